Source: an optimization exercise on an open RTL-to-GDS flow (aim: small area, a short achievable clock period and few clock cycles). Production flows keep margins and buffers that such runs may drop. The RTL was checked by simulation tests, not by an equivalence proof against the original design. Order is by start time. A run may have started before the one above it ended, and the first run may already hold edits. The series may have gaps, and a smaller design here may also do less where the tests do not look. Power figures rest on the tool's default switching activity, not on a simulated workload.

$ cat flow/config.mk
export PLATFORM = sky130hd
export DESIGN_NAME = TPU
export DESIGN_NICKNAME = TPU
export VERILOG_FILES = /design/flow/design.v
export SDC_FILE = /design/flow/constraint.sdc
export NUM_CORES = 4
export LEC_CHECK = 0
export CAP_MARGIN = 20
export CORE_MARGIN = 2
export CORE_UTILIZATION = 40
export SLEW_MARGIN = 20
$ cat flow/constraint.sdc
create_clock -name core_clock -period 8.0 [get_ports {clk}]
set_input_delay 1.6000 -clock core_clock [delete_from_list [all_inputs] [get_ports {clk}]]
set_output_delay 1.6000 -clock core_clock [all_outputs]
set_load 0.01 [all_outputs]
$ cat flow/design.v
module TPU(
    clk,
    rst_n,
    in_valid,
    K,
    M,
    N,
    busy,
    A_wr_en,
    A_index,
    A_data_in,
    A_data_out,
    B_wr_en,
    B_index,
    B_data_in,
    B_data_out,
    C_wr_en,
    C_index,
    C_data_in,
    C_data_out
);
input clk;
input rst_n;
input            in_valid;
input [7:0]      K;
input [7:0]      M;
input [7:0]      N;
output  reg      busy;
output           A_wr_en;
output [15:0]    A_index;
output [31:0]    A_data_in;
input  [31:0]    A_data_out;
output           B_wr_en;
output [15:0]    B_index;
output [31:0]    B_data_in;
input  [31:0]    B_data_out;
output           C_wr_en;
output [15:0]    C_index;
output [127:0]   C_data_in;
input  [127:0]   C_data_out;
parameter STATE_IDLE =      'd0;
parameter STATE_CALC =      'd1;
parameter STATE_WRITE =     'd2;
parameter STATE_OUTPUT =    'd3;
genvar idx, idy;
reg     [1:0] current_state, next_state;
reg     [5:0] cnt;           
reg     [5:0] subcnt;        
reg     [8:0] tile_cycle;    
reg     [1:0] write_cycle;   
wire    last_tile, last_tiles;
wire    not_finish_feedsig, finish_tile, finish_tiles, finish_calc, finish_write;
reg     [1:0] last_write_cycle;
reg     [7:0] A_row, A_col, B_row, B_col;
wire    [5:0] A_row_tile, B_col_tile;
reg     [127:0] C_data_in_reg;
reg     [7:0] in_left_buf_arr[3:0][3:0], in_top_buf_arr[3:0][3:0];
reg     pe_reset;
wire    [7:0] in_left_arr[3:0][3:0], in_top_arr[3:0][3:0];
wire    [7:0] out_bot_arr[3:0][3:0], out_right_arr[3:0][3:0];
wire    [31:0] out_sum_arr[3:0][3:0];
always @(posedge clk or negedge rst_n) begin
    if (!rst_n) current_state <= STATE_IDLE;
    else        current_state <= next_state;
end
always @(*) begin
    next_state = current_state;
    case (current_state)
        STATE_IDLE: if (in_valid)       next_state = STATE_CALC;
        STATE_CALC: if (finish_tile)    next_state = STATE_WRITE;
        STATE_WRITE: begin
            if (finish_write) begin
                if (finish_calc)        next_state = STATE_OUTPUT;
                else                    next_state = STATE_CALC;
            end
        end
        STATE_OUTPUT:                   next_state = STATE_IDLE;
        default:                        next_state = current_state;
    endcase
end
assign last_tile =          (B_col_tile == subcnt);
assign last_tiles =         (A_row_tile == cnt);
assign not_finish_feedsig = (current_state == STATE_CALC) && (tile_cycle <= A_col - 1);
assign finish_tile =        (tile_cycle == A_col + 6);
assign finish_tiles =       (last_tile) && (finish_tile);
assign finish_calc =        (last_tiles) && (finish_tiles);
assign finish_write =       (current_state == STATE_WRITE) && (write_cycle == 3);
always @(posedge clk or negedge rst_n) begin
    if (!rst_n)                 cnt <= 0;
    else if (finish_write) begin
        if (finish_calc)        cnt <= 0;
        else if (finish_tiles)  cnt <= cnt + 1;  
    end
end
always @(posedge clk or negedge rst_n) begin
    if (!rst_n)             subcnt <= 0;
    else if (finish_write) begin
        if (finish_tiles)   subcnt <= 0;
        else                subcnt <= subcnt + 1;  
    end
end
always @(posedge clk or negedge rst_n) begin
    if (!rst_n)                                                 tile_cycle <= 0;
    else if ((current_state == STATE_CALC) && (!finish_tile))   tile_cycle <= tile_cycle + 1;  
    else if (finish_write)                                      tile_cycle <= 0;
end
always @(posedge clk or negedge rst_n) begin
    if (!rst_n)                             write_cycle <= 0;
    else if (current_state == STATE_WRITE)  write_cycle <= write_cycle + 1;  
end
always @(posedge clk or negedge rst_n) begin
    if (!rst_n)                             busy <= 0;
    else if (in_valid)                      busy <= 1;
    else if (current_state == STATE_OUTPUT) busy <= 0;
end
assign A_wr_en =    0;
assign A_index =    cnt * A_col + tile_cycle;
assign A_data_in =  0;
assign B_wr_en =    0;
assign B_index =    subcnt * B_row + tile_cycle;
assign B_data_in =  0;
assign C_wr_en =    (current_state == STATE_WRITE) && !(last_tiles && (|A_row[1:0]) && (A_row[1:0] <= write_cycle));  
assign C_index =    (subcnt * A_row + cnt * 4) + write_cycle;  
assign C_data_in =  C_data_in_reg;
always @(*) begin
    case (write_cycle)
        'd0:        C_data_in_reg = {out_sum_arr[0][0], out_sum_arr[0][1], out_sum_arr[0][2], out_sum_arr[0][3]};
        'd1:        C_data_in_reg = {out_sum_arr[1][0], out_sum_arr[1][1], out_sum_arr[1][2], out_sum_arr[1][3]};
        'd2:        C_data_in_reg = {out_sum_arr[2][0], out_sum_arr[2][1], out_sum_arr[2][2], out_sum_arr[2][3]};
        'd3:        C_data_in_reg = {out_sum_arr[3][0], out_sum_arr[3][1], out_sum_arr[3][2], out_sum_arr[3][3]};
        default:    C_data_in_reg = 0;
    endcase
end
always @(posedge clk or negedge rst_n) begin
    if (!rst_n) begin
        A_row <= 0;
        A_col <= 0;
        B_col <= 0;
    end
    else if (in_valid) begin
        A_row <= M;
        A_col <= K;
        B_col <= N;
    end
end
always @(*) begin
    B_row = A_col;
end
assign A_row_tile = A_row[7:2] + |A_row[1:0] - 1;  
assign B_col_tile = B_col[7:2] + |B_col[1:0] - 1;  
generate
    for (idx=0; idx<4; idx=idx+1) begin
        always @(posedge clk or negedge rst_n) begin
            if (!rst_n)                     in_left_buf_arr[idx][idx] <= 0;
            else if (not_finish_feedsig)    in_left_buf_arr[idx][idx] <= A_data_out[(3-idx)*8+7:(3-idx)*8];
            else                            in_left_buf_arr[idx][idx] <= 0;
        end
        always @(posedge clk or negedge rst_n) begin
            if (!rst_n)                     in_top_buf_arr[idx][idx] <= 0;
            else if (not_finish_feedsig)    in_top_buf_arr[idx][idx] <= B_data_out[(3-idx)*8+7:(3-idx)*8];
            else                            in_top_buf_arr[idx][idx] <= 0;
        end
    end
    for (idx=1; idx<4; idx=idx+1) begin
        for (idy=0; idy< idx; idy=idy+1) begin
            always @(posedge clk or negedge rst_n) begin
                if (!rst_n) in_left_buf_arr[idx][idy] <= 0;
                else        in_left_buf_arr[idx][idy] <= in_left_buf_arr[idx][idy+1];
            end
            always @(posedge clk or negedge rst_n) begin
                if (!rst_n) in_top_buf_arr[idx][idy] <= 0;
                else        in_top_buf_arr[idx][idy] <= in_top_buf_arr[idx][idy+1];
            end
        end
    end
endgenerate
always @(posedge clk or negedge rst_n) begin
    if (!rst_n) pe_reset <= 1;
    else        pe_reset <= finish_write;
end
generate
    for (idx=0; idx<4; idx=idx+1) begin
        assign in_left_arr[idx][0] = in_left_buf_arr[idx][0];
    end
    for (idx=0; idx<4; idx=idx+1) begin
        for (idy=1; idy<4; idy=idy+1) begin
            assign in_left_arr[idx][idy] = out_right_arr[idx][idy-1];
        end
    end
    for (idy=0; idy<4; idy=idy+1) begin
        assign in_top_arr[0][idy] = in_top_buf_arr[idy][0];
    end
    for (idx=1; idx<4; idx=idx+1) begin
        for (idy=0; idy<4; idy=idy+1) begin
            assign in_top_arr[idx][idy] = out_bot_arr[idx-1][idy];
        end
    end
endgenerate
generate
    for (idx=0; idx<4; idx=idx+1) begin
        for (idy=0; idy<4; idy=idy+1) begin
            PE pe(
                .clk        (clk),
                .rst_n      (rst_n),
                .reset      (pe_reset),
                .in_top     (in_top_arr     [idx][idy]),
                .in_left    (in_left_arr    [idx][idy]),
                .out_bot    (out_bot_arr    [idx][idy]),
                .out_right  (out_right_arr  [idx][idy]),
                .out_sum    (out_sum_arr    [idx][idy])
            );
        end
    end
endgenerate
endmodule
module PE (
    clk,
    rst_n,
    reset,
    in_top,
    in_left,
    out_bot,
    out_right,
    out_sum
);
input clk;
input rst_n;
input reset;
input       [ 7:0]  in_top, in_left;
output reg  [ 7:0]  out_bot, out_right;
output reg  [31:0]  out_sum;
always @(posedge clk or negedge rst_n) begin
    if (!rst_n)     out_sum <= 0;
    else if (reset) out_sum <= 0;
    else            out_sum <= out_sum + in_top * in_left;
end
always @(posedge clk or negedge rst_n) begin
    if (!rst_n)     out_bot <= 0;
    else            out_bot <= in_top;
end
always @(posedge clk or negedge rst_n) begin
    if (!rst_n)     out_right <= 0;
    else            out_right <= in_left;
end
endmodule
$ cat flow/run.sh
#!/bin/bash
# synth_recipe.tcl (not shown) runs the flow's synth.tcl, then flattens the netlist and writes it again
# the make line also repeats each setting of config.mk as NAME=value (left out here)
make -C /OpenROAD-flow-scripts/flow DESIGN_CONFIG=/design/flow/config.mk WORK_HOME=/design/flow/orfs CLKGATE_MAP_FILE= SYNTH_SCRIPT=/design/flow/synth_recipe.tcl finish
==> run_results.csv, run 1 <==
group,metric,value,unit
run_status,outcome,"complete, no violations",
global_route,grt_pass1_wl,375000,µm
placed_design,dp_hpwl,184000,µm
logic_synthesis,synthesis.area,87500,µm²
logic_synthesis,synth_edf_count,0,
clocking,numCtsBuffers,110,
global_route,met1_usage,0.271,
layout,final_cell_mix,"1,248 x inv_1, 990 x ha_1, 944 x and2_1, 909 x dfrtp_1, 684 x fa_1",
global_route,grtUsageMet2,0.365,
global_route,grt_pass1_vias,68520,
min_path,hold_class,"reg -> reg",
die,rows,171,
critical_path,worstPathMaxFanout,18,
critical_path,cpMaxStageDelayCell,"dfrtp_1",
critical_path,worst-path-buf-inv,2,
route,dr.pass1.iters,14,
die,dieArea,223000,µm²
clocking,cts_root_buf,"clkbuf_16",
logic_synthesis,ys.warnings.count,6,
clocking,path_clk_slew,60,ps
die,num_io_pins,463,
clocking,postCtsSetupRepairBufs,0,
logic_synthesis,dominantRegCellSynth,"dfrtp_1",
timing,timing.final.crit_period,7570,ps
timing,slew_headroom,0.223,
clocking,cts_buffer_depth,3,
route,via_count,66743,
layout,final_nets,11464,
critical_path,path_common_cell,"fa_1",
global_route,antenna_found_initial,4,
placed_design,port_buffers,266,
route,drt_iter0_markers,4571,
timing,drv_slew,0,
critical_path,critPathKind,"reg -> out",
critical_path,required,6400,ps
route,vias_per_cell,5.33,
timing,fmaxAchievable,132,MHz
logic_synthesis,async_flop_share,1.00,
critical_path,crit_family,"adder cells",
layout,drive_above_1_share,0.0339,
logic_synthesis,synth-seq-cells,915,
timing,rsz0062_at_grt,"no",
clocking,cts_tree,"built",
layout,layout_commonest_cell,"inv_1",
die,die_h,472,µm
global_route,grt_busiest_layer,"met2",
logic_synthesis,post-synth-top-area-cell,"dfrtp_1",
placed_design,gp_congestion,0.891,
route,routed_wl,234000,µm
die,initial_utilization,0.403,
logic_synthesis,synth_area_per_cell,9.37,µm²
critical_path,critPathMaxStageDelay,840,ps
critical_path,start_kind,"flop",
critical_path,crit_path_end_kind,"primary output",
global_route,gr-usage-met3,0.0242,
timing,tightest_slew,1170,ps
timing,hold_ws,340,ps
critical_path,path_cells,"nand2_1, fa_1, fa_1, fa_1, inv_1, fa_1, ha_1, nand2_1, o21ai_0, or3_1, a32o_1, o221a_2, nor2_1, xnor2_1, clkdlybuf4s50_1",
logic_synthesis,synthCells,9346,
global_route,grt_use_total,0.210,
timing,period_share,0.946,
timing,setup_violations,0,
critical_path,worstPathArrival,5970,ps
global_route,grt_start_max_net_pins,218,
layout,syn_to_final_growth,11.0,%
logic_synthesis,synth_top_area_frac,0.261,
die,die_x,472,µm
logic_synthesis,synth_area_leaders,"dfrtp_1 26%, fa_1 16%, ha_1 14%, and2_1 6.7%, inv_1 5.4%",
logic_synthesis,yosysSeqAreaShare,0.262,
timing,final_hold_viol_count,0,
clocking,htreeDepth,3,
logic_synthesis,ys_types,96,
die,core-area,217000,µm²
global_route,grt_overflow_total,0,
clocking,cts.sinks,915,
clocking,clkLatencyLatePin,800,ps
route,wire_per_inst,18.7,µm
route,drc,0,
run,max_cap_violations,0,
route,antenna_left,0,
timing,finalSetupTns,0,ps
timing,clock_skew,90.0,ps
-- area by class of cell --
cell class	count	area (µm²)
fillers	20859	120000
multi-input cells	6981	59000
flip-flops and latches	915	22900
inverters	1248	4680
well taps	2854	3570
repair buffers	311	3130
clock buffers	149	3120
clock inverters	53	744
diodes	2	5.00
-- registers in the layout, indices dropped and copies added, names as in the netlist, 2 cells and up --
signal                        count
subcnt                            6
current_state                     2
cnt                               6
in_left_buf_arr                  80
write_cycle                       2
genblk7.genblk1.pe.out_right     96
A_row                             8
in_top_buf_arr                   80
tile_cycle                        9
B_col                             8
genblk7.genblk1.pe.out_bot       96
A_col                             8
genblk7.genblk1.pe.out_sum      512
-- through the flow --
stage          setup WS, ps  utilization  area (µm²)  cells
5_1_grt                83.2        0.447       97100  12511
3_3_place_gp            777        0.429       93300  12309
4_1_cts                 118        0.447       97100  12511
3_5_place_dp            745        0.429       93300  12309
6_report                434        0.447       97100  12513
2_1_floorplan          1810            -       87800   9413
-- cell families (layout without fill, tap and decap cells) --
kind of cell | count (synthesis) | count (layout) | share of synthesized area
DFF | 915 | 915 | 0.262
buffers and inverters | 1517 | 1761 | 0.0682
xor gates and xnor gates | 615 | 615 | 0.0615
other | 1 | 70 | 0.0000428
and+or+nand+nor | 2988 | 2988 | 0.178
AOI/OAI and AO/OA | 1478 | 1478 | 0.114
adders and majority gates | 1678 | 1678 | 0.299
muxes | 154 | 154 | 0.0179
-- synthesized netlist by cell type (73+ instances only) --
cell type and instances:
dfrtp_1 914, nand2_1 538, nor2_1 655, xor2_1 232, nand2b_1 76, nor2b_1 106
nand3_1 146, a21o_1 168, ha_1 994, a21oi_1 442, inv_1 1248, fa_1 684
and2_1 944, mux2i_1 134, nor3_1 133, a222oi_1 130, clkbuf_1 176, a211oi_1 122
xnor2_1 383, o21ai_0 226, and3_1 83, or3_1 73
-- final timing paths --
| path | start | to | slack, ps | depth (start not counted) |
|---|---|---|---|---|
| max | subcnt[5] | C_index[13] | 430 | 15 |
| min | in_left_buf_arr[0][3] | in_left_buf_arr[1][3] | 340 | 0 |
| max reg2reg | in_left_buf_arr[15][7] | genblk7[0].genblk1[0].pe.out_sum[20] | 700 | 22 |
| min reg2reg | in_left_buf_arr[0][3] | in_left_buf_arr[1][3] | 340 | 0 |
| max in group asynchronous | rst_n | in_top_buf_arr[5][7] | 5310 | 3 |
| min in group asynchronous | rst_n | genblk7[0].genblk1[0].pe.out_bot[7] | 840 | 1 |
-- layer usage --
metal  vias to the layer above  share of wire
li1                      31552              -
met3                       316          0.040
met4                         0          0.032
met2                      1395           0.50
met1                     33480           0.43
met5                         -              0
-- timing repair --
action	in CTS	in global routing
resized for setup	0	5
setup endpoints to repair	0	6
hold buffers	0	0
hold endpoints to repair	0	0
Testbench counts, summed over its fixed seeds: cycles 160,404.
Power of run 1 is left out: the tool's default activity adds up to more than one toggle a clock period on the data nets, which glitch-free logic cannot reach.
==> inputs of run 2 (changes only) <==
==> flow/design.v (replaced) <==
module TPU(
    clk,
    rst_n,
    in_valid,
    K,
    M,
    N,
    busy,
    A_wr_en,
    A_index,
    A_data_in,
    A_data_out,
    B_wr_en,
    B_index,
    B_data_in,
    B_data_out,
    C_wr_en,
    C_index,
    C_data_in,
    C_data_out
);
input clk;
input rst_n;
input            in_valid;
input [7:0]      K;
input [7:0]      M;
input [7:0]      N;
output  reg      busy;
output           A_wr_en;
output [15:0]    A_index;
output [31:0]    A_data_in;
input  [31:0]    A_data_out;
output           B_wr_en;
output [15:0]    B_index;
output [31:0]    B_data_in;
input  [31:0]    B_data_out;
output           C_wr_en;
output [15:0]    C_index;
output [127:0]   C_data_in;
input  [127:0]   C_data_out;
parameter PIPE = 0;      
genvar r, c;
reg  [7:0] k_last;       
reg  [7:0] k_end;        
reg  [5:0] mt_last;      
reg  [5:0] nt_last;      
reg  [3:0] last_rows;    
reg  [3:0] top_row;      
wire [5:0] mt_last_in = M[7:2] + {5'd0, |M[1:0]} - 6'd1;
wire [5:0] nt_last_in = N[7:2] + {5'd0, |N[1:0]} - 6'd1;
always @(posedge clk or negedge rst_n) begin
    if (!rst_n) begin
        k_last    <= 8'd0;
        k_end     <= 8'd3;
        mt_last   <= 6'd0;
        nt_last   <= 6'd0;
        last_rows <= 4'hF;
        top_row   <= 4'h8;
    end else if (in_valid) begin
        k_last    <= K - 8'd1;
        k_end     <= (K < 8'd4) ? 8'd3 : K - 8'd1;
        mt_last   <= mt_last_in;
        nt_last   <= nt_last_in;
        case (M[1:0])
            2'd1:    begin last_rows <= 4'b0001; top_row <= 4'b0001; end
            2'd2:    begin last_rows <= 4'b0011; top_row <= 4'b0010; end
            2'd3:    begin last_rows <= 4'b0111; top_row <= 4'b0100; end
            default: begin last_rows <= 4'b1111; top_row <= 4'b1000; end
        endcase
    end
end
reg        issuing;
reg  [7:0] kc;
reg  [5:0] ic, jc;
reg [13:0] a_addr, b_addr, b_base;
wire k_valid   = (kc <= k_last);
wire tile_end  = (kc == k_end);
wire i_end     = (ic == mt_last);
wire j_end     = (jc == nt_last);
always @(posedge clk or negedge rst_n) begin
    if (!rst_n) begin
        issuing <= 1'b0;
        kc      <= 8'd0;
        ic      <= 6'd0;
        jc      <= 6'd0;
        a_addr  <= 14'd0;
        b_addr  <= 14'd0;
        b_base  <= 14'd0;
    end else if (in_valid) begin
        issuing <= 1'b1;
        kc      <= 8'd0;
        ic      <= 6'd0;
        jc      <= 6'd0;
        a_addr  <= 14'd0;
        b_addr  <= 14'd0;
        b_base  <= 14'd0;
    end else if (issuing) begin
        if (tile_end) begin
            kc <= 8'd0;
            if (i_end) begin
                ic     <= 6'd0;
                jc     <= jc + 6'd1;
                a_addr <= 14'd0;
                b_base <= b_addr + {13'd0, k_valid};
                b_addr <= b_addr + {13'd0, k_valid};
                if (j_end) issuing <= 1'b0;
            end else begin
                ic     <= ic + 6'd1;
                a_addr <= a_addr + {13'd0, k_valid};
                b_addr <= b_base;
            end
        end else begin
            kc <= kc + 8'd1;
            if (k_valid) begin
                a_addr <= a_addr + 14'd1;
                b_addr <= b_addr + 14'd1;
            end
        end
    end
end
assign A_wr_en   = 1'b0;
assign A_data_in = 32'd0;
assign B_wr_en   = 1'b0;
assign B_data_in = 32'd0;
assign A_index   = {2'd0, a_addr};
assign B_index   = {2'd0, b_addr};
localparam CW = 11;
wire [3:0] wmask = i_end ? last_rows : 4'hF;
wire [3:0] fmask = (i_end & j_end) ? top_row : 4'h0;
wire          iss_v     = issuing & k_valid;
wire [CW-1:0] ctl_issue = {fmask, wmask, (kc == k_last), issuing & (kc == 8'd0), iss_v};
reg  [31:0] a_q, b_q;
reg  [CW-1:0] ctl_q;
always @(posedge clk) begin
    a_q <= A_data_out & {32{iss_v}};
    b_q <= B_data_out;
end
always @(posedge clk or negedge rst_n) begin
    if (!rst_n) ctl_q <= {CW{1'b0}};
    else        ctl_q <= ctl_issue;
end
reg  [31:0] b_d [1:3];
reg  [7:0]  a1_d1, a2_d1, a2_d2, a3_d1, a3_d2, a3_d3;
reg  [CW-1:0] ctl_d [1:3];
always @(posedge clk) begin
    b_d[1] <= b_q;
    b_d[2] <= b_d[1];
    b_d[3] <= b_d[2];
    a1_d1  <= a_q[23:16];
    a2_d1  <= a_q[15:8];
    a2_d2  <= a2_d1;
    a3_d1  <= a_q[7:0];
    a3_d2  <= a3_d1;
    a3_d3  <= a3_d2;
end
always @(posedge clk or negedge rst_n) begin
    if (!rst_n) begin
        ctl_d[1] <= {CW{1'b0}};
        ctl_d[2] <= {CW{1'b0}};
        ctl_d[3] <= {CW{1'b0}};
    end else begin
        ctl_d[1] <= ctl_q;
        ctl_d[2] <= ctl_d[1];
        ctl_d[3] <= ctl_d[2];
    end
end
wire [7:0]  a_row [0:3];
wire [31:0] b_row [0:3];
wire [CW-1:0] ctl_row [0:3];
assign a_row[0] = a_q[31:24];
assign a_row[1] = a1_d1;
assign a_row[2] = a2_d2;
assign a_row[3] = a3_d3;
assign b_row[0] = b_q;
assign b_row[1] = b_d[1];
assign b_row[2] = b_d[2];
assign b_row[3] = b_d[3];
assign ctl_row[0] = ctl_q;
assign ctl_row[1] = ctl_d[1];
assign ctl_row[2] = ctl_d[2];
assign ctl_row[3] = ctl_d[3];
wire [23:0] acc [0:3][0:3];
reg  [3:0]  wr_row;       
reg  [3:0]  fin_row;      
generate
    for (r = 0; r < 4; r = r + 1) begin : row
        wire [CW-1:0] ctl_m;
        wire [15:0] p [0:3];
        if (PIPE) begin : pp
            reg [CW-1:0] ctl_p;
            reg [15:0] p_q [0:3];
            always @(posedge clk or negedge rst_n) begin
                if (!rst_n) ctl_p <= {CW{1'b0}};
                else        ctl_p <= ctl_row[r];
            end
            for (c = 0; c < 4; c = c + 1) begin : col
                always @(posedge clk) p_q[c] <= a_row[r] * b_row[r][31-8*c -: 8];
                assign p[c] = p_q[c];
            end
            assign ctl_m = ctl_p;
        end else begin : np
            for (c = 0; c < 4; c = c + 1) begin : col
                assign p[c] = a_row[r] * b_row[r][31-8*c -: 8];
            end
            assign ctl_m = ctl_row[r];
        end
        for (c = 0; c < 4; c = c + 1) begin : pe
            reg [23:0] s;
            always @(posedge clk) begin
                s <= (ctl_m[1] ? 24'd0 : s) + {8'd0, p[c]};
            end
            assign acc[r][c] = s;
        end
        always @(posedge clk or negedge rst_n) begin
            if (!rst_n) begin
                wr_row[r]  <= 1'b0;
                fin_row[r] <= 1'b0;
            end else begin
                wr_row[r]  <= ctl_m[0] & ctl_m[2] & ctl_m[3+r];
                fin_row[r] <= ctl_m[0] & ctl_m[2] & ctl_m[7+r];
            end
        end
    end
endgenerate
reg [13:0] c_addr;
always @(posedge clk or negedge rst_n) begin
    if (!rst_n)         c_addr <= 14'd0;
    else if (in_valid)  c_addr <= 14'd0;
    else if (C_wr_en)   c_addr <= c_addr + 14'd1;
end
assign C_wr_en = |wr_row;
assign C_index = {2'd0, c_addr};
generate
    for (c = 0; c < 4; c = c + 1) begin : cout
        assign C_data_in[127-32*c -: 32] = {8'd0,
              ({24{wr_row[0]}} & acc[0][c]) | ({24{wr_row[1]}} & acc[1][c])
            | ({24{wr_row[2]}} & acc[2][c]) | ({24{wr_row[3]}} & acc[3][c])};
    end
endgenerate
always @(posedge clk or negedge rst_n) begin
    if (!rst_n)          busy <= 1'b0;
    else if (in_valid)   busy <= 1'b1;
    else if (|fin_row)   busy <= 1'b0;
end
endmodule
==> run_results.csv, run 2 <==
group,metric,value,unit
timing,final_hold_viol_count,0,
timing,finalSetupTns,0,ps
clocking,cts_tree,"built",
placed_design,dp_cells,9838,
logic_synthesis,async_flop_share,0.204,
timing,hold_ws,322,ps
placed_design,gp_congestion,0.872,
timing,setup_violations,0,
critical_path,start_kind,"flop",
logic_synthesis,dominantRegCellSynth,"dfxtp_1",
clocking,cts_resized,0,
route,drt_iter0_markers,2866,
global_route,grt_pass1_vias,52011,
logic_synthesis,synthTopCellsByCount,"1,386 x inv_1, 800 x fa_1, 721 x nand2_1",
logic_synthesis,synthCells,7596,
clocking,cts.hold.buffers_added,0,
layout,drive_above_1_share,0.0363,
logic_synthesis,synth_edf_count,0,
clocking,postCtsSetupRepairBufs,0,
run_status,outcome,"complete, no violations",
die,core-area,170000,µm²
run,max_cap_violations,0,
global_route,grt_use_total,0.209,
layout,multi_input_area,46200,µm²
layout,final_nets,9419,
route,antenna_left,0,
layout,diodes,0,
placed_design,port_buffers,230,
clocking,cts_buffer_depth,3,
layout,syn_to_final_growth,10.9,%
critical_path,crit_path_end_kind,"flop",
min_path,hold_class,"reg -> reg",
pwr,leakagePower,0.0378,µW
global_route,grt_overflow_total,0,
route,wire_per_inst,17.8,µm
layout,stdcell_count,10012,
clocking,numCtsBuffers,93,
timing,timing.final.crit_period,5910,ps
route,routed_wl,178000,µm
timing,drv_slew,0,
logic_synthesis,yosysSeqAreaShare,0.229,
logic_synthesis,synth_top_area_frac,0.234,
die,die_x,418,µm
die,initial_utilization,0.404,
critical_path,worstPathMaxFanout,36,
clocking,clkLatencyLatePin,750,ps
clocking,path_clk_slew,60,ps
route,drc,0,
layout,largestRegisters,"row.pe.s: 384 flops, b_d: 96 flops",
critical_path,r2r_cells,20,
global_route,grt_start_max_net_pins,80,
critical_path,worstPathArrival,6500,ps
timing,slew_headroom,0.218,
timing,rsz0062_at_grt,"no",
logic_synthesis,ys_types,94,
logic_synthesis,yosys.cell_count.top_type,"inv_1",
clocking,htreeDepth,3,
timing,clock_skew,49.0,ps
route,met1_length,81500,µm
route,vias_per_cell,5.05,
layout,final_cell_mix,"1,386 x inv_1, 800 x fa_1, 721 x nand2_1, 685 x ha_1, 647 x and2_1",
logic_synthesis,synthesis.area,68500,µm²
layout,largest_register,"row.pe.s",
route,dr.pass1.iters,6,
timing,period_share,0.739,
route,highest_layer,"met5",
clocking,cts.sinks,744,
global_route,grt_pass1_wl,288000,µm
logic_synthesis,synth_area_per_cell,9.01,µm²
logic_synthesis,post-synth-top-area-cell,"fa_1",
logic_synthesis,ys.warnings.count,3,
timing,fmaxAchievable,169,MHz
logic_synthesis,synth-seq-cells,744,
die,rows,151,
die,num_io_pins,463,
layout,fillerInstances,16413,
die,die_h,418,µm
layout,seqCellArea,15700,µm²
min_path,min_path_cells,0,
logic_synthesis,synth_area_leaders,"fa_1 23%, dfxtp_1 17%, ha_1 13%, inv_1 7.6%, and2_1 5.9%",
route,met3_wirelength,9370,µm
die,dieArea,175000,µm²
global_route,antenna_found_initial,15,
route,via_count,50584,
critical_path,critPathKind,"reg -> reg",
layout,largest_reg_flops,384,
route,route.met2.wl,80800,µm
clocking,cts_root_buf,"clkbuf_16",
placed_design,dp_hpwl,138000,µm
critical_path,required,8590,ps
layout,layout_commonest_cell,"inv_1",
pwr,powerDensity,340,nW/µm²
pwr,max-vdd-ir-drop,177,µV
timing,tightest_slew,1160,ps
run 2: cell count changes after synthesis, sizes merged, moves of 130 or more:
cell / before / now
inv: 1248 / 1386
a21oi: 444 / 228
ha: 994 / 685
and2: 945 / 647
xnor2: 383 / 200
nand2: 538 / 722
nor2: 655 / 288
a222oi: 130 / 0
dfxtp: 0 / 592
a22oi: 2 / 202
dfrtp: 914 / 147
run 2: logic make-up after synthesis:
logic type / after synthesis / synth area share
AND/OR/NAND/NOR: 2277 / 0.170
buffers and inverters: 1752 / 0.102
adder cells (fa/ha/maj): 1485 / 0.359
AO/OA/AOI/OAI: 998 / 0.0962
flip-flops: 744 / 0.229
XOR/XNOR: 312 / 0.0399
multiplexers: 26 / 0.00400
other: 2 / 0.000110
run 2: stage by stage:
stage / utilization / worst slack (ps) / power (µW) / area (µm²)
3_5_place_dp: 0.428 / 2080 / 21200 / 72600
5_1_grt: 0.448 / 1660 / 28700 / 76000
2_1_floorplan: - / 2760 / 17800 / 68900
6_report: 0.448 / 2090 / 25800 / 76000
4_1_cts: 0.448 / 2030 / 26000 / 76000
3_3_place_gp: 0.428 / 2140 / 20900 / 72600
run 2: layer usage:
| layer | up-vias | GRT usage |
|---|---|---|
| met5 | - | 0 |
| met4 | 22 | 0.0781 |
| met3 | 248 | 0.0296 |
| met2 | 1125 | 0.334 |
| met1 | 25250 | 0.287 |
| li1 | 23939 | - |
run 2: critical path, cell delays in order (launching register included):
cell and delay, ps:
dfrtp_2 380, buf_4 260, inv_1 190, buf_4 550
nand2_1 180, fa_1 460, inv_1 90, fa_1 390
ha_1 280, inv_1 50, fa_1 520, inv_1 60
ha_1 270, a21o_1 120, a21oi_1 90, nor2b_1 170
o31a_1 230, a31oi_1 160, o31ai_1 810, nand3_1 170
mux2_2 300
run 2: path summary, 6_finish.rpt:
kind,startpoint,to,slack (ps)
min in group asynchronous,rst_n,nt_last[0],900
worst max-delay path,ctl_d[1][1],row[1].pe[2].s[20],2090
worst min register to register,a_q[14],a2_d1[6],320
max in group asynchronous,rst_n,wr_row[0],5510
worst max register to register,ctl_d[1][1],row[1].pe[2].s[20],2090
worst min-delay path,a_q[14],a2_d1[6],320
run 2: final cells by class:
| class | instances | area share |
|---|---|---|
| clock inverter | 51 | 0.00945 |
| inverter | 1387 | 0.0685 |
| sequential | 744 | 0.207 |
| clock buffer | 123 | 0.0345 |
| timing repair buffer | 286 | 0.0358 |
| multi-input combinational | 5203 | 0.609 |
| tap | 2218 | 0.0365 |
run 2: power by group:
group | internal, µW | switching (µW) | total (µW)
clock | 2730 | 1890 | 4620
sequential | 4770 | 771 | 5540
combinational | 6990 | 8690 | 15700
Testbench counts for the RTL of run 2, summed over its fixed seeds: cycles 122,561.
==> inputs of run 3 (changes only) <==
--- a/flow/design.v
+++ b/flow/design.v
@@ -39,7 +39,6 @@
 output [127:0]   C_data_in;
 input  [127:0]   C_data_out;
 parameter PIPE = 0;      
-genvar r, c;
 reg  [7:0] k_last;       
 reg  [7:0] k_end;        
 reg  [5:0] mt_last;      
@@ -124,24 +123,18 @@
 assign B_data_in = 32'd0;
 assign A_index   = {2'd0, a_addr};
 assign B_index   = {2'd0, b_addr};
-localparam CW = 11;
-wire [3:0] wmask = i_end ? last_rows : 4'hF;
-wire [3:0] fmask = (i_end & j_end) ? top_row : 4'h0;
-wire          iss_v     = issuing & k_valid;
-wire [CW-1:0] ctl_issue = {fmask, wmask, (kc == k_last), issuing & (kc == 8'd0), iss_v};
+wire       iss_v   = issuing & k_valid;
+wire       iss_clr = issuing & (kc == 8'd0);
+wire       iss_wr  = iss_v & (kc == k_last);
+wire [3:0] wmask   = i_end ? last_rows : 4'hF;
+wire [3:0] fmask   = (i_end & j_end) ? top_row : 4'h0;
 reg  [31:0] a_q, b_q;
-reg  [CW-1:0] ctl_q;
 always @(posedge clk) begin
     a_q <= A_data_out & {32{iss_v}};
     b_q <= B_data_out;
 end
-always @(posedge clk or negedge rst_n) begin
-    if (!rst_n) ctl_q <= {CW{1'b0}};
-    else        ctl_q <= ctl_issue;
-end
 reg  [31:0] b_d [1:3];
 reg  [7:0]  a1_d1, a2_d1, a2_d2, a3_d1, a3_d2, a3_d3;
-reg  [CW-1:0] ctl_d [1:3];
 always @(posedge clk) begin
     b_d[1] <= b_q;
     b_d[2] <= b_d[1];
@@ -153,20 +146,8 @@
     a3_d2  <= a3_d1;
     a3_d3  <= a3_d2;
 end
-always @(posedge clk or negedge rst_n) begin
-    if (!rst_n) begin
-        ctl_d[1] <= {CW{1'b0}};
-        ctl_d[2] <= {CW{1'b0}};
-        ctl_d[3] <= {CW{1'b0}};
-    end else begin
-        ctl_d[1] <= ctl_q;
-        ctl_d[2] <= ctl_d[1];
-        ctl_d[3] <= ctl_d[2];
-    end
-end
 wire [7:0]  a_row [0:3];
 wire [31:0] b_row [0:3];
-wire [CW-1:0] ctl_row [0:3];
 assign a_row[0] = a_q[31:24];
 assign a_row[1] = a1_d1;
 assign a_row[2] = a2_d2;
@@ -175,71 +156,355 @@
 assign b_row[1] = b_d[1];
 assign b_row[2] = b_d[2];
 assign b_row[3] = b_d[3];
-assign ctl_row[0] = ctl_q;
-assign ctl_row[1] = ctl_d[1];
-assign ctl_row[2] = ctl_d[2];
-assign ctl_row[3] = ctl_d[3];
-wire [23:0] acc [0:3][0:3];
-reg  [3:0]  wr_row;       
-reg  [3:0]  fin_row;      
+reg        clr_d [0:3][0:2];
+reg  [3:0] clr_c [0:3];
+reg  [4:0] wr_d [0:3];
+reg  [4:0] fin_d [0:3];
+wire [3:0] wr_row, fin_row;
+always @(posedge clk) begin
+    clr_d[1][0] <= iss_clr;
+    clr_d[2][0] <= iss_clr;
+    clr_d[2][1] <= clr_d[2][0];
+    clr_d[3][0] <= iss_clr;
+    clr_d[3][1] <= clr_d[3][0];
+    clr_d[3][2] <= clr_d[3][1];
+    clr_c[0]    <= {4{iss_clr}};
+    clr_c[1]    <= {4{clr_d[1][0]}};
+    clr_c[2]    <= {4{clr_d[2][1]}};
+    clr_c[3]    <= {4{clr_d[3][2]}};
+end
+genvar r, c;
 generate
-    for (r = 0; r < 4; r = r + 1) begin : row
-        wire [CW-1:0] ctl_m;
-        wire [15:0] p [0:3];
-        if (PIPE) begin : pp
-            reg [CW-1:0] ctl_p;
-            reg [15:0] p_q [0:3];
-            always @(posedge clk or negedge rst_n) begin
-                if (!rst_n) ctl_p <= {CW{1'b0}};
-                else        ctl_p <= ctl_row[r];
-            end
-            for (c = 0; c < 4; c = c + 1) begin : col
-                always @(posedge clk) p_q[c] <= a_row[r] * b_row[r][31-8*c -: 8];
-                assign p[c] = p_q[c];
-            end
-            assign ctl_m = ctl_p;
-        end else begin : np
-            for (c = 0; c < 4; c = c + 1) begin : col
-                assign p[c] = a_row[r] * b_row[r][31-8*c -: 8];
-            end
-            assign ctl_m = ctl_row[r];
-        end
-        for (c = 0; c < 4; c = c + 1) begin : pe
-            reg [23:0] s;
-            always @(posedge clk) begin
-                s <= (ctl_m[1] ? 24'd0 : s) + {8'd0, p[c]};
-            end
-            assign acc[r][c] = s;
-        end
+    for (r = 0; r < 4; r = r + 1) begin : flag
         always @(posedge clk or negedge rst_n) begin
             if (!rst_n) begin
-                wr_row[r]  <= 1'b0;
-                fin_row[r] <= 1'b0;
+                wr_d[r]  <= 5'd0;
+                fin_d[r] <= 5'd0;
             end else begin
-                wr_row[r]  <= ctl_m[0] & ctl_m[2] & ctl_m[3+r];
-                fin_row[r] <= ctl_m[0] & ctl_m[2] & ctl_m[7+r];
+                wr_d[r]  <= {wr_d[r][3:0], iss_wr & wmask[r]};
+                fin_d[r] <= {fin_d[r][3:0], iss_wr & fmask[r]};
             end
         end
+        assign wr_row[r]  = wr_d[r][r+1];
+        assign fin_row[r] = fin_d[r][r+1];
     end
 endgenerate
+wire [23:0] acc_x [0:3][0:3];
+wire [23:0] acc_y [0:3][0:3];
+generate
+    for (r = 0; r < 4; r = r + 1) begin : row
+        for (c = 0; c < 4; c = c + 1) begin : pe
+            TPU_mac mac (
+                .clk (clk),
+                .clr (clr_c[r][c]),
+                .a   (a_row[r]),
+                .b   (b_row[r][31-8*c -: 8]),
+                .x   (acc_x[r][c]),
+                .y   (acc_y[r][c])
+            );
+        end
+    end
+endgenerate
+reg [23:0] out_q [0:3];
+reg        wr_q, fin_q;
 reg [13:0] c_addr;
+generate
+    for (c = 0; c < 4; c = c + 1) begin : cout
+        wire [23:0] sx = ({24{wr_row[0]}} & acc_x[0][c]) | ({24{wr_row[1]}} & acc_x[1][c])
+                       | ({24{wr_row[2]}} & acc_x[2][c]) | ({24{wr_row[3]}} & acc_x[3][c]);
+        wire [23:0] sy = ({24{wr_row[0]}} & acc_y[0][c]) | ({24{wr_row[1]}} & acc_y[1][c])
+                       | ({24{wr_row[2]}} & acc_y[2][c]) | ({24{wr_row[3]}} & acc_y[3][c]);
+        always @(posedge clk) out_q[c] <= sx + sy;
+        assign C_data_in[127-32*c -: 32] = {8'd0, out_q[c]};
+    end
+endgenerate
+always @(posedge clk or negedge rst_n) begin
+    if (!rst_n) begin
+        wr_q  <= 1'b0;
+        fin_q <= 1'b0;
+    end else begin
+        wr_q  <= |wr_row;
+        fin_q <= |fin_row;
+    end
+end
 always @(posedge clk or negedge rst_n) begin
     if (!rst_n)         c_addr <= 14'd0;
     else if (in_valid)  c_addr <= 14'd0;
-    else if (C_wr_en)   c_addr <= c_addr + 14'd1;
+    else if (wr_q)      c_addr <= c_addr + 14'd1;
 end
-assign C_wr_en = |wr_row;
+assign C_wr_en = wr_q;
 assign C_index = {2'd0, c_addr};
-generate
-    for (c = 0; c < 4; c = c + 1) begin : cout
-        assign C_data_in[127-32*c -: 32] = {8'd0,
-              ({24{wr_row[0]}} & acc[0][c]) | ({24{wr_row[1]}} & acc[1][c])
-            | ({24{wr_row[2]}} & acc[2][c]) | ({24{wr_row[3]}} & acc[3][c])};
-    end
-endgenerate
 always @(posedge clk or negedge rst_n) begin
     if (!rst_n)          busy <= 1'b0;
     else if (in_valid)   busy <= 1'b1;
-    else if (|fin_row)   busy <= 1'b0;
+    else if (fin_q)      busy <= 1'b0;
+end
+endmodule
+module TPU_mac (
+    input             clk,
+    input             clr,
+    input      [7:0]  a,
+    input      [7:0]  b,
+    output     [23:0] x,
+    output     [23:0] y
+);
+reg  [23:0] xr;
+reg  [23:0] yr;
+wire [23:0] xc = xr & {24{~clr}};
+wire [23:0] yfull;
+assign yfull[0] = yr[0];
+assign yfull[1] = yr[1];
+assign yfull[2] = yr[2];
+assign yfull[3] = yr[3];
+assign yfull[4] = yr[4];
+assign yfull[5] = yr[5];
+assign yfull[6] = yr[6];
+assign yfull[7] = yr[7];
+assign yfull[8] = yr[8];
+assign yfull[9] = yr[9];
+assign yfull[10] = yr[10];
+assign yfull[11] = yr[11];
+assign yfull[12] = yr[12];
+assign yfull[13] = yr[13];
+assign yfull[14] = yr[14];
+assign yfull[15] = yr[15];
+assign yfull[16] = yr[16];
+assign yfull[17] = yr[17];
+assign yfull[18] = yr[18];
+assign yfull[19] = yr[19];
+assign yfull[20] = yr[20];
+assign yfull[21] = yr[21];
+assign yfull[22] = yr[22];
+assign yfull[23] = yr[23];
+wire [23:0] yc = yfull & {24{~clr}};
+wire p0_0 = a[0] & b[0];
+wire p0_1 = a[0] & b[1];
+wire p0_2 = a[0] & b[2];
+wire p0_3 = a[0] & b[3];
+wire p0_4 = a[0] & b[4];
+wire p0_5 = a[0] & b[5];
+wire p0_6 = a[0] & b[6];
+wire p0_7 = a[0] & b[7];
+wire p1_0 = a[1] & b[0];
+wire p1_1 = a[1] & b[1];
+wire p1_2 = a[1] & b[2];
+wire p1_3 = a[1] & b[3];
+wire p1_4 = a[1] & b[4];
+wire p1_5 = a[1] & b[5];
+wire p1_6 = a[1] & b[6];
+wire p1_7 = a[1] & b[7];
+wire p2_0 = a[2] & b[0];
+wire p2_1 = a[2] & b[1];
+wire p2_2 = a[2] & b[2];
+wire p2_3 = a[2] & b[3];
+wire p2_4 = a[2] & b[4];
+wire p2_5 = a[2] & b[5];
+wire p2_6 = a[2] & b[6];
+wire p2_7 = a[2] & b[7];
+wire p3_0 = a[3] & b[0];
+wire p3_1 = a[3] & b[1];
+wire p3_2 = a[3] & b[2];
+wire p3_3 = a[3] & b[3];
+wire p3_4 = a[3] & b[4];
+wire p3_5 = a[3] & b[5];
+wire p3_6 = a[3] & b[6];
+wire p3_7 = a[3] & b[7];
+wire p4_0 = a[4] & b[0];
+wire p4_1 = a[4] & b[1];
+wire p4_2 = a[4] & b[2];
+wire p4_3 = a[4] & b[3];
+wire p4_4 = a[4] & b[4];
+wire p4_5 = a[4] & b[5];
+wire p4_6 = a[4] & b[6];
+wire p4_7 = a[4] & b[7];
+wire p5_0 = a[5] & b[0];
+wire p5_1 = a[5] & b[1];
+wire p5_2 = a[5] & b[2];
+wire p5_3 = a[5] & b[3];
+wire p5_4 = a[5] & b[4];
+wire p5_5 = a[5] & b[5];
+wire p5_6 = a[5] & b[6];
+wire p5_7 = a[5] & b[7];
+wire p6_0 = a[6] & b[0];
+wire p6_1 = a[6] & b[1];
+wire p6_2 = a[6] & b[2];
+wire p6_3 = a[6] & b[3];
+wire p6_4 = a[6] & b[4];
+wire p6_5 = a[6] & b[5];
+wire p6_6 = a[6] & b[6];
+wire p6_7 = a[6] & b[7];
+wire p7_0 = a[7] & b[0];
+wire p7_1 = a[7] & b[1];
+wire p7_2 = a[7] & b[2];
+wire p7_3 = a[7] & b[3];
+wire p7_4 = a[7] & b[4];
+wire p7_5 = a[7] & b[5];
+wire p7_6 = a[7] & b[6];
+wire p7_7 = a[7] & b[7];
+wire t1 = xc[7] ^ yc[7];
+wire t2 = xc[7] & yc[7];
+wire t3 = xc[8] ^ yc[8];
+wire t4 = xc[8] & yc[8];
+wire t5 = xc[4] ^ yc[4];
+wire t6 = xc[4] & yc[4];
+wire t7 = xc[5] ^ yc[5] ^ p0_5;
+wire t8 = (xc[5] & yc[5]) | (xc[5] & p0_5) | (yc[5] & p0_5);
+wire t9 = p1_4 ^ p2_3;
+wire t10 = p1_4 & p2_3;
+wire t11 = xc[6] ^ yc[6] ^ p0_6;
+wire t12 = (xc[6] & yc[6]) | (xc[6] & p0_6) | (yc[6] & p0_6);
+wire t13 = p1_5 ^ p2_4 ^ p3_3;
+wire t14 = (p1_5 & p2_4) | (p1_5 & p3_3) | (p2_4 & p3_3);
+wire t15 = p4_2 ^ p5_1;
+wire t16 = p4_2 & p5_1;
+wire t17 = t1 ^ p0_7 ^ p1_6;
+wire t18 = (t1 & p0_7) | (t1 & p1_6) | (p0_7 & p1_6);
+wire t19 = p2_5 ^ p3_4 ^ p4_3;
+wire t20 = (p2_5 & p3_4) | (p2_5 & p4_3) | (p3_4 & p4_3);
+wire t21 = p5_2 ^ p6_1 ^ p7_0;
+wire t22 = (p5_2 & p6_1) | (p5_2 & p7_0) | (p6_1 & p7_0);
+wire t23 = t2 ^ t3 ^ p1_7;
+wire t24 = (t2 & t3) | (t2 & p1_7) | (t3 & p1_7);
+wire t25 = p2_6 ^ p3_5 ^ p4_4;
+wire t26 = (p2_6 & p3_5) | (p2_6 & p4_4) | (p3_5 & p4_4);
+wire t27 = p5_3 ^ p6_2 ^ p7_1;
+wire t28 = (p5_3 & p6_2) | (p5_3 & p7_1) | (p6_2 & p7_1);
+wire t29 = t4 ^ xc[9] ^ yc[9];
+wire t30 = (t4 & xc[9]) | (t4 & yc[9]) | (xc[9] & yc[9]);
+wire t31 = p2_7 ^ p3_6 ^ p4_5;
+wire t32 = (p2_7 & p3_6) | (p2_7 & p4_5) | (p3_6 & p4_5);
+wire t33 = p5_4 ^ p6_3 ^ p7_2;
+wire t34 = (p5_4 & p6_3) | (p5_4 & p7_2) | (p6_3 & p7_2);
+wire t35 = xc[10] ^ yc[10] ^ p3_7;
+wire t36 = (xc[10] & yc[10]) | (xc[10] & p3_7) | (yc[10] & p3_7);
+wire t37 = p4_6 ^ p5_5 ^ p6_4;
+wire t38 = (p4_6 & p5_5) | (p4_6 & p6_4) | (p5_5 & p6_4);
+wire t39 = xc[11] ^ yc[11] ^ p4_7;
+wire t40 = (xc[11] & yc[11]) | (xc[11] & p4_7) | (yc[11] & p4_7);
+wire t41 = xc[2] ^ yc[2];
+wire t42 = xc[2] & yc[2];
+wire t43 = xc[3] ^ yc[3] ^ p0_3;
+wire t44 = (xc[3] & yc[3]) | (xc[3] & p0_3) | (yc[3] & p0_3);
+wire t45 = p1_2 ^ p2_1;
+wire t46 = p1_2 & p2_1;
+wire t47 = t5 ^ p0_4 ^ p1_3;
+wire t48 = (t5 & p0_4) | (t5 & p1_3) | (p0_4 & p1_3);
+wire t49 = p2_2 ^ p3_1 ^ p4_0;
+wire t50 = (p2_2 & p3_1) | (p2_2 & p4_0) | (p3_1 & p4_0);
+wire t51 = t6 ^ t7 ^ t9;
+wire t52 = (t6 & t7) | (t6 & t9) | (t7 & t9);
+wire t53 = p3_2 ^ p4_1 ^ p5_0;
+wire t54 = (p3_2 & p4_1) | (p3_2 & p5_0) | (p4_1 & p5_0);
+wire t55 = t8 ^ t10 ^ t11;
+wire t56 = (t8 & t10) | (t8 & t11) | (t10 & t11);
+wire t57 = t13 ^ t15 ^ p6_0;
+wire t58 = (t13 & t15) | (t13 & p6_0) | (t15 & p6_0);
+wire t59 = t12 ^ t14 ^ t16;
+wire t60 = (t12 & t14) | (t12 & t16) | (t14 & t16);
+wire t61 = t17 ^ t19 ^ t21;
+wire t62 = (t17 & t19) | (t17 & t21) | (t19 & t21);
+wire t63 = t18 ^ t20 ^ t22;
+wire t64 = (t18 & t20) | (t18 & t22) | (t20 & t22);
+wire t65 = t23 ^ t25 ^ t27;
+wire t66 = (t23 & t25) | (t23 & t27) | (t25 & t27);
+wire t67 = t24 ^ t26 ^ t28;
+wire t68 = (t24 & t26) | (t24 & t28) | (t26 & t28);
+wire t69 = t29 ^ t31 ^ t33;
+wire t70 = (t29 & t31) | (t29 & t33) | (t31 & t33);
+wire t71 = t30 ^ t32 ^ t34;
+wire t72 = (t30 & t32) | (t30 & t34) | (t32 & t34);
+wire t73 = t35 ^ t37 ^ p7_3;
+wire t74 = (t35 & t37) | (t35 & p7_3) | (t37 & p7_3);
+wire t75 = t36 ^ t38 ^ t39;
+wire t76 = (t36 & t38) | (t36 & t39) | (t38 & t39);
+wire t77 = p5_6 ^ p6_5 ^ p7_4;
+wire t78 = (p5_6 & p6_5) | (p5_6 & p7_4) | (p6_5 & p7_4);
+wire t79 = t40 ^ xc[12] ^ yc[12];
+wire t80 = (t40 & xc[12]) | (t40 & yc[12]) | (xc[12] & yc[12]);
+wire t81 = p5_7 ^ p6_6 ^ p7_5;
+wire t82 = (p5_7 & p6_6) | (p5_7 & p7_5) | (p6_6 & p7_5);
+wire t83 = xc[13] ^ yc[13] ^ p6_7;
+wire t84 = (xc[13] & yc[13]) | (xc[13] & p6_7) | (yc[13] & p6_7);
+wire t85 = xc[1] ^ yc[1];
+wire t86 = xc[1] & yc[1];
+wire t87 = t41 ^ p0_2 ^ p1_1;
+wire t88 = (t41 & p0_2) | (t41 & p1_1) | (p0_2 & p1_1);
+wire t89 = t42 ^ t43 ^ t45;
+wire t90 = (t42 & t43) | (t42 & t45) | (t43 & t45);
+wire t91 = t44 ^ t46 ^ t47;
+wire t92 = (t44 & t46) | (t44 & t47) | (t46 & t47);
+wire t93 = t48 ^ t50 ^ t51;
+wire t94 = (t48 & t50) | (t48 & t51) | (t50 & t51);
+wire t95 = t52 ^ t54 ^ t55;
+wire t96 = (t52 & t54) | (t52 & t55) | (t54 & t55);
+wire t97 = t56 ^ t58 ^ t59;
+wire t98 = (t56 & t58) | (t56 & t59) | (t58 & t59);
+wire t99 = t60 ^ t62 ^ t63;
+wire t100 = (t60 & t62) | (t60 & t63) | (t62 & t63);
+wire t101 = t64 ^ t66 ^ t67;
+wire t102 = (t64 & t66) | (t64 & t67) | (t66 & t67);
+wire t103 = t68 ^ t70 ^ t71;
+wire t104 = (t68 & t70) | (t68 & t71) | (t70 & t71);
+wire t105 = t72 ^ t74 ^ t75;
+wire t106 = (t72 & t74) | (t72 & t75) | (t74 & t75);
+wire t107 = t76 ^ t78 ^ t79;
+wire t108 = (t76 & t78) | (t76 & t79) | (t78 & t79);
+wire t109 = t80 ^ t82 ^ t83;
+wire t110 = (t80 & t82) | (t80 & t83) | (t82 & t83);
+wire t111 = t84 ^ xc[14] ^ yc[14];
+wire t112 = (t84 & xc[14]) | (t84 & yc[14]) | (xc[14] & yc[14]);
+wire t113 = xc[0] ^ yc[0];
+wire t114 = xc[0] & yc[0];
+wire t115 = t85 ^ p0_1 ^ p1_0;
+wire t116 = (t85 & p0_1) | (t85 & p1_0) | (p0_1 & p1_0);
+wire t117 = t86 ^ t87 ^ p2_0;
+wire t118 = (t86 & t87) | (t86 & p2_0) | (t87 & p2_0);
+wire t119 = t88 ^ t89 ^ p3_0;
+wire t120 = (t88 & t89) | (t88 & p3_0) | (t89 & p3_0);
+wire t121 = t90 ^ t91 ^ t49;
+wire t122 = (t90 & t91) | (t90 & t49) | (t91 & t49);
+wire t123 = t92 ^ t93 ^ t53;
+wire t124 = (t92 & t93) | (t92 & t53) | (t93 & t53);
+wire t125 = t94 ^ t95 ^ t57;
+wire t126 = (t94 & t95) | (t94 & t57) | (t95 & t57);
+wire t127 = t96 ^ t97 ^ t61;
+wire t128 = (t96 & t97) | (t96 & t61) | (t97 & t61);
+wire t129 = t98 ^ t99 ^ t65;
+wire t130 = (t98 & t99) | (t98 & t65) | (t99 & t65);
+wire t131 = t100 ^ t101 ^ t69;
+wire t132 = (t100 & t101) | (t100 & t69) | (t101 & t69);
+wire t133 = t102 ^ t103 ^ t73;
+wire t134 = (t102 & t103) | (t102 & t73) | (t103 & t73);
+wire t135 = t104 ^ t105 ^ t77;
+wire t136 = (t104 & t105) | (t104 & t77) | (t105 & t77);
+wire t137 = t106 ^ t107 ^ t81;
+wire t138 = (t106 & t107) | (t106 & t81) | (t107 & t81);
+wire t139 = t108 ^ t109 ^ p7_6;
+wire t140 = (t108 & t109) | (t108 & p7_6) | (t109 & p7_6);
+wire t141 = t110 ^ t111 ^ p7_7;
+wire t142 = (t110 & t111) | (t110 & p7_7) | (t111 & p7_7);
+wire t143 = t112 ^ xc[15] ^ yc[15];
+wire t144 = (t112 & xc[15]) | (t112 & yc[15]) | (xc[15] & yc[15]);
+wire t145 = xc[16] ^ yc[16];
+wire t146 = xc[16] & yc[16];
+wire t147 = xc[17] ^ yc[17];
+wire t148 = xc[17] & yc[17];
+wire t149 = xc[18] ^ yc[18];
+wire t150 = xc[18] & yc[18];
+wire t151 = xc[19] ^ yc[19];
+wire t152 = xc[19] & yc[19];
+wire t153 = xc[20] ^ yc[20];
+wire t154 = xc[20] & yc[20];
+wire t155 = xc[21] ^ yc[21];
+wire t156 = xc[21] & yc[21];
+wire t157 = xc[22] ^ yc[22];
+wire t158 = xc[22] & yc[22];
+wire t159 = xc[23] ^ yc[23];
+wire t160 = xc[23] & yc[23];
+always @(posedge clk) begin
+    xr <= {t158, t156, t154, t152, t150, t148, t146, t144, t142, t140, t138, t136, t134, t132, t130, t128, t126, t124, t122, t120, t118, t116, t114, t113};
+    yr <= {t159, t157, t155, t153, t151, t149, t147, t145, t143, t141, t139, t137, t135, t133, t131, t129, t127, t125, t123, t121, t119, t117, t115, p0_0};
 end
+assign x = xr;
+assign y = yfull;
 endmodule
==> run_results.csv, run 3 <==
group,metric,value,unit
route,antenna_left,0,
critical_path,crit_family,"compound AO/OA/AOI/OAI gates",
global_route,grt_overflow_total,0,
die,initial_utilization,0.402,
clocking,cts_root_buf,"clkbuf_16",
pwr,powerDensity,264,nW/µm²
route,dr.pass1.iters,6,
layout,final_cell_mix,"1,082 x inv_1, 1,063 x dfxtp_1, 1,012 x fa_1, 747 x and2_1, 590 x nor2b_1",
logic_synthesis,post-synth-top-area-cell,"dfxtp_1",
die,rows,160,
layout,fillerInstances,17933,
timing,hold_ws,319,ps
critical_path,crit_path_end_kind,"flop",
clocking,cts_buffer_depth,3,
critical_path,critPathMaxStageDelay,860,ps
logic_synthesis,ys_types,80,
critical_path,critPathKind,"reg -> reg",
route,drt_iter0_markers,3249,
timing,drv_slew,0,
timing,clock_skew,27.8,ps
clocking,cts.sinks,1218,
logic_synthesis,synth-seq-cells,1218,
route,routed_wl,198000,µm
logic_synthesis,dominantRegCellSynth,"dfxtp_1",
clocking,postCtsSetupRepairBufs,0,
route,via_count,51091,
timing,period_share,0.567,
pwr,leakagePower,0.0401,µW
logic_synthesis,synth_edf_count,0,
global_route,grt_pass1_vias,54370,
die,dieArea,195000,µm²
logic_synthesis,async_flop_share,0.117,
die,die_x,441,µm
min_path,hold_class,"reg -> reg",
timing,fmaxAchievable,221,MHz
pwr,p_total,22600,µW
clocking,cts_tree,"built",
clocking,numCtsBuffers,148,
layout,finalCoreUtilization,0.451,
run_status,outcome,"complete, no violations",
critical_path,required,8730,ps
critical_path,cpMaxStageDelayCell,"dfrtp_4",
clocking,htreeDepth,4,
layout,layout_commonest_cell,"inv_1",
global_route,gr-usage-met3,0.0422,
placed_design,placedInstanceArea,80800,µm²
critical_path,rrSetupSlack,3470,ps
die,num_io_pins,463,
global_route,antenna_found_initial,14,
logic_synthesis,yosys.cell_count.top_type,"inv_1",
global_route,grt_start_max_net_pins,190,
logic_synthesis,synthCells,7488,
placed_design,dp_hpwl,143000,µm
logic_synthesis,synthesis.area,76500,µm²
route,drc,0,
critical_path,worst-path-buf-inv,1,
logic_synthesis,synthTopCellsByCount,"1,082 x inv_1, 1,076 x dfxtp_1, 1,012 x fa_1",
timing,slew_headroom,0.267,
die,die_h,441,µm
pwr,max-vdd-ir-drop,181,µV
timing,tightest_slew,1100,ps
timing,finalSetupTns,0,ps
layout,syn_to_final_growth,12.1,%
route,wire_per_inst,19.4,µm
global_route,grt_busiest_layer,"met2",
layout,largestRegisters,"row.pe.mac.xr: 384 flops, row.pe.mac.yr: 384 flops",
clocking,path_clk_slew,60,ps
logic_synthesis,synth_area_leaders,"dfxtp_1 28%, fa_1 26%, ha_1 6.2%, and2_1 6.1%, inv_1 5.3%",
clocking,clkLatencyLatePin,830,ps
layout,drive_above_1_share,0.0425,
run,max_cap_violations,0,
global_route,grtUsageMet2,0.324,
global_route,met1_usage,0.298,
placed_design,port_buffers,230,
route,vias_per_cell,5.00,
critical_path,worstPathArrival,5260,ps
layout,postLayoutCellArea,85700,µm²
global_route,grt_pass1_wl,316000,µm
clocking,cts_resized,0,
logic_synthesis,synth_top_area_frac,0.282,
logic_synthesis,yosysSeqAreaShare,0.328,
global_route,grt_use_total,0.209,
placed_design,gp_congestion,0.874,
clocking,cts.hold.buffers_added,0,
critical_path,start_kind,"flop",
critical_path,path_cells,"buf_12, a22oi_1, nand2_1, ha_1, a211oi_1, o21ai_1, a31oi_1, o21ai_1, a31oi_1, o311ai_1, a21oi_1, xnor2_1",
logic_synthesis,synth_area_per_cell,10.2,µm²
timing,timing.final.crit_period,4530,ps
timing,rsz0062_at_grt,"no",
logic_synthesis,ys.warnings.count,14,
die,core-area,190000,µm²
critical_path,worstPathMaxFanout,142,
timing,setup_violations,0,
timing,final_hold_viol_count,0,
layout,final_nets,9199,
==> run 3: metal layers <==
| layer | vias to the layer above | wire [µm] |
|---|---|---|
| met1 | 26167 | 92800 |
| met5 | - | 109 |
| met2 | 1316 | 88100 |
| met4 | 18 | 4750 |
| li1 | 23313 | - |
| met3 | 277 | 12400 |
==> run 3: report_power, final <==
group / total [µW] / switching [µW] / leakage (µW) / internal [µW]
Combinational: 7330 / 4180 / 0.0269 / 3150
Sequential: 8420 / 951 / 0.0108 / 7460
Clock: 6850 / 2880 / 0.00242 / 3980
==> run 3: final timing paths <==
path                       startpoint      endpoint  depth (start not counted)
hold / removal               a3_d1[1]      a3_d2[1]                          0
min in group asynchronous       rst_n    mt_last[2]                          1
hold reg to reg              a3_d1[1]      a3_d2[1]                          0
setup / recovery           wr_d[0][1]  out_q[2][21]                         12
setup reg to reg           wr_d[0][1]  out_q[2][21]                         12
max in group asynchronous       rst_n    wr_d[1][2]                          2
==> run 3: layout make-up <==
type	count	area (µm²)	area share
antenna	3	7.51	0.0000876
clock buffer	208	4250	0.0496
clock inverter	63	696	0.00811
inverter	1083	4070	0.0474
multi-input combinational	4872	45800	0.534
sequential	1218	25100	0.293
tap	2511	3140	0.0366
timing repair buffer	268	2680	0.0313
==> run 3: cells by family (layout without fill, tap and decap cells) <==
| group | count (synthesis) | after routing | synth area share |
|---|---|---|---|
| multiplexers | 14 | 14 | 0.00193 |
| other | 1 | 107 | 0.0000490 |
| flip-flops | 1218 | 1218 | 0.328 |
| buffers and inverters | 1501 | 1622 | 0.0790 |
| XOR/XNOR | 172 | 172 | 0.0197 |
| AO/OA/AOI/OAI | 778 | 778 | 0.0710 |
| AND/OR/NAND/NOR | 2415 | 2415 | 0.174 |
| adder cells (fa/ha/maj) | 1389 | 1389 | 0.326 |
==> run 3: metrics by stage <==
stage / worst slack (ps) / instances
after global placement: 3610 / 9952
final: 3470 / 10226
after global routing: 3180 / 10223
after detailed placement: 3570 / 9952
after CTS: 3530 / 10223
after floorplan: 4560 / 7591
==> run 3: worst reg2reg max path: stages (launching register included) <==
cell	delay (ps)
dfrtp_4	860
buf_12	540
a22oi_1	550
nand2_1	200
ha_1	270
a211oi_1	330
o21ai_1	140
a31oi_1	440
o21ai_1	280
a31oi_1	310
o311ai_1	170
a21oi_1	240
xnor2_1	140
Testbench counts for the RTL of run 3, summed over its fixed seeds: cycles 122,601.
==> inputs of run 4 (changes only) <==
==> flow/design.v (replaced) <==
module TPU(
    clk,
    rst_n,
    in_valid,
    K,
    M,
    N,
    busy,
    A_wr_en,
    A_index,
    A_data_in,
    A_data_out,
    B_wr_en,
    B_index,
    B_data_in,
    B_data_out,
    C_wr_en,
    C_index,
    C_data_in,
    C_data_out
);
input clk;
input rst_n;
input            in_valid;
input [7:0]      K;
input [7:0]      M;
input [7:0]      N;
output  reg      busy;
output           A_wr_en;
output [15:0]    A_index;
output [31:0]    A_data_in;
input  [31:0]    A_data_out;
output           B_wr_en;
output [15:0]    B_index;
output [31:0]    B_data_in;
input  [31:0]    B_data_out;
output           C_wr_en;
output [15:0]    C_index;
output [127:0]   C_data_in;
input  [127:0]   C_data_out;
reg  [7:0] k_end;        
reg  [2:0] pad1;         
reg        k_one;        
reg  [5:0] mt_last;      
reg        mt_zero;      
reg  [3:0] last_rows;    
reg  [3:0] top_row;      
wire [5:0] mt_last_in = M[7:2] + {5'd0, |M[1:0]} - 6'd1;
wire [5:0] nt_last_in = N[7:2] + {5'd0, |N[1:0]} - 6'd1;
wire       k_small    = (K[7:2] == 6'd0);                
wire [7:0] k_end_in   = k_small ? 8'd3 : K - 8'd1;
always @(posedge clk) begin
    if (in_valid) begin
        k_end     <= k_end_in;
        pad1      <= k_small ? 3'd5 - {1'b0, K[1:0]} : 3'd1;
        k_one     <= (K == 8'd1);
        mt_last   <= mt_last_in;
        mt_zero   <= (mt_last_in == 6'd0);
        case (M[1:0])
            2'd1:    begin last_rows <= 4'b0001; top_row <= 4'b0001; end
            2'd2:    begin last_rows <= 4'b0011; top_row <= 4'b0010; end
            2'd3:    begin last_rows <= 4'b0111; top_row <= 4'b0100; end
            default: begin last_rows <= 4'b1111; top_row <= 4'b1000; end
        endcase
    end
end
reg        issuing;
reg  [7:0] kd;           
reg  [5:0] id, jd;       
reg        f_te;         
reg        f_k0;         
reg        f_kv;         
reg        f_kl;         
reg        f_ie;         
reg        f_je;         
reg [13:0] a_addr, b_addr, b_base;
always @(posedge clk or negedge rst_n) begin
    if (!rst_n)                          issuing <= 1'b0;
    else if (in_valid)                   issuing <= 1'b1;
    else if (f_te & f_ie & f_je)         issuing <= 1'b0;
end
always @(posedge clk) begin
    if (in_valid) begin
        kd     <= k_end_in;
        id     <= mt_last_in;
        jd     <= nt_last_in;
        f_te   <= 1'b0;
        f_k0   <= 1'b1;
        f_kv   <= 1'b1;
        f_kl   <= (K == 8'd1);
        f_ie   <= (mt_last_in == 6'd0);
        f_je   <= (nt_last_in == 6'd0);
        a_addr <= 14'd0;
        b_addr <= 14'd0;
        b_base <= 14'd0;
    end else if (issuing) begin
        f_k0 <= f_te;
        if (f_te) begin
            kd   <= k_end;
            f_te <= 1'b0;
            f_kv <= 1'b1;
            f_kl <= k_one;
            if (f_ie) begin
                id     <= mt_last;
                f_ie   <= mt_zero;
                jd     <= jd - 6'd1;
                f_je   <= (jd == 6'd1);
                a_addr <= 14'd0;
                b_base <= b_addr + {13'd0, f_kv};
                b_addr <= b_addr + {13'd0, f_kv};
            end else begin
                id     <= id - 6'd1;
                f_ie   <= (id == 6'd1);
                a_addr <= a_addr + {13'd0, f_kv};
                b_addr <= b_base;
            end
        end else begin
            kd   <= kd - 8'd1;
            f_te <= (kd == 8'd1);
            f_kv <= (kd >= {5'd0, pad1});
            f_kl <= (kd == {5'd0, pad1});
            if (f_kv) begin
                a_addr <= a_addr + 14'd1;
                b_addr <= b_addr + 14'd1;
            end
        end
    end
end
assign A_wr_en   = 1'b0;
assign A_data_in = 32'd0;
assign B_wr_en   = 1'b0;
assign B_data_in = 32'd0;
assign A_index   = {2'd0, a_addr};
assign B_index   = {2'd0, b_addr};
wire       iss_v   = issuing & f_kv;
wire       iss_clr = issuing & f_k0;
wire       iss_wr  = iss_v & f_kl;
wire [3:0] wmask   = f_ie ? last_rows : 4'hF;
wire [3:0] fmask   = (f_ie & f_je) ? top_row : 4'h0;
reg  [31:0] a_q, b_q;
always @(posedge clk) begin
    a_q <= A_data_out & {32{iss_v}};
    b_q <= B_data_out;
end
reg  [31:0] b_d [1:3];
reg  [7:0]  a1_d1, a2_d1, a2_d2, a3_d1, a3_d2, a3_d3;
always @(posedge clk) begin
    b_d[1] <= b_q;
    b_d[2] <= b_d[1];
    b_d[3] <= b_d[2];
    a1_d1  <= a_q[23:16];
    a2_d1  <= a_q[15:8];
    a2_d2  <= a2_d1;
    a3_d1  <= a_q[7:0];
    a3_d2  <= a3_d1;
    a3_d3  <= a3_d2;
end
wire [7:0]  a_row [0:3];
wire [31:0] b_row [0:3];
assign a_row[0] = a_q[31:24];
assign a_row[1] = a1_d1;
assign a_row[2] = a2_d2;
assign a_row[3] = a3_d3;
assign b_row[0] = b_q;
assign b_row[1] = b_d[1];
assign b_row[2] = b_d[2];
assign b_row[3] = b_d[3];
reg        clr_d [0:3][0:2];
reg  [3:0] clr_c [0:3];
reg  [4:0] wr_d [0:3];
reg  [4:0] fin_d [0:3];
wire [3:0] wr_row, fin_row;
always @(posedge clk) begin
    clr_d[1][0] <= iss_clr;
    clr_d[2][0] <= iss_clr;
    clr_d[2][1] <= clr_d[2][0];
    clr_d[3][0] <= iss_clr;
    clr_d[3][1] <= clr_d[3][0];
    clr_d[3][2] <= clr_d[3][1];
    clr_c[0]    <= {4{iss_clr}};
    clr_c[1]    <= {4{clr_d[1][0]}};
    clr_c[2]    <= {4{clr_d[2][1]}};
    clr_c[3]    <= {4{clr_d[3][2]}};
end
genvar r, c;
generate
    for (r = 0; r < 4; r = r + 1) begin : flag
        always @(posedge clk or negedge rst_n) begin
            if (!rst_n) begin
                wr_d[r]  <= 5'd0;
                fin_d[r] <= 5'd0;
            end else begin
                wr_d[r]  <= {wr_d[r][3:0], iss_wr & wmask[r]};
                fin_d[r] <= {fin_d[r][3:0], iss_wr & fmask[r]};
            end
        end
        assign wr_row[r]  = wr_d[r][r+1];
        assign fin_row[r] = fin_d[r][r+1];
    end
endgenerate
wire [23:0] acc_x [0:3][0:3];
wire [23:0] acc_y [0:3][0:3];
generate
    for (r = 0; r < 4; r = r + 1) begin : row
        for (c = 0; c < 4; c = c + 1) begin : pe
            TPU_mac mac (
                .clk (clk),
                .clr (clr_c[r][c]),
                .a   (a_row[r]),
                .b   (b_row[r][31-8*c -: 8]),
                .x   (acc_x[r][c]),
                .y   (acc_y[r][c])
            );
        end
    end
endgenerate
reg [23:0] out_q [0:3];
reg [3:0]  sel [0:3];
always @(posedge clk) begin
    sel[0] <= {4{wr_d[0][0]}};
    sel[1] <= {4{wr_d[1][1]}};
    sel[2] <= {4{wr_d[2][2]}};
    sel[3] <= {4{wr_d[3][3]}};
end
reg        wr_q, fin_q;
reg [13:0] c_addr;
generate
    for (c = 0; c < 4; c = c + 1) begin : cout
        wire [23:0] sx = ({24{sel[0][c]}} & acc_x[0][c]) | ({24{sel[1][c]}} & acc_x[1][c])
                       | ({24{sel[2][c]}} & acc_x[2][c]) | ({24{sel[3][c]}} & acc_x[3][c]);
        wire [23:0] sy = ({24{sel[0][c]}} & acc_y[0][c]) | ({24{sel[1][c]}} & acc_y[1][c])
                       | ({24{sel[2][c]}} & acc_y[2][c]) | ({24{sel[3][c]}} & acc_y[3][c]);
        always @(posedge clk) out_q[c] <= sx + sy;
        assign C_data_in[127-32*c -: 32] = {8'd0, out_q[c]};
    end
endgenerate
always @(posedge clk or negedge rst_n) begin
    if (!rst_n) begin
        wr_q  <= 1'b0;
        fin_q <= 1'b0;
    end else begin
        wr_q  <= |wr_row;
        fin_q <= |fin_row;
    end
end
always @(posedge clk or negedge rst_n) begin
    if (!rst_n)         c_addr <= 14'd0;
    else if (in_valid)  c_addr <= 14'd0;
    else if (wr_q)      c_addr <= c_addr + 14'd1;
end
assign C_wr_en = wr_q;
assign C_index = {2'd0, c_addr};
always @(posedge clk or negedge rst_n) begin
    if (!rst_n)          busy <= 1'b0;
    else if (in_valid)   busy <= 1'b1;
    else if (fin_q)      busy <= 1'b0;
end
endmodule
module TPU_mac (
    input             clk,
    input             clr,
    input      [7:0]  a,
    input      [7:0]  b,
    output     [23:0] x,
    output     [23:0] y
);
reg  [23:0] xr;
reg  [23:0] yr;
wire [23:0] xc = xr & {24{~clr}};
wire [23:0] yfull;
assign yfull[0] = yr[0];
assign yfull[1] = yr[1];
assign yfull[2] = yr[2];
assign yfull[3] = yr[3];
assign yfull[4] = yr[4];
assign yfull[5] = yr[5];
assign yfull[6] = yr[6];
assign yfull[7] = yr[7];
assign yfull[8] = yr[8];
assign yfull[9] = yr[9];
assign yfull[10] = yr[10];
assign yfull[11] = yr[11];
assign yfull[12] = yr[12];
assign yfull[13] = yr[13];
assign yfull[14] = yr[14];
assign yfull[15] = yr[15];
assign yfull[16] = yr[16];
assign yfull[17] = yr[17];
assign yfull[18] = yr[18];
assign yfull[19] = yr[19];
assign yfull[20] = yr[20];
assign yfull[21] = yr[21];
assign yfull[22] = yr[22];
assign yfull[23] = yr[23];
wire [23:0] yc = yfull & {24{~clr}};
wire p0_0 = a[0] & b[0];
wire p0_1 = a[0] & b[1];
wire p0_2 = a[0] & b[2];
wire p0_3 = a[0] & b[3];
wire p0_4 = a[0] & b[4];
wire p0_5 = a[0] & b[5];
wire p0_6 = a[0] & b[6];
wire p0_7 = a[0] & b[7];
wire p1_0 = a[1] & b[0];
wire p1_1 = a[1] & b[1];
wire p1_2 = a[1] & b[2];
wire p1_3 = a[1] & b[3];
wire p1_4 = a[1] & b[4];
wire p1_5 = a[1] & b[5];
wire p1_6 = a[1] & b[6];
wire p1_7 = a[1] & b[7];
wire p2_0 = a[2] & b[0];
wire p2_1 = a[2] & b[1];
wire p2_2 = a[2] & b[2];
wire p2_3 = a[2] & b[3];
wire p2_4 = a[2] & b[4];
wire p2_5 = a[2] & b[5];
wire p2_6 = a[2] & b[6];
wire p2_7 = a[2] & b[7];
wire p3_0 = a[3] & b[0];
wire p3_1 = a[3] & b[1];
wire p3_2 = a[3] & b[2];
wire p3_3 = a[3] & b[3];
wire p3_4 = a[3] & b[4];
wire p3_5 = a[3] & b[5];
wire p3_6 = a[3] & b[6];
wire p3_7 = a[3] & b[7];
wire p4_0 = a[4] & b[0];
wire p4_1 = a[4] & b[1];
wire p4_2 = a[4] & b[2];
wire p4_3 = a[4] & b[3];
wire p4_4 = a[4] & b[4];
wire p4_5 = a[4] & b[5];
wire p4_6 = a[4] & b[6];
wire p4_7 = a[4] & b[7];
wire p5_0 = a[5] & b[0];
wire p5_1 = a[5] & b[1];
wire p5_2 = a[5] & b[2];
wire p5_3 = a[5] & b[3];
wire p5_4 = a[5] & b[4];
wire p5_5 = a[5] & b[5];
wire p5_6 = a[5] & b[6];
wire p5_7 = a[5] & b[7];
wire p6_0 = a[6] & b[0];
wire p6_1 = a[6] & b[1];
wire p6_2 = a[6] & b[2];
wire p6_3 = a[6] & b[3];
wire p6_4 = a[6] & b[4];
wire p6_5 = a[6] & b[5];
wire p6_6 = a[6] & b[6];
wire p6_7 = a[6] & b[7];
wire p7_0 = a[7] & b[0];
wire p7_1 = a[7] & b[1];
wire p7_2 = a[7] & b[2];
wire p7_3 = a[7] & b[3];
wire p7_4 = a[7] & b[4];
wire p7_5 = a[7] & b[5];
wire p7_6 = a[7] & b[6];
wire p7_7 = a[7] & b[7];
wire t1 = p0_0 ^ xc[0];
wire t2 = p0_0 & xc[0];
wire t3 = p0_1 ^ p1_0 ^ xc[1];
wire t4 = (p0_1 & p1_0) | (p0_1 & xc[1]) | (p1_0 & xc[1]);
wire t5 = yc[1] ^ t2;
wire t6 = yc[1] & t2;
wire t7 = p0_2 ^ p1_1 ^ p2_0;
wire t8 = (p0_2 & p1_1) | (p0_2 & p2_0) | (p1_1 & p2_0);
wire t9 = t7 ^ xc[2] ^ yc[2];
wire t10 = (t7 & xc[2]) | (t7 & yc[2]) | (xc[2] & yc[2]);
wire t11 = t4 ^ t9;
wire t12 = t4 & t9;
wire t13 = p0_3 ^ p1_2 ^ p2_1;
wire t14 = (p0_3 & p1_2) | (p0_3 & p2_1) | (p1_2 & p2_1);
wire t15 = p3_0 ^ t8 ^ t13;
wire t16 = (p3_0 & t8) | (p3_0 & t13) | (t8 & t13);
wire t17 = xc[3] ^ yc[3] ^ t15;
wire t18 = (xc[3] & yc[3]) | (xc[3] & t15) | (yc[3] & t15);
wire t19 = t10 ^ t12;
wire t20 = t10 & t12;
wire t21 = p0_4 ^ p1_3 ^ p2_2;
wire t22 = (p0_4 & p1_3) | (p0_4 & p2_2) | (p1_3 & p2_2);
wire t23 = p3_1 ^ p4_0 ^ t14;
wire t24 = (p3_1 & p4_0) | (p3_1 & t14) | (p4_0 & t14);
wire t25 = t21 ^ xc[4] ^ yc[4];
wire t26 = (t21 & xc[4]) | (t21 & yc[4]) | (xc[4] & yc[4]);
wire t27 = t16 ^ t23 ^ t25;
wire t28 = (t16 & t23) | (t16 & t25) | (t23 & t25);
wire t29 = t18 ^ t27;
wire t30 = t18 & t27;
wire t31 = p0_5 ^ p1_4 ^ p2_3;
wire t32 = (p0_5 & p1_4) | (p0_5 & p2_3) | (p1_4 & p2_3);
wire t33 = p3_2 ^ p4_1 ^ p5_0;
wire t34 = (p3_2 & p4_1) | (p3_2 & p5_0) | (p4_1 & p5_0);
wire t35 = t22 ^ t31 ^ t33;
wire t36 = (t22 & t31) | (t22 & t33) | (t31 & t33);
wire t37 = xc[5] ^ yc[5] ^ t24;
wire t38 = (xc[5] & yc[5]) | (xc[5] & t24) | (yc[5] & t24);
wire t39 = t35 ^ t26 ^ t37;
wire t40 = (t35 & t26) | (t35 & t37) | (t26 & t37);
wire t41 = t28 ^ t39;
wire t42 = t28 & t39;
wire t43 = p0_6 ^ p1_5 ^ p2_4;
wire t44 = (p0_6 & p1_5) | (p0_6 & p2_4) | (p1_5 & p2_4);
wire t45 = p3_3 ^ p4_2 ^ p5_1;
wire t46 = (p3_3 & p4_2) | (p3_3 & p5_1) | (p4_2 & p5_1);
wire t47 = p6_0 ^ t32 ^ t34;
wire t48 = (p6_0 & t32) | (p6_0 & t34) | (t32 & t34);
wire t49 = t43 ^ t45 ^ xc[6];
wire t50 = (t43 & t45) | (t43 & xc[6]) | (t45 & xc[6]);
wire t51 = yc[6] ^ t36 ^ t47;
wire t52 = (yc[6] & t36) | (yc[6] & t47) | (t36 & t47);
wire t53 = t49 ^ t38 ^ t51;
wire t54 = (t49 & t38) | (t49 & t51) | (t38 & t51);
wire t55 = t40 ^ t53;
wire t56 = t40 & t53;
wire t57 = p0_7 ^ p1_6 ^ p2_5;
wire t58 = (p0_7 & p1_6) | (p0_7 & p2_5) | (p1_6 & p2_5);
wire t59 = p3_4 ^ p4_3 ^ p5_2;
wire t60 = (p3_4 & p4_3) | (p3_4 & p5_2) | (p4_3 & p5_2);
wire t61 = p6_1 ^ p7_0 ^ t44;
wire t62 = (p6_1 & p7_0) | (p6_1 & t44) | (p7_0 & t44);
wire t63 = t46 ^ t57 ^ t59;
wire t64 = (t46 & t57) | (t46 & t59) | (t57 & t59);
wire t65 = xc[7] ^ yc[7] ^ t48;
wire t66 = (xc[7] & yc[7]) | (xc[7] & t48) | (yc[7] & t48);
wire t67 = t61 ^ t63 ^ t50;
wire t68 = (t61 & t63) | (t61 & t50) | (t63 & t50);
wire t69 = t52 ^ t65 ^ t67;
wire t70 = (t52 & t65) | (t52 & t67) | (t65 & t67);
wire t71 = t54 ^ t69;
wire t72 = t54 & t69;
wire t73 = p1_7 ^ p2_6 ^ p3_5;
wire t74 = (p1_7 & p2_6) | (p1_7 & p3_5) | (p2_6 & p3_5);
wire t75 = p4_4 ^ p5_3 ^ p6_2;
wire t76 = (p4_4 & p5_3) | (p4_4 & p6_2) | (p5_3 & p6_2);
wire t77 = p7_1 ^ t58 ^ t60;
wire t78 = (p7_1 & t58) | (p7_1 & t60) | (t58 & t60);
wire t79 = t73 ^ t75 ^ xc[8];
wire t80 = (t73 & t75) | (t73 & xc[8]) | (t75 & xc[8]);
wire t81 = yc[8] ^ t62 ^ t64;
wire t82 = (yc[8] & t62) | (yc[8] & t64) | (t62 & t64);
wire t83 = t77 ^ t79 ^ t66;
wire t84 = (t77 & t79) | (t77 & t66) | (t79 & t66);
wire t85 = t81 ^ t68 ^ t83;
wire t86 = (t81 & t68) | (t81 & t83) | (t68 & t83);
wire t87 = t70 ^ t85;
wire t88 = t70 & t85;
wire t89 = p2_7 ^ p3_6 ^ p4_5;
wire t90 = (p2_7 & p3_6) | (p2_7 & p4_5) | (p3_6 & p4_5);
wire t91 = p5_4 ^ p6_3 ^ p7_2;
wire t92 = (p5_4 & p6_3) | (p5_4 & p7_2) | (p6_3 & p7_2);
wire t93 = t74 ^ t76 ^ t89;
wire t94 = (t74 & t76) | (t74 & t89) | (t76 & t89);
wire t95 = t91 ^ xc[9] ^ yc[9];
wire t96 = (t91 & xc[9]) | (t91 & yc[9]) | (xc[9] & yc[9]);
wire t97 = t78 ^ t93 ^ t80;
wire t98 = (t78 & t93) | (t78 & t80) | (t93 & t80);
wire t99 = t95 ^ t82 ^ t97;
wire t100 = (t95 & t82) | (t95 & t97) | (t82 & t97);
wire t101 = t84 ^ t99 ^ t86;
wire t102 = (t84 & t99) | (t84 & t86) | (t99 & t86);
wire t103 = p3_7 ^ p4_6 ^ p5_5;
wire t104 = (p3_7 & p4_6) | (p3_7 & p5_5) | (p4_6 & p5_5);
wire t105 = p6_4 ^ p7_3 ^ t90;
wire t106 = (p6_4 & p7_3) | (p6_4 & t90) | (p7_3 & t90);
wire t107 = t92 ^ t103 ^ xc[10];
wire t108 = (t92 & t103) | (t92 & xc[10]) | (t103 & xc[10]);
wire t109 = yc[10] ^ t105 ^ t94;
wire t110 = (yc[10] & t105) | (yc[10] & t94) | (t105 & t94);
wire t111 = t96 ^ t107 ^ t109;
wire t112 = (t96 & t107) | (t96 & t109) | (t107 & t109);
wire t113 = t98 ^ t111 ^ t100;
wire t114 = (t98 & t111) | (t98 & t100) | (t111 & t100);
wire t115 = p4_7 ^ p5_6 ^ p6_5;
wire t116 = (p4_7 & p5_6) | (p4_7 & p6_5) | (p5_6 & p6_5);
wire t117 = p7_4 ^ t104 ^ t115;
wire t118 = (p7_4 & t104) | (p7_4 & t115) | (t104 & t115);
wire t119 = xc[11] ^ yc[11] ^ t106;
wire t120 = (xc[11] & yc[11]) | (xc[11] & t106) | (yc[11] & t106);
wire t121 = t117 ^ t108 ^ t110;
wire t122 = (t117 & t108) | (t117 & t110) | (t108 & t110);
wire t123 = t119 ^ t121 ^ t112;
wire t124 = (t119 & t121) | (t119 & t112) | (t121 & t112);
wire t125 = p5_7 ^ p6_6 ^ p7_5;
wire t126 = (p5_7 & p6_6) | (p5_7 & p7_5) | (p6_6 & p7_5);
wire t127 = t116 ^ t125 ^ xc[12];
wire t128 = (t116 & t125) | (t116 & xc[12]) | (t125 & xc[12]);
wire t129 = yc[12] ^ t118 ^ t127;
wire t130 = (yc[12] & t118) | (yc[12] & t127) | (t118 & t127);
wire t131 = t120 ^ t129 ^ t122;
wire t132 = (t120 & t129) | (t120 & t122) | (t129 & t122);
wire t133 = p6_7 ^ p7_6 ^ t126;
wire t134 = (p6_7 & p7_6) | (p6_7 & t126) | (p7_6 & t126);
wire t135 = xc[13] ^ yc[13] ^ t133;
wire t136 = (xc[13] & yc[13]) | (xc[13] & t133) | (yc[13] & t133);
wire t137 = t128 ^ t135 ^ t130;
wire t138 = (t128 & t135) | (t128 & t130) | (t135 & t130);
wire t139 = p7_7 ^ xc[14] ^ yc[14];
wire t140 = (p7_7 & xc[14]) | (p7_7 & yc[14]) | (xc[14] & yc[14]);
wire t141 = t134 ^ t139 ^ t136;
wire t142 = (t134 & t139) | (t134 & t136) | (t139 & t136);
wire t143 = xc[15] ^ yc[15] ^ t140;
wire t144 = (xc[15] & yc[15]) | (xc[15] & t140) | (yc[15] & t140);
wire t145 = xc[16] ^ yc[16];
wire t146 = xc[16] & yc[16];
wire t147 = xc[17] ^ yc[17];
wire t148 = xc[17] & yc[17];
wire t149 = xc[18] ^ yc[18];
wire t150 = xc[18] & yc[18];
wire t151 = xc[19] ^ yc[19];
wire t152 = xc[19] & yc[19];
wire t153 = xc[20] ^ yc[20];
wire t154 = xc[20] & yc[20];
wire t155 = xc[21] ^ yc[21];
wire t156 = xc[21] & yc[21];
wire t157 = xc[22] ^ yc[22];
wire t158 = xc[22] & yc[22];
wire t159 = xc[23] ^ yc[23];
wire t160 = xc[23] & yc[23];
always @(posedge clk) begin
    xr <= {t158, t156, t154, t152, t150, t148, t146, t145, t143, t141, t137, t124, t123, t113, t88, t72, t56, t42, t30, t20, t17, t6, t3, yc[0]};
    yr <= {t159, t157, t155, t153, t151, t149, t147, t144, t142, t138, t132, t131, t114, t102, t101, t87, t71, t55, t41, t29, t19, t11, t5, t1};
end
assign x = xr;
assign y = yfull;
endmodule
==> run_results.csv, run 4 <==
group,metric,value,unit
run_status,outcome,"complete, no violations",
min_path,min_path_cells,0,
logic_synthesis,synth-seq-cells,1219,
route,drc,0,
global_route,grt_start_max_net_pins,168,
clocking,path_clk_slew,60,ps
layout,multi_input_area,44900,µm²
pwr,seqPwrFrac,0.381,
critical_path,worstPathArrival,5050,ps
logic_synthesis,synthTopCellsByCount,"1,125 x dfxtp_1, 1,012 x fa_1, 995 x inv_1",
global_route,grt_overflow_total,0,
logic_synthesis,yosysSeqAreaShare,0.333,
layout,syn_to_final_growth,12.3,%
layout,drive_above_1_share,0.0422,
logic_synthesis,synthCells,7370,
timing,drv_slew,0,
clocking,cts_tree,"built",
die,die_h,438,µm
placed_design,gp_congestion,0.900,
layout,layout_commonest_cell,"dfxtp_1",
route,vias_per_cell,4.99,
route,routed_wl,199000,µm
critical_path,r2r_start,"sel[0][0]",
die,num_io_pins,463,
critical_path,rrSetupSlack,3630,ps
critical_path,worstReg2RegEnd,"out_q[2][23]",
route,dr.pass1.iters,6,
critical_path,start_kind,"flop",
route,drt_iter0_markers,3145,
critical_path,crit_path_end_kind,"flop",
logic_synthesis,ys.warnings.count,16,
clocking,clkLatencyLatePin,820,ps
global_route,antenna_found_initial,20,
clocking,numCtsBuffers,141,
min_path,hold_path_end,"a3_d2[1]",
clocking,cts_buffer_depth,3,
die,die_x,438,µm
layout,final_nets,9087,
placed_design,port_buffers,230,
min_path,hold_class,"reg -> reg",
clocking,htreeDepth,4,
die,rows,159,
run,max_cap_violations,0,
pwr,clock_power_share,0.313,
timing,slew_headroom,0.262,
timing,tightest_slew,1100,ps
logic_synthesis,ys_types,78,
global_route,grt_pass1_wl,314000,µm
route,wire_per_inst,19.7,µm
logic_synthesis,synth_area_per_cell,10.2,µm²
timing,rsz0062_at_grt,"no",
critical_path,required,8680,ps
critical_path,critPathMaxStageDelay,720,ps
clocking,cts.hold.buffers_added,0,
timing,fmaxAchievable,229,MHz
global_route,grt_pass1_vias,53737,
layout,largestRegisters,"row.pe.mac.xr: 384 flops, row.pe.mac.yr: 384 flops",
global_route,grt_use_total,0.211,
layout,fillerInstances,17725,
timing,final_hold_viol_count,0,
critical_path,path_cells,"buf_12, a22oi_1, nand2_1, ha_1, a21oi_1, o21ai_0, a221oi_1, nor2_1, a211oi_1, o21ai_1, xnor2_1",
timing,period_share,0.546,
clocking,cts.sinks,1219,
route,via_count,50387,
critical_path,worstPathMaxFanout,148,
pwr,p_sw_frac,0.339,
timing,finalSetupTns,0,ps
pwr,max-vdd-ir-drop,172,µV
logic_synthesis,yosys.cell_count.top_type,"dfxtp_1",
logic_synthesis,post-synth-top-area-cell,"dfxtp_1",
pwr,leakagePower,0.0388,µW
pwr,internal_power,14200,µW
layout,postLayoutCellArea,84600,µm²
logic_synthesis,synthesis.area,75300,µm²
layout,seqCellArea,25200,µm²
clocking,cts_root_buf,"clkbuf_16",
pwr,powerDensity,255,nW/µm²
clocking,postCtsSetupRepairBufs,0,
route,antenna_left,0,
logic_synthesis,synth_top_area_frac,0.299,
die,dieArea,192000,µm²
pwr,switchingPower,7300,µW
critical_path,cpMaxStageDelayCell,"dfxtp_4",
die,initial_utilization,0.402,
logic_synthesis,async_flop_share,0.0377,
layout,final_cell_mix,"1,110 x dfxtp_1, 1,012 x fa_1, 995 x inv_1, 814 x nand2_1, 506 x and2_1",
placed_design,dp_hpwl,143000,µm
die,core-area,187000,µm²
timing,clock_skew,51.9,ps
timing,setup_violations,0,
placed_design,placedInstanceArea,79700,µm²
timing,timing.final.crit_period,4370,ps
logic_synthesis,synth_area_leaders,"dfxtp_1 30%, fa_1 27%, ha_1 6.2%, inv_1 5.0%, and2_1 4.2%",
critical_path,critPathKind,"reg -> reg",
pwr,combPwrFrac,0.306,
logic_synthesis,dominantRegCellSynth,"dfxtp_1",
clocking,cts_resized,0,
min_path,hp-start,"a3_d1[1]",
logic_synthesis,synth_edf_count,48,
critical_path,r2r_cells,11,
run 4: worst max path at each step:
stage | start | endpoint | slack [ps] | cells after the start
floorplan | M[0] | f_ie | 4570 | 8
global placement | M[0] | f_ie | 3820 | 9
detailed placement | M[0] | f_ie | 3770 | 9
CTS | sel[3][0] | out_q[1][9] | 3850 | 9
global route | sel[0][0] | out_q[2][23] | 3400 | 11
finish | sel[0][0] | out_q[2][23] | 3630 | 11
run 4: metal layers:
metal  vias up  global-route usage  share of wire  wire length (µm)
met1     25477               0.282           0.43             86300
met4        12              0.0828          0.038              7480
li1      23061                   -              -                 -
met5         -                   0        0.00040                79
met2      1465               0.340           0.47             92700
met3       372              0.0382          0.063             12500
run 4: power groups by stage:
stage                     Clock [µW]  Sequential (µW)  Combinational [µW]
after detailed placement           0             8310                6620
after floorplan                    0             7960                4890
final                           6740             8210                6590
after global routing            7160             8330                7930
after CTS                       6920             8200                6730
after global placement             0             8310                6350
run 4: area by class of cell:
| cell class | instances | area share |
|---|---|---|
| timing repair buffer | 282 | 0.0326 |
| clock buffer | 200 | 0.0487 |
| antenna | 12 | 0.000355 |
| inverter | 997 | 0.0443 |
| multi-input combinational | 4840 | 0.531 |
| tap | 2495 | 0.0369 |
| clock inverter | 53 | 0.00872 |
| sequential | 1219 | 0.297 |
run 4: critical path, delay by kind of cell (launching register included):
kind / cells / cell delay, ps
AOI/OAI and AO/OA: 6 / 1940
xor gates and xnor gates: 1 / 140
and+or+nand+nor: 2 / 240
DFF: 1 / 720
adders and majority gates: 1 / 320
buffers and inverters: 1 / 540
run 4: logic make-up after synthesis:
family	share of synthesized area
xor+xnor	0.0178
fa+ha+maj	0.331
buf+inv	0.0757
other cells	0.0000498
compound gates	0.0712
simple gates	0.168
flops	0.333
mux	0.00218
run 4: metrics by stage:
| step | hold WS (ps) | total power [µW] | setup slack, ps | util | cells |
|---|---|---|---|---|---|
| floorplan | 310 | 12800 | 4570 | - | 7473 |
| global placement | 310 | 14700 | 3820 | 0.425 | 9833 |
| detailed placement | 312 | 14900 | 3770 | 0.425 | 9833 |
| CTS | 307 | 21900 | 3850 | 0.451 | 10086 |
| global route | 310 | 23400 | 3400 | 0.451 | 10092 |
| finish | 317 | 21500 | 3630 | 0.451 | 10098 |
Testbench counts for the RTL of run 4, summed over its fixed seeds: cycles 122,601.
==> inputs of run 5 (changes only) <==
--- a/flow/config.mk
+++ b/flow/config.mk
@@ -8,4 +8,5 @@
 export CAP_MARGIN = 20
 export CORE_MARGIN = 2
 export CORE_UTILIZATION = 40
+export SETUP_SLACK_MARGIN = 4.6
 export SLEW_MARGIN = 20
==> run_results.csv, run 5 <==
group,metric,value,unit
critical_path,crit_family,"adder cells",
layout,final_cell_mix,"1,027 x dfxtp_1, 888 x inv_1, 862 x fa_1, 781 x nand2_1, 485 x nor2b_1",
clocking,cts_root_buf,"clkbuf_16",
pwr,max-vdd-ir-drop,163,µV
critical_path,rrSetupSlack,4530,ps
logic_synthesis,synth_area_leaders,"dfxtp_1 30%, fa_1 27%, ha_1 6.2%, inv_1 5.0%, and2_1 4.2%",
logic_synthesis,ys.warnings.count,16,
global_route,grt_pass1_wl,344000,µm
timing,timing.final.crit_period,3470,ps
critical_path,r2r_cells,12,
placed_design,gp_congestion,0.849,
die,rows,159,
pwr,leakagePower,0.0409,µW
logic_synthesis,synth_top_area_frac,0.299,
layout,syn_to_final_growth,18.7,%
critical_path,endpoint,"row[3].pe[1].mac.yr[9]",
pwr,seqPwrFrac,0.365,
clocking,cts_buffer_depth,3,
logic_synthesis,yosys.cell_count.top_type,"dfxtp_1",
layout,final_nets,9289,
timing,period_share,0.434,
critical_path,r2r_start,"a3_d3[4]",
clocking,cts_tree,"built",
die,die_x,438,µm
route,routed_wl,230000,µm
pwr,combPwrFrac,0.326,
logic_synthesis,yosysSeqAreaShare,0.333,
critical_path,path_cells,"buf_12, buf_16, and2_4, fa_1, inv_2, fa_1, inv_2, fa_1, inv_2, fa_2, inv_2, fa_1",
critical_path,critPathKind,"reg -> reg",
timing,final_hold_viol_count,0,
critical_path,worstPathMaxFanout,6,
route,via_count,52308,
clocking,numCtsBuffers,143,
route,antenna_left,0,
logic_synthesis,synth_edf_count,48,
timing,fmaxAchievable,288,MHz
placed_design,port_buffers,230,
critical_path,worstPathArrival,4150,ps
route,dr.pass1.iters,7,
global_route,grt_overflow_total,0,
clocking,cts.hold.buffers_added,0,
clocking,path_clk_slew,60,ps
run_status,outcome,"complete, no violations",
global_route,grt_pass1_vias,55100,
route,drc,0,
die,initial_utilization,0.402,
timing,rsz0062_at_grt,"yes",
critical_path,cp_num_cells,12,
route,drt_iter0_markers,3525,
critical_path,setup.worst_path.start,"a3_d3[4]",
timing,setup_violations,0,
logic_synthesis,synthTopCellsByCount,"1,125 x dfxtp_1, 1,012 x fa_1, 995 x inv_1",
global_route,grt_use_total,0.238,
die,die_h,438,µm
critical_path,worst-path-buf-inv,6,
pwr,internal_power,14700,µW
timing,finalSetupTns,0,ps
timing,tightest_slew,997,ps
pwr,clock_power_share,0.309,
die,dieArea,192000,µm²
layout,drive_above_1_share,0.132,
timing,slew_headroom,0.330,
critical_path,worstReg2RegEnd,"row[3].pe[1].mac.yr[9]",
route,vias_per_cell,5.08,
pwr,p_sw_frac,0.348,
logic_synthesis,synth_area_per_cell,10.2,µm²
logic_synthesis,synthesis.area,75300,µm²
timing,clock_skew,54.0,ps
timing,drv_slew,0,
critical_path,cpMaxStageDelayCell,"fa_1",
pwr,powerDensity,252,nW/µm²
run,max_cap_violations,0,
critical_path,start_kind,"flop",
critical_path,required,8680,ps
logic_synthesis,ys_types,78,
logic_synthesis,post-synth-top-area-cell,"dfxtp_1",
placed_design,dp_hpwl,142000,µm
critical_path,critPathMaxStageDelay,570,ps
global_route,antenna_found_initial,35,
die,num_io_pins,463,
clocking,cts.sinks,1219,
layout,layout_commonest_cell,"dfxtp_1",
min_path,hold_class,"reg -> reg",
clocking,htreeDepth,4,
pwr,p_total,22500,µW
logic_synthesis,synthCells,7370,
pwr,switchingPower,7830,µW
critical_path,crit_path_end_kind,"flop",
clocking,clkLatencyLatePin,830,ps
layout,largestRegisters,"row.pe.mac.xr: 384 flops, row.pe.mac.yr: 384 flops",
logic_synthesis,async_flop_share,0.0377,
route,wire_per_inst,22.3,µm
global_route,grt_start_max_net_pins,167,
logic_synthesis,dominantRegCellSynth,"dfxtp_1",
logic_synthesis,synth-seq-cells,1219,
die,core-area,187000,µm²
[run 5: changes by cell type in the layout (fill, tap and decap cells not counted), moves of 45 or more]
| cell | before | now |
|---|---|---|
| buf_4 | 47 | 102 |
| dfxtp_2 | 7 | 71 |
| buf_12 | 6 | 78 |
| clkdlybuf4s50_1 | 228 | 161 |
| inv_2 | 1 | 108 |
| fa_2 | 0 | 150 |
| and2_4 | 0 | 45 |
| dlygate4sd2_1 | 0 | 67 |
| fa_1 | 1012 | 862 |
| and2_1 | 506 | 461 |
| dfxtp_1 | 1110 | 1027 |
| inv_1 | 995 | 888 |
[run 5: how the worst min path moves through the flow]
stage	start	cells past startpoint	end	slack (ps)
after floorplan	a_q[16]	0	a1_d1[0]	310
after global placement	a3_d1[1]	0	a3_d2[1]	310
after detailed placement	a_q[15]	0	a2_d1[7]	310
after CTS	a2_d1[3]	0	a2_d2[3]	320
after global routing	a2_d1[3]	0	a2_d2[3]	330
final	a3_d2[5]	0	a3_d3[5]	320
[run 5: area by class of cell]
cell class | instances | area (µm²)
Clock inverter | 71 | 1030
Inverter | 997 | 3740
Sequential cell | 1219 | 25300
Clock buffer | 185 | 3990
Multi-Input combinational cell | 4840 | 46000
Fill cell | 17221 | 98000
Antenna cell | 16 | 40.0
Tap cell | 2495 | 3120
Timing Repair Buffer | 482 | 6130
[run 5: metal layers]
layer  track usage  vias to the layer above  wire length (µm)
met1         0.318                    26620             98000
li1              -                    23486                 -
met2         0.376                     1762            104000
met4        0.0936                       20             10600
met3        0.0524                      420             17000
met5             0                        -               133
[run 5: power groups by stage]
stage / combinational (µW) / clock (µW) / sequential, µW
final: 7340 / 6950 / 8220
after floorplan: 4890 / 0 / 7960
after detailed placement: 6540 / 0 / 8330
after global placement: 6280 / 0 / 8320
after global routing: 8600 / 7360 / 8340
after CTS: 7130 / 7110 / 8200
[run 5: per-stage QoR]
step	cells	setup slack [ps]	util	area [µm²]	hold WS, ps
finish	10305	4530	0.477	89400	322
global route	10300	4440	0.477	89400	328
CTS	10248	4470	0.470	88100	324
detailed placement	9827	3720	0.425	79700	313
global placement	9827	3800	0.425	79700	310
floorplan	7473	4580	-	75700	310
[run 5: what timing repair did]
item,4_1_cts,5_1_grt
buffers inserted,141,34
pin swaps,152,234
resized for setup,457,280
setup endpoints to repair,364,176
cloned,24,7
[run 5: logic make-up (layout without fill, tap and decap cells)]
group,after synthesis,after routing,synth area share
flops,1219,1219,0.333
fa+ha+maj,1387,1387,0.331
mux,16,16,0.00218
xor+xnor,153,153,0.0178
simple gates,2421,2421,0.168
other cells,1,120,0.0000498
compound gates,759,759,0.0712
buf+inv,1414,1735,0.0757
[run 5: worst reg2reg max path, delay by kind of cell, from the launching register on]
kind          cells  cell delay, ps
simple gates      1             170
flops             1             360
buf+inv           6             510
fa+ha+maj         5            2320
==> inputs of run 6 (changes only) <==
--- a/flow/config.mk
+++ b/flow/config.mk
@@ -8,5 +8,5 @@
 export CAP_MARGIN = 20
 export CORE_MARGIN = 2
 export CORE_UTILIZATION = 40
-export SETUP_SLACK_MARGIN = 4.6
+export SETUP_SLACK_MARGIN = 5.0
 export SLEW_MARGIN = 20
==> run_results.csv, run 6 <==
group,metric,value,unit
clocking,cts_buffer_depth,3,
timing,slew_headroom,0.411,
timing,drv_slew,0,
global_route,grt_overflow_total,0,
layout,drive_above_1_share,0.289,
logic_synthesis,synth_area_per_cell,10.2,µm²
clocking,path_clk_slew,60,ps
layout,layout_commonest_cell,"dfxtp_1",
clocking,htreeDepth,4,
logic_synthesis,synthesis.area,75300,µm²
timing,timing.final.crit_period,3450,ps
timing,setup_violations,0,
min_path,hold_class,"reg -> reg",
timing,period_share,0.432,
clocking,clkLatencyLatePin,810,ps
clocking,numCtsBuffers,143,
critical_path,start_kind,"flop",
global_route,grt_pass1_vias,57479,
layout,seqCellArea,25400,µm²
layout,syn_to_final_growth,28.1,%
timing,final_hold_viol_count,0,
route,vias_per_cell,5.19,
critical_path,critPathMaxStageDelay,530,ps
route,via_count,55086,
global_route,grt_pass1_wl,363000,µm
critical_path,cpMaxStageDelayCell,"fa_1",
die,dieArea,192000,µm²
route,wire_per_inst,23.9,µm
route,dr.pass1.iters,8,
die,core-area,187000,µm²
logic_synthesis,dominantRegCellSynth,"dfxtp_1",
layout,multi_input_area,49300,µm²
logic_synthesis,ys.warnings.count,16,
die,num_io_pins,463,
logic_synthesis,yosys.cell_count.top_type,"dfxtp_1",
run_status,outcome,"complete, no violations",
placed_design,dp_hpwl,138000,µm
critical_path,crit_path_end_kind,"flop",
timing,tightest_slew,882,ps
layout,finalCoreUtilization,0.515,
logic_synthesis,synthCells,7370,
critical_path,crit_family,"adder cells",
global_route,grt_start_max_net_pins,132,
logic_synthesis,synthTopCellsByCount,"1,125 x dfxtp_1, 1,012 x fa_1, 995 x inv_1",
pwr,leakagePower,0.0431,µW
placed_design,gp_congestion,0.830,
logic_synthesis,async_flop_share,0.0377,
logic_synthesis,synth_edf_count,48,
logic_synthesis,post-synth-top-area-cell,"dfxtp_1",
placed_design,port_buffers,230,
route,drt_iter0_markers,3970,
route,routed_wl,253000,µm
pwr,max-vdd-ir-drop,186,µV
layout,fillerInstances,16461,
route,antenna_left,0,
timing,hold_ws,309,ps
timing,clock_skew,46.4,ps
critical_path,required,8670,ps
die,die_x,438,µm
global_route,grt_use_total,0.254,
die,rows,159,
logic_synthesis,yosysSeqAreaShare,0.333,
clocking,cts.sinks,1219,
critical_path,path_common_cell,"fa_2",
die,initial_utilization,0.402,
timing,rsz0062_at_grt,"yes",
global_route,antenna_found_initial,35,
clocking,cts_root_buf,"clkbuf_16",
logic_synthesis,synth_top_area_frac,0.299,
critical_path,worstPathArrival,4130,ps
pwr,powerDensity,244,nW/µm²
die,die_h,438,µm
layout,final_cell_mix,"1,003 x dfxtp_1, 693 x inv_1, 647 x nand2_1, 621 x fa_1, 485 x nor2b_1",
logic_synthesis,ys_types,78,
timing,fmaxAchievable,290,MHz
layout,largestRegisters,"row.pe.mac.xr: 384 flops, row.pe.mac.yr: 384 flops",
route,drc,0,
layout,final_nets,9591,
timing,finalSetupTns,0,ps
critical_path,path_cells,"buf_12, buf_12, and2_4, fa_1, inv_1, fa_2, inv_2, fa_1, inv_1, fa_2, inv_2, fa_2",
logic_synthesis,synth-seq-cells,1219,
run,max_cap_violations,0,
logic_synthesis,synth_area_leaders,"dfxtp_1 30%, fa_1 27%, ha_1 6.2%, inv_1 5.0%, and2_1 4.2%",
critical_path,critPathKind,"reg -> reg",
critical_path,worst-path-buf-inv,6,
clocking,cts_tree,"built",
critical_path,worstPathMaxFanout,7,
[run 6: kinds of logic after synthesis]
| family | count (synthesis) | share of synthesized area |
|---|---|---|
| other | 1 | 0.0000498 |
| AND/OR/NAND/NOR | 2421 | 0.168 |
| buffers and inverters | 1414 | 0.0757 |
| flip-flops | 1219 | 0.333 |
| adder cells (fa/ha/maj) | 1387 | 0.331 |
| AO/OA/AOI/OAI | 759 | 0.0712 |
| multiplexers | 16 | 0.00218 |
| XOR/XNOR | 153 | 0.0178 |
[run 6: timing repair]
action / 4_1_cts / 5_1_grt
cloned: 44 / 12
resized for setup: 1578 / 653
buffers inserted: 325 / 120
pin swaps: 393 / 430
setup endpoints to repair: 543 / 390
hold buffers: 0 / 0
[run 6: worst paths after layout]
check,from,to,slack (ps),cells after the start
max,a_q[28],row[0].pe[3].mac.yr[9],4550,12
min,a_q[23],a1_d1[7],310,0
max reg2reg,a_q[28],row[0].pe[3].mac.yr[9],4550,12
min in group asynchronous,rst_n,c_addr[6],790,1
max in group asynchronous,rst_n,c_addr[9],6780,1
min reg2reg,a_q[23],a1_d1[7],310,0
[run 6: final cells by class]
type | count | area share
Clock inverter | 68 | 0.0101
Sequential cell | 1219 | 0.263
Inverter | 997 | 0.0390
Timing Repair Buffer | 784 | 0.102
Antenna cell | 15 | 0.000389
Multi-Input combinational cell | 4840 | 0.511
Tap cell | 2495 | 0.0323
Clock buffer | 196 | 0.0422
[run 6: through the flow]
step / power (µW) / setup WS (ps) / cells / area [µm²]
floorplan: 13000 / 4680 / 7473 / 77000
global route: 25300 / 4460 / 10602 / 96500
detailed placement: 14900 / 3620 / 9834 / 80300
CTS: 23100 / 4550 / 10467 / 93000
global placement: 14700 / 3600 / 9834 / 80300
finish: 23500 / 4550 / 10614 / 96500
[run 6: where the power goes]
part	internal [µW]	switching (µW)	leakage, µW	total [µW]
sequential	7400	872	0.0104	8270
clock	4030	2920	0.00246	6950
combinational	3720	4580	0.0302	8290
[run 6: per-layer routing]
metal | vias to the layer above | track usage | wire (µm)
li1 | 24157 | - | -
met1 | 28233 | 0.326 | 101000
met2 | 2080 | 0.405 | 114000
met3 | 602 | 0.0541 | 21200
met4 | 14 | 0.127 | 16300
met5 | - | 0 | 100
==> inputs of run 7 (changes only) <==
--- a/flow/config.mk
+++ b/flow/config.mk
@@ -7,6 +7,6 @@
 export LEC_CHECK = 0
 export CAP_MARGIN = 20
 export CORE_MARGIN = 2
-export CORE_UTILIZATION = 40
-export SETUP_SLACK_MARGIN = 5.0
+export CORE_UTILIZATION = 60
+export SETUP_SLACK_MARGIN = 4.6
 export SLEW_MARGIN = 20
==> run_results.csv, run 7 <==
group,metric,value,unit
critical_path,required,8640,ps
placed_design,port_buffers,230,
critical_path,worstPathMaxFanout,7,
logic_synthesis,synth_area_per_cell,10.2,µm²
layout,drive_above_1_share,0.140,
global_route,grt_pass1_vias,54388,
placed_design,gp_congestion,0.891,
clocking,path_clk_slew,60,ps
logic_synthesis,ys_types,78,
clocking,cts.hold.buffers_added,0,
route,via_count,53382,
critical_path,path_common_cell,"buf_12",
die,initial_utilization,0.602,
timing,finalSetupTns,0,ps
die,rows,130,
critical_path,critPathKind,"reg -> reg",
layout,final_cell_mix,"1,031 x dfxtp_1, 879 x inv_1, 857 x fa_1, 765 x nand2_1, 485 x nor2b_1",
die,dieArea,128000,µm²
global_route,antenna_found_initial,21,
pwr,p_total,22200,µW
die,num_io_pins,463,
pwr,leakagePower,0.0406,µW
route,routed_wl,226000,µm
critical_path,critPathMaxStageDelay,380,ps
critical_path,path_cells,"buf_12, buf_16, buf_12, a22oi_2, nand2_1, ha_4, nand4_1, or2_1, o32ai_4, nor3b_4, buf_4, o31ai_4, buf_6, a41oi_4, xnor2_2",
die,core-area,125000,µm²
critical_path,crit_path_end_kind,"flop",
timing,fmaxAchievable,287,MHz
clocking,htreeDepth,4,
clocking,clkLatencyLatePin,780,ps
logic_synthesis,yosysSeqAreaShare,0.333,
global_route,grt_pass1_wl,335000,µm
route,antenna_left,0,
critical_path,worst-path-buf-inv,5,
layout,fillerInstances,9451,
logic_synthesis,ys.warnings.count,16,
logic_synthesis,synthCells,7370,
timing,clock_skew,23.4,ps
clocking,cts_root_buf,"clkbuf_16",
layout,final_nets,9297,
logic_synthesis,synth-seq-cells,1219,
route,drt_iter0_markers,4294,
logic_synthesis,yosys.cell_count.top_type,"dfxtp_1",
die,die_h,358,µm
logic_synthesis,synth_area_leaders,"dfxtp_1 30%, fa_1 27%, ha_1 6.2%, inv_1 5.0%, and2_1 4.2%",
placed_design,dp_hpwl,139000,µm
critical_path,worstPathArrival,4130,ps
die,die_x,358,µm
layout,largestRegisters,"row.pe.mac.xr: 384 flops, row.pe.mac.yr: 384 flops",
route,drc,0,
clocking,numCtsBuffers,138,
pwr,max-vdd-ir-drop,253,µV
timing,timing.final.crit_period,3490,ps
timing,period_share,0.436,
logic_synthesis,dominantRegCellSynth,"dfxtp_1",
route,dr.pass1.iters,6,
pwr,powerDensity,251,nW/µm²
clocking,cts_tree,"built",
logic_synthesis,post-synth-top-area-cell,"dfxtp_1",
min_path,hold_class,"reg -> reg",
route,vias_per_cell,5.64,
layout,syn_to_final_growth,17.7,%
layout,finalCoreUtilization,0.709,
run,max_cap_violations,0,
timing,drv_slew,0,
timing,tightest_slew,1050,ps
route,wire_per_inst,23.9,µm
global_route,grt_overflow_total,0,
clocking,cts_buffer_depth,3,
timing,slew_headroom,0.298,
global_route,grt_start_max_net_pins,88,
run_status,outcome,"complete, no violations",
timing,setup_violations,0,
timing,final_hold_viol_count,0,
critical_path,start_kind,"flop",
global_route,grt_use_total,0.352,
logic_synthesis,synth_top_area_frac,0.299,
layout,layout_commonest_cell,"dfxtp_1",
logic_synthesis,async_flop_share,0.0377,
critical_path,crit_family,"compound AO/OA/AOI/OAI gates",
logic_synthesis,synthesis.area,75300,µm²
clocking,cts.sinks,1219,
critical_path,cpMaxStageDelayCell,"dfxtp_4",
timing,rsz0062_at_grt,"yes",
logic_synthesis,synthTopCellsByCount,"1,125 x dfxtp_1, 1,012 x fa_1, 995 x inv_1",
logic_synthesis,synth_edf_count,48,
run 7: cell families (layout without fill, tap and decap cells):
kind of cell,after synthesis,in the layout,synth area share
compound gates,759,759,0.0712
mux,16,16,0.00218
buf+inv,1414,1745,0.0757
simple gates,2421,2421,0.168
other cells,1,108,0.0000498
fa+ha+maj,1387,1387,0.331
xor+xnor,153,153,0.0178
flops,1219,1219,0.333
run 7: final cells by class:
cell class | instances | area (µm²) | share of cell area
Timing Repair Buffer | 495 | 6460 | 0.0729
Clock inverter | 65 | 788 | 0.00889
Sequential cell | 1219 | 25300 | 0.286
Clock buffer | 188 | 3890 | 0.0438
Tap cell | 1650 | 2060 | 0.0233
Inverter | 997 | 3740 | 0.0422
Antenna cell | 4 | 10.0 | 0.000113
Multi-Input combinational cell | 4840 | 46400 | 0.523
run 7: worst register-to-register path, stage by stage (launching register included):
cell	delay [ps]
dfxtp_4	380
buf_12	170
buf_16	170
buf_12	170
a22oi_2	210
nand2_1	110
ha_4	310
nand4_1	110
or2_1	290
o32ai_4	380
nor3b_4	110
buf_4	160
o31ai_4	210
buf_6	190
a41oi_4	170
xnor2_2	200
run 7: path summary, 6_finish.rpt:
kind	start	endpoint	slack [ps]	cells past startpoint
max	sel[3][0]	out_q[1][20]	4510	15
min	a_q[22]	a1_d1[6]	320	0
max reg2reg	sel[3][0]	out_q[1][20]	4510	15
min reg2reg	a_q[22]	a1_d1[6]	320	0
max in group asynchronous	rst_n	wr_q	6720	1
min in group asynchronous	rst_n	issuing	820	1
run 7: per-layer routing:
| metal | track usage | wire length [µm] | up-vias |
|---|---|---|---|
| met5 | 0 | 176 | - |
| met4 | 0.136 | 9930 | 14 |
| met3 | 0.0959 | 23700 | 530 |
| met2 | 0.526 | 97800 | 2263 |
| met1 | 0.491 | 94200 | 27076 |
| li1 | - | - | 23499 |
run 7: power breakdown:
group          internal, µW  switching, µW  total, µW
logic                  3270           4170       7440
clock network          3730           2790       6520
registers              7400            884       8290
total                 14400           7840      22200
run 7: stage by stage:
step	worst slack, ps	hold WS (ps)	instance area (µm²)	cells
global placement	3480	312	78600	8991
global route	4450	328	88700	9456
CTS	4500	322	86700	9388
floorplan	4580	310	75700	7473
finish	4510	324	88700	9458
detailed placement	3450	312	78600	8991
run 7: repair_timing:
item | CTS | global route
gates cloned | 32 | 3
setup buffers | 112 | 63
resized for setup | 414 | 401
hold endpoints to repair | 0 | 0
pin swaps | 138 | 273
endpoints found under the setup margin | 299 | 182
==> inputs of run 8 (changes only) <==
--- a/flow/design.v
+++ b/flow/design.v
@@ -45,17 +45,22 @@
 reg        mt_zero;      
 reg  [3:0] last_rows;    
 reg  [3:0] top_row;      
-wire [5:0] mt_last_in = M[7:2] + {5'd0, |M[1:0]} - 6'd1;
-wire [5:0] nt_last_in = N[7:2] + {5'd0, |N[1:0]} - 6'd1;
+wire [7:0] m_dec      = M - 8'd1;
+wire [7:0] n_dec      = N - 8'd1;
+wire [7:0] k_dec      = K - 8'd1;
+wire [5:0] mt_last_in = m_dec[7:2];                      
+wire [5:0] nt_last_in = n_dec[7:2];                      
+wire       m_one_tile = (M[7:3] == 5'd0) & ~(M[2] & |M[1:0]);    
+wire       n_one_tile = (N[7:3] == 5'd0) & ~(N[2] & |N[1:0]);    
 wire       k_small    = (K[7:2] == 6'd0);                
-wire [7:0] k_end_in   = k_small ? 8'd3 : K - 8'd1;
+wire [7:0] k_end_in   = k_small ? 8'd3 : k_dec;
 always @(posedge clk) begin
     if (in_valid) begin
         k_end     <= k_end_in;
         pad1      <= k_small ? 3'd5 - {1'b0, K[1:0]} : 3'd1;
         k_one     <= (K == 8'd1);
         mt_last   <= mt_last_in;
-        mt_zero   <= (mt_last_in == 6'd0);
+        mt_zero   <= m_one_tile;
         case (M[1:0])
             2'd1:    begin last_rows <= 4'b0001; top_row <= 4'b0001; end
             2'd2:    begin last_rows <= 4'b0011; top_row <= 4'b0010; end
@@ -88,8 +93,8 @@
         f_k0   <= 1'b1;
         f_kv   <= 1'b1;
         f_kl   <= (K == 8'd1);
-        f_ie   <= (mt_last_in == 6'd0);
-        f_je   <= (nt_last_in == 6'd0);
+        f_ie   <= m_one_tile;
+        f_je   <= n_one_tile;
         a_addr <= 14'd0;
         b_addr <= 14'd0;
         b_base <= 14'd0;
@@ -166,7 +171,7 @@
 assign b_row[2] = b_d[2];
 assign b_row[3] = b_d[3];
 reg        clr_d [0:3][0:2];
-reg  [3:0] clr_c [0:3];
+reg        clr_c [0:3];
 reg  [4:0] wr_d [0:3];
 reg  [4:0] fin_d [0:3];
 wire [3:0] wr_row, fin_row;
@@ -177,10 +182,10 @@
     clr_d[3][0] <= iss_clr;
     clr_d[3][1] <= clr_d[3][0];
     clr_d[3][2] <= clr_d[3][1];
-    clr_c[0]    <= {4{iss_clr}};
-    clr_c[1]    <= {4{clr_d[1][0]}};
-    clr_c[2]    <= {4{clr_d[2][1]}};
-    clr_c[3]    <= {4{clr_d[3][2]}};
+    clr_c[0]    <= iss_clr;
+    clr_c[1]    <= clr_d[1][0];
+    clr_c[2]    <= clr_d[2][1];
+    clr_c[3]    <= clr_d[3][2];
 end
 genvar r, c;
 generate
@@ -205,7 +210,7 @@
         for (c = 0; c < 4; c = c + 1) begin : pe
             TPU_mac mac (
                 .clk (clk),
-                .clr (clr_c[r][c]),
+                .clr (clr_c[r]),
                 .a   (a_row[r]),
                 .b   (b_row[r][31-8*c -: 8]),
                 .x   (acc_x[r][c]),
@@ -215,21 +220,16 @@
     end
 endgenerate
 reg [23:0] out_q [0:3];
-reg [3:0]  sel [0:3];
-always @(posedge clk) begin
-    sel[0] <= {4{wr_d[0][0]}};
-    sel[1] <= {4{wr_d[1][1]}};
-    sel[2] <= {4{wr_d[2][2]}};
-    sel[3] <= {4{wr_d[3][3]}};
-end
+reg [3:0]  sel;
+always @(posedge clk) sel <= {wr_d[3][3], wr_d[2][2], wr_d[1][1], wr_d[0][0]};
 reg        wr_q, fin_q;
 reg [13:0] c_addr;
 generate
     for (c = 0; c < 4; c = c + 1) begin : cout
-        wire [23:0] sx = ({24{sel[0][c]}} & acc_x[0][c]) | ({24{sel[1][c]}} & acc_x[1][c])
-                       | ({24{sel[2][c]}} & acc_x[2][c]) | ({24{sel[3][c]}} & acc_x[3][c]);
-        wire [23:0] sy = ({24{sel[0][c]}} & acc_y[0][c]) | ({24{sel[1][c]}} & acc_y[1][c])
-                       | ({24{sel[2][c]}} & acc_y[2][c]) | ({24{sel[3][c]}} & acc_y[3][c]);
+        wire [23:0] sx = ({24{sel[0]}} & acc_x[0][c]) | ({24{sel[1]}} & acc_x[1][c])
+                       | ({24{sel[2]}} & acc_x[2][c]) | ({24{sel[3]}} & acc_x[3][c]);
+        wire [23:0] sy = ({24{sel[0]}} & acc_y[0][c]) | ({24{sel[1]}} & acc_y[1][c])
+                       | ({24{sel[2]}} & acc_y[2][c]) | ({24{sel[3]}} & acc_y[3][c]);
         always @(posedge clk) out_q[c] <= sx + sy;
         assign C_data_in[127-32*c -: 32] = {8'd0, out_q[c]};
     end
@@ -365,24 +365,24 @@
 wire t6 = yc[1] & t2;
 wire t7 = p0_2 ^ p1_1 ^ p2_0;
 wire t8 = (p0_2 & p1_1) | (p0_2 & p2_0) | (p1_1 & p2_0);
-wire t9 = t7 ^ xc[2] ^ yc[2];
-wire t10 = (t7 & xc[2]) | (t7 & yc[2]) | (xc[2] & yc[2]);
-wire t11 = t4 ^ t9;
-wire t12 = t4 & t9;
+wire t9 = xc[2] ^ yc[2] ^ t7;
+wire t10 = (xc[2] & yc[2]) | (xc[2] & t7) | (yc[2] & t7);
+wire t11 = t4 ^ t6;
+wire t12 = t4 & t6;
 wire t13 = p0_3 ^ p1_2 ^ p2_1;
 wire t14 = (p0_3 & p1_2) | (p0_3 & p2_1) | (p1_2 & p2_1);
-wire t15 = p3_0 ^ t8 ^ t13;
-wire t16 = (p3_0 & t8) | (p3_0 & t13) | (t8 & t13);
-wire t17 = xc[3] ^ yc[3] ^ t15;
-wire t18 = (xc[3] & yc[3]) | (xc[3] & t15) | (yc[3] & t15);
+wire t15 = p3_0 ^ xc[3] ^ yc[3];
+wire t16 = (p3_0 & xc[3]) | (p3_0 & yc[3]) | (xc[3] & yc[3]);
+wire t17 = t8 ^ t13 ^ t15;
+wire t18 = (t8 & t13) | (t8 & t15) | (t13 & t15);
 wire t19 = t10 ^ t12;
 wire t20 = t10 & t12;
 wire t21 = p0_4 ^ p1_3 ^ p2_2;
 wire t22 = (p0_4 & p1_3) | (p0_4 & p2_2) | (p1_3 & p2_2);
-wire t23 = p3_1 ^ p4_0 ^ t14;
-wire t24 = (p3_1 & p4_0) | (p3_1 & t14) | (p4_0 & t14);
-wire t25 = t21 ^ xc[4] ^ yc[4];
-wire t26 = (t21 & xc[4]) | (t21 & yc[4]) | (xc[4] & yc[4]);
+wire t23 = p3_1 ^ p4_0 ^ xc[4];
+wire t24 = (p3_1 & p4_0) | (p3_1 & xc[4]) | (p4_0 & xc[4]);
+wire t25 = yc[4] ^ t14 ^ t21;
+wire t26 = (yc[4] & t14) | (yc[4] & t21) | (t14 & t21);
 wire t27 = t16 ^ t23 ^ t25;
 wire t28 = (t16 & t23) | (t16 & t25) | (t23 & t25);
 wire t29 = t18 ^ t27;
@@ -391,24 +391,24 @@
 wire t32 = (p0_5 & p1_4) | (p0_5 & p2_3) | (p1_4 & p2_3);
 wire t33 = p3_2 ^ p4_1 ^ p5_0;
 wire t34 = (p3_2 & p4_1) | (p3_2 & p5_0) | (p4_1 & p5_0);
-wire t35 = t22 ^ t31 ^ t33;
-wire t36 = (t22 & t31) | (t22 & t33) | (t31 & t33);
-wire t37 = xc[5] ^ yc[5] ^ t24;
-wire t38 = (xc[5] & yc[5]) | (xc[5] & t24) | (yc[5] & t24);
-wire t39 = t35 ^ t26 ^ t37;
-wire t40 = (t35 & t26) | (t35 & t37) | (t26 & t37);
+wire t35 = xc[5] ^ yc[5] ^ t22;
+wire t36 = (xc[5] & yc[5]) | (xc[5] & t22) | (yc[5] & t22);
+wire t37 = t31 ^ t33 ^ t24;
+wire t38 = (t31 & t33) | (t31 & t24) | (t33 & t24);
+wire t39 = t26 ^ t35 ^ t37;
+wire t40 = (t26 & t35) | (t26 & t37) | (t35 & t37);
 wire t41 = t28 ^ t39;
 wire t42 = t28 & t39;
 wire t43 = p0_6 ^ p1_5 ^ p2_4;
 wire t44 = (p0_6 & p1_5) | (p0_6 & p2_4) | (p1_5 & p2_4);
 wire t45 = p3_3 ^ p4_2 ^ p5_1;
 wire t46 = (p3_3 & p4_2) | (p3_3 & p5_1) | (p4_2 & p5_1);
-wire t47 = p6_0 ^ t32 ^ t34;
-wire t48 = (p6_0 & t32) | (p6_0 & t34) | (t32 & t34);
-wire t49 = t43 ^ t45 ^ xc[6];
-wire t50 = (t43 & t45) | (t43 & xc[6]) | (t45 & xc[6]);
-wire t51 = yc[6] ^ t36 ^ t47;
-wire t52 = (yc[6] & t36) | (yc[6] & t47) | (t36 & t47);
+wire t47 = p6_0 ^ xc[6] ^ yc[6];
+wire t48 = (p6_0 & xc[6]) | (p6_0 & yc[6]) | (xc[6] & yc[6]);
+wire t49 = t32 ^ t34 ^ t43;
+wire t50 = (t32 & t34) | (t32 & t43) | (t34 & t43);
+wire t51 = t45 ^ t47 ^ t36;
+wire t52 = (t45 & t47) | (t45 & t36) | (t47 & t36);
 wire t53 = t49 ^ t38 ^ t51;
 wire t54 = (t49 & t38) | (t49 & t51) | (t38 & t51);
 wire t55 = t40 ^ t53;
@@ -417,30 +417,30 @@
 wire t58 = (p0_7 & p1_6) | (p0_7 & p2_5) | (p1_6 & p2_5);
 wire t59 = p3_4 ^ p4_3 ^ p5_2;
 wire t60 = (p3_4 & p4_3) | (p3_4 & p5_2) | (p4_3 & p5_2);
-wire t61 = p6_1 ^ p7_0 ^ t44;
-wire t62 = (p6_1 & p7_0) | (p6_1 & t44) | (p7_0 & t44);
-wire t63 = t46 ^ t57 ^ t59;
-wire t64 = (t46 & t57) | (t46 & t59) | (t57 & t59);
-wire t65 = xc[7] ^ yc[7] ^ t48;
-wire t66 = (xc[7] & yc[7]) | (xc[7] & t48) | (yc[7] & t48);
-wire t67 = t61 ^ t63 ^ t50;
-wire t68 = (t61 & t63) | (t61 & t50) | (t63 & t50);
-wire t69 = t52 ^ t65 ^ t67;
-wire t70 = (t52 & t65) | (t52 & t67) | (t65 & t67);
+wire t61 = p6_1 ^ p7_0 ^ xc[7];
+wire t62 = (p6_1 & p7_0) | (p6_1 & xc[7]) | (p7_0 & xc[7]);
+wire t63 = yc[7] ^ t44 ^ t46;
+wire t64 = (yc[7] & t44) | (yc[7] & t46) | (t44 & t46);
+wire t65 = t57 ^ t59 ^ t48;
+wire t66 = (t57 & t59) | (t57 & t48) | (t59 & t48);
+wire t67 = t61 ^ t50 ^ t63;
+wire t68 = (t61 & t50) | (t61 & t63) | (t50 & t63);
+wire t69 = t65 ^ t52 ^ t67;
+wire t70 = (t65 & t52) | (t65 & t67) | (t52 & t67);
 wire t71 = t54 ^ t69;
 wire t72 = t54 & t69;
 wire t73 = p1_7 ^ p2_6 ^ p3_5;
 wire t74 = (p1_7 & p2_6) | (p1_7 & p3_5) | (p2_6 & p3_5);
 wire t75 = p4_4 ^ p5_3 ^ p6_2;
 wire t76 = (p4_4 & p5_3) | (p4_4 & p6_2) | (p5_3 & p6_2);
-wire t77 = p7_1 ^ t58 ^ t60;
-wire t78 = (p7_1 & t58) | (p7_1 & t60) | (t58 & t60);
-wire t79 = t73 ^ t75 ^ xc[8];
-wire t80 = (t73 & t75) | (t73 & xc[8]) | (t75 & xc[8]);
-wire t81 = yc[8] ^ t62 ^ t64;
-wire t82 = (yc[8] & t62) | (yc[8] & t64) | (t62 & t64);
-wire t83 = t77 ^ t79 ^ t66;
-wire t84 = (t77 & t79) | (t77 & t66) | (t79 & t66);
+wire t77 = p7_1 ^ xc[8] ^ yc[8];
+wire t78 = (p7_1 & xc[8]) | (p7_1 & yc[8]) | (xc[8] & yc[8]);
+wire t79 = t58 ^ t60 ^ t73;
+wire t80 = (t58 & t60) | (t58 & t73) | (t60 & t73);
+wire t81 = t75 ^ t62 ^ t77;
+wire t82 = (t75 & t62) | (t75 & t77) | (t62 & t77);
+wire t83 = t64 ^ t79 ^ t66;
+wire t84 = (t64 & t79) | (t64 & t66) | (t79 & t66);
 wire t85 = t81 ^ t68 ^ t83;
 wire t86 = (t81 & t68) | (t81 & t83) | (t68 & t83);
 wire t87 = t70 ^ t85;
@@ -449,50 +449,50 @@
 wire t90 = (p2_7 & p3_6) | (p2_7 & p4_5) | (p3_6 & p4_5);
 wire t91 = p5_4 ^ p6_3 ^ p7_2;
 wire t92 = (p5_4 & p6_3) | (p5_4 & p7_2) | (p6_3 & p7_2);
-wire t93 = t74 ^ t76 ^ t89;
-wire t94 = (t74 & t76) | (t74 & t89) | (t76 & t89);
-wire t95 = t91 ^ xc[9] ^ yc[9];
-wire t96 = (t91 & xc[9]) | (t91 & yc[9]) | (xc[9] & yc[9]);
-wire t97 = t78 ^ t93 ^ t80;
-wire t98 = (t78 & t93) | (t78 & t80) | (t93 & t80);
+wire t93 = xc[9] ^ yc[9] ^ t74;
+wire t94 = (xc[9] & yc[9]) | (xc[9] & t74) | (yc[9] & t74);
+wire t95 = t76 ^ t89 ^ t91;
+wire t96 = (t76 & t89) | (t76 & t91) | (t89 & t91);
+wire t97 = t78 ^ t80 ^ t93;
+wire t98 = (t78 & t80) | (t78 & t93) | (t80 & t93);
 wire t99 = t95 ^ t82 ^ t97;
 wire t100 = (t95 & t82) | (t95 & t97) | (t82 & t97);
 wire t101 = t84 ^ t99 ^ t86;
 wire t102 = (t84 & t99) | (t84 & t86) | (t99 & t86);
 wire t103 = p3_7 ^ p4_6 ^ p5_5;
 wire t104 = (p3_7 & p4_6) | (p3_7 & p5_5) | (p4_6 & p5_5);
-wire t105 = p6_4 ^ p7_3 ^ t90;
-wire t106 = (p6_4 & p7_3) | (p6_4 & t90) | (p7_3 & t90);
-wire t107 = t92 ^ t103 ^ xc[10];
-wire t108 = (t92 & t103) | (t92 & xc[10]) | (t103 & xc[10]);
-wire t109 = yc[10] ^ t105 ^ t94;
-wire t110 = (yc[10] & t105) | (yc[10] & t94) | (t105 & t94);
-wire t111 = t96 ^ t107 ^ t109;
-wire t112 = (t96 & t107) | (t96 & t109) | (t107 & t109);
+wire t105 = p6_4 ^ p7_3 ^ xc[10];
+wire t106 = (p6_4 & p7_3) | (p6_4 & xc[10]) | (p7_3 & xc[10]);
+wire t107 = yc[10] ^ t90 ^ t92;
+wire t108 = (yc[10] & t90) | (yc[10] & t92) | (t90 & t92);
+wire t109 = t103 ^ t105 ^ t94;
+wire t110 = (t103 & t105) | (t103 & t94) | (t105 & t94);
+wire t111 = t107 ^ t96 ^ t109;
+wire t112 = (t107 & t96) | (t107 & t109) | (t96 & t109);
 wire t113 = t98 ^ t111 ^ t100;
 wire t114 = (t98 & t111) | (t98 & t100) | (t111 & t100);
 wire t115 = p4_7 ^ p5_6 ^ p6_5;
 wire t116 = (p4_7 & p5_6) | (p4_7 & p6_5) | (p5_6 & p6_5);
-wire t117 = p7_4 ^ t104 ^ t115;
-wire t118 = (p7_4 & t104) | (p7_4 & t115) | (t104 & t115);
-wire t119 = xc[11] ^ yc[11] ^ t106;
-wire t120 = (xc[11] & yc[11]) | (xc[11] & t106) | (yc[11] & t106);
-wire t121 = t117 ^ t108 ^ t110;
-wire t122 = (t117 & t108) | (t117 & t110) | (t108 & t110);
-wire t123 = t119 ^ t121 ^ t112;
-wire t124 = (t119 & t121) | (t119 & t112) | (t121 & t112);
+wire t117 = p7_4 ^ xc[11] ^ yc[11];
+wire t118 = (p7_4 & xc[11]) | (p7_4 & yc[11]) | (xc[11] & yc[11]);
+wire t119 = t104 ^ t115 ^ t106;
+wire t120 = (t104 & t115) | (t104 & t106) | (t115 & t106);
+wire t121 = t117 ^ t108 ^ t119;
+wire t122 = (t117 & t108) | (t117 & t119) | (t108 & t119);
+wire t123 = t110 ^ t121 ^ t112;
+wire t124 = (t110 & t121) | (t110 & t112) | (t121 & t112);
 wire t125 = p5_7 ^ p6_6 ^ p7_5;
 wire t126 = (p5_7 & p6_6) | (p5_7 & p7_5) | (p6_6 & p7_5);
-wire t127 = t116 ^ t125 ^ xc[12];
-wire t128 = (t116 & t125) | (t116 & xc[12]) | (t125 & xc[12]);
-wire t129 = yc[12] ^ t118 ^ t127;
-wire t130 = (yc[12] & t118) | (yc[12] & t127) | (t118 & t127);
+wire t127 = xc[12] ^ yc[12] ^ t116;
+wire t128 = (xc[12] & yc[12]) | (xc[12] & t116) | (yc[12] & t116);
+wire t129 = t125 ^ t118 ^ t127;
+wire t130 = (t125 & t118) | (t125 & t127) | (t118 & t127);
 wire t131 = t120 ^ t129 ^ t122;
 wire t132 = (t120 & t129) | (t120 & t122) | (t129 & t122);
-wire t133 = p6_7 ^ p7_6 ^ t126;
-wire t134 = (p6_7 & p7_6) | (p6_7 & t126) | (p7_6 & t126);
-wire t135 = xc[13] ^ yc[13] ^ t133;
-wire t136 = (xc[13] & yc[13]) | (xc[13] & t133) | (yc[13] & t133);
+wire t133 = p6_7 ^ p7_6 ^ xc[13];
+wire t134 = (p6_7 & p7_6) | (p6_7 & xc[13]) | (p7_6 & xc[13]);
+wire t135 = yc[13] ^ t126 ^ t133;
+wire t136 = (yc[13] & t126) | (yc[13] & t133) | (t126 & t133);
 wire t137 = t128 ^ t135 ^ t130;
 wire t138 = (t128 & t135) | (t128 & t130) | (t135 & t130);
 wire t139 = p7_7 ^ xc[14] ^ yc[14];
@@ -518,8 +518,8 @@
 wire t159 = xc[23] ^ yc[23];
 wire t160 = xc[23] & yc[23];
 always @(posedge clk) begin
-    xr <= {t158, t156, t154, t152, t150, t148, t146, t145, t143, t141, t137, t124, t123, t113, t88, t72, t56, t42, t30, t20, t17, t6, t3, yc[0]};
-    yr <= {t159, t157, t155, t153, t151, t149, t147, t144, t142, t138, t132, t131, t114, t102, t101, t87, t71, t55, t41, t29, t19, t11, t5, t1};
+    xr <= {t158, t156, t154, t152, t150, t148, t146, t145, t143, t141, t137, t131, t114, t113, t88, t72, t56, t42, t30, t20, t17, t9, t3, yc[0]};
+    yr <= {t159, t157, t155, t153, t151, t149, t147, t144, t142, t138, t132, t124, t123, t102, t101, t87, t71, t55, t41, t29, t19, t11, t5, t1};
 end
 assign x = xr;
 assign y = yfull;
--- a/flow/config.mk
+++ b/flow/config.mk
@@ -7,6 +7,6 @@
 export LEC_CHECK = 0
 export CAP_MARGIN = 20
 export CORE_MARGIN = 2
-export CORE_UTILIZATION = 60
+export CORE_UTILIZATION = 40
 export SETUP_SLACK_MARGIN = 4.6
 export SLEW_MARGIN = 20
==> run_results.csv, run 8 <==
group,metric,value,unit
die,die_h,441,µm
pwr,powerDensity,255,nW/µm²
timing,finalSetupTns,0,ps
logic_synthesis,synth-seq-cells,1219,
timing,drv_slew,0,
placed_design,dp_hpwl,142000,µm
logic_synthesis,dominantRegCellSynth,"dfxtp_1",
layout,fillerInstances,17551,
logic_synthesis,synth_edf_count,48,
logic_synthesis,synth_top_area_frac,0.295,
logic_synthesis,synthCells,7500,
critical_path,cpMaxStageDelayCell,"fa_2",
layout,final_cell_mix,"1,112 x inv_1, 1,024 x dfxtp_1, 932 x fa_1, 693 x and2_1, 596 x nand2_1",
critical_path,critPathKind,"reg -> reg",
pwr,seqPwrFrac,0.363,
clocking,cts.sinks,1219,
route,dr.pass1.iters,5,
pwr,combPwrFrac,0.325,
timing,period_share,0.426,
route,antenna_left,0,
critical_path,cp_num_cells,11,
critical_path,r2r_cells,11,
logic_synthesis,post-synth-top-area-cell,"dfxtp_1",
layout,multi_input_area,45900,µm²
critical_path,worstPathMaxFanout,5,
timing,slew_headroom,0.450,
timing,clock_skew,28.2,ps
logic_synthesis,synth_area_per_cell,10.2,µm²
global_route,antenna_found_initial,33,
placed_design,gp_congestion,0.873,
layout,largestRegisters,"row.pe.mac.xr: 384 flops, row.pe.mac.yr: 384 flops",
layout,drive_above_1_share,0.0980,
clocking,clkLatencyLatePin,810,ps
pwr,clock_power_share,0.312,
layout,layout_commonest_cell,"inv_1",
timing,final_hold_viol_count,0,
clocking,cts_buffer_depth,3,
logic_synthesis,ys_types,76,
critical_path,setup.worst_path.start,"a_q[27]",
logic_synthesis,yosysSeqAreaShare,0.329,
global_route,grt_pass1_vias,55485,
pwr,max-vdd-ir-drop,188,µV
die,die_x,441,µm
route,drc,0,
placed_design,port_buffers,230,
logic_synthesis,yosys.cell_count.top_type,"inv_1",
run_status,outcome,"complete, no violations",
route,via_count,52437,
critical_path,r2r_start,"a_q[27]",
pwr,leakagePower,0.0417,µW
timing,setup_violations,0,
timing,fmaxAchievable,293,MHz
critical_path,rrSetupSlack,4590,ps
logic_synthesis,synthTopCellsByCount,"1,141 x inv_1, 1,125 x dfxtp_1, 1,012 x fa_1",
layout,seqCellArea,25300,µm²
run,max_cap_violations,0,
critical_path,crit_path_end_kind,"flop",
logic_synthesis,async_flop_share,0.0377,
critical_path,endpoint,"row[0].pe[2].mac.yr[9]",
clocking,cts.hold.buffers_added,0,
timing,timing.final.crit_period,3410,ps
pwr,p_sw_frac,0.348,
critical_path,critPathMaxStageDelay,550,ps
clocking,path_clk_slew,60,ps
global_route,grt_start_max_net_pins,79,
critical_path,worst-path-buf-inv,5,
critical_path,start_kind,"flop",
layout,final_nets,9373,
route,wire_per_inst,21.4,µm
logic_synthesis,synth_area_leaders,"dfxtp_1 30%, fa_1 27%, ha_1 6.1%, and2_1 5.7%, inv_1 5.6%",
critical_path,worstPathArrival,4070,ps
global_route,grt_use_total,0.230,
min_path,hold_class,"reg -> reg",
layout,postLayoutCellArea,89200,µm²
die,initial_utilization,0.402,
die,dieArea,194000,µm²
global_route,grt_pass1_wl,339000,µm
timing,rsz0062_at_grt,"yes",
global_route,grt_overflow_total,0,
clocking,htreeDepth,4,
timing,tightest_slew,825,ps
route,routed_wl,223000,µm
logic_synthesis,ys.warnings.count,14,
clocking,cts_root_buf,"clkbuf_16",
die,num_io_pins,463,
die,rows,160,
route,drt_iter0_markers,3662,
layout,syn_to_final_growth,17.0,%
placed_design,placedInstanceArea,80600,µm²
clocking,numCtsBuffers,146,
logic_synthesis,synthesis.area,76300,µm²
critical_path,crit_family,"adder cells",
route,vias_per_cell,5.04,
pwr,switchingPower,7920,µW
pwr,internal_power,14900,µW
critical_path,path_cells,"buf_12, buf_12, nand2_4, fa_2, inv_2, fa_2, fa_1, inv_2, fa_1, inv_2, fa_1",
critical_path,worstReg2RegEnd,"row[0].pe[2].mac.yr[9]",
critical_path,required,8660,ps
die,core-area,190000,µm²
clocking,cts_tree,"built",
## run 8: layout make-up
type | instances | area share
antenna | 13 | 0.000365
clock inverter | 76 | 0.0110
tap | 2511 | 0.0352
sequential | 1219 | 0.284
multi-input combinational | 4828 | 0.515
timing repair buffer | 433 | 0.0608
inverter | 1141 | 0.0480
clock buffer | 189 | 0.0462
## run 8: how the worst min path moves through the flow
| stage | depth (start not counted) | start | slack [ps] | to |
|---|---|---|---|---|
| 6_report | 0 | a3_d1[1] | 320 | a3_d2[1] |
| 5_1_grt | 0 | a2_d1[2] | 330 | a2_d2[2] |
| 4_1_cts | 0 | a_q[17] | 310 | a1_d1[1] |
| 3_5_place_dp | 0 | a_q[14] | 310 | a2_d1[6] |
| 3_3_place_gp | 0 | a_q[15] | 310 | a2_d1[7] |
| 2_1_floorplan | 0 | a_q[16] | 310 | a1_d1[0] |
## run 8: cells by family (layout without fill, tap and decap cells)
group                      after synthesis  in the layout  share of synthesized area
xor gates and xnor gates               147            147                     0.0169
muxes                                   20             20                    0.00269
adders and majority gates             1385           1385                      0.327
other                                    1            117                  0.0000492
AOI/OAI and AO/OA                      752            752                     0.0698
and+or+nand+nor                       2420           2420                      0.173
buffers and inverters                 1556           1839                     0.0817
DFF                                   1219           1219                      0.329
## run 8: worst register-to-register path, cell delays in order (launching register included)
cell and delay [ps]:
dfxtp_4 400, buf_12 140, buf_12 130, nand2_4 60
fa_2 550, inv_2 40, fa_2 400, fa_1 540
inv_2 40, fa_1 490, inv_2 40, fa_1 470
## run 8: metal layers
metal / GRT usage / up-vias / part of all wire
li1: - / 23652 / -
met1: 0.306 / 26678 / 0.42
met2: 0.372 / 1674 / 0.46
met5: 0 / - / 0.0011
met3: 0.0499 / 397 / 0.075
met4: 0.0784 / 36 / 0.038
## run 8: power by group through the flow
stage	Clock, µW	Sequential, µW	Combinational [µW]
floorplan	0	7960	5210
global placement	0	8340	6720
detailed placement	0	8340	6970
CTS	7250	8230	7350
global route	7490	8370	8790
finish	7110	8260	7410
## run 8: through the flow
stage          std cells  power [µW]  worst slack [ps]  hold WS (ps)   util
2_1_floorplan       7603       13200              4580           310      -
3_3_place_gp        9988       15100              3520           312  0.425
3_5_place_dp        9988       15300              3480           312  0.425
4_1_cts            10359       22800              4510           314  0.465
5_1_grt            10399       24600              4500           329  0.470
6_report           10410       22800              4590           320  0.470
## run 8: what timing repair did
action	CTS	global route
setup buffers	80	31
pin swaps	57	114
resized for setup	350	197
cloned	26	7
endpoints found under the setup margin	313	109
Testbench counts for the RTL of run 8, summed over its fixed seeds: cycles 122,601.
==> inputs of run 9 (changes only) <==
==> flow/design.v (replaced) <==
module TPU(
    clk,
    rst_n,
    in_valid,
    K,
    M,
    N,
    busy,
    A_wr_en,
    A_index,
    A_data_in,
    A_data_out,
    B_wr_en,
    B_index,
    B_data_in,
    B_data_out,
    C_wr_en,
    C_index,
    C_data_in,
    C_data_out
);
input clk;
input rst_n;
input            in_valid;
input [7:0]      K;
input [7:0]      M;
input [7:0]      N;
output  reg      busy;
output           A_wr_en;
output [15:0]    A_index;
output [31:0]    A_data_in;
input  [31:0]    A_data_out;
output           B_wr_en;
output [15:0]    B_index;
output [31:0]    B_data_in;
input  [31:0]    B_data_out;
output           C_wr_en;
output [15:0]    C_index;
output [127:0]   C_data_in;
input  [127:0]   C_data_out;
reg  [7:0] k_end;        
reg  [2:0] pad1;         
reg        k_one;        
reg  [5:0] mt_last;      
reg        mt_zero;      
reg  [3:0] last_rows;    
reg  [3:0] top_row;      
wire [7:0] m_dec      = M - 8'd1;
wire [7:0] n_dec      = N - 8'd1;
wire [7:0] k_dec      = K - 8'd1;
wire [5:0] mt_last_in = m_dec[7:2];                      
wire [5:0] nt_last_in = n_dec[7:2];                      
wire       m_one_tile = (M[7:3] == 5'd0) & ~(M[2] & |M[1:0]);    
wire       n_one_tile = (N[7:3] == 5'd0) & ~(N[2] & |N[1:0]);    
wire       k_small    = (K[7:2] == 6'd0);                
wire [7:0] k_end_in   = k_small ? 8'd3 : k_dec;
always @(posedge clk) begin
    if (in_valid) begin
        k_end     <= k_end_in;
        pad1      <= k_small ? 3'd5 - {1'b0, K[1:0]} : 3'd1;
        k_one     <= (K == 8'd1);
        mt_last   <= mt_last_in;
        mt_zero   <= m_one_tile;
        case (M[1:0])
            2'd1:    begin last_rows <= 4'b0001; top_row <= 4'b0001; end
            2'd2:    begin last_rows <= 4'b0011; top_row <= 4'b0010; end
            2'd3:    begin last_rows <= 4'b0111; top_row <= 4'b0100; end
            default: begin last_rows <= 4'b1111; top_row <= 4'b1000; end
        endcase
    end
end
reg        issuing;
reg  [7:0] kd;           
reg  [5:0] id, jd;       
reg        f_te;         
reg        f_k0;         
reg        f_kv;         
reg        f_kl;         
reg        f_ie;         
reg        f_je;         
reg [13:0] a_addr, b_addr, b_base;
always @(posedge clk or negedge rst_n) begin
    if (!rst_n)                          issuing <= 1'b0;
    else if (in_valid)                   issuing <= 1'b1;
    else if (f_te & f_ie & f_je)         issuing <= 1'b0;
end
always @(posedge clk) begin
    if (in_valid) begin
        kd     <= k_end_in;
        id     <= mt_last_in;
        jd     <= nt_last_in;
        f_te   <= 1'b0;
        f_k0   <= 1'b1;
        f_kv   <= 1'b1;
        f_kl   <= (K == 8'd1);
        f_ie   <= m_one_tile;
        f_je   <= n_one_tile;
        a_addr <= 14'd0;
        b_addr <= 14'd0;
        b_base <= 14'd0;
    end else if (issuing) begin
        f_k0 <= f_te;
        if (f_te) begin
            kd   <= k_end;
            f_te <= 1'b0;
            f_kv <= 1'b1;
            f_kl <= k_one;
            if (f_ie) begin
                id     <= mt_last;
                f_ie   <= mt_zero;
                jd     <= jd - 6'd1;
                f_je   <= (jd == 6'd1);
                a_addr <= 14'd0;
                b_base <= b_addr + {13'd0, f_kv};
                b_addr <= b_addr + {13'd0, f_kv};
            end else begin
                id     <= id - 6'd1;
                f_ie   <= (id == 6'd1);
                a_addr <= a_addr + {13'd0, f_kv};
                b_addr <= b_base;
            end
        end else begin
            kd   <= kd - 8'd1;
            f_te <= (kd == 8'd1);
            f_kv <= (kd >= {5'd0, pad1});
            f_kl <= (kd == {5'd0, pad1});
            if (f_kv) begin
                a_addr <= a_addr + 14'd1;
                b_addr <= b_addr + 14'd1;
            end
        end
    end
end
assign A_wr_en   = 1'b0;
assign A_data_in = 32'd0;
assign B_wr_en   = 1'b0;
assign B_data_in = 32'd0;
assign A_index   = {2'd0, a_addr};
assign B_index   = {2'd0, b_addr};
wire       iss_v   = issuing & f_kv;
wire       iss_clr = issuing & f_k0;
wire       iss_wr  = iss_v & f_kl;
wire [3:0] wmask   = f_ie ? last_rows : 4'hF;
wire [3:0] fmask   = (f_ie & f_je) ? top_row : 4'h0;
reg  [31:0] a_q, b_q;
always @(posedge clk) begin
    a_q <= A_data_out & {32{iss_v}};
    b_q <= B_data_out;
end
reg  [31:0] b_d [1:3];
reg  [7:0]  a1_d1, a2_d1, a2_d2, a3_d1, a3_d2, a3_d3;
always @(posedge clk) begin
    b_d[1] <= b_q;
    b_d[2] <= b_d[1];
    b_d[3] <= b_d[2];
    a1_d1  <= a_q[23:16];
    a2_d1  <= a_q[15:8];
    a2_d2  <= a2_d1;
    a3_d1  <= a_q[7:0];
    a3_d2  <= a3_d1;
    a3_d3  <= a3_d2;
end
wire [9:0]  a3_row [0:3];
reg  [9:0]  tq [0:3];
reg  [9:0]  t1_d1, t2_d1, t2_d2, t3_d1, t3_d2, t3_d3;
genvar l;
generate
    for (l = 0; l < 4; l = l + 1) begin : triple
        wire [7:0] lane = A_data_out[31-8*l -: 8];
        always @(posedge clk) tq[l] <= ({2'b00, lane} + {1'b0, lane, 1'b0}) & {10{iss_v}};
    end
endgenerate
always @(posedge clk) begin
    t1_d1 <= tq[1];
    t2_d1 <= tq[2];
    t2_d2 <= t2_d1;
    t3_d1 <= tq[3];
    t3_d2 <= t3_d1;
    t3_d3 <= t3_d2;
end
assign a3_row[0] = tq[0];
assign a3_row[1] = t1_d1;
assign a3_row[2] = t2_d2;
assign a3_row[3] = t3_d3;
wire [7:0]  a_row [0:3];
wire [31:0] b_row [0:3];
assign a_row[0] = a_q[31:24];
assign a_row[1] = a1_d1;
assign a_row[2] = a2_d2;
assign a_row[3] = a3_d3;
assign b_row[0] = b_q;
assign b_row[1] = b_d[1];
assign b_row[2] = b_d[2];
assign b_row[3] = b_d[3];
reg        clr_d [0:3][0:2];
reg        clr_c [0:3];
reg  [4:0] wr_d [0:3];
reg  [4:0] fin_d [0:3];
wire [3:0] wr_row, fin_row;
always @(posedge clk) begin
    clr_d[1][0] <= iss_clr;
    clr_d[2][0] <= iss_clr;
    clr_d[2][1] <= clr_d[2][0];
    clr_d[3][0] <= iss_clr;
    clr_d[3][1] <= clr_d[3][0];
    clr_d[3][2] <= clr_d[3][1];
    clr_c[0]    <= iss_clr;
    clr_c[1]    <= clr_d[1][0];
    clr_c[2]    <= clr_d[2][1];
    clr_c[3]    <= clr_d[3][2];
end
genvar r, c;
generate
    for (r = 0; r < 4; r = r + 1) begin : flag
        always @(posedge clk or negedge rst_n) begin
            if (!rst_n) begin
                wr_d[r]  <= 5'd0;
                fin_d[r] <= 5'd0;
            end else begin
                wr_d[r]  <= {wr_d[r][3:0], iss_wr & wmask[r]};
                fin_d[r] <= {fin_d[r][3:0], iss_wr & fmask[r]};
            end
        end
        assign wr_row[r]  = wr_d[r][r+1];
        assign fin_row[r] = fin_d[r][r+1];
    end
endgenerate
wire [23:0] acc_x [0:3][0:3];
wire [23:0] acc_y [0:3][0:3];
generate
    for (r = 0; r < 4; r = r + 1) begin : row
        for (c = 0; c < 4; c = c + 1) begin : pe
            TPU_mac mac (
                .clk (clk),
                .clr (clr_c[r]),
                .a   (a_row[r]),
                .b   (b_row[r][31-8*c -: 8]),
                .a3  (a3_row[r]),
                .x   (acc_x[r][c]),
                .y   (acc_y[r][c])
            );
        end
    end
endgenerate
reg [23:0] out_q [0:3];
reg [3:0]  sel;
always @(posedge clk) sel <= {wr_d[3][3], wr_d[2][2], wr_d[1][1], wr_d[0][0]};
reg        wr_q, fin_q;
reg [13:0] c_addr;
generate
    for (c = 0; c < 4; c = c + 1) begin : cout
        wire [23:0] sx = ({24{sel[0]}} & acc_x[0][c]) | ({24{sel[1]}} & acc_x[1][c])
                       | ({24{sel[2]}} & acc_x[2][c]) | ({24{sel[3]}} & acc_x[3][c]);
        wire [23:0] sy = ({24{sel[0]}} & acc_y[0][c]) | ({24{sel[1]}} & acc_y[1][c])
                       | ({24{sel[2]}} & acc_y[2][c]) | ({24{sel[3]}} & acc_y[3][c]);
        always @(posedge clk) out_q[c] <= sx + sy;
        assign C_data_in[127-32*c -: 32] = {8'd0, out_q[c]};
    end
endgenerate
always @(posedge clk or negedge rst_n) begin
    if (!rst_n) begin
        wr_q  <= 1'b0;
        fin_q <= 1'b0;
    end else begin
        wr_q  <= |wr_row;
        fin_q <= |fin_row;
    end
end
always @(posedge clk or negedge rst_n) begin
    if (!rst_n)         c_addr <= 14'd0;
    else if (in_valid)  c_addr <= 14'd0;
    else if (wr_q)      c_addr <= c_addr + 14'd1;
end
assign C_wr_en = wr_q;
assign C_index = {2'd0, c_addr};
always @(posedge clk or negedge rst_n) begin
    if (!rst_n)          busy <= 1'b0;
    else if (in_valid)   busy <= 1'b1;
    else if (fin_q)      busy <= 1'b0;
end
endmodule
module TPU_mac (
    input             clk,
    input             clr,
    input      [7:0]  a,
    input      [7:0]  b,
    input      [9:0]  a3,    
    output     [23:0] x,
    output     [23:0] y
);
reg  [23:0] xr;
reg  [23:0] yr;
wire [23:0] xc = xr & {24{~clr}};
wire [23:0] yfull;
assign yfull[0] = yr[0];
assign yfull[1] = yr[1];
assign yfull[2] = yr[2];
assign yfull[3] = yr[3];
assign yfull[4] = yr[4];
assign yfull[5] = yr[5];
assign yfull[6] = yr[6];
assign yfull[7] = yr[7];
assign yfull[8] = yr[8];
assign yfull[9] = yr[9];
assign yfull[10] = yr[10];
assign yfull[11] = yr[11];
assign yfull[12] = yr[12];
assign yfull[13] = yr[13];
assign yfull[14] = yr[14];
assign yfull[15] = yr[15];
assign yfull[16] = yr[16];
assign yfull[17] = yr[17];
assign yfull[18] = yr[18];
assign yfull[19] = yr[19];
assign yfull[20] = yr[20];
assign yfull[21] = yr[21];
assign yfull[22] = yr[22];
assign yfull[23] = yr[23];
wire [23:0] yc = yfull & {24{~clr}};
wire [9:0] m1 = {2'b00, a};
wire [9:0] m2 = {1'b0, a, 1'b0};
wire s0_1 = ~b[1] &  b[0];
wire s0_2 =  b[1] & ~b[0];
wire s0_3 =  b[1] &  b[0];
wire q0_0 = (s0_1 & m1[0]) | (s0_2 & m2[0]) | (s0_3 & a3[0]);
wire q0_1 = (s0_1 & m1[1]) | (s0_2 & m2[1]) | (s0_3 & a3[1]);
wire q0_2 = (s0_1 & m1[2]) | (s0_2 & m2[2]) | (s0_3 & a3[2]);
wire q0_3 = (s0_1 & m1[3]) | (s0_2 & m2[3]) | (s0_3 & a3[3]);
wire q0_4 = (s0_1 & m1[4]) | (s0_2 & m2[4]) | (s0_3 & a3[4]);
wire q0_5 = (s0_1 & m1[5]) | (s0_2 & m2[5]) | (s0_3 & a3[5]);
wire q0_6 = (s0_1 & m1[6]) | (s0_2 & m2[6]) | (s0_3 & a3[6]);
wire q0_7 = (s0_1 & m1[7]) | (s0_2 & m2[7]) | (s0_3 & a3[7]);
wire q0_8 = (s0_1 & m1[8]) | (s0_2 & m2[8]) | (s0_3 & a3[8]);
wire q0_9 = (s0_1 & m1[9]) | (s0_2 & m2[9]) | (s0_3 & a3[9]);
wire s1_1 = ~b[3] &  b[2];
wire s1_2 =  b[3] & ~b[2];
wire s1_3 =  b[3] &  b[2];
wire q1_0 = (s1_1 & m1[0]) | (s1_2 & m2[0]) | (s1_3 & a3[0]);
wire q1_1 = (s1_1 & m1[1]) | (s1_2 & m2[1]) | (s1_3 & a3[1]);
wire q1_2 = (s1_1 & m1[2]) | (s1_2 & m2[2]) | (s1_3 & a3[2]);
wire q1_3 = (s1_1 & m1[3]) | (s1_2 & m2[3]) | (s1_3 & a3[3]);
wire q1_4 = (s1_1 & m1[4]) | (s1_2 & m2[4]) | (s1_3 & a3[4]);
wire q1_5 = (s1_1 & m1[5]) | (s1_2 & m2[5]) | (s1_3 & a3[5]);
wire q1_6 = (s1_1 & m1[6]) | (s1_2 & m2[6]) | (s1_3 & a3[6]);
wire q1_7 = (s1_1 & m1[7]) | (s1_2 & m2[7]) | (s1_3 & a3[7]);
wire q1_8 = (s1_1 & m1[8]) | (s1_2 & m2[8]) | (s1_3 & a3[8]);
wire q1_9 = (s1_1 & m1[9]) | (s1_2 & m2[9]) | (s1_3 & a3[9]);
wire s2_1 = ~b[5] &  b[4];
wire s2_2 =  b[5] & ~b[4];
wire s2_3 =  b[5] &  b[4];
wire q2_0 = (s2_1 & m1[0]) | (s2_2 & m2[0]) | (s2_3 & a3[0]);
wire q2_1 = (s2_1 & m1[1]) | (s2_2 & m2[1]) | (s2_3 & a3[1]);
wire q2_2 = (s2_1 & m1[2]) | (s2_2 & m2[2]) | (s2_3 & a3[2]);
wire q2_3 = (s2_1 & m1[3]) | (s2_2 & m2[3]) | (s2_3 & a3[3]);
wire q2_4 = (s2_1 & m1[4]) | (s2_2 & m2[4]) | (s2_3 & a3[4]);
wire q2_5 = (s2_1 & m1[5]) | (s2_2 & m2[5]) | (s2_3 & a3[5]);
wire q2_6 = (s2_1 & m1[6]) | (s2_2 & m2[6]) | (s2_3 & a3[6]);
wire q2_7 = (s2_1 & m1[7]) | (s2_2 & m2[7]) | (s2_3 & a3[7]);
wire q2_8 = (s2_1 & m1[8]) | (s2_2 & m2[8]) | (s2_3 & a3[8]);
wire q2_9 = (s2_1 & m1[9]) | (s2_2 & m2[9]) | (s2_3 & a3[9]);
wire s3_1 = ~b[7] &  b[6];
wire s3_2 =  b[7] & ~b[6];
wire s3_3 =  b[7] &  b[6];
wire q3_0 = (s3_1 & m1[0]) | (s3_2 & m2[0]) | (s3_3 & a3[0]);
wire q3_1 = (s3_1 & m1[1]) | (s3_2 & m2[1]) | (s3_3 & a3[1]);
wire q3_2 = (s3_1 & m1[2]) | (s3_2 & m2[2]) | (s3_3 & a3[2]);
wire q3_3 = (s3_1 & m1[3]) | (s3_2 & m2[3]) | (s3_3 & a3[3]);
wire q3_4 = (s3_1 & m1[4]) | (s3_2 & m2[4]) | (s3_3 & a3[4]);
wire q3_5 = (s3_1 & m1[5]) | (s3_2 & m2[5]) | (s3_3 & a3[5]);
wire q3_6 = (s3_1 & m1[6]) | (s3_2 & m2[6]) | (s3_3 & a3[6]);
wire q3_7 = (s3_1 & m1[7]) | (s3_2 & m2[7]) | (s3_3 & a3[7]);
wire q3_8 = (s3_1 & m1[8]) | (s3_2 & m2[8]) | (s3_3 & a3[8]);
wire q3_9 = (s3_1 & m1[9]) | (s3_2 & m2[9]) | (s3_3 & a3[9]);
wire t1 = q0_0 ^ xc[0];
wire t2 = q0_0 & xc[0];
wire t3 = q0_1 ^ xc[1] ^ yc[1];
wire t4 = (q0_1 & xc[1]) | (q0_1 & yc[1]) | (xc[1] & yc[1]);
wire t5 = q0_2 ^ q1_0 ^ xc[2];
wire t6 = (q0_2 & q1_0) | (q0_2 & xc[2]) | (q1_0 & xc[2]);
wire t7 = yc[2] ^ t4;
wire t8 = yc[2] & t4;
wire t9 = q0_3 ^ q1_1 ^ xc[3];
wire t10 = (q0_3 & q1_1) | (q0_3 & xc[3]) | (q1_1 & xc[3]);
wire t11 = yc[3] ^ t6 ^ t9;
wire t12 = (yc[3] & t6) | (yc[3] & t9) | (t6 & t9);
wire t13 = q0_4 ^ q1_2 ^ q2_0;
wire t14 = (q0_4 & q1_2) | (q0_4 & q2_0) | (q1_2 & q2_0);
wire t15 = xc[4] ^ yc[4] ^ t13;
wire t16 = (xc[4] & yc[4]) | (xc[4] & t13) | (yc[4] & t13);
wire t17 = t10 ^ t15;
wire t18 = t10 & t15;
wire t19 = q0_5 ^ q1_3 ^ q2_1;
wire t20 = (q0_5 & q1_3) | (q0_5 & q2_1) | (q1_3 & q2_1);
wire t21 = xc[5] ^ yc[5] ^ t14;
wire t22 = (xc[5] & yc[5]) | (xc[5] & t14) | (yc[5] & t14);
wire t23 = t19 ^ t16 ^ t21;
wire t24 = (t19 & t16) | (t19 & t21) | (t16 & t21);
wire t25 = q0_6 ^ q1_4 ^ q2_2;
wire t26 = (q0_6 & q1_4) | (q0_6 & q2_2) | (q1_4 & q2_2);
wire t27 = q3_0 ^ xc[6] ^ yc[6];
wire t28 = (q3_0 & xc[6]) | (q3_0 & yc[6]) | (xc[6] & yc[6]);
wire t29 = t20 ^ t25 ^ t27;
wire t30 = (t20 & t25) | (t20 & t27) | (t25 & t27);
wire t31 = t22 ^ t29;
wire t32 = t22 & t29;
wire t33 = q0_7 ^ q1_5 ^ q2_3;
wire t34 = (q0_7 & q1_5) | (q0_7 & q2_3) | (q1_5 & q2_3);
wire t35 = q3_1 ^ xc[7] ^ yc[7];
wire t36 = (q3_1 & xc[7]) | (q3_1 & yc[7]) | (xc[7] & yc[7]);
wire t37 = t26 ^ t33 ^ t28;
wire t38 = (t26 & t33) | (t26 & t28) | (t33 & t28);
wire t39 = t35 ^ t30 ^ t37;
wire t40 = (t35 & t30) | (t35 & t37) | (t30 & t37);
wire t41 = q0_8 ^ q1_6 ^ q2_4;
wire t42 = (q0_8 & q1_6) | (q0_8 & q2_4) | (q1_6 & q2_4);
wire t43 = q3_2 ^ xc[8] ^ yc[8];
wire t44 = (q3_2 & xc[8]) | (q3_2 & yc[8]) | (xc[8] & yc[8]);
wire t45 = t34 ^ t41 ^ t36;
wire t46 = (t34 & t41) | (t34 & t36) | (t41 & t36);
wire t47 = t43 ^ t38 ^ t45;
wire t48 = (t43 & t38) | (t43 & t45) | (t38 & t45);
wire t49 = q0_9 ^ q1_7 ^ q2_5;
wire t50 = (q0_9 & q1_7) | (q0_9 & q2_5) | (q1_7 & q2_5);
wire t51 = q3_3 ^ xc[9] ^ yc[9];
wire t52 = (q3_3 & xc[9]) | (q3_3 & yc[9]) | (xc[9] & yc[9]);
wire t53 = t42 ^ t49 ^ t44;
wire t54 = (t42 & t49) | (t42 & t44) | (t49 & t44);
wire t55 = t51 ^ t46 ^ t53;
wire t56 = (t51 & t46) | (t51 & t53) | (t46 & t53);
wire t57 = q1_8 ^ q2_6 ^ q3_4;
wire t58 = (q1_8 & q2_6) | (q1_8 & q3_4) | (q2_6 & q3_4);
wire t59 = xc[10] ^ yc[10] ^ t50;
wire t60 = (xc[10] & yc[10]) | (xc[10] & t50) | (yc[10] & t50);
wire t61 = t57 ^ t52 ^ t59;
wire t62 = (t57 & t52) | (t57 & t59) | (t52 & t59);
wire t63 = t54 ^ t61;
wire t64 = t54 & t61;
wire t65 = q1_9 ^ q2_7 ^ q3_5;
wire t66 = (q1_9 & q2_7) | (q1_9 & q3_5) | (q2_7 & q3_5);
wire t67 = xc[11] ^ yc[11] ^ t58;
wire t68 = (xc[11] & yc[11]) | (xc[11] & t58) | (yc[11] & t58);
wire t69 = t65 ^ t60 ^ t67;
wire t70 = (t65 & t60) | (t65 & t67) | (t60 & t67);
wire t71 = t62 ^ t69;
wire t72 = t62 & t69;
wire t73 = q2_8 ^ q3_6 ^ xc[12];
wire t74 = (q2_8 & q3_6) | (q2_8 & xc[12]) | (q3_6 & xc[12]);
wire t75 = yc[12] ^ t66 ^ t73;
wire t76 = (yc[12] & t66) | (yc[12] & t73) | (t66 & t73);
wire t77 = t68 ^ t75 ^ t70;
wire t78 = (t68 & t75) | (t68 & t70) | (t75 & t70);
wire t79 = q2_9 ^ q3_7 ^ xc[13];
wire t80 = (q2_9 & q3_7) | (q2_9 & xc[13]) | (q3_7 & xc[13]);
wire t81 = yc[13] ^ t74 ^ t79;
wire t82 = (yc[13] & t74) | (yc[13] & t79) | (t74 & t79);
wire t83 = t76 ^ t81;
wire t84 = t76 & t81;
wire t85 = q3_8 ^ xc[14] ^ yc[14];
wire t86 = (q3_8 & xc[14]) | (q3_8 & yc[14]) | (xc[14] & yc[14]);
wire t87 = t80 ^ t85 ^ t82;
wire t88 = (t80 & t85) | (t80 & t82) | (t85 & t82);
wire t89 = q3_9 ^ xc[15] ^ yc[15];
wire t90 = (q3_9 & xc[15]) | (q3_9 & yc[15]) | (xc[15] & yc[15]);
wire t91 = t86 ^ t89;
wire t92 = t86 & t89;
wire t93 = xc[16] ^ yc[16] ^ t90;
wire t94 = (xc[16] & yc[16]) | (xc[16] & t90) | (yc[16] & t90);
wire t95 = xc[17] ^ yc[17];
wire t96 = xc[17] & yc[17];
wire t97 = xc[18] ^ yc[18];
wire t98 = xc[18] & yc[18];
wire t99 = xc[19] ^ yc[19];
wire t100 = xc[19] & yc[19];
wire t101 = xc[20] ^ yc[20];
wire t102 = xc[20] & yc[20];
wire t103 = xc[21] ^ yc[21];
wire t104 = xc[21] & yc[21];
wire t105 = xc[22] ^ yc[22];
wire t106 = xc[22] & yc[22];
wire t107 = xc[23] ^ yc[23];
wire t108 = xc[23] & yc[23];
always @(posedge clk) begin
    xr <= {t106, t104, t102, t100, t98, t96, t95, t92, t91, t84, t83, t72, t64, t56, t48, t40, t32, t24, t18, t12, t8, t5, t2, yc[0]};
    yr <= {t107, t105, t103, t101, t99, t97, t94, t93, t88, t87, t78, t77, t71, t63, t55, t47, t39, t31, t23, t17, t11, t7, t3, t1};
end
assign x = xr;
assign y = yfull;
endmodule
==> run_results.csv, run 9 <==
group,metric,value,unit
run_status,outcome,"complete, no violations",
critical_path,critPathKind,"reg -> reg",
route,drt_iter0_markers,4458,
die,core-area,188000,µm²
layout,multi_input_area,44000,µm²
route,vias_per_cell,5.43,
logic_synthesis,synthTopCellsByCount,"1,215 x dfxtp_1, 720 x inv_1, 632 x fa_1",
logic_synthesis,synth_edf_count,48,
route,via_count,53943,
logic_synthesis,synth_area_per_cell,10.3,µm²
pwr,leakagePower,0.0386,µW
logic_synthesis,synth-adder-area-share,0.229,
clocking,cts_root_buf,"clkbuf_16",
critical_path,worstPathArrival,4090,ps
critical_path,rrSetupSlack,4600,ps
critical_path,critPathMaxStageDelay,500,ps
die,rows,159,
timing,finalSetupTns,0,ps
timing,drv_slew,0,
timing,timing.final.crit_period,3400,ps
placed_design,dpl_worst_slack,3580,ps
layout,fillerInstances,17491,
logic_synthesis,synthCells,7351,
logic_synthesis,synth-seq-cells,1309,
placed_design,dp_cells,9616,
layout,seqCellArea,27000,µm²
die,die_h,439,µm
timing,worst_slack,4600,ps
critical_path,crit_path_end_kind,"flop",
critical_path,worstPathMaxFanout,7,
clocking,htreeDepth,4,
pwr,p_total,24200,µW
min_path,hold_class,"reg -> reg",
layout,stdcell_count,9937,
die,dieArea,193000,µm²
clocking,clkLatencyLatePin,820,ps
global_route,grt_overflow_total,0,
logic_synthesis,ys_types,81,
logic_synthesis,synth_xor_xnor_area_share,0.0196,
layout,final_nets,8535,
clocking,cts.hold.buffers_added,0,
timing,hold_ws,308,ps
placed_design,port_buffers,230,
pwr,powerDensity,283,nW/µm²
global_route,grt_use_total,0.234,
placed_design,gp_congestion,0.894,
critical_path,r2r_cells,11,
route,drc,0,
logic_synthesis,synth-compound-area-share,0.122,
critical_path,cpMaxStageDelayCell,"or4_4",
timing,period_share,0.425,
logic_synthesis,yosysSeqAreaShare,0.356,
die,num_io_pins,463,
route,dr.pass1.iters,6,
clocking,cts_buffer_depth,3,
global_route,grt_pass1_vias,55880,
clocking,cts_tree,"built",
placed_design,dp_hpwl,153000,µm
layout,final_cell_mix,"1,133 x dfxtp_1, 720 x inv_1, 628 x fa_1, 588 x a22oi_1, 498 x mux2_2",
clocking,numCtsBuffers,152,
min_path,min_path_cells,0,
layout,largestRegisters,"row.pe.mac.xr: 384 flops, row.pe.mac.yr: 384 flops",
logic_synthesis,synthesis.area,75700,µm²
layout,drive_above_1_share,0.139,
timing,fmaxAchievable,294,MHz
logic_synthesis,ys.warnings.count,16,
clocking,path_clk_slew,60,ps
logic_synthesis,yosys.area_share.simple,0.123,
layout,layout_commonest_cell,"dfxtp_1",
clocking,cts.sinks,1309,
timing,final_hold_viol_count,0,
route,routed_wl,226000,µm
route,wire_per_inst,22.8,µm
timing,slew_headroom,0.231,
logic_synthesis,dominantRegCellSynth,"dfxtp_1",
critical_path,r2r_start,"sel[3]",
global_route,grt_start_max_net_pins,159,
die,initial_utilization,0.403,
logic_synthesis,yosys.cell_count.top_type,"dfxtp_1",
logic_synthesis,post-synth-top-area-cell,"dfxtp_1",
timing,rsz0062_at_grt,"yes",
route,antenna_left,0,
timing,tightest_slew,1150,ps
logic_synthesis,synth_top_area_frac,0.321,
critical_path,path_common_cell,"o21ai_2",
die,die_x,439,µm
logic_synthesis,async_flop_share,0.0351,
layout,syn_to_final_growth,13.2,%
min_path,hp-start,"a3_d2[4]",
critical_path,worstReg2RegEnd,"out_q[2][20]",
run,max_cap_violations,0,
min_path,hold_path_end,"a3_d3[4]",
critical_path,required,8690,ps
global_route,antenna_found_initial,16,
critical_path,start_kind,"flop",
pwr,max-vdd-ir-drop,212,µV
critical_path,path_cells,"buf_4, a22oi_1, nand2_1, fa_2, a211oi_4, o21ai_2, a22o_2, or4_4, a31oi_4, o21ai_2, xor2_1",
logic_synthesis,synthMuxAreaShare,0.0774,
logic_synthesis,synth_top_family_by_area,"adder cells",
timing,clock_skew,42.2,ps
timing,setup_violations,0,
logic_synthesis,synth_area_leaders,"dfxtp_1 32%, fa_1 17%, mux2_2 7.4%, ha_1 6.2%, a22oi_1 6.1%",
global_route,grt_pass1_wl,346000,µm
run 9: worst max path at each step:
| stage | start | to |
|---|---|---|
| 3_5_place_dp | sel[2] | out_q[2][20] |
| 5_1_grt | sel[3] | out_q[3][23] |
| 3_3_place_gp | sel[2] | out_q[2][20] |
| 6_report | sel[3] | out_q[2][20] |
| 4_1_cts | sel[1] | out_q[2][20] |
| 2_1_floorplan | sel[0] | out_q[2][20] |
run 9: where the power goes:
part / total, µW / switching, µW / internal [µW]
clock network: 7160 / 2900 / 4250
logic: 7930 / 4530 / 3400
registers: 9120 / 1070 / 8050
total: 24200 / 8500 / 15700
run 9: critical path: cells and delay by family, from the launching register on:
family | cells | cell delay [ps]
fa+ha+maj | 1 | 450
xor+xnor | 1 | 150
simple gates | 2 | 670
flops | 1 | 420
compound gates | 6 | 1360
buf+inv | 1 | 210
run 9: cells by family (layout without fill, tap and decap cells):
| group | Yosys count | after routing |
|---|---|---|
| AOI/OAI and AO/OA | 1255 | 1255 |
| xor gates and xnor gates | 169 | 169 |
| adders and majority gates | 1005 | 1005 |
| buffers and inverters | 1366 | 1338 |
| DFF | 1309 | 1309 |
| muxes | 523 | 523 |
| other | 1 | 120 |
| and+or+nand+nor | 1723 | 1723 |
run 9: final cells by class:
cell class | count | area share
clock inverter | 58 | 0.00849
multi-input combinational | 4779 | 0.514
clock buffer | 211 | 0.0512
timing repair buffer | 348 | 0.0420
sequential | 1309 | 0.316
antenna | 16 | 0.000467
tap | 2495 | 0.0364
inverter | 721 | 0.0316
run 9: metrics by stage:
stage	utilization	instance area (µm²)
finish	0.456	85700
global route	0.456	85600
CTS	0.453	85100
detailed placement	0.423	79400
global placement	0.423	79400
floorplan	-	76100
run 9: metal layers:
layer  wire, µm  vias to the layer above  track usage
met5          0                        -            0
met4       8230                        0       0.0894
met3      18500                      473       0.0559
met2     104000                     2074        0.373
met1      95400                    27011        0.307
li1           -                    24385            -
run 9: timing repair:
| item | 4_1_cts | 5_1_grt |
|---|---|---|
| setup endpoints to repair | 132 | 65 |
| resized for setup | 109 | 124 |
| pin swaps | 3 | 17 |
| cloned | 2 | 3 |
| setup buffers | 25 | 6 |
Testbench counts for the RTL of run 9, summed over its fixed seeds: cycles 122,601.
==> inputs of run 10 (changes only) <==
--- a/flow/design.v
+++ b/flow/design.v
@@ -289,33 +289,33 @@
     output     [23:0] y
 );
 reg  [23:0] xr;
-reg  [23:0] yr;
+reg  [2:0] yr;
 wire [23:0] xc = xr & {24{~clr}};
 wire [23:0] yfull;
-assign yfull[0] = yr[0];
-assign yfull[1] = yr[1];
-assign yfull[2] = yr[2];
-assign yfull[3] = yr[3];
-assign yfull[4] = yr[4];
-assign yfull[5] = yr[5];
-assign yfull[6] = yr[6];
-assign yfull[7] = yr[7];
-assign yfull[8] = yr[8];
-assign yfull[9] = yr[9];
-assign yfull[10] = yr[10];
-assign yfull[11] = yr[11];
-assign yfull[12] = yr[12];
-assign yfull[13] = yr[13];
-assign yfull[14] = yr[14];
-assign yfull[15] = yr[15];
-assign yfull[16] = yr[16];
-assign yfull[17] = yr[17];
-assign yfull[18] = yr[18];
-assign yfull[19] = yr[19];
-assign yfull[20] = yr[20];
-assign yfull[21] = yr[21];
-assign yfull[22] = yr[22];
-assign yfull[23] = yr[23];
+assign yfull[0] = 1'b0;
+assign yfull[1] = 1'b0;
+assign yfull[2] = 1'b0;
+assign yfull[3] = 1'b0;
+assign yfull[4] = 1'b0;
+assign yfull[5] = 1'b0;
+assign yfull[6] = yr[0];
+assign yfull[7] = 1'b0;
+assign yfull[8] = 1'b0;
+assign yfull[9] = 1'b0;
+assign yfull[10] = 1'b0;
+assign yfull[11] = 1'b0;
+assign yfull[12] = yr[1];
+assign yfull[13] = 1'b0;
+assign yfull[14] = 1'b0;
+assign yfull[15] = 1'b0;
+assign yfull[16] = 1'b0;
+assign yfull[17] = 1'b0;
+assign yfull[18] = yr[2];
+assign yfull[19] = 1'b0;
+assign yfull[20] = 1'b0;
+assign yfull[21] = 1'b0;
+assign yfull[22] = 1'b0;
+assign yfull[23] = 1'b0;
 wire [23:0] yc = yfull & {24{~clr}};
 wire [9:0] m1 = {2'b00, a};
 wire [9:0] m2 = {1'b0, a, 1'b0};
@@ -371,117 +371,75 @@
 wire q3_7 = (s3_1 & m1[7]) | (s3_2 & m2[7]) | (s3_3 & a3[7]);
 wire q3_8 = (s3_1 & m1[8]) | (s3_2 & m2[8]) | (s3_3 & a3[8]);
 wire q3_9 = (s3_1 & m1[9]) | (s3_2 & m2[9]) | (s3_3 & a3[9]);
-wire t1 = q0_0 ^ xc[0];
-wire t2 = q0_0 & xc[0];
-wire t3 = q0_1 ^ xc[1] ^ yc[1];
-wire t4 = (q0_1 & xc[1]) | (q0_1 & yc[1]) | (xc[1] & yc[1]);
-wire t5 = q0_2 ^ q1_0 ^ xc[2];
-wire t6 = (q0_2 & q1_0) | (q0_2 & xc[2]) | (q1_0 & xc[2]);
-wire t7 = yc[2] ^ t4;
-wire t8 = yc[2] & t4;
-wire t9 = q0_3 ^ q1_1 ^ xc[3];
-wire t10 = (q0_3 & q1_1) | (q0_3 & xc[3]) | (q1_1 & xc[3]);
-wire t11 = yc[3] ^ t6 ^ t9;
-wire t12 = (yc[3] & t6) | (yc[3] & t9) | (t6 & t9);
-wire t13 = q0_4 ^ q1_2 ^ q2_0;
-wire t14 = (q0_4 & q1_2) | (q0_4 & q2_0) | (q1_2 & q2_0);
-wire t15 = xc[4] ^ yc[4] ^ t13;
-wire t16 = (xc[4] & yc[4]) | (xc[4] & t13) | (yc[4] & t13);
-wire t17 = t10 ^ t15;
-wire t18 = t10 & t15;
-wire t19 = q0_5 ^ q1_3 ^ q2_1;
-wire t20 = (q0_5 & q1_3) | (q0_5 & q2_1) | (q1_3 & q2_1);
-wire t21 = xc[5] ^ yc[5] ^ t14;
-wire t22 = (xc[5] & yc[5]) | (xc[5] & t14) | (yc[5] & t14);
-wire t23 = t19 ^ t16 ^ t21;
-wire t24 = (t19 & t16) | (t19 & t21) | (t16 & t21);
-wire t25 = q0_6 ^ q1_4 ^ q2_2;
-wire t26 = (q0_6 & q1_4) | (q0_6 & q2_2) | (q1_4 & q2_2);
-wire t27 = q3_0 ^ xc[6] ^ yc[6];
-wire t28 = (q3_0 & xc[6]) | (q3_0 & yc[6]) | (xc[6] & yc[6]);
-wire t29 = t20 ^ t25 ^ t27;
-wire t30 = (t20 & t25) | (t20 & t27) | (t25 & t27);
-wire t31 = t22 ^ t29;
-wire t32 = t22 & t29;
-wire t33 = q0_7 ^ q1_5 ^ q2_3;
-wire t34 = (q0_7 & q1_5) | (q0_7 & q2_3) | (q1_5 & q2_3);
-wire t35 = q3_1 ^ xc[7] ^ yc[7];
-wire t36 = (q3_1 & xc[7]) | (q3_1 & yc[7]) | (xc[7] & yc[7]);
-wire t37 = t26 ^ t33 ^ t28;
-wire t38 = (t26 & t33) | (t26 & t28) | (t33 & t28);
-wire t39 = t35 ^ t30 ^ t37;
-wire t40 = (t35 & t30) | (t35 & t37) | (t30 & t37);
-wire t41 = q0_8 ^ q1_6 ^ q2_4;
-wire t42 = (q0_8 & q1_6) | (q0_8 & q2_4) | (q1_6 & q2_4);
-wire t43 = q3_2 ^ xc[8] ^ yc[8];
-wire t44 = (q3_2 & xc[8]) | (q3_2 & yc[8]) | (xc[8] & yc[8]);
-wire t45 = t34 ^ t41 ^ t36;
-wire t46 = (t34 & t41) | (t34 & t36) | (t41 & t36);
-wire t47 = t43 ^ t38 ^ t45;
-wire t48 = (t43 & t38) | (t43 & t45) | (t38 & t45);
-wire t49 = q0_9 ^ q1_7 ^ q2_5;
-wire t50 = (q0_9 & q1_7) | (q0_9 & q2_5) | (q1_7 & q2_5);
-wire t51 = q3_3 ^ xc[9] ^ yc[9];
-wire t52 = (q3_3 & xc[9]) | (q3_3 & yc[9]) | (xc[9] & yc[9]);
-wire t53 = t42 ^ t49 ^ t44;
-wire t54 = (t42 & t49) | (t42 & t44) | (t49 & t44);
-wire t55 = t51 ^ t46 ^ t53;
-wire t56 = (t51 & t46) | (t51 & t53) | (t46 & t53);
-wire t57 = q1_8 ^ q2_6 ^ q3_4;
-wire t58 = (q1_8 & q2_6) | (q1_8 & q3_4) | (q2_6 & q3_4);
-wire t59 = xc[10] ^ yc[10] ^ t50;
-wire t60 = (xc[10] & yc[10]) | (xc[10] & t50) | (yc[10] & t50);
-wire t61 = t57 ^ t52 ^ t59;
-wire t62 = (t57 & t52) | (t57 & t59) | (t52 & t59);
-wire t63 = t54 ^ t61;
-wire t64 = t54 & t61;
-wire t65 = q1_9 ^ q2_7 ^ q3_5;
-wire t66 = (q1_9 & q2_7) | (q1_9 & q3_5) | (q2_7 & q3_5);
-wire t67 = xc[11] ^ yc[11] ^ t58;
-wire t68 = (xc[11] & yc[11]) | (xc[11] & t58) | (yc[11] & t58);
-wire t69 = t65 ^ t60 ^ t67;
-wire t70 = (t65 & t60) | (t65 & t67) | (t60 & t67);
-wire t71 = t62 ^ t69;
-wire t72 = t62 & t69;
-wire t73 = q2_8 ^ q3_6 ^ xc[12];
-wire t74 = (q2_8 & q3_6) | (q2_8 & xc[12]) | (q3_6 & xc[12]);
-wire t75 = yc[12] ^ t66 ^ t73;
-wire t76 = (yc[12] & t66) | (yc[12] & t73) | (t66 & t73);
-wire t77 = t68 ^ t75 ^ t70;
-wire t78 = (t68 & t75) | (t68 & t70) | (t75 & t70);
-wire t79 = q2_9 ^ q3_7 ^ xc[13];
-wire t80 = (q2_9 & q3_7) | (q2_9 & xc[13]) | (q3_7 & xc[13]);
-wire t81 = yc[13] ^ t74 ^ t79;
-wire t82 = (yc[13] & t74) | (yc[13] & t79) | (t74 & t79);
-wire t83 = t76 ^ t81;
-wire t84 = t76 & t81;
-wire t85 = q3_8 ^ xc[14] ^ yc[14];
-wire t86 = (q3_8 & xc[14]) | (q3_8 & yc[14]) | (xc[14] & yc[14]);
-wire t87 = t80 ^ t85 ^ t82;
-wire t88 = (t80 & t85) | (t80 & t82) | (t85 & t82);
-wire t89 = q3_9 ^ xc[15] ^ yc[15];
-wire t90 = (q3_9 & xc[15]) | (q3_9 & yc[15]) | (xc[15] & yc[15]);
-wire t91 = t86 ^ t89;
-wire t92 = t86 & t89;
-wire t93 = xc[16] ^ yc[16] ^ t90;
-wire t94 = (xc[16] & yc[16]) | (xc[16] & t90) | (yc[16] & t90);
-wire t95 = xc[17] ^ yc[17];
-wire t96 = xc[17] & yc[17];
-wire t97 = xc[18] ^ yc[18];
-wire t98 = xc[18] & yc[18];
-wire t99 = xc[19] ^ yc[19];
-wire t100 = xc[19] & yc[19];
-wire t101 = xc[20] ^ yc[20];
-wire t102 = xc[20] & yc[20];
-wire t103 = xc[21] ^ yc[21];
-wire t104 = xc[21] & yc[21];
-wire t105 = xc[22] ^ yc[22];
-wire t106 = xc[22] & yc[22];
-wire t107 = xc[23] ^ yc[23];
-wire t108 = xc[23] & yc[23];
+wire t1 = xc[2] ^ q0_2;
+wire t2 = xc[2] & q0_2;
+wire t3 = xc[3] ^ q0_3 ^ q1_1;
+wire t4 = (xc[3] & q0_3) | (xc[3] & q1_1) | (q0_3 & q1_1);
+wire t5 = xc[4] ^ q0_4 ^ q1_2;
+wire t6 = (xc[4] & q0_4) | (xc[4] & q1_2) | (q0_4 & q1_2);
+wire t7 = q2_0 ^ t4;
+wire t8 = q2_0 & t4;
+wire t9 = xc[5] ^ q0_5 ^ q1_3;
+wire t10 = (xc[5] & q0_5) | (xc[5] & q1_3) | (q0_5 & q1_3);
+wire t11 = q2_1 ^ t6 ^ t9;
+wire t12 = (q2_1 & t6) | (q2_1 & t9) | (t6 & t9);
+wire t13 = xc[6] ^ yc[6] ^ q0_6;
+wire t14 = (xc[6] & yc[6]) | (xc[6] & q0_6) | (yc[6] & q0_6);
+wire t15 = q1_4 ^ q2_2 ^ q3_0;
+wire t16 = (q1_4 & q2_2) | (q1_4 & q3_0) | (q2_2 & q3_0);
+wire t17 = t10 ^ t13 ^ t15;
+wire t18 = (t10 & t13) | (t10 & t15) | (t13 & t15);
+wire t19 = xc[7] ^ q0_7 ^ q1_5;
+wire t20 = (xc[7] & q0_7) | (xc[7] & q1_5) | (q0_7 & q1_5);
+wire t21 = q2_3 ^ q3_1 ^ t14;
+wire t22 = (q2_3 & q3_1) | (q2_3 & t14) | (q3_1 & t14);
+wire t23 = t16 ^ t19 ^ t18;
+wire t24 = (t16 & t19) | (t16 & t18) | (t19 & t18);
+wire t25 = xc[8] ^ q0_8 ^ q1_6;
+wire t26 = (xc[8] & q0_8) | (xc[8] & q1_6) | (q0_8 & q1_6);
+wire t27 = q2_4 ^ q3_2 ^ t20;
+wire t28 = (q2_4 & q3_2) | (q2_4 & t20) | (q3_2 & t20);
+wire t29 = t25 ^ t22 ^ t27;
+wire t30 = (t25 & t22) | (t25 & t27) | (t22 & t27);
+wire t31 = xc[9] ^ q0_9 ^ q1_7;
+wire t32 = (xc[9] & q0_9) | (xc[9] & q1_7) | (q0_9 & q1_7);
+wire t33 = q2_5 ^ q3_3 ^ t26;
+wire t34 = (q2_5 & q3_3) | (q2_5 & t26) | (q3_3 & t26);
+wire t35 = t31 ^ t28 ^ t33;
+wire t36 = (t31 & t28) | (t31 & t33) | (t28 & t33);
+wire t37 = xc[10] ^ q1_8 ^ q2_6;
+wire t38 = (xc[10] & q1_8) | (xc[10] & q2_6) | (q1_8 & q2_6);
+wire t39 = q3_4 ^ t32 ^ t37;
+wire t40 = (q3_4 & t32) | (q3_4 & t37) | (t32 & t37);
+wire t41 = t34 ^ t39;
+wire t42 = t34 & t39;
+wire t43 = xc[11] ^ q1_9 ^ q2_7;
+wire t44 = (xc[11] & q1_9) | (xc[11] & q2_7) | (q1_9 & q2_7);
+wire t45 = q3_5 ^ t38 ^ t43;
+wire t46 = (q3_5 & t38) | (q3_5 & t43) | (t38 & t43);
+wire t47 = t40 ^ t45;
+wire t48 = t40 & t45;
+wire t49 = xc[12] ^ yc[12] ^ q2_8;
+wire t50 = (xc[12] & yc[12]) | (xc[12] & q2_8) | (yc[12] & q2_8);
+wire t51 = q3_6 ^ t44 ^ t49;
+wire t52 = (q3_6 & t44) | (q3_6 & t49) | (t44 & t49);
+wire t53 = t46 ^ t51;
+wire t54 = t46 & t51;
+wire t55 = xc[13] ^ q2_9 ^ q3_7;
+wire t56 = (xc[13] & q2_9) | (xc[13] & q3_7) | (q2_9 & q3_7);
+wire t57 = t50 ^ t55 ^ t52;
+wire t58 = (t50 & t55) | (t50 & t52) | (t55 & t52);
+wire t59 = xc[14] ^ q3_8 ^ t56;
+wire t60 = (xc[14] & q3_8) | (xc[14] & t56) | (q3_8 & t56);
+wire t61 = xc[15] ^ q3_9;
+wire t62 = xc[15] & q3_9;
+wire [6:0] ch0 = {1'b0, t8, t5, t2, q1_0, xc[1], xc[0]} + {1'b0, t11, t7, t3, t1, q0_1, q0_0};
+wire [6:0] ch6 = {1'b0, t42, t41, t30, t24, t21, t12} + {1'b0, t47, t36, t35, t29, t23, t17};
+wire [6:0] ch12 = {1'b0, xc[17], xc[16], t61, t59, t54, t48} + {1'b0, 1'b0, t62, t60, t58, t57, t53};
+wire [6:0] ch18 = {1'b0, xc[23], xc[22], xc[21], xc[20], xc[19], xc[18]} + {1'b0, 1'b0, 1'b0, 1'b0, 1'b0, 1'b0, yc[18]};
 always @(posedge clk) begin
-    xr <= {t106, t104, t102, t100, t98, t96, t95, t92, t91, t84, t83, t72, t64, t56, t48, t40, t32, t24, t18, t12, t8, t5, t2, yc[0]};
-    yr <= {t107, t105, t103, t101, t99, t97, t94, t93, t88, t87, t78, t77, t71, t63, t55, t47, t39, t31, t23, t17, t11, t7, t3, t1};
+    xr <= {ch18[5], ch18[4], ch18[3], ch18[2], ch18[1], ch18[0], ch12[5], ch12[4], ch12[3], ch12[2], ch12[1], ch12[0], ch6[5], ch6[4], ch6[3], ch6[2], ch6[1], ch6[0], ch0[5], ch0[4], ch0[3], ch0[2], ch0[1], ch0[0]};
+    yr <= {ch12[6], ch6[6], ch0[6]};
 end
 assign x = xr;
 assign y = yfull;
==> run_results.csv, run 10 <==
group,metric,value,unit
logic_synthesis,synth-adder-area-share,0.229,
logic_synthesis,synthCells,6490,
logic_synthesis,yosysSeqAreaShare,0.308,
route,drt_iter0_markers,4010,
critical_path,path_cells,"buf_12, buf_16, mux2_2, a22o_1, fa_1, fa_2, fa_1, ha_1, a21o_1, a21oi_2, o21bai_1, a21oi_1, xnor2_1",
placed_design,dp_cells,8510,
pwr,internal_power,16200,µW
timing,final_hold_viol_count,0,
die,initial_utilization,0.403,
run,max_cap_violations,0,
pwr,powerDensity,323,nW/µm²
logic_synthesis,synth_xor_xnor_area_share,0.0528,
layout,layout_commonest_cell,"dfxtp_1",
clocking,cts_tree,"built",
layout,largestRegisters,"row.pe.mac.xr: 384 flops, b_d: 96 flops, out_q: 96 flops",
timing,rsz0062_at_grt,"yes",
logic_synthesis,synthesis.area,65500,µm²
die,die_x,409,µm
pwr,max-vdd-ir-drop,195,µV
timing,finalSetupTns,0,ps
layout,drive_above_1_share,0.274,
global_route,grt_overflow_total,0,
layout,final_nets,8046,
die,die_h,409,µm
route,wire_per_inst,24.6,µm
timing,period_share,0.450,
logic_synthesis,dominantRegCellSynth,"dfxtp_1",
logic_synthesis,ys_types,76,
global_route,gr-usage-met3,0.0597,
logic_synthesis,yosys.cell_count.top_type,"dfxtp_1",
clocking,path_clk_slew,60,ps
die,num_io_pins,463,
logic_synthesis,synth_area_per_cell,10.1,µm²
clocking,cts.sinks,973,
route,drc,0,
pwr,combPwrFrac,0.517,
global_route,grt_busiest_layer,"met2",
logic_synthesis,post-synth-top-area-cell,"dfxtp_1",
critical_path,critPathMaxStageDelay,510,ps
timing,setup_violations,0,
clocking,cts_buffer_depth,3,
timing,drv_slew,0,
timing,tightest_slew,1160,ps
clocking,clkLatencyLatePin,760,ps
clocking,numCtsBuffers,111,
pwr,switchingPower,10000,µW
logic_synthesis,ys.warnings.count,16,
critical_path,worstPathMaxFanout,7,
route,dr.pass1.iters,6,
timing,worst_slack,4400,ps
critical_path,required,8680,ps
timing,timing.final.crit_period,3600,ps
logic_synthesis,synth-seq-cells,973,
logic_synthesis,synth_top_family_by_area,"adder cells",
critical_path,start_kind,"flop",
logic_synthesis,synthTopCellsByCount,"879 x dfxtp_1, 489 x inv_1, 473 x ha_1",
placed_design,gp_congestion,0.883,
critical_path,critPathKind,"reg -> reg",
clocking,cts.hold.buffers_added,0,
layout,finalCoreUtilization,0.501,
critical_path,cpMaxStageDelayCell,"fa_1",
die,dieArea,167000,µm²
route,routed_wl,226000,µm
clocking,htreeDepth,3,
clocking,cts_root_buf,"clkbuf_16",
global_route,antenna_found_initial,22,
pwr,clock_power_share,0.213,
layout,syn_to_final_growth,24.3,%
timing,slew_headroom,0.223,
critical_path,worstPathArrival,4280,ps
global_route,met1_usage,0.333,
layout,stdcell_count,9184,
critical_path,crit_path_end_kind,"flop",
global_route,grt_pass1_vias,51417,
layout,largest_register,"row.pe.mac.xr",
route,via_count,50843,
placed_design,dpl_worst_slack,3380,ps
timing,clock_skew,56.7,ps
pwr,p_sw_frac,0.382,
global_route,grtUsageMet2,0.402,
logic_synthesis,async_flop_share,0.0473,
die,core-area,163000,µm²
route,antenna_left,0,
global_route,grt_use_total,0.257,
layout,final_cell_mix,"709 x dfxtp_1, 449 x mux2_2, 419 x inv_1, 403 x nor2b_1, 389 x ha_1",
die,rows,148,
global_route,grt_start_max_net_pins,92,
layout,fillerInstances,14631,
run_status,outcome,"complete, no violations",
pwr,seqPwrFrac,0.270,
logic_synthesis,yosys.area_share.simple,0.115,
min_path,hold_class,"reg -> reg",
pwr,leakagePower,0.0364,µW
logic_synthesis,synth_area_leaders,"dfxtp_1 27%, fa_1 14%, ha_1 9.0%, mux2_2 8.0%, a22o_1 4.5%",
route,vias_per_cell,5.54,
global_route,grt_pass1_wl,327000,µm
logic_synthesis,synth-compound-area-share,0.138,
logic_synthesis,synthMuxAreaShare,0.0890,
logic_synthesis,synth_top_area_frac,0.269,
logic_synthesis,synth_edf_count,48,
timing,fmaxAchievable,278,MHz
placed_design,dp_hpwl,139000,µm
layout,largest_reg_flops,384,
critical_path,path_common_cell,"fa_1",
placed_design,port_buffers,230,
run 10: changes by cell type in the layout (fill, tap and decap cells not counted), sizes merged, moves of 126 or more:
cell	change
nand2	-174
nand2b	-251
buf	+392
a22oi	-298
dfxtp	-336
inv	-224
xnor2	+126
fa	-180
run 10: layer usage:
metal,up-vias,wire [µm]
li1,22856,-
met2,2338,99300
met5,-,68
met4,10,13400
met3,616,21400
met1,25023,91800
run 10: cell families (layout without fill, tap and decap cells):
group,count (synthesis),in the layout
buffers and inverters,1059,1466
AOI/OAI and AO/OA,1215,1215
other,1,113
muxes,524,524
DFF,973,973
and+or+nand+nor,1398,1398
adders and majority gates,925,925
xor gates and xnor gates,395,395
run 10: path summary, 6_finish.rpt:
kind	start	to	slack (ps)	depth (start not counted)
max in group asynchronous	rst_n	issuing	6710	1
setup / recovery	a_q[30]	row[0].pe[3].mac.xr[11]	4400	13
setup reg to reg	a_q[30]	row[0].pe[3].mac.xr[11]	4400	13
hold reg to reg	a_q[18]	a1_d1[2]	320	0
min in group asynchronous	rst_n	c_addr[13]	850	1
hold / removal	a_q[18]	a1_d1[2]	320	0
run 10: power by group through the flow:
stage	Combinational [µW]	Clock (µW)	Sequential, µW
after floorplan	8200	0	6730
after global placement	10600	0	7150
after detailed placement	10900	0	7170
after CTS	12300	5710	7060
after global routing	14900	5910	7170
final	13600	5600	7080
run 10: timing repair:
item	in CTS	in global routing
setup buffers	293	121
endpoints found under the setup margin	236	126
cloned	28	12
resized for setup	692	297
pin swaps	253	208
run 10: through the flow:
stage               power (µW)  area, µm²  hold slack (ps)
finish                   26300      81400              318
global route             28000      81400              325
CTS                      25100      78900              320
detailed placement       18000      69400              312
global placement         17700      69400              312
floorplan                14900      67000              310
run 10: layout make-up:
class                      count  area (µm²)  share of cell area
sequential                   973       20700               0.254
clock inverter                71         943              0.0116
clock buffer                 140        3090              0.0380
inverter                     489        1840              0.0225
antenna                        9        22.5            0.000277
timing repair buffer         766        8440               0.104
multi-input combinational   4561       43700               0.537
tap                         2175        2720              0.0334
run 10: worst max-delay path: cells and delay by family, from the launching register on:
family          cells  cell delay [ps]
compound gates      5              820
fa+ha+maj           4             1640
mux                 1              260
flops               1              370
buf+inv             2              290
xor+xnor            1              140
Testbench counts for the RTL of run 10, summed over its fixed seeds: cycles 122,601.
==> inputs of run 11 (changes only) <==
--- a/flow/config.mk
+++ b/flow/config.mk
@@ -8,5 +8,5 @@
 export CAP_MARGIN = 20
 export CORE_MARGIN = 2
 export CORE_UTILIZATION = 40
-export SETUP_SLACK_MARGIN = 4.6
+export SETUP_SLACK_MARGIN = 4.3
 export SLEW_MARGIN = 20
==> run_results.csv, run 11 <==
group,metric,value,unit
clocking,clkLatencyLatePin,780,ps
critical_path,required,6400,ps
logic_synthesis,synthTopCellsByCount,"879 x dfxtp_1, 489 x inv_1, 473 x ha_1",
layout,final_nets,7749,
clocking,cts_tree,"built",
logic_synthesis,synthCells,6490,
global_route,antenna_found_initial,8,
critical_path,critPathMaxStageDelay,670,ps
clocking,numCtsBuffers,113,
clocking,cts.hold.buffers_added,0,
timing,rsz0062_at_grt,"yes",
layout,largestRegisters,"row.pe.mac.xr: 384 flops, b_d: 96 flops, out_q: 96 flops",
route,antenna_left,0,
timing,timing.final.crit_period,3650,ps
global_route,grt_use_total,0.236,
critical_path,worst-path-buf-inv,1,
layout,largest_register,"row.pe.mac.xr",
timing,fmaxAchievable,274,MHz
critical_path,crit_path_end_kind,"primary output",
die,dieArea,167000,µm²
critical_path,cpMaxStageDelayCell,"clkdlybuf4s50_1",
die,num_io_pins,463,
clocking,path_clk_slew,60,ps
die,rows,148,
critical_path,crit_family,"buffers and inverters",
min_path,hp-start,"tq[1][2]",
critical_path,worstPathArrival,2050,ps
placed_design,gp_congestion,0.882,
die,initial_utilization,0.403,
critical_path,critPathKind,"reg -> out",
run,max_cap_violations,0,
placed_design,dpl_worst_slack,3540,ps
min_path,min_path_cells,0,
logic_synthesis,ys.warnings.count,16,
timing,clock_skew,52.9,ps
critical_path,worstPathMaxFanout,13,
critical_path,r2r_cells,13,
critical_path,path_cells,"clkdlybuf4s50_1",
route,dr.pass1.iters,5,
logic_synthesis,synth_area_leaders,"dfxtp_1 27%, fa_1 14%, ha_1 9.0%, mux2_2 8.0%, a22o_1 4.5%",
layout,final_cell_mix,"750 x dfxtp_1, 489 x inv_1, 463 x mux2_2, 460 x ha_1, 406 x nor2b_1",
logic_synthesis,ys_types,76,
die,core-area,163000,µm²
route,drc,0,
clocking,cts_root_buf,"clkbuf_16",
route,drt_iter0_markers,3415,
layout,layout_commonest_cell,"dfxtp_1",
route,wire_per_inst,23.2,µm
global_route,grt_start_max_net_pins,77,
critical_path,worstReg2RegEnd,"row[1].pe[1].mac.yr[2]",
logic_synthesis,synth_top_area_frac,0.269,
timing,period_share,0.456,
layout,syn_to_final_growth,16.5,%
timing,slew_headroom,0.234,
clocking,htreeDepth,3,
run_status,outcome,"complete, no violations",
clocking,cts_buffer_depth,3,
logic_synthesis,synth-seq-cells,973,
timing,worst_slack,4350,ps
route,via_count,48414,
timing,setup_violations,0,
timing,tightest_slew,1150,ps
route,vias_per_cell,5.45,
global_route,grt_pass1_wl,303000,µm
min_path,hold_path_end,"t1_d1[2]",
logic_synthesis,dominantRegCellSynth,"dfxtp_1",
placed_design,dp_hpwl,141000,µm
logic_synthesis,yosysSeqAreaShare,0.308,
layout,drive_above_1_share,0.188,
die,die_h,409,µm
critical_path,r2r_start,"a1_d1[6]",
logic_synthesis,yosys.cell_count.top_type,"dfxtp_1",
route,routed_wl,206000,µm
timing,final_hold_viol_count,0,
placed_design,port_buffers,230,
layout,fillerInstances,15220,
critical_path,rrSetupSlack,4350,ps
global_route,grt_pass1_vias,49039,
critical_path,start_kind,"flop",
timing,drv_slew,0,
die,die_x,409,µm
global_route,grt_overflow_total,0,
logic_synthesis,synth_area_per_cell,10.1,µm²
logic_synthesis,async_flop_share,0.0473,
layout,largest_reg_flops,384,
pwr,max-vdd-ir-drop,194,µV
min_path,hold_class,"reg -> reg",
pwr,leakagePower,0.0342,µW
timing,finalSetupTns,0,ps
pwr,powerDensity,316,nW/µm²
logic_synthesis,post-synth-top-area-cell,"dfxtp_1",
logic_synthesis,synth_edf_count,48,
logic_synthesis,synthesis.area,65500,µm²
clocking,cts.sinks,973,
==> run 11: changes by cell type in the layout (fill, tap and decap cells not counted), moves of 22 or more <==
cell / delta
a22oi_1: +26
a22oi_2: -26
buf_12: -42
buf_4: -208
dfxtp_1: +41
dfxtp_4: -22
fa_1: +76
fa_2: -76
ha_1: +71
ha_4: -61
inv_1: +70
inv_2: -70
==> run 11: worst max-delay path by stage <==
stage,from,endpoint,slack (ps),cells past startpoint
after floorplan,b_d[2][26],row[2].pe[0].mac.yr[1],4300,12
after CTS,b_d[1][1],row[1].pe[3].mac.yr[1],4290,12
after global placement,clr_c[1],row[1].pe[3].mac.yr[1],3610,11
after detailed placement,b_d[1][2],row[1].pe[3].mac.yr[1],3540,12
after global routing,b_q[3],row[0].pe[3].mac.yr[1],4240,15
final,b_addr[2],B_index[2],4350,1
==> run 11: where the power goes <==
part           internal, µW  total [µW]  switching, µW  leakage, µW
logic                  5370       11300           5960       0.0238
registers              6180        7110            930      0.00844
clock network          3410        5690           2270      0.00201
==> run 11: per-layer routing <==
metal	wire, µm	share of wire	vias to the layer above	track usage
met5	13	0.000063	-	0
met4	10500	0.051	2	0.112
met3	15200	0.074	456	0.0408
met2	94000	0.46	1876	0.381
met1	86400	0.42	23847	0.306
li1	-	-	22233	-
==> run 11: repair_timing <==
item / CTS / global route
pin swaps: 14 / 38
buffers inserted: 65 / 81
endpoints found under the setup margin: 166 / 83
gates resized for setup: 355 / 207
cloned: 1 / 10
==> run 11: logic make-up after synthesis <==
logic type,Yosys count,synth area share
other,1,0.0000573
AOI/OAI and AO/OA,1215,0.138
and+or+nand+nor,1398,0.115
adders and majority gates,925,0.229
muxes,524,0.0890
buffers and inverters,1059,0.0687
DFF,973,0.308
xor gates and xnor gates,395,0.0528
==> run 11: layout make-up <==
cell class,count,area (µm²),area share
multi-input combinational,4561,42100,0.551
sequential,973,20500,0.269
timing repair buffer,467,4960,0.0650
clock buffer,146,3140,0.0412
tap,2175,2720,0.0357
inverter,489,1840,0.0241
clock inverter,68,996,0.0131
antenna,6,15.0,0.000197
==> run 11: metrics by stage <==
step	total power (µW)	instance area [µm²]	hold slack (ps)	instances	util
6_report	24100	76300	318	8885	0.469
5_1_grt	25900	76300	324	8880	0.469
4_1_cts	23600	74700	319	8788	0.460
3_5_place_dp	17500	68900	312	8508	0.423
3_3_place_gp	17300	68900	310	8508	0.423
2_1_floorplan	14500	65900	310	6593	-
==> inputs of run 12 (changes only) <==
==> flow/design.v: back to that of run 9 <==
--- a/flow/config.mk
+++ b/flow/config.mk
@@ -5,8 +5,9 @@
 export SDC_FILE = /design/flow/constraint.sdc
 export NUM_CORES = 4
 export LEC_CHECK = 0
+export ABC_AREA = 1
 export CAP_MARGIN = 20
 export CORE_MARGIN = 2
 export CORE_UTILIZATION = 40
-export SETUP_SLACK_MARGIN = 4.3
+export SETUP_SLACK_MARGIN = 4.6
 export SLEW_MARGIN = 20
==> run_results.csv, run 12 <==
group,metric,value,unit
die,dieArea,187000,µm²
route,dr.pass1.iters,6,
pwr,powerDensity,283,nW/µm²
layout,layout_commonest_cell,"nand2_1",
layout,final_nets,10207,
clocking,cts_root_buf,"clkbuf_16",
timing,drv_slew,0,
layout,final_cell_mix,"1,739 x nand2_1, 1,546 x inv_1, 1,180 x dfxtp_1, 820 x nor2_1, 632 x fa_1",
placed_design,dp_hpwl,187000,µm
min_path,hold_class,"reg -> reg",
logic_synthesis,async_flop_share,0.0351,
critical_path,critPathKind,"reg -> reg",
placed_design,gp_congestion,0.972,
placed_design,port_buffers,230,
logic_synthesis,post-synth-top-area-cell,"dfxtp_1",
timing,setup_violations,0,
timing,clock_skew,35.3,ps
run_status,outcome,"complete, no violations",
critical_path,worst-path-buf-inv,3,
logic_synthesis,yosysSeqAreaShare,0.366,
logic_synthesis,ys_types,51,
layout,stdcell_count,11574,
logic_synthesis,synthTopCellsByCount,"1,740 x nand2_1, 1,569 x inv_1, 1,215 x dfxtp_1",
layout,syn_to_final_growth,14.0,%
timing,final_hold_viol_count,0,
route,via_count,61157,
critical_path,critPathMaxStageDelay,590,ps
logic_synthesis,synthCells,8805,
critical_path,path_common_cell,"fa_1",
logic_synthesis,synth_area_per_cell,8.36,µm²
pwr,leakagePower,0.0389,µW
timing,rsz0062_at_grt,"yes",
layout,fillerInstances,17934,
route,vias_per_cell,5.28,
clocking,cts.hold.buffers_added,0,
route,drc,0,
global_route,grt_pass1_wl,371000,µm
critical_path,setup.worst_path.start,"a2_d2[1]",
die,rows,157,
die,die_h,433,µm
critical_path,r2r_start,"a2_d2[1]",
logic_synthesis,synthesis.area,73600,µm²
clocking,cts_buffer_depth,3,
route,drt_iter0_markers,6543,
pwr,max-vdd-ir-drop,198,µV
global_route,antenna_found_initial,26,
run,max_cap_violations,0,
clocking,cts.sinks,1309,
logic_synthesis,dominantRegCellSynth,"dfxtp_1",
route,routed_wl,250000,µm
global_route,grt_overflow_total,0,
critical_path,cpMaxStageDelayCell,"clkinvlp_4",
die,num_io_pins,463,
critical_path,crit_family,"adder cells",
route,antenna_left,0,
logic_synthesis,synth_edf_count,48,
logic_synthesis,ys.warnings.count,16,
clocking,htreeDepth,4,
critical_path,worstPathArrival,4130,ps
die,core-area,183000,µm²
logic_synthesis,synth_area_leaders,"dfxtp_1 33%, fa_1 17%, nand2_1 8.9%, inv_1 8.0%, ha_1 6.3%",
layout,drive_above_1_share,0.0538,
critical_path,worstPathMaxFanout,17,
clocking,clkLatencyLatePin,820,ps
min_path,hp-start,"tq[1][8]",
placed_design,dp_cells,11251,
clocking,cts_tree,"built",
route,wire_per_inst,21.6,µm
timing,finalSetupTns,0,ps
timing,timing.final.crit_period,3450,ps
clocking,numCtsBuffers,150,
timing,fmaxAchievable,290,MHz
logic_synthesis,synth_top_area_frac,0.330,
global_route,grt_start_max_net_pins,79,
layout,largestRegisters,"row.pe.mac.xr: 384 flops, row.pe.mac.yr: 384 flops",
logic_synthesis,yosys.cell_count.top_type,"nand2_1",
die,initial_utilization,0.402,
critical_path,start_kind,"flop",
critical_path,path_cells,"buf_4, clkinvlp_4, o22ai_1, a31oi_1, fa_1, fa_1, inv_1, fa_1",
critical_path,required,8680,ps
clocking,path_clk_slew,60,ps
global_route,grt_use_total,0.263,
die,die_x,433,µm
timing,period_share,0.431,
timing,tightest_slew,1140,ps
critical_path,crit_path_end_kind,"flop",
timing,slew_headroom,0.239,
global_route,grt_pass1_vias,59969,
logic_synthesis,synth-seq-cells,1309,
[run 12: changes by cell type in the layout (fill, tap and decap cells not counted), moves of 299 or more]
| cell | previous run | this run |
|---|---|---|
| a21oi_1 | 168 | 484 |
| mux2_2 | 463 | 0 |
| nand2_1 | 212 | 1739 |
| nor2b_1 | 406 | 0 |
| a22oi_1 | 301 | 2 |
| dfxtp_1 | 750 | 1180 |
| o22ai_1 | 2 | 319 |
| inv_1 | 489 | 1546 |
| nor2_1 | 228 | 820 |
| a22o_1 | 334 | 0 |
[run 12: stage by stage]
stage          setup slack, ps   util  hold slack [ps]  instance area, µm²  total power [µW]
2_1_floorplan             4910      -              310               74000             13600
3_3_place_gp              3760  0.426              310               77900             16300
3_5_place_dp              3720  0.426              312               77900             16500
4_1_cts                   4600  0.456              324               83400             23800
5_1_grt                   4590  0.459              328               83900             25400
6_report                  4550  0.459              321               83900             23800
[run 12: timing repair]
item | in CTS | in global routing
setup endpoints to repair | 320 | 111
pin swaps | 0 | 0
gates resized for setup | 109 | 46
gates cloned | 1 | 3
buffers inserted | 18 | 22
[run 12: final timing paths]
path                                           to  slack (ps)  depth (start not counted)
setup / recovery           row[2].pe[0].mac.yr[8]        4550                          8
hold / removal                           t1_d1[8]         320                          0
setup reg to reg           row[2].pe[0].mac.yr[8]        4550                          8
hold reg to reg                          t1_d1[8]         320                          0
max in group asynchronous                    wr_q        6730                          1
min in group asynchronous               c_addr[7]         810                          1
[run 12: cells by family after synthesis]
logic type / share of synthesized area
AND/OR/NAND/NOR: 0.163
flip-flops: 0.366
other: 0.0000509
adder cells (fa/ha/maj): 0.235
buffers and inverters: 0.109
XOR/XNOR: 0.00964
multiplexers: 0.000408
AO/OA/AOI/OAI: 0.116
[run 12: layer usage]
metal / vias up / global-route usage / wire length (µm)
li1: 28224 / - / -
met3: 586 / 0.0835 / 29400
met1: 29408 / 0.359 / 107000
met4: 42 / 0.0959 / 9480
met2: 2897 / 0.387 / 104000
met5: - / 0 / 276
[run 12: layout make-up]
class / instances / area (µm²) / share of cell area
diodes: 3 / 7.51 / 0.0000894
clock buffers: 207 / 4290 / 0.0511
clock inverters: 69 / 856 / 0.0102
inverters: 1584 / 6080 / 0.0724
multi-input cells: 5582 / 39100 / 0.466
flip-flops and latches: 1309 / 27000 / 0.322
well taps: 2464 / 3080 / 0.0367
repair buffers: 354 / 3540 / 0.0421
repair inverters: 2 / 12.5 / 0.000149
[run 12: power by group]
group          total [µW]  internal (µW)  switching (µW)
combinational        7790           2800            4990
clock                7140           4180            2960
sequential           8860           8020             837
total               23800          15000            8790
Testbench counts for the RTL of run 12, summed over its fixed seeds: cycles 122,601.
==> inputs of run 13 (changes only) <==
==> flow/design.v: back to that of run 10 <==
--- a/flow/config.mk
+++ b/flow/config.mk
@@ -9,5 +9,5 @@
 export CAP_MARGIN = 20
 export CORE_MARGIN = 2
 export CORE_UTILIZATION = 40
-export SETUP_SLACK_MARGIN = 4.6
+export SETUP_SLACK_MARGIN = 4.3
 export SLEW_MARGIN = 20
==> run_results.csv, run 13 <==
group,metric,value,unit
critical_path,r2r_cells,14,
placed_design,gp_congestion,0.983,
die,num_io_pins,463,
critical_path,path_common_cell,"fa_1",
clocking,htreeDepth,3,
timing,clock_skew,58.6,ps
critical_path,cp_num_cells,14,
global_route,grt_start_max_net_pins,64,
global_route,grt_use_total,0.271,
clocking,cts_buffer_depth,3,
layout,final_cell_mix,"1,378 x nand2_1, 1,235 x inv_1, 800 x nor2_1, 798 x dfxtp_1, 455 x ha_1",
critical_path,start_kind,"flop",
placed_design,dp_hpwl,167000,µm
global_route,gr-usage-met3,0.0706,
clocking,cts_root_buf,"clkbuf_16",
run,max_cap_violations,0,
clocking,cts_tree,"built",
die,die_h,403,µm
clocking,cts.sinks,973,
die,core-area,158000,µm²
pwr,switchingPower,8820,µW
min_path,hold_class,"reg -> reg",
pwr,seqPwrFrac,0.305,
logic_synthesis,yosysSeqAreaShare,0.318,
critical_path,worstReg2RegEnd,"row[2].pe[2].mac.yr[2]",
critical_path,setup.worst_path.start,"t2_d2[8]",
critical_path,crit_family,"adder cells",
route,drt_iter0_markers,5088,
die,dieArea,162000,µm²
critical_path,endpoint,"row[2].pe[2].mac.yr[2]",
layout,largest_register,"row.pe.mac.xr",
run_status,outcome,"complete, no violations",
layout,largest_reg_flops,384,
logic_synthesis,ys_types,60,
clocking,path_clk_slew,60,ps
logic_synthesis,synth_area_leaders,"dfxtp_1 28%, fa_1 14%, ha_1 9.3%, nand2_1 8.5%, inv_1 7.6%",
logic_synthesis,synthesis.area,63500,µm²
logic_synthesis,synth_edf_count,48,
pwr,p_sw_frac,0.400,
pwr,leakagePower,0.0355,µW
die,die_x,403,µm
global_route,grt_pass1_wl,332000,µm
placed_design,placedInstanceArea,67400,µm²
global_route,grt_pass1_vias,53828,
logic_synthesis,synth_top_area_frac,0.277,
global_route,grt_overflow_total,0,
timing,final_hold_viol_count,0,
global_route,met1_usage,0.352,
timing,period_share,0.455,
logic_synthesis,synth_area_per_cell,8.15,µm²
die,rows,146,
layout,layout_commonest_cell,"nand2_1",
timing,timing.final.crit_period,3640,ps
route,routed_wl,227000,µm
timing,finalSetupTns,0,ps
critical_path,worstPathArrival,4250,ps
critical_path,cpMaxStageDelayCell,"fa_1",
pwr,max-vdd-ir-drop,195,µV
die,initial_utilization,0.402,
pwr,combPwrFrac,0.449,
timing,fmaxAchievable,275,MHz
pwr,internal_power,13200,µW
logic_synthesis,async_flop_share,0.0473,
layout,fillerInstances,15244,
layout,drive_above_1_share,0.117,
logic_synthesis,yosys.cell_count.top_type,"nand2_1",
timing,worst_slack,4360,ps
critical_path,worstPathMaxFanout,5,
layout,largestRegisters,"row.pe.mac.xr: 384 flops, b_d: 96 flops, out_q: 96 flops",
global_route,grt_busiest_layer,"met2",
timing,slew_headroom,0.401,
layout,postLayoutCellArea,75300,µm²
layout,finalCoreUtilization,0.476,
layout,syn_to_final_growth,18.5,%
clocking,clkLatencyLatePin,780,ps
logic_synthesis,post-synth-top-area-cell,"dfxtp_1",
placed_design,dp_cells,9909,
critical_path,crit_path_end_kind,"flop",
timing,drv_slew,0,
placed_design,port_buffers,230,
logic_synthesis,synthTopCellsByCount,"1,442 x nand2_1, 1,286 x inv_1, 879 x dfxtp_1",
pwr,powerDensity,293,nW/µm²
placed_design,dpl_worst_slack,3110,ps
clocking,cts.hold.buffers_added,0,
route,wire_per_inst,22.0,µm
layout,stdcell_count,10338,
critical_path,r2r_start,"t2_d2[8]",
timing,tightest_slew,897,ps
route,antenna_left,0,
critical_path,path_cells,"clkinvlp_4, buf_12, o21ai_0, inv_1, fa_1, inv_1, fa_1, ha_1, ha_1, fa_1, nand3_1, nand2_1, nand2_1, a21oi_2",
pwr,clock_power_share,0.246,
critical_path,rrSetupSlack,4360,ps
critical_path,critPathMaxStageDelay,480,ps
layout,final_nets,9310,
timing,rsz0062_at_grt,"yes",
logic_synthesis,ys.warnings.count,16,
route,vias_per_cell,5.37,
critical_path,critPathKind,"reg -> reg",
global_route,grtUsageMet2,0.419,
logic_synthesis,dominantRegCellSynth,"dfxtp_1",
route,via_count,55494,
timing,setup_violations,0,
global_route,antenna_found_initial,5,
logic_synthesis,synthCells,7792,
critical_path,required,8610,ps
route,drc,0,
critical_path,worst-path-buf-inv,4,
logic_synthesis,synth-seq-cells,973,
clocking,numCtsBuffers,109,
route,dr.pass1.iters,8,
[run 13: changes by cell type in the layout (fill, tap and decap cells not counted), sizes merged, moves of 114 or more]
cell / change
xor2: +203
o22ai: -131
nand4: -124
buf: +161
dfxtp: -336
nand2: -287
fa: -180
inv: -294
o221ai: +114
[run 13: power by group through the flow]
stage,clock network (µW),logic (µW),registers (µW)
5_1_grt,5700,11100,6800
3_3_place_gp,0,8540,6780
2_1_floorplan,0,6610,6430
4_1_cts,5530,9170,6700
3_5_place_dp,0,8760,6790
6_report,5420,9880,6730
[run 13: layer usage]
layer | up-vias | routed length [µm]
met4 | 4 | 12900
met5 | - | 54
met3 | 607 | 23400
li1 | 25807 | -
met2 | 2711 | 98700
met1 | 26365 | 92300
[run 13: cells by family after synthesis]
kind of cell	share of synthesized area
simple gates	0.170
buf+inv	0.108
compound gates	0.128
flops	0.318
fa+ha+maj	0.236
xor+xnor	0.0415
mux	0.000315
other cells	0.0000590
[run 13: how the worst min path moves through the flow]
stage	depth (start not counted)	start	to	slack, ps
after floorplan	0	a_q[16]	a1_d1[0]	310
after global placement	0	a_q[16]	a1_d1[0]	310
after detailed placement	0	a_q[16]	a1_d1[0]	310
after CTS	0	a_q[8]	a2_d1[0]	320
after global routing	0	a_q[8]	a2_d1[0]	320
final	0	a_q[8]	a2_d1[0]	300
[run 13: metrics by stage]
stage / hold WS [ps] / total power (µW)
after global routing: 324 / 23600
after floorplan: 310 / 13000
after global placement: 310 / 15300
final: 302 / 22000
after CTS: 316 / 21400
after detailed placement: 312 / 15500
[run 13: final cells by class]
class / count / area (µm²) / share of cell area
Antenna cell: 4 / 10.0 / 0.000133
Clock buffer: 145 / 3170 / 0.0421
Clock inverter: 62 / 734 / 0.00976
Inverter: 1302 / 5100 / 0.0678
Multi-Input combinational cell: 5261 / 38100 / 0.506
Sequential cell: 973 / 20300 / 0.270
Tap cell: 2072 / 2590 / 0.0344
Timing Repair Buffer: 518 / 5190 / 0.0689
Timing Repair inverter: 1 / 7.51 / 0.0000998
[run 13: repair_timing]
item,in CTS,in global routing
endpoints found under the setup margin,163,95
gates resized for setup,229,307
hold endpoints to repair,0,0
setup buffers,127,84
pin swaps,3,35
gates cloned,2,5
[run 13: worst reg2reg max path, cell delays in order, from the launching register on]
cell	delay (ps)
dfxtp_1	360
clkinvlp_4	240
buf_12	210
o21ai_0	190
inv_1	110
fa_1	490
inv_1	50
fa_1	440
ha_1	290
ha_1	300
fa_1	440
nand3_1	100
nand2_1	90
nand2_1	90
a21oi_2	100
Testbench counts for the RTL of run 13, summed over its fixed seeds: cycles 122,601.
==> inputs of run 14 (changes only) <==
--- a/flow/config.mk
+++ b/flow/config.mk
@@ -5,9 +5,8 @@
 export SDC_FILE = /design/flow/constraint.sdc
 export NUM_CORES = 4
 export LEC_CHECK = 0
-export ABC_AREA = 1
 export CAP_MARGIN = 20
 export CORE_MARGIN = 2
 export CORE_UTILIZATION = 40
-export SETUP_SLACK_MARGIN = 4.3
+export SETUP_SLACK_MARGIN = 4.0
 export SLEW_MARGIN = 20
==> run_results.csv, run 14 <==
group,metric,value,unit
run_status,outcome,"complete, no violations",
timing,setup_violations,0,
timing,fmaxAchievable,256,MHz
global_route,grt_overflow_total,0,
timing,period_share,0.488,
critical_path,setup.worst_path.start,"b_q[12]",
clocking,cts.sinks,973,
clocking,cts.hold.buffers_added,0,
layout,final_cell_mix,"790 x dfxtp_1, 489 x inv_1, 473 x ha_1, 463 x mux2_2, 451 x fa_1",
layout,seqCellArea,20400,µm²
die,core-area,163000,µm²
critical_path,endpoint,"row[0].pe[2].mac.yr[2]",
timing,rsz0062_at_grt,"no",
die,num_io_pins,463,
pwr,powerDensity,317,nW/µm²
timing,final_hold_viol_count,0,
timing,tightest_slew,1090,ps
die,die_h,409,µm
logic_synthesis,ys.warnings.count,16,
critical_path,start_kind,"flop",
critical_path,r2r_cells,12,
die,initial_utilization,0.403,
critical_path,crit_path_end_kind,"flop",
global_route,grt_use_total,0.225,
logic_synthesis,synth_top_area_frac,0.269,
critical_path,worstPathArrival,4530,ps
logic_synthesis,synth-seq-cells,973,
clocking,clkLatencyLatePin,790,ps
clocking,path_clk_slew,60,ps
placed_design,dp_hpwl,138000,µm
route,drt_iter0_markers,3155,
clocking,numCtsBuffers,115,
global_route,grt_pass1_wl,291000,µm
layout,layout_commonest_cell,"dfxtp_1",
clocking,cts_root_buf,"clkbuf_16",
timing,drv_slew,0,
route,dr.pass1.iters,7,
logic_synthesis,synthesis.area,65500,µm²
logic_synthesis,synth_area_leaders,"dfxtp_1 27%, fa_1 14%, ha_1 9.0%, mux2_2 8.0%, a22o_1 4.5%",
critical_path,critPathKind,"reg -> reg",
critical_path,rrSetupSlack,4090,ps
route,highest_layer,"met4",
layout,largestRegisters,"row.pe.mac.xr: 384 flops, b_d: 96 flops, out_q: 96 flops",
logic_synthesis,ys_types,76,
route,met3_wirelength,10700,µm
route,met1_length,83200,µm
layout,largest_register,"row.pe.mac.xr",
die,die_x,409,µm
layout,finalCoreUtilization,0.455,
critical_path,r2r_start,"b_q[12]",
layout,largest_reg_flops,384,
logic_synthesis,synth_area_per_cell,10.1,µm²
route,drc,0,
layout,syn_to_final_growth,12.9,%
placed_design,gp_congestion,0.881,
logic_synthesis,async_flop_share,0.0473,
die,rows,148,
route,vias_per_cell,5.39,
clocking,cts_buffer_depth,3,
layout,final_nets,7596,
logic_synthesis,yosysSeqAreaShare,0.308,
critical_path,worstPathMaxFanout,12,
route,wire_per_inst,22.0,µm
timing,slew_headroom,0.271,
logic_synthesis,dominantRegCellSynth,"dfxtp_1",
clocking,cts_tree,"built",
run,max_cap_violations,0,
pwr,max-vdd-ir-drop,190,µV
global_route,grt_pass1_vias,48006,
placed_design,port_buffers,230,
timing,finalSetupTns,0,ps
critical_path,required,8620,ps
critical_path,worstReg2RegEnd,"row[0].pe[2].mac.yr[2]",
layout,multi_input_area,41500,µm²
logic_synthesis,yosys.cell_count.top_type,"dfxtp_1",
min_path,hp-start,"tq[2][1]",
route,via_count,47039,
global_route,grt_start_max_net_pins,92,
logic_synthesis,post-synth-top-area-cell,"dfxtp_1",
pwr,p_total,23400,µW
min_path,hold_class,"reg -> reg",
route,antenna_left,0,
pwr,leakagePower,0.0333,µW
timing,clock_skew,77.9,ps
route,routed_wl,192000,µm
die,dieArea,167000,µm²
route,route.met2.wl,89800,µm
logic_synthesis,synthTopCellsByCount,"879 x dfxtp_1, 489 x inv_1, 473 x ha_1",
layout,fillerInstances,15384,
global_route,antenna_found_initial,4,
logic_synthesis,synth_edf_count,48,
logic_synthesis,synthCells,6490,
layout,drive_above_1_share,0.143,
clocking,htreeDepth,3,
timing,timing.final.crit_period,3910,ps
[run 14: worst min-delay path by stage]
| stage | cells past startpoint | end | slack, ps |
|---|---|---|---|
| final | 0 | t2_d1[1] | 300 |
| after global routing | 0 | t2_d1[1] | 290 |
| after CTS | 0 | t2_d1[1] | 290 |
| after detailed placement | 0 | a1_d1[4] | 310 |
| after global placement | 0 | t3_d2[6] | 310 |
| after floorplan | 0 | a1_d1[0] | 310 |
[run 14: logic make-up after synthesis]
group                      count (synthesis)  share of synthesized area
and+or+nand+nor                         1398                      0.115
AOI/OAI and AO/OA                       1215                      0.138
buffers and inverters                   1059                     0.0687
DFF                                      973                      0.308
adders and majority gates                925                      0.229
muxes                                    524                     0.0890
xor gates and xnor gates                 395                     0.0528
other                                      1                  0.0000573
[run 14: area by class of cell]
class	count	share of cell area
timing repair buffer	312	0.0431
sequential	973	0.276
antenna	2	0.0000677
tap	2175	0.0368
clock buffer	151	0.0440
inverter	489	0.0248
multi-input combinational	4561	0.562
clock inverter	63	0.0139
[run 14: critical path, stage by stage, from the launching register on]
cell     delay (ps)
dfxtp_2         550
nor2b_4         330
a22oi_1         150
fa_1            440
fa_1            510
inv_1            40
ha_1            270
ha_1            230
fa_1            420
a21o_1          200
a21oi_1         270
nor2b_1          80
o21a_1          280
[run 14: per-layer routing]
metal	vias to the layer above	track usage
met5	-	0
met4	0	0.0942
met3	350	0.0326
met2	1468	0.370
met1	23315	0.294
li1	21906	-
[run 14: power by group]
group / switching (µW) / internal [µW] / leakage [µW]
Combinational: 5540 / 4890 / 0.0228
Clock: 2320 / 3510 / 0.00205
Sequential: 998 / 6180 / 0.00843
[run 14: through the flow]
step	setup WS, ps	instance area, µm²	instances	hold slack (ps)
after floorplan	4180	65900	6593	310
after global placement	3550	68800	8499	310
after detailed placement	3540	68800	8499	312
after CTS	3980	73300	8716	291
after global routing	3990	73900	8724	291
final	4090	73900	8726	297
[run 14: repair_timing]
action / CTS / global route
endpoints found under the setup margin: 87 / 55
endpoints found under the hold margin: 0 / 0
cloned: 0 / 0
gates resized for setup: 102 / 143
buffers inserted: 3 / 8
==> inputs of run 15 (changes only) <==
--- a/flow/design.v
+++ b/flow/design.v
@@ -289,30 +289,30 @@
     output     [23:0] y
 );
 reg  [23:0] xr;
-reg  [2:0] yr;
+reg  [4:0] yr;
 wire [23:0] xc = xr & {24{~clr}};
 wire [23:0] yfull;
 assign yfull[0] = 1'b0;
 assign yfull[1] = 1'b0;
 assign yfull[2] = 1'b0;
 assign yfull[3] = 1'b0;
-assign yfull[4] = 1'b0;
+assign yfull[4] = yr[0];
 assign yfull[5] = 1'b0;
-assign yfull[6] = yr[0];
+assign yfull[6] = 1'b0;
 assign yfull[7] = 1'b0;
-assign yfull[8] = 1'b0;
+assign yfull[8] = yr[1];
 assign yfull[9] = 1'b0;
 assign yfull[10] = 1'b0;
 assign yfull[11] = 1'b0;
-assign yfull[12] = yr[1];
+assign yfull[12] = yr[2];
 assign yfull[13] = 1'b0;
 assign yfull[14] = 1'b0;
 assign yfull[15] = 1'b0;
-assign yfull[16] = 1'b0;
+assign yfull[16] = yr[3];
 assign yfull[17] = 1'b0;
-assign yfull[18] = yr[2];
+assign yfull[18] = 1'b0;
 assign yfull[19] = 1'b0;
-assign yfull[20] = 1'b0;
+assign yfull[20] = yr[4];
 assign yfull[21] = 1'b0;
 assign yfull[22] = 1'b0;
 assign yfull[23] = 1'b0;
@@ -375,38 +375,38 @@
 wire t2 = xc[2] & q0_2;
 wire t3 = xc[3] ^ q0_3 ^ q1_1;
 wire t4 = (xc[3] & q0_3) | (xc[3] & q1_1) | (q0_3 & q1_1);
-wire t5 = xc[4] ^ q0_4 ^ q1_2;
-wire t6 = (xc[4] & q0_4) | (xc[4] & q1_2) | (q0_4 & q1_2);
-wire t7 = q2_0 ^ t4;
-wire t8 = q2_0 & t4;
+wire t5 = xc[4] ^ yc[4] ^ q0_4;
+wire t6 = (xc[4] & yc[4]) | (xc[4] & q0_4) | (yc[4] & q0_4);
+wire t7 = q1_2 ^ q2_0;
+wire t8 = q1_2 & q2_0;
 wire t9 = xc[5] ^ q0_5 ^ q1_3;
 wire t10 = (xc[5] & q0_5) | (xc[5] & q1_3) | (q0_5 & q1_3);
-wire t11 = q2_1 ^ t6 ^ t9;
-wire t12 = (q2_1 & t6) | (q2_1 & t9) | (t6 & t9);
-wire t13 = xc[6] ^ yc[6] ^ q0_6;
-wire t14 = (xc[6] & yc[6]) | (xc[6] & q0_6) | (yc[6] & q0_6);
-wire t15 = q1_4 ^ q2_2 ^ q3_0;
-wire t16 = (q1_4 & q2_2) | (q1_4 & q3_0) | (q2_2 & q3_0);
-wire t17 = t10 ^ t13 ^ t15;
-wire t18 = (t10 & t13) | (t10 & t15) | (t13 & t15);
+wire t11 = q2_1 ^ t8 ^ t6;
+wire t12 = (q2_1 & t8) | (q2_1 & t6) | (t8 & t6);
+wire t13 = xc[6] ^ q0_6 ^ q1_4;
+wire t14 = (xc[6] & q0_6) | (xc[6] & q1_4) | (q0_6 & q1_4);
+wire t15 = q2_2 ^ q3_0 ^ t10;
+wire t16 = (q2_2 & q3_0) | (q2_2 & t10) | (q3_0 & t10);
+wire t17 = t13 ^ t12;
+wire t18 = t13 & t12;
 wire t19 = xc[7] ^ q0_7 ^ q1_5;
 wire t20 = (xc[7] & q0_7) | (xc[7] & q1_5) | (q0_7 & q1_5);
 wire t21 = q2_3 ^ q3_1 ^ t14;
 wire t22 = (q2_3 & q3_1) | (q2_3 & t14) | (q3_1 & t14);
-wire t23 = t16 ^ t19 ^ t18;
-wire t24 = (t16 & t19) | (t16 & t18) | (t19 & t18);
-wire t25 = xc[8] ^ q0_8 ^ q1_6;
-wire t26 = (xc[8] & q0_8) | (xc[8] & q1_6) | (q0_8 & q1_6);
-wire t27 = q2_4 ^ q3_2 ^ t20;
-wire t28 = (q2_4 & q3_2) | (q2_4 & t20) | (q3_2 & t20);
-wire t29 = t25 ^ t22 ^ t27;
-wire t30 = (t25 & t22) | (t25 & t27) | (t22 & t27);
+wire t23 = t19 ^ t16 ^ t21;
+wire t24 = (t19 & t16) | (t19 & t21) | (t16 & t21);
+wire t25 = xc[8] ^ yc[8] ^ q0_8;
+wire t26 = (xc[8] & yc[8]) | (xc[8] & q0_8) | (yc[8] & q0_8);
+wire t27 = q1_6 ^ q2_4 ^ q3_2;
+wire t28 = (q1_6 & q2_4) | (q1_6 & q3_2) | (q2_4 & q3_2);
+wire t29 = t20 ^ t25 ^ t27;
+wire t30 = (t20 & t25) | (t20 & t27) | (t25 & t27);
 wire t31 = xc[9] ^ q0_9 ^ q1_7;
 wire t32 = (xc[9] & q0_9) | (xc[9] & q1_7) | (q0_9 & q1_7);
 wire t33 = q2_5 ^ q3_3 ^ t26;
 wire t34 = (q2_5 & q3_3) | (q2_5 & t26) | (q3_3 & t26);
-wire t35 = t31 ^ t28 ^ t33;
-wire t36 = (t31 & t28) | (t31 & t33) | (t28 & t33);
+wire t35 = t28 ^ t31 ^ t30;
+wire t36 = (t28 & t31) | (t28 & t30) | (t31 & t30);
 wire t37 = xc[10] ^ q1_8 ^ q2_6;
 wire t38 = (xc[10] & q1_8) | (xc[10] & q2_6) | (q1_8 & q2_6);
 wire t39 = q3_4 ^ t32 ^ t37;
@@ -423,23 +423,23 @@
 wire t50 = (xc[12] & yc[12]) | (xc[12] & q2_8) | (yc[12] & q2_8);
 wire t51 = q3_6 ^ t44 ^ t49;
 wire t52 = (q3_6 & t44) | (q3_6 & t49) | (t44 & t49);
-wire t53 = t46 ^ t51;
-wire t54 = t46 & t51;
-wire t55 = xc[13] ^ q2_9 ^ q3_7;
-wire t56 = (xc[13] & q2_9) | (xc[13] & q3_7) | (q2_9 & q3_7);
-wire t57 = t50 ^ t55 ^ t52;
-wire t58 = (t50 & t55) | (t50 & t52) | (t55 & t52);
-wire t59 = xc[14] ^ q3_8 ^ t56;
-wire t60 = (xc[14] & q3_8) | (xc[14] & t56) | (q3_8 & t56);
-wire t61 = xc[15] ^ q3_9;
-wire t62 = xc[15] & q3_9;
-wire [6:0] ch0 = {1'b0, t8, t5, t2, q1_0, xc[1], xc[0]} + {1'b0, t11, t7, t3, t1, q0_1, q0_0};
-wire [6:0] ch6 = {1'b0, t42, t41, t30, t24, t21, t12} + {1'b0, t47, t36, t35, t29, t23, t17};
-wire [6:0] ch12 = {1'b0, xc[17], xc[16], t61, t59, t54, t48} + {1'b0, 1'b0, t62, t60, t58, t57, t53};
-wire [6:0] ch18 = {1'b0, xc[23], xc[22], xc[21], xc[20], xc[19], xc[18]} + {1'b0, 1'b0, 1'b0, 1'b0, 1'b0, 1'b0, yc[18]};
+wire t53 = xc[13] ^ q2_9 ^ q3_7;
+wire t54 = (xc[13] & q2_9) | (xc[13] & q3_7) | (q2_9 & q3_7);
+wire t55 = t50 ^ t53;
+wire t56 = t50 & t53;
+wire t57 = xc[14] ^ q3_8 ^ t54;
+wire t58 = (xc[14] & q3_8) | (xc[14] & t54) | (q3_8 & t54);
+wire t59 = xc[15] ^ q3_9;
+wire t60 = xc[15] & q3_9;
+wire [4:0] ch0 = {1'b0, t2, q1_0, xc[1], xc[0]} + {1'b0, t3, t1, q0_1, q0_0};
+wire [4:0] ch4 = {1'b0, t18, t15, t9, t7} + {1'b0, t23, t17, t11, t4} + {4'd0, t5};
+wire [4:0] ch8 = {1'b0, t42, t41, t33, t22} + {1'b0, t47, t36, t35, t29} + {4'd0, t24};
+wire [4:0] ch12 = {1'b0, t59, t56, t55, t46} + {1'b0, t58, t57, t52, t51} + {4'd0, t48};
+wire [4:0] ch16 = {1'b0, xc[19], xc[18], xc[17], xc[16]} + {1'b0, 1'b0, 1'b0, 1'b0, yc[16]} + {4'd0, t60};
+wire [4:0] ch20 = {1'b0, xc[23], xc[22], xc[21], xc[20]} + {1'b0, 1'b0, 1'b0, 1'b0, yc[20]};
 always @(posedge clk) begin
-    xr <= {ch18[5], ch18[4], ch18[3], ch18[2], ch18[1], ch18[0], ch12[5], ch12[4], ch12[3], ch12[2], ch12[1], ch12[0], ch6[5], ch6[4], ch6[3], ch6[2], ch6[1], ch6[0], ch0[5], ch0[4], ch0[3], ch0[2], ch0[1], ch0[0]};
-    yr <= {ch12[6], ch6[6], ch0[6]};
+    xr <= {ch20[3], ch20[2], ch20[1], ch20[0], ch16[3], ch16[2], ch16[1], ch16[0], ch12[3], ch12[2], ch12[1], ch12[0], ch8[3], ch8[2], ch8[1], ch8[0], ch4[3], ch4[2], ch4[1], ch4[0], ch0[3], ch0[2], ch0[1], ch0[0]};
+    yr <= {ch16[4], ch12[4], ch8[4], ch4[4], ch0[4]};
 end
 assign x = xr;
 assign y = yfull;
--- a/flow/config.mk
+++ b/flow/config.mk
@@ -5,8 +5,9 @@
 export SDC_FILE = /design/flow/constraint.sdc
 export NUM_CORES = 4
 export LEC_CHECK = 0
+export ABC_AREA = 1
 export CAP_MARGIN = 20
 export CORE_MARGIN = 2
 export CORE_UTILIZATION = 40
-export SETUP_SLACK_MARGIN = 4.0
+export SETUP_SLACK_MARGIN = 4.3
 export SLEW_MARGIN = 20
==> run_results.csv, run 15 <==
group,metric,value,unit
timing,period_share,0.462,
logic_synthesis,synth_area_leaders,"dfxtp_1 28%, fa_1 16%, nand2_1 9.9%, ha_1 8.7%, inv_1 7.6%",
logic_synthesis,synth-adder-area-share,0.243,
global_route,grt_start_max_net_pins,61,
critical_path,r2r_start,"clr_c[1]",
run_status,outcome,"complete, no violations",
min_path,hold_class,"reg -> reg",
timing,tightest_slew,1110,ps
clocking,cts_buffer_depth,3,
layout,syn_to_final_growth,14.2,%
layout,drive_above_1_share,0.0606,
critical_path,start_kind,"flop",
logic_synthesis,yosys.area_share.simple,0.175,
global_route,grt_use_total,0.277,
global_route,grt_pass1_vias,54322,
critical_path,r2r_cells,12,
layout,largestRegisters,"row.pe.mac.xr: 384 flops, b_d: 96 flops, out_q: 96 flops",
logic_synthesis,synth-seq-cells,1005,
timing,worst_slack,4300,ps
clocking,htreeDepth,3,
pwr,p_sw_frac,0.388,
global_route,grt_overflow_total,0,
logic_synthesis,synthTopCellsByCount,"1,703 x nand2_1, 1,309 x inv_1, 911 x dfxtp_1",
run,max_cap_violations,0,
route,routed_wl,230000,µm
pwr,combPwrFrac,0.401,
layout,multi_input_area,37100,µm²
die,core-area,160000,µm²
logic_synthesis,post-synth-top-area-cell,"dfxtp_1",
route,drc,0,
layout,seqCellArea,20900,µm²
route,wire_per_inst,22.2,µm
route,dr.pass1.iters,9,
pwr,switchingPower,7980,µW
timing,setup_violations,0,
clocking,cts.sinks,1005,
die,die_h,405,µm
die,num_io_pins,463,
route,drt_iter0_markers,5591,
timing,clock_skew,43.3,ps
pwr,powerDensity,280,nW/µm²
critical_path,worstReg2RegEnd,"row[1].pe[0].mac.yr[3]",
placed_design,placedInstanceArea,68300,µm²
logic_synthesis,synthesis.area,64300,µm²
clocking,numCtsBuffers,107,
logic_synthesis,yosysSeqAreaShare,0.324,
placed_design,port_buffers,230,
logic_synthesis,yosys.cell_count.top_type,"nand2_1",
logic_synthesis,synth-compound-area-share,0.119,
layout,fillerInstances,15847,
clocking,cts_tree,"built",
placed_design,gp_congestion,1.02,
route,antenna_left,0,
logic_synthesis,synth_edf_count,48,
clocking,path_clk_slew,70,ps
die,rows,147,
critical_path,rrSetupSlack,4300,ps
timing,fmaxAchievable,271,MHz
critical_path,endpoint,"row[1].pe[0].mac.yr[3]",
layout,postLayoutCellArea,73400,µm²
critical_path,crit_path_end_kind,"flop",
pwr,seqPwrFrac,0.335,
layout,layout_commonest_cell,"nand2_1",
logic_synthesis,synth_area_per_cell,8.11,µm²
logic_synthesis,synthCells,7930,
layout,finalCoreUtilization,0.459,
clocking,cts_root_buf,"clkbuf_16",
timing,rsz0062_at_grt,"yes",
route,vias_per_cell,5.41,
timing,finalSetupTns,0,ps
global_route,grt_pass1_wl,339000,µm
pwr,clock_power_share,0.264,
placed_design,dpl_worst_slack,3550,ps
critical_path,required,8620,ps
placed_design,dp_hpwl,174000,µm
layout,largest_register,"row.pe.mac.xr",
logic_synthesis,ys_types,47,
die,die_x,405,µm
critical_path,worstPathMaxFanout,25,
logic_synthesis,ys.warnings.count,16,
logic_synthesis,synth_xor_xnor_area_share,0.0328,
critical_path,worstPathArrival,4310,ps
logic_synthesis,synth_top_family_by_area,"adder cells",
min_path,hp-start,"tq[3][4]",
layout,final_cell_mix,"1,694 x nand2_1, 1,278 x inv_1, 887 x dfxtp_1, 713 x nor2_1, 499 x fa_1",
route,via_count,56085,
logic_synthesis,async_flop_share,0.0458,
clocking,clkLatencyLatePin,760,ps
timing,timing.final.crit_period,3700,ps
logic_synthesis,synth_top_area_frac,0.284,
timing,slew_headroom,0.249,
die,initial_utilization,0.402,
timing,drv_slew,0,
pwr,internal_power,12600,µW
logic_synthesis,dominantRegCellSynth,"dfxtp_1",
layout,largest_reg_flops,384,
pwr,max-vdd-ir-drop,204,µV
pwr,leakagePower,0.0349,µW
global_route,antenna_found_initial,8,
layout,final_nets,9346,
timing,final_hold_viol_count,0,
critical_path,setup.worst_path.start,"clr_c[1]",
logic_synthesis,synthMuxAreaShare,0.000156,
die,dieArea,164000,µm²
critical_path,critPathKind,"reg -> reg",
[run 15: changes by cell type after synthesis, sizes merged, moves of 211 or more]
cell,previous run,this run
a22o,337,3
a22oi,314,1
clkbuf,405,194
inv,489,1316
mux2,463,0
nand2,213,1703
nor2,234,748
nor2b,465,0
o221ai,0,260
o22ai,2,237
[run 15: how the worst min path moves through the flow]
stage                to  cells after the start
3_5_place_dp   a3_d1[3]                      0
2_1_floorplan  a1_d1[0]                      0
6_report       t3_d1[4]                      0
4_1_cts        t3_d1[4]                      0
3_3_place_gp   t1_d1[8]                      0
5_1_grt        t3_d2[8]                      0
[run 15: area by class of cell]
class / count / area share
clock inverter: 61 / 0.0115
tap: 2086 / 0.0355
clock buffer: 140 / 0.0413
inverter: 1327 / 0.0698
multi-input combinational: 5337 / 0.505
antenna: 5 / 0.000170
sequential: 1005 / 0.284
timing repair buffer: 400 / 0.0525
[run 15: layer usage]
metal | share of wire | wire length, µm | up-vias | track usage
li1 | - | - | 25773 | -
met3 | 0.11 | 24300 | 689 | 0.0718
met5 | 0.00029 | 67 | - | 0
met4 | 0.068 | 15600 | 10 | 0.156
met2 | 0.43 | 98300 | 3022 | 0.422
met1 | 0.40 | 92100 | 26591 | 0.357
[run 15: timing repair]
| action | in CTS | in global routing |
|---|---|---|
| cloned | 0 | 1 |
| pin swaps | 0 | 0 |
| setup endpoints to repair | 154 | 82 |
| buffers inserted | 63 | 26 |
| hold buffers | 0 | 0 |
| resized for setup | 71 | 77 |
[run 15: critical path, stage by stage, from the launching register on]
cell and delay (ps):
dfxtp_2 310, buf_6 200, inv_8 190, buf_16 200
nand2_1 100, fa_1 520, fa_1 510, inv_1 50
ha_1 240, fa_1 460, fa_1 440, nand3_1 130
nand2_2 120
[run 15: kinds of logic after synthesis]
family                     Yosys count
DFF                               1005
buffers and inverters             1691
xor gates and xnor gates           241
adders and majority gates          949
and+or+nand+nor                   2827
other                                1
AOI/OAI and AO/OA                 1215
muxes                                1
[run 15: power by group through the flow]
stage | logic, µW | clock network [µW] | registers, µW
2_1_floorplan | 5920 | 0 | 6590
3_3_place_gp | 7740 | 0 | 6960
3_5_place_dp | 7970 | 0 | 6970
4_1_cts | 8130 | 5540 | 6870
5_1_grt | 9380 | 5740 | 6960
6_report | 8260 | 5440 | 6890
[run 15: per-stage QoR]
step	hold WS, ps	total power (µW)	std cells
floorplan	310	12500	8033
CTS	315	20500	10329
detailed placement	312	14900	10065
finish	318	20600	10361
global route	323	22100	10356
global placement	311	14700	10065
Testbench counts for the RTL of run 15, summed over its fixed seeds: cycles 122,601.
==> inputs of run 16 (changes only) <==
--- a/flow/config.mk
+++ b/flow/config.mk
@@ -9,5 +9,5 @@
 export CAP_MARGIN = 20
 export CORE_MARGIN = 2
 export CORE_UTILIZATION = 40
-export SETUP_SLACK_MARGIN = 4.3
+export SETUP_SLACK_MARGIN = 4.5
 export SLEW_MARGIN = 20
==> run_results.csv, run 16 <==
group,metric,value,unit
run_status,outcome,"complete, no violations",
timing,finalSetupTns,0,ps
logic_synthesis,yosys.cell_count.top_type,"nand2_1",
die,num_io_pins,463,
placed_design,dp_hpwl,175000,µm
timing,tightest_slew,950,ps
logic_synthesis,synth-seq-cells,1005,
layout,largestRegisters,"row.pe.mac.xr: 384 flops, b_d: 96 flops, out_q: 96 flops",
critical_path,critPathMaxStageDelay,550,ps
placed_design,port_buffers,230,
logic_synthesis,synth_area_leaders,"dfxtp_1 28%, fa_1 16%, nand2_1 9.9%, ha_1 8.7%, inv_1 7.6%",
logic_synthesis,synthCells,7930,
critical_path,start_kind,"flop",
min_path,hold_class,"reg -> reg",
global_route,grt_use_total,0.284,
layout,final_nets,9438,
clocking,cts.sinks,1005,
die,die_h,405,µm
clocking,numCtsBuffers,109,
timing,rsz0062_at_grt,"yes",
route,via_count,56738,
die,rows,147,
logic_synthesis,async_flop_share,0.0458,
layout,syn_to_final_growth,16.9,%
logic_synthesis,ys.warnings.count,16,
logic_synthesis,yosysSeqAreaShare,0.324,
min_path,hp-start,"a_q[9]",
logic_synthesis,dominantRegCellSynth,"dfxtp_1",
clocking,clkLatencyLatePin,780,ps
placed_design,placedInstanceArea,68300,µm²
critical_path,cpMaxStageDelayCell,"fa_1",
layout,layout_commonest_cell,"nand2_1",
critical_path,crit_path_end_kind,"flop",
layout,largest_register,"row.pe.mac.xr",
clocking,cts_buffer_depth,3,
die,dieArea,164000,µm²
clocking,cts_tree,"built",
global_route,grt_start_max_net_pins,61,
critical_path,setup.worst_path.start,"t1_d1[2]",
critical_path,path_common_cell,"fa_1",
logic_synthesis,synth_top_area_frac,0.284,
timing,slew_headroom,0.360,
run,max_cap_violations,0,
logic_synthesis,synthesis.area,64300,µm²
placed_design,gp_congestion,1.01,
route,routed_wl,237000,µm
timing,drv_slew,0,
die,initial_utilization,0.402,
route,wire_per_inst,22.6,µm
logic_synthesis,synth_edf_count,48,
layout,final_cell_mix,"1,645 x nand2_1, 1,262 x inv_1, 834 x dfxtp_1, 677 x nor2_1, 485 x fa_1",
timing,period_share,0.433,
critical_path,required,8620,ps
route,antenna_left,0,
die,die_x,405,µm
layout,largest_reg_flops,384,
logic_synthesis,synthTopCellsByCount,"1,703 x nand2_1, 1,309 x inv_1, 911 x dfxtp_1",
critical_path,path_cells,"inv_2, buf_4, o22ai_1, a21oi_1, fa_1, inv_1, fa_1, fa_1, fa_1, xor2_1",
timing,final_hold_viol_count,0,
die,core-area,160000,µm²
layout,drive_above_1_share,0.0922,
route,dr.pass1.iters,8,
clocking,htreeDepth,3,
timing,clock_skew,73.3,ps
route,drc,0,
global_route,grt_pass1_wl,347000,µm
route,drt_iter0_markers,5956,
pwr,max-vdd-ir-drop,184,µV
logic_synthesis,ys_types,47,
logic_synthesis,post-synth-top-area-cell,"dfxtp_1",
layout,postLayoutCellArea,75200,µm²
critical_path,r2r_start,"t1_d1[2]",
timing,fmaxAchievable,288,MHz
logic_synthesis,synth_area_per_cell,8.11,µm²
route,vias_per_cell,5.43,
global_route,grt_pass1_vias,54793,
pwr,powerDensity,275,nW/µm²
critical_path,critPathKind,"reg -> reg",
timing,timing.final.crit_period,3470,ps
timing,setup_violations,0,
pwr,leakagePower,0.0355,µW
critical_path,worstPathMaxFanout,8,
global_route,antenna_found_initial,24,
global_route,grt_overflow_total,0,
critical_path,worstPathArrival,4080,ps
clocking,cts_root_buf,"clkbuf_16",
clocking,path_clk_slew,70,ps
==> run 16: cell counts after synthesis <==
Identical to the previous run, type by type.
==> run 16: through the flow <==
| stage | power (µW) | setup slack (ps) | utilization | hold slack, ps | cells |
|---|---|---|---|---|---|
| floorplan | 12500 | 4500 | - | 310 | 8033 |
| global placement | 14700 | 3230 | 0.427 | 313 | 10060 |
| detailed placement | 14900 | 3230 | 0.427 | 312 | 10060 |
| CTS | 20500 | 4460 | 0.460 | 324 | 10371 |
| global route | 22200 | 4430 | 0.470 | 329 | 10450 |
| finish | 20700 | 4530 | 0.470 | 321 | 10457 |
==> run 16: repair_timing <==
| action | in CTS | in global routing |
|---|---|---|
| pin swaps | 0 | 4 |
| buffers inserted | 102 | 74 |
| setup endpoints to repair | 205 | 120 |
| gates cloned | 4 | 5 |
| hold buffers | 0 | 0 |
| resized for setup | 204 | 245 |
==> run 16: cell type report <==
| class | instances | area, µm² |
|---|---|---|
| multi-input combinational | 5337 | 37500 |
| clock buffer | 147 | 3020 |
| fill | 15620 | 84900 |
| antenna | 7 | 17.5 |
| inverter | 1327 | 5220 |
| timing repair inverter | 1 | 7.51 |
| timing repair buffer | 489 | 5050 |
| tap | 2086 | 2610 |
| sequential | 1005 | 21000 |
| clock inverter | 58 | 722 |
==> run 16: cells by family after synthesis <==
family                     count (synthesis)  synth area share
adders and majority gates                949             0.243
and+or+nand+nor                         2827             0.175
DFF                                     1005             0.324
xor gates and xnor gates                 241            0.0328
muxes                                      1          0.000156
AOI/OAI and AO/OA                       1215             0.119
buffers and inverters                   1691             0.107
other                                      1         0.0000583
==> run 16: worst paths after layout <==
| kind | endpoint | slack [ps] | cells past startpoint |
|---|---|---|---|
| max | row[1].pe[1].mac.xr[10] | 4530 | 10 |
| min | a2_d1[1] | 320 | 0 |
| max reg2reg | row[1].pe[1].mac.xr[10] | 4530 | 10 |
| min reg2reg | a2_d1[1] | 320 | 0 |
| max in group asynchronous | wr_q | 6700 | 1 |
| min in group asynchronous | c_addr[12] | 830 | 1 |
==> run 16: routing by layer <==
layer | track usage | vias up | part of all wire
met5 | 0 | - | 0.00055
met4 | 0.152 | 18 | 0.062
met3 | 0.0696 | 711 | 0.11
met2 | 0.430 | 3031 | 0.43
met1 | 0.372 | 27009 | 0.40
li1 | - | 25969 | -
==> run 16: where the power goes <==
part | leakage [µW] | internal (µW) | switching, µW | total [µW]
sequential | 0.00868 | 6160 | 733 | 6890
combinational | 0.0250 | 3490 | 5040 | 8530
clock | 0.00180 | 2960 | 2320 | 5280
total | 0.0355 | 12600 | 8090 | 20700
==> run 16: critical path, delay by kind of cell, from the launching register on <==
family                     cells  cell delay, ps
xor gates and xnor gates       1             180
DFF                            1             430
AOI/OAI and AO/OA              2             350
buffers and inverters          3             420
adders and majority gates      4            1970
==> inputs of run 17 (changes only) <==
--- a/flow/design.v
+++ b/flow/design.v
@@ -289,32 +289,32 @@
     output     [23:0] y
 );
 reg  [23:0] xr;
-reg  [4:0] yr;
+reg  [10:0] yr;
 wire [23:0] xc = xr & {24{~clr}};
 wire [23:0] yfull;
 assign yfull[0] = 1'b0;
 assign yfull[1] = 1'b0;
-assign yfull[2] = 1'b0;
+assign yfull[2] = yr[0];
 assign yfull[3] = 1'b0;
-assign yfull[4] = yr[0];
+assign yfull[4] = yr[1];
 assign yfull[5] = 1'b0;
-assign yfull[6] = 1'b0;
+assign yfull[6] = yr[2];
 assign yfull[7] = 1'b0;
-assign yfull[8] = yr[1];
+assign yfull[8] = yr[3];
 assign yfull[9] = 1'b0;
-assign yfull[10] = 1'b0;
+assign yfull[10] = yr[4];
 assign yfull[11] = 1'b0;
-assign yfull[12] = yr[2];
+assign yfull[12] = yr[5];
 assign yfull[13] = 1'b0;
-assign yfull[14] = 1'b0;
+assign yfull[14] = yr[6];
 assign yfull[15] = 1'b0;
-assign yfull[16] = yr[3];
+assign yfull[16] = yr[7];
 assign yfull[17] = 1'b0;
-assign yfull[18] = 1'b0;
+assign yfull[18] = yr[8];
 assign yfull[19] = 1'b0;
-assign yfull[20] = yr[4];
+assign yfull[20] = yr[9];
 assign yfull[21] = 1'b0;
-assign yfull[22] = 1'b0;
+assign yfull[22] = yr[10];
 assign yfull[23] = 1'b0;
 wire [23:0] yc = yfull & {24{~clr}};
 wire [9:0] m1 = {2'b00, a};
@@ -371,8 +371,8 @@
 wire q3_7 = (s3_1 & m1[7]) | (s3_2 & m2[7]) | (s3_3 & a3[7]);
 wire q3_8 = (s3_1 & m1[8]) | (s3_2 & m2[8]) | (s3_3 & a3[8]);
 wire q3_9 = (s3_1 & m1[9]) | (s3_2 & m2[9]) | (s3_3 & a3[9]);
-wire t1 = xc[2] ^ q0_2;
-wire t2 = xc[2] & q0_2;
+wire t1 = xc[2] ^ yc[2];
+wire t2 = xc[2] & yc[2];
 wire t3 = xc[3] ^ q0_3 ^ q1_1;
 wire t4 = (xc[3] & q0_3) | (xc[3] & q1_1) | (q0_3 & q1_1);
 wire t5 = xc[4] ^ yc[4] ^ q0_4;
@@ -383,18 +383,18 @@
 wire t10 = (xc[5] & q0_5) | (xc[5] & q1_3) | (q0_5 & q1_3);
 wire t11 = q2_1 ^ t8 ^ t6;
 wire t12 = (q2_1 & t8) | (q2_1 & t6) | (t8 & t6);
-wire t13 = xc[6] ^ q0_6 ^ q1_4;
-wire t14 = (xc[6] & q0_6) | (xc[6] & q1_4) | (q0_6 & q1_4);
-wire t15 = q2_2 ^ q3_0 ^ t10;
-wire t16 = (q2_2 & q3_0) | (q2_2 & t10) | (q3_0 & t10);
-wire t17 = t13 ^ t12;
-wire t18 = t13 & t12;
+wire t13 = xc[6] ^ yc[6] ^ q0_6;
+wire t14 = (xc[6] & yc[6]) | (xc[6] & q0_6) | (yc[6] & q0_6);
+wire t15 = q1_4 ^ q2_2 ^ q3_0;
+wire t16 = (q1_4 & q2_2) | (q1_4 & q3_0) | (q2_2 & q3_0);
+wire t17 = t10 ^ t13;
+wire t18 = t10 & t13;
 wire t19 = xc[7] ^ q0_7 ^ q1_5;
 wire t20 = (xc[7] & q0_7) | (xc[7] & q1_5) | (q0_7 & q1_5);
 wire t21 = q2_3 ^ q3_1 ^ t14;
 wire t22 = (q2_3 & q3_1) | (q2_3 & t14) | (q3_1 & t14);
-wire t23 = t19 ^ t16 ^ t21;
-wire t24 = (t19 & t16) | (t19 & t21) | (t16 & t21);
+wire t23 = t16 ^ t19 ^ t18;
+wire t24 = (t16 & t19) | (t16 & t18) | (t19 & t18);
 wire t25 = xc[8] ^ yc[8] ^ q0_8;
 wire t26 = (xc[8] & yc[8]) | (xc[8] & q0_8) | (yc[8] & q0_8);
 wire t27 = q1_6 ^ q2_4 ^ q3_2;
@@ -407,12 +407,12 @@
 wire t34 = (q2_5 & q3_3) | (q2_5 & t26) | (q3_3 & t26);
 wire t35 = t28 ^ t31 ^ t30;
 wire t36 = (t28 & t31) | (t28 & t30) | (t31 & t30);
-wire t37 = xc[10] ^ q1_8 ^ q2_6;
-wire t38 = (xc[10] & q1_8) | (xc[10] & q2_6) | (q1_8 & q2_6);
-wire t39 = q3_4 ^ t32 ^ t37;
-wire t40 = (q3_4 & t32) | (q3_4 & t37) | (t32 & t37);
-wire t41 = t34 ^ t39;
-wire t42 = t34 & t39;
+wire t37 = xc[10] ^ yc[10] ^ q1_8;
+wire t38 = (xc[10] & yc[10]) | (xc[10] & q1_8) | (yc[10] & q1_8);
+wire t39 = q2_6 ^ q3_4 ^ t32;
+wire t40 = (q2_6 & q3_4) | (q2_6 & t32) | (q3_4 & t32);
+wire t41 = t37 ^ t34;
+wire t42 = t37 & t34;
 wire t43 = xc[11] ^ q1_9 ^ q2_7;
 wire t44 = (xc[11] & q1_9) | (xc[11] & q2_7) | (q1_9 & q2_7);
 wire t45 = q3_5 ^ t38 ^ t43;
@@ -427,19 +427,25 @@
 wire t54 = (xc[13] & q2_9) | (xc[13] & q3_7) | (q2_9 & q3_7);
 wire t55 = t50 ^ t53;
 wire t56 = t50 & t53;
-wire t57 = xc[14] ^ q3_8 ^ t54;
-wire t58 = (xc[14] & q3_8) | (xc[14] & t54) | (q3_8 & t54);
+wire t57 = xc[14] ^ yc[14] ^ q3_8;
+wire t58 = (xc[14] & yc[14]) | (xc[14] & q3_8) | (yc[14] & q3_8);
 wire t59 = xc[15] ^ q3_9;
 wire t60 = xc[15] & q3_9;
-wire [4:0] ch0 = {1'b0, t2, q1_0, xc[1], xc[0]} + {1'b0, t3, t1, q0_1, q0_0};
-wire [4:0] ch4 = {1'b0, t18, t15, t9, t7} + {1'b0, t23, t17, t11, t4} + {4'd0, t5};
-wire [4:0] ch8 = {1'b0, t42, t41, t33, t22} + {1'b0, t47, t36, t35, t29} + {4'd0, t24};
-wire [4:0] ch12 = {1'b0, t59, t56, t55, t46} + {1'b0, t58, t57, t52, t51} + {4'd0, t48};
-wire [4:0] ch16 = {1'b0, xc[19], xc[18], xc[17], xc[16]} + {1'b0, 1'b0, 1'b0, 1'b0, yc[16]} + {4'd0, t60};
-wire [4:0] ch20 = {1'b0, xc[23], xc[22], xc[21], xc[20]} + {1'b0, 1'b0, 1'b0, 1'b0, yc[20]};
+wire [2:0] ch0 = {1'b0, xc[1], xc[0]} + {1'b0, q0_1, q0_0};
+wire [2:0] ch2 = {1'b0, t2, q0_2} + {1'b0, t3, q1_0} + {2'd0, t1};
+wire [2:0] ch4 = {1'b0, t9, t7} + {1'b0, t11, t4} + {2'd0, t5};
+wire [2:0] ch6 = {1'b0, t21, t15} + {1'b0, t23, t17} + {2'd0, t12};
+wire [2:0] ch8 = {1'b0, t33, t22} + {1'b0, t35, t29} + {2'd0, t24};
+wire [2:0] ch10 = {1'b0, t42, t39} + {1'b0, t47, t41} + {2'd0, t36};
+wire [2:0] ch12 = {1'b0, t55, t46} + {1'b0, t52, t51} + {2'd0, t48};
+wire [2:0] ch14 = {1'b0, t59, t54} + {1'b0, t58, t57} + {2'd0, t56};
+wire [2:0] ch16 = {1'b0, xc[17], xc[16]} + {1'b0, 1'b0, yc[16]} + {2'd0, t60};
+wire [2:0] ch18 = {1'b0, xc[19], xc[18]} + {1'b0, 1'b0, yc[18]};
+wire [2:0] ch20 = {1'b0, xc[21], xc[20]} + {1'b0, 1'b0, yc[20]};
+wire [2:0] ch22 = {1'b0, xc[23], xc[22]} + {1'b0, 1'b0, yc[22]};
 always @(posedge clk) begin
-    xr <= {ch20[3], ch20[2], ch20[1], ch20[0], ch16[3], ch16[2], ch16[1], ch16[0], ch12[3], ch12[2], ch12[1], ch12[0], ch8[3], ch8[2], ch8[1], ch8[0], ch4[3], ch4[2], ch4[1], ch4[0], ch0[3], ch0[2], ch0[1], ch0[0]};
-    yr <= {ch16[4], ch12[4], ch8[4], ch4[4], ch0[4]};
+    xr <= {ch22[1], ch22[0], ch20[1], ch20[0], ch18[1], ch18[0], ch16[1], ch16[0], ch14[1], ch14[0], ch12[1], ch12[0], ch10[1], ch10[0], ch8[1], ch8[0], ch6[1], ch6[0], ch4[1], ch4[0], ch2[1], ch2[0], ch0[1], ch0[0]};
+    yr <= {ch20[2], ch18[2], ch16[2], ch14[2], ch12[2], ch10[2], ch8[2], ch6[2], ch4[2], ch2[2], ch0[2]};
 end
 assign x = xr;
 assign y = yfull;
==> run_results.csv, run 17 <==
group,metric,value,unit
global_route,grt_start_max_net_pins,58,
critical_path,critPathKind,"reg -> reg",
timing,finalSetupTns,0,ps
pwr,powerDensity,264,nW/µm²
global_route,grtUsageMet2,0.405,
clocking,path_clk_slew,60,ps
logic_synthesis,ys.warnings.count,16,
timing,period_share,0.434,
critical_path,r2r_cells,10,
logic_synthesis,yosys.cell_count.top_type,"inv_1",
die,die_x,412,µm
logic_synthesis,synthesis.area,66600,µm²
run,max_cap_violations,0,
layout,final_cell_mix,"1,541 x nand2_1, 1,524 x inv_1, 978 x dfxtp_1, 793 x nor2_1, 628 x fa_1",
die,die_h,412,µm
min_path,hold_path_end,"a1_d1[6]",
timing,setup_violations,0,
critical_path,r2r_start,"clr_c[1]",
global_route,met1_usage,0.372,
die,dieArea,170000,µm²
layout,stdcell_count,10541,
clocking,cts.hold.buffers_added,0,
layout,largest_register,"row.pe.mac.xr",
logic_synthesis,synth_area_leaders,"dfxtp_1 30%, fa_1 19%, inv_1 8.7%, nand2_1 8.7%, ha_1 6.2%",
route,antenna_left,0,
clocking,clkLatencyLatePin,800,ps
route,wire_per_inst,21.8,µm
clocking,cts_buffer_depth,3,
global_route,grt_pass1_wl,341000,µm
pwr,leakagePower,0.0364,µW
clocking,cts_tree,"built",
clocking,htreeDepth,4,
timing,clock_skew,39.4,ps
logic_synthesis,synth_area_per_cell,8.32,µm²
layout,layout_commonest_cell,"nand2_1",
die,core-area,165000,µm²
timing,drv_slew,0,
layout,final_nets,9421,
timing,final_hold_viol_count,0,
placed_design,port_buffers,230,
clocking,numCtsBuffers,130,
route,routed_wl,230000,µm
critical_path,crit_path_end_kind,"flop",
critical_path,path_cells,"buf_12, clkinv_2, buf_12, nand2_1, fa_1, fa_1, inv_1, ha_1, fa_1, fa_1",
global_route,grt_pass1_vias,53559,
layout,drive_above_1_share,0.0668,
layout,largest_reg_flops,384,
layout,syn_to_final_growth,14.5,%
global_route,grt_overflow_total,0,
placed_design,gp_congestion,0.986,
layout,fillerInstances,16288,
placed_design,dp_hpwl,174000,µm
route,via_count,55077,
logic_synthesis,synth_edf_count,48,
pwr,max-vdd-ir-drop,246,µV
global_route,antenna_found_initial,9,
global_route,grt_use_total,0.269,
critical_path,worstReg2RegEnd,"row[1].pe[0].mac.xr[13]",
min_path,hold_class,"reg -> reg",
logic_synthesis,dominantRegCellSynth,"dfxtp_1",
die,initial_utilization,0.403,
die,rows,149,
min_path,hp-start,"a_q[22]",
global_route,gr-usage-met3,0.0708,
logic_synthesis,yosysSeqAreaShare,0.342,
layout,seqCellArea,22800,µm²
min_path,min_path_cells,0,
timing,timing.final.crit_period,3470,ps
logic_synthesis,post-synth-top-area-cell,"dfxtp_1",
layout,multi_input_area,36300,µm²
route,drt_iter0_markers,5338,
layout,finalCoreUtilization,0.461,
die,num_io_pins,463,
logic_synthesis,synthCells,8000,
timing,fmaxAchievable,288,MHz
logic_synthesis,synth_top_area_frac,0.303,
critical_path,start_kind,"flop",
placed_design,dp_cells,10227,
logic_synthesis,async_flop_share,0.0418,
global_route,grt_busiest_layer,"met2",
critical_path,rrSetupSlack,4530,ps
route,vias_per_cell,5.23,
critical_path,path_common_cell,"fa_1",
logic_synthesis,synthTopCellsByCount,"1,551 x inv_1, 1,543 x nand2_1, 1,007 x dfxtp_1",
logic_synthesis,ys_types,56,
clocking,cts.sinks,1101,
layout,largestRegisters,"row.pe.mac.xr: 384 flops, row.pe.mac.yr: 176 flops",
route,drc,0,
critical_path,critPathMaxStageDelay,530,ps
critical_path,worstPathArrival,4140,ps
run_status,outcome,"complete, no violations",
critical_path,cpMaxStageDelayCell,"fa_1",
critical_path,worstPathMaxFanout,33,
timing,slew_headroom,0.205,
clocking,cts_root_buf,"clkbuf_16",
logic_synthesis,synth-seq-cells,1101,
critical_path,required,8670,ps
timing,rsz0062_at_grt,"yes",
route,dr.pass1.iters,8,
timing,tightest_slew,1180,ps
-- run 17: cells by family after synthesis --
family          share of synthesized area
flops                               0.342
compound gates                      0.113
mux                              0.000301
buf+inv                             0.119
fa+ha+maj                           0.251
other cells                     0.0000563
xor+xnor                           0.0118
simple gates                        0.163
-- run 17: cell type report --
class / count / area share
Antenna cell: 4 / 0.000131
Clock buffer: 184 / 0.0496
Clock inverter: 51 / 0.00831
Inverter: 1576 / 0.0795
Multi-Input combinational cell: 5043 / 0.477
Sequential cell: 1101 / 0.299
Tap cell: 2189 / 0.0359
Timing Repair Buffer: 391 / 0.0505
Timing Repair inverter: 2 / 0.000164
-- run 17: timing repair --
item,in CTS,in global routing
gates cloned,1,1
endpoints found under the setup margin,245,90
setup buffers,50,23
resized for setup,77,72
-- run 17: worst max-delay path, delay by kind of cell (launching register included) --
| kind | cells | cell delay (ps) |
|---|---|---|
| fa+ha+maj | 5 | 2110 |
| simple gates | 1 | 180 |
| buf+inv | 4 | 590 |
| flops | 1 | 420 |
-- run 17: how the worst max path moves through the flow --
stage / cells after the start / endpoint / slack [ps] / from
2_1_floorplan: 13 / row[0].pe[1].mac.xr[11] / 4770 / a_q[30]
3_3_place_gp: 9 / row[0].pe[2].mac.xr[13] / 3680 / a_q[31]
3_5_place_dp: 9 / row[0].pe[2].mac.xr[13] / 3640 / a_q[31]
4_1_cts: 1 / B_index[5] / 4500 / b_addr[5]
5_1_grt: 11 / row[2].pe[1].mac.xr[11] / 4450 / clr_c[2]
6_report: 10 / row[1].pe[0].mac.xr[13] / 4530 / clr_c[1]
-- run 17: routing by layer --
metal / up-vias / part of all wire
li1: 25513 / -
met1: 26462 / 0.44
met2: 2527 / 0.43
met3: 563 / 0.096
met4: 12 / 0.040
met5: - / 0.00034
-- run 17: metrics by stage --
stage,power [µW],cell area [µm²],hold WS (ps),setup slack [ps]
floorplan,11700,66900,310,4770
global placement,13600,70700,312,3680
detailed placement,13800,70700,312,3640
CTS,20100,75800,325,4500
global route,21600,76200,328,4450
finish,20100,76200,324,4530
-- run 17: power by group --
part           total, µW  switching (µW)  internal (µW)
Combinational       6520            4060           2460
Sequential          7430             694           6740
Clock               6170            2530           3640
Testbench counts for the RTL of run 17, summed over its fixed seeds: cycles 122,601.
==> inputs of run 18 (changes only) <==
==> flow/design.v: back to that of run 15 <==
--- a/flow/config.mk
+++ b/flow/config.mk
@@ -9,5 +9,5 @@
 export CAP_MARGIN = 20
 export CORE_MARGIN = 2
 export CORE_UTILIZATION = 40
-export SETUP_SLACK_MARGIN = 4.5
+export SETUP_SLACK_MARGIN = 4.7
 export SLEW_MARGIN = 20
==> run_results.csv, run 18 <==
group,metric,value,unit
critical_path,required,8670,ps
route,antenna_left,0,
logic_synthesis,post-synth-top-area-cell,"dfxtp_1",
min_path,hold_class,"reg -> reg",
pwr,switchingPower,8230,µW
layout,layout_commonest_cell,"nand2_1",
timing,period_share,0.411,
clocking,numCtsBuffers,111,
pwr,combPwrFrac,0.415,
layout,final_cell_mix,"1,584 x nand2_1, 1,239 x inv_1, 770 x dfxtp_1, 664 x nor2_1, 440 x ha_1",
die,core-area,160000,µm²
timing,setup_violations,0,
timing,clock_skew,59.3,ps
clocking,cts.sinks,1005,
logic_synthesis,yosys.cell_count.top_type,"nand2_1",
timing,slew_headroom,0.262,
global_route,antenna_found_initial,9,
pwr,max-vdd-ir-drop,185,µV
timing,rsz0062_at_grt,"yes",
placed_design,gp_congestion,0.997,
timing,drv_slew,0,
layout,stdcell_count,10544,
critical_path,start_kind,"flop",
route,drc,0,
global_route,grt_start_max_net_pins,62,
clocking,htreeDepth,3,
logic_synthesis,async_flop_share,0.0458,
pwr,clock_power_share,0.264,
layout,postLayoutCellArea,77500,µm²
layout,largestRegisters,"row.pe.mac.xr: 384 flops, b_d: 96 flops, out_q: 96 flops",
pwr,powerDensity,277,nW/µm²
route,dr.pass1.iters,7,
logic_synthesis,yosysSeqAreaShare,0.324,
placed_design,dp_cells,10057,
clocking,cts.hold.buffers_added,0,
layout,final_nets,9525,
logic_synthesis,synth_edf_count,48,
logic_synthesis,ys_types,47,
timing,finalSetupTns,0,ps
placed_design,dp_hpwl,171000,µm
placed_design,placedInstanceArea,68300,µm²
clocking,cts_tree,"built",
run_status,outcome,"complete, no violations",
die,die_x,405,µm
run,max_cap_violations,0,
global_route,grt_overflow_total,0,
route,via_count,57118,
critical_path,rrSetupSlack,4710,ps
global_route,grt_pass1_vias,55152,
global_route,grt_pass1_wl,346000,µm
layout,syn_to_final_growth,20.6,%
die,initial_utilization,0.402,
route,vias_per_cell,5.42,
logic_synthesis,synthesis.area,64300,µm²
layout,fillerInstances,15496,
logic_synthesis,ys.warnings.count,16,
logic_synthesis,synth-seq-cells,1005,
layout,largest_reg_flops,384,
timing,fmaxAchievable,304,MHz
die,die_h,405,µm
timing,tightest_slew,1100,ps
critical_path,worstPathMaxFanout,6,
pwr,leakagePower,0.0366,µW
global_route,grt_use_total,0.283,
logic_synthesis,synth_top_area_frac,0.284,
route,wire_per_inst,22.6,µm
critical_path,r2r_cells,10,
die,dieArea,164000,µm²
die,num_io_pins,463,
critical_path,critPathKind,"reg -> reg",
critical_path,crit_path_end_kind,"flop",
timing,timing.final.crit_period,3290,ps
pwr,internal_power,13200,µW
clocking,cts_buffer_depth,3,
critical_path,r2r_start,"t2_d2[2]",
critical_path,worstReg2RegEnd,"row[2].pe[2].mac.xr[9]",
route,routed_wl,238000,µm
logic_synthesis,synthCells,7930,
min_path,min_path_cells,0,
min_path,hp-start,"a_q[3]",
die,rows,147,
logic_synthesis,synth_area_leaders,"dfxtp_1 28%, fa_1 16%, nand2_1 9.9%, ha_1 8.7%, inv_1 7.6%",
layout,drive_above_1_share,0.132,
pwr,p_sw_frac,0.384,
logic_synthesis,synth_area_per_cell,8.11,µm²
pwr,p_total,21500,µW
pwr,seqPwrFrac,0.321,
critical_path,worstPathArrival,3950,ps
clocking,clkLatencyLatePin,770,ps
timing,final_hold_viol_count,0,
min_path,hold_path_end,"a3_d1[3]",
clocking,cts_root_buf,"clkbuf_16",
logic_synthesis,synthTopCellsByCount,"1,703 x nand2_1, 1,309 x inv_1, 911 x dfxtp_1",
logic_synthesis,dominantRegCellSynth,"dfxtp_1",
clocking,path_clk_slew,70,ps
route,drt_iter0_markers,6285,
placed_design,port_buffers,230,
layout,largest_register,"row.pe.mac.xr",
[run 18: changes by cell type in the layout (fill, tap and decap cells not counted), sizes merged, moves of 85 or more]
cell and delta:
buf +170, dfxtp -96, fa -128, ha +120, inv -261, nand2 +145
nand3 +99, nor2 -117, o22ai -85, xor2 +117
[run 18: critical path, stage by stage (launching register included)]
cell        delay, ps
dfxtp_4           400
clkinvlp_4        230
o22ai_1           240
a21oi_1           100
fa_1              550
inv_1              50
fa_1              430
fa_1              530
inv_1              70
fa_2              550
inv_1              40
[run 18: per-stage QoR]
stage               setup WS, ps   util  hold WS (ps)
floorplan                   4700      -           310
global placement            3660  0.427           312
detailed placement          3640  0.427           312
CTS                         4660  0.472           307
global route                4630  0.484           314
finish                      4710  0.484           316
[run 18: how the worst max path moves through the flow]
stage	end	depth (start not counted)	slack, ps	from
6_report	row[2].pe[2].mac.xr[9]	10	4710	t2_d2[2]
5_1_grt	row[2].pe[0].mac.yr[2]	13	4630	a2_d2[5]
4_1_cts	row[3].pe[3].mac.xr[9]	9	4660	t3_d3[3]
3_5_place_dp	row[0].pe[1].mac.yr[3]	11	3640	a_q[30]
3_3_place_gp	row[1].pe[1].mac.xr[9]	9	3660	a1_d1[5]
2_1_floorplan	row[0].pe[3].mac.xr[10]	11	4700	a_q[29]
[run 18: final cells by class]
| type | count | area (µm²) | area share |
|---|---|---|---|
| Timing Repair Buffer | 572 | 5990 | 0.0773 |
| Clock buffer | 147 | 3050 | 0.0394 |
| Clock inverter | 64 | 1000 | 0.0129 |
| Timing Repair inverter | 3 | 22.5 | 0.000291 |
| Inverter | 1327 | 5330 | 0.0688 |
| Tap cell | 2086 | 2610 | 0.0337 |
| Multi-Input combinational cell | 5337 | 38400 | 0.495 |
| Sequential cell | 1005 | 21100 | 0.272 |
| Antenna cell | 3 | 7.51 | 0.0000968 |
[run 18: cells by family after synthesis]
group,count (synthesis),synth area share
DFF,1005,0.324
xor gates and xnor gates,241,0.0328
buffers and inverters,1691,0.107
adders and majority gates,949,0.243
other,1,0.0000583
AOI/OAI and AO/OA,1215,0.119
and+or+nand+nor,2827,0.175
muxes,1,0.000156
[run 18: power by group through the flow]
stage                     logic (µW)  clock network, µW  registers [µW]
final                           8920               5660            6890
after global routing            9990               5960            6950
after CTS                       8440               5750            6850
after detailed placement        7960                  0            6940
after global placement          7690                  0            6920
after floorplan                 5940                  0            6590
[run 18: timing repair]
action                                  4_1_cts  5_1_grt
endpoints found under the setup margin      311      132
pin swaps                                    11       39
cloned                                       10        5
buffers inserted                            181       77
resized for setup                           554      338
[run 18: metal layers]
metal,global-route usage,wire [µm],vias up
li1,-,-,26160
met1,0.368,94700,27142
met2,0.424,101000,3086
met3,0.0766,26800,720
met4,0.155,15700,10
met5,0,69,-
Testbench counts for the RTL of run 18, summed over its fixed seeds: cycles 122,601.
==> inputs of run 19 (changes only) <==
--- a/flow/design.v
+++ b/flow/design.v
@@ -161,27 +161,18 @@
     a3_d3  <= a3_d2;
 end
 wire [9:0]  a3_row [0:3];
-reg  [9:0]  tq [0:3];
-reg  [9:0]  t1_d1, t2_d1, t2_d2, t3_d1, t3_d2, t3_d3;
-genvar l;
-generate
-    for (l = 0; l < 4; l = l + 1) begin : triple
-        wire [7:0] lane = A_data_out[31-8*l -: 8];
-        always @(posedge clk) tq[l] <= ({2'b00, lane} + {1'b0, lane, 1'b0}) & {10{iss_v}};
-    end
-endgenerate
+reg  [9:0]  tq0, tq1, tq2, tq3;
+wire [7:0]  lane0 = A_data_out[31:24];
 always @(posedge clk) begin
-    t1_d1 <= tq[1];
-    t2_d1 <= tq[2];
-    t2_d2 <= t2_d1;
-    t3_d1 <= tq[3];
-    t3_d2 <= t3_d1;
-    t3_d3 <= t3_d2;
+    tq0 <= ({2'b00, lane0} + {1'b0, lane0, 1'b0}) & {10{iss_v}};
+    tq1 <= {2'b00, a_q[23:16]} + {1'b0, a_q[23:16], 1'b0};
+    tq2 <= {2'b00, a2_d1} + {1'b0, a2_d1, 1'b0};
+    tq3 <= {2'b00, a3_d2} + {1'b0, a3_d2, 1'b0};
 end
-assign a3_row[0] = tq[0];
-assign a3_row[1] = t1_d1;
-assign a3_row[2] = t2_d2;
-assign a3_row[3] = t3_d3;
+assign a3_row[0] = tq0;
+assign a3_row[1] = tq1;
+assign a3_row[2] = tq2;
+assign a3_row[3] = tq3;
 wire [7:0]  a_row [0:3];
 wire [31:0] b_row [0:3];
 assign a_row[0] = a_q[31:24];
@@ -290,7 +281,8 @@
 );
 reg  [23:0] xr;
 reg  [4:0] yr;
-wire [23:0] xc = xr & {24{~clr}};
+wire [23:0] xt = xr;
+wire [23:0] xc = xt & {24{~clr}};
 wire [23:0] yfull;
 assign yfull[0] = 1'b0;
 assign yfull[1] = 1'b0;
@@ -441,6 +433,6 @@
     xr <= {ch20[3], ch20[2], ch20[1], ch20[0], ch16[3], ch16[2], ch16[1], ch16[0], ch12[3], ch12[2], ch12[1], ch12[0], ch8[3], ch8[2], ch8[1], ch8[0], ch4[3], ch4[2], ch4[1], ch4[0], ch0[3], ch0[2], ch0[1], ch0[0]};
     yr <= {ch16[4], ch12[4], ch8[4], ch4[4], ch0[4]};
 end
-assign x = xr;
+assign x = xt;
 assign y = yfull;
 endmodule
--- a/flow/config.mk
+++ b/flow/config.mk
@@ -9,5 +9,5 @@
 export CAP_MARGIN = 20
 export CORE_MARGIN = 2
 export CORE_UTILIZATION = 40
-export SETUP_SLACK_MARGIN = 4.7
+export SETUP_SLACK_MARGIN = 4.5
 export SLEW_MARGIN = 20
==> run_results.csv, run 19 <==
group,metric,value,unit
global_route,met1_usage,0.364,
route,dr.pass1.iters,8,
layout,final_cell_mix,"1,668 x nand2_1, 1,274 x inv_1, 806 x dfxtp_1, 624 x nor2_1, 489 x fa_1",
clocking,cts.sinks,951,
logic_synthesis,dominantRegCellSynth,"dfxtp_1",
placed_design,gp_congestion,0.991,
layout,largest_register,"row.pe.mac.xr",
timing,tightest_slew,1120,ps
critical_path,rrSetupSlack,4530,ps
critical_path,critPathMaxStageDelay,540,ps
route,antenna_left,0,
layout,largestRegisters,"row.pe.mac.xr: 384 flops, b_d: 96 flops, out_q: 96 flops",
timing,period_share,0.433,
critical_path,worstReg2RegEnd,"row[1].pe[1].mac.xr[9]",
global_route,grt_pass1_vias,53847,
clocking,cts_root_buf,"clkbuf_16",
route,drt_iter0_markers,5828,
clocking,cts_tree,"built",
logic_synthesis,yosys.cell_count.top_type,"nand2_1",
logic_synthesis,synth_edf_count,48,
timing,finalSetupTns,0,ps
global_route,grt_start_max_net_pins,62,
logic_synthesis,async_flop_share,0.0484,
run_status,outcome,"complete, no violations",
logic_synthesis,synth_area_leaders,"dfxtp_1 27%, fa_1 16%, nand2_1 10%, ha_1 8.9%, inv_1 7.8%",
min_path,hold_path_end,"a2_d1[5]",
route,routed_wl,225000,µm
timing,hold_ws,319,ps
route,via_count,55384,
layout,final_nets,9330,
layout,largest_reg_flops,384,
global_route,antenna_found_initial,17,
placed_design,dp_hpwl,169000,µm
critical_path,required,8620,ps
critical_path,start_kind,"flop",
critical_path,worstPathArrival,4090,ps
timing,rsz0062_at_grt,"yes",
global_route,grtUsageMet2,0.420,
clocking,cts_buffer_depth,3,
min_path,min_path_cells,0,
critical_path,cpMaxStageDelayCell,"fa_1",
global_route,grt_use_total,0.271,
critical_path,r2r_cells,10,
timing,clock_skew,29.0,ps
placed_design,placedInstanceArea,67400,µm²
logic_synthesis,synthCells,7864,
layout,syn_to_final_growth,16.2,%
timing,setup_violations,0,
global_route,gr-usage-met3,0.0633,
critical_path,critPathKind,"reg -> reg",
global_route,grt_pass1_wl,333000,µm
critical_path,worstPathMaxFanout,29,
clocking,path_clk_slew,60,ps
logic_synthesis,synth-seq-cells,951,
die,dieArea,162000,µm²
timing,fmaxAchievable,289,MHz
timing,slew_headroom,0.242,
route,drc,0,
layout,finalCoreUtilization,0.467,
logic_synthesis,post-synth-top-area-cell,"dfxtp_1",
route,vias_per_cell,5.36,
timing,drv_slew,0,
logic_synthesis,ys_types,55,
min_path,hold_class,"reg -> reg",
pwr,leakagePower,0.0350,µW
logic_synthesis,ys.warnings.count,14,
timing,timing.final.crit_period,3470,ps
placed_design,port_buffers,230,
layout,postLayoutCellArea,73600,µm²
logic_synthesis,synth_top_area_frac,0.271,
min_path,hp-start,"a_q[13]",
critical_path,path_common_cell,"fa_1",
pwr,powerDensity,283,nW/µm²
clocking,clkLatencyLatePin,760,ps
logic_synthesis,synthTopCellsByCount,"1,694 x nand2_1, 1,309 x inv_1, 857 x dfxtp_1",
pwr,max-vdd-ir-drop,188,µV
die,rows,146,
pwr,p_total,20900,µW
logic_synthesis,synth_area_per_cell,8.06,µm²
die,die_x,402,µm
route,wire_per_inst,21.8,µm
timing,final_hold_viol_count,0,
logic_synthesis,yosysSeqAreaShare,0.312,
critical_path,path_cells,"buf_12, buf_12, nor2_1, fa_2, fa_1, inv_1, fa_1, fa_1, inv_2, fa_1",
die,initial_utilization,0.402,
clocking,numCtsBuffers,109,
die,core-area,158000,µm²
global_route,grt_busiest_layer,"met2",
clocking,cts.hold.buffers_added,0,
run,max_cap_violations,0,
clocking,htreeDepth,3,
die,num_io_pins,463,
critical_path,crit_path_end_kind,"flop",
critical_path,r2r_start,"clr_c[1]",
logic_synthesis,synthesis.area,63400,µm²
layout,drive_above_1_share,0.0831,
global_route,grt_overflow_total,0,
layout,layout_commonest_cell,"nand2_1",
die,die_h,402,µm
## run 19: cell types whose count changed after synthesis, sizes merged, moves of 5 or more
| cell | delta |
|---|---|
| xor2 | +11 |
| dfxtp | -54 |
| a21oi | -17 |
| clkbuf | -5 |
| nand3 | +12 |
| clkinv | +8 |
| o21ai | -9 |
| nor3 | +5 |
| inv | +16 |
| nor2 | -49 |
## run 19: kinds of logic (layout without fill, tap and decap cells)
kind of cell    Yosys count  after routing  synth area share
other cells               1            108         0.0000592
fa+ha+maj               952            952             0.247
buf+inv                1711           1995             0.110
simple gates           2802           2802             0.177
compound gates         1197           1197             0.119
mux                       2              2          0.000316
flops                   951            951             0.312
xor+xnor                248            248            0.0343
## run 19: area by class of cell
class	instances	area [µm²]
fill	15463	84200
multi-input combinational	5305	37400
sequential	951	19900
inverter	1351	5270
timing repair buffer	439	4620
clock buffer	137	3050
tap	2072	2590
clock inverter	66	825
timing repair inverter	2	12.5
antenna	4	10.0
## run 19: metal layers
layer,part of all wire,vias up
met5,0.00039,-
met4,0.049,14
met3,0.099,624
met2,0.43,2791
met1,0.42,26279
li1,-,25676
## run 19: how the worst max path moves through the flow
stage | startpoint | end | slack, ps
final | clr_c[1] | row[1].pe[1].mac.xr[9] | 4530
after global routing | clr_c[1] | row[1].pe[1].mac.xr[9] | 4440
after CTS | clr_c[0] | row[0].pe[2].mac.yr[3] | 4460
after detailed placement | a_q[31] | row[0].pe[1].mac.yr[3] | 3470
after global placement | a_q[31] | row[0].pe[1].mac.yr[3] | 3480
after floorplan | a1_d1[6] | row[1].pe[0].mac.xr[9] | 4510
## run 19: metrics by stage
step | setup WS, ps | instances
floorplan | 4510 | 7967
global placement | 3480 | 9998
detailed placement | 3470 | 9998
CTS | 4460 | 10284
global route | 4440 | 10326
finish | 4530 | 10327
## run 19: power breakdown
group / switching, µW / internal (µW)
Clock: 2280 / 3140
Combinational: 5210 / 3630
Sequential: 737 / 5870
Total: 8220 / 12600
## run 19: worst max-delay path: cells and delay by family (launching register included)
family / cells / cell delay [ps]
adder cells (fa/ha/maj): 5 / 2240
buffers and inverters: 4 / 550
flip-flops: 1 / 400
AND/OR/NAND/NOR: 1 / 90
## run 19: what timing repair did
action	4_1_cts	5_1_grt
setup endpoints to repair	205	116
gates cloned	1	5
resized for setup	130	219
setup buffers	82	34
pin swaps	0	8
Testbench counts for the RTL of run 19, summed over its fixed seeds: cycles 122,601.
==> inputs of run 20 (changes only) <==
--- a/flow/config.mk
+++ b/flow/config.mk
@@ -9,5 +9,6 @@
 export CAP_MARGIN = 20
 export CORE_MARGIN = 2
 export CORE_UTILIZATION = 40
-export SETUP_SLACK_MARGIN = 4.5
+export CTS_BUF_LIST = sky130_fd_sc_hd__clkbuf_4 sky130_fd_sc_hd__clkbuf_8
+export SETUP_SLACK_MARGIN = 4.7
 export SLEW_MARGIN = 20
==> run_results.csv, run 20 <==
group,metric,value,unit
run_status,outcome,"complete, no violations",
route,wire_per_inst,22.2,µm
global_route,antenna_found_initial,24,
timing,final_hold_viol_count,0,
die,initial_utilization,0.402,
clocking,htreeDepth,4,
layout,drive_above_1_share,0.146,
route,vias_per_cell,5.39,
critical_path,worstPathArrival,4120,ps
timing,finalSetupTns,0,ps
layout,largest_register,"row.pe.mac.xr",
pwr,leakagePower,0.0369,µW
layout,layout_commonest_cell,"nand2_1",
timing,slew_headroom,0.205,
layout,largest_reg_flops,384,
clocking,path_clk_slew,70,ps
logic_synthesis,synthCells,7864,
logic_synthesis,synth-seq-cells,951,
clocking,cts_tree,"built",
min_path,hold_class,"reg -> reg",
timing,rsz0062_at_grt,"yes",
route,antenna_left,0,
logic_synthesis,yosysSeqAreaShare,0.312,
placed_design,port_buffers,230,
route,via_count,57112,
timing,clock_skew,60.7,ps
logic_synthesis,ys_types,55,
logic_synthesis,synth_area_per_cell,8.06,µm²
global_route,grt_pass1_wl,346000,µm
clocking,cts.sinks,951,
logic_synthesis,async_flop_share,0.0484,
clocking,cts_root_buf,"clkbuf_8",
logic_synthesis,post-synth-top-area-cell,"dfxtp_1",
clocking,cts.hold.buffers_added,0,
die,dieArea,162000,µm²
die,die_x,402,µm
critical_path,worstPathMaxFanout,5,
timing,timing.final.crit_period,3300,ps
timing,tightest_slew,1180,ps
logic_synthesis,synth_area_leaders,"dfxtp_1 27%, fa_1 16%, nand2_1 10%, ha_1 8.9%, inv_1 7.8%",
pwr,powerDensity,278,nW/µm²
die,die_h,402,µm
global_route,grt_start_max_net_pins,62,
critical_path,crit_path_end_kind,"flop",
critical_path,critPathKind,"reg -> reg",
logic_synthesis,synth_edf_count,48,
logic_synthesis,ys.warnings.count,14,
layout,syn_to_final_growth,20.6,%
logic_synthesis,yosys.cell_count.top_type,"nand2_1",
timing,fmaxAchievable,303,MHz
logic_synthesis,dominantRegCellSynth,"dfxtp_1",
run,max_cap_violations,0,
route,drt_iter0_markers,6474,
die,num_io_pins,463,
route,dr.pass1.iters,9,
clocking,numCtsBuffers,176,
logic_synthesis,synthTopCellsByCount,"1,694 x nand2_1, 1,309 x inv_1, 857 x dfxtp_1",
timing,setup_violations,0,
placed_design,gp_congestion,0.988,
timing,drv_slew,0,
timing,hold_ws,326,ps
route,drc,0,
clocking,cts_buffer_depth,3,
global_route,grt_pass1_vias,55070,
critical_path,required,8820,ps
placed_design,dp_hpwl,168000,µm
timing,period_share,0.413,
layout,final_nets,9536,
clocking,clkLatencyLatePin,930,ps
global_route,grt_overflow_total,0,
die,rows,146,
pwr,max-vdd-ir-drop,206,µV
logic_synthesis,synthesis.area,63400,µm²
route,routed_wl,235000,µm
critical_path,start_kind,"flop",
logic_synthesis,synth_top_area_frac,0.271,
global_route,grt_use_total,0.284,
die,core-area,158000,µm²
layout,largestRegisters,"row.pe.mac.xr: 384 flops, b_d: 96 flops, out_q: 96 flops",
layout,final_cell_mix,"1,594 x nand2_1, 1,254 x inv_1, 726 x dfxtp_1, 612 x nor2_1, 446 x fa_1",
layout,fillerInstances,15347,
## run 20: changes by cell type in the layout (fill, tap and decap cells not counted), sizes merged
cell,change
dlygate4sd2,+125
bufinv,+1
clkdlybuf4s50,-140
clkinvlp,-2
clkbuf,+116
diode,+15
inv,-13
buf,+130
clkdlybuf4s15,+15
bufbuf,+9
clkinv,+9
## run 20: worst paths after layout
kind / end / from / slack [ps] / depth (start not counted)
worst max-delay path: row[3].pe[1].mac.xr[9] / tq3[4] / 4700 / 10
worst min-delay path: a3_d1[0] / a_q[0] / 330 / 0
worst max register to register: row[3].pe[1].mac.xr[9] / tq3[4] / 4700 / 10
worst min register to register: a3_d1[0] / a_q[0] / 330 / 0
max in group asynchronous: wr_q / rst_n / 6750 / 2
min in group asynchronous: c_addr[0] / rst_n / 780 / 2
## run 20: critical path: stages (launching register included)
cell        delay [ps]
dfxtp_4            410
clkinvlp_4         270
o22ai_2            240
a21oi_2             60
fa_1               560
inv_1               60
fa_2               350
fa_1               580
inv_1               70
fa_2               560
inv_1               40
## run 20: metrics by stage
| stage | power (µW) | instance area (µm²) | worst slack, ps | std cells | util |
|---|---|---|---|---|---|
| finish | 21300 | 76400 | 4700 | 10592 | 0.484 |
| global route | 22900 | 76400 | 4620 | 10586 | 0.484 |
| CTS | 20800 | 74400 | 4500 | 10496 | 0.471 |
| detailed placement | 14900 | 67400 | 3360 | 9989 | 0.427 |
| global placement | 14700 | 67400 | 3350 | 9989 | 0.427 |
| floorplan | 12500 | 63800 | 4650 | 7967 | - |
## run 20: cell type report
cell class                 count  area [µm²]  share of cell area
multi-input combinational   5305       38300               0.502
sequential                   951       20000               0.262
timing repair buffer         578        6060              0.0792
inverter                    1351        5430              0.0711
clock buffer                 253        3240              0.0425
tap                         2072        2590              0.0339
clock inverter                61         716             0.00936
antenna                       19        47.5            0.000622
timing repair inverter         2        16.3            0.000213
## run 20: report_power, final
| group | switching (µW) | internal [µW] | total [µW] |
|---|---|---|---|
| clock network | 2230 | 3060 | 5300 |
| logic | 5430 | 3920 | 9350 |
| registers | 734 | 5880 | 6620 |
| total | 8390 | 12900 | 21300 |
## run 20: metal layers
metal  GRT usage  wire length, µm  vias to the layer above
li1            -                -                    26170
met1       0.371            95000                    27041
met2       0.439           102000                     3081
met3      0.0720            24700                      802
met4       0.136            13900                       18
met5           0              112                        -
## run 20: kinds of logic after synthesis
family,Yosys count,share of synthesized area
and+or+nand+nor,2802,0.177
xor gates and xnor gates,248,0.0343
adders and majority gates,952,0.247
AOI/OAI and AO/OA,1197,0.119
DFF,951,0.312
buffers and inverters,1711,0.110
muxes,2,0.000316
other,1,0.0000592
## run 20: repair_timing
item / 4_1_cts / 5_1_grt
cloned: 13 / 3
resized for setup: 536 / 413
buffers inserted: 180 / 74
endpoints found under the setup margin: 396 / 153
hold endpoints to repair: 0 / 0
pin swaps: 6 / 45
==> inputs of run 21 (changes only) <==
--- a/flow/config.mk
+++ b/flow/config.mk
@@ -9,6 +9,5 @@
 export CAP_MARGIN = 20
 export CORE_MARGIN = 2
 export CORE_UTILIZATION = 40
-export CTS_BUF_LIST = sky130_fd_sc_hd__clkbuf_4 sky130_fd_sc_hd__clkbuf_8
-export SETUP_SLACK_MARGIN = 4.7
+export SETUP_SLACK_MARGIN = 4.9
 export SLEW_MARGIN = 20
==> run_results.csv, run 21 <==
group,metric,value,unit
run_status,outcome,"complete, no violations",
logic_synthesis,synth_top_area_frac,0.271,
layout,finalCoreUtilization,0.512,
logic_synthesis,post-synth-top-area-cell,"dfxtp_1",
logic_synthesis,ys.warnings.count,14,
logic_synthesis,yosys.cell_count.top_type,"nand2_1",
timing,fmaxAchievable,311,MHz
layout,largest_register,"row.pe.mac.xr",
timing,final_hold_viol_count,0,
layout,largest_reg_flops,384,
clocking,cts_root_buf,"clkbuf_16",
logic_synthesis,synth_edf_count,48,
die,die_h,402,µm
timing,hold_ws,324,ps
route,drc,0,
global_route,grt_pass1_wl,357000,µm
critical_path,worstPathMaxFanout,8,
timing,rsz0062_at_grt,"yes",
pwr,leakagePower,0.0381,µW
route,wire_per_inst,23.0,µm
layout,final_cell_mix,"1,547 x nand2_1, 1,165 x inv_1, 680 x dfxtp_1, 589 x nor2_1, 414 x ha_1",
die,rows,146,
route,drt_iter0_markers,5912,
die,initial_utilization,0.402,
clocking,numCtsBuffers,115,
timing,setup_violations,0,
timing,drv_slew,0,
logic_synthesis,synthTopCellsByCount,"1,694 x nand2_1, 1,309 x inv_1, 857 x dfxtp_1",
timing,period_share,0.402,
critical_path,start_kind,"flop",
die,dieArea,162000,µm²
die,core-area,158000,µm²
clocking,cts.sinks,951,
pwr,max-vdd-ir-drop,207,µV
route,vias_per_cell,5.44,
route,antenna_left,0,
critical_path,required,8620,ps
global_route,grt_pass1_vias,56272,
die,num_io_pins,463,
pwr,powerDensity,285,nW/µm²
min_path,hold_class,"reg -> reg",
timing,timing.final.crit_period,3210,ps
timing,clock_skew,70.5,ps
logic_synthesis,synthesis.area,63400,µm²
logic_synthesis,ys_types,55,
global_route,grt_start_max_net_pins,68,
logic_synthesis,synth-seq-cells,951,
timing,finalSetupTns,0,ps
route,via_count,58013,
clocking,cts_buffer_depth,3,
clocking,path_clk_slew,60,ps
critical_path,crit_path_end_kind,"flop",
layout,fillerInstances,14851,
layout,layout_commonest_cell,"nand2_1",
layout,largestRegisters,"row.pe.mac.xr: 384 flops, b_d: 96 flops, out_q: 96 flops",
clocking,clkLatencyLatePin,780,ps
logic_synthesis,synth_area_per_cell,8.06,µm²
placed_design,dp_hpwl,171000,µm
global_route,grt_overflow_total,0,
route,routed_wl,245000,µm
clocking,cts_tree,"built",
global_route,grt_use_total,0.293,
logic_synthesis,synth_area_leaders,"dfxtp_1 27%, fa_1 16%, nand2_1 10%, ha_1 8.9%, inv_1 7.8%",
timing,slew_headroom,0.179,
logic_synthesis,synthCells,7864,
critical_path,worstPathArrival,3830,ps
layout,drive_above_1_share,0.202,
logic_synthesis,yosysSeqAreaShare,0.312,
placed_design,gp_congestion,0.987,
clocking,htreeDepth,3,
layout,final_nets,9649,
global_route,antenna_found_initial,17,
layout,syn_to_final_growth,27.4,%
route,dr.pass1.iters,10,
logic_synthesis,dominantRegCellSynth,"dfxtp_1",
placed_design,port_buffers,230,
run,max_cap_violations,0,
critical_path,critPathKind,"reg -> reg",
logic_synthesis,async_flop_share,0.0484,
timing,tightest_slew,1220,ps
die,die_x,402,µm
-- run 21: cell count changes in the layout (fill, tap and decap cells not counted), moves of 89 or more --
cell       previous run  this run
buf_4               243       350
inv_1              1254      1165
clkbuf_16             3       121
clkbuf_8            215        20
-- run 21: kinds of logic (layout without fill, tap and decap cells) --
logic type      count (synthesis)  after routing  share of synthesized area
simple gates                 2802           2802                      0.177
other cells                     1            109                  0.0000592
flops                         951            951                      0.312
fa+ha+maj                     952            952                      0.247
xor+xnor                      248            248                     0.0343
compound gates               1197           1197                      0.119
mux                             2              2                   0.000316
buf+inv                      1711           2322                      0.110
-- run 21: power breakdown --
| group | leakage [µW] | total, µW | internal [µW] | switching [µW] |
|---|---|---|---|---|
| clock | 0.00204 | 5840 | 3500 | 2330 |
| combinational | 0.0278 | 10500 | 4610 | 5930 |
| sequential | 0.00825 | 6610 | 5880 | 737 |
-- run 21: cell type report --
cell class / count / area (µm²) / share of cell area
antenna: 5 / 12.5 / 0.000155
clock buffer: 150 / 3250 / 0.0403
clock inverter: 67 / 1000 / 0.0124
inverter: 1351 / 5600 / 0.0693
multi-input combinational: 5305 / 40200 / 0.497
sequential: 951 / 20200 / 0.250
tap: 2072 / 2590 / 0.0321
timing repair buffer: 749 / 7910 / 0.0979
timing repair inverter: 5 / 50.0 / 0.000620
-- run 21: worst paths after layout --
| path | start | end | slack [ps] | cells past startpoint |
|---|---|---|---|---|
| max reg2reg | tq2[4] | row[2].pe[2].mac.xr[10] | 4790 | 13 |
| max in group asynchronous | rst_n | wr_q | 6720 | 1 |
| min in group asynchronous | rst_n | c_addr[13] | 850 | 1 |
| max | tq2[4] | row[2].pe[2].mac.xr[10] | 4790 | 13 |
| min | a_q[1] | a3_d1[1] | 320 | 0 |
| min reg2reg | a_q[1] | a3_d1[1] | 320 | 0 |
-- run 21: metal layers --
layer	track usage	share of wire	vias up
met5	0.00208	0.00066	-
met4	0.154	0.064	19
met3	0.0740	0.10	882
met2	0.453	0.43	3091
met1	0.378	0.40	27645
li1	-	-	26376
-- run 21: critical path, cell delays in order, from the launching register on --
cell	delay [ps]
dfxtp_2	320
buf_6	130
clkinvlp_4	80
buf_12	140
buf_12	130
o221ai_4	120
fa_2	410
fa_1	460
inv_2	70
fa_2	190
inv_2	40
fa_2	430
fa_2	410
xor2_1	150
-- run 21: timing repair --
item / 4_1_cts / 5_1_grt
pin swaps: 103 / 166
setup buffers: 305 / 119
cloned: 17 / 5
gates resized for setup: 1104 / 526
hold buffers: 0 / 0
endpoints found under the setup margin: 431 / 168
-- run 21: through the flow --
| step | setup slack [ps] | cell area (µm²) | total power, µW | std cells |
|---|---|---|---|---|
| floorplan | 4880 | 64100 | 12600 | 7967 |
| global placement | 3350 | 67400 | 14800 | 9987 |
| detailed placement | 3300 | 67400 | 15100 | 9987 |
| CTS | 4770 | 77700 | 22100 | 10526 |
| global route | 4740 | 80800 | 24500 | 10653 |
| finish | 4790 | 80800 | 23000 | 10655 |
==> inputs of run 22 (changes only) <==
--- a/flow/config.mk
+++ b/flow/config.mk
@@ -8,6 +8,7 @@
 export ABC_AREA = 1
 export CAP_MARGIN = 20
 export CORE_MARGIN = 2
-export CORE_UTILIZATION = 40
-export SETUP_SLACK_MARGIN = 4.9
+export CORE_UTILIZATION = 55
+export PLACE_DENSITY = 0.7
+export SETUP_SLACK_MARGIN = 4.7
 export SLEW_MARGIN = 20
==> run_results.csv, run 22 <==
group,metric,value,unit
clocking,htreeDepth,3,
timing,finalSetupTns,0,ps
die,initial_utilization,0.554,
route,met3_wirelength,26300,µm
layout,largest_reg_flops,384,
logic_synthesis,synth-compound-area-share,0.119,
logic_synthesis,synth_xor_xnor_area_share,0.0343,
route,route.met2.wl,96800,µm
timing,setup_violations,0,
run_status,outcome,"complete, no violations",
route,vias_per_cell,5.84,
min_path,hold_class,"reg -> reg",
logic_synthesis,post-synth-top-area-cell,"dfxtp_1",
timing,fmaxAchievable,305,MHz
logic_synthesis,dominantRegCellSynth,"dfxtp_1",
timing,rsz0062_at_grt,"yes",
critical_path,cpMaxStageDelayCell,"fa_1",
placed_design,dp_hpwl,162000,µm
run,max_cap_violations,0,
pwr,max-vdd-ir-drop,234,µV
die,num_io_pins,463,
timing,clock_skew,68.9,ps
clocking,cts.sinks,951,
die,die_x,343,µm
logic_synthesis,yosysSeqAreaShare,0.312,
clocking,cts_buffer_depth,3,
logic_synthesis,synth_top_area_frac,0.271,
logic_synthesis,synth-seq-cells,951,
route,routed_wl,226000,µm
route,drt_iter0_markers,6993,
route,antenna_left,0,
die,dieArea,118000,µm²
logic_synthesis,ys_types,55,
placed_design,dpl_worst_slack,3270,ps
route,met1_length,85500,µm
logic_synthesis,synthTopCellsByCount,"1,694 x nand2_1, 1,309 x inv_1, 857 x dfxtp_1",
logic_synthesis,yosys.area_share.simple,0.177,
critical_path,crit_path_end_kind,"flop",
pwr,leakagePower,0.0359,µW
logic_synthesis,synth_top_family_by_area,"adder cells",
min_path,min_path_cells,0,
route,highest_layer,"met5",
critical_path,required,8600,ps
layout,largestRegisters,"row.pe.mac.xr: 384 flops, b_d: 96 flops, out_q: 96 flops",
logic_synthesis,synth-adder-area-share,0.247,
route,wire_per_inst,22.9,µm
timing,final_hold_viol_count,0,
critical_path,r2r_start,"tq0[6]",
placed_design,port_buffers,230,
route,dr.pass1.iters,9,
clocking,cts_root_buf,"clkbuf_16",
layout,largest_register,"row.pe.mac.xr",
logic_synthesis,synth_area_leaders,"dfxtp_1 27%, fa_1 16%, nand2_1 10%, ha_1 8.9%, inv_1 7.8%",
clocking,cts_tree,"built",
layout,syn_to_final_growth,18.8,%
logic_synthesis,async_flop_share,0.0484,
die,core-area,114000,µm²
global_route,grt_overflow_total,0,
critical_path,start_kind,"flop",
timing,tightest_slew,1180,ps
critical_path,critPathKind,"reg -> reg",
layout,finalCoreUtilization,0.659,
critical_path,r2r_cells,10,
logic_synthesis,synth_edf_count,48,
logic_synthesis,synthMuxAreaShare,0.000316,
timing,drv_slew,0,
global_route,grt_pass1_vias,55425,
logic_synthesis,synth_area_per_cell,8.06,µm²
critical_path,worstPathMaxFanout,6,
global_route,grt_use_total,0.374,
clocking,numCtsBuffers,104,
timing,period_share,0.410,
timing,slew_headroom,0.206,
die,rows,124,
die,die_h,343,µm
logic_synthesis,yosys.cell_count.top_type,"nand2_1",
route,via_count,57686,
layout,final_nets,9436,
logic_synthesis,synthCells,7864,
global_route,grt_start_max_net_pins,78,
global_route,antenna_found_initial,18,
critical_path,critPathMaxStageDelay,490,ps
pwr,powerDensity,284,nW/µm²
min_path,hp-start,"a_q[1]",
critical_path,worstReg2RegEnd,"row[0].pe[0].mac.xr[11]",
layout,final_cell_mix,"1,583 x nand2_1, 1,234 x inv_1, 706 x dfxtp_1, 607 x nor2_1, 448 x fa_1",
clocking,path_clk_slew,60,ps
logic_synthesis,ys.warnings.count,14,
timing,timing.final.crit_period,3280,ps
global_route,grt_pass1_wl,332000,µm
min_path,hold_path_end,"a3_d1[1]",
placed_design,gp_congestion,1.04,
route,drc,0,
layout,drive_above_1_share,0.137,
critical_path,rrSetupSlack,4720,ps
logic_synthesis,synthesis.area,63400,µm²
clocking,clkLatencyLatePin,730,ps
layout,layout_commonest_cell,"nand2_1",
critical_path,path_cells,"clkinvlp_4, buf_4, o221ai_1, fa_1, fa_1, ha_1, ha_1, a21oi_1, o21ai_0, xor2_1",
critical_path,worstPathArrival,3890,ps
timing,worst_slack,4720,ps
==> run 22: cell counts after synthesis <==
Identical to the previous run, type by type.
==> run 22: power by group <==
group	switching (µW)	internal (µW)	leakage, µW
Clock	2190	3150	0.00186
Sequential	789	5870	0.00825
Combinational	5470	3910	0.0258
==> run 22: logic make-up after synthesis <==
group | Yosys count
and+or+nand+nor | 2802
other | 1
AOI/OAI and AO/OA | 1197
muxes | 2
xor gates and xnor gates | 248
buffers and inverters | 1711
DFF | 951
adders and majority gates | 952
==> run 22: cell type report <==
| class | count | area, µm² |
|---|---|---|
| multi-input combinational | 5305 | 38500 |
| tap | 1512 | 1890 |
| timing repair inverter | 4 | 28.8 |
| antenna | 7 | 17.5 |
| inverter | 1351 | 5400 |
| clock inverter | 68 | 942 |
| timing repair buffer | 548 | 5570 |
| fill | 9542 | 39000 |
| clock buffer | 129 | 2890 |
| sequential | 951 | 20100 |
==> run 22: timing repair <==
item | in CTS | in global routing
cloned | 6 | 3
hold buffers | 0 | 0
pin swaps | 6 | 48
endpoints found under the hold margin | 0 | 0
gates resized for setup | 441 | 428
buffers inserted | 169 | 91
setup endpoints to repair | 298 | 149
==> run 22: worst max path at each step <==
stage	startpoint	endpoint	cells past startpoint
detailed placement	a_q[30]	row[0].pe[1].mac.yr[3]	11
floorplan	a1_d1[6]	row[1].pe[0].mac.xr[9]	11
CTS	b_d[2][3]	row[2].pe[3].mac.xr[13]	11
global route	tq2[9]	row[2].pe[3].mac.yr[3]	12
finish	tq0[6]	row[0].pe[0].mac.xr[11]	10
global placement	a_q[30]	row[0].pe[1].mac.yr[3]	11
==> run 22: metrics by stage <==
stage	power [µW]	cells	cell area, µm²	hold WS [ps]
3_5_place_dp	14900	9402	66500	312
4_1_cts	20700	9774	73000	323
5_1_grt	22800	9868	75300	327
2_1_floorplan	12500	7967	63800	310
3_3_place_gp	14600	9401	66500	313
6_report	21400	9875	75300	322
==> run 22: per-layer routing <==
metal  up-vias  GRT usage
met5         -          0
met4        18      0.228
met3      1005     0.0953
met2      3604      0.571
met1     27156      0.476
li1      25903          -
==> run 22: critical path: cells and delay by family, from the launching register on <==
| kind | cells | cell delay (ps) |
|---|---|---|
| adder cells (fa/ha/maj) | 4 | 1560 |
| AO/OA/AOI/OAI | 3 | 560 |
| buffers and inverters | 2 | 460 |
| flip-flops | 1 | 450 |
| XOR/XNOR | 1 | 150 |
==> inputs of run 23 (changes only) <==
--- a/flow/config.mk
+++ b/flow/config.mk
@@ -8,7 +8,6 @@
 export ABC_AREA = 1
 export CAP_MARGIN = 20
 export CORE_MARGIN = 2
-export CORE_UTILIZATION = 55
-export PLACE_DENSITY = 0.7
+export CORE_UTILIZATION = 40
 export SETUP_SLACK_MARGIN = 4.7
 export SLEW_MARGIN = 20
==> run_results.csv, run 23 <==
group,metric,value,unit
critical_path,r2r_start,"tq1[7]",
global_route,antenna_found_initial,23,
critical_path,r2r_cells,12,
clocking,htreeDepth,3,
timing,worst_slack,4700,ps
layout,final_cell_mix,"1,592 x nand2_1, 1,251 x inv_1, 726 x dfxtp_1, 610 x nor2_1, 443 x ha_1",
run,max_cap_violations,0,
timing,clock_skew,25.1,ps
min_path,hold_path_end,"a3_d1[0]",
global_route,grt_pass1_vias,54503,
route,dr.pass1.iters,9,
run_status,outcome,"complete, no violations",
die,die_x,402,µm
layout,stdcell_count,10461,
logic_synthesis,ys_types,55,
route,drt_iter0_markers,5884,
global_route,grt_pass1_wl,341000,µm
critical_path,required,8700,ps
logic_synthesis,synth_area_per_cell,8.06,µm²
critical_path,critPathKind,"reg -> reg",
critical_path,crit_path_end_kind,"flop",
global_route,grt_overflow_total,0,
min_path,hp-start,"a_q[0]",
logic_synthesis,synth_top_area_frac,0.271,
clocking,cts_root_buf,"clkbuf_16",
route,vias_per_cell,5.40,
critical_path,setup.worst_path.start,"tq1[7]",
route,met3_wirelength,25100,µm
clocking,cts.hold.buffers_added,0,
route,route.met2.wl,101000,µm
die,die_h,402,µm
timing,fmaxAchievable,303,MHz
route,antenna_left,0,
placed_design,dpl_worst_slack,3360,ps
die,num_io_pins,463,
logic_synthesis,synth-seq-cells,951,
placed_design,gp_congestion,0.988,
timing,rsz0062_at_grt,"yes",
min_path,hold_class,"reg -> reg",
die,initial_utilization,0.402,
critical_path,worstPathMaxFanout,3,
route,routed_wl,233000,µm
pwr,p_total,21600,µW
logic_synthesis,yosysSeqAreaShare,0.312,
die,dieArea,162000,µm²
clocking,cts_tree,"built",
route,wire_per_inst,22.2,µm
global_route,grt_use_total,0.278,
global_route,grt_start_max_net_pins,62,
timing,slew_headroom,0.264,
layout,largest_reg_flops,384,
critical_path,worstPathArrival,4000,ps
route,highest_layer,"met5",
timing,tightest_slew,1090,ps
pwr,max-vdd-ir-drop,216,µV
logic_synthesis,yosys.cell_count.top_type,"nand2_1",
clocking,cts_buffer_depth,3,
layout,largest_register,"row.pe.mac.xr",
layout,syn_to_final_growth,20.7,%
logic_synthesis,synthTopCellsByCount,"1,694 x nand2_1, 1,309 x inv_1, 857 x dfxtp_1",
clocking,cts.sinks,951,
logic_synthesis,dominantRegCellSynth,"dfxtp_1",
placed_design,dp_cells,9989,
logic_synthesis,post-synth-top-area-cell,"dfxtp_1",
route,drc,0,
timing,timing.final.crit_period,3300,ps
layout,largestRegisters,"row.pe.mac.xr: 384 flops, b_d: 96 flops, out_q: 96 flops",
timing,period_share,0.413,
logic_synthesis,synthesis.area,63400,µm²
pwr,powerDensity,283,nW/µm²
clocking,clkLatencyLatePin,760,ps
placed_design,port_buffers,230,
die,rows,146,
logic_synthesis,synth_area_leaders,"dfxtp_1 27%, fa_1 16%, nand2_1 10%, ha_1 8.9%, inv_1 7.8%",
layout,fillerInstances,15229,
layout,final_nets,9449,
timing,setup_violations,0,
timing,finalSetupTns,0,ps
clocking,path_clk_slew,60,ps
logic_synthesis,synth_edf_count,48,
timing,drv_slew,0,
timing,final_hold_viol_count,0,
critical_path,worstReg2RegEnd,"row[1].pe[1].mac.xr[13]",
logic_synthesis,ys.warnings.count,14,
route,met1_length,93600,µm
logic_synthesis,synthCells,7864,
route,via_count,56522,
layout,layout_commonest_cell,"nand2_1",
critical_path,path_cells,"clkinvlp_4, buf_4, o22ai_2, a21oi_2, fa_1, fa_1, inv_1, ha_1, fa_2, inv_1, fa_2, inv_1",
placed_design,dp_hpwl,168000,µm
critical_path,path_common_cell,"inv_1",
critical_path,start_kind,"flop",
pwr,leakagePower,0.0363,µW
clocking,numCtsBuffers,111,
layout,drive_above_1_share,0.133,
die,core-area,158000,µm²
logic_synthesis,async_flop_share,0.0484,
min_path,min_path_cells,0,
critical_path,critPathMaxStageDelay,550,ps
critical_path,rrSetupSlack,4700,ps
critical_path,cpMaxStageDelayCell,"fa_1",
[run 23: kinds of logic after synthesis]
family / Yosys count / share of synthesized area
simple gates: 2802 / 0.177
compound gates: 1197 / 0.119
other cells: 1 / 0.0000592
buf+inv: 1711 / 0.110
mux: 2 / 0.000316
xor+xnor: 248 / 0.0343
fa+ha+maj: 952 / 0.247
flops: 951 / 0.312
[run 23: area by class of cell]
class | count | area (µm²) | area share
Antenna cell | 16 | 40.0 | 0.000523
Tap cell | 2072 | 2590 | 0.0339
Timing Repair Buffer | 556 | 5940 | 0.0776
Timing Repair inverter | 2 | 15.0 | 0.000196
Sequential cell | 951 | 20000 | 0.262
Inverter | 1351 | 5430 | 0.0710
Clock buffer | 146 | 3140 | 0.0411
Clock inverter | 62 | 877 | 0.0115
Multi-Input combinational cell | 5305 | 38500 | 0.503
[run 23: stage by stage]
| stage | instance area (µm²) | util | hold WS (ps) |
|---|---|---|---|
| final | 76500 | 0.485 | 327 |
| after global routing | 76500 | 0.485 | 332 |
| after CTS | 74200 | 0.470 | 329 |
| after detailed placement | 67400 | 0.427 | 315 |
| after global placement | 67400 | 0.427 | 312 |
| after floorplan | 63800 | - | 310 |
[run 23: layer usage]
layer  GRT usage  up-vias
li1            -    25969
met1       0.363    26755
met2       0.431     2962
met3      0.0762      818
met4       0.124       18
met5           0        -
[run 23: repair_timing]
| item | 4_1_cts | 5_1_grt |
|---|---|---|
| pin swaps | 5 | 52 |
| setup buffers | 155 | 78 |
| gates cloned | 9 | 6 |
| resized for setup | 450 | 427 |
| setup endpoints to repair | 315 | 143 |
[run 23: worst max path at each step]
stage / to / slack [ps] / cells past startpoint
after detailed placement: row[0].pe[3].mac.yr[3] / 3360 / 11
after floorplan: row[1].pe[0].mac.xr[9] / 4650 / 11
after global placement: row[0].pe[3].mac.yr[3] / 3350 / 11
final: row[1].pe[1].mac.xr[13] / 4700 / 12
after global routing: row[2].pe[1].mac.yr[2] / 4610 / 13
after CTS: row[3].pe[1].mac.yr[2] / 4620 / 12
[run 23: worst max-delay path: cells and delay by family (launching register included)]
kind / cells / cell delay, ps
fa+ha+maj: 5 / 2130
flops: 1 / 350
compound gates: 2 / 240
buf+inv: 5 / 520
[run 23: where the power goes]
part | total (µW) | switching [µW] | internal [µW]
registers | 6610 | 733 | 5880
logic | 9420 | 5440 | 3970
clock network | 5610 | 2270 | 3340
==> inputs of run 24 (changes only) <==
--- a/flow/design.v
+++ b/flow/design.v
@@ -144,7 +144,7 @@
 wire [3:0] fmask   = (f_ie & f_je) ? top_row : 4'h0;
 reg  [31:0] a_q, b_q;
 always @(posedge clk) begin
-    a_q <= A_data_out & {32{iss_v}};
+    a_q <= A_data_out;
     b_q <= B_data_out;
 end
 reg  [31:0] b_d [1:3];
@@ -164,7 +164,7 @@
 reg  [9:0]  tq0, tq1, tq2, tq3;
 wire [7:0]  lane0 = A_data_out[31:24];
 always @(posedge clk) begin
-    tq0 <= ({2'b00, lane0} + {1'b0, lane0, 1'b0}) & {10{iss_v}};
+    tq0 <= {2'b00, lane0} + {1'b0, lane0, 1'b0};
     tq1 <= {2'b00, a_q[23:16]} + {1'b0, a_q[23:16], 1'b0};
     tq2 <= {2'b00, a2_d1} + {1'b0, a2_d1, 1'b0};
     tq3 <= {2'b00, a3_d2} + {1'b0, a3_d2, 1'b0};
--- a/flow/config.mk
+++ b/flow/config.mk
@@ -8,6 +8,7 @@
 export ABC_AREA = 1
 export CAP_MARGIN = 20
 export CORE_MARGIN = 2
-export CORE_UTILIZATION = 40
+export CORE_UTILIZATION = 55
+export PLACE_DENSITY = 0.7
 export SETUP_SLACK_MARGIN = 4.7
 export SLEW_MARGIN = 20
==> run_results.csv, run 24 <==
group,metric,value,unit
run_status,outcome,"complete, no violations",
logic_synthesis,synth_top_area_frac,0.272,
logic_synthesis,synthMuxAreaShare,0.000159,
layout,finalCoreUtilization,0.657,
logic_synthesis,dominantRegCellSynth,"dfxtp_1",
route,drc,0,
route,via_count,57356,
logic_synthesis,synth_area_per_cell,8.08,µm²
critical_path,worstReg2RegEnd,"row[3].pe[0].mac.xr[9]",
timing,drv_slew,0,
min_path,min_path_cells,0,
global_route,grtUsageMet2,0.572,
global_route,met1_usage,0.481,
route,wire_per_inst,23.4,µm
critical_path,path_cells,"inv_1, nor2_1, a21oi_1, fa_1, inv_1, fa_1, fa_1, inv_1, fa_2, inv_1",
die,num_io_pins,463,
min_path,hold_class,"reg -> reg",
logic_synthesis,synth_edf_count,48,
min_path,hp-start,"a_q[11]",
die,dieArea,117000,µm²
logic_synthesis,yosysSeqAreaShare,0.314,
layout,drive_above_1_share,0.132,
placed_design,dp_hpwl,164000,µm
global_route,grt_pass1_wl,335000,µm
logic_synthesis,synth-compound-area-share,0.118,
layout,largest_reg_flops,384,
pwr,internal_power,12300,µW
critical_path,worstPathArrival,3960,ps
pwr,p_sw_frac,0.394,
placed_design,gp_congestion,1.01,
timing,slew_headroom,0.343,
logic_synthesis,post-synth-top-area-cell,"dfxtp_1",
critical_path,rrSetupSlack,4660,ps
global_route,grt_busiest_layer,"met2",
global_route,grt_overflow_total,0,
logic_synthesis,synth-seq-cells,951,
layout,postLayoutCellArea,74900,µm²
pwr,clock_power_share,0.248,
route,antenna_left,0,
timing,fmaxAchievable,299,MHz
logic_synthesis,ys.warnings.count,14,
layout,final_nets,9399,
logic_synthesis,async_flop_share,0.0484,
die,initial_utilization,0.552,
global_route,grt_pass1_vias,54477,
critical_path,critPathKind,"reg -> reg",
placed_design,port_buffers,230,
route,vias_per_cell,5.83,
timing,setup_violations,0,
layout,syn_to_final_growth,18.9,%
critical_path,r2r_cells,10,
logic_synthesis,synth-adder-area-share,0.249,
global_route,grt_use_total,0.381,
route,routed_wl,230000,µm
clocking,cts.hold.buffers_added,0,
critical_path,crit_path_end_kind,"flop",
timing,rsz0062_at_grt,"yes",
pwr,max-vdd-ir-drop,237,µV
die,die_h,342,µm
critical_path,required,8620,ps
logic_synthesis,synthesis.area,63000,µm²
run,max_cap_violations,0,
layout,largest_register,"row.pe.mac.xr",
global_route,grt_start_max_net_pins,73,
clocking,cts_root_buf,"clkbuf_16",
min_path,hold_path_end,"a2_d1[3]",
timing,finalSetupTns,0,ps
timing,worst_slack,4660,ps
clocking,numCtsBuffers,104,
clocking,path_clk_slew,70,ps
logic_synthesis,ys_types,53,
logic_synthesis,synthCells,7792,
critical_path,path_common_cell,"inv_1",
logic_synthesis,synth_area_leaders,"dfxtp_1 27%, fa_1 16%, nand2_1 10%, ha_1 9.0%, inv_1 7.6%",
die,core-area,114000,µm²
layout,layout_commonest_cell,"nand2_1",
clocking,clkLatencyLatePin,730,ps
critical_path,cpMaxStageDelayCell,"fa_2",
clocking,cts.sinks,951,
critical_path,critPathMaxStageDelay,550,ps
timing,tightest_slew,975,ps
die,rows,124,
logic_synthesis,yosys.area_share.simple,0.177,
logic_synthesis,synth_top_family_by_area,"adder cells",
pwr,powerDensity,272,nW/µm²
timing,clock_skew,34.1,ps
pwr,combPwrFrac,0.426,
pwr,leakagePower,0.0357,µW
layout,final_cell_mix,"1,595 x nand2_1, 1,214 x inv_1, 717 x dfxtp_1, 622 x nor2_1, 443 x ha_1",
logic_synthesis,synth_xor_xnor_area_share,0.0359,
clocking,cts_tree,"built",
timing,period_share,0.418,
critical_path,worstPathMaxFanout,7,
pwr,seqPwrFrac,0.327,
critical_path,r2r_start,"b_d[3][30]",
layout,largestRegisters,"row.pe.mac.xr: 384 flops, b_d: 96 flops, out_q: 96 flops",
placed_design,dpl_worst_slack,3450,ps
clocking,htreeDepth,3,
die,die_x,342,µm
clocking,cts_buffer_depth,3,
critical_path,start_kind,"flop",
timing,final_hold_viol_count,0,
pwr,switchingPower,8010,µW
global_route,gr-usage-met3,0.108,
logic_synthesis,yosys.cell_count.top_type,"nand2_1",
route,drt_iter0_markers,6475,
route,dr.pass1.iters,8,
placed_design,placedInstanceArea,66100,µm²
timing,timing.final.crit_period,3340,ps
global_route,antenna_found_initial,17,
logic_synthesis,synthTopCellsByCount,"1,698 x nand2_1, 1,278 x inv_1, 857 x dfxtp_1",
==> run 24: cell count changes in the layout (fill, tap and decap cells not counted), sizes merged, moves of 13 or more <==
| cell | change |
|---|---|
| buf | +23 |
| clkbuf | -14 |
| clkdlybuf4s50 | +31 |
| clkinvlp | +17 |
| dlygate4sd2 | -38 |
| inv | -61 |
| o21ai | -13 |
==> run 24: through the flow <==
step,total power [µW],std cells,hold slack [ps]
floorplan,12100,7895,310
global placement,14000,9333,314
detailed placement,14300,9333,312
CTS,19800,9715,326
global route,21700,9826,331
finish,20400,9831,318
==> run 24: kinds of logic after synthesis <==
kind of cell / count (synthesis)
fa+ha+maj: 953
mux: 1
other cells: 1
simple gates: 2791
compound gates: 1180
buf+inv: 1657
xor+xnor: 258
flops: 951
==> run 24: cell type report <==
class | count | area (µm²)
antenna | 5 | 12.5
clock buffer | 135 | 2870
clock inverter | 58 | 683
fill | 9594 | 39100
inverter | 1300 | 5230
multi-input combinational | 5287 | 38300
sequential | 951 | 20100
tap | 1512 | 1890
timing repair buffer | 576 | 5800
timing repair inverter | 7 | 48.8
==> run 24: repair_timing <==
action	4_1_cts	5_1_grt
endpoints found under the setup margin	288	159
setup buffers	177	105
pin swaps	5	33
cloned	12	6
gates resized for setup	447	383
==> run 24: worst max-delay path, delay by kind of cell (launching register included) <==
| kind | cells | cell delay, ps |
|---|---|---|
| adders and majority gates | 4 | 1970 |
| and+or+nand+nor | 1 | 480 |
| DFF | 1 | 360 |
| AOI/OAI and AO/OA | 1 | 210 |
| buffers and inverters | 4 | 220 |
==> run 24: power by group through the flow <==
stage | clock (µW) | sequential [µW] | combinational (µW)
3_3_place_gp | 0 | 6660 | 7380
5_1_grt | 5270 | 6690 | 9720
4_1_cts | 5090 | 6580 | 8100
3_5_place_dp | 0 | 6670 | 7650
6_report | 5040 | 6650 | 8660
2_1_floorplan | 0 | 6260 | 5810
==> run 24: worst max-delay path by stage <==
| stage | startpoint | endpoint | slack (ps) |
|---|---|---|---|
| floorplan | clr_c[2] | row[2].pe[2].mac.xr[13] | 4690 |
| global placement | a3_d3[6] | row[3].pe[2].mac.yr[3] | 3420 |
| detailed placement | a3_d3[6] | row[3].pe[2].mac.yr[3] | 3450 |
| CTS | tq3[9] | row[3].pe[2].mac.yr[3] | 4660 |
| global route | sel[0] | out_q[1][20] | 4610 |
| finish | b_d[3][30] | row[3].pe[0].mac.xr[9] | 4660 |
==> run 24: layer usage <==
metal | vias up | wire [µm]
met5 | - | 219
met1 | 26958 | 84900
met4 | 24 | 19200
li1 | 25756 | -
met3 | 1016 | 28600
met2 | 3602 | 97000
Testbench counts for the RTL of run 24, summed over its fixed seeds: cycles 122,601.
==> inputs of run 25 (changes only) <==
--- a/flow/config.mk
+++ b/flow/config.mk
@@ -6,9 +6,9 @@
 export NUM_CORES = 4
 export LEC_CHECK = 0
 export ABC_AREA = 1
-export CAP_MARGIN = 20
+export CAP_MARGIN = 10
 export CORE_MARGIN = 2
 export CORE_UTILIZATION = 55
 export PLACE_DENSITY = 0.7
 export SETUP_SLACK_MARGIN = 4.7
-export SLEW_MARGIN = 20
+export SLEW_MARGIN = 10
==> run_results.csv, run 25 <==
group,metric,value,unit
die,initial_utilization,0.552,
timing,drv_slew,0,
pwr,combPwrFrac,0.426,
global_route,grt_overflow_total,0,
clocking,htreeDepth,3,
layout,multi_input_area,38300,µm²
logic_synthesis,synthCells,7792,
die,core-area,114000,µm²
die,die_h,342,µm
pwr,leakagePower,0.0357,µW
die,rows,124,
route,routed_wl,230000,µm
logic_synthesis,dominantRegCellSynth,"dfxtp_1",
logic_synthesis,post-synth-top-area-cell,"dfxtp_1",
timing,tightest_slew,1030,ps
route,met3_wirelength,28400,µm
pwr,p_sw_frac,0.393,
route,via_count,57482,
route,antenna_left,0,
logic_synthesis,yosys.cell_count.top_type,"nand2_1",
global_route,grt_use_total,0.381,
timing,hold_ws,318,ps
placed_design,gp_congestion,1.01,
layout,layout_commonest_cell,"nand2_1",
timing,finalSetupTns,0,ps
clocking,cts_root_buf,"clkbuf_16",
critical_path,worstPathArrival,3870,ps
die,dieArea,117000,µm²
die,num_io_pins,463,
clocking,cts_buffer_depth,3,
layout,finalCoreUtilization,0.657,
global_route,grt_pass1_wl,335000,µm
route,vias_per_cell,5.85,
layout,syn_to_final_growth,18.9,%
clocking,cts.hold.buffers_added,0,
layout,drive_above_1_share,0.132,
logic_synthesis,synth_top_area_frac,0.272,
critical_path,crit_path_end_kind,"flop",
clocking,clkLatencyLatePin,720,ps
pwr,clock_power_share,0.248,
logic_synthesis,async_flop_share,0.0484,
logic_synthesis,synth_edf_count,48,
timing,clock_skew,28.9,ps
timing,setup_violations,0,
pwr,seqPwrFrac,0.327,
layout,fillerInstances,9596,
route,dr.pass1.iters,10,
logic_synthesis,synthesis.area,63000,µm²
logic_synthesis,ys.warnings.count,14,
die,die_x,342,µm
timing,period_share,0.418,
clocking,path_clk_slew,60,ps
run_status,outcome,"complete, no violations",
critical_path,worstPathMaxFanout,46,
clocking,numCtsBuffers,104,
logic_synthesis,yosysSeqAreaShare,0.314,
layout,largest_register,"row.pe.mac.xr",
placed_design,placedInstanceArea,66100,µm²
logic_synthesis,synth-seq-cells,951,
pwr,powerDensity,272,nW/µm²
pwr,switchingPower,8000,µW
placed_design,port_buffers,230,
route,route.met2.wl,96700,µm
layout,seqCellArea,20100,µm²
timing,fmaxAchievable,299,MHz
layout,postLayoutCellArea,74900,µm²
layout,largestRegisters,"row.pe.mac.xr: 384 flops, b_d: 96 flops, out_q: 96 flops",
logic_synthesis,synth_area_per_cell,8.08,µm²
logic_synthesis,synth_area_leaders,"dfxtp_1 27%, fa_1 16%, nand2_1 10%, ha_1 9.0%, inv_1 7.6%",
route,drt_iter0_markers,6781,
global_route,antenna_found_initial,17,
global_route,grt_start_max_net_pins,73,
clocking,cts.sinks,951,
timing,timing.final.crit_period,3340,ps
layout,final_cell_mix,"1,595 x nand2_1, 1,214 x inv_1, 717 x dfxtp_1, 622 x nor2_1, 443 x ha_1",
route,met1_length,85200,µm
pwr,max-vdd-ir-drop,237,µV
timing,slew_headroom,0.303,
critical_path,start_kind,"flop",
logic_synthesis,synthTopCellsByCount,"1,698 x nand2_1, 1,278 x inv_1, 857 x dfxtp_1",
min_path,hold_class,"reg -> reg",
layout,largest_reg_flops,384,
layout,final_nets,9399,
critical_path,critPathKind,"reg -> reg",
placed_design,dp_hpwl,164000,µm
global_route,grt_pass1_vias,54477,
clocking,cts_tree,"built",
pwr,p_total,20300,µW
timing,rsz0062_at_grt,"yes",
critical_path,required,8530,ps
route,wire_per_inst,23.4,µm
route,drc,0,
critical_path,rrSetupSlack,4660,ps
run,max_cap_violations,0,
route,highest_layer,"met5",
logic_synthesis,ys_types,53,
pwr,internal_power,12300,µW
timing,final_hold_viol_count,0,
[run 25: cell counts after synthesis]
No cell type changed its count.
[run 25: final timing paths]
| check | start | to | cells past startpoint |
|---|---|---|---|
| worst max-delay path | sel[3] | out_q[2][8] | 8 |
| worst min-delay path | a_q[11] | a2_d1[3] | 0 |
| worst max register to register | sel[3] | out_q[2][8] | 8 |
| worst min register to register | a_q[11] | a2_d1[3] | 0 |
| max in group asynchronous | rst_n | wr_q | 1 |
| min in group asynchronous | rst_n | c_addr[3] | 1 |
[run 25: logic make-up after synthesis]
logic type | Yosys count | share of synthesized area
compound gates | 1180 | 0.118
xor+xnor | 258 | 0.0359
fa+ha+maj | 953 | 0.249
buf+inv | 1657 | 0.107
flops | 951 | 0.314
mux | 1 | 0.000159
other cells | 1 | 0.0000595
simple gates | 2791 | 0.177
[run 25: layer usage]
| layer | up-vias | global-route usage |
|---|---|---|
| li1 | 25776 | - |
| met1 | 26916 | 0.481 |
| met2 | 3723 | 0.572 |
| met3 | 1045 | 0.108 |
| met4 | 22 | 0.249 |
| met5 | - | 0 |
[run 25: stage by stage]
stage / setup slack [ps] / instances
after floorplan: 4690 / 7895
after global placement: 3420 / 9333
after detailed placement: 3450 / 9333
after CTS: 4660 / 9715
after global routing: 4610 / 9826
final: 4660 / 9832
[run 25: power groups by stage]
| stage | Combinational [µW] | Sequential [µW] | Clock [µW] |
|---|---|---|---|
| after floorplan | 5810 | 6260 | 0 |
| after global placement | 7380 | 6660 | 0 |
| after detailed placement | 7650 | 6670 | 0 |
| after CTS | 8100 | 6580 | 5090 |
| after global routing | 9720 | 6690 | 5270 |
| final | 8660 | 6640 | 5040 |
[run 25: cell type report]
| type | instances | share of cell area |
|---|---|---|
| Clock inverter | 58 | 0.00912 |
| Timing Repair inverter | 7 | 0.000651 |
| Inverter | 1300 | 0.0699 |
| Clock buffer | 135 | 0.0383 |
| Antenna cell | 6 | 0.000200 |
| Sequential cell | 951 | 0.268 |
| Tap cell | 1512 | 0.0253 |
| Multi-Input combinational cell | 5287 | 0.511 |
| Timing Repair Buffer | 576 | 0.0774 |
[run 25: critical path, cell delays in order, from the launching register on]
cell	delay [ps]
dfxtp_4	560
buf_8	340
nand2_1	310
nand4_1	200
ha_1	310
ha_1	290
inv_1	130
nor3_2	340
xor2_1	660
[run 25: repair_timing]
| item | in CTS | in global routing |
|---|---|---|
| pin swaps | 5 | 33 |
| resized for setup | 447 | 383 |
| setup endpoints to repair | 288 | 159 |
| buffers inserted | 177 | 105 |
| cloned | 12 | 6 |
==> inputs of run 26 (changes only) <==
--- a/flow/design.v
+++ b/flow/design.v
@@ -144,7 +144,7 @@
 wire [3:0] fmask   = (f_ie & f_je) ? top_row : 4'h0;
 reg  [31:0] a_q, b_q;
 always @(posedge clk) begin
-    a_q <= A_data_out;
+    a_q <= A_data_out & {32{iss_v}};
     b_q <= B_data_out;
 end
 reg  [31:0] b_d [1:3];
@@ -164,7 +164,7 @@
 reg  [9:0]  tq0, tq1, tq2, tq3;
 wire [7:0]  lane0 = A_data_out[31:24];
 always @(posedge clk) begin
-    tq0 <= {2'b00, lane0} + {1'b0, lane0, 1'b0};
+    tq0 <= ({2'b00, lane0} + {1'b0, lane0, 1'b0}) & {10{iss_v}};
     tq1 <= {2'b00, a_q[23:16]} + {1'b0, a_q[23:16], 1'b0};
     tq2 <= {2'b00, a2_d1} + {1'b0, a2_d1, 1'b0};
     tq3 <= {2'b00, a3_d2} + {1'b0, a3_d2, 1'b0};
--- a/flow/config.mk
+++ b/flow/config.mk
@@ -6,9 +6,9 @@
 export NUM_CORES = 4
 export LEC_CHECK = 0
 export ABC_AREA = 1
-export CAP_MARGIN = 10
+export CAP_MARGIN = 20
 export CORE_MARGIN = 2
 export CORE_UTILIZATION = 55
 export PLACE_DENSITY = 0.7
-export SETUP_SLACK_MARGIN = 4.7
-export SLEW_MARGIN = 10
+export SETUP_SLACK_MARGIN = 4.6
+export SLEW_MARGIN = 20
==> run_results.csv, run 26 <==
group,metric,value,unit
timing,hold_ws,324,ps
route,routed_wl,226000,µm
logic_synthesis,yosys.cell_count.top_type,"nand2_1",
die,dieArea,118000,µm²
layout,syn_to_final_growth,16.6,%
timing,timing.final.crit_period,3380,ps
placed_design,dpl_worst_slack,3250,ps
pwr,powerDensity,286,nW/µm²
timing,clock_skew,47.6,ps
timing,finalSetupTns,0,ps
logic_synthesis,ys_types,55,
critical_path,rrSetupSlack,4620,ps
timing,worst_slack,4620,ps
die,die_x,343,µm
logic_synthesis,synthCells,7864,
run,max_cap_violations,0,
global_route,antenna_found_initial,17,
clocking,cts.hold.buffers_added,0,
timing,tightest_slew,984,ps
logic_synthesis,dominantRegCellSynth,"dfxtp_1",
global_route,grt_overflow_total,0,
critical_path,worstPathArrival,3970,ps
die,rows,124,
route,dr.pass1.iters,7,
logic_synthesis,yosysSeqAreaShare,0.312,
critical_path,worstPathMaxFanout,7,
pwr,internal_power,12700,µW
die,num_io_pins,463,
route,vias_per_cell,5.81,
route,antenna_left,0,
clocking,htreeDepth,3,
layout,largest_register,"row.pe.mac.xr",
die,die_h,343,µm
timing,slew_headroom,0.344,
route,drt_iter0_markers,6836,
layout,final_nets,9362,
clocking,numCtsBuffers,105,
logic_synthesis,synth_area_leaders,"dfxtp_1 27%, fa_1 16%, nand2_1 10%, ha_1 8.9%, inv_1 7.8%",
critical_path,crit_path_end_kind,"flop",
pwr,max-vdd-ir-drop,245,µV
logic_synthesis,ys.warnings.count,14,
critical_path,required,8590,ps
die,initial_utilization,0.554,
timing,rsz0062_at_grt,"yes",
critical_path,r2r_start,"tq3[6]",
global_route,grt_use_total,0.377,
min_path,hold_path_end,"a3_d2[1]",
run_status,outcome,"complete, no violations",
critical_path,r2r_cells,10,
min_path,min_path_cells,0,
layout,finalCoreUtilization,0.646,
timing,final_hold_viol_count,0,
placed_design,port_buffers,230,
die,core-area,114000,µm²
layout,layout_commonest_cell,"nand2_1",
clocking,path_clk_slew,70,ps
critical_path,cpMaxStageDelayCell,"fa_2",
placed_design,gp_congestion,1.02,
timing,period_share,0.422,
route,via_count,56897,
pwr,clock_power_share,0.248,
pwr,switchingPower,8460,µW
pwr,leakagePower,0.0353,µW
layout,final_cell_mix,"1,617 x nand2_1, 1,263 x inv_1, 742 x dfxtp_1, 615 x nor2_1, 470 x fa_1",
critical_path,worstReg2RegEnd,"row[3].pe[3].mac.xr[9]",
clocking,cts_tree,"built",
route,drc,0,
pwr,p_sw_frac,0.400,
critical_path,critPathMaxStageDelay,540,ps
logic_synthesis,synth-seq-cells,951,
pwr,combPwrFrac,0.434,
layout,largest_reg_flops,384,
route,wire_per_inst,23.1,µm
logic_synthesis,synth_area_per_cell,8.06,µm²
layout,fillerInstances,9815,
clocking,cts_root_buf,"clkbuf_16",
placed_design,dp_hpwl,165000,µm
layout,largestRegisters,"row.pe.mac.xr: 384 flops, b_d: 96 flops, out_q: 96 flops",
critical_path,path_cells,"clkinvlp_4, buf_6, o221ai_1, fa_1, fa_1, inv_1, fa_1, fa_2, fa_2, inv_1",
logic_synthesis,synth_edf_count,48,
critical_path,path_common_cell,"fa_1",
global_route,grt_pass1_wl,333000,µm
timing,drv_slew,0,
clocking,cts.sinks,951,
global_route,grt_pass1_vias,55122,
timing,setup_violations,0,
clocking,clkLatencyLatePin,740,ps
critical_path,critPathKind,"reg -> reg",
clocking,cts_buffer_depth,3,
logic_synthesis,synthesis.area,63400,µm²
timing,fmaxAchievable,296,MHz
logic_synthesis,synth_top_area_frac,0.271,
logic_synthesis,async_flop_share,0.0484,
critical_path,start_kind,"flop",
min_path,hp-start,"a3_d1[1]",
pwr,seqPwrFrac,0.318,
logic_synthesis,post-synth-top-area-cell,"dfxtp_1",
min_path,hold_class,"reg -> reg",
layout,drive_above_1_share,0.110,
logic_synthesis,synthTopCellsByCount,"1,694 x nand2_1, 1,309 x inv_1, 857 x dfxtp_1",
global_route,grt_start_max_net_pins,69,
==> run 26: changes by cell type after synthesis, sizes merged, moves of 4 or more <==
cell    before   now
clkbuf     197   189
o221ai     264   257
nand3      262   269
xnor2       61    57
buf        160   171
a21oi      404   398
inv       1284  1332
xor2       197   191
o211ai       7    11
o22ai      231   240
o21ai      193   206
nor3        55    59
a211oi       8    14
==> run 26: how the worst max path moves through the flow <==
stage,endpoint,cells past startpoint,startpoint,slack [ps]
final,row[3].pe[3].mac.xr[9],10,tq3[6],4620
after global routing,row[2].pe[2].mac.xr[13],11,b_d[2][11],4550
after CTS,row[1].pe[0].mac.xr[9],10,b_d[1][24],4520
after detailed placement,row[3].pe[1].mac.yr[3],11,a3_d3[7],3250
after global placement,row[3].pe[1].mac.yr[3],11,a3_d3[7],3260
after floorplan,row[3].pe[3].mac.xr[10],11,a3_d3[6],4600
==> run 26: what timing repair did <==
action / CTS / global route
buffers inserted: 119 / 54
resized for setup: 296 / 324
pin swaps: 3 / 18
gates cloned: 9 / 4
setup endpoints to repair: 245 / 123
==> run 26: kinds of logic after synthesis <==
family / synth area share
compound gates: 0.119
flops: 0.312
buf+inv: 0.110
simple gates: 0.177
mux: 0.000316
xor+xnor: 0.0343
other cells: 0.0000592
fa+ha+maj: 0.247
==> run 26: final cells by class <==
class / count / area (µm²) / share of cell area
diodes: 1 / 2.50 / 0.0000339
clock buffers: 127 / 2820 / 0.0382
clock inverters: 72 / 915 / 0.0124
inverters: 1351 / 5370 / 0.0727
multi-input cells: 5305 / 38000 / 0.514
flip-flops and latches: 951 / 20000 / 0.270
well taps: 1512 / 1890 / 0.0256
repair buffers: 472 / 4940 / 0.0668
repair inverters: 5 / 33.8 / 0.000457
==> run 26: per-layer routing <==
layer / GRT usage / up-vias / wire, µm
li1: - / 25742 / -
met1: 0.472 / 26890 / 84800
met2: 0.584 / 3341 / 98500
met3: 0.100 / 902 / 25900
met4: 0.227 / 22 / 16600
met5: 0 / - / 189
==> run 26: power groups by stage <==
stage | registers (µW) | clock network (µW) | logic, µW
floorplan | 6300 | 0 | 6230
global placement | 6730 | 0 | 8000
detailed placement | 6730 | 0 | 8340
CTS | 6660 | 5280 | 8720
global route | 6760 | 5450 | 10300
finish | 6720 | 5230 | 9170
==> run 26: critical path: cells and delay by family (launching register included) <==
family	cells	cell delay, ps
AO/OA/AOI/OAI	1	170
flip-flops	1	390
buffers and inverters	4	440
adder cells (fa/ha/maj)	5	2230
==> run 26: stage by stage <==
stage / total power [µW] / area, µm² / cells
after floorplan: 12500 / 63800 / 7967
after global placement: 14700 / 66500 / 9410
after detailed placement: 15100 / 66500 / 9410
after CTS: 20700 / 72300 / 9737
after global routing: 22500 / 73900 / 9795
final: 21100 / 73900 / 9796
Testbench counts for the RTL of run 26, summed over its fixed seeds: cycles 122,601.
==> inputs of run 27 (changes only) <==
--- a/flow/config.mk
+++ b/flow/config.mk
@@ -10,5 +10,5 @@
 export CORE_MARGIN = 2
 export CORE_UTILIZATION = 55
 export PLACE_DENSITY = 0.7
-export SETUP_SLACK_MARGIN = 4.6
+export SETUP_SLACK_MARGIN = 4.8
 export SLEW_MARGIN = 20
==> run_results.csv, run 27 <==
group,metric,value,unit
die,rows,124,
pwr,clock_power_share,0.241,
logic_synthesis,async_flop_share,0.0484,
critical_path,r2r_start,"tq2[5]",
critical_path,critPathKind,"reg -> reg",
layout,layout_commonest_cell,"nand2_1",
timing,worst_slack,4700,ps
run,max_cap_violations,0,
pwr,p_sw_frac,0.399,
pwr,combPwrFrac,0.453,
layout,largest_register,"row.pe.mac.xr",
min_path,hp-start,"a_q[11]",
critical_path,worstReg2RegEnd,"row[2].pe[0].mac.xr[9]",
route,drc,0,
global_route,gr-usage-met3,0.108,
clocking,cts_tree,"built",
global_route,grt_busiest_layer,"met2",
min_path,hold_path_end,"a2_d1[3]",
min_path,hold_class,"reg -> reg",
route,routed_wl,234000,µm
clocking,path_clk_slew,60,ps
die,dieArea,118000,µm²
critical_path,rrSetupSlack,4700,ps
global_route,grt_start_max_net_pins,78,
timing,setup_violations,0,
timing,tightest_slew,945,ps
timing,final_hold_viol_count,0,
logic_synthesis,post-synth-top-area-cell,"dfxtp_1",
pwr,internal_power,13100,µW
route,vias_per_cell,5.90,
placed_design,gp_congestion,1.03,
logic_synthesis,ys.warnings.count,14,
global_route,antenna_found_initial,22,
layout,final_nets,9566,
layout,largestRegisters,"row.pe.mac.xr: 384 flops, b_d: 96 flops, out_q: 96 flops",
timing,slew_headroom,0.363,
route,drt_iter0_markers,7154,
logic_synthesis,yosysSeqAreaShare,0.312,
critical_path,crit_path_end_kind,"flop",
layout,largest_reg_flops,384,
timing,drv_slew,0,
layout,syn_to_final_growth,22.5,%
clocking,clkLatencyLatePin,740,ps
min_path,min_path_cells,0,
logic_synthesis,synthTopCellsByCount,"1,694 x nand2_1, 1,309 x inv_1, 857 x dfxtp_1",
route,antenna_left,0,
placed_design,dpl_worst_slack,3330,ps
clocking,htreeDepth,3,
die,num_io_pins,463,
pwr,powerDensity,282,nW/µm²
die,die_x,343,µm
logic_synthesis,synth_top_area_frac,0.271,
die,die_h,343,µm
layout,fillerInstances,9188,
die,core-area,114000,µm²
logic_synthesis,synth_area_per_cell,8.06,µm²
pwr,leakagePower,0.0378,µW
pwr,max-vdd-ir-drop,203,µV
layout,stdcell_count,10001,
logic_synthesis,synthesis.area,63400,µm²
layout,final_cell_mix,"1,563 x nand2_1, 1,203 x inv_1, 687 x dfxtp_1, 602 x nor2_1, 439 x ha_1",
critical_path,r2r_cells,14,
layout,finalCoreUtilization,0.679,
logic_synthesis,dominantRegCellSynth,"dfxtp_1",
global_route,grt_pass1_wl,338000,µm
route,wire_per_inst,23.4,µm
timing,fmaxAchievable,303,MHz
logic_synthesis,synth-seq-cells,951,
pwr,seqPwrFrac,0.305,
timing,timing.final.crit_period,3300,ps
timing,period_share,0.413,
global_route,grt_pass1_vias,56036,
global_route,grtUsageMet2,0.576,
global_route,grt_use_total,0.382,
placed_design,port_buffers,230,
timing,hold_ws,324,ps
clocking,cts_root_buf,"clkbuf_16",
route,dr.pass1.iters,10,
timing,clock_skew,31.8,ps
critical_path,start_kind,"flop",
timing,rsz0062_at_grt,"yes",
run_status,outcome,"complete, no violations",
placed_design,dp_cells,9406,
pwr,switchingPower,8720,µW
clocking,numCtsBuffers,105,
global_route,met1_usage,0.482,
logic_synthesis,ys_types,55,
global_route,grt_overflow_total,0,
placed_design,dp_hpwl,161000,µm
logic_synthesis,synthCells,7864,
layout,drive_above_1_share,0.170,
route,via_count,58960,
timing,finalSetupTns,0,ps
logic_synthesis,synth_area_leaders,"dfxtp_1 27%, fa_1 16%, nand2_1 10%, ha_1 8.9%, inv_1 7.8%",
logic_synthesis,yosys.cell_count.top_type,"nand2_1",
die,initial_utilization,0.554,
critical_path,worstPathMaxFanout,7,
clocking,cts.sinks,951,
critical_path,required,8620,ps
clocking,cts_buffer_depth,3,
critical_path,worstPathArrival,3920,ps
logic_synthesis,synth_edf_count,48,
run 27: cell counts after synthesis:
Identical to the previous run, type by type.
run 27: cell families (layout without fill, tap and decap cells):
family | Yosys count | in the layout | synth area share
XOR/XNOR | 248 | 248 | 0.0343
adder cells (fa/ha/maj) | 952 | 952 | 0.247
multiplexers | 2 | 2 | 0.000316
AO/OA/AOI/OAI | 1197 | 1197 | 0.119
AND/OR/NAND/NOR | 2802 | 2802 | 0.177
other | 1 | 107 | 0.0000592
buffers and inverters | 1711 | 2230 | 0.110
flip-flops | 951 | 951 | 0.312
run 27: worst max-delay path, cell delays in order (launching register included):
cell and delay (ps):
dfxtp_2 450, clkinvlp_4 140, buf_4 200, o22ai_1 180, a21oi_1 110, fa_1 410, inv_1 70, fa_1 150
inv_1 50, fa_1 430, inv_1 110, fa_2 220, inv_1 60, fa_2 540, inv_1 40
run 27: per-layer routing:
layer / share of wire / vias to the layer above / wire length, µm
li1: - / 26200 / -
met1: 0.36 / 27447 / 84200
met2: 0.42 / 4073 / 98400
met3: 0.13 / 1216 / 30500
met4: 0.088 / 24 / 20600
met5: 0.00072 / - / 168
run 27: worst max-delay path by stage:
stage | end | start | slack [ps] | depth (start not counted)
after floorplan | row[3].pe[3].mac.xr[10] | clr_c[3] | 4720 | 11
after global placement | row[3].pe[1].mac.yr[3] | a3_d3[7] | 3410 | 11
after detailed placement | row[3].pe[1].mac.yr[3] | a3_d3[7] | 3330 | 11
after CTS | row[1].pe[1].mac.xr[9] | a1_d1[6] | 4780 | 11
after global routing | row[0].pe[0].mac.xr[9] | a_q[26] | 4650 | 10
final | row[2].pe[0].mac.xr[9] | tq2[5] | 4700 | 14
run 27: timing repair:
action	4_1_cts	5_1_grt
setup buffers	207	164
hold endpoints to repair	0	0
resized for setup	747	525
cloned	17	6
hold buffers	0	0
setup endpoints to repair	347	201
pin swaps	17	108
run 27: area by class of cell:
| type | instances | area (µm²) | share of cell area |
|---|---|---|---|
| Inverter | 1351 | 5540 | 0.0713 |
| Sequential cell | 951 | 20200 | 0.260 |
| Timing Repair Buffer | 677 | 7010 | 0.0903 |
| Tap cell | 1512 | 1890 | 0.0244 |
| Antenna cell | 3 | 7.51 | 0.0000966 |
| Clock buffer | 138 | 2970 | 0.0382 |
| Multi-Input combinational cell | 5305 | 39200 | 0.505 |
| Timing Repair inverter | 4 | 28.8 | 0.000370 |
| Clock inverter | 60 | 817 | 0.0105 |
run 27: per-stage QoR:
| step | total power (µW) | area, µm² |
|---|---|---|
| floorplan | 12600 | 63900 |
| global placement | 14600 | 66500 |
| detailed placement | 14900 | 66500 |
| CTS | 20900 | 74400 |
| global route | 23300 | 77700 |
| finish | 21900 | 77700 |
run 27: power by group through the flow:
stage                     clock network [µW]  registers [µW]  logic (µW)
after floorplan                            0            6300        6250
after global placement                     0            6670        7950
after detailed placement                   0            6690        8250
after CTS                               5320            6620        8940
after global routing                    5510            6720       11000
final                                   5280            6680        9910

re-timing with driven ports:
How much do the figures lean on ideal ports? The routed layouts below were timed once more, with nothing changed but the port constraints.
Step 1 sets driving cells, clkbuf_16 on the clock port and buf_2 on the other inputs (assumed; they add their load-dependent delay and slew).
Step 2 adds t to the input delays and takes it off the output delays; t is the mean of the earliest and latest rising clock arrival at the registers after step 1. Input paths then give back, and output paths get back, about the clock's delay inside the block.
a / b / c = ideal / step 1 / step 2; a / b = the first two.
run | t (ns) | setup slack, ns | worst hold slack (ns) | worst setup path at the end | latest minus earliest clock arrival (ns)
run 1 | 0.853 | 0.434 / 0.341 / 0.699 | 0.340 / 0.340 / 0.340 | register to register | 0.106 / 0.105
run 2 | 0.807 | 2.089 / 2.089 / 2.089 | 0.322 / 0.322 / 0.322 | register to register | 0.057 / 0.056
run 3 | 0.889 | 3.468 / 3.468 / 3.468 | 0.319 / 0.319 / 0.319 | register to register | 0.032 / 0.031
run 4 | 0.882 | 3.634 / 3.634 / 3.634 | 0.317 / 0.317 / 0.317 | register to register | 0.051 / 0.052
run 5 | 0.893 | 4.531 / 4.531 / 3.847 | 0.322 / 0.322 / 0.322 | input to register | 0.056 / 0.056
run 6 | 0.878 | 4.548 / 4.548 / 4.228 | 0.309 / 0.309 / 0.309 | input to register | 0.046 / 0.046
run 7 | 0.857 | 4.513 / 4.513 / 4.010 | 0.324 / 0.324 / 0.324 | input to register | 0.024 / 0.025
run 8 | 0.885 | 4.591 / 4.582 / 4.145 | 0.320 / 0.320 / 0.320 | input to register | 0.029 / 0.029
run 9 | 0.884 | 4.596 / 4.596 / 4.089 | 0.308 / 0.308 / 0.308 | input to register | 0.043 / 0.042
run 10 | 0.828 | 4.399 / 4.399 / 4.123 | 0.318 / 0.318 / 0.318 | input to register | 0.061 / 0.061
run 11 | 0.837 | 4.349 / 4.263 / 4.127 | 0.318 / 0.318 / 0.318 | input to register | 0.056 / 0.056
run 12 | 0.889 | 4.554 / 4.554 / 4.119 | 0.321 / 0.321 / 0.321 | input to register | 0.040 / 0.040
run 13 | 0.837 | 4.359 / 4.359 / 4.317 | 0.302 / 0.302 / 0.302 | input to register | 0.059 / 0.059
run 14 | 0.843 | 4.095 / 4.095 / 4.095 | 0.297 / 0.297 / 0.297 | register to register | 0.084 / 0.084
run 15 | 0.822 | 4.305 / 4.305 / 4.015 | 0.318 / 0.318 / 0.318 | input to register | 0.045 / 0.046
run 16 | 0.835 | 4.533 / 4.484 / 4.149 | 0.321 / 0.321 / 0.321 | input to register | 0.074 / 0.074
run 17 | 0.865 | 4.526 / 4.486 / 4.252 | 0.324 / 0.324 / 0.324 | input to register | 0.043 / 0.044
run 18 | 0.830 | 4.712 / 4.683 / 4.277 | 0.316 / 0.316 / 0.316 | input to register | 0.060 / 0.060
run 19 | 0.823 | 4.534 / 4.475 / 4.222 | 0.319 / 0.319 / 0.319 | input to register | 0.030 / 0.031
run 20 | 0.983 | 4.700 / 4.698 / 4.362 | 0.326 / 0.326 / 0.326 | input to register | 0.063 / 0.062
run 21 | 0.834 | 4.787 / 4.787 / 4.297 | 0.324 / 0.324 / 0.324 | input to register | 0.072 / 0.072
run 22 | 0.779 | 4.716 / 4.664 / 4.362 | 0.322 / 0.322 / 0.322 | input to register | 0.070 / 0.070
run 23 | 0.832 | 4.696 / 4.665 / 4.351 | 0.327 / 0.327 / 0.327 | input to register | 0.030 / 0.030
run 24 | 0.791 | 4.658 / 4.658 / 4.261 | 0.318 / 0.318 / 0.318 | input to register | 0.034 / 0.034
run 25 | 0.788 | 4.660 / 4.659 / 4.261 | 0.318 / 0.318 / 0.318 | input to register | 0.029 / 0.029
run 26 | 0.799 | 4.623 / 4.551 / 4.367 | 0.324 / 0.324 / 0.324 | input to register | 0.056 / 0.057
run 27 | 0.811 | 4.699 / 4.699 / 4.333 | 0.324 / 0.324 / 0.324 | input to register | 0.038 / 0.037
After both steps every run listed still meets setup and hold. The setup slack of run 5, which loses most, moves by 0.000 ns with the drivers and by -0.684 ns with both steps.
